Background: an optimization exercise with open tools, aiming at small area, a short achievable clock period and few clock cycles per item. Do not read the settings as production practice. At most, simulation tests tie the RTL to the original design; equivalence was not proved. Runs are listed by start time; runs that overlapped did not see each other's results, and the first one shown may already differ from the original design. Not every run is shown, and edits may drop behaviour that the tests do not exercise. No functional check of the RTL was part of runs 2 to 7, 10, 11, 18, 20, 22, 23, 27, 28, 31 and 32. No activity file was given, so power comes from the tool's default toggle rates.

<file path="design/flow/design.v">
module and_4bit (
	output [3:0] out,
	input [3:0] ain,
	input [3:0] bin
);
	and (out[0], ain[0], bin[0]);
	and (out[1], ain[1], bin[1]);
	and (out[2], ain[2], bin[2]);
	and (out[3], ain[3], bin[3]);
endmodule
module and_8bit (
	output [7:0] out,
	input [7:0] ain,
	input [7:0] bin
);
	and_4bit and1 (
		.out(out[3:0]),
		.ain(ain[3:0]),
		.bin(bin[3:0])
	);
	and_4bit and2 (
		.out(out[7:4]),
		.ain(ain[7:4]),
		.bin(bin[7:4])
	);
endmodule
module and_16bit (
	output [15:0] out,
	input [15:0] ain,
	input [15:0] bin
);
	and_8bit and1 (
		.out(out[7:0]),
		.ain(ain[7:0]),
		.bin(bin[7:0])
	);
	and_8bit and2 (
		.out(out[15:8]),
		.ain(ain[15:8]),
		.bin(bin[15:8])
	);
endmodule
module and_32bit (
	output [31:0] out,
	input [31:0] ain,
	input [31:0] bin
);
	and_16bit and1 (
		.out(out[15:0]),
		.ain(ain[15:0]),
		.bin(bin[15:0])
	);
	and_16bit and2 (
		.out(out[31:16]),
		.ain(ain[31:16]),
		.bin(bin[31:16])
	);
endmodule
module or_4bit (
	output [3:0] out,
	input [3:0] ain,
	input [3:0] bin
);
	or (out[0], ain[0], bin[0]);
	or (out[1], ain[1], bin[1]);
	or (out[2], ain[2], bin[2]);
	or (out[3], ain[3], bin[3]);
endmodule
module or_8bit (
	output [7:0] out,
	input [7:0] ain,
	input [7:0] bin
);
	or_4bit or1 (
		.out(out[3:0]),
		.ain(ain[3:0]),
		.bin(bin[3:0])
	);
	or_4bit or2 (
		.out(out[7:4]),
		.ain(ain[7:4]),
		.bin(bin[7:4])
	);
endmodule
module or_16bit (
	output [15:0] out,
	input [15:0] ain,
	input [15:0] bin
);
	or_8bit or1 (
		.out(out[7:0]),
		.ain(ain[7:0]),
		.bin(bin[7:0])
	);
	or_8bit or2 (
		.out(out[15:8]),
		.ain(ain[15:8]),
		.bin(bin[15:8])
	);
endmodule
module or_32bit (
	output [31:0] out,
	input [31:0] ain,
	input [31:0] bin
);
	or_16bit or1 (
		.out(out[15:0]),
		.ain(ain[15:0]),
		.bin(bin[15:0])
	);
	or_16bit or2 (
		.out(out[31:16]),
		.ain(ain[31:16]),
		.bin(bin[31:16])
	);
endmodule
module xor_4bit (
	output [3:0] out,
	input [3:0] ain,
	input [3:0] bin
);
	xor (out[0], ain[0], bin[0]);
	xor (out[1], ain[1], bin[1]);
	xor (out[2], ain[2], bin[2]);
	xor (out[3], ain[3], bin[3]);
endmodule
module xor_8bit (
	output [7:0] out,
	input [7:0] ain,
	input [7:0] bin
);
	xor_4bit xor1 (
		.out(out[3:0]),
		.ain(ain[3:0]),
		.bin(bin[3:0])
	);
	xor_4bit xor2 (
		.out(out[7:4]),
		.ain(ain[7:4]),
		.bin(bin[7:4])
	);
endmodule
module xor_16bit (
	output [15:0] out,
	input [15:0] ain,
	input [15:0] bin
);
	xor_8bit xor1 (
		.out(out[7:0]),
		.ain(ain[7:0]),
		.bin(bin[7:0])
	);
	xor_8bit xor2 (
		.out(out[15:8]),
		.ain(ain[15:8]),
		.bin(bin[15:8])
	);
endmodule
module xor_32bit (
	output [31:0] out,
	input [31:0] ain,
	input [31:0] bin
);
	xor_16bit xor1 (
		.out(out[15:0]),
		.ain(ain[15:0]),
		.bin(bin[15:0])
	);
	xor_16bit xor2 (
		.out(out[31:16]),
		.ain(ain[31:16]),
		.bin(bin[31:16])
	);
endmodule
module nor_4bit (
	output [3:0] out,
	input [3:0] ain,
	input [3:0] bin
);
	nor (out[0], ain[0], bin[0]);
	nor (out[1], ain[1], bin[1]);
	nor (out[2], ain[2], bin[2]);
	nor (out[3], ain[3], bin[3]);
endmodule
module nor_8bit (
	output [7:0] out,
	input [7:0] ain,
	input [7:0] bin
);
	nor_4bit nor1 (
		.out(out[3:0]),
		.ain(ain[3:0]),
		.bin(bin[3:0])
	);
	nor_4bit nor2 (
		.out(out[7:4]),
		.ain(ain[7:4]),
		.bin(bin[7:4])
	);
endmodule
module nor_16bit (
	output [15:0] out,
	input [15:0] ain,
	input [15:0] bin
);
	nor_8bit nor1 (
		.out(out[7:0]),
		.ain(ain[7:0]),
		.bin(bin[7:0])
	);
	nor_8bit nor2 (
		.out(out[15:8]),
		.ain(ain[15:8]),
		.bin(bin[15:8])
	);
endmodule
module nor_32bit (
	output [31:0] out,
	input [31:0] ain,
	input [31:0] bin
);
	nor_16bit nor1 (
		.out(out[15:0]),
		.ain(ain[15:0]),
		.bin(bin[15:0])
	);
	nor_16bit nor2 (
		.out(out[31:16]),
		.ain(ain[31:16]),
		.bin(bin[31:16])
	);
endmodule
module not_4bit (
	output [3:0] out,
	input [3:0] inp
);
	not (out[0], inp[0]);
	not (out[1], inp[1]);
	not (out[2], inp[2]);
	not (out[3], inp[3]);
endmodule
module not_8bit (
	output [7:0] out,
	input [7:0] inp
);
	not_4bit not1 (
		.out(out[3:0]),
		.inp(inp[3:0])
	);
	not_4bit not2 (
		.out(out[7:4]),
		.inp(inp[7:4])
	);
endmodule
module not_16bit (
	output [15:0] out,
	input [15:0] inp
);
	not_8bit not1 (
		.out(out[7:0]),
		.inp(inp[7:0])
	);
	not_8bit not2 (
		.out(out[15:8]),
		.inp(inp[15:8])
	);
endmodule
module not_32bit (
	output [31:0] out,
	input [31:0] inp
);
	not_16bit not1 (
		.out(out[15:0]),
		.inp(inp[15:0])
	);
	not_16bit not2 (
		.out(out[31:16]),
		.inp(inp[31:16])
	);
endmodule
module prop_gen_generator (
	output
		prop,
		gen,
	input
		ain,
		bin
);
	xor (prop, ain, bin);	 
	and (gen, ain, bin);		 
endmodule
module cla_2bit (
	output [1:0] sum,
	output cout,
	input [1:0] ain,
	input [1:0] bin,
	input cin
);
	wire [1:0] prop;
	wire [1:0] gen;
	wire carry;
	wire [2:0] tmp;
	prop_gen_generator genr1 (
		.prop(prop[0]),
		.gen(gen[0]),
		.ain(ain[0]),
		.bin(bin[0])
	);
	prop_gen_generator genr2 (
		.prop(prop[1]),
		.gen(gen[1]),
		.ain(ain[1]),
		.bin(bin[1])
	);
	and (tmp[0], prop[0], cin);				 
	or (carry, gen[0], tmp[0]);				 
	and (tmp[1], prop[1], prop[0], cin);	 
	and (tmp[2], prop[1], gen[0]);			 
	or (cout, gen[1], tmp[2], tmp[1]);		 
	xor (sum[0], prop[0], cin);				 
	xor (sum[1], prop[1], carry);				 
endmodule
module cla_4bit (
	output [3:0] sum,
	output cout,
	input [3:0] ain,
	input [3:0] bin,
	input cin
);
	wire [3:0] prop;
	wire [3:0] gen;
	wire carry;
	wire [4:0] tmp;
	cla_2bit cla1 (
		.sum(sum[1:0]),
		.cout(carry),
		.ain(ain[1:0]),
		.bin(bin[1:0]),
		.cin(cin)
	);
	cla_2bit cla2 (
		.sum(sum[3:2]),
		.cout(cout),
		.ain(ain[3:2]),
		.bin(bin[3:2]),
		.cin(carry)
	);
endmodule
module cla_8bit (
	output [7:0] sum,
	output cout,
	input [7:0] ain,
	input [7:0] bin,
	input cin
);
	wire [7:0] prop;
	wire [7:0] gen;
	wire carry;
	cla_4bit cla1 (
		.sum(sum[3:0]),
		.cout(carry),
		.ain(ain[3:0]),
		.bin(bin[3:0]),
		.cin(cin)
	);
	cla_4bit cla2 (
		.sum(sum[7:4]),
		.cout(cout),
		.ain(ain[7:4]),
		.bin(bin[7:4]),
		.cin(carry)
	);
endmodule
module cla_16bit (
	output [15:0] sum,
	output cout,
	input [15:0] ain,
	input [15:0] bin,
	input cin
);
	wire [15:0] prop;
	wire [15:0] gen;
	wire carry;
	cla_8bit cla1 (
		.sum(sum[7:0]),
		.cout(carry),
		.ain(ain[7:0]),
		.bin(bin[7:0]),
		.cin(cin)
	);
	cla_8bit cla2 (
		.sum(sum[15:8]),
		.cout(cout),
		.ain(ain[15:8]),
		.bin(bin[15:8]),
		.cin(carry)
	);
endmodule
module cla_32bit (
	output [31:0] sum,
	output cout,
	input [31:0] ain,
	input [31:0] bin,
	input cin
);
	wire [31:0] prop;
	wire [31:0] gen;
	wire carry;
	cla_16bit cla1 (
		.sum(sum[15:0]),
		.cout(carry),
		.ain(ain[15:0]),
		.bin(bin[15:0]),
		.cin(cin)
	);
	cla_16bit cla2 (
		.sum(sum[31:16]),
		.cout(cout),
		.ain(ain[31:16]),
		.bin(bin[31:16]),
		.cin(carry)
	);
endmodule
module subtractor_32bit (
	output [31:0] diff,
	input [31:0] ain,
	input [31:0] bin
);
	wire [31:0] temp, wcout;
	not_32bit not1 (
		.out(temp),
		.inp(bin)
	);
	cla_32bit cla1 (
		.sum(diff),
		.cout(wcout),
		.ain(ain),
		.bin(temp),
		.cin(1'b1)
	);
endmodule
module comparator_2bit (
	output
		greater,
		less,
		equal,
	input [1:0] ain,
	input [1:0] bin
);
	wire [2:0] w;
	wire [5:0] tmp_g;
	wire [5:0] tmp_l;
	wire [5:0] tmp_e;
	not (tmp_g[0], bin[0]);					 
	and (tmp_g[1], ain[0], tmp_g[0]);	 
	xnor (tmp_g[2], ain[1], bin[1]);		 
	not (tmp_g[3], bin[1]);					 
	and (tmp_g[4], ain[1], tmp_g[3]);	 
	and (tmp_g[5], tmp_g[1], tmp_g[2]);	 
	or (greater, tmp_g[4], tmp_g[5]);	 
	not (tmp_l[0], ain[0]);					 
	and (tmp_l[1], tmp_l[0], bin[0]);	 
	xnor (tmp_l[2], ain[1], bin[1]);		 
	not (tmp_l[3], ain[1]);					 
	and (tmp_l[4], tmp_l[3], bin[1]);	 
	and (tmp_l[5], tmp_l[1], tmp_l[2]);	 
	or (less, tmp_l[4], tmp_l[5]);		 
	xnor (tmp_e[0], ain[0], bin[0]);	 
	xnor (tmp_e[1], ain[1], bin[1]);	 
	and (equal, tmp_e[0], tmp_e[1]);	 
endmodule
module comparator_4bit (
	output
		greater,
		less,
		equal,
	input [3:0] ain,
	input [3:0] bin
);
	wire [1:0] G;
	wire [1:0] L;
	wire [1:0] E;
	wire [1:0] tmp;
	comparator_2bit comp1 (
		.greater(G[0]),
		.less(L[0]),
		.equal(E[0]),
		.ain(ain[1:0]),
		.bin(bin[1:0])
	);
	comparator_2bit comp2 (
		.greater(G[1]),
		.less(L[1]),
		.equal(E[1]),
		.ain(ain[3:2]),
		.bin(bin[3:2])
	);
	and (tmp[0], E[1], G[0]);		 
	or (greater, G[1], tmp[0]);	 
	and (tmp[1], E[1], L[0]);		 
	or (less, L[1], tmp[1]);		 
	and (equal, E[0], E[1]);		 
endmodule
module comparator_8bit (
	output
		greater,
		less,
		equal,
	input [7:0] ain,
	input [7:0] bin
);
	wire [1:0] G;
	wire [1:0] L;
	wire [1:0] E;
	wire [1:0] tmp;
	comparator_4bit comp1 (
		.greater(G[0]),
		.less(L[0]),
		.equal(E[0]),
		.ain(ain[3:0]),
		.bin(bin[3:0])
	);
	comparator_4bit comp2 (
		.greater(G[1]),
		.less(L[1]),
		.equal(E[1]),
		.ain(ain[7:4]),
		.bin(bin[7:4])
	);
	and (tmp[0], E[1], G[0]);		 
	or (greater, G[1], tmp[0]);	 
	and (tmp[1], E[1], L[0]);		 
	or (less, L[1], tmp[1]);		 
	and (equal, E[0], E[1]);		 
endmodule
module comparator_16bit (
	output
		greater,
		less,
		equal,
	input [15:0] ain,
	input [15:0] bin
);
	wire [1:0] G;
	wire [1:0] L;
	wire [1:0] E;
	wire [1:0] tmp;
	comparator_8bit comp1 (
		.greater(G[0]),
		.less(L[0]),
		.equal(E[0]),
		.ain(ain[7:0]),
		.bin(bin[7:0])
	);
	comparator_8bit comp2 (
		.greater(G[1]),
		.less(L[1]),
		.equal(E[1]),
		.ain(ain[15:8]),
		.bin(bin[15:8])
	);
	and (tmp[0], E[1], G[0]);		 
	or (greater, G[1], tmp[0]);	 
	and (tmp[1], E[1], L[0]);		 
	or (less, L[1], tmp[1]);		 
	and (equal, E[0], E[1]);		 
endmodule
module comparator_32bit (
	output
		greater,
		less,
		equal,
	input [31:0] ain,
	input [31:0] bin
);
	wire [1:0] G;
	wire [1:0] L;
	wire [1:0] E;
	wire [1:0] tmp;
	comparator_16bit comp1 (
		.greater(G[0]),
		.less(L[0]),
		.equal(E[0]),
		.ain(ain[15:0]),
		.bin(bin[15:0])
	);
	comparator_16bit comp2 (
		.greater(G[1]),
		.less(L[1]),
		.equal(E[1]),
		.ain(ain[31:16]),
		.bin(bin[31:16])
	);
	and (tmp[0], E[1], G[0]);		 
	or (greater, G[1], tmp[0]);	 
	and (tmp[1], E[1], L[0]);		 
	or (less, L[1], tmp[1]);		 
	and (equal, E[0], E[1]);		 
endmodule
module less_than_32bit (
	output out,
	input [31:0] ain,
	input [31:0] bin
);
	wire tmp [1:0];
	comparator_32bit comp1 (
		.greater(tmp[0]),
		.less(out),
		.equal(tmp[1]),
		.ain(ain),
		.bin(bin)
	);
endmodule
module and41_32bit (
	output [31:0] out,
	input [31:0] ain,
	input
		bin,
		cin,
		din
);
	and(w, bin, cin, din);
	and_32bit and1 (out, ain, {32{w}});
endmodule
module or81_32bit(
	output [31:0] out,
	input [31:0] ain,
	input [31:0] bin,
	input [31:0] cin,
	input [31:0] din,
	input [31:0] ein,
	input [31:0] fin,
	input [31:0] gin,
	input [31:0] hin
);
	wire [31:0] w [5:0];
	or_32bit or1 (
		.out(w[0]),
		.ain(ain),
		.bin(bin)
	);
	or_32bit or2 (
		.out(w[1]),
		.ain(w[0]),
		.bin(cin)
	);
	or_32bit or3 (
		.out(w[2]),
		.ain(w[1]),
		.bin(din)
	);
	or_32bit or4 (
		.out(w[3]),
		.ain(w[2]),
		.bin(ein)
	);
	or_32bit or5 (
		.out(w[4]),
		.ain(w[3]),
		.bin(fin)
	);
	or_32bit or6 (
		.out(w[5]),
		.ain(w[4]),
		.bin(gin)
	);
	or_32bit or7 (
		.out(out),
		.ain(w[5]),
		.bin(hin)
	);
endmodule
module mux81_32bit (
	output [31:0] out,
	input [31:0] ain,
	input [31:0] bin,
	input [31:0] cin,
	input [31:0] din,
	input [31:0] ein,
	input [31:0] fin,
	input [31:0] gin,
	input [31:0] hin,
	input [2:0] control
);
	wire [31:0] w [7:0];
	and41_32bit and1(
		.out(w[0]),
		.ain(ain),
		.bin(!control[0]),
		.cin(!control[1]),
		.din(!control[2])
	);
	and41_32bit and2(
		.out(w[1]),
		.ain(bin),
		.bin(control[0]),
		.cin(!control[1]),
		.din(!control[2])
	);
	and41_32bit and3(
		.out(w[2]),
		.ain(cin),
		.bin(!control[0]),
		.cin(control[1]),
		.din(!control[2])
	);
	and41_32bit and4(
		.out(w[3]),
		.ain(din),
		.bin(control[0]),
		.cin(control[1]),
		.din(!control[2])
	);
	and41_32bit and5(
		.out(w[4]),
		.ain(ein),
		.bin(!control[0]),
		.cin(!control[1]),
		.din(control[2])
	);
	and41_32bit and6(
		.out(w[5]),
		.ain(fin),
		.bin(control[0]),
		.cin(!control[1]),
		.din(control[2])
	);
	and41_32bit and7(
		.out(w[6]),
		.ain(gin),
		.bin(!control[0]),
		.cin(control[1]),
		.din(control[2])
	);
	and41_32bit and8(
		.out(w[7]),
		.ain(hin),
		.bin(control[0]),
		.cin(control[1]),
		.din(control[2])
	);
	or81_32bit or1(
		.out(out),
		.ain(w[0]),
		.bin(w[1]),
		.cin(w[2]),
		.din(w[3]),
		.ein(w[4]),
		.fin(w[5]),
		.gin(w[6]),
		.hin(w[7])
	);
endmodule
module mod_dp (
	output reg [31:0] res,
	output less_than,
	input [31:0] ain,
	input [31:0] bin,
	input
		isSub,
		isAssgn,
		isComp,
		assgn,
		isDone,
		CLK
);
	reg[31:0] wres;
	reg[31:0] wsub;
	assign less_than = (wres < bin) || (bin == 32'd0);
	always @(posedge CLK)
		begin
			if(isAssgn)
				wres <= ain;
			else if(isSub)
				wsub <= wres - bin;
			else if(assgn)
				wres <= wsub;
			if(isDone)
				res <= wres;
		end
endmodule
module mod_cu (
	output reg
		isSub,
		isAssgn,
		isComp,
		assgn,
		isDone,
	output done,
	input
		less_than,
		start,
		CLK,
		reset
);
	reg [2:0] curr_state, next_state;
	localparam 
		START = 3'b000,
		SUB 	= 3'b001,
		ASSGN = 3'b010,
		COMP	= 3'b011,
		END = 3'b100;
	assign done = (curr_state == END);
	always @(posedge CLK)
		begin
			if(reset)
				curr_state <= START;
			else
				curr_state <= next_state;
		end
	always @(*)
		begin
			case(curr_state)
				START:
					begin
						if(start)
							next_state = COMP;
						else
							next_state = START;
					end		
				SUB: 
					begin
						next_state = ASSGN;
					end
				ASSGN:
					begin
						next_state = COMP;
					end
				COMP:
					begin
						if(less_than)
							next_state = END;
						else
							next_state = SUB;
					end
				END:
					begin
						if(start)
							next_state = COMP;
						else
							next_state = END; 
					end
				default:
					begin
						next_state = START;
					end
			endcase
		end
	always @(*)
		begin
			isSub = 1'b0;
			isAssgn = 1'b0;
			isComp = 1'b0;
			assgn = 1'b0;
			isDone = 1'b0;
			case(curr_state)
				START:
					begin
						isAssgn = start;
					end
				SUB: 
					begin
						isSub = 1'b1;
					end		
				ASSGN:
					begin
						assgn = 1'b1;
					end
				COMP:
					begin
						isComp = 1'b1;
						isDone = less_than;
					end	
				END:
					begin
						isAssgn = start;
					end
				default:
					begin
					end
			endcase
		end
endmodule
module mod (
	output [31:0] res,
	output done,
	input [31:0] ain, 
	input [31:0] bin, 
	input
		start,
		CLK,
		reset
	);
	wire Wsub, weq, wcomp, wtemp, wdone, wlt;
	mod_cu cu (
		.isSub(Wsub), 
		.isAssgn(weq), 
		.isComp(wcomp), 
		.assgn(wtemp), 
		.isDone(wdone),
		.done(done),
		.less_than(wlt),
		.start(start),
		.CLK(CLK), 
		.reset(reset) 
	);
	mod_dp dp (
		.res(res),
		.less_than(wlt),
		.ain(ain),
		.bin(bin),
		.isSub(Wsub), 
		.isAssgn(weq), 
		.isComp(wcomp), 
		.assgn(wtemp), 
		.isDone(wdone),
		.CLK(CLK) 
	);
endmodule
module alu (
	output [31:0] result,
	output cout,
	output done,
	input [31:0] ain,
	input [31:0] bin,
	input [2:0] alu_op,
	input
		cin,
		start,
		CLK,
		reset
);
	wire [31:0] res [7:0];
	and_32bit and1 (
		.out(res[0]),
		.ain(ain),
		.bin(bin)
	);
	or_32bit or1 (
		.out(res[1]),
		.ain(ain),
		.bin(bin)
	);
	xor_32bit xor1 (
		.out(res[2]),
		.ain(ain),
		.bin(bin)
	);
	nor_32bit nor1 (
		.out(res[3]),
		.ain(ain),
		.bin(bin)
	);
	less_than_32bit lt1 (
		.out(res[4][0]),
		.ain(ain),
		.bin(bin)
	);
	assign res[4][31:1] = 31'b0;
	cla_32bit cla1 (
		.sum(res[5]),
		.cout(cout),
		.ain(ain),
		.bin(bin),
		.cin(cin)
	);
	subtractor_32bit sub1 (
		.diff(res[6]),
		.ain(ain),
		.bin(bin)
	);
	mod mod1 (
		.res(res[7]),
		.done(done),
		.ain(ain),
		.bin(bin),
		.start(start),
		.CLK(CLK),
		.reset(reset)
	);
	mux81_32bit mux1 (
		.out(result),
		.ain(res[0]),
		.bin(res[1]),
		.cin(res[2]),
		.din(res[3]),
		.ein(res[4]),
		.fin(res[5]),
		.gin(res[6]),
		.hin(res[7]),
		.control(alu_op)
	);
endmodule
</file>
<file path="design/flow/run.sh">
#!/bin/bash
# synth_recipe.tcl (not shown) runs the flow's synth.tcl, then flattens the netlist and writes it again
# the make line also repeats each setting of config.mk as NAME=value (left out here)
make -C /OpenROAD-flow-scripts/flow DESIGN_CONFIG=/design/flow/config.mk WORK_HOME=/design/flow/orfs CLKGATE_MAP_FILE= SYNTH_SCRIPT=/design/flow/synth_recipe.tcl finish
</file>
<file path="design/flow/config.mk">
export PLATFORM = sky130hd
export DESIGN_NAME = alu
export DESIGN_NICKNAME = alu
export VERILOG_FILES = /design/flow/design.v
export SDC_FILE = /design/flow/constraint.sdc
export NUM_CORES = 4
export LEC_CHECK = 0
export CAP_MARGIN = 20
export CORE_MARGIN = 2
export CORE_UTILIZATION = 40
export SLEW_MARGIN = 20
</file>
<file path="design/flow/constraint.sdc">
create_clock -name core_clock -period 11.0 [get_ports {CLK}]
set_input_delay 2.2000 -clock core_clock [delete_from_list [all_inputs] [get_ports {CLK}]]
set_output_delay 2.2000 -clock core_clock [all_outputs]
set_load 0.01 [all_outputs]
</file>
==> qor.yml, run 1 <==
outcome: "timing/DRC/antenna clean"
pre_cts_slack_ps: 1610
arrival_ps: 7300
skew_ps: 7.32
swShare: 0.387
syn-num-nets: 1449
die_h_um: 169
netlist_instances: 1188
grt_pass1_wl_um: 52000
start_util: 0.405
synth-seq-cells: 99
cts_tree: "built"
hold_class: "flop to flop"
antenna_found_initial: 0
layout_common_cells: "157 x ha_1, 110 x inv_1, 106 x a21oi_1, 101 x clkdlybuf4s50_1, 96 x edfxtp_1"
clock_path_buffers: 2
synth_top_area_frac: 0.265
ys_seq_area_frac: 0.270
grt_max_degree: 89
cts_buffers: 9
drcViolationCount: 0
ir_drop_uv: 69.6
timing.setup.tns_ps: 0
worst_slew_pin_slew_ps: 1040
synth_cell_type_count: 70
yosys.area_share.xor_xnor: 0.0402
p_int_mw: 1.14
comb_power_share: 0.475
fmax_mhz: 105
final_cell_area_sq_um: 12600
cts_root_buf: "clkbuf_16"
synthAdderAreaFrac: 0.241
syn_avg_cell_area_sq_um: 9.17
setup_slack_ps: 1500
cts.htree.levels: 3
seq_power_share: 0.325
cp_common_cell: "clkdlybuf4s50_1"
rsz0062_at_grt: "false"
critical_path_class: "input pin to output pin"
vias: 9185
layout_commonest_cell: "ha_1"
ant_nets: 0
yosys-top-cells-area: "edfxtp_1 26%, ha_1 18%, fa_1 6.1%"
drive_above_1_share: 0.0720
final_util: 0.468
drv_cap: 0
drt_first_pass_iters: 7
path_cells: "clkdlybuf4s50_1 -> inv_1 -> ha_1 -> nand4_1 -> nor4_1 -> o2111ai_1 -> nand3_1 -> nor3_1 -> o31ai_1 -> a31oi_1 -> fa_1 -> xor2_1 -> nor2_1 -> a21oi_1 -> o221ai_1 -> clkdlybuf4s50_1"
postSynth.asyncResetShare: 0
track_usage: 0.239
worst-path-buf-inv: 3
grt_pass1_vias: 8822
rr_worst_depth: 12
fin_cells: 1605
timing.final.crit_share: 0.863
final_nets: 1520
power.density_nw_per_um2: 148
io_pins: 105
power_mw: 1.86
synth_compound_area_frac: 0.211
rows: 60
p_leak_nw: 5.24
die_w_um: 169
postCtsSetupRepairBufs: 0
hold_slack_ps: 457
die_area_sq_um: 28600
post-route-min-period_ps: 9500
hold_path_depth: 0
pwr-share-clk: 0.201
clkTransAtPathRegs_ps: 80
cts.sinks: 99
syn_area_sq_um: 10900
gr-total-overflow: 0
final_hold_viol_count: 0
place_congestion: 0.943
yosys_warnings: 8
drtIter0Drc: 800
dpl.cell_count: 1589
hold_buffers: 0
synthToLayoutAreaGrowth_pct: 15.4
wl_per_cell_um: 21.1
max_stage_delay_ps: 750
routed_wl_um: 33800
clk_latency_ps: 370
yosysTopAreaCell: "edfxtp_1"
cp_slowest_cell: "clkdlybuf4s50_1"
synth_edf_count: 96
max-slew-margin-rel: 0.298
crit_required_ps: 8800
place_area_sq_um: 12200
core-area_sq_um: 26900
ys.flop_type: "edfxtp_1"
io_buffers: 104
synth-simple-area-share: 0.120
finalSetupViolCount: 0
cp-end-kind: "output pin"
viasPerCell: 5.72
finalMaxSlewViolations: 0
cts_resized: 0
critical-path-top-delay-family: "buffers and inverters"
dp_hpwl_um: 25600
synth_mux_area_frac: 0.0606
antenna_cells: 0
worstSetupPathDepth: 16
p_sw_mw: 0.721
path_max_fanout: 6
synth_top_family_by_area: "adder cells"
worstSetupStartpointType: "input pin"
-- path summary, 6_finish.rpt --
path / start / end / slack [ps]
hold / removal: mod1.dp.wres[22]$_DFFE_PP_ / mod1.dp.res[22]$_DFFE_PP_ / 460
setup reg to reg: mod1.dp.wres[0]$_DFFE_PP_ / mod1.dp.res[20]$_DFFE_PP_ / 6430
setup / recovery: bin[12] / result[31] / 1500
hold reg to reg: mod1.dp.wres[22]$_DFFE_PP_ / mod1.dp.res[22]$_DFFE_PP_ / 460
-- routing by layer --
metal,wire length [um],vias up,global-route usage,share of wire
met2,15100,313,0.372,0.45
met3,2170,43,0.0367,0.064
met5,0,-,0,0
li1,-,4414,-,-
met4,817,0,0.0684,0.024
met1,15800,4415,0.344,0.47
-- area by class of cell --
| cell class | instances | area, sq um |
|---|---|---|
| multi-input combinational | 927 | 7370 |
| inverter | 110 | 413 |
| fill | 2586 | 14300 |
| clock inverter | 7 | 108 |
| timing repair buffer | 112 | 1090 |
| sequential | 99 | 2940 |
| clock buffer | 9 | 225 |
| tap | 341 | 427 |
-- Yosys cell counts, types with 24 or more instances --
| cell | n |
|---|---|
| clkbuf_1 | 34 |
| nand2_1 | 72 |
| xnor2_1 | 32 |
| a21oi_1 | 107 |
| nor2_1 | 90 |
| mux2_2 | 46 |
| nor2b_1 | 24 |
| ha_1 | 157 |
| o21ai_0 | 71 |
| edfxtp_1 | 96 |
| fa_1 | 33 |
| inv_1 | 110 |
| a21o_1 | 26 |
-- power by group through the flow --
stage | clock network (mW) | registers, mW | logic (mW)
floorplan | 0 | 0.598 | 0.607
global placement | 0 | 0.611 | 0.868
detailed placement | 0 | 0.614 | 0.876
CTS | 0.382 | 0.606 | 0.882
global route | 0.392 | 0.616 | 0.978
finish | 0.374 | 0.605 | 0.884
-- cell families (layout without fill, tap and decap cells) --
logic type,count (synthesis),after routing
xor+xnor,50,50
fa+ha+maj,190,190
compound gates,351,351
simple gates,277,277
mux,59,59
flops,99,99
buf+inv,162,238
-- registers in the layout, indices dropped and copies added (netlist names) --
signal / cells
mod1.dp.res: 32
mod1.cu.curr_state: 3
mod1.dp.wres: 32
mod1.dp.wsub: 32
-- worst reg2reg max path: stages, from the launching register on --
cell      delay [ps]
edfxtp_1         350
inv_1             50
ha_1             210
fa_1             500
nor2b_4          160
o31ai_1          120
a311oi_2         530
o21ai_1          280
a21oi_2          360
o21ai_0          150
o311ai_1         900
nor2_4           350
buf_4            350
Testbench counts, summed over its fixed seeds: cycles 381,936, items 1,200.
==> inputs of run 2 (changes only) <==
==> design/flow/design.v (replaced) <==
module mod #(parameter K = 3) (
	output [31:0] res,
	output reg done,
	input [31:0] ain,
	input [31:0] bin,
	input lt,
	input start,
	input CLK,
	input reset
);
	localparam NG = (32 + K - 1) / K;
	localparam W  = NG * K;
	wire [W-1:0] a = {{(W-32){1'b0}}, ain};
	wire [W-1:0] b = {{(W-32){1'b0}}, bin};
	reg [31:0] p;
	reg [3:0] cnt;
	reg busy;
	assign res = p;
	reg [3:0] ia, ib;
	integer i;
	always @(*) begin
		ia = 4'd0;
		ib = 4'd0;
		for (i = 0; i < NG; i = i + 1) begin
			if (|a[i*K +: K]) ia = i;
			if (|b[i*K +: K]) ib = i;
		end
	end
	wire bz = ~|bin;
	wire [3:0] span = ia - ib;
	reg [31:0] pinit;
	always @(*) begin
		pinit = 32'd0;
		for (i = 0; i < NG; i = i + 1)
			if (span == i) pinit = a >> (K * (i + 1));
	end
	reg [K-1:0] grp;
	always @(*) begin
		grp = {K{1'b0}};
		for (i = 0; i < NG; i = i + 1)
			if (cnt == i) grp = a[i*K +: K];
	end
	reg [31:0] q;
	reg [33:0] t;
	integer j;
	always @(*) begin
		q = p;
		for (j = 0; j < K; j = j + 1) begin
			t = {1'b0, q, grp[K-1-j]} - {2'b0, bin};
			q = t[33] ? {q[30:0], grp[K-1-j]} : t[31:0];
		end
	end
	always @(posedge CLK) begin
		if (reset) begin
			busy <= 1'b0;
			done <= 1'b0;
		end else if (start) begin
			busy <= ~(bz | lt);
			done <= bz | lt;
		end else if (busy) begin
			busy <= |cnt;
			done <= ~|cnt;
		end
		if (start) begin
			p <= (bz | lt) ? ain : pinit;
			cnt <= span;
		end else if (busy) begin
			p <= q;
			cnt <= cnt - 4'd1;
		end
	end
endmodule
module alu (
	output reg [31:0] result,
	output cout,
	output done,
	input [31:0] ain,
	input [31:0] bin,
	input [2:0] alu_op,
	input
		cin,
		start,
		CLK,
		reset
);
	wire [32:0] sum  = {1'b0, ain} + {1'b0, bin} + {32'b0, cin};
	wire [32:0] diff = {1'b0, ain} - {1'b0, bin};
	wire lt = diff[32];
	wire [31:0] rem;
	assign cout = sum[32];
	mod mod1 (
		.res(rem),
		.done(done),
		.ain(ain),
		.bin(bin),
		.lt(lt),
		.start(start),
		.CLK(CLK),
		.reset(reset)
	);
	always @(*)
		case (alu_op)
			3'd0: result = ain & bin;
			3'd1: result = ain | bin;
			3'd2: result = ain ^ bin;
			3'd3: result = ~(ain | bin);
			3'd4: result = {31'b0, lt};
			3'd5: result = sum[31:0];
			3'd6: result = diff[31:0];
			default: result = rem;
		endcase
endmodule
==> run 2 against run 1 <==
Effect of this change: die area is 36% higher; register-to-register slack worse by 5100 ps; fmax is 10% lower; cell count is 72% higher; sequential share of layout area is 17 points lower; core utilization is 2.2 points higher; largest cell class unchanged.
==> qor.yml, run 2 <==
path_max_fanout: 5  # -1
hold_slack_ps: 574  # +116 ps
gr-total-overflow: 0  # unchanged
skew_ps: 6.48  # -0.833 ps
worstSetupStartpointType: "input pin"
start_util: 0.407  # +0.00160
synth_cell_type_count: 93  # +33%
netlist_instances: 2095  # +76%
antenna_found_initial: 0  # unchanged
crit_required_ps: 11030  # +2230 ps
met1Wirelength_um: 26600  # +68%
layout_commonest_cell: "nor2_1"
drv_cap: 0  # unchanged
finalMaxSlewViolations: 0  # unchanged
arrival_ps: 10630  # +3330 ps
io_buffers: 104  # unchanged
timing.setup.tns_ps: 0  # unchanged
max_stage_delay_ps: 490  # -260 ps
timing.final.crit_share: 0.963  # +0.100
rows: 70  # +17%
die_h_um: 197  # +17%
yosysMostFrequentCell: "nor2_1"
synth-seq-cells: 38  # -62%
synth_edf_count: 36  # -63%
critical_path_class: "input pin to flop"
reg.largest.list: "mod1.p (32), mod1.cnt (4)"
cts.htree.levels: 2  # -1
place_congestion: 1.01  # +6.8%
critical-path-top-delay-family: "compound AO/OA/AOI/OAI gates"
drtIter0Drc: 1817  # +130%
clock_path_buffers: 2  # unchanged
drive_above_1_share: 0.141  # +0.0692
worst-path-buf-inv: 4  # +1
dp_hpwl_um: 51500  # +100%
setup_slack_ps: 402  # -1100 ps
clk_latency_ps: 300  # -70 ps
io_pins: 105  # unchanged
postSynth.asyncResetShare: 0  # unchanged
ys.flop_type: "edfxtp_1"
dpl.cell_count: 2745  # +73%
synth_top_area_frac: 0.168  # -0.0967
fillers: 3730  # +44%
wl_met3_um: 5240  # +140%
yosys-top-cells-count: "206 x nor2_1, 200 x a21oi_1, 200 x ha_1"
grt_max_degree: 53  # -40%
max-slew-margin-rel: 0.244  # -0.0539
fmax_mhz: 94.4  # -10%
grt_pass1_vias: 16400  # +86%
die_area_sq_um: 38800  # +36%
cts_root_buf: "clkbuf_16"
core-area_sq_um: 36600  # +36%
routed_wl_um: 64400  # +91%
vias: 17500  # +90%
maxUsedRoutingLayer: "met4"
clkTransAtPathRegs_ps: 70  # about the same
yosysTopAreaCell: "ha_1"
syn_area_sq_um: 14900  # +37%
final_nets: 2565  # +69%
cp_slowest_cell: "clkdlybuf4s50_1"
ant_nets: 0  # unchanged
ys_seq_area_frac: 0.0753  # -0.195
cp-end-kind: "flop"
layout_common_cells: "203 x nor2_1, 199 x buf_4, 197 x ha_1, 193 x a21oi_1, 177 x nand2_1"
seqCellArea_sq_um: 1120  # -62%
hold_class: "flop to flop"
die_w_um: 197  # +17%
viasPerCell: 6.34  # +11%
wl_per_cell_um: 23.4  # +11%
final_hold_viol_count: 0  # unchanged
cts_buffers: 5  # -4
syn-num-nets: 2373  # +64%
syn_avg_cell_area_sq_um: 7.11  # -22%
route.met2.wl_um: 29000  # +93%
outcome: "timing/DRC/antenna clean"
worst_slew_pin_slew_ps: 1130  # +94.5 ps
hold_buffers: 0  # unchanged
cts_tree: "built"
largest-register: "mod1.p"
rrSetupSlack_ps: 1310  # -5120 ps
grt_pass1_wl_um: 96000  # +85%
yosys_warnings: 2  # -6
cts.sinks: 38  # -62%
track_usage: 0.320  # +0.0812
post-route-min-period_ps: 10600  # +1100 ps
synthToLayoutAreaGrowth_pct: 20.5
finalSetupViolCount: 0  # unchanged
pre_cts_slack_ps: -448  # -2050 ps
multi_input_area_sq_um: 13000  # +76%
drcViolationCount: 0  # unchanged
fin_cells: 2757  # +72%
yosys-top-cells-area: "ha_1 17%, edfxtp_1 7.3%, a21oi_1 6.7%"
drt_first_pass_iters: 6  # -1
largest_register_ffs: 32
-- run 2: cell types whose count changed in the layout (fill, tap and decap cells not counted), sizes merged, moves of 22 or more --
cell,previous run,this run
buf,11,206
nor2,90,206
nand2,72,177
a21oi,108,201
o21ai,76,149
mux2i,12,79
edfxtp,96,36
ha,157,200
nor3,18,57
a21o,26,62
a211oi,13,47
fa,33,7
o211ai,7,29
xnor2,32,54
-- run 2: kinds of logic after synthesis --
kind of cell	after synthesis	synth area share
AO/OA/AOI/OAI	775	0.350
AND/OR/NAND/NOR	611	0.187
buffers and inverters	250	0.0667
adder cells (fa/ha/maj)	207	0.177
multiplexers	121	0.0879
XOR/XNOR	93	0.0556
flip-flops	38	0.0753
-- run 2: layer usage --
metal / track usage / vias to the layer above
met5: 0 / -
met4: 0.155 / 0
met3: 0.0414 / 157
met2: 0.526 / 862
met1: 0.415 / 8308
li1: - / 8159
-- run 2: worst paths after layout --
kind / startpoint / depth (start not counted) / to
min reg2reg: mod1.busy$_SDFF_PP0_ / 2 / mod1.busy$_SDFF_PP0_
max reg2reg: mod1.cnt[1]$_DFFE_PP_ / 41 / mod1.p[28]$_DFFE_PP_
max: ain[26] / 41 / mod1.p[28]$_DFFE_PP_
min: mod1.busy$_SDFF_PP0_ / 2 / mod1.busy$_SDFF_PP0_
-- run 2: worst reg2reg max path: cells and delay by family, from the launching register on --
| family | cells | cell delay (ps) |
|---|---|---|
| AO/OA/AOI/OAI | 23 | 4530 |
| buffers and inverters | 4 | 650 |
| multiplexers | 3 | 900 |
| XOR/XNOR | 1 | 80 |
| adder cells (fa/ha/maj) | 4 | 1620 |
| flip-flops | 1 | 440 |
| AND/OR/NAND/NOR | 6 | 1180 |
-- run 2: layout make-up --
| type | instances | area share |
|---|---|---|
| Antenna cell | 1 | 0.000139 |
| Clock buffer | 7 | 0.00795 |
| Clock inverter | 1 | 0.00167 |
| Inverter | 128 | 0.0268 |
| Multi-Input combinational cell | 1807 | 0.724 |
| Sequential cell | 38 | 0.0625 |
| Tap cell | 468 | 0.0326 |
| Timing Repair Buffer | 307 | 0.144 |
-- run 2: timing repair --
item / in CTS / in global routing
setup buffers: 0 / 3
pin swaps: 0 / 13
endpoints found under the setup margin: 32 / 32
gates resized for setup: 4 / 39
-- run 2: per-stage QoR --
| stage | util | instance area (sq um) |
|---|---|---|
| 6_report | 0.490 | 17900 |
| 5_1_grt | 0.490 | 17900 |
| 4_1_cts | 0.484 | 17700 |
| 3_5_place_dp | 0.479 | 17500 |
| 3_3_place_gp | 0.479 | 17500 |
| 2_1_floorplan | - | 14900 |
Power of run 2 is not shown: the default activity estimate is doubtful for this run.
==> inputs of run 3 (changes only) <==
--- a/design/flow/design.v
+++ b/design/flow/design.v
@@ -34,11 +34,13 @@
 		for (i = 0; i < NG; i = i + 1)
 			if (span == i) pinit = a >> (K * (i + 1));
 	end
-	reg [K-1:0] grp;
+	wire [3:0] nidx = start ? span : cnt - 4'd1;
+	reg [K-1:0] grp_n, grp;
+	reg [31:0] b_r;
 	always @(*) begin
-		grp = {K{1'b0}};
+		grp_n = {K{1'b0}};
 		for (i = 0; i < NG; i = i + 1)
-			if (cnt == i) grp = a[i*K +: K];
+			if (nidx == i) grp_n = a[i*K +: K];
 	end
 	reg [31:0] q;
 	reg [33:0] t;
@@ -46,7 +48,7 @@
 	always @(*) begin
 		q = p;
 		for (j = 0; j < K; j = j + 1) begin
-			t = {1'b0, q, grp[K-1-j]} - {2'b0, bin};
+			t = {1'b0, q, grp[K-1-j]} - {2'b0, b_r};
 			q = t[33] ? {q[30:0], grp[K-1-j]} : t[31:0];
 		end
 	end
@@ -61,6 +63,8 @@
 			busy <= |cnt;
 			done <= ~|cnt;
 		end
+		b_r <= bin;
+		grp <= grp_n;
 		if (start) begin
 			p <= (bz | lt) ? ain : pinit;
 			cnt <= span;
==> run 3 against run 2 <==
Effect of this change: largest cell class unchanged; sequential share of layout area rose by 4.2 points; non-clock buffer count fell by 180; design area fell by 3.2%; synthesized cell count rose by 3.5%; critical path type is now flop to flop; die area rose by 5.4%; still clean; critical path depth fell by 11; synthesized area rose by 5.5%.
==> qor.yml, run 3 <==
timing.setup.tns_ps: 0  # unchanged
wl_per_cell_um: 23.1  # -1.2%
crit_required_ps: 11190  # +160 ps
cts_tree: "built"
cts.sinks: 73  # +92%
worstSetupStartpointType: "flop"
clkTransAtPathRegs_ps: 60  # about the same
grt_max_degree: 47  # -11%
max_stage_delay_ps: 730  # +240 ps
io_pins: 105  # unchanged
clk_latency_ps: 350  # +50 ps
clock_path_buffers: 2  # unchanged
die_w_um: 202  # +2.6%
syn_avg_cell_area_sq_um: 7.25  # +1.9%
drcViolationCount: 0  # unchanged
seqCellArea_sq_um: 1820  # +62%
gr-total-overflow: 0  # unchanged
finalMaxSlewViolations: 0  # unchanged
antenna_cells: 0  # -1
rsz0062_at_grt: "false"
synth_top_area_frac: 0.156  # -0.0119
drt_first_pass_iters: 6  # unchanged
yosys-top-cells-count: "196 x ha_1, 196 x o21ai_0, 182 x a21oi_1"
cp-end-kind: "flop"
cts.htree.levels: 3  # +1
max-slew-margin-rel: 0.315  # +0.0709
postSynth.asyncResetShare: 0  # unchanged
yosysTopAreaCell: "ha_1"
synth-seq-cells: 73  # +92%
die_area_sq_um: 40900  # +5.4%
cts_resized: 0  # -4
cts_root_buf: "clkbuf_16"
arrival_ps: 10400  # -230 ps
post-route-min-period_ps: 10210  # -386 ps
layout_commonest_cell: "o21ai_0"
layout_common_cells: "196 x o21ai_0, 195 x ha_1, 182 x a21oi_1, 179 x nor2_1, 176 x nand2_1"
track_usage: 0.299  # -0.0213
cts_buffers: 9  # +4
start_util: 0.406  # -0.00132
fmax_mhz: 97.9  # +3.8%
synth_edf_count: 36  # unchanged
cp_slowest_cell: "a2111o_2"
skew_ps: 8.45  # +1.97 ps
io_buffers: 104  # unchanged
grt_pass1_wl_um: 95900  # -0.12%
finalSetupViolCount: 0  # unchanged
core-area_sq_um: 38700  # +5.8%
vias: 17400  # -0.77%
yosys-top-cells-area: "ha_1 16%, edfxtp_1 6.9%, o21ai_0 6.2%"
critical-path-top-delay-family: "compound AO/OA/AOI/OAI gates"
die_h_um: 202  # +2.6%
hold_class: "flop to flop"
fillers: 4041  # +8.3%
rows: 72  # +2.9%
path_max_fanout: 31  # +26
reg.largest.list: "mod1.b_r (32), mod1.p (32), mod1.cnt (4)"
yosys_warnings: 2  # unchanged
ys_seq_area_frac: 0.116  # +0.0407
ys.flop_type: "dfxtp_1"
viasPerCell: 6.39  # +0.73%
final_hold_viol_count: 0  # unchanged
ant_nets: 0  # unchanged
final_nets: 2467  # -3.8%
outcome: "timing/DRC/antenna clean"
timing.final.crit_share: 0.928  # -0.0351
place_congestion: 0.979  # -2.7%
synthToLayoutAreaGrowth_pct: 10.6
drtIter0Drc: 1550  # -15%
postCtsSetupRepairBufs: 0  # unchanged
drive_above_1_share: 0.0528  # -0.0884
grt_pass1_vias: 16700  # +1.9%
worst-path-buf-inv: 1  # -3
syn_area_sq_um: 15700  # +5.5%
netlist_instances: 2168  # +3.5%
multi_input_area_sq_um: 12800  # -1.6%
drv_cap: 0  # unchanged
critical_path_class: "flop to flop"
synth_cell_type_count: 96  # +3.2%
routed_wl_um: 62700  # -2.7%
antenna_found_initial: 0  # unchanged
dp_hpwl_um: 49300  # -4.3%
hold_buffers: 0  # unchanged
worst_slew_pin_slew_ps: 1030  # -104 ps
syn-num-nets: 2442  # +2.9%
## run 3: cell types whose count changed after synthesis, sizes merged, moves of 7 or more
| cell | change |
|---|---|
| mux2i | -19 |
| o21ai | +52 |
| nor4 | +9 |
| a21oi | -19 |
| nor2 | -24 |
| nor3 | +10 |
| dfxtp | +35 |
| mux2 | -7 |
| or2 | -9 |
| o21a | +9 |
| a211o | -7 |
| inv | +42 |
| a21o | -8 |
| clkbuf | -10 |
## run 3: logic make-up after synthesis
group	count (synthesis)	share of synthesized area
mux	98	0.0698
simple gates	597	0.176
xor+xnor	92	0.0522
buf+inv	283	0.0706
fa+ha+maj	203	0.165
flops	73	0.116
compound gates	822	0.350
## run 3: cell type report
| cell class | count | area share |
|---|---|---|
| Tap cell | 518 | 0.0373 |
| Inverter | 170 | 0.0367 |
| Clock inverter | 6 | 0.00346 |
| Timing Repair Buffer | 127 | 0.0687 |
| Clock buffer | 10 | 0.0132 |
| Sequential cell | 73 | 0.105 |
| Multi-Input combinational cell | 1812 | 0.736 |
## run 3: final timing paths
kind | start | to | slack, ps | depth (start not counted)
max | mod1.p[1]$_DFFE_PP_ | mod1.p[20]$_DFFE_PP_ | 790 | 30
min reg2reg | mod1.done$_SDFFE_PP0P_ | mod1.done$_SDFFE_PP0P_ | 530 | 2
min | mod1.done$_SDFFE_PP0P_ | mod1.done$_SDFFE_PP0P_ | 530 | 2
max reg2reg | mod1.p[1]$_DFFE_PP_ | mod1.p[20]$_DFFE_PP_ | 790 | 30
## run 3: metal layers
metal  track usage  share of wire  wire [um]
met3        0.0311          0.079       4960
met1         0.408           0.44      27300
met4         0.136          0.051       3170
met5             0              0          0
met2         0.475           0.43      27200
## run 3: per-stage QoR
step	setup WS, ps	hold WS, ps	utilization	instances	instance area [sq um]
6_report	788	532	0.449	2716	17400
5_1_grt	192	597	0.449	2716	17400
4_1_cts	902	529	0.449	2716	17400
3_5_place_dp	943	516	0.441	2700	17100
3_3_place_gp	1240	491	0.441	2700	17100
2_1_floorplan	3190	510	-	2168	15700
## run 3: worst reg2reg max path: cells and delay by family (launching register included)
kind	cells	cell delay (ps)
compound gates	19	5310
fa+ha+maj	3	1130
buf+inv	1	460
flops	1	450
mux	2	860
simple gates	5	1820
Power of run 3 is not shown: the default activity estimate is doubtful for this run.
==> inputs of run 4 (changes only) <==
--- a/design/flow/config.mk
+++ b/design/flow/config.mk
@@ -5,7 +5,9 @@
 export SDC_FILE = /design/flow/constraint.sdc
 export NUM_CORES = 4
 export LEC_CHECK = 0
+export ABC_CLOCK_PERIOD_IN_PS = 6500
 export CAP_MARGIN = 20
 export CORE_MARGIN = 2
 export CORE_UTILIZATION = 40
+export SETUP_SLACK_MARGIN = 4
 export SLEW_MARGIN = 20
==> run 4 against run 3 <==
Effect of this change: sequential share of layout area shrank 1.8 points; routed wire length up 16%; first-iteration DRC count grew 46%; synthesized cell count unchanged; largest cell class unchanged; critical endpoint is now mod1.p[24]$_DFFE_PP_; clock skew rose by 3.5 ps; setup slack better by 2100 ps; clock-buffer cell count increased by 1; non-clock buffer count grew 189; die area did not move; still clean on timing, DRC and antenna; synthesized area stayed put; highest routed layer unchanged; design area increased by 22%; sequential cell count unchanged.
==> qor.yml, run 4 <==
layout_commonest_cell: "buf_4"
layout_common_cells: "179 x buf_4, 169 x nand2_1, 168 x nor2_1, 151 x a21oi_1, 147 x o21ai_0"
drv_cap: 0  # unchanged
syn_area_sq_um: 15700  # unchanged
reg.largest.list: "mod1.b_r (32), mod1.p (32), mod1.cnt (4)"
io_buffers: 104  # unchanged
rows: 72  # unchanged
place_congestion: 0.976  # -0.33%
outcome: "timing/DRC/antenna clean"
antenna_found_initial: 1  # +1
synthToLayoutAreaGrowth_pct: 34.5
synth_edf_count: 36  # unchanged
start_util: 0.406  # unchanged
dp_hpwl_um: 51400  # +4.1%
pre_cts_slack_ps: 1440  # +502 ps
syn_avg_cell_area_sq_um: 7.25  # unchanged
clkTransAtPathRegs_ps: 70  # about the same
drive_above_1_share: 0.286  # +0.233
arrival_ps: 8160  # -2240 ps
grt_pass1_wl_um: 107000  # +11%
cts_root_buf: "clkbuf_16"
netlist_instances: 2168  # unchanged
gr-max-usage-layer: "met2"
cts_tree: "built"
dpl.cell_count: 2700  # unchanged
path_max_fanout: 8  # -74%
core-area_sq_um: 38700  # unchanged
synth_cell_type_count: 96  # unchanged
syn-num-nets: 2442  # unchanged
yosys_warnings: 2  # unchanged
vias: 18800  # +8.6%
routed_wl_um: 72500  # +16%
timing.final.crit_share: 0.736  # -0.193
timing.setup.tns_ps: 0  # unchanged
setup_slack_ps: 2910  # +2120 ps
use_met2: 0.539  # +0.0641
rsz0062_at_grt: "true"
cp-end-kind: "flop"
wl_per_cell_um: 24.9  # +8.0%
skew_ps: 12.0  # +3.53 ps
fmax_mhz: 124  # +26%
final_hold_viol_count: 0  # unchanged
fin_cells: 2909  # +7.1%
cts_buffers: 9  # unchanged
worst_slew_pin_slew_ps: 1090  # +66.2 ps
clk_latency_ps: 360  # about the same
cts.htree.levels: 3  # unchanged
grt_max_degree: 47  # unchanged
finalMaxSlewViolations: 0  # unchanged
crit_required_ps: 11060  # -130 ps
finalSetupViolCount: 0  # unchanged
drt_first_pass_iters: 8  # +2
grt_use_met3: 0.0342  # +0.00306
die_h_um: 202  # unchanged
clock_path_buffers: 2  # unchanged
postSynth.asyncResetShare: 0  # unchanged
antenna_cells: 0  # unchanged
yosysTopAreaCell: "ha_1"
max-slew-margin-rel: 0.271  # -0.0441
synth-seq-cells: 73  # unchanged
drtIter0Drc: 2257  # +46%
worstSetupStartpointType: "flop"
viasPerCell: 6.48  # +1.4%
ys.flop_type: "dfxtp_1"
hold_class: "flop to flop"
post-route-min-period_ps: 8090  # -2120 ps
track_usage: 0.336  # +0.0374
max_stage_delay_ps: 500  # -230 ps
cp_slowest_cell: "edfxtp_1"
die_w_um: 202  # unchanged
hold_buffers: 0  # unchanged
yosys-top-cells-count: "196 x ha_1, 196 x o21ai_0, 182 x a21oi_1"
grt_pass1_vias: 17500  # +5.0%
final_nets: 2660  # +7.8%
grtUsageMet1: 0.466  # +0.0580
ys_seq_area_frac: 0.116  # unchanged
yosys-top-cells-area: "ha_1 16%, edfxtp_1 6.9%, o21ai_0 6.2%"
cp_common_cell: "buf_4"
critical_path_class: "flop to flop"
ant_nets: 0  # unchanged
cts.sinks: 73  # unchanged
drcViolationCount: 0  # unchanged
io_pins: 105  # unchanged
gr-total-overflow: 0  # unchanged
die_area_sq_um: 40900  # unchanged
synth_top_area_frac: 0.156  # unchanged
rrSetupSlack_ps: 2910  # +2120 ps
[run 4: logic make-up after synthesis]
| group | after synthesis | synth area share |
|---|---|---|
| AO/OA/AOI/OAI | 822 | 0.350 |
| AND/OR/NAND/NOR | 597 | 0.176 |
| buffers and inverters | 283 | 0.0706 |
| adder cells (fa/ha/maj) | 203 | 0.165 |
| multiplexers | 98 | 0.0698 |
| XOR/XNOR | 92 | 0.0522 |
| flip-flops | 73 | 0.116 |
[run 4: per-layer routing]
layer  up-vias  wire length (um)
met3       194              5860
met4         0              3140
met1      9083             31100
met5         -                 0
li1       8559                 -
met2      1009             32400
[run 4: layout make-up]
type | instances | area (sq um)
repair buffers | 316 | 2740
fillers | 3656 | 17600
clock inverters | 5 | 62.6
clock buffers | 11 | 254
well taps | 518 | 648
flip-flops and latches | 73 | 1830
multi-input cells | 1816 | 14900
inverters | 170 | 678
[run 4: final timing paths]
path                                        startpoint  cells after the start                endpoint
worst min register to register  mod1.done$_SDFFE_PP0P_                      2  mod1.done$_SDFFE_PP0P_
worst max-delay path              mod1.p[11]$_DFFE_PP_                     35    mod1.p[24]$_DFFE_PP_
worst max register to register    mod1.p[11]$_DFFE_PP_                     35    mod1.p[24]$_DFFE_PP_
worst min-delay path            mod1.done$_SDFFE_PP0P_                      2  mod1.done$_SDFFE_PP0P_
[run 4: timing repair]
action / CTS / global route
setup endpoints to repair: 67 / 62
hold endpoints to repair: 0 / 0
pin swaps: 132 / 106
resized for setup: 661 / 185
buffers inserted: 131 / 56
cloned: 5 / 1
[run 4: critical path, delay by kind of cell (launching register included)]
family          cells  cell delay (ps)
flops               1              500
mux                 1              300
compound gates     16             3910
buf+inv             7             1010
simple gates        8             1110
fa+ha+maj           3              910
[run 4: metrics by stage]
stage               utilization  hold slack, ps  instance area (sq um)
floorplan                     -             510                  16100
global placement          0.450             488                  17400
detailed placement        0.450             515                  17400
CTS                       0.519             521                  20100
global route              0.545             545                  21100
finish                    0.545             532                  21100
Power of run 4 is not shown: the default activity estimate is doubtful for this run.
==> inputs of run 5 (changes only) <==
--- a/design/flow/design.v
+++ b/design/flow/design.v
@@ -1,9 +1,10 @@
-module mod #(parameter K = 3) (
+module mod #(parameter K = 2) (
 	output [31:0] res,
 	output reg done,
 	input [31:0] ain,
 	input [31:0] bin,
 	input lt,
+	input [31:0] diff,
 	input start,
 	input CLK,
 	input reset
@@ -16,18 +17,20 @@
 	reg [3:0] cnt;
 	reg busy;
 	assign res = p;
-	reg [3:0] ia, ib;
+	reg [4:0] ia, ib;
 	integer i;
 	always @(*) begin
-		ia = 4'd0;
-		ib = 4'd0;
-		for (i = 0; i < NG; i = i + 1) begin
-			if (|a[i*K +: K]) ia = i;
-			if (|b[i*K +: K]) ib = i;
+		ia = 5'd0;
+		ib = 5'd0;
+		for (i = 0; i < 32; i = i + 1) begin
+			if (ain[i]) ia = i;
+			if (bin[i]) ib = i;
 		end
 	end
 	wire bz = ~|bin;
-	wire [3:0] span = ia - ib;
+	wire [4:0] s = ia - ib;
+	wire [3:0] span = s / K;
+	wire s0 = (s == 5'd0);
 	reg [31:0] pinit;
 	always @(*) begin
 		pinit = 32'd0;
@@ -57,8 +60,8 @@
 			busy <= 1'b0;
 			done <= 1'b0;
 		end else if (start) begin
-			busy <= ~(bz | lt);
-			done <= bz | lt;
+			busy <= ~(bz | lt | s0);
+			done <= bz | lt | s0;
 		end else if (busy) begin
 			busy <= |cnt;
 			done <= ~|cnt;
@@ -66,7 +69,7 @@
 		b_r <= bin;
 		grp <= grp_n;
 		if (start) begin
-			p <= (bz | lt) ? ain : pinit;
+			p <= (bz | lt) ? ain : s0 ? diff : pinit;
 			cnt <= span;
 		end else if (busy) begin
 			p <= q;
@@ -98,6 +101,7 @@
 		.ain(ain),
 		.bin(bin),
 		.lt(lt),
+		.diff(diff[31:0]),
 		.start(start),
 		.CLK(CLK),
 		.reset(reset)
==> run 5 against run 4 <==
Effect of this change: clock-buffer cell count decreased by 1; design area decreased by 3.3%; cell count increased by 0.65%; critical path type is now input pin to output pin; critical endpoint is now result[28]; largest cell class unchanged.
==> qor.yml, run 5 <==
cts_tree: "built"
worstSetupStartpointType: "input pin"
drcViolationCount: 0  # unchanged
synth_cell_type_count: 96  # unchanged
yosysTopAreaCell: "ha_1"
max-slew-margin-rel: 0.288  # +0.0174
fmax_mhz: 129  # +4.5%
synth-seq-cells: 72  # -1.4%
yosys_warnings: 2  # unchanged
skew_ps: 16.8  # +4.79 ps
drv_cap: 0  # unchanged
hold_slack_ps: 497  # -35.6 ps
viasPerCell: 6.64  # +2.6%
routed_wl_um: 79600  # +9.7%
ys_seq_area_frac: 0.114  # -0.00211
place_congestion: 1.02  # +4.1%
synth_mux_area_frac: 0.0705  # +0.000758
p_leak_nw: 8.37
layout_commonest_cell: "nand2_1"
ys.flop_type: "edfxtp_1"
track_usage: 0.373  # +0.0367
netlist_instances: 2241  # +3.4%
yosysMostFrequentCell: "a21oi_1"
yosys-top-cells-area: "ha_1 13%, edfxtp_1 6.8%, a21oi_1 6.5%"
grt_pass1_wl_um: 116000  # +8.9%
hold_class: "flop to flop"
grt_max_degree: 74  # +57%
drtIter0Drc: 2630  # +17%
grt_pass1_vias: 18000  # +2.9%
drt_first_pass_iters: 6  # -2
power.density_nw_per_um2: 241
synth-simple-area-share: 0.186  # +0.0101
ir_drop_uv: 126
layout_common_cells: "183 x nand2_1, 178 x nor2_1, 174 x a21oi_1, 173 x buf_4, 159 x o21ai_0"
syn-num-nets: 2483  # +1.7%
syn_area_sq_um: 15800  # +0.73%
core-area_sq_um: 38800  # +0.23%
synthToLayoutAreaGrowth_pct: 29.2
arrival_ps: 5540  # -2620 ps
io_pins: 105  # unchanged
synthAdderAreaFrac: 0.138  # -0.0270
synth_top_area_frac: 0.130  # -0.0256
synth_compound_area_frac: 0.355  # +0.00465
syn_avg_cell_area_sq_um: 7.06  # -2.5%
worst_slew_pin_slew_ps: 1070  # -26.1 ps
path_max_fanout: 12  # +4
reg.largest.list: "mod1.b_r (32), mod1.p (32), mod1.cnt (4)"
drive_above_1_share: 0.258  # -0.0282
finalSetupViolCount: 0  # unchanged
die_h_um: 203  # +0.36%
cts.sinks: 72  # -1.4%
rsz0062_at_grt: "true"
wl_per_cell_um: 27.2  # +9.0%
io_buffers: 104  # unchanged
post-route-min-period_ps: 7740  # -352 ps
cp-end-kind: "output pin"
postSynth.asyncResetShare: 0  # unchanged
final_nets: 2645  # -0.56%
die_w_um: 203  # +0.36%
rows: 72  # unchanged
clock_path_buffers: 2  # unchanged
synth_edf_count: 36  # unchanged
finalMaxSlewViolations: 0  # unchanged
fillers: 3736  # +2.2%
timing.final.crit_share: 0.704  # -0.0320
crit_required_ps: 8800  # -2260 ps
gr-total-overflow: 0  # unchanged
clk_latency_ps: 380  # +20 ps
dp_hpwl_um: 57800  # +13%
yosys.area_share.xor_xnor: 0.0572  # +0.00508
final_hold_viol_count: 0  # unchanged
outcome: "timing/DRC/antenna clean"
start_util: 0.408  # +0.00202
cts_root_buf: "clkbuf_16"
cts.htree.levels: 3  # unchanged
antenna_found_initial: 4  # +3
timing.setup.tns_ps: 0  # unchanged
cts_buffers: 9  # unchanged
synth_top_family_by_area: "compound AO/OA/AOI/OAI gates"
die_area_sq_um: 41200  # +0.72%
clkTransAtPathRegs_ps: 60  # about the same
hold_buffers: 0  # unchanged
yosys-top-cells-count: "207 x a21oi_1, 194 x nand2_1, 193 x o21ai_0"
critical_path_class: "input pin to output pin"
ant_nets: 0  # unchanged
vias: 19500  # +3.2%
## run 5: cell count changes in the layout (fill, tap and decap cells not counted), moves of 12 or more
cell,previous run,this run
a31oi_1,22,34
buf_6,43,26
o21ai_0,147,159
xnor2_1,55,68
mux2_2,24,36
inv_2,35,16
nor3_1,56,40
xor2_1,36,22
a21o_1,54,30
o21ai_1,37,19
ha_4,57,25
nand3_1,30,56
nand2_1,169,183
a21oi_1,151,174
## run 5: final timing paths
check	startpoint	to	slack (ps)	depth (start not counted)
worst max-delay path	ain[17]	result[28]	3260	15
worst max register to register	mod1.b_r[1]$_DFF_P_	mod1.p[26]$_DFFE_PP_	4270	23
worst min register to register	mod1.done$_SDFFE_PP0P_	mod1.done$_SDFFE_PP0P_	500	2
worst min-delay path	mod1.done$_SDFFE_PP0P_	mod1.done$_SDFFE_PP0P_	500	2
## run 5: critical path, stage by stage
cell and delay (ps):
buf_2 340, inv_1 260, ha_4 400, inv_1 110, a21oi_2 360, o221ai_2 200, a31oi_4 260, o41ai_4 90
buf_6 150, buf_12 130, o31ai_4 320, xnor2_1 180, nor3_2 70, o22ai_1 240, buf_2 190
## run 5: timing repair
item / CTS / global route
endpoints found under the setup margin: 70 / 67
gates resized for setup: 616 / 150
cloned: 2 / 3
pin swaps: 99 / 80
buffers inserted: 108 / 38
## run 5: where the power goes
group	internal (mW)	switching [mW]	leakage, nW	total [mW]
Combinational	1.68	2.39	7.56	4.08
Sequential	0.414	0.108	0.660	0.522
Clock	0.197	0.135	0.146	0.332
## run 5: metal layers
layer	GRT usage	vias to the layer above	wire length, um
li1	-	8612	-
met1	0.507	9290	32900
met2	0.547	1283	33100
met3	0.0966	266	9200
met4	0.178	2	4320
met5	0	-	13
## run 5: cells by family after synthesis
| logic type | Yosys count |
|---|---|
| xor+xnor | 100 |
| simple gates | 638 |
| buf+inv | 314 |
| fa+ha+maj | 171 |
| flops | 72 |
| mux | 102 |
| compound gates | 844 |
## run 5: final cells by class
| class | instances | area (sq um) | share of cell area |
|---|---|---|---|
| timing repair buffer | 295 | 2570 | 0.126 |
| antenna | 2 | 5.00 | 0.000245 |
| tap | 518 | 648 | 0.0317 |
| clock inverter | 6 | 83.8 | 0.00410 |
| inverter | 167 | 693 | 0.0339 |
| sequential | 72 | 1800 | 0.0881 |
| multi-input combinational | 1858 | 14400 | 0.705 |
| clock buffer | 10 | 229 | 0.0112 |
## run 5: through the flow
stage                util  power, mW  worst slack, ps  area [sq um]  cells
finish              0.526       4.93             3260         20400   2928
global route        0.526       5.27             3250         20400   2927
CTS                 0.504       4.66             3360         19600   2885
detailed placement  0.446       4.13             1790         17300   2759
global placement    0.446       4.10             1750         17300   2759
floorplan               -       3.14             3820         15900   2241
==> inputs of run 6 (changes only) <==
--- a/design/flow/design.v
+++ b/design/flow/design.v
@@ -1,4 +1,4 @@
-module mod #(parameter K = 2) (
+module mod #(parameter K = 3) (
 	output [31:0] res,
 	output reg done,
 	input [31:0] ain,
==> run 6 against run 5 <==
Effect of this change: design area up 13%; register-to-register slack got worse by 2000 ps; cell count up 3.7%; critical path depth rose by 20; clock-buffer cell count rose by 1; synthesized cell count is essentially flat; routed wire length decreased by 2.4%; fmax is 11% lower; still clean on timing, DRC and antenna; die area is 4.0% higher.
==> qor.yml, run 6 <==
outcome: "timing/DRC/antenna clean"
routed_wl_um: 77600  # -2.4%
finalSetupViolCount: 0  # unchanged
pre_cts_slack_ps: 938  # -853 ps
synth-seq-cells: 73  # +1.4%
hold_buffers: 0  # unchanged
max_stage_delay_ps: 430  # +30 ps
start_util: 0.404  # -0.00334
grtUsageMet1: 0.469  # -0.0380
cp-end-kind: "flop"
grt_pass1_vias: 18700  # +3.7%
yosysTopAreaCell: "ha_1"
syn-num-nets: 2519  # +1.4%
yosys-top-cells-count: "217 x a21oi_1, 199 x ha_1, 185 x nor2_1"
path_max_fanout: 7  # -5
drv_cap: 0  # unchanged
grt_use_met3: 0.0538  # -0.0428
gr-max-usage-layer: "met2"
gr-total-overflow: 0  # unchanged
postSynth.asyncResetShare: 0  # unchanged
yosysMostFrequentCell: "a21oi_1"
rows: 74  # +2.8%
clk_latency_ps: 350  # -30 ps
critical_path_class: "flop to flop"
yosys-top-cells-area: "ha_1 15%, a21oi_1 6.6%, edfxtp_1 6.6%"
drtIter0Drc: 2105  # -20%
cts_buffers: 9  # unchanged
reg.largest.list: "mod1.b_r (32), mod1.p (32), mod1.cnt (4)"
netlist_instances: 2242  # +0.045%
timing.final.crit_share: 0.793  # +0.0886
core-area_sq_um: 40700  # +4.9%
clkTransAtPathRegs_ps: 60  # about the same
layout_common_cells: "203 x buf_4, 168 x nor2_1, 165 x a21oi_1, 158 x nand2_1, 136 x ha_1"
cp_slowest_cell: "a2111oi_4"
crit_required_ps: 11190  # +2390 ps
vias: 20000  # +2.7%
use_met2: 0.538  # -0.00887
cts_root_buf: "clkbuf_16"
antenna_cells: 0  # -2
wl_per_cell_um: 25.6  # -5.9%
worst_slew_pin_slew_ps: 1170  # +104 ps
clock_path_buffers: 2  # unchanged
drive_above_1_share: 0.341  # +0.0836
die_h_um: 207  # +2.0%
syn_avg_cell_area_sq_um: 7.35  # +4.0%
place_congestion: 1.00  # -1.6%
final_hold_viol_count: 0  # unchanged
cts_tree: "built"
viasPerCell: 6.58  # -0.98%
max-slew-margin-rel: 0.214  # -0.0741
synth_edf_count: 36  # unchanged
drcViolationCount: 0  # unchanged
synth_top_area_frac: 0.151  # +0.0207
yosys_warnings: 2  # unchanged
ys_seq_area_frac: 0.111  # -0.00323
drt_first_pass_iters: 8  # +2
die_w_um: 207  # +2.0%
io_pins: 105  # unchanged
die_area_sq_um: 42800  # +4.0%
final_nets: 2776  # +5.0%
finalMaxSlewViolations: 0  # unchanged
setup_slack_ps: 2280  # -975 ps
hold_class: "flop to flop"
ys.flop_type: "dfxtp_1"
antenna_found_initial: 0  # -4
ant_nets: 0  # unchanged
arrival_ps: 8910  # +3370 ps
rsz0062_at_grt: "true"
grt_pass1_wl_um: 113000  # -2.5%
dp_hpwl_um: 54200  # -6.2%
grt_max_degree: 61  # -18%
synth_cell_type_count: 104  # +8.3%
skew_ps: 8.33  # -8.45 ps
layout_commonest_cell: "buf_4"
fmax_mhz: 115  # -11%
worstSetupStartpointType: "flop"
io_buffers: 104  # unchanged
timing.setup.tns_ps: 0  # unchanged
cts.htree.levels: 3  # unchanged
track_usage: 0.347  # -0.0260
cts.sinks: 73  # +1.4%
syn_area_sq_um: 16500  # +4.1%
synthToLayoutAreaGrowth_pct: 40.2
post-route-min-period_ps: 8720  # +975 ps
==> run 6: cell count changes in the layout (fill, tap and decap cells not counted), moves of 16 or more <==
cell      previous run  this run
a222oi_1             0        22
buf_4              173       203
o21ai_0            159        93
mux2i_1             59        31
ha_4                25        50
nand2_1            183       158
a21oi_2             30        46
a21o_1              30        55
a31oi_1             34        12
xor2_1              22        39
buf_6               26        58
==> run 6: final timing paths <==
| path | start | to | slack (ps) | cells past startpoint |
|---|---|---|---|---|
| min reg2reg | mod1.busy$_SDFF_PP0_ | mod1.busy$_SDFF_PP0_ | 560 | 2 |
| min | mod1.busy$_SDFF_PP0_ | mod1.busy$_SDFF_PP0_ | 560 | 2 |
| max | mod1.b_r[6]$_DFF_P_ | mod1.p[30]$_DFFE_PP_ | 2280 | 35 |
| max reg2reg | mod1.b_r[6]$_DFF_P_ | mod1.p[30]$_DFFE_PP_ | 2280 | 35 |
==> run 6: area by class of cell <==
type | count | area [sq um]
well taps | 532 | 666
multi-input cells | 1885 | 16300
clock inverters | 5 | 103
clock buffers | 11 | 243
repair buffers | 365 | 3290
flip-flops and latches | 73 | 1830
fillers | 3609 | 17700
inverters | 165 | 678
==> run 6: cell families (layout without fill, tap and decap cells) <==
kind of cell               after synthesis  after routing  share of synthesized area
AOI/OAI and AO/OA                      816            817                      0.340
xor gates and xnor gates               133            133                     0.0738
adders and majority gates              206            206                      0.160
buffers and inverters                  291            546                     0.0714
DFF                                     73             73                      0.111
muxes                                   96             96                     0.0642
and+or+nand+nor                        627            633                      0.180
==> run 6: worst max-delay path, delay by kind of cell (launching register included) <==
kind                       cells  cell delay (ps)
DFF                            1              300
AOI/OAI and AO/OA             20             4660
and+or+nand+nor                6             1280
muxes                          2              660
buffers and inverters          3              570
xor gates and xnor gates       1              140
adders and majority gates      3              890
==> run 6: routing by layer <==
layer,routed length (um),share of wire,up-vias
met3,7750,0.10,279
met4,4560,0.059,0
met2,33700,0.43,1235
met1,31600,0.41,9555
met5,0,0,-
li1,-,-,8903
==> run 6: timing repair <==
item,4_1_cts,5_1_grt
endpoints found under the setup margin,72,68
buffers inserted,157,73
pin swaps,148,160
resized for setup,676,209
gates cloned,11,0
==> run 6: metrics by stage <==
step	util	cells	hold WS, ps	area, sq um
2_1_floorplan	-	2242	480	17300
3_3_place_gp	0.454	2779	504	18500
3_5_place_dp	0.454	2779	530	18500
4_1_cts	0.534	2963	549	21800
5_1_grt	0.567	3036	614	23100
6_report	0.567	3036	557	23100
Power of run 6 is not shown: default switching activity piles up to over one toggle a cycle in this logic, so the estimate is an artifact.
==> inputs of run 7 (changes only) <==
==> design/flow/design.v (replaced) <==
module add32 (input [31:0] a, input [31:0] b, input ci, output [31:0] s, output co);
	wire [31:0] bx = b;
	wire [31:0] p0 = a ^ bx;
	wire [31:0] g0 = a & bx;
	wire g_0_1 = g0[0] | (p0[0] & ci);
	wire g_0_3 = g0[2] | (p0[2] & g0[1]);
	wire p_0_3 = p0[2] & p0[1];
	wire g_0_5 = g0[4] | (p0[4] & g0[3]);
	wire p_0_5 = p0[4] & p0[3];
	wire g_0_7 = g0[6] | (p0[6] & g0[5]);
	wire p_0_7 = p0[6] & p0[5];
	wire g_0_9 = g0[8] | (p0[8] & g0[7]);
	wire p_0_9 = p0[8] & p0[7];
	wire g_0_11 = g0[10] | (p0[10] & g0[9]);
	wire p_0_11 = p0[10] & p0[9];
	wire g_0_13 = g0[12] | (p0[12] & g0[11]);
	wire p_0_13 = p0[12] & p0[11];
	wire g_0_15 = g0[14] | (p0[14] & g0[13]);
	wire p_0_15 = p0[14] & p0[13];
	wire g_0_17 = g0[16] | (p0[16] & g0[15]);
	wire p_0_17 = p0[16] & p0[15];
	wire g_0_19 = g0[18] | (p0[18] & g0[17]);
	wire p_0_19 = p0[18] & p0[17];
	wire g_0_21 = g0[20] | (p0[20] & g0[19]);
	wire p_0_21 = p0[20] & p0[19];
	wire g_0_23 = g0[22] | (p0[22] & g0[21]);
	wire p_0_23 = p0[22] & p0[21];
	wire g_0_25 = g0[24] | (p0[24] & g0[23]);
	wire p_0_25 = p0[24] & p0[23];
	wire g_0_27 = g0[26] | (p0[26] & g0[25]);
	wire p_0_27 = p0[26] & p0[25];
	wire g_0_29 = g0[28] | (p0[28] & g0[27]);
	wire p_0_29 = p0[28] & p0[27];
	wire g_0_31 = g0[30] | (p0[30] & g0[29]);
	wire p_0_31 = p0[30] & p0[29];
	wire g_1_3 = g_0_3 | (p_0_3 & g_0_1);
	wire g_1_7 = g_0_7 | (p_0_7 & g_0_5);
	wire p_1_7 = p_0_7 & p_0_5;
	wire g_1_11 = g_0_11 | (p_0_11 & g_0_9);
	wire p_1_11 = p_0_11 & p_0_9;
	wire g_1_15 = g_0_15 | (p_0_15 & g_0_13);
	wire p_1_15 = p_0_15 & p_0_13;
	wire g_1_19 = g_0_19 | (p_0_19 & g_0_17);
	wire p_1_19 = p_0_19 & p_0_17;
	wire g_1_23 = g_0_23 | (p_0_23 & g_0_21);
	wire p_1_23 = p_0_23 & p_0_21;
	wire g_1_27 = g_0_27 | (p_0_27 & g_0_25);
	wire p_1_27 = p_0_27 & p_0_25;
	wire g_1_31 = g_0_31 | (p_0_31 & g_0_29);
	wire p_1_31 = p_0_31 & p_0_29;
	wire g_2_7 = g_1_7 | (p_1_7 & g_1_3);
	wire g_2_15 = g_1_15 | (p_1_15 & g_1_11);
	wire p_2_15 = p_1_15 & p_1_11;
	wire g_2_23 = g_1_23 | (p_1_23 & g_1_19);
	wire p_2_23 = p_1_23 & p_1_19;
	wire g_2_31 = g_1_31 | (p_1_31 & g_1_27);
	wire p_2_31 = p_1_31 & p_1_27;
	wire g_3_15 = g_2_15 | (p_2_15 & g_2_7);
	wire g_3_31 = g_2_31 | (p_2_31 & g_2_23);
	wire p_3_31 = p_2_31 & p_2_23;
	wire g_4_31 = g_3_31 | (p_3_31 & g_3_15);
	wire g_5_23 = g_2_23 | (p_2_23 & g_3_15);
	wire g_6_11 = g_1_11 | (p_1_11 & g_2_7);
	wire g_6_19 = g_1_19 | (p_1_19 & g_3_15);
	wire g_6_27 = g_1_27 | (p_1_27 & g_5_23);
	wire g_7_5 = g_0_5 | (p_0_5 & g_1_3);
	wire g_7_9 = g_0_9 | (p_0_9 & g_2_7);
	wire g_7_13 = g_0_13 | (p_0_13 & g_6_11);
	wire g_7_17 = g_0_17 | (p_0_17 & g_3_15);
	wire g_7_21 = g_0_21 | (p_0_21 & g_6_19);
	wire g_7_25 = g_0_25 | (p_0_25 & g_5_23);
	wire g_7_29 = g_0_29 | (p_0_29 & g_6_27);
	wire g_8_2 = g0[1] | (p0[1] & g_0_1);
	wire g_8_4 = g0[3] | (p0[3] & g_1_3);
	wire g_8_6 = g0[5] | (p0[5] & g_7_5);
	wire g_8_8 = g0[7] | (p0[7] & g_2_7);
	wire g_8_10 = g0[9] | (p0[9] & g_7_9);
	wire g_8_12 = g0[11] | (p0[11] & g_6_11);
	wire g_8_14 = g0[13] | (p0[13] & g_7_13);
	wire g_8_16 = g0[15] | (p0[15] & g_3_15);
	wire g_8_18 = g0[17] | (p0[17] & g_7_17);
	wire g_8_20 = g0[19] | (p0[19] & g_6_19);
	wire g_8_22 = g0[21] | (p0[21] & g_7_21);
	wire g_8_24 = g0[23] | (p0[23] & g_5_23);
	wire g_8_26 = g0[25] | (p0[25] & g_7_25);
	wire g_8_28 = g0[27] | (p0[27] & g_6_27);
	wire g_8_30 = g0[29] | (p0[29] & g_7_29);
	wire g_8_32 = g0[31] | (p0[31] & g_4_31);
	assign s[0] = p0[0] ^ ci;
	assign s[1] = p0[1] ^ g_0_1;
	assign s[2] = p0[2] ^ g_8_2;
	assign s[3] = p0[3] ^ g_1_3;
	assign s[4] = p0[4] ^ g_8_4;
	assign s[5] = p0[5] ^ g_7_5;
	assign s[6] = p0[6] ^ g_8_6;
	assign s[7] = p0[7] ^ g_2_7;
	assign s[8] = p0[8] ^ g_8_8;
	assign s[9] = p0[9] ^ g_7_9;
	assign s[10] = p0[10] ^ g_8_10;
	assign s[11] = p0[11] ^ g_6_11;
	assign s[12] = p0[12] ^ g_8_12;
	assign s[13] = p0[13] ^ g_7_13;
	assign s[14] = p0[14] ^ g_8_14;
	assign s[15] = p0[15] ^ g_3_15;
	assign s[16] = p0[16] ^ g_8_16;
	assign s[17] = p0[17] ^ g_7_17;
	assign s[18] = p0[18] ^ g_8_18;
	assign s[19] = p0[19] ^ g_6_19;
	assign s[20] = p0[20] ^ g_8_20;
	assign s[21] = p0[21] ^ g_7_21;
	assign s[22] = p0[22] ^ g_8_22;
	assign s[23] = p0[23] ^ g_5_23;
	assign s[24] = p0[24] ^ g_8_24;
	assign s[25] = p0[25] ^ g_7_25;
	assign s[26] = p0[26] ^ g_8_26;
	assign s[27] = p0[27] ^ g_6_27;
	assign s[28] = p0[28] ^ g_8_28;
	assign s[29] = p0[29] ^ g_7_29;
	assign s[30] = p0[30] ^ g_8_30;
	assign s[31] = p0[31] ^ g_4_31;
	assign co = g_8_32;
endmodule
module sub32 (input [31:0] a, input [31:0] b, input ci, output [31:0] s, output co);
	wire [31:0] bx = ~b;
	wire [31:0] p0 = a ^ bx;
	wire [31:0] g0 = a & bx;
	wire g_0_1 = g0[0] | (p0[0] & ci);
	wire g_0_3 = g0[2] | (p0[2] & g0[1]);
	wire p_0_3 = p0[2] & p0[1];
	wire g_0_5 = g0[4] | (p0[4] & g0[3]);
	wire p_0_5 = p0[4] & p0[3];
	wire g_0_7 = g0[6] | (p0[6] & g0[5]);
	wire p_0_7 = p0[6] & p0[5];
	wire g_0_9 = g0[8] | (p0[8] & g0[7]);
	wire p_0_9 = p0[8] & p0[7];
	wire g_0_11 = g0[10] | (p0[10] & g0[9]);
	wire p_0_11 = p0[10] & p0[9];
	wire g_0_13 = g0[12] | (p0[12] & g0[11]);
	wire p_0_13 = p0[12] & p0[11];
	wire g_0_15 = g0[14] | (p0[14] & g0[13]);
	wire p_0_15 = p0[14] & p0[13];
	wire g_0_17 = g0[16] | (p0[16] & g0[15]);
	wire p_0_17 = p0[16] & p0[15];
	wire g_0_19 = g0[18] | (p0[18] & g0[17]);
	wire p_0_19 = p0[18] & p0[17];
	wire g_0_21 = g0[20] | (p0[20] & g0[19]);
	wire p_0_21 = p0[20] & p0[19];
	wire g_0_23 = g0[22] | (p0[22] & g0[21]);
	wire p_0_23 = p0[22] & p0[21];
	wire g_0_25 = g0[24] | (p0[24] & g0[23]);
	wire p_0_25 = p0[24] & p0[23];
	wire g_0_27 = g0[26] | (p0[26] & g0[25]);
	wire p_0_27 = p0[26] & p0[25];
	wire g_0_29 = g0[28] | (p0[28] & g0[27]);
	wire p_0_29 = p0[28] & p0[27];
	wire g_0_31 = g0[30] | (p0[30] & g0[29]);
	wire p_0_31 = p0[30] & p0[29];
	wire g_1_3 = g_0_3 | (p_0_3 & g_0_1);
	wire g_1_7 = g_0_7 | (p_0_7 & g_0_5);
	wire p_1_7 = p_0_7 & p_0_5;
	wire g_1_11 = g_0_11 | (p_0_11 & g_0_9);
	wire p_1_11 = p_0_11 & p_0_9;
	wire g_1_15 = g_0_15 | (p_0_15 & g_0_13);
	wire p_1_15 = p_0_15 & p_0_13;
	wire g_1_19 = g_0_19 | (p_0_19 & g_0_17);
	wire p_1_19 = p_0_19 & p_0_17;
	wire g_1_23 = g_0_23 | (p_0_23 & g_0_21);
	wire p_1_23 = p_0_23 & p_0_21;
	wire g_1_27 = g_0_27 | (p_0_27 & g_0_25);
	wire p_1_27 = p_0_27 & p_0_25;
	wire g_1_31 = g_0_31 | (p_0_31 & g_0_29);
	wire p_1_31 = p_0_31 & p_0_29;
	wire g_2_7 = g_1_7 | (p_1_7 & g_1_3);
	wire g_2_15 = g_1_15 | (p_1_15 & g_1_11);
	wire p_2_15 = p_1_15 & p_1_11;
	wire g_2_23 = g_1_23 | (p_1_23 & g_1_19);
	wire p_2_23 = p_1_23 & p_1_19;
	wire g_2_31 = g_1_31 | (p_1_31 & g_1_27);
	wire p_2_31 = p_1_31 & p_1_27;
	wire g_3_15 = g_2_15 | (p_2_15 & g_2_7);
	wire g_3_31 = g_2_31 | (p_2_31 & g_2_23);
	wire p_3_31 = p_2_31 & p_2_23;
	wire g_4_31 = g_3_31 | (p_3_31 & g_3_15);
	wire g_5_23 = g_2_23 | (p_2_23 & g_3_15);
	wire g_6_11 = g_1_11 | (p_1_11 & g_2_7);
	wire g_6_19 = g_1_19 | (p_1_19 & g_3_15);
	wire g_6_27 = g_1_27 | (p_1_27 & g_5_23);
	wire g_7_5 = g_0_5 | (p_0_5 & g_1_3);
	wire g_7_9 = g_0_9 | (p_0_9 & g_2_7);
	wire g_7_13 = g_0_13 | (p_0_13 & g_6_11);
	wire g_7_17 = g_0_17 | (p_0_17 & g_3_15);
	wire g_7_21 = g_0_21 | (p_0_21 & g_6_19);
	wire g_7_25 = g_0_25 | (p_0_25 & g_5_23);
	wire g_7_29 = g_0_29 | (p_0_29 & g_6_27);
	wire g_8_2 = g0[1] | (p0[1] & g_0_1);
	wire g_8_4 = g0[3] | (p0[3] & g_1_3);
	wire g_8_6 = g0[5] | (p0[5] & g_7_5);
	wire g_8_8 = g0[7] | (p0[7] & g_2_7);
	wire g_8_10 = g0[9] | (p0[9] & g_7_9);
	wire g_8_12 = g0[11] | (p0[11] & g_6_11);
	wire g_8_14 = g0[13] | (p0[13] & g_7_13);
	wire g_8_16 = g0[15] | (p0[15] & g_3_15);
	wire g_8_18 = g0[17] | (p0[17] & g_7_17);
	wire g_8_20 = g0[19] | (p0[19] & g_6_19);
	wire g_8_22 = g0[21] | (p0[21] & g_7_21);
	wire g_8_24 = g0[23] | (p0[23] & g_5_23);
	wire g_8_26 = g0[25] | (p0[25] & g_7_25);
	wire g_8_28 = g0[27] | (p0[27] & g_6_27);
	wire g_8_30 = g0[29] | (p0[29] & g_7_29);
	wire g_8_32 = g0[31] | (p0[31] & g_4_31);
	assign s[0] = p0[0] ^ ci;
	assign s[1] = p0[1] ^ g_0_1;
	assign s[2] = p0[2] ^ g_8_2;
	assign s[3] = p0[3] ^ g_1_3;
	assign s[4] = p0[4] ^ g_8_4;
	assign s[5] = p0[5] ^ g_7_5;
	assign s[6] = p0[6] ^ g_8_6;
	assign s[7] = p0[7] ^ g_2_7;
	assign s[8] = p0[8] ^ g_8_8;
	assign s[9] = p0[9] ^ g_7_9;
	assign s[10] = p0[10] ^ g_8_10;
	assign s[11] = p0[11] ^ g_6_11;
	assign s[12] = p0[12] ^ g_8_12;
	assign s[13] = p0[13] ^ g_7_13;
	assign s[14] = p0[14] ^ g_8_14;
	assign s[15] = p0[15] ^ g_3_15;
	assign s[16] = p0[16] ^ g_8_16;
	assign s[17] = p0[17] ^ g_7_17;
	assign s[18] = p0[18] ^ g_8_18;
	assign s[19] = p0[19] ^ g_6_19;
	assign s[20] = p0[20] ^ g_8_20;
	assign s[21] = p0[21] ^ g_7_21;
	assign s[22] = p0[22] ^ g_8_22;
	assign s[23] = p0[23] ^ g_5_23;
	assign s[24] = p0[24] ^ g_8_24;
	assign s[25] = p0[25] ^ g_7_25;
	assign s[26] = p0[26] ^ g_8_26;
	assign s[27] = p0[27] ^ g_6_27;
	assign s[28] = p0[28] ^ g_8_28;
	assign s[29] = p0[29] ^ g_7_29;
	assign s[30] = p0[30] ^ g_8_30;
	assign s[31] = p0[31] ^ g_4_31;
	assign co = g_8_32;
endmodule
module div_step (
	input [31:0] r,
	input x,
	input [31:0] b,
	output [31:0] ro
);
	wire [31:0] t = {r[30:0], x};
	wire [31:0] d;
	wire nb;
	stepsub32 sub (.a(t), .b(b), .ci(1'b1), .s(d), .co(nb));
	assign ro = (r[31] | nb) ? d : t;
endmodule
module stepsub32 (input [31:0] a, input [31:0] b, input ci, output [31:0] s, output co);
	wire [31:0] bx = ~b;
	wire [31:0] p0 = a ^ bx;
	wire [31:0] g0 = a & bx;
	wire g_0_1 = g0[0] | (p0[0] & ci);
	wire g_0_2 = g0[1] | (p0[1] & g0[0]);
	wire p_0_2 = p0[1] & p0[0];
	wire g_0_3 = g0[2] | (p0[2] & g0[1]);
	wire p_0_3 = p0[2] & p0[1];
	wire g_0_4 = g0[3] | (p0[3] & g0[2]);
	wire p_0_4 = p0[3] & p0[2];
	wire g_0_5 = g0[4] | (p0[4] & g0[3]);
	wire p_0_5 = p0[4] & p0[3];
	wire g_0_6 = g0[5] | (p0[5] & g0[4]);
	wire p_0_6 = p0[5] & p0[4];
	wire g_0_7 = g0[6] | (p0[6] & g0[5]);
	wire p_0_7 = p0[6] & p0[5];
	wire g_0_8 = g0[7] | (p0[7] & g0[6]);
	wire p_0_8 = p0[7] & p0[6];
	wire g_0_9 = g0[8] | (p0[8] & g0[7]);
	wire p_0_9 = p0[8] & p0[7];
	wire g_0_10 = g0[9] | (p0[9] & g0[8]);
	wire p_0_10 = p0[9] & p0[8];
	wire g_0_11 = g0[10] | (p0[10] & g0[9]);
	wire p_0_11 = p0[10] & p0[9];
	wire g_0_12 = g0[11] | (p0[11] & g0[10]);
	wire p_0_12 = p0[11] & p0[10];
	wire g_0_13 = g0[12] | (p0[12] & g0[11]);
	wire p_0_13 = p0[12] & p0[11];
	wire g_0_14 = g0[13] | (p0[13] & g0[12]);
	wire p_0_14 = p0[13] & p0[12];
	wire g_0_15 = g0[14] | (p0[14] & g0[13]);
	wire p_0_15 = p0[14] & p0[13];
	wire g_0_16 = g0[15] | (p0[15] & g0[14]);
	wire p_0_16 = p0[15] & p0[14];
	wire g_0_17 = g0[16] | (p0[16] & g0[15]);
	wire p_0_17 = p0[16] & p0[15];
	wire g_0_18 = g0[17] | (p0[17] & g0[16]);
	wire p_0_18 = p0[17] & p0[16];
	wire g_0_19 = g0[18] | (p0[18] & g0[17]);
	wire p_0_19 = p0[18] & p0[17];
	wire g_0_20 = g0[19] | (p0[19] & g0[18]);
	wire p_0_20 = p0[19] & p0[18];
	wire g_0_21 = g0[20] | (p0[20] & g0[19]);
	wire p_0_21 = p0[20] & p0[19];
	wire g_0_22 = g0[21] | (p0[21] & g0[20]);
	wire p_0_22 = p0[21] & p0[20];
	wire g_0_23 = g0[22] | (p0[22] & g0[21]);
	wire p_0_23 = p0[22] & p0[21];
	wire g_0_24 = g0[23] | (p0[23] & g0[22]);
	wire p_0_24 = p0[23] & p0[22];
	wire g_0_25 = g0[24] | (p0[24] & g0[23]);
	wire p_0_25 = p0[24] & p0[23];
	wire g_0_26 = g0[25] | (p0[25] & g0[24]);
	wire p_0_26 = p0[25] & p0[24];
	wire g_0_27 = g0[26] | (p0[26] & g0[25]);
	wire p_0_27 = p0[26] & p0[25];
	wire g_0_28 = g0[27] | (p0[27] & g0[26]);
	wire p_0_28 = p0[27] & p0[26];
	wire g_0_29 = g0[28] | (p0[28] & g0[27]);
	wire p_0_29 = p0[28] & p0[27];
	wire g_0_30 = g0[29] | (p0[29] & g0[28]);
	wire p_0_30 = p0[29] & p0[28];
	wire g_0_31 = g0[30] | (p0[30] & g0[29]);
	wire p_0_31 = p0[30] & p0[29];
	wire g_0_32 = g0[31] | (p0[31] & g0[30]);
	wire p_0_32 = p0[31] & p0[30];
	wire g_1_2 = g_0_2 | (p_0_2 & ci);
	wire g_1_3 = g_0_3 | (p_0_3 & g_0_1);
	wire g_1_4 = g_0_4 | (p_0_4 & g_0_2);
	wire p_1_4 = p_0_4 & p_0_2;
	wire g_1_5 = g_0_5 | (p_0_5 & g_0_3);
	wire p_1_5 = p_0_5 & p_0_3;
	wire g_1_6 = g_0_6 | (p_0_6 & g_0_4);
	wire p_1_6 = p_0_6 & p_0_4;
	wire g_1_7 = g_0_7 | (p_0_7 & g_0_5);
	wire p_1_7 = p_0_7 & p_0_5;
	wire g_1_8 = g_0_8 | (p_0_8 & g_0_6);
	wire p_1_8 = p_0_8 & p_0_6;
	wire g_1_9 = g_0_9 | (p_0_9 & g_0_7);
	wire p_1_9 = p_0_9 & p_0_7;
	wire g_1_10 = g_0_10 | (p_0_10 & g_0_8);
	wire p_1_10 = p_0_10 & p_0_8;
	wire g_1_11 = g_0_11 | (p_0_11 & g_0_9);
	wire p_1_11 = p_0_11 & p_0_9;
	wire g_1_12 = g_0_12 | (p_0_12 & g_0_10);
	wire p_1_12 = p_0_12 & p_0_10;
	wire g_1_13 = g_0_13 | (p_0_13 & g_0_11);
	wire p_1_13 = p_0_13 & p_0_11;
	wire g_1_14 = g_0_14 | (p_0_14 & g_0_12);
	wire p_1_14 = p_0_14 & p_0_12;
	wire g_1_15 = g_0_15 | (p_0_15 & g_0_13);
	wire p_1_15 = p_0_15 & p_0_13;
	wire g_1_16 = g_0_16 | (p_0_16 & g_0_14);
	wire p_1_16 = p_0_16 & p_0_14;
	wire g_1_17 = g_0_17 | (p_0_17 & g_0_15);
	wire p_1_17 = p_0_17 & p_0_15;
	wire g_1_18 = g_0_18 | (p_0_18 & g_0_16);
	wire p_1_18 = p_0_18 & p_0_16;
	wire g_1_19 = g_0_19 | (p_0_19 & g_0_17);
	wire p_1_19 = p_0_19 & p_0_17;
	wire g_1_20 = g_0_20 | (p_0_20 & g_0_18);
	wire p_1_20 = p_0_20 & p_0_18;
	wire g_1_21 = g_0_21 | (p_0_21 & g_0_19);
	wire p_1_21 = p_0_21 & p_0_19;
	wire g_1_22 = g_0_22 | (p_0_22 & g_0_20);
	wire p_1_22 = p_0_22 & p_0_20;
	wire g_1_23 = g_0_23 | (p_0_23 & g_0_21);
	wire p_1_23 = p_0_23 & p_0_21;
	wire g_1_24 = g_0_24 | (p_0_24 & g_0_22);
	wire p_1_24 = p_0_24 & p_0_22;
	wire g_1_25 = g_0_25 | (p_0_25 & g_0_23);
	wire p_1_25 = p_0_25 & p_0_23;
	wire g_1_26 = g_0_26 | (p_0_26 & g_0_24);
	wire p_1_26 = p_0_26 & p_0_24;
	wire g_1_27 = g_0_27 | (p_0_27 & g_0_25);
	wire p_1_27 = p_0_27 & p_0_25;
	wire g_1_28 = g_0_28 | (p_0_28 & g_0_26);
	wire p_1_28 = p_0_28 & p_0_26;
	wire g_1_29 = g_0_29 | (p_0_29 & g_0_27);
	wire p_1_29 = p_0_29 & p_0_27;
	wire g_1_30 = g_0_30 | (p_0_30 & g_0_28);
	wire p_1_30 = p_0_30 & p_0_28;
	wire g_1_31 = g_0_31 | (p_0_31 & g_0_29);
	wire p_1_31 = p_0_31 & p_0_29;
	wire g_1_32 = g_0_32 | (p_0_32 & g_0_30);
	wire p_1_32 = p_0_32 & p_0_30;
	wire g_2_4 = g_1_4 | (p_1_4 & ci);
	wire g_2_5 = g_1_5 | (p_1_5 & g_0_1);
	wire g_2_6 = g_1_6 | (p_1_6 & g_1_2);
	wire g_2_7 = g_1_7 | (p_1_7 & g_1_3);
	wire g_2_8 = g_1_8 | (p_1_8 & g_1_4);
	wire p_2_8 = p_1_8 & p_1_4;
	wire g_2_9 = g_1_9 | (p_1_9 & g_1_5);
	wire p_2_9 = p_1_9 & p_1_5;
	wire g_2_10 = g_1_10 | (p_1_10 & g_1_6);
	wire p_2_10 = p_1_10 & p_1_6;
	wire g_2_11 = g_1_11 | (p_1_11 & g_1_7);
	wire p_2_11 = p_1_11 & p_1_7;
	wire g_2_12 = g_1_12 | (p_1_12 & g_1_8);
	wire p_2_12 = p_1_12 & p_1_8;
	wire g_2_13 = g_1_13 | (p_1_13 & g_1_9);
	wire p_2_13 = p_1_13 & p_1_9;
	wire g_2_14 = g_1_14 | (p_1_14 & g_1_10);
	wire p_2_14 = p_1_14 & p_1_10;
	wire g_2_15 = g_1_15 | (p_1_15 & g_1_11);
	wire p_2_15 = p_1_15 & p_1_11;
	wire g_2_16 = g_1_16 | (p_1_16 & g_1_12);
	wire p_2_16 = p_1_16 & p_1_12;
	wire g_2_17 = g_1_17 | (p_1_17 & g_1_13);
	wire p_2_17 = p_1_17 & p_1_13;
	wire g_2_18 = g_1_18 | (p_1_18 & g_1_14);
	wire p_2_18 = p_1_18 & p_1_14;
	wire g_2_19 = g_1_19 | (p_1_19 & g_1_15);
	wire p_2_19 = p_1_19 & p_1_15;
	wire g_2_20 = g_1_20 | (p_1_20 & g_1_16);
	wire p_2_20 = p_1_20 & p_1_16;
	wire g_2_21 = g_1_21 | (p_1_21 & g_1_17);
	wire p_2_21 = p_1_21 & p_1_17;
	wire g_2_22 = g_1_22 | (p_1_22 & g_1_18);
	wire p_2_22 = p_1_22 & p_1_18;
	wire g_2_23 = g_1_23 | (p_1_23 & g_1_19);
	wire p_2_23 = p_1_23 & p_1_19;
	wire g_2_24 = g_1_24 | (p_1_24 & g_1_20);
	wire p_2_24 = p_1_24 & p_1_20;
	wire g_2_25 = g_1_25 | (p_1_25 & g_1_21);
	wire p_2_25 = p_1_25 & p_1_21;
	wire g_2_26 = g_1_26 | (p_1_26 & g_1_22);
	wire p_2_26 = p_1_26 & p_1_22;
	wire g_2_27 = g_1_27 | (p_1_27 & g_1_23);
	wire p_2_27 = p_1_27 & p_1_23;
	wire g_2_28 = g_1_28 | (p_1_28 & g_1_24);
	wire p_2_28 = p_1_28 & p_1_24;
	wire g_2_29 = g_1_29 | (p_1_29 & g_1_25);
	wire p_2_29 = p_1_29 & p_1_25;
	wire g_2_30 = g_1_30 | (p_1_30 & g_1_26);
	wire p_2_30 = p_1_30 & p_1_26;
	wire g_2_31 = g_1_31 | (p_1_31 & g_1_27);
	wire p_2_31 = p_1_31 & p_1_27;
	wire g_2_32 = g_1_32 | (p_1_32 & g_1_28);
	wire p_2_32 = p_1_32 & p_1_28;
	wire g_3_8 = g_2_8 | (p_2_8 & ci);
	wire g_3_9 = g_2_9 | (p_2_9 & g_0_1);
	wire g_3_10 = g_2_10 | (p_2_10 & g_1_2);
	wire g_3_11 = g_2_11 | (p_2_11 & g_1_3);
	wire g_3_12 = g_2_12 | (p_2_12 & g_2_4);
	wire g_3_13 = g_2_13 | (p_2_13 & g_2_5);
	wire g_3_14 = g_2_14 | (p_2_14 & g_2_6);
	wire g_3_15 = g_2_15 | (p_2_15 & g_2_7);
	wire g_3_16 = g_2_16 | (p_2_16 & g_2_8);
	wire p_3_16 = p_2_16 & p_2_8;
	wire g_3_17 = g_2_17 | (p_2_17 & g_2_9);
	wire p_3_17 = p_2_17 & p_2_9;
	wire g_3_18 = g_2_18 | (p_2_18 & g_2_10);
	wire p_3_18 = p_2_18 & p_2_10;
	wire g_3_19 = g_2_19 | (p_2_19 & g_2_11);
	wire p_3_19 = p_2_19 & p_2_11;
	wire g_3_20 = g_2_20 | (p_2_20 & g_2_12);
	wire p_3_20 = p_2_20 & p_2_12;
	wire g_3_21 = g_2_21 | (p_2_21 & g_2_13);
	wire p_3_21 = p_2_21 & p_2_13;
	wire g_3_22 = g_2_22 | (p_2_22 & g_2_14);
	wire p_3_22 = p_2_22 & p_2_14;
	wire g_3_23 = g_2_23 | (p_2_23 & g_2_15);
	wire p_3_23 = p_2_23 & p_2_15;
	wire g_3_24 = g_2_24 | (p_2_24 & g_2_16);
	wire p_3_24 = p_2_24 & p_2_16;
	wire g_3_25 = g_2_25 | (p_2_25 & g_2_17);
	wire p_3_25 = p_2_25 & p_2_17;
	wire g_3_26 = g_2_26 | (p_2_26 & g_2_18);
	wire p_3_26 = p_2_26 & p_2_18;
	wire g_3_27 = g_2_27 | (p_2_27 & g_2_19);
	wire p_3_27 = p_2_27 & p_2_19;
	wire g_3_28 = g_2_28 | (p_2_28 & g_2_20);
	wire p_3_28 = p_2_28 & p_2_20;
	wire g_3_29 = g_2_29 | (p_2_29 & g_2_21);
	wire p_3_29 = p_2_29 & p_2_21;
	wire g_3_30 = g_2_30 | (p_2_30 & g_2_22);
	wire p_3_30 = p_2_30 & p_2_22;
	wire g_3_31 = g_2_31 | (p_2_31 & g_2_23);
	wire p_3_31 = p_2_31 & p_2_23;
	wire g_3_32 = g_2_32 | (p_2_32 & g_2_24);
	wire p_3_32 = p_2_32 & p_2_24;
	wire g_4_16 = g_3_16 | (p_3_16 & ci);
	wire g_4_17 = g_3_17 | (p_3_17 & g_0_1);
	wire g_4_18 = g_3_18 | (p_3_18 & g_1_2);
	wire g_4_19 = g_3_19 | (p_3_19 & g_1_3);
	wire g_4_20 = g_3_20 | (p_3_20 & g_2_4);
	wire g_4_21 = g_3_21 | (p_3_21 & g_2_5);
	wire g_4_22 = g_3_22 | (p_3_22 & g_2_6);
	wire g_4_23 = g_3_23 | (p_3_23 & g_2_7);
	wire g_4_24 = g_3_24 | (p_3_24 & g_3_8);
	wire g_4_25 = g_3_25 | (p_3_25 & g_3_9);
	wire g_4_26 = g_3_26 | (p_3_26 & g_3_10);
	wire g_4_27 = g_3_27 | (p_3_27 & g_3_11);
	wire g_4_28 = g_3_28 | (p_3_28 & g_3_12);
	wire g_4_29 = g_3_29 | (p_3_29 & g_3_13);
	wire g_4_30 = g_3_30 | (p_3_30 & g_3_14);
	wire g_4_31 = g_3_31 | (p_3_31 & g_3_15);
	wire g_4_32 = g_3_32 | (p_3_32 & g_3_16);
	wire p_4_32 = p_3_32 & p_3_16;
	wire g_5_32 = g_4_32 | (p_4_32 & ci);
	assign s[0] = p0[0] ^ ci;
	assign s[1] = p0[1] ^ g_0_1;
	assign s[2] = p0[2] ^ g_1_2;
	assign s[3] = p0[3] ^ g_1_3;
	assign s[4] = p0[4] ^ g_2_4;
	assign s[5] = p0[5] ^ g_2_5;
	assign s[6] = p0[6] ^ g_2_6;
	assign s[7] = p0[7] ^ g_2_7;
	assign s[8] = p0[8] ^ g_3_8;
	assign s[9] = p0[9] ^ g_3_9;
	assign s[10] = p0[10] ^ g_3_10;
	assign s[11] = p0[11] ^ g_3_11;
	assign s[12] = p0[12] ^ g_3_12;
	assign s[13] = p0[13] ^ g_3_13;
	assign s[14] = p0[14] ^ g_3_14;
	assign s[15] = p0[15] ^ g_3_15;
	assign s[16] = p0[16] ^ g_4_16;
	assign s[17] = p0[17] ^ g_4_17;
	assign s[18] = p0[18] ^ g_4_18;
	assign s[19] = p0[19] ^ g_4_19;
	assign s[20] = p0[20] ^ g_4_20;
	assign s[21] = p0[21] ^ g_4_21;
	assign s[22] = p0[22] ^ g_4_22;
	assign s[23] = p0[23] ^ g_4_23;
	assign s[24] = p0[24] ^ g_4_24;
	assign s[25] = p0[25] ^ g_4_25;
	assign s[26] = p0[26] ^ g_4_26;
	assign s[27] = p0[27] ^ g_4_27;
	assign s[28] = p0[28] ^ g_4_28;
	assign s[29] = p0[29] ^ g_4_29;
	assign s[30] = p0[30] ^ g_4_30;
	assign s[31] = p0[31] ^ g_4_31;
	assign co = g_5_32;
endmodule
module mod #(parameter K = 3) (
	output [31:0] res,
	output reg done,
	input [31:0] ain,
	input [31:0] bin,
	input lt,
	input [31:0] diff,
	input start,
	input CLK,
	input reset
);
	localparam NG = (32 + K - 1) / K;	 
	localparam W  = NG * K;
	wire [W-1:0] a = {{(W-32){1'b0}}, ain};
	reg [31:0] p;		 
	reg [3:0] cnt;		 
	reg busy;
	reg [K-1:0] grp;	 
	reg [31:0] b_r;
	assign res = p;
	reg [4:0] ia, ib;
	integer i;
	always @(*) begin
		ia = 5'd0;
		ib = 5'd0;
		for (i = 0; i < 32; i = i + 1) begin
			if (ain[i]) ia = i;
			if (bin[i]) ib = i;
		end
	end
	wire bz = ~|bin;
	wire [4:0] s = ia - ib;
	wire [3:0] span = s / K;
	wire s0 = (s == 5'd0);
	wire fin = bz | lt | s0;
	reg [W-1:0] sh;
	always @(*) begin
		sh = a >> K;
		for (i = 0; i < 4; i = i + 1)
			if (span[i]) sh = sh >> (K << i);
	end
	wire [3:0] nidx = start ? span : cnt - 4'd1;
	reg [K-1:0] grp_n;
	always @(*) begin
		grp_n = {K{1'b0}};
		for (i = 0; i < NG; i = i + 1)
			if (nidx == i) grp_n = a[i*K +: K];
	end
	wire [32*K+31:0] q;
	assign q[31:0] = p;
	genvar j;
	generate
		for (j = 0; j < K; j = j + 1) begin : step
			div_step st (
				.r(q[32*j +: 32]),
				.x(grp[K-1-j]),
				.b(b_r),
				.ro(q[32*(j+1) +: 32])
			);
		end
	endgenerate
	always @(posedge CLK) begin
		if (reset) begin
			busy <= 1'b0;
			done <= 1'b0;
		end else if (start) begin
			busy <= ~fin;
			done <= fin;
		end else if (busy) begin
			busy <= |cnt;
			done <= ~|cnt;
		end
		b_r <= bin;
		grp <= grp_n;
		if (start) begin
			p <= (bz | lt) ? ain : s0 ? diff : sh[31:0];
			cnt <= span;
		end else if (busy) begin
			p <= q[32*K +: 32];
			cnt <= cnt - 4'd1;
		end
	end
endmodule
module alu (
	output reg [31:0] result,
	output cout,
	output done,
	input [31:0] ain,
	input [31:0] bin,
	input [2:0] alu_op,
	input
		cin,
		start,
		CLK,
		reset
);
	wire [31:0] sum, diff, rem;
	wire nb;
	wire lt = ~nb;
	add32 add1 (.a(ain), .b(bin), .ci(cin), .s(sum), .co(cout));
	sub32 sub1 (.a(ain), .b(bin), .ci(1'b1), .s(diff), .co(nb));
	mod mod1 (
		.res(rem),
		.done(done),
		.ain(ain),
		.bin(bin),
		.lt(lt),
		.diff(diff),
		.start(start),
		.CLK(CLK),
		.reset(reset)
	);
	always @(*)
		case (alu_op)
			3'd0: result = ain & bin;
			3'd1: result = ain | bin;
			3'd2: result = ain ^ bin;
			3'd3: result = ~(ain | bin);
			3'd4: result = {31'b0, lt};
			3'd5: result = sum;
			3'd6: result = diff;
			default: result = rem;
		endcase
endmodule
==> design/flow/config.mk (replaced) <==
export PLATFORM = sky130hd
export DESIGN_NAME = alu
export DESIGN_NICKNAME = alu
export VERILOG_FILES = /design/flow/design.v
export SDC_FILE = /design/flow/constraint.sdc
export NUM_CORES = 4
export LEC_CHECK = 0
export ABC_CLOCK_PERIOD_IN_PS = 8000
export CAP_MARGIN = 20
export CORE_MARGIN = 2
export CORE_UTILIZATION = 40
export SETUP_SLACK_MARGIN = 2.5
export SLEW_MARGIN = 20
==> run 7 against run 6 <==
Effect of this change: still clean; design area shrank 11%; global-route usage shrank 1.2 points; synthesized cell count shrank 7.3%; core utilization shrank 3.7 points; first-iteration DRC count shrank 4.4%; via count shrank 9.3%; clock-buffer cell count shrank 1; critical path type unchanged; critical endpoint is now mod1.p[6]$_DFFE_PP_; highest routed layer unchanged.
==> qor.yml, run 7 <==
die_w_um: 202  # -2.5%
grt_pass1_wl_um: 105000  # -7.6%
syn_avg_cell_area_sq_um: 7.53  # +2.5%
synth_top_family_by_area: "compound AO/OA/AOI/OAI gates"
postSynth.asyncResetShare: 0  # unchanged
fmax_mhz: 115  # -0.13%
place_congestion: 1.02  # +2.2%
timing.setup.tns_ps: 0  # unchanged
syn_area_sq_um: 15600  # -5.0%
drt_first_pass_iters: 5  # -3
drive_above_1_share: 0.233  # -0.109
drtIter0Drc: 2012  # -4.4%
yosysTopAreaCell: "ha_1"
netlist_instances: 2078  # -7.3%
hold_slack_ps: 513  # -44.1 ps
layout_commonest_cell: "a21oi_1"
clock_path_buffers: 2  # unchanged
skew_ps: 13.7  # +5.36 ps
ant_nets: 0  # unchanged
clk_latency_ps: 360  # about the same
cts_tree: "built"
final_hold_viol_count: 0  # unchanged
ys.flop_type: "dfxtp_1"
yosys-top-cells-area: "ha_1 16%, a21oi_1 7.3%, edfxtp_1 6.9%"
cts.sinks: 73  # unchanged
hold_path_depth: 2  # unchanged
ys_seq_area_frac: 0.116  # +0.00583
core-area_sq_um: 38600  # -5.1%
cp-end-kind: "flop"
post-route-min-period_ps: 8730  # +11.2 ps
path_max_fanout: 7  # unchanged
timing.final.crit_share: 0.794  # +0.00102
syn-num-nets: 2384  # -5.4%
fillers: 3629  # +0.55%
synth_edf_count: 36  # unchanged
drcViolationCount: 0  # unchanged
cts.htree.levels: 3  # unchanged
drv_cap: 0  # unchanged
setup_slack_ps: 2270  # -11.2 ps
reg.largest.list: "mod1.b_r (32), mod1.p (32), mod1.cnt (4)"
pre_cts_slack_ps: 675  # -263 ps
synth_top_area_frac: 0.161  # +0.00957
synth-simple-area-share: 0.151  # -0.0298
yosys_warnings: 2  # unchanged
rr_worst_depth: 35  # unchanged
track_usage: 0.335  # -0.0120
antenna_cells: 0  # unchanged
dp_hpwl_um: 52100  # -4.0%
die_h_um: 202  # -2.5%
cts_root_buf: "clkbuf_16"
crit_required_ps: 11100  # -90 ps
finalSetupViolCount: 0  # unchanged
routed_wl_um: 71700  # -7.7%
rsz0062_at_grt: "true"
die_area_sq_um: 40700  # -4.9%
synth_cell_type_count: 82  # -21%
synthAdderAreaFrac: 0.204  # +0.0446
cts_buffers: 9  # unchanged
synth-seq-cells: 73  # unchanged
clkTransAtPathRegs_ps: 70  # about the same
synth_mux_area_frac: 0.0682  # +0.00402
grt_pass1_vias: 17200  # -8.3%
critical_path_class: "flop to flop"
max_stage_delay_ps: 550  # +120 ps
worst_slew_pin_slew_ps: 1200  # +31.7 ps
hold_class: "flop to flop"
wl_per_cell_um: 25.6  # about the same
grt_max_degree: 67  # +9.8%
synthToLayoutAreaGrowth_pct: 30.8
gr-total-overflow: 0  # unchanged
vias: 18100  # -9.3%
yosys.area_share.xor_xnor: 0.0607  # -0.0131
cp_slowest_cell: "edfxtp_1"
antenna_found_initial: 1  # +1
outcome: "timing/DRC/antenna clean"
max-slew-margin-rel: 0.198  # -0.0164
start_util: 0.405  # +0.000548
arrival_ps: 8830  # -80 ps
finalMaxSlewViolations: 0  # unchanged
worstSetupStartpointType: "flop"
rows: 72  # -2.7%
viasPerCell: 6.46  # -1.7%
io_pins: 105  # unchanged
yosysMostFrequentCell: "a21oi_1"
io_buffers: 104  # unchanged
synth_compound_area_frac: 0.334  # -0.00536
yosys-top-cells-count: "227 x a21oi_1, 201 x ha_1, 186 x o21ai_0"
layout_common_cells: "201 x a21oi_1, 159 x nor2_1, 154 x o21ai_0, 151 x ha_1, 144 x buf_4"
final_nets: 2584  # -6.9%
==> run 7: cell families after synthesis <==
family | Yosys count
buffers and inverters | 262
XOR/XNOR | 104
AND/OR/NAND/NOR | 503
multiplexers | 93
AO/OA/AOI/OAI | 808
flip-flops | 73
adder cells (fa/ha/maj) | 235
==> run 7: path summary, 6_finish.rpt <==
path,start,to,slack (ps)
max,mod1.p[6]$_DFFE_PP_,mod1.p[6]$_DFFE_PP_,2270
min,mod1.busy$_SDFF_PP0_,mod1.busy$_SDFF_PP0_,510
max reg2reg,mod1.p[6]$_DFFE_PP_,mod1.p[6]$_DFFE_PP_,2270
min reg2reg,mod1.busy$_SDFF_PP0_,mod1.busy$_SDFF_PP0_,510
==> run 7: stage by stage <==
step | cell area, sq um | instances | util
after floorplan | 15700 | 2078 | -
after global placement | 17300 | 2644 | 0.447
after detailed placement | 17300 | 2644 | 0.447
after CTS | 19100 | 2736 | 0.494
after global routing | 20500 | 2801 | 0.530
final | 20500 | 2801 | 0.530
==> run 7: what timing repair did <==
action / 4_1_cts / 5_1_grt
endpoints found under the setup margin: 59 / 49
gates cloned: 5 / 2
buffers inserted: 71 / 63
resized for setup: 266 / 246
hold buffers: 0 / 0
hold endpoints to repair: 0 / 0
pin swaps: 72 / 71
==> run 7: critical path: cells and delay by family, from the launching register on <==
family,cells,cell delay (ps)
AND/OR/NAND/NOR,7,1690
multiplexers,3,1010
adder cells (fa/ha/maj),3,790
flip-flops,1,550
buffers and inverters,6,860
AO/OA/AOI/OAI,16,3500
==> run 7: cell type report <==
cell class                 count  area (sq um)  share of cell area
clock buffer                  10           229              0.0112
clock inverter                 6          90.1             0.00440
inverter                     166           647              0.0316
multi-input combinational   1744         14400               0.703
sequential                    73          1820              0.0891
tap                          518           648              0.0317
timing repair buffer         284          2640               0.129
==> run 7: layer usage <==
layer  track usage  vias to the layer above  part of all wire
met5             0                        -                 0
met4         0.168                        0             0.055
met3        0.0674                      252              0.10
met2         0.524                     1079              0.44
met1         0.439                     8658              0.40
li1              -                     8119                 -
Power of run 7 is left out for the same reason.
==> inputs of run 8 (changes only) <==
--- a/design/flow/design.v
+++ b/design/flow/design.v
@@ -259,278 +259,124 @@
 	wire [31:0] p0 = a ^ bx;
 	wire [31:0] g0 = a & bx;
 	wire g_0_1 = g0[0] | (p0[0] & ci);
-	wire g_0_2 = g0[1] | (p0[1] & g0[0]);
-	wire p_0_2 = p0[1] & p0[0];
 	wire g_0_3 = g0[2] | (p0[2] & g0[1]);
 	wire p_0_3 = p0[2] & p0[1];
-	wire g_0_4 = g0[3] | (p0[3] & g0[2]);
-	wire p_0_4 = p0[3] & p0[2];
 	wire g_0_5 = g0[4] | (p0[4] & g0[3]);
 	wire p_0_5 = p0[4] & p0[3];
-	wire g_0_6 = g0[5] | (p0[5] & g0[4]);
-	wire p_0_6 = p0[5] & p0[4];
 	wire g_0_7 = g0[6] | (p0[6] & g0[5]);
 	wire p_0_7 = p0[6] & p0[5];
-	wire g_0_8 = g0[7] | (p0[7] & g0[6]);
-	wire p_0_8 = p0[7] & p0[6];
 	wire g_0_9 = g0[8] | (p0[8] & g0[7]);
 	wire p_0_9 = p0[8] & p0[7];
-	wire g_0_10 = g0[9] | (p0[9] & g0[8]);
-	wire p_0_10 = p0[9] & p0[8];
 	wire g_0_11 = g0[10] | (p0[10] & g0[9]);
 	wire p_0_11 = p0[10] & p0[9];
-	wire g_0_12 = g0[11] | (p0[11] & g0[10]);
-	wire p_0_12 = p0[11] & p0[10];
 	wire g_0_13 = g0[12] | (p0[12] & g0[11]);
 	wire p_0_13 = p0[12] & p0[11];
-	wire g_0_14 = g0[13] | (p0[13] & g0[12]);
-	wire p_0_14 = p0[13] & p0[12];
 	wire g_0_15 = g0[14] | (p0[14] & g0[13]);
 	wire p_0_15 = p0[14] & p0[13];
-	wire g_0_16 = g0[15] | (p0[15] & g0[14]);
-	wire p_0_16 = p0[15] & p0[14];
 	wire g_0_17 = g0[16] | (p0[16] & g0[15]);
 	wire p_0_17 = p0[16] & p0[15];
-	wire g_0_18 = g0[17] | (p0[17] & g0[16]);
-	wire p_0_18 = p0[17] & p0[16];
 	wire g_0_19 = g0[18] | (p0[18] & g0[17]);
 	wire p_0_19 = p0[18] & p0[17];
-	wire g_0_20 = g0[19] | (p0[19] & g0[18]);
-	wire p_0_20 = p0[19] & p0[18];
 	wire g_0_21 = g0[20] | (p0[20] & g0[19]);
 	wire p_0_21 = p0[20] & p0[19];
-	wire g_0_22 = g0[21] | (p0[21] & g0[20]);
-	wire p_0_22 = p0[21] & p0[20];
 	wire g_0_23 = g0[22] | (p0[22] & g0[21]);
 	wire p_0_23 = p0[22] & p0[21];
-	wire g_0_24 = g0[23] | (p0[23] & g0[22]);
-	wire p_0_24 = p0[23] & p0[22];
 	wire g_0_25 = g0[24] | (p0[24] & g0[23]);
 	wire p_0_25 = p0[24] & p0[23];
-	wire g_0_26 = g0[25] | (p0[25] & g0[24]);
-	wire p_0_26 = p0[25] & p0[24];
 	wire g_0_27 = g0[26] | (p0[26] & g0[25]);
 	wire p_0_27 = p0[26] & p0[25];
-	wire g_0_28 = g0[27] | (p0[27] & g0[26]);
-	wire p_0_28 = p0[27] & p0[26];
 	wire g_0_29 = g0[28] | (p0[28] & g0[27]);
 	wire p_0_29 = p0[28] & p0[27];
-	wire g_0_30 = g0[29] | (p0[29] & g0[28]);
-	wire p_0_30 = p0[29] & p0[28];
 	wire g_0_31 = g0[30] | (p0[30] & g0[29]);
 	wire p_0_31 = p0[30] & p0[29];
-	wire g_0_32 = g0[31] | (p0[31] & g0[30]);
-	wire p_0_32 = p0[31] & p0[30];
-	wire g_1_2 = g_0_2 | (p_0_2 & ci);
 	wire g_1_3 = g_0_3 | (p_0_3 & g_0_1);
-	wire g_1_4 = g_0_4 | (p_0_4 & g_0_2);
-	wire p_1_4 = p_0_4 & p_0_2;
-	wire g_1_5 = g_0_5 | (p_0_5 & g_0_3);
-	wire p_1_5 = p_0_5 & p_0_3;
-	wire g_1_6 = g_0_6 | (p_0_6 & g_0_4);
-	wire p_1_6 = p_0_6 & p_0_4;
 	wire g_1_7 = g_0_7 | (p_0_7 & g_0_5);
 	wire p_1_7 = p_0_7 & p_0_5;
-	wire g_1_8 = g_0_8 | (p_0_8 & g_0_6);
-	wire p_1_8 = p_0_8 & p_0_6;
-	wire g_1_9 = g_0_9 | (p_0_9 & g_0_7);
-	wire p_1_9 = p_0_9 & p_0_7;
-	wire g_1_10 = g_0_10 | (p_0_10 & g_0_8);
-	wire p_1_10 = p_0_10 & p_0_8;
 	wire g_1_11 = g_0_11 | (p_0_11 & g_0_9);
 	wire p_1_11 = p_0_11 & p_0_9;
-	wire g_1_12 = g_0_12 | (p_0_12 & g_0_10);
-	wire p_1_12 = p_0_12 & p_0_10;
-	wire g_1_13 = g_0_13 | (p_0_13 & g_0_11);
-	wire p_1_13 = p_0_13 & p_0_11;
-	wire g_1_14 = g_0_14 | (p_0_14 & g_0_12);
-	wire p_1_14 = p_0_14 & p_0_12;
 	wire g_1_15 = g_0_15 | (p_0_15 & g_0_13);
 	wire p_1_15 = p_0_15 & p_0_13;
-	wire g_1_16 = g_0_16 | (p_0_16 & g_0_14);
-	wire p_1_16 = p_0_16 & p_0_14;
-	wire g_1_17 = g_0_17 | (p_0_17 & g_0_15);
-	wire p_1_17 = p_0_17 & p_0_15;
-	wire g_1_18 = g_0_18 | (p_0_18 & g_0_16);
-	wire p_1_18 = p_0_18 & p_0_16;
 	wire g_1_19 = g_0_19 | (p_0_19 & g_0_17);
 	wire p_1_19 = p_0_19 & p_0_17;
-	wire g_1_20 = g_0_20 | (p_0_20 & g_0_18);
-	wire p_1_20 = p_0_20 & p_0_18;
-	wire g_1_21 = g_0_21 | (p_0_21 & g_0_19);
-	wire p_1_21 = p_0_21 & p_0_19;
-	wire g_1_22 = g_0_22 | (p_0_22 & g_0_20);
-	wire p_1_22 = p_0_22 & p_0_20;
 	wire g_1_23 = g_0_23 | (p_0_23 & g_0_21);
 	wire p_1_23 = p_0_23 & p_0_21;
-	wire g_1_24 = g_0_24 | (p_0_24 & g_0_22);
-	wire p_1_24 = p_0_24 & p_0_22;
-	wire g_1_25 = g_0_25 | (p_0_25 & g_0_23);
-	wire p_1_25 = p_0_25 & p_0_23;
-	wire g_1_26 = g_0_26 | (p_0_26 & g_0_24);
-	wire p_1_26 = p_0_26 & p_0_24;
 	wire g_1_27 = g_0_27 | (p_0_27 & g_0_25);
 	wire p_1_27 = p_0_27 & p_0_25;
-	wire g_1_28 = g_0_28 | (p_0_28 & g_0_26);
-	wire p_1_28 = p_0_28 & p_0_26;
-	wire g_1_29 = g_0_29 | (p_0_29 & g_0_27);
-	wire p_1_29 = p_0_29 & p_0_27;
-	wire g_1_30 = g_0_30 | (p_0_30 & g_0_28);
-	wire p_1_30 = p_0_30 & p_0_28;
 	wire g_1_31 = g_0_31 | (p_0_31 & g_0_29);
 	wire p_1_31 = p_0_31 & p_0_29;
-	wire g_1_32 = g_0_32 | (p_0_32 & g_0_30);
-	wire p_1_32 = p_0_32 & p_0_30;
-	wire g_2_4 = g_1_4 | (p_1_4 & ci);
-	wire g_2_5 = g_1_5 | (p_1_5 & g_0_1);
-	wire g_2_6 = g_1_6 | (p_1_6 & g_1_2);
 	wire g_2_7 = g_1_7 | (p_1_7 & g_1_3);
-	wire g_2_8 = g_1_8 | (p_1_8 & g_1_4);
-	wire p_2_8 = p_1_8 & p_1_4;
-	wire g_2_9 = g_1_9 | (p_1_9 & g_1_5);
-	wire p_2_9 = p_1_9 & p_1_5;
-	wire g_2_10 = g_1_10 | (p_1_10 & g_1_6);
-	wire p_2_10 = p_1_10 & p_1_6;
-	wire g_2_11 = g_1_11 | (p_1_11 & g_1_7);
-	wire p_2_11 = p_1_11 & p_1_7;
-	wire g_2_12 = g_1_12 | (p_1_12 & g_1_8);
-	wire p_2_12 = p_1_12 & p_1_8;
-	wire g_2_13 = g_1_13 | (p_1_13 & g_1_9);
-	wire p_2_13 = p_1_13 & p_1_9;
-	wire g_2_14 = g_1_14 | (p_1_14 & g_1_10);
-	wire p_2_14 = p_1_14 & p_1_10;
 	wire g_2_15 = g_1_15 | (p_1_15 & g_1_11);
 	wire p_2_15 = p_1_15 & p_1_11;
-	wire g_2_16 = g_1_16 | (p_1_16 & g_1_12);
-	wire p_2_16 = p_1_16 & p_1_12;
-	wire g_2_17 = g_1_17 | (p_1_17 & g_1_13);
-	wire p_2_17 = p_1_17 & p_1_13;
-	wire g_2_18 = g_1_18 | (p_1_18 & g_1_14);
-	wire p_2_18 = p_1_18 & p_1_14;
-	wire g_2_19 = g_1_19 | (p_1_19 & g_1_15);
-	wire p_2_19 = p_1_19 & p_1_15;
-	wire g_2_20 = g_1_20 | (p_1_20 & g_1_16);
-	wire p_2_20 = p_1_20 & p_1_16;
-	wire g_2_21 = g_1_21 | (p_1_21 & g_1_17);
-	wire p_2_21 = p_1_21 & p_1_17;
-	wire g_2_22 = g_1_22 | (p_1_22 & g_1_18);
-	wire p_2_22 = p_1_22 & p_1_18;
 	wire g_2_23 = g_1_23 | (p_1_23 & g_1_19);
 	wire p_2_23 = p_1_23 & p_1_19;
-	wire g_2_24 = g_1_24 | (p_1_24 & g_1_20);
-	wire p_2_24 = p_1_24 & p_1_20;
-	wire g_2_25 = g_1_25 | (p_1_25 & g_1_21);
-	wire p_2_25 = p_1_25 & p_1_21;
-	wire g_2_26 = g_1_26 | (p_1_26 & g_1_22);
-	wire p_2_26 = p_1_26 & p_1_22;
-	wire g_2_27 = g_1_27 | (p_1_27 & g_1_23);
-	wire p_2_27 = p_1_27 & p_1_23;
-	wire g_2_28 = g_1_28 | (p_1_28 & g_1_24);
-	wire p_2_28 = p_1_28 & p_1_24;
-	wire g_2_29 = g_1_29 | (p_1_29 & g_1_25);
-	wire p_2_29 = p_1_29 & p_1_25;
-	wire g_2_30 = g_1_30 | (p_1_30 & g_1_26);
-	wire p_2_30 = p_1_30 & p_1_26;
 	wire g_2_31 = g_1_31 | (p_1_31 & g_1_27);
 	wire p_2_31 = p_1_31 & p_1_27;
-	wire g_2_32 = g_1_32 | (p_1_32 & g_1_28);
-	wire p_2_32 = p_1_32 & p_1_28;
-	wire g_3_8 = g_2_8 | (p_2_8 & ci);
-	wire g_3_9 = g_2_9 | (p_2_9 & g_0_1);
-	wire g_3_10 = g_2_10 | (p_2_10 & g_1_2);
-	wire g_3_11 = g_2_11 | (p_2_11 & g_1_3);
-	wire g_3_12 = g_2_12 | (p_2_12 & g_2_4);
-	wire g_3_13 = g_2_13 | (p_2_13 & g_2_5);
-	wire g_3_14 = g_2_14 | (p_2_14 & g_2_6);
 	wire g_3_15 = g_2_15 | (p_2_15 & g_2_7);
-	wire g_3_16 = g_2_16 | (p_2_16 & g_2_8);
-	wire p_3_16 = p_2_16 & p_2_8;
-	wire g_3_17 = g_2_17 | (p_2_17 & g_2_9);
-	wire p_3_17 = p_2_17 & p_2_9;
-	wire g_3_18 = g_2_18 | (p_2_18 & g_2_10);
-	wire p_3_18 = p_2_18 & p_2_10;
-	wire g_3_19 = g_2_19 | (p_2_19 & g_2_11);
-	wire p_3_19 = p_2_19 & p_2_11;
-	wire g_3_20 = g_2_20 | (p_2_20 & g_2_12);
-	wire p_3_20 = p_2_20 & p_2_12;
-	wire g_3_21 = g_2_21 | (p_2_21 & g_2_13);
-	wire p_3_21 = p_2_21 & p_2_13;
-	wire g_3_22 = g_2_22 | (p_2_22 & g_2_14);
-	wire p_3_22 = p_2_22 & p_2_14;
-	wire g_3_23 = g_2_23 | (p_2_23 & g_2_15);
-	wire p_3_23 = p_2_23 & p_2_15;
-	wire g_3_24 = g_2_24 | (p_2_24 & g_2_16);
-	wire p_3_24 = p_2_24 & p_2_16;
-	wire g_3_25 = g_2_25 | (p_2_25 & g_2_17);
-	wire p_3_25 = p_2_25 & p_2_17;
-	wire g_3_26 = g_2_26 | (p_2_26 & g_2_18);
-	wire p_3_26 = p_2_26 & p_2_18;
-	wire g_3_27 = g_2_27 | (p_2_27 & g_2_19);
-	wire p_3_27 = p_2_27 & p_2_19;
-	wire g_3_28 = g_2_28 | (p_2_28 & g_2_20);
-	wire p_3_28 = p_2_28 & p_2_20;
-	wire g_3_29 = g_2_29 | (p_2_29 & g_2_21);
-	wire p_3_29 = p_2_29 & p_2_21;
-	wire g_3_30 = g_2_30 | (p_2_30 & g_2_22);
-	wire p_3_30 = p_2_30 & p_2_22;
 	wire g_3_31 = g_2_31 | (p_2_31 & g_2_23);
 	wire p_3_31 = p_2_31 & p_2_23;
-	wire g_3_32 = g_2_32 | (p_2_32 & g_2_24);
-	wire p_3_32 = p_2_32 & p_2_24;
-	wire g_4_16 = g_3_16 | (p_3_16 & ci);
-	wire g_4_17 = g_3_17 | (p_3_17 & g_0_1);
-	wire g_4_18 = g_3_18 | (p_3_18 & g_1_2);
-	wire g_4_19 = g_3_19 | (p_3_19 & g_1_3);
-	wire g_4_20 = g_3_20 | (p_3_20 & g_2_4);
-	wire g_4_21 = g_3_21 | (p_3_21 & g_2_5);
-	wire g_4_22 = g_3_22 | (p_3_22 & g_2_6);
-	wire g_4_23 = g_3_23 | (p_3_23 & g_2_7);
-	wire g_4_24 = g_3_24 | (p_3_24 & g_3_8);
-	wire g_4_25 = g_3_25 | (p_3_25 & g_3_9);
-	wire g_4_26 = g_3_26 | (p_3_26 & g_3_10);
-	wire g_4_27 = g_3_27 | (p_3_27 & g_3_11);
-	wire g_4_28 = g_3_28 | (p_3_28 & g_3_12);
-	wire g_4_29 = g_3_29 | (p_3_29 & g_3_13);
-	wire g_4_30 = g_3_30 | (p_3_30 & g_3_14);
 	wire g_4_31 = g_3_31 | (p_3_31 & g_3_15);
-	wire g_4_32 = g_3_32 | (p_3_32 & g_3_16);
-	wire p_4_32 = p_3_32 & p_3_16;
-	wire g_5_32 = g_4_32 | (p_4_32 & ci);
+	wire g_5_23 = g_2_23 | (p_2_23 & g_3_15);
+	wire g_6_11 = g_1_11 | (p_1_11 & g_2_7);
+	wire g_6_19 = g_1_19 | (p_1_19 & g_3_15);
+	wire g_6_27 = g_1_27 | (p_1_27 & g_5_23);
+	wire g_7_5 = g_0_5 | (p_0_5 & g_1_3);
+	wire g_7_9 = g_0_9 | (p_0_9 & g_2_7);
+	wire g_7_13 = g_0_13 | (p_0_13 & g_6_11);
+	wire g_7_17 = g_0_17 | (p_0_17 & g_3_15);
+	wire g_7_21 = g_0_21 | (p_0_21 & g_6_19);
+	wire g_7_25 = g_0_25 | (p_0_25 & g_5_23);
+	wire g_7_29 = g_0_29 | (p_0_29 & g_6_27);
+	wire g_8_2 = g0[1] | (p0[1] & g_0_1);
+	wire g_8_4 = g0[3] | (p0[3] & g_1_3);
+	wire g_8_6 = g0[5] | (p0[5] & g_7_5);
+	wire g_8_8 = g0[7] | (p0[7] & g_2_7);
+	wire g_8_10 = g0[9] | (p0[9] & g_7_9);
+	wire g_8_12 = g0[11] | (p0[11] & g_6_11);
+	wire g_8_14 = g0[13] | (p0[13] & g_7_13);
+	wire g_8_16 = g0[15] | (p0[15] & g_3_15);
+	wire g_8_18 = g0[17] | (p0[17] & g_7_17);
+	wire g_8_20 = g0[19] | (p0[19] & g_6_19);
+	wire g_8_22 = g0[21] | (p0[21] & g_7_21);
+	wire g_8_24 = g0[23] | (p0[23] & g_5_23);
+	wire g_8_26 = g0[25] | (p0[25] & g_7_25);
+	wire g_8_28 = g0[27] | (p0[27] & g_6_27);
+	wire g_8_30 = g0[29] | (p0[29] & g_7_29);
+	wire g_8_32 = g0[31] | (p0[31] & g_4_31);
 	assign s[0] = p0[0] ^ ci;
 	assign s[1] = p0[1] ^ g_0_1;
-	assign s[2] = p0[2] ^ g_1_2;
+	assign s[2] = p0[2] ^ g_8_2;
 	assign s[3] = p0[3] ^ g_1_3;
-	assign s[4] = p0[4] ^ g_2_4;
-	assign s[5] = p0[5] ^ g_2_5;
-	assign s[6] = p0[6] ^ g_2_6;
+	assign s[4] = p0[4] ^ g_8_4;
+	assign s[5] = p0[5] ^ g_7_5;
+	assign s[6] = p0[6] ^ g_8_6;
 	assign s[7] = p0[7] ^ g_2_7;
-	assign s[8] = p0[8] ^ g_3_8;
-	assign s[9] = p0[9] ^ g_3_9;
-	assign s[10] = p0[10] ^ g_3_10;
-	assign s[11] = p0[11] ^ g_3_11;
-	assign s[12] = p0[12] ^ g_3_12;
-	assign s[13] = p0[13] ^ g_3_13;
-	assign s[14] = p0[14] ^ g_3_14;
+	assign s[8] = p0[8] ^ g_8_8;
+	assign s[9] = p0[9] ^ g_7_9;
+	assign s[10] = p0[10] ^ g_8_10;
+	assign s[11] = p0[11] ^ g_6_11;
+	assign s[12] = p0[12] ^ g_8_12;
+	assign s[13] = p0[13] ^ g_7_13;
+	assign s[14] = p0[14] ^ g_8_14;
 	assign s[15] = p0[15] ^ g_3_15;
-	assign s[16] = p0[16] ^ g_4_16;
-	assign s[17] = p0[17] ^ g_4_17;
-	assign s[18] = p0[18] ^ g_4_18;
-	assign s[19] = p0[19] ^ g_4_19;
-	assign s[20] = p0[20] ^ g_4_20;
-	assign s[21] = p0[21] ^ g_4_21;
-	assign s[22] = p0[22] ^ g_4_22;
-	assign s[23] = p0[23] ^ g_4_23;
-	assign s[24] = p0[24] ^ g_4_24;
-	assign s[25] = p0[25] ^ g_4_25;
-	assign s[26] = p0[26] ^ g_4_26;
-	assign s[27] = p0[27] ^ g_4_27;
-	assign s[28] = p0[28] ^ g_4_28;
-	assign s[29] = p0[29] ^ g_4_29;
-	assign s[30] = p0[30] ^ g_4_30;
+	assign s[16] = p0[16] ^ g_8_16;
+	assign s[17] = p0[17] ^ g_7_17;
+	assign s[18] = p0[18] ^ g_8_18;
+	assign s[19] = p0[19] ^ g_6_19;
+	assign s[20] = p0[20] ^ g_8_20;
+	assign s[21] = p0[21] ^ g_7_21;
+	assign s[22] = p0[22] ^ g_8_22;
+	assign s[23] = p0[23] ^ g_5_23;
+	assign s[24] = p0[24] ^ g_8_24;
+	assign s[25] = p0[25] ^ g_7_25;
+	assign s[26] = p0[26] ^ g_8_26;
+	assign s[27] = p0[27] ^ g_6_27;
+	assign s[28] = p0[28] ^ g_8_28;
+	assign s[29] = p0[29] ^ g_7_29;
+	assign s[30] = p0[30] ^ g_8_30;
 	assign s[31] = p0[31] ^ g_4_31;
-	assign co = g_5_32;
+	assign co = g_8_32;
 endmodule
-module mod #(parameter K = 3) (
+module mod #(parameter K = 2) (
 	output [31:0] res,
 	output reg done,
 	input [31:0] ain,
==> design/flow/config.mk (replaced) <==
export PLATFORM = sky130hd
export DESIGN_NAME = alu
export DESIGN_NICKNAME = alu
export VERILOG_FILES = /design/flow/design.v
export SDC_FILE = /design/flow/constraint.sdc
export NUM_CORES = 4
export LEC_CHECK = 0
export ABC_CLOCK_PERIOD_IN_PS = 7500
export CAP_MARGIN = 20
export CORE_MARGIN = 2
export CORE_UTILIZATION = 40
export SETUP_SLACK_MARGIN = 3.3
export SLEW_MARGIN = 20
==> run 8 against run 7 <==
Effect of this change: fmax rose by 10%; highest routed layer unchanged; cell count down 17%; critical path type is now input pin to output pin; global-route usage fell by 2.2 points; design area shrank 19%; critical path depth down 21; sequential share of layout area rose by 2.0 points; clock-buffer cell count is 2 higher; first-iteration DRC count fell by 18%; register-to-register slack improved by 1500 ps; clock skew up 1.7 ps; synthesized area is 14% lower; core utilization decreased by 3.5 points; still clean.
==> qor.yml, run 8 <==
grt_pass1_wl_um: 84900  # -19%
die_area_sq_um: 35200  # -14%
hold_buffers: 0  # unchanged
io_buffers: 104  # unchanged
cts_tree: "built"
rows: 67  # -6.9%
reg.largest.list: "mod1.b_r (32), mod1.p (32), mod1.cnt (4)"
synth_cell_type_count: 94  # +15%
ir_drop_uv: 115
routed_wl_um: 56000  # -22%
synth-seq-cells: 72  # -1.4%
ys.flop_type: "edfxtp_1"
fmax_mhz: 126  # +10%
die_w_um: 188  # -7.1%
layout_commonest_cell: "nor2_1"
finalSetupViolCount: 0  # unchanged
cp_slowest_cell: "a222oi_1"
wl_per_cell_um: 24.2  # -5.3%
worstSetupStartpointType: "input pin"
netlist_instances: 1739  # -16%
critical_path_class: "input pin to output pin"
dp_hpwl_um: 42800  # -18%
drtIter0Drc: 1647  # -18%
swShare: 0.512
rrSetupSlack_ps: 3800  # +1530 ps
r2r-end: "mod1.p[31]$_DFFE_PP_"
timing.final.crit_share: 0.720  # -0.0730
syn-num-nets: 2038  # -15%
max_stage_delay_ps: 700  # +150 ps
cts.htree.levels: 3  # unchanged
clkTransAtPathRegs_ps: 60  # about the same
ys_seq_area_frac: 0.134  # +0.0173
pwr-share-clk: 0.081
rsz0062_at_grt: "true"
power.density_nw_per_um2: 233
timing.setup.tns_ps: 0  # unchanged
cts_buffers: 9  # unchanged
drv_cap: 0  # unchanged
rr_worst_depth: 28  # -20%
seq_power_share: 0.137
finalMaxSlewViolations: 0  # unchanged
max-slew-margin-rel: 0.248  # +0.0499
cts_root_buf: "clkbuf_16"
path_cells: "buf_6 -> fa_2 -> a211oi_4 -> o21a_1 -> o211ai_2 -> or3_4 -> nand4_1 -> o211ai_1 -> fa_2 -> o21ai_1 -> o21ai_1 -> a222oi_1 -> nor2_1 -> buf_2"
clock_path_buffers: 2  # unchanged
synth_edf_count: 36  # unchanged
final_nets: 2158  # -16%
path_max_fanout: 4  # -3
track_usage: 0.313  # -0.0217
fillers: 3339  # -8.0%
drcViolationCount: 0  # unchanged
grt_max_degree: 67  # unchanged
worst_slew_pin_slew_ps: 1120  # -81.0 ps
skew_ps: 15.4  # +1.74 ps
syn_area_sq_um: 13500  # -14%
antenna_found_initial: 0  # -1
timing.rr.start: "mod1.b_r[16]$_DFF_P_"
yosys_warnings: 2  # unchanged
worst-path-buf-inv: 2  # -4
crit_required_ps: 8800  # -2300 ps
drt_first_pass_iters: 6  # +1
min_to: "mod1.done$_SDFFE_PP0P_"
drive_above_1_share: 0.203  # -0.0293
yosysTopAreaCell: "ha_1"
yosys-top-cells-count: "196 x nor2_1, 162 x ha_1, 148 x inv_1, 148 x nand2_1, 148 x o21ai_0"
grt_pass1_vias: 13900  # -19%
postSynth.asyncResetShare: 0  # unchanged
place_congestion: 0.956  # -6.4%
clk_latency_ps: 350  # about the same
layout_common_cells: "192 x nor2_1, 148 x nand2_1, 137 x ha_1, 133 x a21oi_1, 132 x o21ai_0"
syn_avg_cell_area_sq_um: 7.75  # +2.9%
viasPerCell: 6.21  # -3.9%
hold_path_depth: 2  # unchanged
gr-total-overflow: 0  # unchanged
synthToLayoutAreaGrowth_pct: 22.4
comb_power_share: 0.782
post-route-min-period_ps: 7930  # -803 ps
io_pins: 105  # unchanged
p_int_mw: 1.87
power_mw: 3.83
start_util: 0.404  # -0.00108
yosys-top-cells-area: "ha_1 15%, fa_1 9.8%, edfxtp_1 8.0%"
arrival_ps: 5730  # -3100 ps
ant_nets: 0  # unchanged
p_leak_nw: 7.08
yosysMostFrequentCell: "nor2_1"
min_from: "mod1.done$_SDFFE_PP0P_"
vias: 14400  # -21%
die_h_um: 188  # -7.1%
antenna_cells: 0  # unchanged
hold_class: "flop to flop"
final_hold_viol_count: 0  # unchanged
core-area_sq_um: 33400  # -14%
outcome: "timing/DRC/antenna clean"
cts.sinks: 72  # -1.4%
critical-path-top-delay-family: "compound AO/OA/AOI/OAI gates"
cp-end-kind: "output pin"
synth_top_area_frac: 0.150  # -0.0103
p_sw_mw: 1.96
==> run 8: cell types whose count changed after synthesis, sizes merged, moves of 23 or more <==
cell    before  now
a21oi      229  147
fa          34   66
ha         201  162
nor2       162  197
o21ai      187  150
o211ai      35   12
==> run 8: worst register-to-register path: cells and delay by family (launching register included) <==
family                   cells  cell delay, ps
AO/OA/AOI/OAI               12            2510
adder cells (fa/ha/maj)      4            1550
buffers and inverters        2             290
flip-flops                   1             400
multiplexers                 2             650
AND/OR/NAND/NOR              8            1510
==> run 8: power by group through the flow <==
stage	combinational, mW	sequential, mW	clock, mW
after floorplan	2.00	0.462	0
after global placement	2.63	0.519	0
after detailed placement	2.69	0.524	0
after CTS	2.86	0.522	0.312
after global routing	3.35	0.534	0.322
final	3.00	0.527	0.310
==> run 8: how the worst max path moves through the flow <==
stage,startpoint,endpoint,cells after the start
6_report,cin,result[23],14
5_1_grt,cin,result[23],14
4_1_cts,ain[18],result[0],18
3_5_place_dp,ain[1],result[0],18
3_3_place_gp,ain[1],result[0],18
2_1_floorplan,ain[20],result[0],16
==> run 8: layout make-up <==
class | instances | area [sq um] | share of cell area
Tap cell | 448 | 561 | 0.0340
Timing Repair Buffer | 200 | 1720 | 0.104
Multi-Input combinational cell | 1424 | 11500 | 0.697
Clock inverter | 4 | 31.3 | 0.00190
Sequential cell | 72 | 1800 | 0.109
Clock buffer | 12 | 278 | 0.0168
Inverter | 152 | 616 | 0.0373
==> run 8: routing by layer <==
| metal | share of wire | global-route usage | vias to the layer above |
|---|---|---|---|
| li1 | - | - | 6493 |
| met1 | 0.43 | 0.449 | 6949 |
| met2 | 0.43 | 0.473 | 791 |
| met3 | 0.10 | 0.0526 | 130 |
| met4 | 0.039 | 0.112 | 0 |
| met5 | 0 | 0 | - |
==> run 8: cell families after synthesis <==
family / after synthesis / synth area share
AOI/OAI and AO/OA: 558 / 0.267
xor gates and xnor gates: 65 / 0.0434
adders and majority gates: 228 / 0.249
buffers and inverters: 246 / 0.0747
DFF: 72 / 0.134
muxes: 85 / 0.0676
and+or+nand+nor: 485 / 0.165
==> run 8: repair_timing <==
action	4_1_cts	5_1_grt
cloned	2	1
resized for setup	447	130
pin swaps	62	62
setup buffers	43	29
setup endpoints to repair	62	57
==> run 8: per-stage QoR <==
| stage | instance area (sq um) | setup WS (ps) | std cells | hold WS, ps | util |
|---|---|---|---|---|---|
| CTS | 16000 | 3070 | 2282 | 519 | 0.479 |
| floorplan | 13500 | 3380 | 1739 | 534 | - |
| finish | 16500 | 3070 | 2312 | 514 | 0.494 |
| global placement | 14800 | 1370 | 2221 | 493 | 0.445 |
| global route | 16500 | 2960 | 2312 | 537 | 0.494 |
| detailed placement | 14800 | 1270 | 2221 | 503 | 0.445 |
Testbench counts for the RTL of run 8, summed over its fixed seeds: cycles 3,717, items 1,200.
==> inputs of run 9 (changes only) <==
==> design/flow/config.mk (replaced) <==
export PLATFORM = sky130hd
export DESIGN_NAME = alu
export DESIGN_NICKNAME = alu
export VERILOG_FILES = /design/flow/design.v
export SDC_FILE = /design/flow/constraint.sdc
export NUM_CORES = 4
export LEC_CHECK = 0
export CAP_MARGIN = 20
export CORE_MARGIN = 2
export CORE_UTILIZATION = 60
export SETUP_SLACK_MARGIN = 3.3
export SLEW_MARGIN = 20
==> run 9 against run 8 <==
Effect of this change: still clean; routed wire length is 2.2% lower; total power is 3.4% higher; register-to-register slack worse by 100 ps; critical endpoint is now result[0].
==> qor.yml, run 9 <==
io_buffers: 104  # unchanged
cts_buffers: 9  # unchanged
cts.htree.levels: 3  # unchanged
cts_root_buf: "clkbuf_16"
worst_slew_pin_slew_ps: 1090  # -27.8 ps
final_nets: 2164  # +0.28%
yosysTopAreaCell: "ha_1"
worstSetupStartpointType: "input pin"
clk_latency_ps: 360  # about the same
synthToLayoutAreaGrowth_pct: 21.8
max-slew-margin-rel: 0.270  # +0.0226
ys.flop_type: "edfxtp_1"
arrival_ps: 5790  # +60 ps
critical_path_class: "input pin to output pin"
clkTransAtPathRegs_ps: 50  # about the same
yosys-top-cells-count: "196 x nor2_1, 162 x ha_1, 148 x inv_1, 148 x nand2_1, 148 x o21ai_0"
timing.setup.tns_ps: 0  # unchanged
yosysMostFrequentCell: "nor2_1"
grt_max_degree: 72  # +7.5%
drtIter0Drc: 2236  # +36%
post-route-min-period_ps: 7990  # +61.6 ps
synth_edf_count: 36  # unchanged
place_congestion: 1.03  # +8.1%
ys_seq_area_frac: 0.134  # unchanged
antenna_found_initial: 3  # +3
path_max_fanout: 5  # +1
synth-seq-cells: 72  # unchanged
rsz0062_at_grt: "true"
start_util: 0.613  # +0.210
layout_commonest_cell: "nor2_1"
netlist_instances: 1739  # unchanged
viasPerCell: 6.89  # +11%
clock_path_buffers: 2  # unchanged
postSynth.asyncResetShare: 0  # unchanged
ir_drop_uv: 175  # +52%
gr-total-overflow: 0  # unchanged
met1Wirelength_um: 21100  # -12%
final_cell_area_sq_um: 16400  # -0.47%
wl_per_cell_um: 25.5  # +5.1%
drive_above_1_share: 0.209  # +0.00534
die_h_um: 154  # -18%
rows: 54  # -19%
cts.sinks: 72  # unchanged
timing.final.crit_share: 0.726  # +0.00560
routed_wl_um: 54800  # -2.2%
route.met2.wl_um: 22200  # -7.5%
track_usage: 0.451  # +0.137
grt_pass1_wl_um: 81900  # -3.5%
final_hold_viol_count: 0  # unchanged
ant_nets: 0  # unchanged
cp-end-kind: "output pin"
dpl.cell_count: 2052  # -7.6%
skew_ps: 18.4  # +3.00 ps
fin_cells: 2150  # -7.0%
dp_hpwl_um: 40700  # -4.9%
core-area_sq_um: 22000  # -34%
outcome: "timing/DRC/antenna clean"
wl_met3_um: 8420  # +47%
io_pins: 105  # unchanged
syn_area_sq_um: 13500  # unchanged
synth_cell_type_count: 94  # unchanged
finalMaxSlewViolations: 0  # unchanged
cts_tree: "built"
drv_cap: 0  # unchanged
drt_first_pass_iters: 6  # unchanged
finalSetupViolCount: 0  # unchanged
die_area_sq_um: 23700  # -33%
drcViolationCount: 0  # unchanged
die_w_um: 154  # -18%
setup_slack_ps: 3010  # -61.6 ps
power_mw: 3.97  # +3.4%
yosys-top-cells-area: "ha_1 15%, fa_1 9.8%, edfxtp_1 8.0%"
power.density_nw_per_um2: 242  # +3.9%
rrSetupSlack_ps: 3700  # -100 ps
pre_cts_slack_ps: 1430  # +160 ps
syn-num-nets: 2038  # unchanged
hold_buffers: 0  # unchanged
place_area_sq_um: 14600  # -1.5%
vias: 14800  # +3.1%
synth_top_area_frac: 0.150  # unchanged
reg.largest.list: "mod1.b_r (32), mod1.p (32), mod1.cnt (4)"
grt_pass1_vias: 14100  # +1.7%
maxUsedRoutingLayer: "met5"
layout_common_cells: "191 x nor2_1, 147 x nand2_1, 137 x a21oi_1, 134 x ha_1, 126 x o21ai_0"
yosys_warnings: 2  # unchanged
fmax_mhz: 125  # -0.77%
p_leak_nw: 7.10  # +0.32%
syn_avg_cell_area_sq_um: 7.75  # unchanged
crit_required_ps: 8800  # about the same
hold_class: "flop to flop"
-- run 9: cell counts after synthesis --
No cell type changed its count.
-- run 9: per-stage QoR --
stage / util / hold WS (ps)
2_1_floorplan: - / 534
3_3_place_gp: 0.666 / 485
3_5_place_dp: 0.666 / 493
4_1_cts: 0.719 / 510
5_1_grt: 0.747 / 543
6_report: 0.747 / 502
-- run 9: worst paths after layout --
kind                               start                     end  depth (start not counted)
setup / recovery                 bin[14]               result[0]                         19
hold / removal    mod1.done$_SDFFE_PP0P_  mod1.done$_SDFFE_PP0P_                          2
setup reg to reg     mod1.p[8]$_DFFE_PP_    mod1.p[22]$_DFFE_PP_                         28
hold reg to reg   mod1.done$_SDFFE_PP0P_  mod1.done$_SDFFE_PP0P_                          2
-- run 9: kinds of logic (layout without fill, tap and decap cells) --
family                     after synthesis  count (layout)  share of synthesized area
AOI/OAI and AO/OA                      558             558                      0.267
and+or+nand+nor                        485             487                      0.165
buffers and inverters                  246             374                     0.0747
adders and majority gates              228             228                      0.249
muxes                                   85              85                     0.0676
DFF                                     72              72                      0.134
xor gates and xnor gates                65              65                     0.0434
other                                    0               1                          0
-- run 9: power by group --
group	internal, mW	leakage (nW)	switching (mW)
registers	0.410	0.663	0.107
logic	1.34	6.27	1.75
clock network	0.233	0.169	0.126
total	1.98	7.10	1.99
-- run 9: layout make-up --
type / count / area (sq um)
timing repair buffer: 207 / 1760
clock buffer: 12 / 256
sequential: 72 / 1800
tap: 280 / 350
multi-input combinational: 1423 / 11500
inverter: 152 / 627
fill: 1653 / 5550
antenna: 1 / 2.50
clock inverter: 3 / 90.1
-- run 9: metal layers --
layer | global-route usage | vias to the layer above
li1 | - | 6501
met5 | 0 | -
met3 | 0.169 | 241
met2 | 0.639 | 1115
met4 | 0.196 | 2
met1 | 0.612 | 6951
-- run 9: repair_timing --
| action | in CTS | in global routing |
|---|---|---|
| gates cloned | 1 | 1 |
| pin swaps | 62 | 58 |
| gates resized for setup | 449 | 145 |
| setup endpoints to repair | 62 | 54 |
| setup buffers | 45 | 35 |
-- run 9: worst max-delay path, stage by stage --
cell,delay [ps]
buf_12,110
inv_4,50
ha_1,210
nor2_2,200
a221oi_4,100
or4b_4,500
a31o_1,210
a211oi_2,260
o41ai_2,100
buf_4,160
a221oi_4,250
o31ai_2,100
fa_2,390
nor2_1,110
o22ai_1,80
o22ai_1,240
o21ai_1,130
a21oi_2,200
buf_2,160
==> inputs of run 10 (changes only) <==
==> design/flow/design.v: back to that of run 7 <==
--- a/design/flow/config.mk
+++ b/design/flow/config.mk
@@ -5,8 +5,9 @@
 export SDC_FILE = /design/flow/constraint.sdc
 export NUM_CORES = 4
 export LEC_CHECK = 0
+export ABC_AREA = 1
 export CAP_MARGIN = 20
 export CORE_MARGIN = 2
 export CORE_UTILIZATION = 60
-export SETUP_SLACK_MARGIN = 3.3
+export SETUP_SLACK_MARGIN = 2.5
 export SLEW_MARGIN = 20
==> run 10 against run 9 <==
Effect of this change: global-route usage down 1.1 points; via count up 22%; die area up 13%; cell count up 30%; sequential cell count up 1; fmax down 4.6%; synthesized cell count up 36%; core utilization down 5.5 points; first-iteration DRC count up 4.0%; critical path type unchanged.
==> qor.yml, run 10 <==
outcome: "timing/DRC/antenna clean"
layout_commonest_cell: "nand2_1"
die_area_sq_um: 26700  # +13%
hold_slack_ps: 501  # -0.994 ps
netlist_instances: 2363  # +36%
timing.setup.tns_ps: 0  # unchanged
synth_cell_type_count: 65  # -31%
die_w_um: 163  # +6.2%
layout_common_cells: "526 x nand2_1, 287 x inv_1, 237 x a21oi_1, 194 x ha_1, 155 x nor2_1"
critical_path_class: "input pin to output pin"
syn_avg_cell_area_sq_um: 6.45  # -17%
reg.largest.list: "mod1.b_r (32), mod1.p (32), mod1.cnt (4)"
antenna_found_initial: 0  # -3
ant_nets: 0  # unchanged
drtIter0Drc: 2325  # +4.0%
path_max_fanout: 3  # -2
drcViolationCount: 0  # unchanged
drt_first_pass_iters: 6  # unchanged
synth_top_area_frac: 0.165  # +0.0144
gr-total-overflow: 0  # unchanged
grt_max_degree: 51  # -29%
pre_cts_slack_ps: 1460  # +29.7 ps
ys.flop_type: "dfxtp_1"
postSynth.asyncResetShare: 0  # unchanged
cts.sinks: 73  # +1.4%
synth-seq-cells: 73  # +1.4%
cts.htree.levels: 3  # unchanged
io_buffers: 104  # unchanged
fillers: 2219  # +34%
finalMaxSlewViolations: 0  # unchanged
worst_slew_pin_slew_ps: 1160  # +61.0 ps
fin_cells: 2787  # +30%
final_nets: 2757  # +27%
grt_pass1_wl_um: 90400  # +10%
yosys_warnings: 2  # unchanged
cp_common_cell: "nand2_1"
cts_root_buf: "clkbuf_16"
cts_tree: "built"
path_cells: "clkdlybuf4s50_1 -> fa_2 -> a21oi_1 -> o21bai_2 -> nand4_1 -> nand2_2 -> nand2_1 -> nand2_2 -> nand3_1 -> nand2_2 -> nand2_1 -> nand2_1 -> nand3_1 -> o21ai_2 -> nand3_2 -> o21ai_4 -> nand3_4 -> o21ai_4 -> nand2_1 -> nand2_1 -> fa_1 -> a221oi_1 -> o211ai_1 -> dlygate4sd2_1"
wl_met3_um: 8140  # -3.4%
yosys-top-cells-count: "533 x nand2_1, 297 x inv_1, 241 x a21oi_1"
grt_pass1_vias: 16700  # +18%
max-slew-margin-rel: 0.229  # -0.0415
arrival_ps: 6170  # +380 ps
yosysMostFrequentCell: "nand2_1"
yosysTopAreaCell: "ha_1"
timing.final.crit_share: 0.761  # +0.0351
synthToLayoutAreaGrowth_pct: 13.6
cts_buffers: 9  # unchanged
synth_edf_count: 36  # unchanged
skew_ps: 20.0  # +1.59 ps
core-area_sq_um: 25000  # +14%
drive_above_1_share: 0.0900  # -0.119
start_util: 0.609  # -0.00425
route.met2.wl_um: 26300  # +19%
syn-num-nets: 2669  # +31%
syn_area_sq_um: 15300  # +13%
clock_path_buffers: 2  # unchanged
rows: 58  # +7.4%
routed_wl_um: 60900  # +11%
track_usage: 0.440  # -0.0107
place_congestion: 1.06  # +2.3%
rsz0062_at_grt: "true"
maxUsedRoutingLayer: "met4"
seqCellArea_sq_um: 1820  # +1.1%
crit_required_ps: 8800  # about the same
finalSetupViolCount: 0  # unchanged
max_stage_delay_ps: 480  # -20 ps
multi_input_area_sq_um: 12200  # +6.2%
io_pins: 105  # unchanged
final_hold_viol_count: 0  # unchanged
viasPerCell: 6.47  # -6.1%
dpl.cell_count: 2741  # +34%
met1Wirelength_um: 23400  # +11%
setup_slack_ps: 2630  # -386 ps
yosys-top-cells-area: "ha_1 16%, nand2_1 13%, a21oi_1 7.9%"
clk_latency_ps: 370  # about the same
post-route-min-period_ps: 8370  # +386 ps
cp-end-kind: "output pin"
hold_class: "flop to flop"
ys_seq_area_frac: 0.119  # -0.0143
fmax_mhz: 119  # -4.6%
wl_per_cell_um: 21.8  # -14%
die_h_um: 163  # +6.2%
drv_cap: 0  # unchanged
vias: 18000  # +22%
cp_slowest_cell: "clkdlybuf4s50_1"
worstSetupStartpointType: "input pin"
clkTransAtPathRegs_ps: 80  # +30 ps
dp_hpwl_um: 47100  # +16%
[run 10: changes by cell type in the layout (fill, tap and decap cells not counted), moves of 24 or more]
cell / delta
xor2_1: +46
o21ai_1: +42
buf_4: -68
inv_1: +174
nand3_1: +63
mux2i_1: -49
clkdlybuf4s50_1: +42
nand2_1: +379
a21oi_1: +100
nor2_1: -36
buf_2: -24
ha_1: +60
[run 10: per-layer routing]
| layer | GRT usage | vias up |
|---|---|---|
| li1 | - | 8223 |
| met1 | 0.571 | 8333 |
| met2 | 0.695 | 1272 |
| met3 | 0.111 | 205 |
| met4 | 0.182 | 0 |
| met5 | 0 | - |
[run 10: cell families (layout without fill, tap and decap cells)]
logic type	after synthesis	in the layout	share of synthesized area
simple gates	897	898	0.250
compound gates	639	639	0.244
buf+inv	388	480	0.100
fa+ha+maj	235	235	0.210
xor+xnor	116	116	0.0666
flops	73	73	0.119
mux	15	15	0.00984
other cells	0	1	0
[run 10: layout make-up]
type | instances | area share
timing repair inverter | 2 | 0.000938
tap | 330 | 0.0238
timing repair buffer | 144 | 0.0753
multi-input combinational | 1903 | 0.706
antenna | 1 | 0.000144
sequential | 73 | 0.105
clock inverter | 7 | 0.00448
inverter | 318 | 0.0708
clock buffer | 9 | 0.0130
[run 10: timing repair]
item,CTS,global route
setup buffers,6,20
resized for setup,79,117
endpoints found under the setup margin,54,48
hold buffers,0,0
cloned,0,3
pin swaps,6,18
[run 10: worst paths after layout]
path	cells past startpoint	slack, ps	end	startpoint
worst max register to register	43	3030	mod1.p[7]$_DFFE_PP_	mod1.b_r[5]$_DFF_P_
worst min-delay path	2	500	mod1.done$_SDFFE_PP0P_	mod1.done$_SDFFE_PP0P_
worst min register to register	2	500	mod1.done$_SDFFE_PP0P_	mod1.done$_SDFFE_PP0P_
worst max-delay path	24	2630	result[31]	cin
[run 10: worst max-delay path, delay by kind of cell]
kind | cells | cell delay, ps
buffers and inverters | 2 | 790
AOI/OAI and AO/OA | 7 | 1250
adders and majority gates | 2 | 620
and+or+nand+nor | 13 | 1290
[run 10: stage by stage]
step,utilization,area [sq um]
finish,0.692,17300
global route,0.692,17300
CTS,0.676,16900
detailed placement,0.659,16500
global placement,0.659,16500
floorplan,-,15300
Power of run 10 is left out: the tool's default activity adds up to more than one toggle a clock period on the data nets, which glitch-free logic cannot reach.
==> inputs of run 11 (changes only) <==
==> design/flow/design.v (replaced) <==
module add32 (input [31:0] a, input [31:0] b, input ci, output [31:0] s, output co);
	wire [31:0] bx = b;
	wire [31:0] p0 = a ^ bx;
	wire [31:0] g0 = a & bx;
	wire g_0_1 = g0[0] | (p0[0] & ci);
	wire g_0_3 = g0[2] | (p0[2] & g0[1]);
	wire p_0_3 = p0[2] & p0[1];
	wire g_0_5 = g0[4] | (p0[4] & g0[3]);
	wire p_0_5 = p0[4] & p0[3];
	wire g_0_7 = g0[6] | (p0[6] & g0[5]);
	wire p_0_7 = p0[6] & p0[5];
	wire g_0_9 = g0[8] | (p0[8] & g0[7]);
	wire p_0_9 = p0[8] & p0[7];
	wire g_0_11 = g0[10] | (p0[10] & g0[9]);
	wire p_0_11 = p0[10] & p0[9];
	wire g_0_13 = g0[12] | (p0[12] & g0[11]);
	wire p_0_13 = p0[12] & p0[11];
	wire g_0_15 = g0[14] | (p0[14] & g0[13]);
	wire p_0_15 = p0[14] & p0[13];
	wire g_0_17 = g0[16] | (p0[16] & g0[15]);
	wire p_0_17 = p0[16] & p0[15];
	wire g_0_19 = g0[18] | (p0[18] & g0[17]);
	wire p_0_19 = p0[18] & p0[17];
	wire g_0_21 = g0[20] | (p0[20] & g0[19]);
	wire p_0_21 = p0[20] & p0[19];
	wire g_0_23 = g0[22] | (p0[22] & g0[21]);
	wire p_0_23 = p0[22] & p0[21];
	wire g_0_25 = g0[24] | (p0[24] & g0[23]);
	wire p_0_25 = p0[24] & p0[23];
	wire g_0_27 = g0[26] | (p0[26] & g0[25]);
	wire p_0_27 = p0[26] & p0[25];
	wire g_0_29 = g0[28] | (p0[28] & g0[27]);
	wire p_0_29 = p0[28] & p0[27];
	wire g_0_31 = g0[30] | (p0[30] & g0[29]);
	wire p_0_31 = p0[30] & p0[29];
	wire g_1_2 = g0[1] | (p0[1] & g_0_1);
	wire g_1_3 = g_0_3 | (p_0_3 & g_0_1);
	wire g_1_6 = g0[5] | (p0[5] & g_0_5);
	wire p_1_6 = p0[5] & p_0_5;
	wire g_1_7 = g_0_7 | (p_0_7 & g_0_5);
	wire p_1_7 = p_0_7 & p_0_5;
	wire g_1_10 = g0[9] | (p0[9] & g_0_9);
	wire p_1_10 = p0[9] & p_0_9;
	wire g_1_11 = g_0_11 | (p_0_11 & g_0_9);
	wire p_1_11 = p_0_11 & p_0_9;
	wire g_1_14 = g0[13] | (p0[13] & g_0_13);
	wire p_1_14 = p0[13] & p_0_13;
	wire g_1_15 = g_0_15 | (p_0_15 & g_0_13);
	wire p_1_15 = p_0_15 & p_0_13;
	wire g_1_18 = g0[17] | (p0[17] & g_0_17);
	wire p_1_18 = p0[17] & p_0_17;
	wire g_1_19 = g_0_19 | (p_0_19 & g_0_17);
	wire p_1_19 = p_0_19 & p_0_17;
	wire g_1_22 = g0[21] | (p0[21] & g_0_21);
	wire p_1_22 = p0[21] & p_0_21;
	wire g_1_23 = g_0_23 | (p_0_23 & g_0_21);
	wire p_1_23 = p_0_23 & p_0_21;
	wire g_1_26 = g0[25] | (p0[25] & g_0_25);
	wire p_1_26 = p0[25] & p_0_25;
	wire g_1_27 = g_0_27 | (p_0_27 & g_0_25);
	wire p_1_27 = p_0_27 & p_0_25;
	wire g_1_30 = g0[29] | (p0[29] & g_0_29);
	wire p_1_30 = p0[29] & p_0_29;
	wire g_1_31 = g_0_31 | (p_0_31 & g_0_29);
	wire p_1_31 = p_0_31 & p_0_29;
	wire g_2_4 = g0[3] | (p0[3] & g_1_3);
	wire g_2_5 = g_0_5 | (p_0_5 & g_1_3);
	wire g_2_6 = g_1_6 | (p_1_6 & g_1_3);
	wire g_2_7 = g_1_7 | (p_1_7 & g_1_3);
	wire g_2_12 = g0[11] | (p0[11] & g_1_11);
	wire p_2_12 = p0[11] & p_1_11;
	wire g_2_13 = g_0_13 | (p_0_13 & g_1_11);
	wire p_2_13 = p_0_13 & p_1_11;
	wire g_2_14 = g_1_14 | (p_1_14 & g_1_11);
	wire p_2_14 = p_1_14 & p_1_11;
	wire g_2_15 = g_1_15 | (p_1_15 & g_1_11);
	wire p_2_15 = p_1_15 & p_1_11;
	wire g_2_20 = g0[19] | (p0[19] & g_1_19);
	wire p_2_20 = p0[19] & p_1_19;
	wire g_2_21 = g_0_21 | (p_0_21 & g_1_19);
	wire p_2_21 = p_0_21 & p_1_19;
	wire g_2_22 = g_1_22 | (p_1_22 & g_1_19);
	wire p_2_22 = p_1_22 & p_1_19;
	wire g_2_23 = g_1_23 | (p_1_23 & g_1_19);
	wire p_2_23 = p_1_23 & p_1_19;
	wire g_2_28 = g0[27] | (p0[27] & g_1_27);
	wire p_2_28 = p0[27] & p_1_27;
	wire g_2_29 = g_0_29 | (p_0_29 & g_1_27);
	wire p_2_29 = p_0_29 & p_1_27;
	wire g_2_30 = g_1_30 | (p_1_30 & g_1_27);
	wire p_2_30 = p_1_30 & p_1_27;
	wire g_2_31 = g_1_31 | (p_1_31 & g_1_27);
	wire p_2_31 = p_1_31 & p_1_27;
	wire g_3_8 = g0[7] | (p0[7] & g_2_7);
	wire g_3_9 = g_0_9 | (p_0_9 & g_2_7);
	wire g_3_10 = g_1_10 | (p_1_10 & g_2_7);
	wire g_3_11 = g_1_11 | (p_1_11 & g_2_7);
	wire g_3_12 = g_2_12 | (p_2_12 & g_2_7);
	wire g_3_13 = g_2_13 | (p_2_13 & g_2_7);
	wire g_3_14 = g_2_14 | (p_2_14 & g_2_7);
	wire g_3_15 = g_2_15 | (p_2_15 & g_2_7);
	wire g_3_24 = g0[23] | (p0[23] & g_2_23);
	wire p_3_24 = p0[23] & p_2_23;
	wire g_3_25 = g_0_25 | (p_0_25 & g_2_23);
	wire p_3_25 = p_0_25 & p_2_23;
	wire g_3_26 = g_1_26 | (p_1_26 & g_2_23);
	wire p_3_26 = p_1_26 & p_2_23;
	wire g_3_27 = g_1_27 | (p_1_27 & g_2_23);
	wire p_3_27 = p_1_27 & p_2_23;
	wire g_3_28 = g_2_28 | (p_2_28 & g_2_23);
	wire p_3_28 = p_2_28 & p_2_23;
	wire g_3_29 = g_2_29 | (p_2_29 & g_2_23);
	wire p_3_29 = p_2_29 & p_2_23;
	wire g_3_30 = g_2_30 | (p_2_30 & g_2_23);
	wire p_3_30 = p_2_30 & p_2_23;
	wire g_3_31 = g_2_31 | (p_2_31 & g_2_23);
	wire p_3_31 = p_2_31 & p_2_23;
	wire g_4_16 = g0[15] | (p0[15] & g_3_15);
	wire g_4_17 = g_0_17 | (p_0_17 & g_3_15);
	wire g_4_18 = g_1_18 | (p_1_18 & g_3_15);
	wire g_4_19 = g_1_19 | (p_1_19 & g_3_15);
	wire g_4_20 = g_2_20 | (p_2_20 & g_3_15);
	wire g_4_21 = g_2_21 | (p_2_21 & g_3_15);
	wire g_4_22 = g_2_22 | (p_2_22 & g_3_15);
	wire g_4_23 = g_2_23 | (p_2_23 & g_3_15);
	wire g_4_24 = g_3_24 | (p_3_24 & g_3_15);
	wire g_4_25 = g_3_25 | (p_3_25 & g_3_15);
	wire g_4_26 = g_3_26 | (p_3_26 & g_3_15);
	wire g_4_27 = g_3_27 | (p_3_27 & g_3_15);
	wire g_4_28 = g_3_28 | (p_3_28 & g_3_15);
	wire g_4_29 = g_3_29 | (p_3_29 & g_3_15);
	wire g_4_30 = g_3_30 | (p_3_30 & g_3_15);
	wire g_4_31 = g_3_31 | (p_3_31 & g_3_15);
	wire g_5_32 = g0[31] | (p0[31] & g_4_31);
	assign s[0] = p0[0] ^ ci;
	assign s[1] = p0[1] ^ g_0_1;
	assign s[2] = p0[2] ^ g_1_2;
	assign s[3] = p0[3] ^ g_1_3;
	assign s[4] = p0[4] ^ g_2_4;
	assign s[5] = p0[5] ^ g_2_5;
	assign s[6] = p0[6] ^ g_2_6;
	assign s[7] = p0[7] ^ g_2_7;
	assign s[8] = p0[8] ^ g_3_8;
	assign s[9] = p0[9] ^ g_3_9;
	assign s[10] = p0[10] ^ g_3_10;
	assign s[11] = p0[11] ^ g_3_11;
	assign s[12] = p0[12] ^ g_3_12;
	assign s[13] = p0[13] ^ g_3_13;
	assign s[14] = p0[14] ^ g_3_14;
	assign s[15] = p0[15] ^ g_3_15;
	assign s[16] = p0[16] ^ g_4_16;
	assign s[17] = p0[17] ^ g_4_17;
	assign s[18] = p0[18] ^ g_4_18;
	assign s[19] = p0[19] ^ g_4_19;
	assign s[20] = p0[20] ^ g_4_20;
	assign s[21] = p0[21] ^ g_4_21;
	assign s[22] = p0[22] ^ g_4_22;
	assign s[23] = p0[23] ^ g_4_23;
	assign s[24] = p0[24] ^ g_4_24;
	assign s[25] = p0[25] ^ g_4_25;
	assign s[26] = p0[26] ^ g_4_26;
	assign s[27] = p0[27] ^ g_4_27;
	assign s[28] = p0[28] ^ g_4_28;
	assign s[29] = p0[29] ^ g_4_29;
	assign s[30] = p0[30] ^ g_4_30;
	assign s[31] = p0[31] ^ g_4_31;
	assign co = g_5_32;
endmodule
module sub32 (input [31:0] a, input [31:0] b, input ci, output [31:0] s, output co);
	wire [31:0] bx = ~b;
	wire [31:0] p0 = a ^ bx;
	wire [31:0] g0 = a & bx;
	wire g_0_1 = g0[0] | (p0[0] & ci);
	wire g_0_3 = g0[2] | (p0[2] & g0[1]);
	wire p_0_3 = p0[2] & p0[1];
	wire g_0_5 = g0[4] | (p0[4] & g0[3]);
	wire p_0_5 = p0[4] & p0[3];
	wire g_0_7 = g0[6] | (p0[6] & g0[5]);
	wire p_0_7 = p0[6] & p0[5];
	wire g_0_9 = g0[8] | (p0[8] & g0[7]);
	wire p_0_9 = p0[8] & p0[7];
	wire g_0_11 = g0[10] | (p0[10] & g0[9]);
	wire p_0_11 = p0[10] & p0[9];
	wire g_0_13 = g0[12] | (p0[12] & g0[11]);
	wire p_0_13 = p0[12] & p0[11];
	wire g_0_15 = g0[14] | (p0[14] & g0[13]);
	wire p_0_15 = p0[14] & p0[13];
	wire g_0_17 = g0[16] | (p0[16] & g0[15]);
	wire p_0_17 = p0[16] & p0[15];
	wire g_0_19 = g0[18] | (p0[18] & g0[17]);
	wire p_0_19 = p0[18] & p0[17];
	wire g_0_21 = g0[20] | (p0[20] & g0[19]);
	wire p_0_21 = p0[20] & p0[19];
	wire g_0_23 = g0[22] | (p0[22] & g0[21]);
	wire p_0_23 = p0[22] & p0[21];
	wire g_0_25 = g0[24] | (p0[24] & g0[23]);
	wire p_0_25 = p0[24] & p0[23];
	wire g_0_27 = g0[26] | (p0[26] & g0[25]);
	wire p_0_27 = p0[26] & p0[25];
	wire g_0_29 = g0[28] | (p0[28] & g0[27]);
	wire p_0_29 = p0[28] & p0[27];
	wire g_0_31 = g0[30] | (p0[30] & g0[29]);
	wire p_0_31 = p0[30] & p0[29];
	wire g_1_2 = g0[1] | (p0[1] & g_0_1);
	wire g_1_3 = g_0_3 | (p_0_3 & g_0_1);
	wire g_1_6 = g0[5] | (p0[5] & g_0_5);
	wire p_1_6 = p0[5] & p_0_5;
	wire g_1_7 = g_0_7 | (p_0_7 & g_0_5);
	wire p_1_7 = p_0_7 & p_0_5;
	wire g_1_10 = g0[9] | (p0[9] & g_0_9);
	wire p_1_10 = p0[9] & p_0_9;
	wire g_1_11 = g_0_11 | (p_0_11 & g_0_9);
	wire p_1_11 = p_0_11 & p_0_9;
	wire g_1_14 = g0[13] | (p0[13] & g_0_13);
	wire p_1_14 = p0[13] & p_0_13;
	wire g_1_15 = g_0_15 | (p_0_15 & g_0_13);
	wire p_1_15 = p_0_15 & p_0_13;
	wire g_1_18 = g0[17] | (p0[17] & g_0_17);
	wire p_1_18 = p0[17] & p_0_17;
	wire g_1_19 = g_0_19 | (p_0_19 & g_0_17);
	wire p_1_19 = p_0_19 & p_0_17;
	wire g_1_22 = g0[21] | (p0[21] & g_0_21);
	wire p_1_22 = p0[21] & p_0_21;
	wire g_1_23 = g_0_23 | (p_0_23 & g_0_21);
	wire p_1_23 = p_0_23 & p_0_21;
	wire g_1_26 = g0[25] | (p0[25] & g_0_25);
	wire p_1_26 = p0[25] & p_0_25;
	wire g_1_27 = g_0_27 | (p_0_27 & g_0_25);
	wire p_1_27 = p_0_27 & p_0_25;
	wire g_1_30 = g0[29] | (p0[29] & g_0_29);
	wire p_1_30 = p0[29] & p_0_29;
	wire g_1_31 = g_0_31 | (p_0_31 & g_0_29);
	wire p_1_31 = p_0_31 & p_0_29;
	wire g_2_4 = g0[3] | (p0[3] & g_1_3);
	wire g_2_5 = g_0_5 | (p_0_5 & g_1_3);
	wire g_2_6 = g_1_6 | (p_1_6 & g_1_3);
	wire g_2_7 = g_1_7 | (p_1_7 & g_1_3);
	wire g_2_12 = g0[11] | (p0[11] & g_1_11);
	wire p_2_12 = p0[11] & p_1_11;
	wire g_2_13 = g_0_13 | (p_0_13 & g_1_11);
	wire p_2_13 = p_0_13 & p_1_11;
	wire g_2_14 = g_1_14 | (p_1_14 & g_1_11);
	wire p_2_14 = p_1_14 & p_1_11;
	wire g_2_15 = g_1_15 | (p_1_15 & g_1_11);
	wire p_2_15 = p_1_15 & p_1_11;
	wire g_2_20 = g0[19] | (p0[19] & g_1_19);
	wire p_2_20 = p0[19] & p_1_19;
	wire g_2_21 = g_0_21 | (p_0_21 & g_1_19);
	wire p_2_21 = p_0_21 & p_1_19;
	wire g_2_22 = g_1_22 | (p_1_22 & g_1_19);
	wire p_2_22 = p_1_22 & p_1_19;
	wire g_2_23 = g_1_23 | (p_1_23 & g_1_19);
	wire p_2_23 = p_1_23 & p_1_19;
	wire g_2_28 = g0[27] | (p0[27] & g_1_27);
	wire p_2_28 = p0[27] & p_1_27;
	wire g_2_29 = g_0_29 | (p_0_29 & g_1_27);
	wire p_2_29 = p_0_29 & p_1_27;
	wire g_2_30 = g_1_30 | (p_1_30 & g_1_27);
	wire p_2_30 = p_1_30 & p_1_27;
	wire g_2_31 = g_1_31 | (p_1_31 & g_1_27);
	wire p_2_31 = p_1_31 & p_1_27;
	wire g_3_8 = g0[7] | (p0[7] & g_2_7);
	wire g_3_9 = g_0_9 | (p_0_9 & g_2_7);
	wire g_3_10 = g_1_10 | (p_1_10 & g_2_7);
	wire g_3_11 = g_1_11 | (p_1_11 & g_2_7);
	wire g_3_12 = g_2_12 | (p_2_12 & g_2_7);
	wire g_3_13 = g_2_13 | (p_2_13 & g_2_7);
	wire g_3_14 = g_2_14 | (p_2_14 & g_2_7);
	wire g_3_15 = g_2_15 | (p_2_15 & g_2_7);
	wire g_3_24 = g0[23] | (p0[23] & g_2_23);
	wire p_3_24 = p0[23] & p_2_23;
	wire g_3_25 = g_0_25 | (p_0_25 & g_2_23);
	wire p_3_25 = p_0_25 & p_2_23;
	wire g_3_26 = g_1_26 | (p_1_26 & g_2_23);
	wire p_3_26 = p_1_26 & p_2_23;
	wire g_3_27 = g_1_27 | (p_1_27 & g_2_23);
	wire p_3_27 = p_1_27 & p_2_23;
	wire g_3_28 = g_2_28 | (p_2_28 & g_2_23);
	wire p_3_28 = p_2_28 & p_2_23;
	wire g_3_29 = g_2_29 | (p_2_29 & g_2_23);
	wire p_3_29 = p_2_29 & p_2_23;
	wire g_3_30 = g_2_30 | (p_2_30 & g_2_23);
	wire p_3_30 = p_2_30 & p_2_23;
	wire g_3_31 = g_2_31 | (p_2_31 & g_2_23);
	wire p_3_31 = p_2_31 & p_2_23;
	wire g_4_16 = g0[15] | (p0[15] & g_3_15);
	wire g_4_17 = g_0_17 | (p_0_17 & g_3_15);
	wire g_4_18 = g_1_18 | (p_1_18 & g_3_15);
	wire g_4_19 = g_1_19 | (p_1_19 & g_3_15);
	wire g_4_20 = g_2_20 | (p_2_20 & g_3_15);
	wire g_4_21 = g_2_21 | (p_2_21 & g_3_15);
	wire g_4_22 = g_2_22 | (p_2_22 & g_3_15);
	wire g_4_23 = g_2_23 | (p_2_23 & g_3_15);
	wire g_4_24 = g_3_24 | (p_3_24 & g_3_15);
	wire g_4_25 = g_3_25 | (p_3_25 & g_3_15);
	wire g_4_26 = g_3_26 | (p_3_26 & g_3_15);
	wire g_4_27 = g_3_27 | (p_3_27 & g_3_15);
	wire g_4_28 = g_3_28 | (p_3_28 & g_3_15);
	wire g_4_29 = g_3_29 | (p_3_29 & g_3_15);
	wire g_4_30 = g_3_30 | (p_3_30 & g_3_15);
	wire g_4_31 = g_3_31 | (p_3_31 & g_3_15);
	wire g_5_32 = g0[31] | (p0[31] & g_4_31);
	assign s[0] = p0[0] ^ ci;
	assign s[1] = p0[1] ^ g_0_1;
	assign s[2] = p0[2] ^ g_1_2;
	assign s[3] = p0[3] ^ g_1_3;
	assign s[4] = p0[4] ^ g_2_4;
	assign s[5] = p0[5] ^ g_2_5;
	assign s[6] = p0[6] ^ g_2_6;
	assign s[7] = p0[7] ^ g_2_7;
	assign s[8] = p0[8] ^ g_3_8;
	assign s[9] = p0[9] ^ g_3_9;
	assign s[10] = p0[10] ^ g_3_10;
	assign s[11] = p0[11] ^ g_3_11;
	assign s[12] = p0[12] ^ g_3_12;
	assign s[13] = p0[13] ^ g_3_13;
	assign s[14] = p0[14] ^ g_3_14;
	assign s[15] = p0[15] ^ g_3_15;
	assign s[16] = p0[16] ^ g_4_16;
	assign s[17] = p0[17] ^ g_4_17;
	assign s[18] = p0[18] ^ g_4_18;
	assign s[19] = p0[19] ^ g_4_19;
	assign s[20] = p0[20] ^ g_4_20;
	assign s[21] = p0[21] ^ g_4_21;
	assign s[22] = p0[22] ^ g_4_22;
	assign s[23] = p0[23] ^ g_4_23;
	assign s[24] = p0[24] ^ g_4_24;
	assign s[25] = p0[25] ^ g_4_25;
	assign s[26] = p0[26] ^ g_4_26;
	assign s[27] = p0[27] ^ g_4_27;
	assign s[28] = p0[28] ^ g_4_28;
	assign s[29] = p0[29] ^ g_4_29;
	assign s[30] = p0[30] ^ g_4_30;
	assign s[31] = p0[31] ^ g_4_31;
	assign co = g_5_32;
endmodule
module div_step (
	input [31:0] r,
	input x,
	input [31:0] b,
	output [31:0] ro
);
	wire [31:0] t = {r[30:0], x};
	wire [31:0] d;
	wire nb;
	stepsub32 sub (.a(t), .b(b), .ci(1'b1), .s(d), .co(nb));
	assign ro = (r[31] | nb) ? d : t;
endmodule
module stepsub32 (input [31:0] a, input [31:0] b, input ci, output [31:0] s, output co);
	wire [31:0] bx = ~b;
	wire [31:0] p0 = a ^ bx;
	wire [31:0] g0 = a & bx;
	wire g_0_1 = g0[0] | (p0[0] & ci);
	wire g_0_3 = g0[2] | (p0[2] & g0[1]);
	wire p_0_3 = p0[2] & p0[1];
	wire g_0_5 = g0[4] | (p0[4] & g0[3]);
	wire p_0_5 = p0[4] & p0[3];
	wire g_0_7 = g0[6] | (p0[6] & g0[5]);
	wire p_0_7 = p0[6] & p0[5];
	wire g_0_9 = g0[8] | (p0[8] & g0[7]);
	wire p_0_9 = p0[8] & p0[7];
	wire g_0_11 = g0[10] | (p0[10] & g0[9]);
	wire p_0_11 = p0[10] & p0[9];
	wire g_0_13 = g0[12] | (p0[12] & g0[11]);
	wire p_0_13 = p0[12] & p0[11];
	wire g_0_15 = g0[14] | (p0[14] & g0[13]);
	wire p_0_15 = p0[14] & p0[13];
	wire g_0_17 = g0[16] | (p0[16] & g0[15]);
	wire p_0_17 = p0[16] & p0[15];
	wire g_0_19 = g0[18] | (p0[18] & g0[17]);
	wire p_0_19 = p0[18] & p0[17];
	wire g_0_21 = g0[20] | (p0[20] & g0[19]);
	wire p_0_21 = p0[20] & p0[19];
	wire g_0_23 = g0[22] | (p0[22] & g0[21]);
	wire p_0_23 = p0[22] & p0[21];
	wire g_0_25 = g0[24] | (p0[24] & g0[23]);
	wire p_0_25 = p0[24] & p0[23];
	wire g_0_27 = g0[26] | (p0[26] & g0[25]);
	wire p_0_27 = p0[26] & p0[25];
	wire g_0_29 = g0[28] | (p0[28] & g0[27]);
	wire p_0_29 = p0[28] & p0[27];
	wire g_0_31 = g0[30] | (p0[30] & g0[29]);
	wire p_0_31 = p0[30] & p0[29];
	wire g_1_2 = g0[1] | (p0[1] & g_0_1);
	wire g_1_3 = g_0_3 | (p_0_3 & g_0_1);
	wire g_1_6 = g0[5] | (p0[5] & g_0_5);
	wire p_1_6 = p0[5] & p_0_5;
	wire g_1_7 = g_0_7 | (p_0_7 & g_0_5);
	wire p_1_7 = p_0_7 & p_0_5;
	wire g_1_10 = g0[9] | (p0[9] & g_0_9);
	wire p_1_10 = p0[9] & p_0_9;
	wire g_1_11 = g_0_11 | (p_0_11 & g_0_9);
	wire p_1_11 = p_0_11 & p_0_9;
	wire g_1_14 = g0[13] | (p0[13] & g_0_13);
	wire p_1_14 = p0[13] & p_0_13;
	wire g_1_15 = g_0_15 | (p_0_15 & g_0_13);
	wire p_1_15 = p_0_15 & p_0_13;
	wire g_1_18 = g0[17] | (p0[17] & g_0_17);
	wire p_1_18 = p0[17] & p_0_17;
	wire g_1_19 = g_0_19 | (p_0_19 & g_0_17);
	wire p_1_19 = p_0_19 & p_0_17;
	wire g_1_22 = g0[21] | (p0[21] & g_0_21);
	wire p_1_22 = p0[21] & p_0_21;
	wire g_1_23 = g_0_23 | (p_0_23 & g_0_21);
	wire p_1_23 = p_0_23 & p_0_21;
	wire g_1_26 = g0[25] | (p0[25] & g_0_25);
	wire p_1_26 = p0[25] & p_0_25;
	wire g_1_27 = g_0_27 | (p_0_27 & g_0_25);
	wire p_1_27 = p_0_27 & p_0_25;
	wire g_1_30 = g0[29] | (p0[29] & g_0_29);
	wire p_1_30 = p0[29] & p_0_29;
	wire g_1_31 = g_0_31 | (p_0_31 & g_0_29);
	wire p_1_31 = p_0_31 & p_0_29;
	wire g_2_4 = g0[3] | (p0[3] & g_1_3);
	wire g_2_5 = g_0_5 | (p_0_5 & g_1_3);
	wire g_2_6 = g_1_6 | (p_1_6 & g_1_3);
	wire g_2_7 = g_1_7 | (p_1_7 & g_1_3);
	wire g_2_12 = g0[11] | (p0[11] & g_1_11);
	wire p_2_12 = p0[11] & p_1_11;
	wire g_2_13 = g_0_13 | (p_0_13 & g_1_11);
	wire p_2_13 = p_0_13 & p_1_11;
	wire g_2_14 = g_1_14 | (p_1_14 & g_1_11);
	wire p_2_14 = p_1_14 & p_1_11;
	wire g_2_15 = g_1_15 | (p_1_15 & g_1_11);
	wire p_2_15 = p_1_15 & p_1_11;
	wire g_2_20 = g0[19] | (p0[19] & g_1_19);
	wire p_2_20 = p0[19] & p_1_19;
	wire g_2_21 = g_0_21 | (p_0_21 & g_1_19);
	wire p_2_21 = p_0_21 & p_1_19;
	wire g_2_22 = g_1_22 | (p_1_22 & g_1_19);
	wire p_2_22 = p_1_22 & p_1_19;
	wire g_2_23 = g_1_23 | (p_1_23 & g_1_19);
	wire p_2_23 = p_1_23 & p_1_19;
	wire g_2_28 = g0[27] | (p0[27] & g_1_27);
	wire p_2_28 = p0[27] & p_1_27;
	wire g_2_29 = g_0_29 | (p_0_29 & g_1_27);
	wire p_2_29 = p_0_29 & p_1_27;
	wire g_2_30 = g_1_30 | (p_1_30 & g_1_27);
	wire p_2_30 = p_1_30 & p_1_27;
	wire g_2_31 = g_1_31 | (p_1_31 & g_1_27);
	wire p_2_31 = p_1_31 & p_1_27;
	wire g_3_8 = g0[7] | (p0[7] & g_2_7);
	wire g_3_9 = g_0_9 | (p_0_9 & g_2_7);
	wire g_3_10 = g_1_10 | (p_1_10 & g_2_7);
	wire g_3_11 = g_1_11 | (p_1_11 & g_2_7);
	wire g_3_12 = g_2_12 | (p_2_12 & g_2_7);
	wire g_3_13 = g_2_13 | (p_2_13 & g_2_7);
	wire g_3_14 = g_2_14 | (p_2_14 & g_2_7);
	wire g_3_15 = g_2_15 | (p_2_15 & g_2_7);
	wire g_3_24 = g0[23] | (p0[23] & g_2_23);
	wire p_3_24 = p0[23] & p_2_23;
	wire g_3_25 = g_0_25 | (p_0_25 & g_2_23);
	wire p_3_25 = p_0_25 & p_2_23;
	wire g_3_26 = g_1_26 | (p_1_26 & g_2_23);
	wire p_3_26 = p_1_26 & p_2_23;
	wire g_3_27 = g_1_27 | (p_1_27 & g_2_23);
	wire p_3_27 = p_1_27 & p_2_23;
	wire g_3_28 = g_2_28 | (p_2_28 & g_2_23);
	wire p_3_28 = p_2_28 & p_2_23;
	wire g_3_29 = g_2_29 | (p_2_29 & g_2_23);
	wire p_3_29 = p_2_29 & p_2_23;
	wire g_3_30 = g_2_30 | (p_2_30 & g_2_23);
	wire p_3_30 = p_2_30 & p_2_23;
	wire g_3_31 = g_2_31 | (p_2_31 & g_2_23);
	wire p_3_31 = p_2_31 & p_2_23;
	wire g_4_16 = g0[15] | (p0[15] & g_3_15);
	wire g_4_17 = g_0_17 | (p_0_17 & g_3_15);
	wire g_4_18 = g_1_18 | (p_1_18 & g_3_15);
	wire g_4_19 = g_1_19 | (p_1_19 & g_3_15);
	wire g_4_20 = g_2_20 | (p_2_20 & g_3_15);
	wire g_4_21 = g_2_21 | (p_2_21 & g_3_15);
	wire g_4_22 = g_2_22 | (p_2_22 & g_3_15);
	wire g_4_23 = g_2_23 | (p_2_23 & g_3_15);
	wire g_4_24 = g_3_24 | (p_3_24 & g_3_15);
	wire g_4_25 = g_3_25 | (p_3_25 & g_3_15);
	wire g_4_26 = g_3_26 | (p_3_26 & g_3_15);
	wire g_4_27 = g_3_27 | (p_3_27 & g_3_15);
	wire g_4_28 = g_3_28 | (p_3_28 & g_3_15);
	wire g_4_29 = g_3_29 | (p_3_29 & g_3_15);
	wire g_4_30 = g_3_30 | (p_3_30 & g_3_15);
	wire g_4_31 = g_3_31 | (p_3_31 & g_3_15);
	wire g_5_32 = g0[31] | (p0[31] & g_4_31);
	assign s[0] = p0[0] ^ ci;
	assign s[1] = p0[1] ^ g_0_1;
	assign s[2] = p0[2] ^ g_1_2;
	assign s[3] = p0[3] ^ g_1_3;
	assign s[4] = p0[4] ^ g_2_4;
	assign s[5] = p0[5] ^ g_2_5;
	assign s[6] = p0[6] ^ g_2_6;
	assign s[7] = p0[7] ^ g_2_7;
	assign s[8] = p0[8] ^ g_3_8;
	assign s[9] = p0[9] ^ g_3_9;
	assign s[10] = p0[10] ^ g_3_10;
	assign s[11] = p0[11] ^ g_3_11;
	assign s[12] = p0[12] ^ g_3_12;
	assign s[13] = p0[13] ^ g_3_13;
	assign s[14] = p0[14] ^ g_3_14;
	assign s[15] = p0[15] ^ g_3_15;
	assign s[16] = p0[16] ^ g_4_16;
	assign s[17] = p0[17] ^ g_4_17;
	assign s[18] = p0[18] ^ g_4_18;
	assign s[19] = p0[19] ^ g_4_19;
	assign s[20] = p0[20] ^ g_4_20;
	assign s[21] = p0[21] ^ g_4_21;
	assign s[22] = p0[22] ^ g_4_22;
	assign s[23] = p0[23] ^ g_4_23;
	assign s[24] = p0[24] ^ g_4_24;
	assign s[25] = p0[25] ^ g_4_25;
	assign s[26] = p0[26] ^ g_4_26;
	assign s[27] = p0[27] ^ g_4_27;
	assign s[28] = p0[28] ^ g_4_28;
	assign s[29] = p0[29] ^ g_4_29;
	assign s[30] = p0[30] ^ g_4_30;
	assign s[31] = p0[31] ^ g_4_31;
	assign co = g_5_32;
endmodule
module mod #(parameter K = 2) (
	output [31:0] res,
	output reg done,
	input [31:0] ain,
	input [31:0] bin,
	input lt,
	input [31:0] diff,
	input start,
	input CLK,
	input reset
);
	localparam NG = (32 + K - 1) / K;	 
	localparam W  = NG * K;
	wire [W-1:0] a = {{(W-32){1'b0}}, ain};
	reg [31:0] p;		 
	reg [3:0] cnt;		 
	reg busy;
	reg [K-1:0] grp;	 
	reg [31:0] b_r;
	assign res = p;
	reg [4:0] ia, ib;
	integer i;
	always @(*) begin
		ia = 5'd0;
		ib = 5'd0;
		for (i = 0; i < 32; i = i + 1) begin
			if (ain[i]) ia = i;
			if (bin[i]) ib = i;
		end
	end
	wire bz = ~|bin;
	wire [4:0] s = ia - ib;
	wire [3:0] span = s / K;
	wire s0 = (s == 5'd0);
	wire fin = bz | lt | s0;
	reg [W-1:0] sh;
	always @(*) begin
		sh = a >> K;
		for (i = 0; i < 4; i = i + 1)
			if (span[i]) sh = sh >> (K << i);
	end
	wire [3:0] nidx = start ? span : cnt - 4'd1;
	reg [K-1:0] grp_n;
	always @(*) begin
		grp_n = {K{1'b0}};
		for (i = 0; i < NG; i = i + 1)
			if (nidx == i) grp_n = a[i*K +: K];
	end
	wire [32*K+31:0] q;
	assign q[31:0] = p;
	genvar j;
	generate
		for (j = 0; j < K; j = j + 1) begin : step
			div_step st (
				.r(q[32*j +: 32]),
				.x(grp[K-1-j]),
				.b(b_r),
				.ro(q[32*(j+1) +: 32])
			);
		end
	endgenerate
	always @(posedge CLK) begin
		if (reset) begin
			busy <= 1'b0;
			done <= 1'b0;
		end else if (start) begin
			busy <= ~fin;
			done <= fin;
		end else if (busy) begin
			busy <= |cnt;
			done <= ~|cnt;
		end
		b_r <= bin;
		grp <= grp_n;
		if (start) begin
			p <= (bz | lt) ? ain : s0 ? diff : sh[31:0];
			cnt <= span;
		end else if (busy) begin
			p <= q[32*K +: 32];
			cnt <= cnt - 4'd1;
		end
	end
endmodule
module alu (
	output reg [31:0] result,
	output cout,
	output done,
	input [31:0] ain,
	input [31:0] bin,
	input [2:0] alu_op,
	input
		cin,
		start,
		CLK,
		reset
);
	wire [31:0] sum, diff, rem;
	wire nb;
	wire lt = ~nb;
	add32 add1 (.a(ain), .b(bin), .ci(cin), .s(sum), .co(cout));
	sub32 sub1 (.a(ain), .b(bin), .ci(1'b1), .s(diff), .co(nb));
	mod mod1 (
		.res(rem),
		.done(done),
		.ain(ain),
		.bin(bin),
		.lt(lt),
		.diff(diff),
		.start(start),
		.CLK(CLK),
		.reset(reset)
	);
	always @(*)
		case (alu_op)
			3'd0: result = ain & bin;
			3'd1: result = ain | bin;
			3'd2: result = ain ^ bin;
			3'd3: result = ~(ain | bin);
			3'd4: result = {31'b0, lt};
			3'd5: result = sum;
			3'd6: result = diff;
			default: result = rem;
		endcase
endmodule
--- a/design/flow/config.mk
+++ b/design/flow/config.mk
@@ -9,5 +9,5 @@
 export CAP_MARGIN = 20
 export CORE_MARGIN = 2
 export CORE_UTILIZATION = 60
-export SETUP_SLACK_MARGIN = 2.5
+export SETUP_SLACK_MARGIN = 3.3
 export SLEW_MARGIN = 20
==> run 11 against run 10 <==
Effect of this change: still clean on timing, DRC and antenna; non-clock buffer count is 18 higher; sequential cell count shrank 1; critical path depth decreased by 13; via count down 14%; routed wire length is 12% lower; sequential share of layout area grew 1.3 points; cell count shrank 14%; worst hold slack better by 22 ps; clock skew fell by 3.2 ps; synthesized area fell by 17%; die area down 17%; critical endpoint is now result[28].
==> qor.yml, run 11 <==
fillers: 1795  # -19%
grt_max_degree: 40  # -22%
gr-total-overflow: 0  # unchanged
yosys.area_share.xor_xnor: 0.0352  # -0.0314
path_cells: "clkdlybuf4s50_1 -> inv_1 -> nor2_4 -> clkinv_1 -> buf_4 -> o21ai_0 -> a211oi_1 -> o211ai_1 -> o21ai_1 -> inv_1 -> clkdlybuf4s50_1"
outcome: "timing/DRC/antenna clean"
track_usage: 0.465  # +0.0251
yosysMostFrequentCell: "nand2_1"
skew_ps: 16.8  # -3.19 ps
synthToLayoutAreaGrowth_pct: 20.0
synthAdderAreaFrac: 0.195  # -0.0148
cts.sinks: 72  # -1.4%
finalSetupViolCount: 0  # unchanged
worst-path-buf-inv: 6  # +4
syn_area_sq_um: 12700  # -17%
synth_compound_area_frac: 0.229  # -0.0152
yosys_warnings: 2  # unchanged
syn-num-nets: 2257  # -15%
syn_avg_cell_area_sq_um: 6.33  # -1.9%
drv_cap: 0  # unchanged
layout_common_cells: "433 x nand2_1, 269 x inv_1, 145 x nor2_1, 144 x nand3_1, 141 x a21oi_1"
ys_seq_area_frac: 0.142  # +0.0227
drive_above_1_share: 0.129  # +0.0390
dp_hpwl_um: 38500  # -18%
drcViolationCount: 0  # unchanged
hold_class: "flop to flop"
finalMaxSlewViolations: 0  # unchanged
core-area_sq_um: 20900  # -17%
hold_slack_ps: 523  # +21.8 ps
cp-end-kind: "output pin"
critical_path_class: "input pin to output pin"
antenna_found_initial: 0  # unchanged
crit_required_ps: 8800  # about the same
synth-seq-cells: 72  # -1.4%
rsz0062_at_grt: "true"
yosys-top-cells-count: "443 x nand2_1, 299 x inv_1, 162 x ha_1"
start_util: 0.607  # -0.00255
max_stage_delay_ps: 860  # +380 ps
final_hold_viol_count: 0  # unchanged
clk_latency_ps: 370  # about the same
synth_top_family_by_area: "simple AND/OR/NAND/NOR gates"
synth_mux_area_frac: 0.00237  # -0.00747
antenna_cells: 0  # -1
synth_cell_type_count: 69  # +6.2%
worst_slew_pin_slew_ps: 1040  # -112 ps
final_nets: 2366  # -14%
ant_nets: 0  # unchanged
grt_pass1_wl_um: 79300  # -12%
setup_slack_ps: 3170  # +547 ps
p_leak_nw: 7.31
vias: 15500  # -14%
drtIter0Drc: 2063  # -11%
power.density_nw_per_um2: 239
synth_edf_count: 36  # unchanged
wl_per_cell_um: 22.3  # +2.3%
io_pins: 105  # unchanged
arrival_ps: 5630  # -540 ps
routed_wl_um: 53400  # -12%
drt_first_pass_iters: 7  # +1
netlist_instances: 2002  # -15%
clock_path_buffers: 2  # unchanged
place_area_sq_um: 13900  # -16%
postSynth.asyncResetShare: 0  # unchanged
die_area_sq_um: 22300  # -17%
grt_pass1_vias: 14700  # -12%
io_buffers: 104  # unchanged
multi_input_area_sq_um: 10000  # -18%
clkTransAtPathRegs_ps: 70  # about the same
timing.setup.tns_ps: 0  # unchanged
max-slew-margin-rel: 0.304  # +0.0757
place_congestion: 1.08  # +1.7%
layout_commonest_cell: "nand2_1"
fmax_mhz: 128  # +7.0%
hold_buffers: 0  # unchanged
ys.flop_type: "edfxtp_1"
path_max_fanout: 14  # +11
viasPerCell: 6.50  # +0.38%
final_cell_area_sq_um: 15200  # -12%
seqCellArea_sq_um: 1800  # -1.1%
reg.largest.list: "mod1.b_r (32), mod1.p (32), mod1.cnt (4)"
cp_slowest_cell: "clkdlybuf4s50_1"
yosys-top-cells-area: "ha_1 16%, nand2_1 13%, inv_1 8.9%"
ir_drop_uv: 186
yosysTopAreaCell: "ha_1"
cts.htree.levels: 3  # unchanged
critical-path-top-delay-family: "buffers and inverters"
die_w_um: 149  # -8.6%
timing.final.crit_share: 0.711  # -0.0497
cts_root_buf: "clkbuf_16"
cts_buffers: 9  # unchanged
synth-simple-area-share: 0.281  # +0.0315
synth_top_area_frac: 0.160  # -0.00494
die_h_um: 149  # -8.6%
post-route-min-period_ps: 7830  # -547 ps
pre_cts_slack_ps: 1970  # +512 ps
worstSetupStartpointType: "input pin"
cts_tree: "built"
rows: 53  # -8.6%
-- run 11: changes by cell type after synthesis, sizes merged, moves of 28 or more --
cell / before / now
xnor2: 53 / 16
nand2: 546 / 459
ha: 201 / 162
xor2: 63 / 35
o21ai: 218 / 157
a21oi: 244 / 151
nand3: 100 / 148
-- run 11: layout make-up --
class / count / area share
repair buffers: 162 / 0.0962
well taps: 275 / 0.0226
repair inverters: 5 / 0.00247
multi-input cells: 1554 / 0.659
inverters: 307 / 0.0783
flip-flops and latches: 72 / 0.118
clock inverters: 4 / 0.00477
clock buffers: 12 / 0.0183
-- run 11: worst reg2reg max path, delay by kind of cell (launching register included) --
| kind | cells | cell delay, ps |
|---|---|---|
| and+or+nand+nor | 23 | 2260 |
| adders and majority gates | 4 | 1290 |
| buffers and inverters | 10 | 1080 |
| AOI/OAI and AO/OA | 12 | 2180 |
| DFF | 1 | 450 |
-- run 11: where the power goes --
part	switching (mW)	internal, mW
combinational	1.76	1.04
sequential	0.0700	0.406
clock	0.130	0.225
total	1.96	1.67
-- run 11: what timing repair did --
item,CTS,global route
setup endpoints to repair,62,57
setup buffers,15,24
endpoints found under the hold margin,0,0
resized for setup,224,123
cloned,3,2
pin swaps,22,43
-- run 11: routing by layer --
layer | vias to the layer above | GRT usage | part of all wire | routed length, um
met5 | - | 0 | 0 | 0
met4 | 0 | 0.256 | 0.067 | 3590
met3 | 302 | 0.134 | 0.15 | 7840
met2 | 1161 | 0.690 | 0.41 | 21700
met1 | 7094 | 0.606 | 0.38 | 20200
li1 | 6973 | - | - | -
-- run 11: cell families (layout without fill, tap and decap cells) --
family | after synthesis | in the layout
AOI/OAI and AO/OA | 476 | 476
xor gates and xnor gates | 51 | 51
adders and majority gates | 184 | 184
buffers and inverters | 376 | 490
DFF | 72 | 72
muxes | 3 | 3
and+or+nand+nor | 840 | 840
-- run 11: final timing paths --
check / endpoint / depth (start not counted) / startpoint / slack, ps
worst max-delay path: result[28] / 11 / alu_op[2] / 3170
worst min-delay path: mod1.done$_SDFFE_PP0P_ / 2 / mod1.done$_SDFFE_PP0P_ / 520
worst max register to register: mod1.p[27]$_DFFE_PP_ / 49 / mod1.p[0]$_DFFE_PP_ / 3450
worst min register to register: mod1.done$_SDFFE_PP0P_ / 2 / mod1.done$_SDFFE_PP0P_ / 520
-- run 11: per-stage QoR --
stage                      util  std cells  power (mW)
after floorplan               -       2002        2.23
after global placement    0.666       2331        2.81
after detailed placement  0.666       2331        2.89
after CTS                 0.707       2365        3.38
after global routing      0.728       2391        3.89
final                     0.728       2391        3.63
==> inputs of run 12 (changes only) <==
==> design/flow/design.v: back to that of run 8 <==
==> run 12 against run 11 <==
Effect of this change: global-route usage down 2.0 points; clock-buffer cell count is 2 lower; synthesized cell count fell by 12%; critical path depth rose by 10; total power rose by 8.0%; sequential power increased by 4.8%; register-to-register slack improved by 130 ps; first-iteration DRC count fell by 4.7%; cell count shrank 9.2%; clock power fell by 4%; critical endpoint is now result[0]; largest power group unchanged.
==> qor.yml, run 12 <==
fmax_mhz: 128  # +0.18%
ant_nets: 0  # unchanged
routed_wl_um: 50900  # -4.7%
cts_tree: "built"
finalSetupViolCount: 0  # unchanged
drt_first_pass_iters: 6  # -1
vias: 14100  # -9.0%
cts_buffers: 9  # unchanged
track_usage: 0.445  # -0.0199
ys.flop_type: "edfxtp_1"
max-slew-margin-rel: 0.216  # -0.0881
synth_top_area_frac: 0.163  # +0.00329
core-area_sq_um: 20300  # -2.8%
gr-total-overflow: 0  # unchanged
antenna_cells: 0  # unchanged
crit_required_ps: 8800  # about the same
synth-seq-cells: 72  # unchanged
yosys-top-cells-area: "ha_1 16%, nand2_1 11%, fa_1 11%"
cts_root_buf: "clkbuf_16"
drcViolationCount: 0  # unchanged
rr_worst_depth: 52  # +6.1%
power.density_nw_per_um2: 259  # +8.5%
seq_power_share: 0.127  # -0.004
rows: 52  # -1.9%
fillers: 1642  # -8.5%
timing.setup.tns_ps: 0  # unchanged
skew_ps: 24.2  # +7.36 ps
finalMaxSlewViolations: 0  # unchanged
synth_edf_count: 36  # unchanged
die_h_um: 148  # -0.99%
yosysMostFrequentCell: "nand2_1"
antenna_found_initial: 0  # unchanged
p_sw_mw: 2.10  # +6.9%
synth_cell_type_count: 62  # -10%
io_buffers: 104  # unchanged
grt_pass1_wl_um: 74800  # -5.7%
yosys_warnings: 2  # unchanged
clkTransAtPathRegs_ps: 70  # about the same
r2r-end: "mod1.p[28]$_DFFE_PP_"
syn_area_sq_um: 12400  # -2.0%
cts.htree.levels: 3  # unchanged
dpl.cell_count: 2084  # -11%
layout_commonest_cell: "nand2_1"
grt_pass1_vias: 13000  # -11%
viasPerCell: 6.51  # +0.22%
io_pins: 105  # unchanged
p_int_mw: 1.82  # +9.2%
ys_seq_area_frac: 0.145  # +0.00292
path_max_fanout: 6  # -8
rrSetupSlack_ps: 3580  # +130 ps
min_to: "mod1.done$_SDFFE_PP0P_"
yosys-top-cells-count: "378 x nand2_1, 218 x inv_1, 162 x ha_1"
cts.sinks: 72  # unchanged
worst_slew_pin_slew_ps: 1170  # +129 ps
place_congestion: 1.08  # +0.27%
p_leak_nw: 7.12  # -2.6%
final_nets: 2195  # -7.2%
hold_class: "flop to flop"
ir_drop_uv: 179  # -3.9%
timing.final.crit_share: 0.710  # -0.00128
worstSetupStartpointType: "input pin"
wl_per_cell_um: 23.4  # +4.9%
final_hold_viol_count: 0  # unchanged
outcome: "timing/DRC/antenna clean"
drv_cap: 0  # unchanged
min_from: "mod1.done$_SDFFE_PP0P_"
drtIter0Drc: 1967  # -4.7%
pwr-share-clk: 0.087  # -0.011
yosysTopAreaCell: "ha_1"
rsz0062_at_grt: "true"
layout_common_cells: "366 x nand2_1, 184 x inv_1, 145 x ha_1, 136 x nor2_1, 112 x o21ai_0"
syn_avg_cell_area_sq_um: 7.03  # +11%
clock_path_buffers: 2  # unchanged
hold_path_depth: 2  # unchanged
arrival_ps: 5610  # -20 ps
swShare: 0.535  # -0.00526
grt_max_degree: 60  # +50%
hold_slack_ps: 501  # -22.1 ps
netlist_instances: 1766  # -12%
reg.largest.list: "mod1.b_r (32), mod1.p (32), mod1.cnt (4)"
timing.rr.start: "mod1.grp[1]$_DFF_P_"
critical_path_class: "input pin to output pin"
start_util: 0.612  # +0.00504
post-route-min-period_ps: 7810  # -14.1 ps
syn-num-nets: 2065  # -8.5%
fin_cells: 2171  # -9.2%
drive_above_1_share: 0.182  # +0.0530
clk_latency_ps: 370  # about the same
die_w_um: 148  # -0.99%
die_area_sq_um: 21900  # -2.0%
postSynth.asyncResetShare: 0  # unchanged
synthToLayoutAreaGrowth_pct: 21.9
cp-end-kind: "output pin"
dp_hpwl_um: 37000  # -4.1%
comb_power_share: 0.785  # +0.014
==> run 12: layout make-up <==
type / count / area, sq um / share of cell area
multi-input combinational: 1395 / 10100 / 0.666
sequential: 72 / 1810 / 0.119
timing repair buffer: 185 / 1650 / 0.109
inverter: 230 / 928 / 0.0613
tap: 270 / 338 / 0.0223
clock buffer: 10 / 229 / 0.0151
clock inverter: 6 / 85.1 / 0.00562
timing repair inverter: 3 / 17.5 / 0.00116
==> run 12: power by group through the flow <==
stage | Combinational (mW) | Sequential (mW) | Clock [mW]
finish | 3.08 | 0.499 | 0.342
global route | 3.34 | 0.502 | 0.344
CTS | 2.71 | 0.488 | 0.337
detailed placement | 2.50 | 0.493 | 0
global placement | 2.42 | 0.489 | 0
floorplan | 1.84 | 0.457 | 0
==> run 12: cell families after synthesis <==
group           Yosys count  share of synthesized area
fa+ha+maj               228                      0.270
compound gates          452                      0.229
buf+inv                 299                     0.0917
flops                    72                      0.145
simple gates            660                      0.226
xor+xnor                 55                     0.0388
==> run 12: worst max-delay path by stage <==
stage,slack (ps),to,startpoint,depth (start not counted)
final,3190,result[0],ain[1],21
after global routing,3120,result[31],bin[22],19
after CTS,3160,result[0],bin[2],21
after detailed placement,1770,result[30],ain[1],23
after global placement,1820,result[30],ain[1],23
after floorplan,3650,result[30],ain[4],25
==> run 12: critical path: stages <==
cell and delay [ps]:
buf_12 100, inv_6 40, ha_4 250, o31ai_4 320
nand4_1 150, nand2_2 160, a21oi_4 80, o21ai_2 180
a21oi_2 80, o21bai_2 160, nand3_2 120, nor2_2 120
nand2_1 70, nand2_2 120, nand3_4 110, o211ai_1 270
fa_2 410, nor3_2 70, a311oi_1 220, a41oi_1 170
buf_2 180
==> run 12: layer usage <==
| layer | track usage | wire length, um |
|---|---|---|
| met5 | 0.0182 | 53 |
| met4 | 0.139 | 1810 |
| met3 | 0.156 | 8220 |
| met2 | 0.637 | 21000 |
| met1 | 0.628 | 19800 |
==> run 12: metrics by stage <==
step                      instance area, sq um  total power, mW   util  setup WS [ps]
final                                    15100             3.92  0.746           3190
after global routing                     15100             4.18  0.746           3120
after CTS                                14500             3.53  0.716           3160
after detailed placement                 13600             3.00  0.672           1770
after global placement                   13600             2.91  0.672           1820
after floorplan                          12400             2.30      -           3650
==> run 12: what timing repair did <==
item	4_1_cts	5_1_grt
gates cloned	2	4
endpoints found under the hold margin	0	0
buffers inserted	35	30
pin swaps	53	56
endpoints found under the setup margin	63	58
gates resized for setup	296	148
hold buffers	0	0
Testbench counts for the RTL of run 12, summed over its fixed seeds: cycles 3,717, items 1,200.
==> inputs of run 13 (changes only) <==
--- a/design/flow/config.mk
+++ b/design/flow/config.mk
@@ -11,3 +11,4 @@
 export CORE_UTILIZATION = 60
 export SETUP_SLACK_MARGIN = 3.3
 export SLEW_MARGIN = 20
+export TNS_END_PERCENT = 10
==> run 13 against run 12 <==
Effect of this change: clock skew rose by 1.2 ps; first-iteration DRC count is 3.8% lower; synthesized cell count unchanged; register-to-register slack got worse by 30 ps; still clean on timing, DRC and antenna; largest cell class unchanged; clock-buffer cell count unchanged; die area unchanged; critical path type unchanged.
==> qor.yml, run 13 <==
outcome: "timing/DRC/antenna clean"
synth_compound_area_frac: 0.229  # unchanged
routed_wl_um: 49900  # -1.9%
timing.final.crit_share: 0.720  # +0.0101
crit_required_ps: 8800  # about the same
fmax_mhz: 126  # -1.4%
core-area_sq_um: 20300  # unchanged
timing.setup.tns_ps: 0  # unchanged
arrival_ps: 5720  # +110 ps
skew_ps: 25.4  # +1.19 ps
synth_top_area_frac: 0.163  # unchanged
io_buffers: 104  # unchanged
grt_max_degree: 60  # unchanged
path_cells: "buf_2 -> inv_2 -> ha_4 -> inv_2 -> a21o_1 -> a221oi_2 -> nand2_2 -> a21oi_4 -> o21ai_2 -> a21oi_2 -> o21bai_2 -> buf_4 -> buf_4 -> fa_1 -> inv_1 -> nor2_1 -> a221oi_2 -> nand3_1 -> clkdlybuf4s50_1"
finalSetupViolCount: 0  # unchanged
worst-path-buf-inv: 7  # +4
vias: 13900  # -1.6%
antenna_found_initial: 1  # +1
pre_cts_slack_ps: 1770  # unchanged
synth_cell_type_count: 62  # unchanged
cts_root_buf: "clkbuf_16"
clk_latency_ps: 370  # about the same
reg.largest.list: "mod1.b_r (32), mod1.p (32), mod1.cnt (4)"
hold_class: "flop to flop"
syn-num-nets: 2065  # unchanged
clock_path_buffers: 2  # unchanged
drtIter0Drc: 1892  # -3.8%
ys.flop_type: "edfxtp_1"
rsz0062_at_grt: "true"
max-slew-margin-rel: 0.255  # +0.0383
ir_drop_uv: 167  # -7.0%
die_h_um: 148  # unchanged
yosys-top-cells-area: "ha_1 16%, nand2_1 11%, fa_1 11%"
io_pins: 105  # unchanged
worstSetupStartpointType: "input pin"
place_area_sq_um: 13600  # unchanged
setup_slack_ps: 3080  # -111 ps
netlist_instances: 1766  # unchanged
layout_common_cells: "368 x nand2_1, 194 x inv_1, 146 x ha_1, 138 x nor2_1"
path_max_fanout: 6  # unchanged
power.density_nw_per_um2: 260  # +0.43%
yosys.area_share.xor_xnor: 0.0388  # unchanged
wl_per_cell_um: 23.2  # -1.1%
die_w_um: 148  # unchanged
yosysMostFrequentCell: "nand2_1"
ys_seq_area_frac: 0.145  # unchanged
clkTransAtPathRegs_ps: 70  # about the same
gr-total-overflow: 0  # unchanged
dpl.cell_count: 2084  # unchanged
track_usage: 0.444  # -0.000722
worst_slew_pin_slew_ps: 1120  # -57.3 ps
synthToLayoutAreaGrowth_pct: 19.9
yosys_warnings: 2  # unchanged
hold_buffers: 0  # unchanged
critical-path-top-delay-family: "compound AO/OA/AOI/OAI gates"
max_stage_delay_ps: 520  # +110 ps
syn_area_sq_um: 12400  # unchanged
viasPerCell: 6.46  # -0.74%
critical_path_class: "input pin to output pin"
drive_above_1_share: 0.153  # -0.0290
grt_pass1_vias: 13000  # -0.18%
synth_mux_area_frac: 0  # unchanged
drt_first_pass_iters: 7  # +1
fin_cells: 2152  # -0.88%
cts_buffers: 9  # unchanged
rows: 52  # unchanged
synth_top_family_by_area: "adder cells"
final_nets: 2176  # -0.87%
finalMaxSlewViolations: 0  # unchanged
cp_slowest_cell: "clkdlybuf4s50_1"
cts.htree.levels: 3  # unchanged
synth-seq-cells: 72  # unchanged
synth-simple-area-share: 0.226  # unchanged
post-route-min-period_ps: 7920  # +111 ps
drv_cap: 0  # unchanged
cts.sinks: 72  # unchanged
yosys-top-cells-count: "378 x nand2_1, 218 x inv_1, 162 x ha_1"
die_area_sq_um: 21900  # unchanged
final_hold_viol_count: 0  # unchanged
p_leak_nw: 6.99  # -1.9%
drcViolationCount: 0  # unchanged
dp_hpwl_um: 37000  # unchanged
synth_edf_count: 36  # unchanged
layout_commonest_cell: "nand2_1"
grt_pass1_wl_um: 74800  # about the same
syn_avg_cell_area_sq_um: 7.03  # unchanged
synthAdderAreaFrac: 0.270  # unchanged
cts_tree: "built"
postSynth.asyncResetShare: 0  # unchanged
antenna_cells: 0  # unchanged
start_util: 0.612  # unchanged
place_congestion: 1.08  # unchanged
cp-end-kind: "output pin"
ant_nets: 0  # unchanged
yosysTopAreaCell: "ha_1"
final_cell_area_sq_um: 14900  # -1.7%
==> run 13: logic make-up after synthesis <==
family	Yosys count
AOI/OAI and AO/OA	452
DFF	72
adders and majority gates	228
and+or+nand+nor	660
xor gates and xnor gates	55
buffers and inverters	299
==> run 13: path summary, 6_finish.rpt <==
| path | start | end | slack, ps | cells past startpoint |
|---|---|---|---|---|
| min | mod1.done$_SDFFE_PP0P_ | mod1.done$_SDFFE_PP0P_ | 500 | 2 |
| max reg2reg | mod1.p[0]$_DFFE_PP_ | mod1.p[8]$_DFFE_PP_ | 3550 | 47 |
| min reg2reg | mod1.done$_SDFFE_PP0P_ | mod1.done$_SDFFE_PP0P_ | 500 | 2 |
| max | bin[4] | result[15] | 3080 | 19 |
==> run 13: stage by stage <==
| stage | total power, mW | hold slack (ps) | util |
|---|---|---|---|
| after floorplan | 2.30 | 515 | - |
| after global placement | 2.91 | 484 | 0.672 |
| after detailed placement | 3.00 | 497 | 0.672 |
| after CTS | 3.52 | 505 | 0.714 |
| after global routing | 4.14 | 542 | 0.733 |
| final | 3.87 | 501 | 0.733 |
==> run 13: routing by layer <==
metal  track usage  vias up  wire length [um]
met5        0.0182        -                 0
met4         0.137        0              1700
li1              -     6247                 -
met3         0.160      139              7740
met2         0.635     1011             20500
met1         0.625     6508             19900
==> run 13: layout make-up <==
type | count | area [sq um]
flip-flops and latches | 72 | 1810
well taps | 270 | 338
repair inverters | 2 | 12.5
multi-input cells | 1395 | 9980
fillers | 1680 | 5410
inverters | 230 | 895
repair buffers | 167 | 1550
clock inverters | 6 | 85.1
clock buffers | 10 | 229
==> run 13: timing repair <==
item | 4_1_cts | 5_1_grt
resized for setup | 268 | 69
gates cloned | 2 | 3
pin swaps | 47 | 32
setup buffers | 33 | 14
endpoints found under the setup margin | 63 | 58
==> run 13: power by group <==
| part | internal [mW] | switching, mW | total [mW] |
|---|---|---|---|
| logic | 1.20 | 1.83 | 3.03 |
| clock network | 0.199 | 0.142 | 0.341 |
| registers | 0.411 | 0.0865 | 0.498 |
| total | 1.81 | 2.06 | 3.87 |
==> run 13: worst min-delay path: stages, from the launching register on <==
cell	delay [ps]
dfxtp_1	310
nor2_1	90
nor3b_1	50
==> inputs of run 14 (changes only) <==
--- a/design/flow/config.mk
+++ b/design/flow/config.mk
@@ -9,6 +9,6 @@
 export CAP_MARGIN = 20
 export CORE_MARGIN = 2
 export CORE_UTILIZATION = 60
+export CTS_BUF_LIST = sky130_fd_sc_hd__clkbuf_4 sky130_fd_sc_hd__clkbuf_8
 export SETUP_SLACK_MARGIN = 3.3
 export SLEW_MARGIN = 20
-export TNS_END_PERCENT = 10
==> run 14 against run 13 <==
Effect of this change: clock power is 23% lower; synthesized cell count unchanged; total power down 4.2%; sequential share of layout area hardly changed; register-to-register slack improved by 70 ps; non-clock buffer count rose by 4; via count is 0.42% higher; critical path depth increased by 1; worst hold slack better by 4.6 ps.
==> qor.yml, run 14 <==
outcome: "timing/DRC/antenna clean"
seqCellArea_sq_um: 1810  # unchanged
synthToLayoutAreaGrowth_pct: 20.1
fmax_mhz: 129  # +1.9%
post-route-min-period_ps: 7770  # -149 ps
yosys.area_share.xor_xnor: 0.0388  # unchanged
clock_path_buffers: 2  # unchanged
finalMaxSlewViolations: 0  # unchanged
hold_slack_ps: 506  # +4.63 ps
worst-path-buf-inv: 3  # -4
finalSetupViolCount: 0  # unchanged
cts.htree.levels: 3  # unchanged
wl_per_cell_um: 23.0  # -0.92%
hold_class: "flop to flop"
ys.flop_type: "edfxtp_1"
grt_pass1_vias: 12900  # -0.74%
clk_latency_ps: 400  # +30 ps
yosys-top-cells-area: "ha_1 16%, nand2_1 11%, fa_1 11%"
synth_top_family_by_area: "adder cells"
yosys-top-cells-count: "378 x nand2_1, 218 x inv_1, 162 x ha_1"
skew_ps: 37.8  # +12.4 ps
rsz0062_at_grt: "true"
worst_slew_pin_slew_ps: 1150  # +35.9 ps
syn_avg_cell_area_sq_um: 7.03  # unchanged
die_area_sq_um: 21900  # unchanged
track_usage: 0.439  # -0.00489
viasPerCell: 6.48  # +0.23%
syn_area_sq_um: 12400  # unchanged
synthAdderAreaFrac: 0.270  # unchanged
max-slew-margin-rel: 0.231  # -0.0240
die_w_um: 148  # unchanged
yosysTopAreaCell: "ha_1"
drt_first_pass_iters: 7  # unchanged
clkTransAtPathRegs_ps: 100  # +30 ps
worstSetupStartpointType: "input pin"
power.density_nw_per_um2: 249  # -4.3%
timing.setup.tns_ps: 0  # unchanged
ir_drop_uv: 190  # +14%
gr-total-overflow: 0  # unchanged
drtIter0Drc: 1977  # +4.5%
cts_tree: "built"
place_area_sq_um: 13600  # unchanged
max_stage_delay_ps: 510  # about the same
final_cell_area_sq_um: 14900  # +0.13%
antenna_found_initial: 0  # -1
yosysMostFrequentCell: "nand2_1"
timing.final.crit_share: 0.707  # -0.0135
start_util: 0.612  # unchanged
rows: 52  # unchanged
synth-simple-area-share: 0.226  # unchanged
synth_compound_area_frac: 0.229  # unchanged
drive_above_1_share: 0.172  # +0.0189
critical_path_class: "input pin to output pin"
grt_max_degree: 60  # unchanged
multi_input_area_sq_um: 10100  # +0.93%
synth_top_area_frac: 0.163  # unchanged
core-area_sq_um: 20300  # unchanged
die_h_um: 148  # unchanged
dp_hpwl_um: 37000  # unchanged
synth_cell_type_count: 62  # unchanged
crit_required_ps: 8800  # about the same
timing.rr.start: "mod1.p[0]$_DFFE_PP_"
path_max_fanout: 3  # -3
p_leak_nw: 7.04  # +0.81%
rr_worst_depth: 50  # +6.4%
vias: 14000  # +0.42%
drv_cap: 0  # unchanged
layout_common_cells: "368 x nand2_1, 182 x inv_1, 143 x ha_1, 137 x nor2_1, 111 x o21ai_0"
drcViolationCount: 0  # unchanged
grt_pass1_wl_um: 74000  # -1.1%
layout_commonest_cell: "nand2_1"
cts_buffers: 9  # unchanged
place_congestion: 1.08  # unchanged
critical-path-top-delay-family: "compound AO/OA/AOI/OAI gates"
reg.largest.list: "mod1.b_r (32), mod1.p (32), mod1.cnt (4)"
cts_root_buf: "clkbuf_8"
ant_nets: 0  # unchanged
min_from: "mod1.done$_SDFFE_PP0P_"
synth_edf_count: 36  # unchanged
cp-end-kind: "output pin"
io_buffers: 104  # unchanged
final_hold_viol_count: 0  # unchanged
hold_path_depth: 2  # unchanged
io_pins: 105  # unchanged
postSynth.asyncResetShare: 0  # unchanged
critPathLaunch: "ain[2]"
arrival_ps: 5570  # -150 ps
ys_seq_area_frac: 0.145  # unchanged
cp_slowest_cell: "fa_2"
worstSetupPathDepth: 20  # +1
path_cells: "buf_12 -> inv_8 -> ha_4 -> o31ai_4 -> nand4_1 -> nand2_2 -> a21oi_4 -> o21ai_2 -> a21oi_2 -> o21bai_2 -> nand3_2 -> nor2_2 -> nand2_1 -> nand2_2 -> nand3_4 -> o211ai_1 -> fa_2 -> a221oi_2 -> o211ai_1 -> buf_2"
synth_mux_area_frac: 0  # unchanged
yosys_warnings: 2  # unchanged
cts.sinks: 72  # unchanged
syn-num-nets: 2065  # unchanged
final_nets: 2179  # +0.14%
power_mw: 3.71  # -4.2%
routed_wl_um: 49500  # -0.74%
fillers: 1660  # -1.2%
final_util: 0.734  # +0.000925
netlist_instances: 1766  # unchanged
synth-seq-cells: 72  # unchanged
-- run 14: power by group --
part,internal [mW],switching (mW),total (mW)
sequential,0.411,0.0863,0.497
clock,0.130,0.133,0.263
combinational,1.15,1.80,2.95
-- run 14: cell families after synthesis --
| kind of cell | count (synthesis) |
|---|---|
| AOI/OAI and AO/OA | 452 |
| xor gates and xnor gates | 55 |
| adders and majority gates | 228 |
| buffers and inverters | 299 |
| DFF | 72 |
| and+or+nand+nor | 660 |
-- run 14: worst reg2reg max path: cells and delay by family, from the launching register on --
family	cells	cell delay (ps)
buffers and inverters	5	650
adder cells (fa/ha/maj)	4	1470
AO/OA/AOI/OAI	14	1900
flip-flops	1	460
AND/OR/NAND/NOR	27	2560
-- run 14: metal layers --
metal | GRT usage | up-vias | wire (um)
met5 | 0 | - | 0
met3 | 0.136 | 143 | 7920
met4 | 0.130 | 0 | 1590
li1 | - | 6244 | -
met1 | 0.635 | 6497 | 19800
met2 | 0.629 | 1079 | 20200
-- run 14: what timing repair did --
action / in CTS / in global routing
setup buffers: 29 / 23
endpoints found under the setup margin: 63 / 56
hold buffers: 0 / 0
pin swaps: 52 / 56
gates cloned: 1 / 2
gates resized for setup: 295 / 152
endpoints found under the hold margin: 0 / 0
-- run 14: area by class of cell --
class | count | share of cell area
antenna | 1 | 0.000168
tap | 270 | 0.0227
clock buffer | 10 | 0.00881
timing repair inverter | 1 | 0.000420
multi-input combinational | 1395 | 0.676
sequential | 72 | 0.121
inverter | 230 | 0.0619
clock inverter | 6 | 0.00571
timing repair buffer | 171 | 0.104
-- run 14: through the flow --
step           setup slack (ps)  cells
3_3_place_gp               1820   2084
4_1_cts                    3160   2130
6_report                   3230   2156
5_1_grt                    3140   2155
2_1_floorplan              3650   1766
3_5_place_dp               1770   2084
-- run 14: path summary, 6_finish.rpt --
path                             to  slack, ps
max                      result[31]       3230
min          mod1.done$_SDFFE_PP0P_        510
max reg2reg    mod1.p[28]$_DFFE_PP_       3620
min reg2reg  mod1.done$_SDFFE_PP0P_        510
==> inputs of run 15 (changes only) <==
==> design/flow/flow/run.sh (new file) <==
#!/bin/bash
export BUFFER_PORTS_ARGS="-buffer_cell sky130_fd_sc_hd__buf_1"
bash standard.sh > standard.log 2>&1
==> design/flow/standard.sh (new file) <==
#!/bin/bash
# synth_recipe.tcl (not shown) runs the flow's synth.tcl, then flattens the netlist and writes it again
# the make line also repeats each setting of config.mk as NAME=value (left out here)
make -C /OpenROAD-flow-scripts/flow DESIGN_CONFIG=/design/flow/config.mk WORK_HOME=/design/flow/orfs CLKGATE_MAP_FILE= SYNTH_SCRIPT=/design/flow/synth_recipe.tcl "${@:-finish}"
--- a/design/flow/config.mk
+++ b/design/flow/config.mk
@@ -9,6 +9,5 @@
 export CAP_MARGIN = 20
 export CORE_MARGIN = 2
 export CORE_UTILIZATION = 60
-export CTS_BUF_LIST = sky130_fd_sc_hd__clkbuf_4 sky130_fd_sc_hd__clkbuf_8
 export SETUP_SLACK_MARGIN = 3.3
 export SLEW_MARGIN = 20
removed: design/flow/run.sh
==> run 15 against run 14 <==
Effect of this change: synthesized cell count is the same; die area is the same; fmax shrank 0.83%; via count is essentially flat; synthesized area is the same; cell count grew 0.97%; clock-buffer cell count shrank 1; total power grew 1.1%; routed wire length shrank 1.4%; global-route usage shrank 0.38 points; sequential share of layout area grew 0.13 points; combinational power is essentially flat; critical path type unchanged; largest cell class unchanged.
==> qor.yml, run 15 <==
io_pins: 105  # unchanged
grt_pass1_vias: 12900  # -0.0077%
crit_end: "result[31]"
rows: 52  # unchanged
crit_required_ps: 8800  # about the same
ant_nets: 0  # unchanged
drv_cap: 0  # unchanged
synth_cell_type_count: 62  # unchanged
hold_class: "flop to flop"
r2r-end: "mod1.p[4]$_DFFE_PP_"
hold_buffers: 0  # unchanged
synth_compound_area_frac: 0.229  # unchanged
skew_ps: 14.0  # -23.8 ps
syn_area_sq_um: 12400  # unchanged
grtUsageMet1: 0.644  # +0.00904
grt_pass1_wl_um: 73300  # -0.85%
gr-total-overflow: 0  # unchanged
synthToLayoutAreaGrowth_pct: 18.5
yosysMostFrequentCell: "nand2_1"
power_mw: 3.75  # +1.1%
worst_slew_pin_slew_ps: 1070  # -83.2 ps
grt_max_degree: 60  # unchanged
antenna_found_initial: 1  # +1
worstSetupStartpointType: "input pin"
core-area_sq_um: 20300  # unchanged
yosysTopAreaCell: "ha_1"
synth_top_family_by_area: "adder cells"
yosys_warnings: 2  # unchanged
synth_edf_count: 36  # unchanged
timing.final.crit_share: 0.713  # +0.00589
power.density_nw_per_um2: 255  # +2.4%
drcViolationCount: 0  # unchanged
die_h_um: 148  # unchanged
start_util: 0.612  # unchanged
finalMaxSlewViolations: 0  # unchanged
timing.rr.start: "mod1.p[0]$_DFFE_PP_"
synthAdderAreaFrac: 0.270  # unchanged
rr_worst_depth: 50  # unchanged
wl_per_cell_um: 22.4  # -2.3%
grt_use_met3: 0.104  # -0.0321
yosys-top-cells-count: "378 x nand2_1, 218 x inv_1, 162 x ha_1"
ys_seq_area_frac: 0.145  # unchanged
setup_slack_ps: 3160  # -64.8 ps
post-route-min-period_ps: 7840  # +64.8 ps
synth_top_area_frac: 0.163  # unchanged
vias: 14000  # -0.043%
rrSetupSlack_ps: 3770  # +150 ps
layout_commonest_cell: "nand2_1"
yosys.area_share.xor_xnor: 0.0388  # unchanged
p_leak_nw: 6.85  # -2.7%
cts_root_buf: "clkbuf_16"
cts_buffers: 9  # unchanged
dp_hpwl_um: 36400  # -1.5%
cts.htree.levels: 3  # unchanged
die_w_um: 148  # unchanged
die_area_sq_um: 21900  # unchanged
reg.largest.list: "mod1.b_r (32), mod1.p (32), mod1.cnt (4)"
io_buffers: 104  # unchanged
final_hold_viol_count: 0  # unchanged
netlist_instances: 1766  # unchanged
cts_tree: "built"
path_max_fanout: 9  # +6
max-slew-margin-rel: 0.287  # +0.0565
critPathLaunch: "ain[21]"
clk_latency_ps: 360  # -40 ps
postSynth.asyncResetShare: 0  # unchanged
critical_path_class: "input pin to output pin"
synth-seq-cells: 72  # unchanged
syn-num-nets: 2065  # unchanged
clkTransAtPathRegs_ps: 80  # -20 ps
ir_drop_uv: 165  # -14%
min_from: "mod1.done$_SDFFE_PP0P_"
drtIter0Drc: 1985  # +0.40%
finalSetupViolCount: 0  # unchanged
use_met2: 0.633  # +0.00442
syn_avg_cell_area_sq_um: 7.03  # unchanged
pre_cts_slack_ps: 1920  # +151 ps
synth-simple-area-share: 0.226  # unchanged
drt_first_pass_iters: 6  # -1
yosys-top-cells-area: "ha_1 16%, nand2_1 11%, fa_1 11%"
drive_above_1_share: 0.166  # -0.00600
routed_wl_um: 48800  # -1.4%
gr-max-usage-layer: "met1"
ys.flop_type: "edfxtp_1"
timing.setup.tns_ps: 0  # unchanged
track_usage: 0.436  # -0.00378
outcome: "timing/DRC/antenna clean"
cp-end-kind: "output pin"
layout_common_cells: "368 x nand2_1, 195 x inv_1, 146 x ha_1, 138 x nor2_1, 113 x a21oi_1"
cts.sinks: 72  # unchanged
place_congestion: 1.04  # -3.6%
rsz0062_at_grt: "true"
arrival_ps: 5640  # +70 ps
fmax_mhz: 128  # -0.83%
viasPerCell: 6.41  # -1.0%
final_nets: 2199  # +0.92%
clock_path_buffers: 2  # unchanged
synth_mux_area_frac: 0  # unchanged
-- run 15: cell counts after synthesis --
Identical to the previous run, type by type.
-- run 15: final cells by class --
type / count / area, sq um
Sequential cell: 72 / 1800
Fill cell: 1708 / 5580
Timing Repair inverter: 2 / 10.0
Antenna cell: 2 / 5.00
Multi-Input combinational cell: 1395 / 9980
Inverter: 230 / 946
Tap cell: 270 / 338
Timing Repair Buffer: 190 / 1320
Clock buffer: 9 / 225
Clock inverter: 7 / 98.8
-- run 15: worst min-delay path by stage --
stage	endpoint	slack (ps)	cells past startpoint
final	mod1.done$_SDFFE_PP0P_	500	2
after global routing	mod1.done$_SDFFE_PP0P_	550	2
after CTS	mod1.done$_SDFFE_PP0P_	500	2
after detailed placement	mod1.done$_SDFFE_PP0P_	490	2
after global placement	mod1.done$_SDFFE_PP0P_	490	2
after floorplan	mod1.done$_SDFFE_PP0P_	510	2
-- run 15: repair_timing --
action	in CTS	in global routing
pin swaps	51	53
endpoints found under the setup margin	55	49
resized for setup	179	65
cloned	3	2
setup buffers	38	29
-- run 15: power by group --
group | switching (mW) | total (mW) | internal, mW
Clock | 0.143 | 0.345 | 0.202
Sequential | 0.0787 | 0.489 | 0.410
Combinational | 1.78 | 2.92 | 1.13
-- run 15: worst max-delay path, cell delays in order --
cell and delay, ps:
buf_1 510, inv_1 300, ha_1 400, nor4_1 420
a21oi_1 160, nand2_2 160, nand3_4 100, o211ai_1 300
fa_2 520, a221oi_2 260, o211ai_1 120, buf_2 170
-- run 15: metal layers --
metal / routed length (um) / part of all wire / vias to the layer above
met2: 20100 / 0.41 / 1028
met5: 0 / 0 / -
met1: 19500 / 0.40 / 6480
met3: 7400 / 0.15 / 163
met4: 1830 / 0.037 / 0
li1: - / - / 6286
-- run 15: cells by family (layout without fill, tap and decap cells) --
group | Yosys count | count (layout)
other | 0 | 2
AOI/OAI and AO/OA | 452 | 452
xor gates and xnor gates | 55 | 55
DFF | 72 | 72
buffers and inverters | 299 | 438
and+or+nand+nor | 660 | 660
adders and majority gates | 228 | 228
-- run 15: stage by stage --
stage          utilization  std cells  hold WS (ps)  cell area [sq um]
4_1_cts              0.700       2144           500              14200
3_3_place_gp         0.641       2087           485              13000
6_report             0.725       2177           495              14700
5_1_grt              0.725       2176           553              14700
2_1_floorplan            -       1766           515              12400
3_5_place_dp         0.641       2087           491              13000
==> inputs of run 16 (changes only) <==
--- a/design/flow/config.mk
+++ b/design/flow/config.mk
@@ -9,5 +9,7 @@
 export CAP_MARGIN = 20
 export CORE_MARGIN = 2
 export CORE_UTILIZATION = 60
+export CTS_BUF_LIST = sky130_fd_sc_hd__clkbuf_4 sky130_fd_sc_hd__clkbuf_8
 export SETUP_SLACK_MARGIN = 3.3
 export SLEW_MARGIN = 20
+export TNS_END_PERCENT = 10
==> run 16 against run 15 <==
Effect of this change: still clean on timing, DRC and antenna; synthesized area stayed put; register-to-register slack got worse by 80 ps; die area did not move; sequential share of layout area up 0.13 points; clock skew rose by 11 ps; setup slack better by 2.8 ps; worst hold slack improved by 5.3 ps; sequential cell count unchanged; critical path depth up 9; clock power fell by 23%; design area is 1.0% lower.
==> qor.yml, run 16 <==
r2r-end: "mod1.p[22]$_DFFE_PP_"
critPathLaunch: "ain[4]"
critical_path_class: "input pin to output pin"
met1Wirelength_um: 19500  # +0.11%
p_leak_nw: 6.79  # -0.84%
timing.setup.tns_ps: 0  # unchanged
max-slew-margin-rel: 0.316  # +0.0293
route.met2.wl_um: 20300  # +0.84%
yosysTopAreaCell: "ha_1"
viasPerCell: 6.43  # +0.33%
grt_max_degree: 60  # unchanged
post-route-min-period_ps: 7840  # -2.81 ps
arrival_ps: 5640  # about the same
yosys-top-cells-area: "ha_1 16%, nand2_1 11%, fa_1 11%"
timing.rr.start: "mod1.p[0]$_DFFE_PP_"
synth_top_area_frac: 0.163  # unchanged
clkTransAtPathRegs_ps: 110  # +30 ps
yosys-top-cells-count: "378 x nand2_1, 218 x inv_1, 162 x ha_1"
seqCellArea_sq_um: 1800  # about the same
worst_slew_pin_slew_ps: 1020  # -43.9 ps
maxUsedRoutingLayer: "met5"
wl_met3_um: 7350  # -0.76%
ir_drop_uv: 151  # -8.5%
routed_wl_um: 49000  # +0.28%
die_h_um: 148  # unchanged
ys.flop_type: "edfxtp_1"
synthToLayoutAreaGrowth_pct: 17.3
die_w_um: 148  # unchanged
clock_path_buffers: 2  # unchanged
cts_buffers: 9  # unchanged
finalSetupViolCount: 0  # unchanged
hold_class: "flop to flop"
yosys_warnings: 2  # unchanged
syn_area_sq_um: 12400  # unchanged
yosysMostFrequentCell: "nand2_1"
drcViolationCount: 0  # unchanged
cts_tree: "built"
ys_seq_area_frac: 0.145  # unchanged
rows: 52  # unchanged
track_usage: 0.432  # -0.00328
reg.largest.list: "mod1.b_r (32), mod1.p (32), mod1.cnt (4)"
final_cell_area_sq_um: 14600  # -1.0%
rrSetupSlack_ps: 3690  # -80 ps
rr_worst_depth: 51  # +2.0%
drv_cap: 0  # unchanged
place_area_sq_um: 13000  # unchanged
synth_edf_count: 36  # unchanged
core-area_sq_um: 20300  # unchanged
die_area_sq_um: 21900  # unchanged
start_util: 0.612  # unchanged
synth-seq-cells: 72  # unchanged
cts.sinks: 72  # unchanged
wl_per_cell_um: 22.5  # +0.38%
rsz0062_at_grt: "true"
cts_root_buf: "clkbuf_8"
io_buffers: 104  # unchanged
final_nets: 2199  # unchanged
synth_cell_type_count: 62  # unchanged
drtIter0Drc: 1855  # -6.5%
place_congestion: 1.04  # unchanged
hold_buffers: 0  # unchanged
path_max_fanout: 4  # -5
final_util: 0.718  # -0.00727
postSynth.asyncResetShare: 0  # unchanged
drt_first_pass_iters: 6  # unchanged
drive_above_1_share: 0.156  # -0.00945
dp_hpwl_um: 36400  # unchanged
fillers: 1733  # +1.5%
multi_input_area_sq_um: 9920  # -0.58%
cts.htree.levels: 3  # unchanged
grt_pass1_vias: 12700  # -1.6%
antenna_cells: 0  # -2
final_hold_viol_count: 0  # unchanged
syn-num-nets: 2065  # unchanged
dpl.cell_count: 2087  # unchanged
layout_commonest_cell: "nand2_1"
io_pins: 105  # unchanged
finalMaxSlewViolations: 0  # unchanged
fin_cells: 2175  # -0.092%
crit_end: "result[19]"
power.density_nw_per_um2: 268  # +5.3%
netlist_instances: 1766  # unchanged
crit_required_ps: 8800  # about the same
cp-end-kind: "output pin"
outcome: "timing/DRC/antenna clean"
layout_common_cells: "370 x nand2_1, 198 x inv_1, 148 x ha_1, 138 x nor2_1, 114 x a21oi_1"
worstSetupStartpointType: "input pin"
grt_pass1_wl_um: 72800  # -0.77%
timing.final.crit_share: 0.712  # about the same
antenna_found_initial: 2  # +1
skew_ps: 25.5  # +11.5 ps
clk_latency_ps: 390  # +30 ps
fmax_mhz: 128  # about the same
syn_avg_cell_area_sq_um: 7.03  # unchanged
vias: 14000  # +0.24%
gr-total-overflow: 0  # unchanged
hold_slack_ps: 501  # +5.29 ps
ant_nets: 0  # unchanged
==> run 16: cell type report <==
class | count | area share
Timing Repair Buffer | 188 | 0.0889
Inverter | 230 | 0.0659
Clock buffer | 9 | 0.00850
Clock inverter | 7 | 0.00678
Timing Repair inverter | 4 | 0.00215
Sequential cell | 72 | 0.124
Tap cell | 270 | 0.0232
Multi-Input combinational cell | 1395 | 0.681
==> run 16: worst min path at each step <==
stage | to | depth (start not counted) | slack (ps) | from
finish | mod1.done$_SDFFE_PP0P_ | 2 | 500 | mod1.done$_SDFFE_PP0P_
global route | mod1.done$_SDFFE_PP0P_ | 2 | 560 | mod1.done$_SDFFE_PP0P_
CTS | mod1.done$_SDFFE_PP0P_ | 2 | 500 | mod1.done$_SDFFE_PP0P_
detailed placement | mod1.done$_SDFFE_PP0P_ | 2 | 490 | mod1.done$_SDFFE_PP0P_
global placement | mod1.done$_SDFFE_PP0P_ | 2 | 490 | mod1.done$_SDFFE_PP0P_
floorplan | mod1.done$_SDFFE_PP0P_ | 2 | 510 | mod1.done$_SDFFE_PP0P_
==> run 16: cell families after synthesis <==
kind of cell             share of synthesized area
AND/OR/NAND/NOR                              0.226
AO/OA/AOI/OAI                                0.229
buffers and inverters                       0.0917
adder cells (fa/ha/maj)                      0.270
flip-flops                                   0.145
XOR/XNOR                                    0.0388
==> run 16: worst max-delay path, stage by stage <==
cell	delay, ps
buf_12	90
inv_8	30
ha_4	290
inv_4	40
a21o_1	210
a221oi_2	290
nand2_2	140
a21oi_4	220
o21ai_2	90
a21oi_2	170
o21bai_2	90
nand3_2	100
nor2_2	50
or2_1	250
buf_4	140
fa_1	420
inv_1	100
nor2_1	60
a221oi_1	270
nand3_1	190
buf_1	170
==> run 16: metrics by stage <==
| step | worst slack, ps | power, mW |
|---|---|---|
| floorplan | 3650 | 2.30 |
| global placement | 2250 | 2.90 |
| detailed placement | 1920 | 2.95 |
| CTS | 3200 | 3.34 |
| global route | 3030 | 4.20 |
| finish | 3160 | 3.91 |
==> run 16: metal layers <==
metal	track usage	up-vias
met1	0.646	6498
li1	-	6278
met2	0.622	1042
met4	0.113	2
met3	0.106	170
met5	0	-
==> run 16: repair_timing <==
| item | CTS | global route |
|---|---|---|
| endpoints found under the hold margin | 0 | 0 |
| buffers inserted | 27 | 37 |
| gates resized for setup | 152 | 69 |
| pin swaps | 33 | 36 |
| gates cloned | 2 | 6 |
| endpoints found under the setup margin | 55 | 50 |
==> run 16: where the power goes <==
group	internal (mW)	leakage [nW]	total (mW)	switching [mW]
registers	0.410	0.666	0.490	0.0805
clock network	0.130	0.115	0.266	0.135
logic	1.27	6.01	3.15	1.88
total	1.81	6.79	3.91	2.09
==> inputs of run 17 (changes only) <==
--- a/design/flow/config.mk
+++ b/design/flow/config.mk
@@ -9,7 +9,7 @@
 export CAP_MARGIN = 20
 export CORE_MARGIN = 2
 export CORE_UTILIZATION = 60
-export CTS_BUF_LIST = sky130_fd_sc_hd__clkbuf_4 sky130_fd_sc_hd__clkbuf_8
+export CTS_BUF_LIST = sky130_fd_sc_hd__clkbuf_8
 export SETUP_SLACK_MARGIN = 3.3
 export SLEW_MARGIN = 20
 export TNS_END_PERCENT = 10
==> run 17 against run 16 <==
Effect of this change: sequential cell count is the same; register-to-register slack is essentially flat; total power is the same; fmax is the same; clock-buffer cell count is the same; synthesized area is the same; largest cell class unchanged; largest power group unchanged.
==> qor.yml, run 17 <==
finalSetupViolCount: 0  # unchanged
ys_seq_area_frac: 0.145  # unchanged
skew_ps: 25.5  # unchanged
worstSetupStartpointType: "input pin"
cts.htree.levels: 3  # unchanged
crit_required_ps: 8800  # about the same
yosysMostFrequentCell: "nand2_1"
synth_edf_count: 36  # unchanged
synthToLayoutAreaGrowth_pct: 17.3  # unchanged
drive_above_1_share: 0.156  # unchanged
hold_class: "flop to flop"
power_mw: 3.91  # unchanged
max-slew-margin-rel: 0.316  # unchanged
hold_buffers: 0  # unchanged
clock_path_buffers: 2  # unchanged
grt_pass1_wl_um: 72800  # unchanged
p_leak_nw: 6.79  # unchanged
worst-path-buf-inv: 6  # unchanged
cp_slowest_cell: "fa_1"
arrival_ps: 5640  # about the same
syn_avg_cell_area_sq_um: 7.03  # unchanged
yosysTopAreaCell: "ha_1"
viasPerCell: 6.43  # unchanged
ir_drop_uv: 151  # unchanged
fmax_mhz: 128  # unchanged
critical-path-top-delay-family: "compound AO/OA/AOI/OAI gates"
drcViolationCount: 0  # unchanged
cts_root_buf: "clkbuf_8"
ys.flop_type: "edfxtp_1"
postSynth.asyncResetShare: 0  # unchanged
power.density_nw_per_um2: 268  # unchanged
ant_nets: 0  # unchanged
min_to: "mod1.done$_SDFFE_PP0P_"
final_hold_viol_count: 0  # unchanged
min_from: "mod1.done$_SDFFE_PP0P_"
pre_cts_slack_ps: 1920  # unchanged
timing.rr.start: "mod1.p[0]$_DFFE_PP_"
cp-end-kind: "output pin"
drtIter0Drc: 1855  # unchanged
io_buffers: 104  # unchanged
final_cell_area_sq_um: 14600  # unchanged
place_congestion: 1.04  # unchanged
clkTransAtPathRegs_ps: 110  # about the same
io_pins: 105  # unchanged
vias: 14000  # unchanged
clk_latency_ps: 390  # about the same
finalMaxSlewViolations: 0  # unchanged
path_max_fanout: 4  # unchanged
rr_worst_depth: 51  # unchanged
critical_path_class: "input pin to output pin"
yosys-top-cells-area: "ha_1 16%, nand2_1 11%, fa_1 11%"
post-route-min-period_ps: 7840  # unchanged
timing.setup.tns_ps: 0  # unchanged
hold_path_depth: 2  # unchanged
path_cells: "buf_12 -> inv_8 -> ha_4 -> inv_4 -> a21o_1 -> a221oi_2 -> nand2_2 -> a21oi_4 -> o21ai_2 -> a21oi_2 -> o21bai_2 -> nand3_2 -> nor2_2 -> or2_1 -> buf_4 -> fa_1 -> inv_1 -> nor2_1 -> a221oi_1 -> nand3_1 -> buf_1"
drt_first_pass_iters: 6  # unchanged
layout_common_cells: "370 x nand2_1, 198 x inv_1, 148 x ha_1, 138 x nor2_1, 114 x a21oi_1"
syn_area_sq_um: 12400  # unchanged
rsz0062_at_grt: "true"
netlist_instances: 1766  # unchanged
grt_pass1_vias: 12700  # unchanged
synth_cell_type_count: 62  # unchanged
worst_slew_pin_slew_ps: 1020  # unchanged
track_usage: 0.432  # unchanged
syn-num-nets: 2065  # unchanged
dp_hpwl_um: 36400  # unchanged
cts.sinks: 72  # unchanged
final_nets: 2199  # unchanged
die_area_sq_um: 21900  # unchanged
layout_commonest_cell: "nand2_1"
core-area_sq_um: 20300  # unchanged
reg.largest.list: "mod1.b_r (32), mod1.p (32), mod1.cnt (4)"
max_stage_delay_ps: 420  # about the same
antenna_cells: 0  # unchanged
setup_slack_ps: 3160  # unchanged
timing.final.crit_share: 0.712  # unchanged
die_w_um: 148  # unchanged
yosys-top-cells-count: "378 x nand2_1, 218 x inv_1, 162 x ha_1"
grt_max_degree: 60  # unchanged
hold_slack_ps: 501  # unchanged
critPathLaunch: "ain[4]"
antenna_found_initial: 2  # unchanged
gr-total-overflow: 0  # unchanged
place_area_sq_um: 13000  # unchanged
worstSetupPathDepth: 21  # unchanged
cts_tree: "built"
die_h_um: 148  # unchanged
synth_top_area_frac: 0.163  # unchanged
cts_buffers: 9  # unchanged
r2r-end: "mod1.p[22]$_DFFE_PP_"
drv_cap: 0  # unchanged
wl_per_cell_um: 22.5  # unchanged
outcome: "timing/DRC/antenna clean"
rrSetupSlack_ps: 3690  # about the same
rows: 52  # unchanged
synth-seq-cells: 72  # unchanged
routed_wl_um: 49000  # unchanged
start_util: 0.612  # unchanged
yosys_warnings: 2  # unchanged
[run 17: logic make-up (layout without fill, tap and decap cells)]
logic type / count (synthesis) / count (layout) / share of synthesized area
XOR/XNOR: 55 / 55 / 0.0388
adder cells (fa/ha/maj): 228 / 228 / 0.270
flip-flops: 72 / 72 / 0.145
AO/OA/AOI/OAI: 452 / 452 / 0.229
buffers and inverters: 299 / 438 / 0.0917
AND/OR/NAND/NOR: 660 / 660 / 0.226
[run 17: tightest hold or removal path, delay by kind of cell (launching register included)]
family	cells	cell delay, ps
flip-flops	1	320
AND/OR/NAND/NOR	2	140
[run 17: repair_timing]
item	in CTS	in global routing
buffers inserted	27	37
pin swaps	33	36
endpoints found under the setup margin	55	50
endpoints found under the hold margin	0	0
resized for setup	152	69
gates cloned	2	6
[run 17: cell type report]
| type | count | area (sq um) |
|---|---|---|
| Sequential cell | 72 | 1800 |
| Inverter | 230 | 960 |
| Tap cell | 270 | 338 |
| Clock buffer | 9 | 124 |
| Fill cell | 1733 | 5730 |
| Multi-Input combinational cell | 1395 | 9920 |
| Clock inverter | 7 | 98.8 |
| Timing Repair Buffer | 188 | 1290 |
| Timing Repair inverter | 4 | 31.3 |
[run 17: report_power, final]
| part | total (mW) | internal, mW | switching (mW) |
|---|---|---|---|
| Sequential | 0.490 | 0.410 | 0.0805 |
| Clock | 0.266 | 0.130 | 0.135 |
| Combinational | 3.15 | 1.27 | 1.88 |
| Total | 3.91 | 1.81 | 2.09 |
[run 17: how the worst max path moves through the flow]
stage                           endpoint  slack (ps)
detailed placement   mod1.p[8]$_DFFE_PP_        1920
global placement    mod1.p[12]$_DFFE_PP_        2250
global route                  result[31]        3030
finish                        result[19]        3160
floorplan                     result[30]        3650
CTS                           result[22]        3200
[run 17: layer usage]
metal	track usage	part of all wire
met2	0.622	0.41
met4	0.113	0.037
met1	0.646	0.40
met5	0	0.00037
met3	0.106	0.15
[run 17: per-stage QoR]
step,instances,utilization
6_report,2175,0.718
5_1_grt,2175,0.718
4_1_cts,2132,0.687
3_5_place_dp,2087,0.641
3_3_place_gp,2087,0.641
2_1_floorplan,1766,-
==> inputs of run 18 (changes only) <==
==> design/flow/design.v: back to that of run 7 <==
==> run 18 against run 17 <==
Effect of this change: sequential cell count up 1; global-route usage up 0.96 points; critical path depth up 7; clock-buffer cell count unchanged; sequential share of layout area down 1.9 points; synthesized cell count up 34%; register-to-register slack worse by 110 ps.
==> qor.yml, run 18 <==
timing.setup.tns_ps: 0  # unchanged
dp_hpwl_um: 46000  # +26%
hold_class: "flop to flop"
cts.htree.levels: 3  # unchanged
layout_commonest_cell: "nand2_1"
cp-end-kind: "output pin"
rsz0062_at_grt: "true"
place_congestion: 1.03  # -0.53%
ys_seq_area_frac: 0.119  # -0.0257
outcome: "timing/DRC/antenna clean"
arrival_ps: 5600  # -40 ps
fin_cells: 2811  # +29%
vias: 17900  # +28%
crit_required_ps: 8800  # about the same
worst_slew_pin_slew_ps: 1190  # +168 ps
gr-total-overflow: 0  # unchanged
drt_first_pass_iters: 6  # unchanged
fmax_mhz: 128  # +0.43%
final_hold_viol_count: 0  # unchanged
synth-seq-cells: 73  # +1.4%
yosys_warnings: 2  # unchanged
die_h_um: 163  # +11%
reg.largest.list: "mod1.b_r (32), mod1.p (32), mod1.cnt (4)"
antenna_found_initial: 2  # unchanged
fillers: 2253  # +30%
critPathLaunch: "ain[4]"
die_w_um: 163  # +11%
final_nets: 2779  # +26%
viasPerCell: 6.38  # -0.74%
timing.rr.start: "mod1.p[0]$_DFFE_PP_"
finalSetupViolCount: 0  # unchanged
cts_root_buf: "clkbuf_8"
drv_cap: 0  # unchanged
layout_common_cells: "517 x nand2_1, 273 x inv_1, 228 x a21oi_1, 186 x ha_1, 151 x nor2_1"
start_util: 0.609  # -0.00249
grt_pass1_wl_um: 91500  # +26%
clkTransAtPathRegs_ps: 110  # about the same
postSynth.asyncResetShare: 0  # unchanged
yosys-top-cells-area: "ha_1 16%, nand2_1 13%, a21oi_1 7.9%"
track_usage: 0.442  # +0.00957
wl_per_cell_um: 21.5  # -4.7%
drive_above_1_share: 0.130  # -0.0265
worstSetupStartpointType: "input pin"
dpl.cell_count: 2741  # +31%
yosysMostFrequentCell: "nand2_1"
syn_area_sq_um: 15300  # +23%
ant_nets: 0  # unchanged
syn_avg_cell_area_sq_um: 6.45  # -8.2%
io_buffers: 104  # unchanged
synth_top_area_frac: 0.165  # +0.00165
post-route-min-period_ps: 7800  # -33.8 ps
routed_wl_um: 60300  # +23%
cts_buffers: 9  # unchanged
max-slew-margin-rel: 0.204  # -0.112
hold_slack_ps: 501  # -0.0340 ps
finalMaxSlewViolations: 0  # unchanged
multi_input_area_sq_um: 12600  # +27%
syn-num-nets: 2669  # +29%
synth_edf_count: 36  # unchanged
clk_latency_ps: 390  # about the same
place_area_sq_um: 15800  # +22%
yosys-top-cells-count: "533 x nand2_1, 297 x inv_1, 241 x a21oi_1"
final_cell_area_sq_um: 17300  # +19%
timing.final.crit_share: 0.709  # -0.00307
yosysTopAreaCell: "ha_1"
ys.flop_type: "dfxtp_1"
min_from: "mod1.done$_SDFFE_PP0P_"
synth_cell_type_count: 65  # +4.8%
critical_path_class: "input pin to output pin"
grt_pass1_vias: 16900  # +33%
cts_tree: "built"
path_max_fanout: 8  # +4
io_pins: 105  # unchanged
core-area_sq_um: 25000  # +23%
grt_max_degree: 51  # -15%
skew_ps: 30.5  # +4.93 ps
seqCellArea_sq_um: 1820  # +0.97%
rows: 58  # +12%
drcViolationCount: 0  # unchanged
hold_buffers: 0  # unchanged
clock_path_buffers: 2  # unchanged
netlist_instances: 2363  # +34%
drtIter0Drc: 2013  # +8.5%
synthToLayoutAreaGrowth_pct: 13.7
cts.sinks: 73  # +1.4%
die_area_sq_um: 26700  # +22%
## run 18: cell count changes in the layout (fill, tap and decap cells not counted), sizes merged, moves of 34 or more
cell / delta
nand2: +156
a21oi: +119
inv: +86
o21ai: +83
xor2: +43
ha: +39
nand3: +34
## run 18: repair_timing
action,in CTS,in global routing
setup endpoints to repair,56,47
setup buffers,26,20
pin swaps,33,23
gates cloned,2,3
resized for setup,164,95
## run 18: final timing paths
| kind | slack, ps | to | cells past startpoint |
|---|---|---|---|
| setup / recovery | 3200 | result[24] | 28 |
| hold / removal | 500 | mod1.done$_SDFFE_PP0P_ | 2 |
| setup reg to reg | 3580 | mod1.p[27]$_DFFE_PP_ | 39 |
| hold reg to reg | 500 | mod1.done$_SDFFE_PP0P_ | 2 |
## run 18: worst max-delay path, cell delays in order
cell and delay (ps):
buf_6 130, inv_2 90, ha_4 300, inv_1 80, nand2_1 60, nand2_1 80
a221oi_2 250, nand2_2 110, nand3_2 80, nand2_2 80, nand3_2 80, nand2_2 60
nand2_2 60, nand2_2 60, nand4_1 70, nand2_1 80, nand3_1 90, nand2_1 80
nand2_1 90, nand2_2 70, buf_4 140, buf_4 130, fa_1 380, xor2_1 200
o22ai_1 90, a21oi_1 150, o211ai_1 120, buf_1 170
## run 18: per-stage QoR
stage	utilization	setup slack [ps]
floorplan	-	3370
global placement	0.633	2240
detailed placement	0.633	2060
CTS	0.670	3300
global route	0.692	3010
finish	0.693	3200
## run 18: cells by family (layout without fill, tap and decap cells)
logic type      after synthesis  after routing  synth area share
mux                          15             15           0.00984
simple gates                897            901             0.250
buf+inv                     388            499             0.100
flops                        73             73             0.119
other cells                   0              3                 0
xor+xnor                    116            116            0.0666
fa+ha+maj                   235            235             0.210
compound gates              639            639             0.244
## run 18: layer usage
layer / GRT usage / wire length (um) / share of wire / up-vias
li1: - / - / - / 8250
met1: 0.587 / 23600 / 0.39 / 8219
met2: 0.680 / 25800 / 0.43 / 1232
met3: 0.101 / 7560 / 0.13 / 244
met4: 0.204 / 3390 / 0.056 / 2
met5: 0 / 13 / 0.00022 / -
## run 18: layout make-up
cell class | instances | area share
multi-input combinational | 1906 | 0.727
sequential | 73 | 0.105
tap | 330 | 0.0238
timing repair buffer | 164 | 0.0594
clock buffer | 9 | 0.00714
clock inverter | 7 | 0.00447
antenna | 3 | 0.000433
timing repair inverter | 1 | 0.000289
inverter | 318 | 0.0724
Power of run 18 is left out: the tool's default activity adds up to more than one toggle a clock period on the data nets, which glitch-free logic cannot reach.
==> inputs of run 19 (changes only) <==
==> design/flow/design.v: back to that of run 8 <==
--- a/design/flow/config.mk
+++ b/design/flow/config.mk
@@ -10,6 +10,6 @@
 export CORE_MARGIN = 2
 export CORE_UTILIZATION = 60
 export CTS_BUF_LIST = sky130_fd_sc_hd__clkbuf_8
-export SETUP_SLACK_MARGIN = 3.3
+export SETUP_SLACK_MARGIN = 2.2
 export SLEW_MARGIN = 20
 export TNS_END_PERCENT = 10
==> run 19 against run 18 <==
Effect of this change: design area fell by 23%; via count is 26% lower; core utilization fell by 3.9 points; non-clock buffer count is 43 lower; clock skew down 8.7 ps; register-to-register slack lost 570 ps; global-route usage down 2.2 points; critical path depth decreased by 5; worst hold slack got worse by 1.0 ps; synthesized area fell by 19%; setup slack got worse by 920 ps; critical path type unchanged.
==> qor.yml, run 19 <==
die_h_um: 148  # -9.5%
rsz0062_at_grt: "true"
viasPerCell: 6.34  # -0.66%
synthToLayoutAreaGrowth_pct: 6.87
pre_cts_slack_ps: 1920  # -143 ps
yosysTopAreaCell: "ha_1"
finalSetupViolCount: 0  # unchanged
ir_drop_uv: 192
synth_top_family_by_area: "adder cells"
final_nets: 2129  # -23%
seqCellArea_sq_um: 1800  # -1.1%
synth-simple-area-share: 0.226  # -0.0240
cts.htree.levels: 3  # unchanged
die_w_um: 148  # -9.5%
critical_path_class: "input pin to output pin"
final_hold_viol_count: 0  # unchanged
p_sw_mw: 1.84
timing.rr.start: "mod1.p[0]$_DFFE_PP_"
cts_root_buf: "clkbuf_8"
cts_buffers: 9  # unchanged
pwr-share-clk: 0.079
path_max_fanout: 7  # -1
wl_per_cell_um: 21.9  # +1.9%
p_leak_nw: 6.25
cts.sinks: 72  # -1.4%
routed_wl_um: 46000  # -24%
antenna_found_initial: 0  # -2
hold_path_depth: 2  # unchanged
max-slew-margin-rel: 0.296  # +0.0919
crit_required_ps: 8800  # about the same
synthAdderAreaFrac: 0.270  # +0.0601
syn_avg_cell_area_sq_um: 7.03  # +8.9%
track_usage: 0.420  # -0.0217
p_int_mw: 1.48
yosys-top-cells-area: "ha_1 16%, nand2_1 11%, fa_1 11%"
vias: 13400  # -26%
syn-num-nets: 2065  # -23%
power.density_nw_per_um2: 250
fillers: 1919  # -15%
clkTransAtPathRegs_ps: 100  # about the same
drv_cap: 0  # unchanged
cp-end-kind: "output pin"
setup_slack_ps: 2280  # -919 ps
skew_ps: 21.8  # -8.66 ps
finalMaxSlewViolations: 0  # unchanged
yosys-top-cells-count: "378 x nand2_1, 218 x inv_1, 162 x ha_1"
rr_worst_depth: 48  # +23%
layout_commonest_cell: "nand2_1"
netlist_instances: 1766  # -25%
outcome: "timing/DRC/antenna clean"
multi_input_area_sq_um: 9500  # -25%
drive_above_1_share: 0.0649  # -0.0651
drcViolationCount: 0  # unchanged
drtIter0Drc: 1848  # -8.2%
yosys_warnings: 2  # unchanged
postSynth.asyncResetShare: 0  # unchanged
die_area_sq_um: 21900  # -18%
clock_path_buffers: 2  # unchanged
synth_top_area_frac: 0.163  # -0.00165
synth_compound_area_frac: 0.229  # -0.0154
grt_max_degree: 60  # +18%
worstSetupStartpointType: "input pin"
timing.setup.tns_ps: 0  # unchanged
grt_pass1_wl_um: 70700  # -23%
min_from: "mod1.done$_SDFFE_PP0P_"
grt_pass1_vias: 12400  # -27%
synth_cell_type_count: 62  # -4.6%
reg.largest.list: "mod1.b_r (32), mod1.p (32), mod1.cnt (4)"
core-area_sq_um: 20300  # -19%
place_congestion: 1.04  # +0.53%
critPathLaunch: "ain[2]"
ant_nets: 0  # unchanged
syn_area_sq_um: 12400  # -19%
layout_common_cells: "378 x nand2_1, 217 x inv_1, 162 x ha_1, 140 x nor2_1, 120 x o21ai_0"
post-route-min-period_ps: 8720  # +919 ps
synth_edf_count: 36  # unchanged
ys_seq_area_frac: 0.145  # +0.0257
rows: 52  # -10%
ys.flop_type: "edfxtp_1"
fmax_mhz: 115  # -11%
antenna_cells: 0  # -3
synth_mux_area_frac: 0  # -0.00984
cts_tree: "built"
yosysMostFrequentCell: "nand2_1"
comb_power_share: 0.774
clk_latency_ps: 390  # about the same
io_pins: 105  # unchanged
yosys.area_share.xor_xnor: 0.0388  # -0.0278
seq_power_share: 0.147
worst_slew_pin_slew_ps: 1050  # -138 ps
dp_hpwl_um: 36400  # -21%
start_util: 0.612  # +0.00249
drt_first_pass_iters: 6  # unchanged
timing.final.crit_share: 0.793  # +0.0835
gr-total-overflow: 0  # unchanged
synth-seq-cells: 72  # -1.4%
arrival_ps: 6520  # +920 ps
hold_class: "flop to flop"
swShare: 0.553
io_buffers: 104  # unchanged
[run 19: changes by cell type in the layout (fill, tap and decap cells not counted), sizes merged, moves of 32 or more]
cell,delta
nand2,-156
ha,-39
nand3,-34
buf,-44
a21oi,-119
fa,+32
xor2,-43
inv,-85
o21ai,-83
[run 19: worst paths after layout]
| path | end | slack (ps) |
|---|---|---|
| setup reg to reg | mod1.p[28]$_DFFE_PP_ | 3010 |
| hold / removal | mod1.done$_SDFFE_PP0P_ | 500 |
| setup / recovery | result[30] | 2280 |
| hold reg to reg | mod1.done$_SDFFE_PP0P_ | 500 |
[run 19: cell families (layout without fill, tap and decap cells)]
family	count (synthesis)	in the layout
fa+ha+maj	228	228
simple gates	660	660
compound gates	452	452
flops	72	72
buf+inv	299	368
xor+xnor	55	55
[run 19: area by class of cell]
type / instances / share of cell area
Timing Repair Buffer: 121 / 0.0400
Timing Repair inverter: 1 / 0.000377
Inverter: 230 / 0.0656
Multi-Input combinational cell: 1395 / 0.716
Clock inverter: 7 / 0.00745
Tap cell: 270 / 0.0255
Clock buffer: 9 / 0.00933
Sequential cell: 72 / 0.136
[run 19: per-stage QoR]
step / hold WS (ps) / utilization / power (mW) / instances / cell area, sq um
after global placement: 485 / 0.641 / 2.90 / 2087 / 13000
after detailed placement: 491 / 0.641 / 2.95 / 2087 / 13000
after global routing: 557 / 0.654 / 3.64 / 2105 / 13300
after CTS: 505 / 0.652 / 3.24 / 2103 / 13200
final: 500 / 0.654 / 3.32 / 2105 / 13300
after floorplan: 515 / - / 2.30 / 1766 / 12400
[run 19: routing by layer]
| layer | global-route usage | vias up | share of wire |
|---|---|---|---|
| li1 | - | 6137 | - |
| met1 | 0.648 | 6202 | 0.42 |
| met2 | 0.601 | 915 | 0.41 |
| met3 | 0.0818 | 97 | 0.14 |
| met4 | 0.0995 | 0 | 0.026 |
| met5 | 0 | - | 0 |
[run 19: repair_timing]
action	CTS	global route
hold buffers	0	0
gates cloned	0	1
gates resized for setup	1	11
setup endpoints to repair	24	33
buffers inserted	0	1
[run 19: worst max-delay path, stage by stage]
cell and delay, ps:
buf_1 410, inv_1 170, ha_1 390, o31ai_2 400
nand4_1 180, nand2_2 160, a21oi_2 110, o21ai_2 210
a21oi_2 100, o21bai_2 180, nand3_2 120, nor2_2 130
nand2_1 80, nand2_2 120, nand3_2 120, nand2_1 120
a21oi_1 90, fa_1 380, xnor2_1 170, inv_1 90
a221oi_1 280, o211ai_1 130, buf_1 160
[run 19: power groups by stage]
stage | Clock, mW | Combinational [mW] | Sequential (mW)
floorplan | 0 | 1.84 | 0.457
global placement | 0 | 2.41 | 0.486
detailed placement | 0 | 2.46 | 0.488
CTS | 0.264 | 2.49 | 0.482
global route | 0.273 | 2.88 | 0.492
finish | 0.264 | 2.57 | 0.487
Testbench counts for the RTL of run 19, summed over its fixed seeds: cycles 3,717, items 1,200.
==> inputs of run 20 (changes only) <==
==> design/flow/design.v: back to that of run 7 <==
--- a/design/flow/config.mk
+++ b/design/flow/config.mk
@@ -10,6 +10,6 @@
 export CORE_MARGIN = 2
 export CORE_UTILIZATION = 60
 export CTS_BUF_LIST = sky130_fd_sc_hd__clkbuf_8
-export SETUP_SLACK_MARGIN = 2.2
+export SETUP_SLACK_MARGIN = 2.6
 export SLEW_MARGIN = 20
 export TNS_END_PERCENT = 10
==> run 20 against run 19 <==
Effect of this change: worst hold slack better by 1.6 ps; register-to-register slack improved by 50 ps; global-route usage increased by 1.1 points; synthesized cell count is 34% higher; largest cell class unchanged; setup slack better by 530 ps; non-clock buffer count grew 11.
==> qor.yml, run 20 <==
outcome: "timing/DRC/antenna clean"
core-area_sq_um: 25000  # +23%
critPathLaunch: "ain[0]"
start_util: 0.609  # -0.00249
post-route-min-period_ps: 8200  # -525 ps
timing.setup.tns_ps: 0  # unchanged
path_max_fanout: 5  # -2
clkTransAtPathRegs_ps: 110  # about the same
hold_class: "flop to flop"
timing.rr.start: "mod1.p[0]$_DFFE_PP_"
yosysMostFrequentCell: "nand2_1"
yosysTopAreaCell: "ha_1"
ys_seq_area_frac: 0.119  # -0.0257
place_congestion: 1.03  # -0.53%
finalMaxSlewViolations: 0  # unchanged
grt_pass1_vias: 16400  # +33%
drive_above_1_share: 0.0802  # +0.0154
grt_pass1_wl_um: 89200  # +26%
rr_worst_depth: 40  # -17%
drv_cap: 0  # unchanged
cts_root_buf: "clkbuf_8"
ys.flop_type: "dfxtp_1"
rsz0062_at_grt: "true"
cts_tree: "built"
max-slew-margin-rel: 0.262  # -0.0340
netlist_instances: 2363  # +34%
wl_met3_um: 7430  # +13%
maxUsedRoutingLayer: "met4"
crit_required_ps: 8800  # about the same
track_usage: 0.431  # +0.0105
drt_first_pass_iters: 6  # unchanged
ant_nets: 0  # unchanged
pre_cts_slack_ps: 2060  # +143 ps
die_area_sq_um: 26700  # +22%
final_hold_viol_count: 0  # unchanged
skew_ps: 29.8  # +7.97 ps
layout_commonest_cell: "nand2_1"
synth_cell_type_count: 65  # +4.8%
met1Wirelength_um: 23300  # +19%
worst_slew_pin_slew_ps: 1110  # +50.9 ps
layout_common_cells: "529 x nand2_1, 293 x inv_1, 240 x a21oi_1, 195 x ha_1, 154 x nor2_1"
cp-end-kind: "output pin"
hold_buffers: 0  # unchanged
critical_path_class: "input pin to output pin"
rrSetupSlack_ps: 3060  # +50 ps
routed_wl_um: 58800  # +28%
io_buffers: 104  # unchanged
yosys-top-cells-area: "ha_1 16%, nand2_1 13%, a21oi_1 7.9%"
setup_slack_ps: 2800  # +525 ps
wl_per_cell_um: 21.2  # -3.0%
r2r-end: "mod1.p[8]$_DFFE_PP_"
synth_top_area_frac: 0.165  # +0.00165
vias: 17600  # +32%
cts_buffers: 9  # unchanged
timing.final.crit_share: 0.745  # -0.0478
synthToLayoutAreaGrowth_pct: 7.98
io_pins: 105  # unchanged
arrival_ps: 6000  # -520 ps
cts.htree.levels: 3  # unchanged
drcViolationCount: 0  # unchanged
route.met2.wl_um: 25100  # +34%
reg.largest.list: "mod1.b_r (32), mod1.p (32), mod1.cnt (4)"
gr-total-overflow: 0  # unchanged
die_w_um: 163  # +11%
fmax_mhz: 122  # +6.4%
drtIter0Drc: 1960  # +6.1%
syn-num-nets: 2669  # +29%
antenna_found_initial: 1  # +1
hold_slack_ps: 501  # +1.58 ps
rows: 58  # +12%
syn_area_sq_um: 15300  # +23%
yosys-top-cells-count: "533 x nand2_1, 297 x inv_1, 241 x a21oi_1"
grt_max_degree: 51  # -15%
clk_latency_ps: 390  # about the same
viasPerCell: 6.35  # about the same
worstSetupStartpointType: "input pin"
yosys_warnings: 2  # unchanged
final_nets: 2744  # +29%
clock_path_buffers: 2  # unchanged
synth-seq-cells: 73  # +1.4%
cts.sinks: 73  # +1.4%
die_h_um: 163  # +11%
syn_avg_cell_area_sq_um: 6.45  # -8.2%
postSynth.asyncResetShare: 0  # unchanged
crit_end: "result[30]"
synth_edf_count: 36  # unchanged
finalSetupViolCount: 0  # unchanged
dp_hpwl_um: 46000  # +26%
==> run 20: logic make-up (layout without fill, tap and decap cells) <==
kind of cell	after synthesis	count (layout)	synth area share
simple gates	897	898	0.250
compound gates	639	639	0.244
buf+inv	388	467	0.100
fa+ha+maj	235	235	0.210
xor+xnor	116	116	0.0666
flops	73	73	0.119
mux	15	15	0.00984
other cells	0	2	0
==> run 20: timing repair <==
item | in CTS | in global routing
gates cloned | 0 | 2
setup endpoints to repair | 40 | 44
setup buffers | 0 | 14
pin swaps | 0 | 13
gates resized for setup | 20 | 74
hold endpoints to repair | 0 | 0
==> run 20: routing by layer <==
metal | GRT usage | up-vias
li1 | - | 8176
met4 | 0.189 | 0
met3 | 0.0945 | 212
met1 | 0.580 | 8067
met5 | 0 | -
met2 | 0.661 | 1163
==> run 20: layout make-up <==
class	count	area, sq um
Multi-Input combinational cell	1903	12200
Clock buffer	9	124
Inverter	318	1210
Tap cell	330	413
Fill cell	2400	8570
Sequential cell	73	1820
Timing Repair inverter	1	5.00
Antenna cell	2	5.00
Timing Repair Buffer	132	642
Clock inverter	7	77.6
==> run 20: worst max-delay path, cell delays in order <==
cell and delay (ps):
clkbuf_2 200, inv_1 100, ha_1 290, o31ai_4 270, nand4_1 160, nand2_2 130
nand3_1 90, nand2_2 110, nand3_1 80, nand2_1 100, nand2_1 60, nand2_1 120
nand4_1 90, nand2_1 110, nand3_1 80, nand2_1 100, nand2_1 70, nand2_2 90
nand3_2 80, o21ai_2 200, a21oi_1 110, fa_1 390, xnor2_1 230, o22ai_1 100
a21oi_1 160, nand3_1 110, buf_1 150
==> run 20: worst min path at each step <==
stage,start,end,slack (ps),cells past startpoint
floorplan,mod1.done$_SDFFE_PP0P_,mod1.done$_SDFFE_PP0P_,510,2
global placement,mod1.done$_SDFFE_PP0P_,mod1.done$_SDFFE_PP0P_,480,2
detailed placement,mod1.done$_SDFFE_PP0P_,mod1.done$_SDFFE_PP0P_,490,2
CTS,mod1.done$_SDFFE_PP0P_,mod1.done$_SDFFE_PP0P_,500,2
global route,mod1.done$_SDFFE_PP0P_,mod1.done$_SDFFE_PP0P_,540,2
finish,mod1.done$_SDFFE_PP0P_,mod1.done$_SDFFE_PP0P_,500,2
==> run 20: stage by stage <==
| step | area (sq um) | std cells | util |
|---|---|---|---|
| 2_1_floorplan | 15300 | 2363 | - |
| 3_3_place_gp | 15800 | 2741 | 0.633 |
| 3_5_place_dp | 15800 | 2741 | 0.633 |
| 4_1_cts | 16100 | 2757 | 0.643 |
| 5_1_grt | 16500 | 2774 | 0.658 |
| 6_report | 16500 | 2775 | 0.658 |
Power of run 20 is not shown: default switching activity piles up to over one toggle a cycle in this logic, so the estimate is an artifact.
==> inputs of run 21 (changes only) <==
==> design/flow/design.v: back to that of run 8 <==
--- a/design/flow/config.mk
+++ b/design/flow/config.mk
@@ -10,6 +10,6 @@
 export CORE_MARGIN = 2
 export CORE_UTILIZATION = 60
 export CTS_BUF_LIST = sky130_fd_sc_hd__clkbuf_8
-export SETUP_SLACK_MARGIN = 2.6
+export SETUP_SLACK_MARGIN = 2.8
 export SLEW_MARGIN = 20
 export TNS_END_PERCENT = 10
==> run 21 against run 20 <==
Effect of this change: sequential share of layout area grew 2.2 points; first-iteration DRC count shrank 3.3%; cell count shrank 24%; worst hold slack lost 1.4 ps; die area shrank 18%; synthesized cell count shrank 25%; critical endpoint is now result[31].
==> qor.yml, run 21 <==
final_hold_viol_count: 0  # unchanged
synth_edf_count: 36  # unchanged
route.met2.wl_um: 19200  # -24%
grt_pass1_vias: 12400  # -25%
io_pins: 105  # unchanged
start_util: 0.612  # +0.00249
drt_first_pass_iters: 8  # +2
synthToLayoutAreaGrowth_pct: 9.66
timing.final.crit_share: 0.737  # -0.00783
cts.sinks: 72  # -1.4%
drv_cap: 0  # unchanged
synth_top_area_frac: 0.163  # -0.00165
die_w_um: 148  # -9.5%
ant_nets: 0  # unchanged
max-slew-margin-rel: 0.230  # -0.0317
final_nets: 2138  # -22%
p_leak_nw: 6.36
critical_path_class: "input pin to output pin"
postSynth.asyncResetShare: 0  # unchanged
hold_class: "flop to flop"
cp_slowest_cell: "fa_2"
fmax_mhz: 123  # +1.1%
cp-end-kind: "output pin"
worst-path-buf-inv: 3  # unchanged
clkTransAtPathRegs_ps: 110  # about the same
crit_required_ps: 8800  # about the same
fillers: 1886  # -21%
syn-num-nets: 2065  # -23%
path_cells: "buf_4 -> inv_2 -> ha_4 -> o31ai_4 -> nand4_1 -> nand2_2 -> a21oi_4 -> o21ai_2 -> a21oi_2 -> o21bai_2 -> nand3_2 -> nor2_2 -> nand2_1 -> nand2_2 -> nand3_2 -> o211ai_1 -> fa_2 -> a221oi_2 -> o211ai_1 -> buf_2"
critical-path-top-delay-family: "compound AO/OA/AOI/OAI gates"
netlist_instances: 1766  # -25%
grt_pass1_wl_um: 70900  # -21%
yosys_warnings: 2  # unchanged
cts_buffers: 9  # unchanged
drtIter0Drc: 1895  # -3.3%
post-route-min-period_ps: 8110  # -86.2 ps
power.density_nw_per_um2: 250
yosysMostFrequentCell: "nand2_1"
yosys-top-cells-area: "ha_1 16%, nand2_1 11%, fa_1 11%"
hold_buffers: 0  # unchanged
grt_max_degree: 60  # +18%
clock_path_buffers: 2  # unchanged
syn_avg_cell_area_sq_um: 7.03  # +8.9%
power_mw: 3.41
drive_above_1_share: 0.102  # +0.0217
cts_tree: "built"
layout_commonest_cell: "nand2_1"
skew_ps: 24.9  # -4.87 ps
dp_hpwl_um: 36400  # -21%
antenna_found_initial: 0  # -1
layout_common_cells: "377 x nand2_1, 203 x inv_1, 153 x ha_1, 138 x nor2_1, 118 x o21ai_0"
place_congestion: 1.04  # +0.53%
vias: 13600  # -23%
reg.largest.list: "mod1.b_r (32), mod1.p (32), mod1.cnt (4)"
antenna_cells: 0  # -2
viasPerCell: 6.42  # +1.1%
yosys-top-cells-count: "378 x nand2_1, 218 x inv_1, 162 x ha_1"
wl_per_cell_um: 22.2  # +4.5%
gr-total-overflow: 0  # unchanged
rows: 52  # -10%
seqCellArea_sq_um: 1800  # -1.1%
io_buffers: 104  # unchanged
ir_drop_uv: 181
maxUsedRoutingLayer: "met4"
arrival_ps: 5910  # -90 ps
clk_latency_ps: 390  # about the same
path_max_fanout: 7  # +2
met1Wirelength_um: 19400  # -17%
die_area_sq_um: 21900  # -18%
die_h_um: 148  # -9.5%
wl_met3_um: 6800  # -8.5%
cts_root_buf: "clkbuf_8"
outcome: "timing/DRC/antenna clean"
ys.flop_type: "edfxtp_1"
ys_seq_area_frac: 0.145  # +0.0257
cts.htree.levels: 3  # unchanged
core-area_sq_um: 20300  # -19%
drcViolationCount: 0  # unchanged
routed_wl_um: 46800  # -20%
finalMaxSlewViolations: 0  # unchanged
yosysTopAreaCell: "ha_1"
timing.setup.tns_ps: 0  # unchanged
finalSetupViolCount: 0  # unchanged
worst_slew_pin_slew_ps: 1150  # +47.5 ps
max_stage_delay_ps: 520  # +130 ps
track_usage: 0.421  # -0.0101
worstSetupStartpointType: "input pin"
rsz0062_at_grt: "true"
multi_input_area_sq_um: 9700  # -20%
synth-seq-cells: 72  # -1.4%
syn_area_sq_um: 12400  # -19%
synth_cell_type_count: 62  # -4.6%
run 21: cell types whose count changed in the layout (fill, tap and decap cells not counted), moves of 16 or more:
| cell | previous run | this run |
|---|---|---|
| xor2_1 | 63 | 20 |
| o21ai_1 | 52 | 9 |
| nor2_1 | 154 | 138 |
| a21oi_1 | 240 | 117 |
| inv_1 | 293 | 203 |
| ha_1 | 195 | 153 |
| xnor2_1 | 53 | 35 |
| nand3_1 | 89 | 58 |
| o21ai_0 | 148 | 118 |
| fa_1 | 33 | 65 |
| nand2_1 | 529 | 377 |
run 21: final timing paths:
kind         slack [ps]                   start                      to  depth (start not counted)
max                2890                  ain[2]              result[31]                         20
min reg2reg         500  mod1.done$_SDFFE_PP0P_  mod1.done$_SDFFE_PP0P_                          2
min                 500  mod1.done$_SDFFE_PP0P_  mod1.done$_SDFFE_PP0P_                          2
max reg2reg        3540     mod1.p[0]$_DFFE_PP_     mod1.p[4]$_DFFE_PP_                         49
run 21: cell families after synthesis:
family,after synthesis,synth area share
xor gates and xnor gates,55,0.0388
AOI/OAI and AO/OA,452,0.229
buffers and inverters,299,0.0917
and+or+nand+nor,660,0.226
DFF,72,0.145
adders and majority gates,228,0.270
run 21: power breakdown:
group / leakage [nW] / switching, mW / internal [mW]
logic: 5.58 / 1.68 / 0.983
registers: 0.666 / 0.0768 / 0.409
clock network: 0.115 / 0.134 / 0.130
total: 6.36 / 1.89 / 1.52
run 21: final cells by class:
class	instances	share of cell area
flip-flops and latches	72	0.132
multi-input cells	1395	0.712
clock buffers	9	0.00910
repair buffers	130	0.0486
well taps	270	0.0248
clock inverters	7	0.00726
repair inverters	1	0.000368
inverters	230	0.0652
run 21: tightest hold or removal path, delay by kind of cell, from the launching register on:
| kind | cells | cell delay [ps] |
|---|---|---|
| DFF | 1 | 320 |
| and+or+nand+nor | 2 | 140 |
run 21: per-layer routing:
metal	vias to the layer above	track usage
met2	947	0.604
met1	6357	0.648
li1	6150	-
met5	-	0
met4	0	0.0962
met3	110	0.0824
run 21: timing repair:
item,4_1_cts,5_1_grt
setup buffers,1,8
pin swaps,0,12
resized for setup,22,84
gates cloned,1,1
setup endpoints to repair,45,47
endpoints found under the hold margin,0,0
run 21: per-stage QoR:
step           hold WS [ps]  cell area (sq um)  cells  utilization  worst slack [ps]
2_1_floorplan           515              12400   1766            -              3650
3_3_place_gp            485              13000   2087        0.641              2250
3_5_place_dp            491              13000   2087        0.641              1920
4_1_cts                 505              13300   2105        0.655              2760
5_1_grt                 557              13600   2114        0.671              2750
6_report                500              13600   2114        0.671              2890
Testbench counts for the RTL of run 21, summed over its fixed seeds: cycles 3,717, items 1,200.
==> inputs of run 22 (changes only) <==
==> design/flow/design.v (replaced) <==
module add32 (input [31:0] p0, input [31:0] g0, input ci, output [31:0] s, output co);
	wire g_0_1 = g0[0] | (p0[0] & ci);
	wire g_0_3 = g0[2] | (p0[2] & g0[1]);
	wire p_0_3 = p0[2] & p0[1];
	wire g_0_5 = g0[4] | (p0[4] & g0[3]);
	wire p_0_5 = p0[4] & p0[3];
	wire g_0_7 = g0[6] | (p0[6] & g0[5]);
	wire p_0_7 = p0[6] & p0[5];
	wire g_0_9 = g0[8] | (p0[8] & g0[7]);
	wire p_0_9 = p0[8] & p0[7];
	wire g_0_11 = g0[10] | (p0[10] & g0[9]);
	wire p_0_11 = p0[10] & p0[9];
	wire g_0_13 = g0[12] | (p0[12] & g0[11]);
	wire p_0_13 = p0[12] & p0[11];
	wire g_0_15 = g0[14] | (p0[14] & g0[13]);
	wire p_0_15 = p0[14] & p0[13];
	wire g_0_17 = g0[16] | (p0[16] & g0[15]);
	wire p_0_17 = p0[16] & p0[15];
	wire g_0_19 = g0[18] | (p0[18] & g0[17]);
	wire p_0_19 = p0[18] & p0[17];
	wire g_0_21 = g0[20] | (p0[20] & g0[19]);
	wire p_0_21 = p0[20] & p0[19];
	wire g_0_23 = g0[22] | (p0[22] & g0[21]);
	wire p_0_23 = p0[22] & p0[21];
	wire g_0_25 = g0[24] | (p0[24] & g0[23]);
	wire p_0_25 = p0[24] & p0[23];
	wire g_0_27 = g0[26] | (p0[26] & g0[25]);
	wire p_0_27 = p0[26] & p0[25];
	wire g_0_29 = g0[28] | (p0[28] & g0[27]);
	wire p_0_29 = p0[28] & p0[27];
	wire g_0_31 = g0[30] | (p0[30] & g0[29]);
	wire p_0_31 = p0[30] & p0[29];
	wire g_1_3 = g_0_3 | (p_0_3 & g_0_1);
	wire g_1_7 = g_0_7 | (p_0_7 & g_0_5);
	wire p_1_7 = p_0_7 & p_0_5;
	wire g_1_11 = g_0_11 | (p_0_11 & g_0_9);
	wire p_1_11 = p_0_11 & p_0_9;
	wire g_1_15 = g_0_15 | (p_0_15 & g_0_13);
	wire p_1_15 = p_0_15 & p_0_13;
	wire g_1_19 = g_0_19 | (p_0_19 & g_0_17);
	wire p_1_19 = p_0_19 & p_0_17;
	wire g_1_23 = g_0_23 | (p_0_23 & g_0_21);
	wire p_1_23 = p_0_23 & p_0_21;
	wire g_1_27 = g_0_27 | (p_0_27 & g_0_25);
	wire p_1_27 = p_0_27 & p_0_25;
	wire g_1_31 = g_0_31 | (p_0_31 & g_0_29);
	wire p_1_31 = p_0_31 & p_0_29;
	wire g_2_7 = g_1_7 | (p_1_7 & g_1_3);
	wire g_2_15 = g_1_15 | (p_1_15 & g_1_11);
	wire p_2_15 = p_1_15 & p_1_11;
	wire g_2_23 = g_1_23 | (p_1_23 & g_1_19);
	wire p_2_23 = p_1_23 & p_1_19;
	wire g_2_31 = g_1_31 | (p_1_31 & g_1_27);
	wire p_2_31 = p_1_31 & p_1_27;
	wire g_3_15 = g_2_15 | (p_2_15 & g_2_7);
	wire g_3_31 = g_2_31 | (p_2_31 & g_2_23);
	wire p_3_31 = p_2_31 & p_2_23;
	wire g_4_31 = g_3_31 | (p_3_31 & g_3_15);
	wire g_5_23 = g_2_23 | (p_2_23 & g_3_15);
	wire g_6_11 = g_1_11 | (p_1_11 & g_2_7);
	wire g_6_19 = g_1_19 | (p_1_19 & g_3_15);
	wire g_6_27 = g_1_27 | (p_1_27 & g_5_23);
	wire g_7_5 = g_0_5 | (p_0_5 & g_1_3);
	wire g_7_9 = g_0_9 | (p_0_9 & g_2_7);
	wire g_7_13 = g_0_13 | (p_0_13 & g_6_11);
	wire g_7_17 = g_0_17 | (p_0_17 & g_3_15);
	wire g_7_21 = g_0_21 | (p_0_21 & g_6_19);
	wire g_7_25 = g_0_25 | (p_0_25 & g_5_23);
	wire g_7_29 = g_0_29 | (p_0_29 & g_6_27);
	wire g_8_2 = g0[1] | (p0[1] & g_0_1);
	wire g_8_4 = g0[3] | (p0[3] & g_1_3);
	wire g_8_6 = g0[5] | (p0[5] & g_7_5);
	wire g_8_8 = g0[7] | (p0[7] & g_2_7);
	wire g_8_10 = g0[9] | (p0[9] & g_7_9);
	wire g_8_12 = g0[11] | (p0[11] & g_6_11);
	wire g_8_14 = g0[13] | (p0[13] & g_7_13);
	wire g_8_16 = g0[15] | (p0[15] & g_3_15);
	wire g_8_18 = g0[17] | (p0[17] & g_7_17);
	wire g_8_20 = g0[19] | (p0[19] & g_6_19);
	wire g_8_22 = g0[21] | (p0[21] & g_7_21);
	wire g_8_24 = g0[23] | (p0[23] & g_5_23);
	wire g_8_26 = g0[25] | (p0[25] & g_7_25);
	wire g_8_28 = g0[27] | (p0[27] & g_6_27);
	wire g_8_30 = g0[29] | (p0[29] & g_7_29);
	wire g_8_32 = g0[31] | (p0[31] & g_4_31);
	assign s[0] = p0[0] ^ ci;
	assign s[1] = p0[1] ^ g_0_1;
	assign s[2] = p0[2] ^ g_8_2;
	assign s[3] = p0[3] ^ g_1_3;
	assign s[4] = p0[4] ^ g_8_4;
	assign s[5] = p0[5] ^ g_7_5;
	assign s[6] = p0[6] ^ g_8_6;
	assign s[7] = p0[7] ^ g_2_7;
	assign s[8] = p0[8] ^ g_8_8;
	assign s[9] = p0[9] ^ g_7_9;
	assign s[10] = p0[10] ^ g_8_10;
	assign s[11] = p0[11] ^ g_6_11;
	assign s[12] = p0[12] ^ g_8_12;
	assign s[13] = p0[13] ^ g_7_13;
	assign s[14] = p0[14] ^ g_8_14;
	assign s[15] = p0[15] ^ g_3_15;
	assign s[16] = p0[16] ^ g_8_16;
	assign s[17] = p0[17] ^ g_7_17;
	assign s[18] = p0[18] ^ g_8_18;
	assign s[19] = p0[19] ^ g_6_19;
	assign s[20] = p0[20] ^ g_8_20;
	assign s[21] = p0[21] ^ g_7_21;
	assign s[22] = p0[22] ^ g_8_22;
	assign s[23] = p0[23] ^ g_5_23;
	assign s[24] = p0[24] ^ g_8_24;
	assign s[25] = p0[25] ^ g_7_25;
	assign s[26] = p0[26] ^ g_8_26;
	assign s[27] = p0[27] ^ g_6_27;
	assign s[28] = p0[28] ^ g_8_28;
	assign s[29] = p0[29] ^ g_7_29;
	assign s[30] = p0[30] ^ g_8_30;
	assign s[31] = p0[31] ^ g_4_31;
	assign co = g_8_32;
endmodule
module div_step (
	input [31:0] r,
	input x,
	input [31:0] b,
	output [31:0] ro
);
	wire [31:0] t = {r[30:0], x};
	wire [31:0] d;
	wire nb;
	stepsub32 sub (.a(t), .b(b), .ci(1'b1), .s(d), .co(nb));
	assign ro = (r[31] | nb) ? d : t;
endmodule
module stepsub32 (input [31:0] a, input [31:0] b, input ci, output [31:0] s, output co);
	wire [31:0] bx = ~b;
	wire [31:0] p0 = a ^ bx;
	wire [31:0] g0 = a & bx;
	wire g_0_1 = g0[0] | (p0[0] & ci);
	wire g_0_2 = g0[1] | (p0[1] & g0[0]);
	wire p_0_2 = p0[1] & p0[0];
	wire g_0_3 = g0[2] | (p0[2] & g0[1]);
	wire p_0_3 = p0[2] & p0[1];
	wire g_0_4 = g0[3] | (p0[3] & g0[2]);
	wire p_0_4 = p0[3] & p0[2];
	wire g_0_5 = g0[4] | (p0[4] & g0[3]);
	wire p_0_5 = p0[4] & p0[3];
	wire g_0_6 = g0[5] | (p0[5] & g0[4]);
	wire p_0_6 = p0[5] & p0[4];
	wire g_0_7 = g0[6] | (p0[6] & g0[5]);
	wire p_0_7 = p0[6] & p0[5];
	wire g_0_8 = g0[7] | (p0[7] & g0[6]);
	wire p_0_8 = p0[7] & p0[6];
	wire g_0_9 = g0[8] | (p0[8] & g0[7]);
	wire p_0_9 = p0[8] & p0[7];
	wire g_0_10 = g0[9] | (p0[9] & g0[8]);
	wire p_0_10 = p0[9] & p0[8];
	wire g_0_11 = g0[10] | (p0[10] & g0[9]);
	wire p_0_11 = p0[10] & p0[9];
	wire g_0_12 = g0[11] | (p0[11] & g0[10]);
	wire p_0_12 = p0[11] & p0[10];
	wire g_0_13 = g0[12] | (p0[12] & g0[11]);
	wire p_0_13 = p0[12] & p0[11];
	wire g_0_14 = g0[13] | (p0[13] & g0[12]);
	wire p_0_14 = p0[13] & p0[12];
	wire g_0_15 = g0[14] | (p0[14] & g0[13]);
	wire p_0_15 = p0[14] & p0[13];
	wire g_0_16 = g0[15] | (p0[15] & g0[14]);
	wire p_0_16 = p0[15] & p0[14];
	wire g_0_17 = g0[16] | (p0[16] & g0[15]);
	wire p_0_17 = p0[16] & p0[15];
	wire g_0_18 = g0[17] | (p0[17] & g0[16]);
	wire p_0_18 = p0[17] & p0[16];
	wire g_0_19 = g0[18] | (p0[18] & g0[17]);
	wire p_0_19 = p0[18] & p0[17];
	wire g_0_20 = g0[19] | (p0[19] & g0[18]);
	wire p_0_20 = p0[19] & p0[18];
	wire g_0_21 = g0[20] | (p0[20] & g0[19]);
	wire p_0_21 = p0[20] & p0[19];
	wire g_0_22 = g0[21] | (p0[21] & g0[20]);
	wire p_0_22 = p0[21] & p0[20];
	wire g_0_23 = g0[22] | (p0[22] & g0[21]);
	wire p_0_23 = p0[22] & p0[21];
	wire g_0_24 = g0[23] | (p0[23] & g0[22]);
	wire p_0_24 = p0[23] & p0[22];
	wire g_0_25 = g0[24] | (p0[24] & g0[23]);
	wire p_0_25 = p0[24] & p0[23];
	wire g_0_26 = g0[25] | (p0[25] & g0[24]);
	wire p_0_26 = p0[25] & p0[24];
	wire g_0_27 = g0[26] | (p0[26] & g0[25]);
	wire p_0_27 = p0[26] & p0[25];
	wire g_0_28 = g0[27] | (p0[27] & g0[26]);
	wire p_0_28 = p0[27] & p0[26];
	wire g_0_29 = g0[28] | (p0[28] & g0[27]);
	wire p_0_29 = p0[28] & p0[27];
	wire g_0_30 = g0[29] | (p0[29] & g0[28]);
	wire p_0_30 = p0[29] & p0[28];
	wire g_0_31 = g0[30] | (p0[30] & g0[29]);
	wire p_0_31 = p0[30] & p0[29];
	wire g_0_32 = g0[31] | (p0[31] & g0[30]);
	wire p_0_32 = p0[31] & p0[30];
	wire g_1_2 = g_0_2 | (p_0_2 & ci);
	wire g_1_3 = g_0_3 | (p_0_3 & g_0_1);
	wire g_1_4 = g_0_4 | (p_0_4 & g_0_2);
	wire p_1_4 = p_0_4 & p_0_2;
	wire g_1_5 = g_0_5 | (p_0_5 & g_0_3);
	wire p_1_5 = p_0_5 & p_0_3;
	wire g_1_6 = g_0_6 | (p_0_6 & g_0_4);
	wire p_1_6 = p_0_6 & p_0_4;
	wire g_1_7 = g_0_7 | (p_0_7 & g_0_5);
	wire p_1_7 = p_0_7 & p_0_5;
	wire g_1_8 = g_0_8 | (p_0_8 & g_0_6);
	wire p_1_8 = p_0_8 & p_0_6;
	wire g_1_9 = g_0_9 | (p_0_9 & g_0_7);
	wire p_1_9 = p_0_9 & p_0_7;
	wire g_1_10 = g_0_10 | (p_0_10 & g_0_8);
	wire p_1_10 = p_0_10 & p_0_8;
	wire g_1_11 = g_0_11 | (p_0_11 & g_0_9);
	wire p_1_11 = p_0_11 & p_0_9;
	wire g_1_12 = g_0_12 | (p_0_12 & g_0_10);
	wire p_1_12 = p_0_12 & p_0_10;
	wire g_1_13 = g_0_13 | (p_0_13 & g_0_11);
	wire p_1_13 = p_0_13 & p_0_11;
	wire g_1_14 = g_0_14 | (p_0_14 & g_0_12);
	wire p_1_14 = p_0_14 & p_0_12;
	wire g_1_15 = g_0_15 | (p_0_15 & g_0_13);
	wire p_1_15 = p_0_15 & p_0_13;
	wire g_1_16 = g_0_16 | (p_0_16 & g_0_14);
	wire p_1_16 = p_0_16 & p_0_14;
	wire g_1_17 = g_0_17 | (p_0_17 & g_0_15);
	wire p_1_17 = p_0_17 & p_0_15;
	wire g_1_18 = g_0_18 | (p_0_18 & g_0_16);
	wire p_1_18 = p_0_18 & p_0_16;
	wire g_1_19 = g_0_19 | (p_0_19 & g_0_17);
	wire p_1_19 = p_0_19 & p_0_17;
	wire g_1_20 = g_0_20 | (p_0_20 & g_0_18);
	wire p_1_20 = p_0_20 & p_0_18;
	wire g_1_21 = g_0_21 | (p_0_21 & g_0_19);
	wire p_1_21 = p_0_21 & p_0_19;
	wire g_1_22 = g_0_22 | (p_0_22 & g_0_20);
	wire p_1_22 = p_0_22 & p_0_20;
	wire g_1_23 = g_0_23 | (p_0_23 & g_0_21);
	wire p_1_23 = p_0_23 & p_0_21;
	wire g_1_24 = g_0_24 | (p_0_24 & g_0_22);
	wire p_1_24 = p_0_24 & p_0_22;
	wire g_1_25 = g_0_25 | (p_0_25 & g_0_23);
	wire p_1_25 = p_0_25 & p_0_23;
	wire g_1_26 = g_0_26 | (p_0_26 & g_0_24);
	wire p_1_26 = p_0_26 & p_0_24;
	wire g_1_27 = g_0_27 | (p_0_27 & g_0_25);
	wire p_1_27 = p_0_27 & p_0_25;
	wire g_1_28 = g_0_28 | (p_0_28 & g_0_26);
	wire p_1_28 = p_0_28 & p_0_26;
	wire g_1_29 = g_0_29 | (p_0_29 & g_0_27);
	wire p_1_29 = p_0_29 & p_0_27;
	wire g_1_30 = g_0_30 | (p_0_30 & g_0_28);
	wire p_1_30 = p_0_30 & p_0_28;
	wire g_1_31 = g_0_31 | (p_0_31 & g_0_29);
	wire p_1_31 = p_0_31 & p_0_29;
	wire g_1_32 = g_0_32 | (p_0_32 & g_0_30);
	wire p_1_32 = p_0_32 & p_0_30;
	wire g_2_4 = g_1_4 | (p_1_4 & ci);
	wire g_2_5 = g_1_5 | (p_1_5 & g_0_1);
	wire g_2_6 = g_1_6 | (p_1_6 & g_1_2);
	wire g_2_7 = g_1_7 | (p_1_7 & g_1_3);
	wire g_2_8 = g_1_8 | (p_1_8 & g_1_4);
	wire p_2_8 = p_1_8 & p_1_4;
	wire g_2_9 = g_1_9 | (p_1_9 & g_1_5);
	wire p_2_9 = p_1_9 & p_1_5;
	wire g_2_10 = g_1_10 | (p_1_10 & g_1_6);
	wire p_2_10 = p_1_10 & p_1_6;
	wire g_2_11 = g_1_11 | (p_1_11 & g_1_7);
	wire p_2_11 = p_1_11 & p_1_7;
	wire g_2_12 = g_1_12 | (p_1_12 & g_1_8);
	wire p_2_12 = p_1_12 & p_1_8;
	wire g_2_13 = g_1_13 | (p_1_13 & g_1_9);
	wire p_2_13 = p_1_13 & p_1_9;
	wire g_2_14 = g_1_14 | (p_1_14 & g_1_10);
	wire p_2_14 = p_1_14 & p_1_10;
	wire g_2_15 = g_1_15 | (p_1_15 & g_1_11);
	wire p_2_15 = p_1_15 & p_1_11;
	wire g_2_16 = g_1_16 | (p_1_16 & g_1_12);
	wire p_2_16 = p_1_16 & p_1_12;
	wire g_2_17 = g_1_17 | (p_1_17 & g_1_13);
	wire p_2_17 = p_1_17 & p_1_13;
	wire g_2_18 = g_1_18 | (p_1_18 & g_1_14);
	wire p_2_18 = p_1_18 & p_1_14;
	wire g_2_19 = g_1_19 | (p_1_19 & g_1_15);
	wire p_2_19 = p_1_19 & p_1_15;
	wire g_2_20 = g_1_20 | (p_1_20 & g_1_16);
	wire p_2_20 = p_1_20 & p_1_16;
	wire g_2_21 = g_1_21 | (p_1_21 & g_1_17);
	wire p_2_21 = p_1_21 & p_1_17;
	wire g_2_22 = g_1_22 | (p_1_22 & g_1_18);
	wire p_2_22 = p_1_22 & p_1_18;
	wire g_2_23 = g_1_23 | (p_1_23 & g_1_19);
	wire p_2_23 = p_1_23 & p_1_19;
	wire g_2_24 = g_1_24 | (p_1_24 & g_1_20);
	wire p_2_24 = p_1_24 & p_1_20;
	wire g_2_25 = g_1_25 | (p_1_25 & g_1_21);
	wire p_2_25 = p_1_25 & p_1_21;
	wire g_2_26 = g_1_26 | (p_1_26 & g_1_22);
	wire p_2_26 = p_1_26 & p_1_22;
	wire g_2_27 = g_1_27 | (p_1_27 & g_1_23);
	wire p_2_27 = p_1_27 & p_1_23;
	wire g_2_28 = g_1_28 | (p_1_28 & g_1_24);
	wire p_2_28 = p_1_28 & p_1_24;
	wire g_2_29 = g_1_29 | (p_1_29 & g_1_25);
	wire p_2_29 = p_1_29 & p_1_25;
	wire g_2_30 = g_1_30 | (p_1_30 & g_1_26);
	wire p_2_30 = p_1_30 & p_1_26;
	wire g_2_31 = g_1_31 | (p_1_31 & g_1_27);
	wire p_2_31 = p_1_31 & p_1_27;
	wire g_2_32 = g_1_32 | (p_1_32 & g_1_28);
	wire p_2_32 = p_1_32 & p_1_28;
	wire g_3_8 = g_2_8 | (p_2_8 & ci);
	wire g_3_9 = g_2_9 | (p_2_9 & g_0_1);
	wire g_3_10 = g_2_10 | (p_2_10 & g_1_2);
	wire g_3_11 = g_2_11 | (p_2_11 & g_1_3);
	wire g_3_12 = g_2_12 | (p_2_12 & g_2_4);
	wire g_3_13 = g_2_13 | (p_2_13 & g_2_5);
	wire g_3_14 = g_2_14 | (p_2_14 & g_2_6);
	wire g_3_15 = g_2_15 | (p_2_15 & g_2_7);
	wire g_3_16 = g_2_16 | (p_2_16 & g_2_8);
	wire p_3_16 = p_2_16 & p_2_8;
	wire g_3_17 = g_2_17 | (p_2_17 & g_2_9);
	wire p_3_17 = p_2_17 & p_2_9;
	wire g_3_18 = g_2_18 | (p_2_18 & g_2_10);
	wire p_3_18 = p_2_18 & p_2_10;
	wire g_3_19 = g_2_19 | (p_2_19 & g_2_11);
	wire p_3_19 = p_2_19 & p_2_11;
	wire g_3_20 = g_2_20 | (p_2_20 & g_2_12);
	wire p_3_20 = p_2_20 & p_2_12;
	wire g_3_21 = g_2_21 | (p_2_21 & g_2_13);
	wire p_3_21 = p_2_21 & p_2_13;
	wire g_3_22 = g_2_22 | (p_2_22 & g_2_14);
	wire p_3_22 = p_2_22 & p_2_14;
	wire g_3_23 = g_2_23 | (p_2_23 & g_2_15);
	wire p_3_23 = p_2_23 & p_2_15;
	wire g_3_24 = g_2_24 | (p_2_24 & g_2_16);
	wire p_3_24 = p_2_24 & p_2_16;
	wire g_3_25 = g_2_25 | (p_2_25 & g_2_17);
	wire p_3_25 = p_2_25 & p_2_17;
	wire g_3_26 = g_2_26 | (p_2_26 & g_2_18);
	wire p_3_26 = p_2_26 & p_2_18;
	wire g_3_27 = g_2_27 | (p_2_27 & g_2_19);
	wire p_3_27 = p_2_27 & p_2_19;
	wire g_3_28 = g_2_28 | (p_2_28 & g_2_20);
	wire p_3_28 = p_2_28 & p_2_20;
	wire g_3_29 = g_2_29 | (p_2_29 & g_2_21);
	wire p_3_29 = p_2_29 & p_2_21;
	wire g_3_30 = g_2_30 | (p_2_30 & g_2_22);
	wire p_3_30 = p_2_30 & p_2_22;
	wire g_3_31 = g_2_31 | (p_2_31 & g_2_23);
	wire p_3_31 = p_2_31 & p_2_23;
	wire g_3_32 = g_2_32 | (p_2_32 & g_2_24);
	wire p_3_32 = p_2_32 & p_2_24;
	wire g_4_16 = g_3_16 | (p_3_16 & ci);
	wire g_4_17 = g_3_17 | (p_3_17 & g_0_1);
	wire g_4_18 = g_3_18 | (p_3_18 & g_1_2);
	wire g_4_19 = g_3_19 | (p_3_19 & g_1_3);
	wire g_4_20 = g_3_20 | (p_3_20 & g_2_4);
	wire g_4_21 = g_3_21 | (p_3_21 & g_2_5);
	wire g_4_22 = g_3_22 | (p_3_22 & g_2_6);
	wire g_4_23 = g_3_23 | (p_3_23 & g_2_7);
	wire g_4_24 = g_3_24 | (p_3_24 & g_3_8);
	wire g_4_25 = g_3_25 | (p_3_25 & g_3_9);
	wire g_4_26 = g_3_26 | (p_3_26 & g_3_10);
	wire g_4_27 = g_3_27 | (p_3_27 & g_3_11);
	wire g_4_28 = g_3_28 | (p_3_28 & g_3_12);
	wire g_4_29 = g_3_29 | (p_3_29 & g_3_13);
	wire g_4_30 = g_3_30 | (p_3_30 & g_3_14);
	wire g_4_31 = g_3_31 | (p_3_31 & g_3_15);
	wire g_4_32 = g_3_32 | (p_3_32 & g_3_16);
	wire p_4_32 = p_3_32 & p_3_16;
	wire g_5_32 = g_4_32 | (p_4_32 & ci);
	assign s[0] = p0[0] ^ ci;
	assign s[1] = p0[1] ^ g_0_1;
	assign s[2] = p0[2] ^ g_1_2;
	assign s[3] = p0[3] ^ g_1_3;
	assign s[4] = p0[4] ^ g_2_4;
	assign s[5] = p0[5] ^ g_2_5;
	assign s[6] = p0[6] ^ g_2_6;
	assign s[7] = p0[7] ^ g_2_7;
	assign s[8] = p0[8] ^ g_3_8;
	assign s[9] = p0[9] ^ g_3_9;
	assign s[10] = p0[10] ^ g_3_10;
	assign s[11] = p0[11] ^ g_3_11;
	assign s[12] = p0[12] ^ g_3_12;
	assign s[13] = p0[13] ^ g_3_13;
	assign s[14] = p0[14] ^ g_3_14;
	assign s[15] = p0[15] ^ g_3_15;
	assign s[16] = p0[16] ^ g_4_16;
	assign s[17] = p0[17] ^ g_4_17;
	assign s[18] = p0[18] ^ g_4_18;
	assign s[19] = p0[19] ^ g_4_19;
	assign s[20] = p0[20] ^ g_4_20;
	assign s[21] = p0[21] ^ g_4_21;
	assign s[22] = p0[22] ^ g_4_22;
	assign s[23] = p0[23] ^ g_4_23;
	assign s[24] = p0[24] ^ g_4_24;
	assign s[25] = p0[25] ^ g_4_25;
	assign s[26] = p0[26] ^ g_4_26;
	assign s[27] = p0[27] ^ g_4_27;
	assign s[28] = p0[28] ^ g_4_28;
	assign s[29] = p0[29] ^ g_4_29;
	assign s[30] = p0[30] ^ g_4_30;
	assign s[31] = p0[31] ^ g_4_31;
	assign co = g_5_32;
endmodule
module mod #(parameter K = 3) (
	output [31:0] res,
	output reg done,
	input [31:0] ain,
	input [31:0] bin,
	input lt,
	input [31:0] diff,
	input start,
	input CLK,
	input reset
);
	localparam NG = (32 + K - 1) / K;	 
	localparam W  = NG * K;
	wire [W-1:0] a = {{(W-32){1'b0}}, ain};
	reg [31:0] p;		 
	reg [3:0] cnt;		 
	reg busy;
	reg [K-1:0] grp;	 
	reg [31:0] b_r;
	assign res = p;
	reg [4:0] ia, ib;
	integer i;
	always @(*) begin
		ia = 5'd0;
		ib = 5'd0;
		for (i = 0; i < 32; i = i + 1) begin
			if (ain[i]) ia = i;
			if (bin[i]) ib = i;
		end
	end
	wire bz = ~|bin;
	wire [4:0] s = ia - ib;
	wire [3:0] span = s / K;
	wire s0 = (s == 5'd0);
	wire fin = bz | lt | s0;
	reg [W-1:0] sh;
	always @(*) begin
		sh = a;
		for (i = 0; i < 4; i = i + 1)
			if (span[i]) sh = sh >> (K << i);
	end
	wire [3:0] nidx = cnt - 4'd1;
	reg [K-1:0] grp_n;
	always @(*) begin
		grp_n = sh[K-1:0];
		if (!start) begin
			grp_n = {K{1'b0}};
			for (i = 0; i < NG; i = i + 1)
				if (nidx == i) grp_n = a[i*K +: K];
		end
	end
	wire [32*K+31:0] q;
	assign q[31:0] = p;
	genvar j;
	generate
		for (j = 0; j < K; j = j + 1) begin : step
			div_step st (
				.r(q[32*j +: 32]),
				.x(grp[K-1-j]),
				.b(b_r),
				.ro(q[32*(j+1) +: 32])
			);
		end
	endgenerate
	always @(posedge CLK) begin
		if (reset) begin
			busy <= 1'b0;
			done <= 1'b0;
		end else if (start) begin
			busy <= ~fin;
			done <= fin;
		end else if (busy) begin
			busy <= |cnt;
			done <= ~|cnt;
		end
		b_r <= bin;
		grp <= grp_n;
		if (start) begin
			p <= (bz | lt) ? ain : s0 ? diff : sh[W-1:K];
			cnt <= span;
		end else if (busy) begin
			p <= q[32*K +: 32];
			cnt <= cnt - 4'd1;
		end
	end
endmodule
module alu (
	output reg [31:0] result,
	output cout,
	output done,
	input [31:0] ain,
	input [31:0] bin,
	input [2:0] alu_op,
	input
		cin,
		start,
		CLK,
		reset
);
	wire [31:0] sum, diff, rem;
	wire nb;
	wire lt = ~nb;
	wire [31:0] p = ain ^ bin;
	wire [31:0] g = ain & bin;
	add32 add1 (.p0(p), .g0(g), .ci(cin), .s(sum), .co(cout));
	add32 sub1 (.p0(~p), .g0(ain & p), .ci(1'b1), .s(diff), .co(nb));
	mod mod1 (
		.res(rem),
		.done(done),
		.ain(ain),
		.bin(bin),
		.lt(lt),
		.diff(diff),
		.start(start),
		.CLK(CLK),
		.reset(reset)
	);
	always @(*)
		case (alu_op)
			3'd0: result = g;
			3'd1: result = g | p;
			3'd2: result = p;
			3'd3: result = ~(g | p);
			3'd4: result = {31'b0, lt};
			3'd5: result = sum;
			3'd6: result = diff;
			default: result = rem;
		endcase
endmodule
==> run 22 against run 21 <==
Effect of this change: critical path depth increased by 5; setup slack worse by 81 ps; sequential cell count is 1 higher; global-route usage grew 1.8 points; register-to-register slack got worse by 420 ps; first-iteration DRC count rose by 31%; design area grew 24%; cell count up 39%; synthesized cell count up 43%; critical endpoint is now result[30]; via count rose by 42%; highest routed layer unchanged; largest cell class unchanged.
==> qor.yml, run 22 <==
outcome: "timing/DRC/antenna clean"
worstSetupStartpointType: "input pin"
die_w_um: 166  # +12%
reg.largest.list: "mod1.b_r (32), mod1.p (32), mod1.cnt (4)"
final_nets: 2882  # +35%
netlist_instances: 2527  # +43%
yosys-top-cells-count: "618 x nand2_1, 299 x inv_1, 217 x a21oi_1"
clkTransAtPathRegs_ps: 110  # about the same
yosys-top-cells-area: "ha_1 15%, nand2_1 15%, inv_1 7.1%"
place_congestion: 1.09  # +5.2%
max-slew-margin-rel: 0.318  # +0.0878
yosysMostFrequentCell: "nand2_1"
post-route-min-period_ps: 8190  # +81.4 ps
drtIter0Drc: 2478  # +31%
layout_common_cells: "615 x nand2_1, 297 x inv_1, 212 x a21oi_1, 187 x ha_1, 175 x nor2_1"
critical_path_class: "input pin to output pin"
postSynth.asyncResetShare: 0  # unchanged
drive_above_1_share: 0.0763  # -0.0257
drv_cap: 0  # unchanged
gr-total-overflow: 0  # unchanged
drcViolationCount: 0  # unchanged
finalSetupViolCount: 0  # unchanged
hold_class: "flop to flop"
vias: 19200  # +42%
synthToLayoutAreaGrowth_pct: 7.38
ant_nets: 0  # unchanged
timing.final.crit_share: 0.745  # +0.00740
arrival_ps: 5990  # +80 ps
final_hold_viol_count: 0  # unchanged
seqCellArea_sq_um: 1820  # +1.2%
syn-num-nets: 2805  # +36%
timing.setup.tns_ps: 0  # unchanged
skew_ps: 27.3  # +2.40 ps
drt_first_pass_iters: 8  # unchanged
io_pins: 105  # unchanged
io_buffers: 104  # unchanged
cts.sinks: 73  # +1.4%
ys_seq_area_frac: 0.116  # -0.0292
synth_cell_type_count: 70  # +13%
synth_top_area_frac: 0.150  # -0.0128
core-area_sq_um: 25900  # +28%
wl_per_cell_um: 22.0  # -0.91%
layout_commonest_cell: "nand2_1"
rows: 59  # +13%
dp_hpwl_um: 49600  # +36%
clock_path_buffers: 2  # unchanged
grt_max_degree: 55  # -8.3%
cts.htree.levels: 3  # unchanged
grt_pass1_vias: 17300  # +40%
synth_edf_count: 36  # unchanged
rrSetupSlack_ps: 3120  # -420 ps
clk_latency_ps: 390  # about the same
multi_input_area_sq_um: 12600  # +29%
track_usage: 0.438  # +0.0178
ys.flop_type: "dfxtp_1"
syn_area_sq_um: 15700  # +27%
rsz0062_at_grt: "true"
path_max_fanout: 7  # unchanged
yosysTopAreaCell: "ha_1"
die_area_sq_um: 27500  # +26%
cp-end-kind: "output pin"
start_util: 0.607  # -0.00490
routed_wl_um: 64600  # +38%
yosys_warnings: 2  # unchanged
viasPerCell: 6.52  # +1.6%
worst_slew_pin_slew_ps: 1020  # -137 ps
antenna_found_initial: 0  # unchanged
cts_tree: "built"
fillers: 2544  # +35%
fmax_mhz: 122  # -0.99%
hold_buffers: 0  # unchanged
crit_required_ps: 8800  # about the same
synth-seq-cells: 73  # +1.4%
finalMaxSlewViolations: 0  # unchanged
cts_root_buf: "clkbuf_8"
grt_pass1_wl_um: 96000  # +35%
die_h_um: 166  # +12%
cts_buffers: 9  # unchanged
syn_avg_cell_area_sq_um: 6.22  # -12%
run 22: final timing paths:
check / from / end / depth (start not counted)
min: mod1.done$_SDFFE_PP0P_ / mod1.done$_SDFFE_PP0P_ / 2
max: ain[1] / result[30] / 25
min reg2reg: mod1.done$_SDFFE_PP0P_ / mod1.done$_SDFFE_PP0P_ / 2
max reg2reg: mod1.p[22]$_DFFE_PP_ / mod1.p[23]$_DFFE_PP_ / 33
run 22: routing by layer:
| layer | wire length [um] | share of wire | GRT usage | up-vias |
|---|---|---|---|---|
| met4 | 4070 | 0.063 | 0.229 | 0 |
| met3 | 7950 | 0.12 | 0.0734 | 274 |
| met2 | 27500 | 0.43 | 0.675 | 1364 |
| li1 | - | - | - | 8744 |
| met5 | 0 | 0 | 0 | - |
| met1 | 25100 | 0.39 | 0.590 | 8822 |
run 22: layout make-up:
cell class / count / area share
sequential: 73 / 0.108
antenna: 1 / 0.000148
clock inverter: 7 / 0.00593
inverter: 322 / 0.0720
timing repair inverter: 1 / 0.000296
clock buffer: 9 / 0.00734
timing repair buffer: 133 / 0.0379
tap: 335 / 0.0248
multi-input combinational: 2064 / 0.743
run 22: worst max-delay path, stage by stage:
cell      delay (ps)
buf_4            160
inv_1             90
ha_1             350
a21oi_2          170
o21bai_2          90
nand3_1           80
nand2_1          100
a21oi_2          190
o21bai_2         110
nand2_1           90
nand2_2           80
nand3_2          100
o21ai_2           80
a21oi_2          220
o211ai_1         160
nand2_1          130
nand3_2          110
nand3_1          100
nand2_1           70
fa_1             380
xnor2_1          190
o221ai_1         140
a221oi_1         270
a31oi_1          130
buf_2            190
run 22: kinds of logic after synthesis:
group,Yosys count,share of synthesized area
xor gates and xnor gates,121,0.0674
adders and majority gates,207,0.173
buffers and inverters,398,0.104
AOI/OAI and AO/OA,647,0.246
DFF,73,0.116
and+or+nand+nor,1080,0.293
muxes,1,0.000637
run 22: repair_timing:
| action | 4_1_cts | 5_1_grt |
|---|---|---|
| setup endpoints to repair | 21 | 45 |
| gates resized for setup | 19 | 45 |
| pin swaps | 3 | 11 |
| setup buffers | 3 | 17 |
| cloned | 1 | 8 |
run 22: metrics by stage:
step | utilization | instances | instance area (sq um) | hold WS (ps) | setup WS, ps
global placement | 0.624 | 2899 | 16200 | 488 | 2280
finish | 0.652 | 2945 | 16900 | 512 | 2810
floorplan | - | 2527 | 15700 | 515 | 3510
global route | 0.651 | 2944 | 16900 | 565 | 2680
detailed placement | 0.624 | 2899 | 16200 | 498 | 2170
CTS | 0.637 | 2919 | 16500 | 514 | 2750
Power of run 22 is left out: the tool's default activity adds up to more than one toggle a clock period on the data nets, which glitch-free logic cannot reach.
==> inputs of run 23 (changes only) <==
==> design/flow/design.v (replaced) <==
module add32 (input [31:0] p0, input [31:0] g0, input ci, output [31:0] s, output co);
	wire g_0_1 = g0[0] | (p0[0] & ci);
	wire g_0_3 = g0[2] | (p0[2] & g0[1]);
	wire p_0_3 = p0[2] & p0[1];
	wire g_0_5 = g0[4] | (p0[4] & g0[3]);
	wire p_0_5 = p0[4] & p0[3];
	wire g_0_7 = g0[6] | (p0[6] & g0[5]);
	wire p_0_7 = p0[6] & p0[5];
	wire g_0_9 = g0[8] | (p0[8] & g0[7]);
	wire p_0_9 = p0[8] & p0[7];
	wire g_0_11 = g0[10] | (p0[10] & g0[9]);
	wire p_0_11 = p0[10] & p0[9];
	wire g_0_13 = g0[12] | (p0[12] & g0[11]);
	wire p_0_13 = p0[12] & p0[11];
	wire g_0_15 = g0[14] | (p0[14] & g0[13]);
	wire p_0_15 = p0[14] & p0[13];
	wire g_0_17 = g0[16] | (p0[16] & g0[15]);
	wire p_0_17 = p0[16] & p0[15];
	wire g_0_19 = g0[18] | (p0[18] & g0[17]);
	wire p_0_19 = p0[18] & p0[17];
	wire g_0_21 = g0[20] | (p0[20] & g0[19]);
	wire p_0_21 = p0[20] & p0[19];
	wire g_0_23 = g0[22] | (p0[22] & g0[21]);
	wire p_0_23 = p0[22] & p0[21];
	wire g_0_25 = g0[24] | (p0[24] & g0[23]);
	wire p_0_25 = p0[24] & p0[23];
	wire g_0_27 = g0[26] | (p0[26] & g0[25]);
	wire p_0_27 = p0[26] & p0[25];
	wire g_0_29 = g0[28] | (p0[28] & g0[27]);
	wire p_0_29 = p0[28] & p0[27];
	wire g_0_31 = g0[30] | (p0[30] & g0[29]);
	wire p_0_31 = p0[30] & p0[29];
	wire g_1_3 = g_0_3 | (p_0_3 & g_0_1);
	wire g_1_7 = g_0_7 | (p_0_7 & g_0_5);
	wire p_1_7 = p_0_7 & p_0_5;
	wire g_1_11 = g_0_11 | (p_0_11 & g_0_9);
	wire p_1_11 = p_0_11 & p_0_9;
	wire g_1_15 = g_0_15 | (p_0_15 & g_0_13);
	wire p_1_15 = p_0_15 & p_0_13;
	wire g_1_19 = g_0_19 | (p_0_19 & g_0_17);
	wire p_1_19 = p_0_19 & p_0_17;
	wire g_1_23 = g_0_23 | (p_0_23 & g_0_21);
	wire p_1_23 = p_0_23 & p_0_21;
	wire g_1_27 = g_0_27 | (p_0_27 & g_0_25);
	wire p_1_27 = p_0_27 & p_0_25;
	wire g_1_31 = g_0_31 | (p_0_31 & g_0_29);
	wire p_1_31 = p_0_31 & p_0_29;
	wire g_2_7 = g_1_7 | (p_1_7 & g_1_3);
	wire g_2_15 = g_1_15 | (p_1_15 & g_1_11);
	wire p_2_15 = p_1_15 & p_1_11;
	wire g_2_23 = g_1_23 | (p_1_23 & g_1_19);
	wire p_2_23 = p_1_23 & p_1_19;
	wire g_2_31 = g_1_31 | (p_1_31 & g_1_27);
	wire p_2_31 = p_1_31 & p_1_27;
	wire g_3_15 = g_2_15 | (p_2_15 & g_2_7);
	wire g_3_31 = g_2_31 | (p_2_31 & g_2_23);
	wire p_3_31 = p_2_31 & p_2_23;
	wire g_4_31 = g_3_31 | (p_3_31 & g_3_15);
	wire g_5_23 = g_2_23 | (p_2_23 & g_3_15);
	wire g_6_11 = g_1_11 | (p_1_11 & g_2_7);
	wire g_6_19 = g_1_19 | (p_1_19 & g_3_15);
	wire g_6_27 = g_1_27 | (p_1_27 & g_5_23);
	wire g_7_5 = g_0_5 | (p_0_5 & g_1_3);
	wire g_7_9 = g_0_9 | (p_0_9 & g_2_7);
	wire g_7_13 = g_0_13 | (p_0_13 & g_6_11);
	wire g_7_17 = g_0_17 | (p_0_17 & g_3_15);
	wire g_7_21 = g_0_21 | (p_0_21 & g_6_19);
	wire g_7_25 = g_0_25 | (p_0_25 & g_5_23);
	wire g_7_29 = g_0_29 | (p_0_29 & g_6_27);
	wire g_8_2 = g0[1] | (p0[1] & g_0_1);
	wire g_8_4 = g0[3] | (p0[3] & g_1_3);
	wire g_8_6 = g0[5] | (p0[5] & g_7_5);
	wire g_8_8 = g0[7] | (p0[7] & g_2_7);
	wire g_8_10 = g0[9] | (p0[9] & g_7_9);
	wire g_8_12 = g0[11] | (p0[11] & g_6_11);
	wire g_8_14 = g0[13] | (p0[13] & g_7_13);
	wire g_8_16 = g0[15] | (p0[15] & g_3_15);
	wire g_8_18 = g0[17] | (p0[17] & g_7_17);
	wire g_8_20 = g0[19] | (p0[19] & g_6_19);
	wire g_8_22 = g0[21] | (p0[21] & g_7_21);
	wire g_8_24 = g0[23] | (p0[23] & g_5_23);
	wire g_8_26 = g0[25] | (p0[25] & g_7_25);
	wire g_8_28 = g0[27] | (p0[27] & g_6_27);
	wire g_8_30 = g0[29] | (p0[29] & g_7_29);
	wire g_8_32 = g0[31] | (p0[31] & g_4_31);
	assign s[0] = p0[0] ^ ci;
	assign s[1] = p0[1] ^ g_0_1;
	assign s[2] = p0[2] ^ g_8_2;
	assign s[3] = p0[3] ^ g_1_3;
	assign s[4] = p0[4] ^ g_8_4;
	assign s[5] = p0[5] ^ g_7_5;
	assign s[6] = p0[6] ^ g_8_6;
	assign s[7] = p0[7] ^ g_2_7;
	assign s[8] = p0[8] ^ g_8_8;
	assign s[9] = p0[9] ^ g_7_9;
	assign s[10] = p0[10] ^ g_8_10;
	assign s[11] = p0[11] ^ g_6_11;
	assign s[12] = p0[12] ^ g_8_12;
	assign s[13] = p0[13] ^ g_7_13;
	assign s[14] = p0[14] ^ g_8_14;
	assign s[15] = p0[15] ^ g_3_15;
	assign s[16] = p0[16] ^ g_8_16;
	assign s[17] = p0[17] ^ g_7_17;
	assign s[18] = p0[18] ^ g_8_18;
	assign s[19] = p0[19] ^ g_6_19;
	assign s[20] = p0[20] ^ g_8_20;
	assign s[21] = p0[21] ^ g_7_21;
	assign s[22] = p0[22] ^ g_8_22;
	assign s[23] = p0[23] ^ g_5_23;
	assign s[24] = p0[24] ^ g_8_24;
	assign s[25] = p0[25] ^ g_7_25;
	assign s[26] = p0[26] ^ g_8_26;
	assign s[27] = p0[27] ^ g_6_27;
	assign s[28] = p0[28] ^ g_8_28;
	assign s[29] = p0[29] ^ g_7_29;
	assign s[30] = p0[30] ^ g_8_30;
	assign s[31] = p0[31] ^ g_4_31;
	assign co = g_8_32;
endmodule
module div_step (
	input [31:0] r,
	input x,
	input [31:0] b,
	output [31:0] ro
);
	wire [31:0] t = {r[30:0], x};
	wire [31:0] d;
	wire nb;
	stepsub32 sub (.a(t), .b(b), .ci(1'b1), .s(d), .co(nb));
	assign ro = (r[31] | nb) ? d : t;
endmodule
module stepsub32 (input [31:0] a, input [31:0] b, input ci, output [31:0] s, output co);
	wire [31:0] bx = ~b;
	wire [31:0] p0 = a ^ bx;
	wire [31:0] g0 = a & bx;
	wire g_0_1 = g0[0] | (p0[0] & ci);
	wire g_0_3 = g0[2] | (p0[2] & g0[1]);
	wire p_0_3 = p0[2] & p0[1];
	wire g_0_5 = g0[4] | (p0[4] & g0[3]);
	wire p_0_5 = p0[4] & p0[3];
	wire g_0_7 = g0[6] | (p0[6] & g0[5]);
	wire p_0_7 = p0[6] & p0[5];
	wire g_0_9 = g0[8] | (p0[8] & g0[7]);
	wire p_0_9 = p0[8] & p0[7];
	wire g_0_11 = g0[10] | (p0[10] & g0[9]);
	wire p_0_11 = p0[10] & p0[9];
	wire g_0_13 = g0[12] | (p0[12] & g0[11]);
	wire p_0_13 = p0[12] & p0[11];
	wire g_0_15 = g0[14] | (p0[14] & g0[13]);
	wire p_0_15 = p0[14] & p0[13];
	wire g_0_17 = g0[16] | (p0[16] & g0[15]);
	wire p_0_17 = p0[16] & p0[15];
	wire g_0_19 = g0[18] | (p0[18] & g0[17]);
	wire p_0_19 = p0[18] & p0[17];
	wire g_0_21 = g0[20] | (p0[20] & g0[19]);
	wire p_0_21 = p0[20] & p0[19];
	wire g_0_23 = g0[22] | (p0[22] & g0[21]);
	wire p_0_23 = p0[22] & p0[21];
	wire g_0_25 = g0[24] | (p0[24] & g0[23]);
	wire p_0_25 = p0[24] & p0[23];
	wire g_0_27 = g0[26] | (p0[26] & g0[25]);
	wire p_0_27 = p0[26] & p0[25];
	wire g_0_29 = g0[28] | (p0[28] & g0[27]);
	wire p_0_29 = p0[28] & p0[27];
	wire g_0_31 = g0[30] | (p0[30] & g0[29]);
	wire p_0_31 = p0[30] & p0[29];
	wire g_1_3 = g_0_3 | (p_0_3 & g_0_1);
	wire g_1_7 = g_0_7 | (p_0_7 & g_0_5);
	wire p_1_7 = p_0_7 & p_0_5;
	wire g_1_11 = g_0_11 | (p_0_11 & g_0_9);
	wire p_1_11 = p_0_11 & p_0_9;
	wire g_1_15 = g_0_15 | (p_0_15 & g_0_13);
	wire p_1_15 = p_0_15 & p_0_13;
	wire g_1_19 = g_0_19 | (p_0_19 & g_0_17);
	wire p_1_19 = p_0_19 & p_0_17;
	wire g_1_23 = g_0_23 | (p_0_23 & g_0_21);
	wire p_1_23 = p_0_23 & p_0_21;
	wire g_1_27 = g_0_27 | (p_0_27 & g_0_25);
	wire p_1_27 = p_0_27 & p_0_25;
	wire g_1_31 = g_0_31 | (p_0_31 & g_0_29);
	wire p_1_31 = p_0_31 & p_0_29;
	wire g_2_7 = g_1_7 | (p_1_7 & g_1_3);
	wire g_2_15 = g_1_15 | (p_1_15 & g_1_11);
	wire p_2_15 = p_1_15 & p_1_11;
	wire g_2_23 = g_1_23 | (p_1_23 & g_1_19);
	wire p_2_23 = p_1_23 & p_1_19;
	wire g_2_31 = g_1_31 | (p_1_31 & g_1_27);
	wire p_2_31 = p_1_31 & p_1_27;
	wire g_3_15 = g_2_15 | (p_2_15 & g_2_7);
	wire g_3_31 = g_2_31 | (p_2_31 & g_2_23);
	wire p_3_31 = p_2_31 & p_2_23;
	wire g_4_31 = g_3_31 | (p_3_31 & g_3_15);
	wire g_5_23 = g_2_23 | (p_2_23 & g_3_15);
	wire g_6_11 = g_1_11 | (p_1_11 & g_2_7);
	wire g_6_19 = g_1_19 | (p_1_19 & g_3_15);
	wire g_6_27 = g_1_27 | (p_1_27 & g_5_23);
	wire g_7_5 = g_0_5 | (p_0_5 & g_1_3);
	wire g_7_9 = g_0_9 | (p_0_9 & g_2_7);
	wire g_7_13 = g_0_13 | (p_0_13 & g_6_11);
	wire g_7_17 = g_0_17 | (p_0_17 & g_3_15);
	wire g_7_21 = g_0_21 | (p_0_21 & g_6_19);
	wire g_7_25 = g_0_25 | (p_0_25 & g_5_23);
	wire g_7_29 = g_0_29 | (p_0_29 & g_6_27);
	wire g_8_2 = g0[1] | (p0[1] & g_0_1);
	wire g_8_4 = g0[3] | (p0[3] & g_1_3);
	wire g_8_6 = g0[5] | (p0[5] & g_7_5);
	wire g_8_8 = g0[7] | (p0[7] & g_2_7);
	wire g_8_10 = g0[9] | (p0[9] & g_7_9);
	wire g_8_12 = g0[11] | (p0[11] & g_6_11);
	wire g_8_14 = g0[13] | (p0[13] & g_7_13);
	wire g_8_16 = g0[15] | (p0[15] & g_3_15);
	wire g_8_18 = g0[17] | (p0[17] & g_7_17);
	wire g_8_20 = g0[19] | (p0[19] & g_6_19);
	wire g_8_22 = g0[21] | (p0[21] & g_7_21);
	wire g_8_24 = g0[23] | (p0[23] & g_5_23);
	wire g_8_26 = g0[25] | (p0[25] & g_7_25);
	wire g_8_28 = g0[27] | (p0[27] & g_6_27);
	wire g_8_30 = g0[29] | (p0[29] & g_7_29);
	wire g_8_32 = g0[31] | (p0[31] & g_4_31);
	assign s[0] = p0[0] ^ ci;
	assign s[1] = p0[1] ^ g_0_1;
	assign s[2] = p0[2] ^ g_8_2;
	assign s[3] = p0[3] ^ g_1_3;
	assign s[4] = p0[4] ^ g_8_4;
	assign s[5] = p0[5] ^ g_7_5;
	assign s[6] = p0[6] ^ g_8_6;
	assign s[7] = p0[7] ^ g_2_7;
	assign s[8] = p0[8] ^ g_8_8;
	assign s[9] = p0[9] ^ g_7_9;
	assign s[10] = p0[10] ^ g_8_10;
	assign s[11] = p0[11] ^ g_6_11;
	assign s[12] = p0[12] ^ g_8_12;
	assign s[13] = p0[13] ^ g_7_13;
	assign s[14] = p0[14] ^ g_8_14;
	assign s[15] = p0[15] ^ g_3_15;
	assign s[16] = p0[16] ^ g_8_16;
	assign s[17] = p0[17] ^ g_7_17;
	assign s[18] = p0[18] ^ g_8_18;
	assign s[19] = p0[19] ^ g_6_19;
	assign s[20] = p0[20] ^ g_8_20;
	assign s[21] = p0[21] ^ g_7_21;
	assign s[22] = p0[22] ^ g_8_22;
	assign s[23] = p0[23] ^ g_5_23;
	assign s[24] = p0[24] ^ g_8_24;
	assign s[25] = p0[25] ^ g_7_25;
	assign s[26] = p0[26] ^ g_8_26;
	assign s[27] = p0[27] ^ g_6_27;
	assign s[28] = p0[28] ^ g_8_28;
	assign s[29] = p0[29] ^ g_7_29;
	assign s[30] = p0[30] ^ g_8_30;
	assign s[31] = p0[31] ^ g_4_31;
	assign co = g_8_32;
endmodule
module mod #(parameter K = 2) (
	output [31:0] res,
	output reg done,
	input [31:0] ain,
	input [31:0] bin,
	input lt,
	input [31:0] diff,
	input start,
	input CLK,
	input reset
);
	localparam NG = (32 + K - 1) / K;	 
	localparam W  = NG * K;
	wire [W-1:0] a = {{(W-32){1'b0}}, ain};
	reg [31:0] p;		 
	reg [3:0] cnt;		 
	reg busy;
	reg [K-1:0] grp;	 
	reg [31:0] b_r;
	assign res = p;
	reg [4:0] ia, ib;
	integer i;
	always @(*) begin
		ia = 5'd0;
		ib = 5'd0;
		for (i = 0; i < 32; i = i + 1) begin
			if (ain[i]) ia = i;
			if (bin[i]) ib = i;
		end
	end
	wire bz = ~|bin;
	wire [4:0] s = ia - ib;
	wire [3:0] span = s / K;
	wire s0 = (s == 5'd0);
	wire fin = bz | lt | s0;
	reg [W-1:0] sh;
	always @(*) begin
		sh = a;
		for (i = 0; i < 4; i = i + 1)
			if (span[i]) sh = sh >> (K << i);
	end
	wire [3:0] nidx = cnt - 4'd1;
	reg [K-1:0] grp_n;
	always @(*) begin
		grp_n = sh[K-1:0];
		if (!start) begin
			grp_n = {K{1'b0}};
			for (i = 0; i < NG; i = i + 1)
				if (nidx == i) grp_n = a[i*K +: K];
		end
	end
	wire [32*K+31:0] q;
	assign q[31:0] = p;
	genvar j;
	generate
		for (j = 0; j < K; j = j + 1) begin : step
			div_step st (
				.r(q[32*j +: 32]),
				.x(grp[K-1-j]),
				.b(b_r),
				.ro(q[32*(j+1) +: 32])
			);
		end
	endgenerate
	always @(posedge CLK) begin
		if (reset) begin
			busy <= 1'b0;
			done <= 1'b0;
		end else if (start) begin
			busy <= ~fin;
			done <= fin;
		end else if (busy) begin
			busy <= |cnt;
			done <= ~|cnt;
		end
		b_r <= bin;
		grp <= grp_n;
		if (start) begin
			p <= (bz | lt) ? ain : s0 ? diff : sh[W-1:K];
			cnt <= span;
		end else if (busy) begin
			p <= q[32*K +: 32];
			cnt <= cnt - 4'd1;
		end
	end
endmodule
module alu (
	output reg [31:0] result,
	output cout,
	output done,
	input [31:0] ain,
	input [31:0] bin,
	input [2:0] alu_op,
	input
		cin,
		start,
		CLK,
		reset
);
	wire [31:0] sum, diff, rem;
	wire nb;
	wire lt = ~nb;
	wire [31:0] p = ain ^ bin;
	wire [31:0] g = ain & bin;
	add32 add1 (.p0(p), .g0(g), .ci(cin), .s(sum), .co(cout));
	add32 sub1 (.p0(~p), .g0(ain & p), .ci(1'b1), .s(diff), .co(nb));
	mod mod1 (
		.res(rem),
		.done(done),
		.ain(ain),
		.bin(bin),
		.lt(lt),
		.diff(diff),
		.start(start),
		.CLK(CLK),
		.reset(reset)
	);
	always @(*)
		case (alu_op)
			3'd0: result = g;
			3'd1: result = g | p;
			3'd2: result = p;
			3'd3: result = ~(g | p);
			3'd4: result = {31'b0, lt};
			3'd5: result = sum;
			3'd6: result = diff;
			default: result = rem;
		endcase
endmodule
==> run 23 against run 22 <==
Effect of this change: fmax rose by 1.9%; core utilization increased by 2.2 points; register-to-register slack gained 270 ps; still clean on timing, DRC and antenna.
==> qor.yml, run 23 <==
die_w_um: 149  # -10%
fin_cells: 2279  # -23%
critical-path-top-delay-family: "compound AO/OA/AOI/OAI gates"
rows: 52  # -12%
start_util: 0.617  # +0.0102
netlist_instances: 1927  # -24%
vias: 14400  # -25%
viasPerCell: 6.31  # -3.3%
pwr-share-clk: 0.071
synth_cell_type_count: 58  # -17%
p_int_mw: 1.48
critical_path_class: "input pin to output pin"
io_buffers: 104  # unchanged
layout_commonest_cell: "nand2_1"
yosys-top-cells-area: "ha_1 15%, nand2_1 15%, o21ai_0 8.7%"
fmax_mhz: 124  # +1.9%
dpl.cell_count: 2242  # -23%
ir_drop_uv: 218
clk_latency_ps: 390  # about the same
clkTransAtPathRegs_ps: 100  # about the same
syn-num-nets: 2198  # -22%
worst-path-buf-inv: 4  # +1
layout_common_cells: "481 x nand2_1, 243 x inv_1, 213 x o21ai_0, 144 x ha_1, 119 x a21oi_1"
finalSetupViolCount: 0  # unchanged
dp_hpwl_um: 37000  # -25%
swShare: 0.556
cts.sinks: 72  # -1.4%
max_stage_delay_ps: 390  # about the same
drcViolationCount: 0  # unchanged
io_pins: 105  # unchanged
finalMaxSlewViolations: 0  # unchanged
synth_edf_count: 36  # unchanged
die_area_sq_um: 22100  # -20%
place_congestion: 1.06  # -2.9%
synth-seq-cells: 72  # -1.4%
cp_slowest_cell: "fa_1"
cts.htree.levels: 3  # unchanged
rsz0062_at_grt: "true"
grt_pass1_vias: 13100  # -25%
final_nets: 2275  # -21%
power.density_nw_per_um2: 244
worst_slew_pin_slew_ps: 1050  # +32.5 ps
ys_seq_area_frac: 0.143  # +0.0275
drive_above_1_share: 0.0692  # -0.00709
final_hold_viol_count: 0  # unchanged
cts_root_buf: "clkbuf_8"
syn_avg_cell_area_sq_um: 6.52  # +4.8%
arrival_ps: 5840  # -150 ps
cp_common_cell: "nand2_1"
cts_tree: "built"
antenna_cells: 0  # -1
ys.flop_type: "edfxtp_1"
core-area_sq_um: 20400  # -21%
grt_pass1_wl_um: 73100  # -24%
p_leak_nw: 6.46
yosys-top-cells-count: "486 x nand2_1, 253 x inv_1, 219 x o21ai_0"
synth_top_area_frac: 0.149  # -0.00103
final_util: 0.673  # +0.0219
seq_power_share: 0.147
drt_first_pass_iters: 7  # -1
crit_required_ps: 8800  # about the same
postSynth.asyncResetShare: 0  # unchanged
track_usage: 0.431  # -0.00719
routed_wl_um: 49100  # -24%
antenna_found_initial: 1  # +1
path_max_fanout: 6  # -1
hold_class: "flop to flop"
ant_nets: 0  # unchanged
reg.largest.list: "mod1.b_r (32), mod1.p (32), mod1.cnt (4)"
cts_buffers: 9  # unchanged
gr-total-overflow: 0  # unchanged
wl_per_cell_um: 21.5  # -1.9%
grt_max_degree: 62  # +13%
yosysMostFrequentCell: "nand2_1"
comb_power_share: 0.782
pre_cts_slack_ps: 1510  # -658 ps
outcome: "timing/DRC/antenna clean"
yosysTopAreaCell: "ha_1"
setup_slack_ps: 2960  # +149 ps
hold_buffers: 0  # unchanged
timing.setup.tns_ps: 0  # unchanged
cp-end-kind: "output pin"
synthToLayoutAreaGrowth_pct: 9.15
p_sw_mw: 1.86
post-route-min-period_ps: 8040  # -149 ps
die_h_um: 149  # -10%
yosys_warnings: 2  # unchanged
skew_ps: 35.6  # +8.34 ps
syn_area_sq_um: 12600  # -20%
drtIter0Drc: 1683  # -32%
clock_path_buffers: 2  # unchanged
worstSetupStartpointType: "input pin"
drv_cap: 0  # unchanged
max-slew-margin-rel: 0.299  # -0.0192
timing.final.crit_share: 0.731  # -0.0136
==> run 23: changes by cell type after synthesis, moves of 16 or more <==
cell / change
a21oi_1: -97
clkbuf_1: +20
fa_1: +32
ha_1: -39
inv_1: -46
inv_2: -16
nand2_1: -132
nand2_2: -21
nand3_1: -86
nor2_1: -60
o211ai_1: -37
o21ai_0: +72
o21ai_1: -37
xor2_1: -48
==> run 23: power by group through the flow <==
stage	registers (mW)	logic [mW]	clock network [mW]
global placement	0.486	2.29	0
floorplan	0.459	1.78	0
CTS	0.484	2.45	0.234
finish	0.490	2.62	0.238
global route	0.495	2.90	0.246
detailed placement	0.490	2.35	0
==> run 23: cells by family after synthesis <==
kind of cell               Yosys count  synth area share
and+or+nand+nor                    749             0.244
xor gates and xnor gates            61            0.0425
adders and majority gates          200             0.229
AOI/OAI and AO/OA                  507             0.234
DFF                                 72             0.143
muxes                                6           0.00478
buffers and inverters              332             0.102
==> run 23: stage by stage <==
step / power (mW) / cell area [sq um] / hold WS, ps
2_1_floorplan: 2.24 / 12600 / 477
3_3_place_gp: 2.77 / 13100 / 451
3_5_place_dp: 2.84 / 13100 / 461
4_1_cts: 3.17 / 13400 / 475
5_1_grt: 3.64 / 13700 / 504
6_report: 3.34 / 13700 / 477
==> run 23: path summary, 6_finish.rpt <==
check / end / depth (start not counted) / slack [ps] / start
setup reg to reg: mod1.p[28]$_DFFE_PP_ / 42 / 3390 / mod1.p[3]$_DFFE_PP_
setup / recovery: result[30] / 27 / 2960 / ain[4]
hold reg to reg: mod1.done$_SDFFE_PP0P_ / 2 / 480 / mod1.done$_SDFFE_PP0P_
hold / removal: mod1.done$_SDFFE_PP0P_ / 2 / 480 / mod1.done$_SDFFE_PP0P_
==> run 23: repair_timing <==
| item | 4_1_cts | 5_1_grt |
|---|---|---|
| buffers inserted | 4 | 11 |
| gates resized for setup | 9 | 86 |
| pin swaps | 2 | 11 |
| cloned | 2 | 3 |
| endpoints found under the setup margin | 38 | 49 |
| endpoints found under the hold margin | 0 | 0 |
==> run 23: worst reg2reg max path: cells and delay by family, from the launching register on <==
kind / cells / cell delay, ps
buffers and inverters: 3 / 420
flip-flops: 1 / 440
adder cells (fa/ha/maj): 4 / 1560
AND/OR/NAND/NOR: 19 / 2100
AO/OA/AOI/OAI: 16 / 2850
==> run 23: area by class of cell <==
type,count,area [sq um]
clock buffers,10,138
clock inverters,6,68.8
fillers,1921,6650
inverters,259,992
multi-input cells,1524,9680
flip-flops and latches,72,1800
well taps,270,338
repair buffers,134,672
repair inverters,4,22.5
==> run 23: metal layers <==
| layer | global-route usage | part of all wire | vias up |
|---|---|---|---|
| li1 | - | - | 6625 |
| met1 | 0.595 | 0.39 | 6587 |
| met2 | 0.625 | 0.40 | 1004 |
| met3 | 0.163 | 0.17 | 156 |
| met4 | 0.133 | 0.037 | 2 |
| met5 | 0 | 0.00020 | - |
==> inputs of run 24 (changes only) <==
--- a/design/flow/design.v
+++ b/design/flow/design.v
@@ -288,19 +288,16 @@
 	wire fin = bz | lt | s0;
 	reg [W-1:0] sh;
 	always @(*) begin
-		sh = a;
+		sh = a >> K;
 		for (i = 0; i < 4; i = i + 1)
 			if (span[i]) sh = sh >> (K << i);
 	end
-	wire [3:0] nidx = cnt - 4'd1;
+	wire [3:0] nidx = start ? span : cnt - 4'd1;
 	reg [K-1:0] grp_n;
 	always @(*) begin
-		grp_n = sh[K-1:0];
-		if (!start) begin
-			grp_n = {K{1'b0}};
-			for (i = 0; i < NG; i = i + 1)
-				if (nidx == i) grp_n = a[i*K +: K];
-		end
+		grp_n = {K{1'b0}};
+		for (i = 0; i < NG; i = i + 1)
+			if (nidx == i) grp_n = a[i*K +: K];
 	end
 	wire [32*K+31:0] q;
 	assign q[31:0] = p;
@@ -329,7 +326,7 @@
 		b_r <= bin;
 		grp <= grp_n;
 		if (start) begin
-			p <= (bz | lt) ? ain : s0 ? diff : sh[W-1:K];
+			p <= (bz | lt) ? ain : s0 ? diff : sh[31:0];
 			cnt <= span;
 		end else if (busy) begin
 			p <= q[32*K +: 32];
==> run 24 against run 23 <==
Effect of this change: still clean; register-to-register slack got worse by 40 ps; synthesized cell count decreased by 4.0%; die area decreased by 1.7%; sequential power about the same; non-clock buffer count increased by 6; worst hold slack improved by 120 ps; clock power decreased by 6%; global-route usage increased by 0.10 points; critical endpoint unchanged; largest cell class unchanged; highest routed layer unchanged.
==> qor.yml, run 24 <==
hold_class: "flop to flop"
synth_top_area_frac: 0.149  # -0.000316
core-area_sq_um: 20200  # -0.64%
cts.sinks: 72  # unchanged
arrival_ps: 5810  # -30 ps
ys_seq_area_frac: 0.146  # +0.00262
rows: 52  # unchanged
finalSetupViolCount: 0  # unchanged
outcome: "timing/DRC/antenna clean"
place_area_sq_um: 12900  # -1.5%
ys.flop_type: "edfxtp_1"
max-slew-margin-rel: 0.265  # -0.0339
start_util: 0.610  # -0.00716
grt_max_degree: 60  # -3.2%
cp-end-kind: "output pin"
drcViolationCount: 0  # unchanged
hold_buffers: 0  # unchanged
vias: 14200  # -1.1%
timing.final.crit_share: 0.729  # -0.00243
yosys_warnings: 2  # unchanged
yosys-top-cells-area: "ha_1 15%, nand2_1 13%, edfxtp_1 8.8%"
drtIter0Drc: 2011  # +19%
p_int_mw: 1.54  # +4.1%
syn-num-nets: 2118  # -3.6%
post-route-min-period_ps: 8010  # -26.8 ps
clkTransAtPathRegs_ps: 90  # about the same
syn_area_sq_um: 12300  # -1.8%
drv_cap: 0  # unchanged
path_cells: "buf_1 -> inv_1 -> ha_1 -> inv_1 -> nor4_2 -> nand2_1 -> o21ai_4 -> nand3_2 -> o21ai_4 -> nand3_1 -> nand2_1 -> fa_2 -> xnor2_1 -> o221ai_1 -> a2111oi_2 -> a22oi_1 -> clkbuf_2"
synth_cell_type_count: 57  # -1.7%
ir_drop_uv: 140  # -36%
skew_ps: 20.3  # -15.3 ps
worst_slew_pin_slew_ps: 1100  # +52.2 ps
hold_path_depth: 3  # +1
rrSetupSlack_ps: 3350  # -40 ps
worstSetupPathDepth: 17  # -37%
fmax_mhz: 125  # +0.33%
reg.largest.list: "mod1.b_r (32), mod1.p (32), mod1.cnt (4)"
cts.htree.levels: 3  # unchanged
rr_worst_depth: 48  # +14%
layout_common_cells: "418 x nand2_1, 229 x inv_1, 150 x o21ai_0, 141 x ha_1, 125 x nor2_1"
cts_buffers: 9  # unchanged
ant_nets: 0  # unchanged
track_usage: 0.432  # +0.000997
hold_slack_ps: 597  # +119 ps
rsz0062_at_grt: "true"
timing.setup.tns_ps: 0  # unchanged
die_h_um: 147  # -0.88%
antenna_cells: 0  # unchanged
pwr-share-clk: 0.066  # -0.005
power.density_nw_per_um2: 250  # +2.7%
p_sw_mw: 1.85  # -0.48%
io_buffers: 104  # unchanged
finalMaxSlewViolations: 0  # unchanged
comb_power_share: 0.790  # +0.008
max_stage_delay_ps: 520  # +130 ps
grt_pass1_wl_um: 72600  # -0.66%
cts_root_buf: "clkbuf_8"
clock_path_buffers: 2  # unchanged
syn_avg_cell_area_sq_um: 6.67  # +2.3%
critical-path-top-delay-family: "compound AO/OA/AOI/OAI gates"
swShare: 0.545  # -0.0111
critical_path_class: "input pin to output pin"
routed_wl_um: 48000  # -2.3%
drive_above_1_share: 0.0785  # +0.00932
yosys-top-cells-count: "425 x nand2_1, 237 x inv_1, 153 x o21ai_0"
yosysTopAreaCell: "ha_1"
seq_power_share: 0.145  # -0.002
gr-total-overflow: 0  # unchanged
die_w_um: 147  # -0.88%
cp_slowest_cell: "ha_1"
layout_commonest_cell: "nand2_1"
p_leak_nw: 6.33  # -2.1%
grt_pass1_vias: 13000  # -0.79%
final_cell_area_sq_um: 13600  # -1.1%
clk_latency_ps: 380  # about the same
viasPerCell: 6.45  # +2.2%
synthToLayoutAreaGrowth_pct: 9.94
crit_required_ps: 8800  # about the same
wl_per_cell_um: 21.7  # +0.94%
worstSetupStartpointType: "input pin"
cts_tree: "built"
netlist_instances: 1850  # -4.0%
path_max_fanout: 8  # +2
antenna_found_initial: 1  # unchanged
die_area_sq_um: 21700  # -1.7%
io_pins: 105  # unchanged
dp_hpwl_um: 36300  # -1.9%
worst-path-buf-inv: 4  # unchanged
drt_first_pass_iters: 8  # +1
final_hold_viol_count: 0  # unchanged
place_congestion: 1.06  # -0.54%
synth_edf_count: 36  # unchanged
final_nets: 2199  # -3.3%
synth-seq-cells: 72  # unchanged
postSynth.asyncResetShare: 0  # unchanged
yosysMostFrequentCell: "nand2_1"
## run 24: cell count changes in the layout (fill, tap and decap cells not counted), sizes merged, moves of 8 or more
cell    previous run  this run
o21ai            241       184
nand2            490       432
nand3             91       109
inv              254       238
nor2             118       129
nand4             13        21
o211ai            25        36
## run 24: kinds of logic after synthesis
logic type / synth area share
and+or+nand+nor: 0.250
AOI/OAI and AO/OA: 0.230
buffers and inverters: 0.0987
adders and majority gates: 0.230
DFF: 0.146
xor gates and xnor gates: 0.0419
muxes: 0.00406
## run 24: final timing paths
check,startpoint,end
worst min register to register,mod1.done$_SDFFE_PP0P_,mod1.done$_SDFFE_PP0P_
worst max register to register,mod1.b_r[1]$_DFF_P_,mod1.p[16]$_DFFE_PP_
worst min-delay path,mod1.done$_SDFFE_PP0P_,mod1.done$_SDFFE_PP0P_
worst max-delay path,ain[18],result[30]
## run 24: power by group through the flow
| stage | logic (mW) | registers [mW] | clock network, mW |
|---|---|---|---|
| after floorplan | 1.76 | 0.458 | 0 |
| after global placement | 2.25 | 0.488 | 0 |
| after detailed placement | 2.32 | 0.492 | 0 |
| after CTS | 2.43 | 0.486 | 0.222 |
| after global routing | 2.99 | 0.499 | 0.233 |
| final | 2.68 | 0.492 | 0.223 |
## run 24: cell type report
class | count | area, sq um
Inverter | 243 | 932
Sequential cell | 72 | 1800
Fill cell | 1900 | 6670
Timing Repair inverter | 2 | 12.5
Tap cell | 270 | 338
Multi-Input combinational cell | 1463 | 9550
Timing Repair Buffer | 140 | 738
Clock buffer | 9 | 124
Clock inverter | 7 | 66.3
## run 24: worst reg2reg max path, delay by kind of cell (launching register included)
family                   cells  cell delay [ps]
adder cells (fa/ha/maj)      4             1560
AO/OA/AOI/OAI                9             1550
flip-flops                   1              410
AND/OR/NAND/NOR             29             2930
buffers and inverters        6              900
## run 24: per-stage QoR
step                worst slack [ps]   util  power, mW  instances
floorplan                       3530      -       2.22       1850
global placement                2260  0.638       2.74       2169
detailed placement              2170  0.638       2.81       2169
CTS                             2790  0.653       3.13       2190
global route                    2710  0.670       3.72       2206
finish                          2990  0.670       3.40       2206
## run 24: what timing repair did
item	4_1_cts	5_1_grt
pin swaps	1	12
cloned	1	3
hold endpoints to repair	0	0
buffers inserted	4	13
resized for setup	20	62
endpoints found under the setup margin	34	41
## run 24: layer usage
| layer | GRT usage | wire, um |
|---|---|---|
| met5 | 0 | 11 |
| met4 | 0.118 | 1440 |
| met3 | 0.120 | 7250 |
| met2 | 0.634 | 19700 |
| met1 | 0.625 | 19500 |
Testbench counts for the RTL of run 24, summed over its fixed seeds: cycles 3,717, items 1,200.
==> inputs of run 25 (changes only) <==
--- a/design/flow/config.mk
+++ b/design/flow/config.mk
@@ -8,7 +8,7 @@
 export ABC_AREA = 1
 export CAP_MARGIN = 20
 export CORE_MARGIN = 2
-export CORE_UTILIZATION = 60
+export CORE_UTILIZATION = 70
 export CTS_BUF_LIST = sky130_fd_sc_hd__clkbuf_8
 export SETUP_SLACK_MARGIN = 2.8
 export SLEW_MARGIN = 20
==> run 25 against run 24 <==
Effect of this change: routed wire length rose by 2.2%; cell count fell by 2.0%; clock-buffer cell count did not move; register-to-register slack got worse by 340 ps; first-iteration DRC count rose by 21%; fmax fell by 3.0%; critical path depth did not move; synthesized area did not move; global-route usage rose by 6.9 points; largest cell class unchanged.
==> qor.yml, run 25 <==
outcome: "timing/DRC/antenna clean"
grt_pass1_wl_um: 71500  # -1.5%
drcViolationCount: 0  # unchanged
postSynth.asyncResetShare: 0  # unchanged
drtIter0Drc: 2424  # +21%
clock_path_buffers: 2  # unchanged
syn_avg_cell_area_sq_um: 6.67  # unchanged
cts_buffers: 9  # unchanged
netlist_instances: 1850  # unchanged
yosys.area_share.xor_xnor: 0.0419  # unchanged
post-route-min-period_ps: 8260  # +245 ps
hold_class: "flop to flop"
final_util: 0.784  # +0.114
grt_max_degree: 60  # unchanged
synth_edf_count: 36  # unchanged
synthAdderAreaFrac: 0.230  # unchanged
synth_top_area_frac: 0.149  # unchanged
core-area_sq_um: 17200  # -15%
io_pins: 105  # unchanged
timing.setup.tns_ps: 0  # unchanged
grt_pass1_vias: 13100  # +1.2%
layout_commonest_cell: "nand2_1"
synth_mux_area_frac: 0.00406  # unchanged
track_usage: 0.501  # +0.0692
routed_wl_um: 49000  # +2.2%
cp-end-kind: "output pin"
p_leak_nw: 6.34  # +0.28%
final_nets: 2198  # -0.045%
synth-seq-cells: 72  # unchanged
synth-simple-area-share: 0.250  # unchanged
synth_top_family_by_area: "simple AND/OR/NAND/NOR gates"
dp_hpwl_um: 35900  # -1.2%
max-slew-margin-rel: 0.206  # -0.0591
yosys-top-cells-area: "ha_1 15%, nand2_1 13%, edfxtp_1 8.8%"
die_area_sq_um: 18700  # -14%
vias: 14600  # +3.0%
crit_required_ps: 8800  # about the same
final_hold_viol_count: 0  # unchanged
gr-total-overflow: 0  # unchanged
start_util: 0.716  # +0.106
synth_compound_area_frac: 0.230  # unchanged
finalSetupViolCount: 0  # unchanged
yosysMostFrequentCell: "nand2_1"
yosys_warnings: 2  # unchanged
syn_area_sq_um: 12300  # unchanged
layout_common_cells: "419 x nand2_1, 230 x inv_1, 147 x o21ai_0, 143 x ha_1, 124 x nor2_1"
yosys-top-cells-count: "425 x nand2_1, 237 x inv_1, 153 x o21ai_0"
worstSetupStartpointType: "input pin"
place_congestion: 1.07  # +0.95%
cts_tree: "built"
timing.final.crit_share: 0.751  # +0.0222
ir_drop_uv: 285  # +100%
worst_slew_pin_slew_ps: 1190  # +88.6 ps
io_buffers: 104  # unchanged
ys_seq_area_frac: 0.146  # unchanged
path_max_fanout: 9  # +1
finalMaxSlewViolations: 0  # unchanged
clkTransAtPathRegs_ps: 100  # about the same
cts_root_buf: "clkbuf_8"
rsz0062_at_grt: "true"
fmax_mhz: 121  # -3.0%
antenna_found_initial: 2  # +1
drv_cap: 0  # unchanged
synthToLayoutAreaGrowth_pct: 9.57
skew_ps: 28.1  # +7.72 ps
reg.largest.list: "mod1.b_r (32), mod1.p (32), mod1.cnt (4)"
rows: 48  # -7.7%
cts.htree.levels: 3  # unchanged
die_h_um: 137  # -7.2%
yosysTopAreaCell: "ha_1"
ant_nets: 0  # unchanged
drt_first_pass_iters: 7  # -1
drive_above_1_share: 0.0729  # -0.00564
cts.sinks: 72  # unchanged
viasPerCell: 6.78  # +5.1%
clk_latency_ps: 410  # +30 ps
power.density_nw_per_um2: 267  # +6.6%
synth_cell_type_count: 57  # unchanged
arrival_ps: 6060  # +250 ps
power_mw: 3.61  # +6.2%
critical_path_class: "input pin to output pin"
syn-num-nets: 2118  # unchanged
die_w_um: 137  # -7.2%
ys.flop_type: "edfxtp_1"
wl_per_cell_um: 22.7  # +4.3%
==> run 25: cell counts after synthesis <==
Identical to the previous run, type by type.
==> run 25: worst paths after layout <==
check,to,depth (start not counted),start,slack (ps)
worst min-delay path,mod1.done$_SDFFE_PP0P_,3,mod1.done$_SDFFE_PP0P_,660
worst max register to register,mod1.p[15]$_DFFE_PP_,44,mod1.b_r[2]$_DFF_P_,3010
worst min register to register,mod1.done$_SDFFE_PP0P_,3,mod1.done$_SDFFE_PP0P_,660
worst max-delay path,result[30],17,ain[17],2740
==> run 25: per-layer routing <==
| metal | global-route usage | share of wire | up-vias |
|---|---|---|---|
| met5 | 0 | 0 | - |
| met4 | 0.208 | 0.056 | 0 |
| met3 | 0.199 | 0.18 | 312 |
| met2 | 0.718 | 0.40 | 1321 |
| met1 | 0.670 | 0.36 | 6566 |
| li1 | - | - | 6449 |
==> run 25: where the power goes <==
| part | internal, mW | switching, mW | total, mW |
|---|---|---|---|
| Combinational | 1.03 | 1.79 | 2.82 |
| Sequential | 0.410 | 0.0807 | 0.491 |
| Clock | 0.154 | 0.143 | 0.297 |
==> run 25: worst max-delay path, cell delays in order <==
cell and delay (ps):
buf_1 330, clkinv_1 470, ha_1 550, inv_1 120, nor4_1 370, nand2_1 170, o21ai_4 230, nand3_2 140
o21ai_4 200, nand3_1 90, nand2_1 90, fa_1 180, xnor2_1 110, o221ai_1 140, a2111oi_2 350, a22oi_1 160
buf_1 160
==> run 25: cell families (layout without fill, tap and decap cells) <==
group                    after synthesis  after routing
adder cells (fa/ha/maj)              197            197
buffers and inverters                315            400
flip-flops                            72             72
other                                  0              1
XOR/XNOR                              59             59
AO/OA/AOI/OAI                        470            470
multiplexers                           5              5
AND/OR/NAND/NOR                      732            732
==> run 25: cell type report <==
class	instances	area [sq um]
sequential	72	1800
multi-input combinational	1463	9510
antenna	1	2.50
clock inverter	7	126
timing repair inverter	1	7.51
inverter	243	930
timing repair buffer	140	732
fill	1305	3720
clock buffer	9	124
tap	225	282
==> run 25: timing repair <==
action,CTS,global route
hold buffers,0,0
gates cloned,1,2
endpoints found under the setup margin,32,45
setup buffers,4,12
pin swaps,0,12
gates resized for setup,15,59
==> run 25: per-stage QoR <==
step	worst slack, ps	cell area [sq um]	cells	hold WS (ps)
floorplan	3530	12300	1850	550
global placement	2520	12900	2125	558
detailed placement	2350	12900	2125	632
CTS	2770	13200	2146	659
global route	2540	13500	2160	717
finish	2740	13500	2161	658
==> inputs of run 26 (changes only) <==
--- a/design/flow/design.v
+++ b/design/flow/design.v
@@ -30,92 +30,138 @@
 	wire p_0_29 = p0[28] & p0[27];
 	wire g_0_31 = g0[30] | (p0[30] & g0[29]);
 	wire p_0_31 = p0[30] & p0[29];
+	wire g_1_2 = g0[1] | (p0[1] & g_0_1);
 	wire g_1_3 = g_0_3 | (p_0_3 & g_0_1);
+	wire g_1_6 = g0[5] | (p0[5] & g_0_5);
+	wire p_1_6 = p0[5] & p_0_5;
 	wire g_1_7 = g_0_7 | (p_0_7 & g_0_5);
 	wire p_1_7 = p_0_7 & p_0_5;
+	wire g_1_10 = g0[9] | (p0[9] & g_0_9);
+	wire p_1_10 = p0[9] & p_0_9;
 	wire g_1_11 = g_0_11 | (p_0_11 & g_0_9);
 	wire p_1_11 = p_0_11 & p_0_9;
+	wire g_1_14 = g0[13] | (p0[13] & g_0_13);
+	wire p_1_14 = p0[13] & p_0_13;
 	wire g_1_15 = g_0_15 | (p_0_15 & g_0_13);
 	wire p_1_15 = p_0_15 & p_0_13;
+	wire g_1_18 = g0[17] | (p0[17] & g_0_17);
+	wire p_1_18 = p0[17] & p_0_17;
 	wire g_1_19 = g_0_19 | (p_0_19 & g_0_17);
 	wire p_1_19 = p_0_19 & p_0_17;
+	wire g_1_22 = g0[21] | (p0[21] & g_0_21);
+	wire p_1_22 = p0[21] & p_0_21;
 	wire g_1_23 = g_0_23 | (p_0_23 & g_0_21);
 	wire p_1_23 = p_0_23 & p_0_21;
+	wire g_1_26 = g0[25] | (p0[25] & g_0_25);
+	wire p_1_26 = p0[25] & p_0_25;
 	wire g_1_27 = g_0_27 | (p_0_27 & g_0_25);
 	wire p_1_27 = p_0_27 & p_0_25;
+	wire g_1_30 = g0[29] | (p0[29] & g_0_29);
+	wire p_1_30 = p0[29] & p_0_29;
 	wire g_1_31 = g_0_31 | (p_0_31 & g_0_29);
 	wire p_1_31 = p_0_31 & p_0_29;
+	wire g_2_4 = g0[3] | (p0[3] & g_1_3);
+	wire g_2_5 = g_0_5 | (p_0_5 & g_1_3);
+	wire g_2_6 = g_1_6 | (p_1_6 & g_1_3);
 	wire g_2_7 = g_1_7 | (p_1_7 & g_1_3);
+	wire g_2_12 = g0[11] | (p0[11] & g_1_11);
+	wire p_2_12 = p0[11] & p_1_11;
+	wire g_2_13 = g_0_13 | (p_0_13 & g_1_11);
+	wire p_2_13 = p_0_13 & p_1_11;
+	wire g_2_14 = g_1_14 | (p_1_14 & g_1_11);
+	wire p_2_14 = p_1_14 & p_1_11;
 	wire g_2_15 = g_1_15 | (p_1_15 & g_1_11);
 	wire p_2_15 = p_1_15 & p_1_11;
+	wire g_2_20 = g0[19] | (p0[19] & g_1_19);
+	wire p_2_20 = p0[19] & p_1_19;
+	wire g_2_21 = g_0_21 | (p_0_21 & g_1_19);
+	wire p_2_21 = p_0_21 & p_1_19;
+	wire g_2_22 = g_1_22 | (p_1_22 & g_1_19);
+	wire p_2_22 = p_1_22 & p_1_19;
 	wire g_2_23 = g_1_23 | (p_1_23 & g_1_19);
 	wire p_2_23 = p_1_23 & p_1_19;
+	wire g_2_28 = g0[27] | (p0[27] & g_1_27);
+	wire p_2_28 = p0[27] & p_1_27;
+	wire g_2_29 = g_0_29 | (p_0_29 & g_1_27);
+	wire p_2_29 = p_0_29 & p_1_27;
+	wire g_2_30 = g_1_30 | (p_1_30 & g_1_27);
+	wire p_2_30 = p_1_30 & p_1_27;
 	wire g_2_31 = g_1_31 | (p_1_31 & g_1_27);
 	wire p_2_31 = p_1_31 & p_1_27;
+	wire g_3_8 = g0[7] | (p0[7] & g_2_7);
+	wire g_3_9 = g_0_9 | (p_0_9 & g_2_7);
+	wire g_3_10 = g_1_10 | (p_1_10 & g_2_7);
+	wire g_3_11 = g_1_11 | (p_1_11 & g_2_7);
+	wire g_3_12 = g_2_12 | (p_2_12 & g_2_7);
+	wire g_3_13 = g_2_13 | (p_2_13 & g_2_7);
+	wire g_3_14 = g_2_14 | (p_2_14 & g_2_7);
 	wire g_3_15 = g_2_15 | (p_2_15 & g_2_7);
+	wire g_3_24 = g0[23] | (p0[23] & g_2_23);
+	wire p_3_24 = p0[23] & p_2_23;
+	wire g_3_25 = g_0_25 | (p_0_25 & g_2_23);
+	wire p_3_25 = p_0_25 & p_2_23;
+	wire g_3_26 = g_1_26 | (p_1_26 & g_2_23);
+	wire p_3_26 = p_1_26 & p_2_23;
+	wire g_3_27 = g_1_27 | (p_1_27 & g_2_23);
+	wire p_3_27 = p_1_27 & p_2_23;
+	wire g_3_28 = g_2_28 | (p_2_28 & g_2_23);
+	wire p_3_28 = p_2_28 & p_2_23;
+	wire g_3_29 = g_2_29 | (p_2_29 & g_2_23);
+	wire p_3_29 = p_2_29 & p_2_23;
+	wire g_3_30 = g_2_30 | (p_2_30 & g_2_23);
+	wire p_3_30 = p_2_30 & p_2_23;
 	wire g_3_31 = g_2_31 | (p_2_31 & g_2_23);
 	wire p_3_31 = p_2_31 & p_2_23;
+	wire g_4_16 = g0[15] | (p0[15] & g_3_15);
+	wire g_4_17 = g_0_17 | (p_0_17 & g_3_15);
+	wire g_4_18 = g_1_18 | (p_1_18 & g_3_15);
+	wire g_4_19 = g_1_19 | (p_1_19 & g_3_15);
+	wire g_4_20 = g_2_20 | (p_2_20 & g_3_15);
+	wire g_4_21 = g_2_21 | (p_2_21 & g_3_15);
+	wire g_4_22 = g_2_22 | (p_2_22 & g_3_15);
+	wire g_4_23 = g_2_23 | (p_2_23 & g_3_15);
+	wire g_4_24 = g_3_24 | (p_3_24 & g_3_15);
+	wire g_4_25 = g_3_25 | (p_3_25 & g_3_15);
+	wire g_4_26 = g_3_26 | (p_3_26 & g_3_15);
+	wire g_4_27 = g_3_27 | (p_3_27 & g_3_15);
+	wire g_4_28 = g_3_28 | (p_3_28 & g_3_15);
+	wire g_4_29 = g_3_29 | (p_3_29 & g_3_15);
+	wire g_4_30 = g_3_30 | (p_3_30 & g_3_15);
 	wire g_4_31 = g_3_31 | (p_3_31 & g_3_15);
-	wire g_5_23 = g_2_23 | (p_2_23 & g_3_15);
-	wire g_6_11 = g_1_11 | (p_1_11 & g_2_7);
-	wire g_6_19 = g_1_19 | (p_1_19 & g_3_15);
-	wire g_6_27 = g_1_27 | (p_1_27 & g_5_23);
-	wire g_7_5 = g_0_5 | (p_0_5 & g_1_3);
-	wire g_7_9 = g_0_9 | (p_0_9 & g_2_7);
-	wire g_7_13 = g_0_13 | (p_0_13 & g_6_11);
-	wire g_7_17 = g_0_17 | (p_0_17 & g_3_15);
-	wire g_7_21 = g_0_21 | (p_0_21 & g_6_19);
-	wire g_7_25 = g_0_25 | (p_0_25 & g_5_23);
-	wire g_7_29 = g_0_29 | (p_0_29 & g_6_27);
-	wire g_8_2 = g0[1] | (p0[1] & g_0_1);
-	wire g_8_4 = g0[3] | (p0[3] & g_1_3);
-	wire g_8_6 = g0[5] | (p0[5] & g_7_5);
-	wire g_8_8 = g0[7] | (p0[7] & g_2_7);
-	wire g_8_10 = g0[9] | (p0[9] & g_7_9);
-	wire g_8_12 = g0[11] | (p0[11] & g_6_11);
-	wire g_8_14 = g0[13] | (p0[13] & g_7_13);
-	wire g_8_16 = g0[15] | (p0[15] & g_3_15);
-	wire g_8_18 = g0[17] | (p0[17] & g_7_17);
-	wire g_8_20 = g0[19] | (p0[19] & g_6_19);
-	wire g_8_22 = g0[21] | (p0[21] & g_7_21);
-	wire g_8_24 = g0[23] | (p0[23] & g_5_23);
-	wire g_8_26 = g0[25] | (p0[25] & g_7_25);
-	wire g_8_28 = g0[27] | (p0[27] & g_6_27);
-	wire g_8_30 = g0[29] | (p0[29] & g_7_29);
-	wire g_8_32 = g0[31] | (p0[31] & g_4_31);
+	wire g_5_32 = g0[31] | (p0[31] & g_4_31);
 	assign s[0] = p0[0] ^ ci;
 	assign s[1] = p0[1] ^ g_0_1;
-	assign s[2] = p0[2] ^ g_8_2;
+	assign s[2] = p0[2] ^ g_1_2;
 	assign s[3] = p0[3] ^ g_1_3;
-	assign s[4] = p0[4] ^ g_8_4;
-	assign s[5] = p0[5] ^ g_7_5;
-	assign s[6] = p0[6] ^ g_8_6;
+	assign s[4] = p0[4] ^ g_2_4;
+	assign s[5] = p0[5] ^ g_2_5;
+	assign s[6] = p0[6] ^ g_2_6;
 	assign s[7] = p0[7] ^ g_2_7;
-	assign s[8] = p0[8] ^ g_8_8;
-	assign s[9] = p0[9] ^ g_7_9;
-	assign s[10] = p0[10] ^ g_8_10;
-	assign s[11] = p0[11] ^ g_6_11;
-	assign s[12] = p0[12] ^ g_8_12;
-	assign s[13] = p0[13] ^ g_7_13;
-	assign s[14] = p0[14] ^ g_8_14;
+	assign s[8] = p0[8] ^ g_3_8;
+	assign s[9] = p0[9] ^ g_3_9;
+	assign s[10] = p0[10] ^ g_3_10;
+	assign s[11] = p0[11] ^ g_3_11;
+	assign s[12] = p0[12] ^ g_3_12;
+	assign s[13] = p0[13] ^ g_3_13;
+	assign s[14] = p0[14] ^ g_3_14;
 	assign s[15] = p0[15] ^ g_3_15;
-	assign s[16] = p0[16] ^ g_8_16;
-	assign s[17] = p0[17] ^ g_7_17;
-	assign s[18] = p0[18] ^ g_8_18;
-	assign s[19] = p0[19] ^ g_6_19;
-	assign s[20] = p0[20] ^ g_8_20;
-	assign s[21] = p0[21] ^ g_7_21;
-	assign s[22] = p0[22] ^ g_8_22;
-	assign s[23] = p0[23] ^ g_5_23;
-	assign s[24] = p0[24] ^ g_8_24;
-	assign s[25] = p0[25] ^ g_7_25;
-	assign s[26] = p0[26] ^ g_8_26;
-	assign s[27] = p0[27] ^ g_6_27;
-	assign s[28] = p0[28] ^ g_8_28;
-	assign s[29] = p0[29] ^ g_7_29;
-	assign s[30] = p0[30] ^ g_8_30;
+	assign s[16] = p0[16] ^ g_4_16;
+	assign s[17] = p0[17] ^ g_4_17;
+	assign s[18] = p0[18] ^ g_4_18;
+	assign s[19] = p0[19] ^ g_4_19;
+	assign s[20] = p0[20] ^ g_4_20;
+	assign s[21] = p0[21] ^ g_4_21;
+	assign s[22] = p0[22] ^ g_4_22;
+	assign s[23] = p0[23] ^ g_4_23;
+	assign s[24] = p0[24] ^ g_4_24;
+	assign s[25] = p0[25] ^ g_4_25;
+	assign s[26] = p0[26] ^ g_4_26;
+	assign s[27] = p0[27] ^ g_4_27;
+	assign s[28] = p0[28] ^ g_4_28;
+	assign s[29] = p0[29] ^ g_4_29;
+	assign s[30] = p0[30] ^ g_4_30;
 	assign s[31] = p0[31] ^ g_4_31;
-	assign co = g_8_32;
+	assign co = g_5_32;
 endmodule
 module div_step (
 	input [31:0] r,
--- a/design/flow/config.mk
+++ b/design/flow/config.mk
@@ -8,8 +8,8 @@
 export ABC_AREA = 1
 export CAP_MARGIN = 20
 export CORE_MARGIN = 2
-export CORE_UTILIZATION = 70
+export CORE_UTILIZATION = 60
 export CTS_BUF_LIST = sky130_fd_sc_hd__clkbuf_8
-export SETUP_SLACK_MARGIN = 2.8
+export SETUP_SLACK_MARGIN = 3.0
 export SLEW_MARGIN = 20
 export TNS_END_PERCENT = 10
==> run 26 against run 25 <==
Effect of this change: routed wire length up 5.0%; synthesized cell count up 7.0%; clock power down 22%; critical path depth up 3; sequential share of layout area down 0.077 points; global-route usage down 4.8 points; non-clock buffer count down 14; critical path type unchanged; highest routed layer unchanged.
==> qor.yml, run 26 <==
viasPerCell: 6.38  # -5.9%
io_pins: 105  # unchanged
core-area_sq_um: 20900  # +21%
max-slew-margin-rel: 0.258  # +0.0520
vias: 14800  # +1.3%
rr_worst_depth: 40  # -9.1%
cts_buffers: 9  # unchanged
worst_slew_pin_slew_ps: 1110  # -76.7 ps
final_util: 0.651  # -0.134
p_leak_nw: 6.52  # +2.7%
syn-num-nets: 2237  # +5.6%
ant_nets: 0  # unchanged
seq_power_share: 0.150  # +0.014
drive_above_1_share: 0.0517  # -0.0212
comb_power_share: 0.781  # about the same
yosysTopAreaCell: "nand2_1"
syn_area_sq_um: 12700  # +2.6%
yosysMostFrequentCell: "nand2_1"
grt_pass1_vias: 13600  # +3.1%
yosys_warnings: 2  # unchanged
hold_buffers: 0  # unchanged
finalSetupViolCount: 0  # unchanged
die_h_um: 149  # +9.1%
finalMaxSlewViolations: 0  # unchanged
routed_wl_um: 51500  # +5.0%
arrival_ps: 5720  # -340 ps
timing.final.crit_share: 0.720  # -0.0306
rrSetupSlack_ps: 3580  # +570 ps
yosys-top-cells-count: "501 x nand2_1, 263 x inv_1, 178 x o21ai_0"
cts_tree: "built"
synth_top_area_frac: 0.149  # -0.000554
syn_avg_cell_area_sq_um: 6.40  # -4.1%
p_sw_mw: 1.89  # -5.7%
synth_edf_count: 36  # unchanged
r2r-end: "mod1.p[8]$_DFFE_PP_"
p_int_mw: 1.45  # -9.5%
cp_slowest_cell: "fa_1"
layout_commonest_cell: "nand2_1"
ys_seq_area_frac: 0.142  # -0.00374
start_util: 0.606  # -0.110
die_area_sq_um: 22300  # +19%
clk_latency_ps: 400  # about the same
timing.rr.start: "mod1.p[3]$_DFFE_PP_"
cts.htree.levels: 3  # unchanged
die_w_um: 149  # +9.1%
synthToLayoutAreaGrowth_pct: 7.31
synth-seq-cells: 72  # unchanged
cts.sinks: 72  # unchanged
ys.flop_type: "edfxtp_1"
critical_path_class: "input pin to output pin"
post-route-min-period_ps: 7920  # -337 ps
dp_hpwl_um: 39200  # +9.2%
drcViolationCount: 0  # unchanged
yosys-top-cells-area: "nand2_1 15%, ha_1 15%, edfxtp_1 8.5%"
min_to: "mod1.done$_SDFFE_PP0P_"
drt_first_pass_iters: 6  # -1
worstSetupStartpointType: "input pin"
fmax_mhz: 126  # +4.2%
rows: 53  # +10%
power_mw: 3.34  # -7.4%
swShare: 0.567  # +0.0102
cts_root_buf: "clkbuf_8"
grt_max_degree: 61  # +1.7%
path_max_fanout: 5  # -4
place_congestion: 1.02  # -4.6%
hold_class: "flop to flop"
postSynth.asyncResetShare: 0  # unchanged
final_hold_viol_count: 0  # unchanged
min_from: "mod1.done$_SDFFE_PP0P_"
skew_ps: 26.9  # -1.15 ps
reg.largest.list: "mod1.b_r (32), mod1.p (32), mod1.cnt (4)"
cp-end-kind: "output pin"
track_usage: 0.453  # -0.0483
grt_pass1_wl_um: 76600  # +7.2%
power.density_nw_per_um2: 246  # -7.9%
timing.setup.tns_ps: 0  # unchanged
clkTransAtPathRegs_ps: 110  # about the same
rsz0062_at_grt: "true"
drv_cap: 0  # unchanged
clock_path_buffers: 2  # unchanged
synth_cell_type_count: 56  # -1.8%
gr-total-overflow: 0  # unchanged
netlist_instances: 1980  # +7.0%
path_cells: "clkbuf_2 -> inv_1 -> ha_1 -> nand2_1 -> nand2_1 -> a31oi_2 -> o21ai_1 -> nand2_1 -> a21oi_2 -> nor2_2 -> o31ai_4 -> buf_12 -> nand3_1 -> nand2_1 -> nand2_1 -> nand2_1 -> fa_1 -> a221oi_1 -> a32oi_1 -> buf_1"
io_buffers: 104  # unchanged
layout_common_cells: "498 x nand2_1, 261 x inv_1, 173 x o21ai_0, 147 x ha_1, 138 x nand3_1"
pwr-share-clk: 0.069  # -0.013
wl_per_cell_um: 22.1  # -2.4%
cp_common_cell: "nand2_1"
outcome: "timing/DRC/antenna clean"
antenna_found_initial: 1  # -1
drtIter0Drc: 1886  # -22%
ir_drop_uv: 242  # -15%
max_stage_delay_ps: 430  # -120 ps
crit_required_ps: 8800  # about the same
hold_path_depth: 2  # -1
hold_slack_ps: 557  # -102 ps
final_nets: 2302  # +4.7%
## run 26: area by class of cell
type | count | area, sq um
multi-input cells | 1559 | 9610
well taps | 275 | 344
inverters | 276 | 1050
flip-flops and latches | 72 | 1800
repair inverters | 1 | 5.00
repair buffers | 126 | 589
fillers | 1973 | 7300
diodes | 1 | 2.50
clock buffers | 9 | 124
clock inverters | 7 | 60.1
## run 26: power by group through the flow
stage	Clock, mW	Sequential (mW)	Combinational [mW]
global route	0.233	0.505	2.91
global placement	0	0.497	2.34
floorplan	0	0.461	1.81
CTS	0.225	0.495	2.45
detailed placement	0	0.501	2.41
finish	0.231	0.501	2.61
## run 26: how the worst max path moves through the flow
stage,from,to,slack [ps],cells after the start
floorplan,mod1.p[1]$_DFFE_PP_,mod1.p[24]$_DFFE_PP_,3810,43
global placement,mod1.p[1]$_DFFE_PP_,mod1.p[24]$_DFFE_PP_,2010,41
detailed placement,mod1.p[1]$_DFFE_PP_,mod1.p[20]$_DFFE_PP_,1670,41
CTS,ain[17],result[31],2890,15
global route,ain[2],result[13],2860,25
finish,ain[2],result[31],3080,20
## run 26: metrics by stage
stage | setup slack, ps | instances | instance area (sq um)
final | 3080 | 2326 | 13600
after global routing | 2860 | 2325 | 13600
after CTS | 2890 | 2323 | 13500
after detailed placement | 1670 | 2304 | 13200
after global placement | 2010 | 2304 | 13200
after floorplan | 3810 | 1980 | 12700
## run 26: what timing repair did
| item | in CTS | in global routing |
|---|---|---|
| endpoints found under the hold margin | 0 | 0 |
| resized for setup | 8 | 33 |
| setup endpoints to repair | 36 | 54 |
| setup buffers | 3 | 0 |
| cloned | 0 | 2 |
| pin swaps | 1 | 2 |
## run 26: layer usage
metal  GRT usage  up-vias  wire [um]
li1            -     6830          -
met3       0.136      171       7560
met4       0.144        0       2030
met1       0.638     6852      20900
met5           0        -          0
met2       0.663      991      21000
## run 26: critical path: cells and delay by family
kind | cells | cell delay [ps]
buffers and inverters | 4 | 630
adder cells (fa/ha/maj) | 2 | 840
AO/OA/AOI/OAI | 6 | 1130
AND/OR/NAND/NOR | 8 | 900
## run 26: cell families (layout without fill, tap and decap cells)
kind of cell               count (synthesis)  in the layout  share of synthesized area
and+or+nand+nor                          841            842                      0.279
AOI/OAI and AO/OA                        468            468                      0.220
buffers and inverters                    350            419                      0.108
adders and majority gates                186            186                      0.207
DFF                                       72             72                      0.142
xor gates and xnor gates                  54             54                     0.0373
muxes                                      9              9                    0.00711
other                                      0              1                          0
Testbench counts for the RTL of run 26, summed over its fixed seeds: cycles 3,717, items 1,200.
==> inputs of run 27 (changes only) <==
--- a/design/flow/design.v
+++ b/design/flow/design.v
@@ -180,124 +180,278 @@
 	wire [31:0] p0 = a ^ bx;
 	wire [31:0] g0 = a & bx;
 	wire g_0_1 = g0[0] | (p0[0] & ci);
+	wire g_0_2 = g0[1] | (p0[1] & g0[0]);
+	wire p_0_2 = p0[1] & p0[0];
 	wire g_0_3 = g0[2] | (p0[2] & g0[1]);
 	wire p_0_3 = p0[2] & p0[1];
+	wire g_0_4 = g0[3] | (p0[3] & g0[2]);
+	wire p_0_4 = p0[3] & p0[2];
 	wire g_0_5 = g0[4] | (p0[4] & g0[3]);
 	wire p_0_5 = p0[4] & p0[3];
+	wire g_0_6 = g0[5] | (p0[5] & g0[4]);
+	wire p_0_6 = p0[5] & p0[4];
 	wire g_0_7 = g0[6] | (p0[6] & g0[5]);
 	wire p_0_7 = p0[6] & p0[5];
+	wire g_0_8 = g0[7] | (p0[7] & g0[6]);
+	wire p_0_8 = p0[7] & p0[6];
 	wire g_0_9 = g0[8] | (p0[8] & g0[7]);
 	wire p_0_9 = p0[8] & p0[7];
+	wire g_0_10 = g0[9] | (p0[9] & g0[8]);
+	wire p_0_10 = p0[9] & p0[8];
 	wire g_0_11 = g0[10] | (p0[10] & g0[9]);
 	wire p_0_11 = p0[10] & p0[9];
+	wire g_0_12 = g0[11] | (p0[11] & g0[10]);
+	wire p_0_12 = p0[11] & p0[10];
 	wire g_0_13 = g0[12] | (p0[12] & g0[11]);
 	wire p_0_13 = p0[12] & p0[11];
+	wire g_0_14 = g0[13] | (p0[13] & g0[12]);
+	wire p_0_14 = p0[13] & p0[12];
 	wire g_0_15 = g0[14] | (p0[14] & g0[13]);
 	wire p_0_15 = p0[14] & p0[13];
+	wire g_0_16 = g0[15] | (p0[15] & g0[14]);
+	wire p_0_16 = p0[15] & p0[14];
 	wire g_0_17 = g0[16] | (p0[16] & g0[15]);
 	wire p_0_17 = p0[16] & p0[15];
+	wire g_0_18 = g0[17] | (p0[17] & g0[16]);
+	wire p_0_18 = p0[17] & p0[16];
 	wire g_0_19 = g0[18] | (p0[18] & g0[17]);
 	wire p_0_19 = p0[18] & p0[17];
+	wire g_0_20 = g0[19] | (p0[19] & g0[18]);
+	wire p_0_20 = p0[19] & p0[18];
 	wire g_0_21 = g0[20] | (p0[20] & g0[19]);
 	wire p_0_21 = p0[20] & p0[19];
+	wire g_0_22 = g0[21] | (p0[21] & g0[20]);
+	wire p_0_22 = p0[21] & p0[20];
 	wire g_0_23 = g0[22] | (p0[22] & g0[21]);
 	wire p_0_23 = p0[22] & p0[21];
+	wire g_0_24 = g0[23] | (p0[23] & g0[22]);
+	wire p_0_24 = p0[23] & p0[22];
 	wire g_0_25 = g0[24] | (p0[24] & g0[23]);
 	wire p_0_25 = p0[24] & p0[23];
+	wire g_0_26 = g0[25] | (p0[25] & g0[24]);
+	wire p_0_26 = p0[25] & p0[24];
 	wire g_0_27 = g0[26] | (p0[26] & g0[25]);
 	wire p_0_27 = p0[26] & p0[25];
+	wire g_0_28 = g0[27] | (p0[27] & g0[26]);
+	wire p_0_28 = p0[27] & p0[26];
 	wire g_0_29 = g0[28] | (p0[28] & g0[27]);
 	wire p_0_29 = p0[28] & p0[27];
+	wire g_0_30 = g0[29] | (p0[29] & g0[28]);
+	wire p_0_30 = p0[29] & p0[28];
 	wire g_0_31 = g0[30] | (p0[30] & g0[29]);
 	wire p_0_31 = p0[30] & p0[29];
+	wire g_0_32 = g0[31] | (p0[31] & g0[30]);
+	wire p_0_32 = p0[31] & p0[30];
+	wire g_1_2 = g_0_2 | (p_0_2 & ci);
 	wire g_1_3 = g_0_3 | (p_0_3 & g_0_1);
+	wire g_1_4 = g_0_4 | (p_0_4 & g_0_2);
+	wire p_1_4 = p_0_4 & p_0_2;
+	wire g_1_5 = g_0_5 | (p_0_5 & g_0_3);
+	wire p_1_5 = p_0_5 & p_0_3;
+	wire g_1_6 = g_0_6 | (p_0_6 & g_0_4);
+	wire p_1_6 = p_0_6 & p_0_4;
 	wire g_1_7 = g_0_7 | (p_0_7 & g_0_5);
 	wire p_1_7 = p_0_7 & p_0_5;
+	wire g_1_8 = g_0_8 | (p_0_8 & g_0_6);
+	wire p_1_8 = p_0_8 & p_0_6;
+	wire g_1_9 = g_0_9 | (p_0_9 & g_0_7);
+	wire p_1_9 = p_0_9 & p_0_7;
+	wire g_1_10 = g_0_10 | (p_0_10 & g_0_8);
+	wire p_1_10 = p_0_10 & p_0_8;
 	wire g_1_11 = g_0_11 | (p_0_11 & g_0_9);
 	wire p_1_11 = p_0_11 & p_0_9;
+	wire g_1_12 = g_0_12 | (p_0_12 & g_0_10);
+	wire p_1_12 = p_0_12 & p_0_10;
+	wire g_1_13 = g_0_13 | (p_0_13 & g_0_11);
+	wire p_1_13 = p_0_13 & p_0_11;
+	wire g_1_14 = g_0_14 | (p_0_14 & g_0_12);
+	wire p_1_14 = p_0_14 & p_0_12;
 	wire g_1_15 = g_0_15 | (p_0_15 & g_0_13);
 	wire p_1_15 = p_0_15 & p_0_13;
+	wire g_1_16 = g_0_16 | (p_0_16 & g_0_14);
+	wire p_1_16 = p_0_16 & p_0_14;
+	wire g_1_17 = g_0_17 | (p_0_17 & g_0_15);
+	wire p_1_17 = p_0_17 & p_0_15;
+	wire g_1_18 = g_0_18 | (p_0_18 & g_0_16);
+	wire p_1_18 = p_0_18 & p_0_16;
 	wire g_1_19 = g_0_19 | (p_0_19 & g_0_17);
 	wire p_1_19 = p_0_19 & p_0_17;
+	wire g_1_20 = g_0_20 | (p_0_20 & g_0_18);
+	wire p_1_20 = p_0_20 & p_0_18;
+	wire g_1_21 = g_0_21 | (p_0_21 & g_0_19);
+	wire p_1_21 = p_0_21 & p_0_19;
+	wire g_1_22 = g_0_22 | (p_0_22 & g_0_20);
+	wire p_1_22 = p_0_22 & p_0_20;
 	wire g_1_23 = g_0_23 | (p_0_23 & g_0_21);
 	wire p_1_23 = p_0_23 & p_0_21;
+	wire g_1_24 = g_0_24 | (p_0_24 & g_0_22);
+	wire p_1_24 = p_0_24 & p_0_22;
+	wire g_1_25 = g_0_25 | (p_0_25 & g_0_23);
+	wire p_1_25 = p_0_25 & p_0_23;
+	wire g_1_26 = g_0_26 | (p_0_26 & g_0_24);
+	wire p_1_26 = p_0_26 & p_0_24;
 	wire g_1_27 = g_0_27 | (p_0_27 & g_0_25);
 	wire p_1_27 = p_0_27 & p_0_25;
+	wire g_1_28 = g_0_28 | (p_0_28 & g_0_26);
+	wire p_1_28 = p_0_28 & p_0_26;
+	wire g_1_29 = g_0_29 | (p_0_29 & g_0_27);
+	wire p_1_29 = p_0_29 & p_0_27;
+	wire g_1_30 = g_0_30 | (p_0_30 & g_0_28);
+	wire p_1_30 = p_0_30 & p_0_28;
 	wire g_1_31 = g_0_31 | (p_0_31 & g_0_29);
 	wire p_1_31 = p_0_31 & p_0_29;
+	wire g_1_32 = g_0_32 | (p_0_32 & g_0_30);
+	wire p_1_32 = p_0_32 & p_0_30;
+	wire g_2_4 = g_1_4 | (p_1_4 & ci);
+	wire g_2_5 = g_1_5 | (p_1_5 & g_0_1);
+	wire g_2_6 = g_1_6 | (p_1_6 & g_1_2);
 	wire g_2_7 = g_1_7 | (p_1_7 & g_1_3);
+	wire g_2_8 = g_1_8 | (p_1_8 & g_1_4);
+	wire p_2_8 = p_1_8 & p_1_4;
+	wire g_2_9 = g_1_9 | (p_1_9 & g_1_5);
+	wire p_2_9 = p_1_9 & p_1_5;
+	wire g_2_10 = g_1_10 | (p_1_10 & g_1_6);
+	wire p_2_10 = p_1_10 & p_1_6;
+	wire g_2_11 = g_1_11 | (p_1_11 & g_1_7);
+	wire p_2_11 = p_1_11 & p_1_7;
+	wire g_2_12 = g_1_12 | (p_1_12 & g_1_8);
+	wire p_2_12 = p_1_12 & p_1_8;
+	wire g_2_13 = g_1_13 | (p_1_13 & g_1_9);
+	wire p_2_13 = p_1_13 & p_1_9;
+	wire g_2_14 = g_1_14 | (p_1_14 & g_1_10);
+	wire p_2_14 = p_1_14 & p_1_10;
 	wire g_2_15 = g_1_15 | (p_1_15 & g_1_11);
 	wire p_2_15 = p_1_15 & p_1_11;
+	wire g_2_16 = g_1_16 | (p_1_16 & g_1_12);
+	wire p_2_16 = p_1_16 & p_1_12;
+	wire g_2_17 = g_1_17 | (p_1_17 & g_1_13);
+	wire p_2_17 = p_1_17 & p_1_13;
+	wire g_2_18 = g_1_18 | (p_1_18 & g_1_14);
+	wire p_2_18 = p_1_18 & p_1_14;
+	wire g_2_19 = g_1_19 | (p_1_19 & g_1_15);
+	wire p_2_19 = p_1_19 & p_1_15;
+	wire g_2_20 = g_1_20 | (p_1_20 & g_1_16);
+	wire p_2_20 = p_1_20 & p_1_16;
+	wire g_2_21 = g_1_21 | (p_1_21 & g_1_17);
+	wire p_2_21 = p_1_21 & p_1_17;
+	wire g_2_22 = g_1_22 | (p_1_22 & g_1_18);
+	wire p_2_22 = p_1_22 & p_1_18;
 	wire g_2_23 = g_1_23 | (p_1_23 & g_1_19);
 	wire p_2_23 = p_1_23 & p_1_19;
+	wire g_2_24 = g_1_24 | (p_1_24 & g_1_20);
+	wire p_2_24 = p_1_24 & p_1_20;
+	wire g_2_25 = g_1_25 | (p_1_25 & g_1_21);
+	wire p_2_25 = p_1_25 & p_1_21;
+	wire g_2_26 = g_1_26 | (p_1_26 & g_1_22);
+	wire p_2_26 = p_1_26 & p_1_22;
+	wire g_2_27 = g_1_27 | (p_1_27 & g_1_23);
+	wire p_2_27 = p_1_27 & p_1_23;
+	wire g_2_28 = g_1_28 | (p_1_28 & g_1_24);
+	wire p_2_28 = p_1_28 & p_1_24;
+	wire g_2_29 = g_1_29 | (p_1_29 & g_1_25);
+	wire p_2_29 = p_1_29 & p_1_25;
+	wire g_2_30 = g_1_30 | (p_1_30 & g_1_26);
+	wire p_2_30 = p_1_30 & p_1_26;
 	wire g_2_31 = g_1_31 | (p_1_31 & g_1_27);
 	wire p_2_31 = p_1_31 & p_1_27;
+	wire g_2_32 = g_1_32 | (p_1_32 & g_1_28);
+	wire p_2_32 = p_1_32 & p_1_28;
+	wire g_3_8 = g_2_8 | (p_2_8 & ci);
+	wire g_3_9 = g_2_9 | (p_2_9 & g_0_1);
+	wire g_3_10 = g_2_10 | (p_2_10 & g_1_2);
+	wire g_3_11 = g_2_11 | (p_2_11 & g_1_3);
+	wire g_3_12 = g_2_12 | (p_2_12 & g_2_4);
+	wire g_3_13 = g_2_13 | (p_2_13 & g_2_5);
+	wire g_3_14 = g_2_14 | (p_2_14 & g_2_6);
 	wire g_3_15 = g_2_15 | (p_2_15 & g_2_7);
+	wire g_3_16 = g_2_16 | (p_2_16 & g_2_8);
+	wire p_3_16 = p_2_16 & p_2_8;
+	wire g_3_17 = g_2_17 | (p_2_17 & g_2_9);
+	wire p_3_17 = p_2_17 & p_2_9;
+	wire g_3_18 = g_2_18 | (p_2_18 & g_2_10);
+	wire p_3_18 = p_2_18 & p_2_10;
+	wire g_3_19 = g_2_19 | (p_2_19 & g_2_11);
+	wire p_3_19 = p_2_19 & p_2_11;
+	wire g_3_20 = g_2_20 | (p_2_20 & g_2_12);
+	wire p_3_20 = p_2_20 & p_2_12;
+	wire g_3_21 = g_2_21 | (p_2_21 & g_2_13);
+	wire p_3_21 = p_2_21 & p_2_13;
+	wire g_3_22 = g_2_22 | (p_2_22 & g_2_14);
+	wire p_3_22 = p_2_22 & p_2_14;
+	wire g_3_23 = g_2_23 | (p_2_23 & g_2_15);
+	wire p_3_23 = p_2_23 & p_2_15;
+	wire g_3_24 = g_2_24 | (p_2_24 & g_2_16);
+	wire p_3_24 = p_2_24 & p_2_16;
+	wire g_3_25 = g_2_25 | (p_2_25 & g_2_17);
+	wire p_3_25 = p_2_25 & p_2_17;
+	wire g_3_26 = g_2_26 | (p_2_26 & g_2_18);
+	wire p_3_26 = p_2_26 & p_2_18;
+	wire g_3_27 = g_2_27 | (p_2_27 & g_2_19);
+	wire p_3_27 = p_2_27 & p_2_19;
+	wire g_3_28 = g_2_28 | (p_2_28 & g_2_20);
+	wire p_3_28 = p_2_28 & p_2_20;
+	wire g_3_29 = g_2_29 | (p_2_29 & g_2_21);
+	wire p_3_29 = p_2_29 & p_2_21;
+	wire g_3_30 = g_2_30 | (p_2_30 & g_2_22);
+	wire p_3_30 = p_2_30 & p_2_22;
 	wire g_3_31 = g_2_31 | (p_2_31 & g_2_23);
 	wire p_3_31 = p_2_31 & p_2_23;
+	wire g_3_32 = g_2_32 | (p_2_32 & g_2_24);
+	wire p_3_32 = p_2_32 & p_2_24;
+	wire g_4_16 = g_3_16 | (p_3_16 & ci);
+	wire g_4_17 = g_3_17 | (p_3_17 & g_0_1);
+	wire g_4_18 = g_3_18 | (p_3_18 & g_1_2);
+	wire g_4_19 = g_3_19 | (p_3_19 & g_1_3);
+	wire g_4_20 = g_3_20 | (p_3_20 & g_2_4);
+	wire g_4_21 = g_3_21 | (p_3_21 & g_2_5);
+	wire g_4_22 = g_3_22 | (p_3_22 & g_2_6);
+	wire g_4_23 = g_3_23 | (p_3_23 & g_2_7);
+	wire g_4_24 = g_3_24 | (p_3_24 & g_3_8);
+	wire g_4_25 = g_3_25 | (p_3_25 & g_3_9);
+	wire g_4_26 = g_3_26 | (p_3_26 & g_3_10);
+	wire g_4_27 = g_3_27 | (p_3_27 & g_3_11);
+	wire g_4_28 = g_3_28 | (p_3_28 & g_3_12);
+	wire g_4_29 = g_3_29 | (p_3_29 & g_3_13);
+	wire g_4_30 = g_3_30 | (p_3_30 & g_3_14);
 	wire g_4_31 = g_3_31 | (p_3_31 & g_3_15);
-	wire g_5_23 = g_2_23 | (p_2_23 & g_3_15);
-	wire g_6_11 = g_1_11 | (p_1_11 & g_2_7);
-	wire g_6_19 = g_1_19 | (p_1_19 & g_3_15);
-	wire g_6_27 = g_1_27 | (p_1_27 & g_5_23);
-	wire g_7_5 = g_0_5 | (p_0_5 & g_1_3);
-	wire g_7_9 = g_0_9 | (p_0_9 & g_2_7);
-	wire g_7_13 = g_0_13 | (p_0_13 & g_6_11);
-	wire g_7_17 = g_0_17 | (p_0_17 & g_3_15);
-	wire g_7_21 = g_0_21 | (p_0_21 & g_6_19);
-	wire g_7_25 = g_0_25 | (p_0_25 & g_5_23);
-	wire g_7_29 = g_0_29 | (p_0_29 & g_6_27);
-	wire g_8_2 = g0[1] | (p0[1] & g_0_1);
-	wire g_8_4 = g0[3] | (p0[3] & g_1_3);
-	wire g_8_6 = g0[5] | (p0[5] & g_7_5);
-	wire g_8_8 = g0[7] | (p0[7] & g_2_7);
-	wire g_8_10 = g0[9] | (p0[9] & g_7_9);
-	wire g_8_12 = g0[11] | (p0[11] & g_6_11);
-	wire g_8_14 = g0[13] | (p0[13] & g_7_13);
-	wire g_8_16 = g0[15] | (p0[15] & g_3_15);
-	wire g_8_18 = g0[17] | (p0[17] & g_7_17);
-	wire g_8_20 = g0[19] | (p0[19] & g_6_19);
-	wire g_8_22 = g0[21] | (p0[21] & g_7_21);
-	wire g_8_24 = g0[23] | (p0[23] & g_5_23);
-	wire g_8_26 = g0[25] | (p0[25] & g_7_25);
-	wire g_8_28 = g0[27] | (p0[27] & g_6_27);
-	wire g_8_30 = g0[29] | (p0[29] & g_7_29);
-	wire g_8_32 = g0[31] | (p0[31] & g_4_31);
+	wire g_4_32 = g_3_32 | (p_3_32 & g_3_16);
+	wire p_4_32 = p_3_32 & p_3_16;
+	wire g_5_32 = g_4_32 | (p_4_32 & ci);
 	assign s[0] = p0[0] ^ ci;
 	assign s[1] = p0[1] ^ g_0_1;
-	assign s[2] = p0[2] ^ g_8_2;
+	assign s[2] = p0[2] ^ g_1_2;
 	assign s[3] = p0[3] ^ g_1_3;
-	assign s[4] = p0[4] ^ g_8_4;
-	assign s[5] = p0[5] ^ g_7_5;
-	assign s[6] = p0[6] ^ g_8_6;
+	assign s[4] = p0[4] ^ g_2_4;
+	assign s[5] = p0[5] ^ g_2_5;
+	assign s[6] = p0[6] ^ g_2_6;
 	assign s[7] = p0[7] ^ g_2_7;
-	assign s[8] = p0[8] ^ g_8_8;
-	assign s[9] = p0[9] ^ g_7_9;
-	assign s[10] = p0[10] ^ g_8_10;
-	assign s[11] = p0[11] ^ g_6_11;
-	assign s[12] = p0[12] ^ g_8_12;
-	assign s[13] = p0[13] ^ g_7_13;
-	assign s[14] = p0[14] ^ g_8_14;
+	assign s[8] = p0[8] ^ g_3_8;
+	assign s[9] = p0[9] ^ g_3_9;
+	assign s[10] = p0[10] ^ g_3_10;
+	assign s[11] = p0[11] ^ g_3_11;
+	assign s[12] = p0[12] ^ g_3_12;
+	assign s[13] = p0[13] ^ g_3_13;
+	assign s[14] = p0[14] ^ g_3_14;
 	assign s[15] = p0[15] ^ g_3_15;
-	assign s[16] = p0[16] ^ g_8_16;
-	assign s[17] = p0[17] ^ g_7_17;
-	assign s[18] = p0[18] ^ g_8_18;
-	assign s[19] = p0[19] ^ g_6_19;
-	assign s[20] = p0[20] ^ g_8_20;
-	assign s[21] = p0[21] ^ g_7_21;
-	assign s[22] = p0[22] ^ g_8_22;
-	assign s[23] = p0[23] ^ g_5_23;
-	assign s[24] = p0[24] ^ g_8_24;
-	assign s[25] = p0[25] ^ g_7_25;
-	assign s[26] = p0[26] ^ g_8_26;
-	assign s[27] = p0[27] ^ g_6_27;
-	assign s[28] = p0[28] ^ g_8_28;
-	assign s[29] = p0[29] ^ g_7_29;
-	assign s[30] = p0[30] ^ g_8_30;
+	assign s[16] = p0[16] ^ g_4_16;
+	assign s[17] = p0[17] ^ g_4_17;
+	assign s[18] = p0[18] ^ g_4_18;
+	assign s[19] = p0[19] ^ g_4_19;
+	assign s[20] = p0[20] ^ g_4_20;
+	assign s[21] = p0[21] ^ g_4_21;
+	assign s[22] = p0[22] ^ g_4_22;
+	assign s[23] = p0[23] ^ g_4_23;
+	assign s[24] = p0[24] ^ g_4_24;
+	assign s[25] = p0[25] ^ g_4_25;
+	assign s[26] = p0[26] ^ g_4_26;
+	assign s[27] = p0[27] ^ g_4_27;
+	assign s[28] = p0[28] ^ g_4_28;
+	assign s[29] = p0[29] ^ g_4_29;
+	assign s[30] = p0[30] ^ g_4_30;
 	assign s[31] = p0[31] ^ g_4_31;
-	assign co = g_8_32;
+	assign co = g_5_32;
 endmodule
-module mod #(parameter K = 2) (
+module mod #(parameter K = 3) (
 	output [31:0] res,
 	output reg done,
 	input [31:0] ain,
==> run 27 against run 26 <==
Effect of this change: still clean; register-to-register slack got worse by 450 ps; global-route usage rose by 0.39 points; routed wire length rose by 27%; synthesized cell count rose by 30%; critical endpoint unchanged.
==> qor.yml, run 27 <==
outcome: "timing/DRC/antenna clean"
synthToLayoutAreaGrowth_pct: 10.9
cts.htree.levels: 3  # unchanged
cts.sinks: 73  # +1.4%
fmax_mhz: 126  # +0.17%
critPathLaunch: "ain[1]"
die_area_sq_um: 27300  # +22%
place_congestion: 1.09  # +6.8%
yosysMostFrequentCell: "nand2_1"
ys.flop_type: "dfxtp_1"
grt_use_met3: 0.103  # -0.0332
timing.final.crit_share: 0.719  # -0.00119
rr_worst_depth: 43  # +7.5%
dp_hpwl_um: 48700  # +24%
hold_class: "flop to flop"
track_usage: 0.457  # +0.00393
die_h_um: 165  # +11%
syn_avg_cell_area_sq_um: 6.06  # -5.3%
antenna_found_initial: 2  # +1
synth_edf_count: 36  # unchanged
yosys-top-cells-count: "680 x nand2_1, 339 x inv_1, 215 x a21oi_1"
grt_pass1_wl_um: 95700  # +25%
drv_cap: 0  # unchanged
syn-num-nets: 2837  # +27%
max-slew-margin-rel: 0.233  # -0.0246
grtUsageMet1: 0.585  # -0.0526
cp-end-kind: "output pin"
finalSetupViolCount: 0  # unchanged
postSynth.asyncResetShare: 0  # unchanged
clkTransAtPathRegs_ps: 120  # about the same
rrSetupSlack_ps: 3130  # -450 ps
multi_input_area_sq_um: 12600  # +32%
layout_common_cells: "674 x nand2_1, 336 x inv_1, 200 x a21oi_1, 170 x nand3_1, 169 x ha_1"
ant_nets: 0  # unchanged
io_buffers: 104  # unchanged
gr-total-overflow: 0  # unchanged
pre_cts_slack_ps: 1920  # +254 ps
drive_above_1_share: 0.0935  # +0.0418
fillers: 2350  # +19%
drtIter0Drc: 2816  # +49%
wl_per_cell_um: 21.8  # -1.6%
start_util: 0.615  # +0.00922
timing.setup.tns_ps: 0  # unchanged
skew_ps: 35.5  # +8.59 ps
drt_first_pass_iters: 12  # +6
vias: 19600  # +32%
grt_pass1_vias: 17800  # +31%
netlist_instances: 2573  # +30%
worstSetupStartpointType: "input pin"
post-route-min-period_ps: 7910  # -13.1 ps
layout_commonest_cell: "nand2_1"
rows: 58  # +9.4%
final_nets: 2933  # +27%
timing.rr.start: "mod1.p[5]$_DFFE_PP_"
viasPerCell: 6.53  # +2.3%
finalMaxSlewViolations: 0  # unchanged
synth-seq-cells: 73  # +1.4%
yosysTopAreaCell: "nand2_1"
clock_path_buffers: 2  # unchanged
path_max_fanout: 7  # +2
setup_slack_ps: 3090  # +13.1 ps
core-area_sq_um: 25300  # +21%
yosys-top-cells-area: "nand2_1 16%, ha_1 15%, inv_1 8.2%"
routed_wl_um: 65500  # +27%
syn_area_sq_um: 15600  # +23%
cts_tree: "built"
ys_seq_area_frac: 0.117  # -0.0254
crit_required_ps: 8800  # about the same
die_w_um: 165  # +11%
worst_slew_pin_slew_ps: 1150  # +35.7 ps
seqCellArea_sq_um: 1820  # +1.2%
drcViolationCount: 0  # unchanged
rsz0062_at_grt: "true"
gr-max-usage-layer: "met2"
cts_buffers: 9  # unchanged
clk_latency_ps: 380  # -20 ps
crit_end: "result[31]"
yosys_warnings: 2  # unchanged
synth_top_area_frac: 0.164  # +0.0152
synth_cell_type_count: 71  # +27%
critical_path_class: "input pin to output pin"
cts_root_buf: "clkbuf_8"
arrival_ps: 5710  # about the same
io_pins: 105  # unchanged
use_met2: 0.701  # +0.0377
final_hold_viol_count: 0  # unchanged
grt_max_degree: 54  # -11%
r2r-end: "mod1.p[13]$_DFFE_PP_"
reg.largest.list: "mod1.b_r (32), mod1.p (32), mod1.cnt (4)"
[run 27: final cells by class]
class	instances	share of cell area
diodes	2	0.000290
clock buffers	10	0.00796
clock inverters	6	0.00420
inverters	360	0.0800
multi-input cells	2076	0.732
flip-flops and latches	73	0.105
well taps	330	0.0239
repair buffers	148	0.0460
repair inverters	1	0.000434
[run 27: cells by family after synthesis]
| group | Yosys count | share of synthesized area |
|---|---|---|
| compound gates | 619 | 0.235 |
| xor+xnor | 101 | 0.0568 |
| fa+ha+maj | 193 | 0.158 |
| buf+inv | 434 | 0.114 |
| flops | 73 | 0.117 |
| mux | 4 | 0.00265 |
| simple gates | 1149 | 0.317 |
[run 27: stage by stage]
step	instances	area, sq um	hold WS, ps	utilization
floorplan	2573	15600	477	-
global placement	2944	16100	453	0.634
detailed placement	2944	16100	472	0.634
CTS	2968	16500	489	0.651
global route	3005	17300	528	0.682
finish	3006	17300	484	0.682
[run 27: critical path: stages]
cell and delay [ps]:
clkbuf_4 190, inv_1 90, ha_1 360, nand2_1 70, nand2_1 80, a21oi_2 80
o21ai_1 220, nand2_1 110, a21oi_1 190, nor2_1 110, inv_1 130, a31o_2 260
nand3_2 150, nand2_4 140, nand2_1 90, nand2_1 100, nand2_1 70, nand2_1 80
fa_1 410, nand2_1 70, o21ai_0 100, a21oi_1 150, nand3_1 100, buf_1 150
[run 27: repair_timing]
action	CTS	global route
cloned	5	7
setup buffers	3	29
resized for setup	40	112
setup endpoints to repair	45	50
pin swaps	3	20
hold buffers	0	0
[run 27: worst min-delay path by stage]
stage / startpoint / to / slack, ps / cells past startpoint
after global placement: mod1.done$_SDFFE_PP0P_ / mod1.done$_SDFFE_PP0P_ / 450 / 2
final: mod1.done$_SDFFE_PP0P_ / mod1.done$_SDFFE_PP0P_ / 480 / 2
after floorplan: mod1.busy$_SDFF_PP0_ / mod1.done$_SDFFE_PP0P_ / 480 / 3
after detailed placement: mod1.done$_SDFFE_PP0P_ / mod1.done$_SDFFE_PP0P_ / 470 / 2
after global routing: mod1.done$_SDFFE_PP0P_ / mod1.done$_SDFFE_PP0P_ / 530 / 2
after CTS: mod1.done$_SDFFE_PP0P_ / mod1.done$_SDFFE_PP0P_ / 490 / 2
[run 27: per-layer routing]
| metal | wire length (um) | part of all wire | vias to the layer above |
|---|---|---|---|
| met5 | 12 | 0.00018 | - |
| met4 | 4670 | 0.071 | 2 |
| met3 | 9290 | 0.14 | 364 |
| met2 | 27600 | 0.42 | 1588 |
| met1 | 23900 | 0.36 | 8802 |
| li1 | - | - | 8872 |
Power of run 27 is not shown: default switching activity piles up to over one toggle a cycle in this logic, so the estimate is an artifact.
==> inputs of run 28 (changes only) <==
--- a/design/flow/design.v
+++ b/design/flow/design.v
@@ -451,7 +451,7 @@
 	assign s[31] = p0[31] ^ g_4_31;
 	assign co = g_5_32;
 endmodule
-module mod #(parameter K = 3) (
+module mod #(parameter K = 2) (
 	output [31:0] res,
 	output reg done,
 	input [31:0] ain,
--- a/design/flow/config.mk
+++ b/design/flow/config.mk
@@ -10,6 +10,6 @@
 export CORE_MARGIN = 2
 export CORE_UTILIZATION = 60
 export CTS_BUF_LIST = sky130_fd_sc_hd__clkbuf_8
-export SETUP_SLACK_MARGIN = 3.0
+export SETUP_SLACK_MARGIN = 3.3
 export SLEW_MARGIN = 20
 export TNS_END_PERCENT = 10
==> run 28 against run 27 <==
Effect of this change: still clean; register-to-register slack improved by 1200 ps; clock-buffer cell count unchanged; sequential share of layout area up 1.8 points; critical path type unchanged; fmax up 2.4%; routed wire length shrank 16%; setup slack improved by 180 ps.
==> qor.yml, run 28 <==
power.density_nw_per_um2: 279
worst_slew_pin_slew_ps: 1200  # +48.4 ps
p_leak_nw: 7.19
reg.largest.list: "mod1.b_r (32), mod1.p (32), mod1.cnt (4)"
timing.final.crit_share: 0.702  # -0.0168
syn_area_sq_um: 13600  # -13%
arrival_ps: 5520  # -190 ps
cp-end-kind: "output pin"
clkTransAtPathRegs_ps: 100  # -20 ps
synth_top_area_frac: 0.160  # -0.00411
yosysTopAreaCell: "nand2_1"
viasPerCell: 6.42  # -1.8%
final_hold_viol_count: 0  # unchanged
cts_root_buf: "clkbuf_8"
grt_max_degree: 60  # +11%
power_mw: 4.06
postSynth.asyncResetShare: 0  # unchanged
crit_required_ps: 8800  # about the same
syn-num-nets: 2513  # -11%
yosysMostFrequentCell: "nand2_1"
final_cell_area_sq_um: 14600  # -16%
rr_worst_depth: 30  # -30%
yosys-top-cells-count: "579 x nand2_1, 331 x inv_1, 198 x o21ai_0"
ant_nets: 0  # unchanged
max-slew-margin-rel: 0.195  # -0.0388
wl_per_cell_um: 20.9  # -4.0%
post-route-min-period_ps: 7720  # -184 ps
antenna_cells: 0  # -2
ys_seq_area_frac: 0.132  # +0.0155
synthToLayoutAreaGrowth_pct: 7.03
drtIter0Drc: 2423  # -14%
antenna_found_initial: 1  # -1
path_max_fanout: 9  # +2
synth_edf_count: 36  # unchanged
io_pins: 105  # unchanged
core-area_sq_um: 22400  # -11%
critPathLaunch: "ain[8]"
fmax_mhz: 129  # +2.4%
grt_pass1_vias: 15300  # -14%
r2r-end: "mod1.p[31]$_DFFE_PP_"
min_to: "mod1.done$_SDFFE_PP0P_"
yosys_warnings: 2  # unchanged
netlist_instances: 2284  # -11%
clk_latency_ps: 390  # about the same
yosys-top-cells-area: "nand2_1 16%, ha_1 14%, inv_1 9.1%"
timing.setup.tns_ps: 0  # unchanged
drcViolationCount: 0  # unchanged
timing.rr.start: "mod1.p[6]$_DFFE_PP_"
layout_common_cells: "576 x nand2_1, 326 x inv_1, 196 x o21ai_0, 176 x a21oi_1, 168 x nand3_1"
place_area_sq_um: 14200  # -12%
setup_slack_ps: 3280  # +184 ps
dp_hpwl_um: 43500  # -11%
drive_above_1_share: 0.0569  # -0.0366
hold_path_depth: 2  # unchanged
synth_cell_type_count: 62  # -13%
hold_class: "flop to flop"
ir_drop_uv: 306
skew_ps: 31.5  # -4.02 ps
vias: 16900  # -14%
worstSetupStartpointType: "input pin"
layout_commonest_cell: "nand2_1"
cts_tree: "built"
io_buffers: 104  # unchanged
rrSetupSlack_ps: 4360  # +1230 ps
synth-seq-cells: 72  # -1.4%
die_area_sq_um: 23900  # -12%
hold_slack_ps: 510  # +25.9 ps
die_h_um: 155  # -6.4%
gr-total-overflow: 0  # unchanged
min_from: "mod1.done$_SDFFE_PP0P_"
drv_cap: 0  # unchanged
syn_avg_cell_area_sq_um: 5.96  # -1.6%
final_nets: 2578  # -12%
place_congestion: 1.08  # -0.61%
finalSetupViolCount: 0  # unchanged
ys.flop_type: "edfxtp_1"
cts_buffers: 9  # unchanged
die_w_um: 155  # -6.4%
rsz0062_at_grt: "true"
drt_first_pass_iters: 6  # -6
pre_cts_slack_ps: 2380  # +460 ps
finalMaxSlewViolations: 0  # unchanged
cts.htree.levels: 3  # unchanged
critical_path_class: "input pin to output pin"
start_util: 0.607  # -0.00859
clock_path_buffers: 2  # unchanged
hold_buffers: 0  # unchanged
rows: 55  # -5.2%
outcome: "timing/DRC/antenna clean"
grt_pass1_wl_um: 83800  # -12%
cts.sinks: 72  # -1.4%
routed_wl_um: 55200  # -16%
track_usage: 0.448  # -0.00933
run 28: cell count changes after synthesis, moves of 7 or more:
| cell | previous run | this run |
|---|---|---|
| nand2_1 | 680 | 579 |
| a21oi_1 | 215 | 179 |
| ha_1 | 186 | 151 |
| xor2_1 | 76 | 45 |
| o21ai_0 | 176 | 198 |
| o21ai_1 | 38 | 19 |
| inv_2 | 19 | 4 |
| clkbuf_1 | 38 | 52 |
| o211ai_1 | 40 | 28 |
| nand4_1 | 41 | 30 |
| a221oi_1 | 5 | 13 |
| inv_1 | 339 | 331 |
| buf_6 | 9 | 2 |
| o22ai_1 | 37 | 30 |
run 28: worst max-delay path by stage:
stage | end | slack, ps | depth (start not counted)
3_3_place_gp | mod1.p[11]$_DFFE_PP_ | 2560 | 46
4_1_cts | result[29] | 3240 | 25
5_1_grt | result[26] | 3140 | 24
6_report | result[31] | 3280 | 16
3_5_place_dp | mod1.p[9]$_DFFE_PP_ | 2380 | 46
2_1_floorplan | result[31] | 4100 | 18
run 28: worst max-delay path, stage by stage:
cell and delay, ps:
buf_2 200, inv_1 150, ha_1 460, a21oi_2 230, o31ai_2 110, a221oi_2 350, o31ai_4 110, buf_4 180
nand2_1 90, nand2_1 140, nand3_1 130, o311ai_2 130, fa_1 560, a21oi_1 60, a41oi_1 250, buf_1 180
run 28: layout make-up:
type / count / area [sq um]
multi-input combinational: 1798 / 10400
timing repair inverter: 1 / 5.00
sequential: 72 / 1800
tap: 285 / 357
clock buffer: 10 / 138
timing repair buffer: 129 / 606
clock inverter: 6 / 28.8
fill: 2205 / 7860
inverter: 338 / 1280
run 28: cell families (layout without fill, tap and decap cells):
family          Yosys count  after routing  share of synthesized area
simple gates           1005           1005                      0.313
flops                    72             72                      0.132
xor+xnor                 70             70                     0.0450
buf+inv                 414            484                      0.117
fa+ha+maj               158            158                      0.149
mux                       4              4                    0.00294
compound gates          561            561                      0.241
run 28: power by group:
group	leakage (nW)	internal, mW	switching [mW]
registers	0.665	0.416	0.105
clock network	0.101	0.0859	0.121
logic	6.43	1.15	2.19
run 28: metal layers:
metal | global-route usage | routed length [um] | vias to the layer above
met4 | 0.217 | 3070 | 0
li1 | - | - | 7792
met2 | 0.657 | 22500 | 1226
met5 | 0 | 0 | -
met3 | 0.107 | 7560 | 213
met1 | 0.616 | 22100 | 7699
run 28: per-stage QoR:
step,cells,util
finish,2639,0.650
global route,2639,0.650
CTS,2634,0.643
detailed placement,2613,0.631
global placement,2613,0.631
floorplan,2284,-
run 28: what timing repair did:
item | CTS | global route
gates cloned | 1 | 0
setup buffers | 4 | 5
gates resized for setup | 17 | 42
pin swaps | 3 | 9
setup endpoints to repair | 50 | 58
==> inputs of run 29 (changes only) <==
==> design/flow/design.v: back to that of run 26 <==
==> run 29 against run 28 <==
Effect of this change: sequential power fell by 4%; synthesized area fell by 7.0%; routed wire length fell by 4.9%; via count fell by 11%; design area fell by 4.5%; first-iteration DRC count fell by 23%; critical endpoint is now result[28]; die area fell by 6.8%; sequential share of layout area rose by 0.58 points; largest power group unchanged; clock power rose by about 10%; setup slack improved by 45 ps; sequential cell count did not move; global-route usage rose by 0.86 points.
==> qor.yml, run 29 <==
seq_power_share: 0.145  # +0.017
min_to: "mod1.done$_SDFFE_PP0P_"
p_leak_nw: 6.66  # -7.4%
syn_area_sq_um: 12700  # -7.0%
synth_top_area_frac: 0.149  # -0.0111
seqCellArea_sq_um: 1800  # unchanged
synthToLayoutAreaGrowth_pct: 9.89
drt_first_pass_iters: 6  # unchanged
synth_compound_area_frac: 0.220  # -0.0211
syn_avg_cell_area_sq_um: 6.40  # +7.3%
synth-seq-cells: 72  # unchanged
p_int_mw: 1.51  # -8.5%
finalSetupViolCount: 0  # unchanged
arrival_ps: 5480  # -40 ps
synthAdderAreaFrac: 0.207  # +0.0578
ant_nets: 0  # unchanged
rsz0062_at_grt: "true"
layout_commonest_cell: "nand2_1"
worstSetupStartpointType: "input pin"
dpl.cell_count: 2304  # -12%
power.density_nw_per_um2: 248  # -11%
clk_latency_ps: 390  # about the same
hold_buffers: 0  # unchanged
hold_slack_ps: 552  # +42.1 ps
viasPerCell: 6.43  # +0.28%
cts.sinks: 72  # unchanged
pwr-share-clk: 0.066  # +0.015
drcViolationCount: 0  # unchanged
cp_slowest_cell: "nand2_1"
finalMaxSlewViolations: 0  # unchanged
crit_required_ps: 8800  # about the same
reg.largest.list: "mod1.b_r (32), mod1.p (32), mod1.cnt (4)"
clkTransAtPathRegs_ps: 110  # about the same
p_sw_mw: 1.95  # -19%
gr-total-overflow: 0  # unchanged
synth_mux_area_frac: 0.00711  # +0.00417
syn-num-nets: 2237  # -11%
multi_input_area_sq_um: 9730  # -6.1%
path_max_fanout: 12  # +3
io_pins: 105  # unchanged
min_from: "mod1.done$_SDFFE_PP0P_"
post-route-min-period_ps: 7680  # -45.4 ps
grt_pass1_wl_um: 77100  # -8.0%
critical-path-top-delay-family: "buffers and inverters"
yosys.area_share.xor_xnor: 0.0373  # -0.00768
yosys-top-cells-area: "nand2_1 15%, ha_1 15%, edfxtp_1 8.5%"
ys.flop_type: "edfxtp_1"
final_nets: 2322  # -9.9%
postSynth.asyncResetShare: 0  # unchanged
cts.htree.levels: 3  # unchanged
timing.final.crit_share: 0.698  # -0.00413
skew_ps: 25.6  # -5.88 ps
rrSetupSlack_ps: 3740  # -620 ps
final_hold_viol_count: 0  # unchanged
cp_common_cell: "buf_1"
max_stage_delay_ps: 820  # +260 ps
clock_path_buffers: 2  # unchanged
io_buffers: 104  # unchanged
outcome: "timing/DRC/antenna clean"
yosysMostFrequentCell: "nand2_1"
timing.setup.tns_ps: 0  # unchanged
hold_class: "flop to flop"
core-area_sq_um: 20900  # -6.9%
swShare: 0.564  # -0.0312
place_congestion: 1.02  # -5.8%
drive_above_1_share: 0.0841  # +0.0271
timing.rr.start: "mod1.p[3]$_DFFE_PP_"
rows: 53  # -3.6%
antenna_found_initial: 1  # unchanged
die_w_um: 149  # -3.5%
layout_common_cells: "496 x nand2_1, 254 x inv_1, 159 x o21ai_0, 140 x ha_1, 138 x nand3_1"
hold_path_depth: 2  # unchanged
synth_top_family_by_area: "simple AND/OR/NAND/NOR gates"
critical_path_class: "input pin to output pin"
rr_worst_depth: 41  # +37%
netlist_instances: 1980  # -13%
cts_root_buf: "clkbuf_8"
synth-simple-area-share: 0.279  # -0.0337
power_mw: 3.45  # -15%
vias: 15100  # -11%
synth_edf_count: 36  # unchanged
track_usage: 0.456  # +0.00857
fillers: 1936  # -12%
ys_seq_area_frac: 0.142  # +0.00994
worst_slew_pin_slew_ps: 1130  # -63.6 ps
ir_drop_uv: 197  # -36%
worst-path-buf-inv: 6  # +2
cts_tree: "built"
r2r-end: "mod1.p[28]$_DFFE_PP_"
drtIter0Drc: 1858  # -23%
drv_cap: 0  # unchanged
start_util: 0.606  # -0.000631
path_cells: "buf_1 -> buf_4 -> clkinv_1 -> nand2_1 -> clkinvlp_4 -> a211oi_1 -> o211ai_1 -> o21ai_0 -> inv_1 -> buf_1"
routed_wl_um: 52500  # -4.9%
die_h_um: 149  # -3.5%
wl_per_cell_um: 22.4  # +7.0%
yosys-top-cells-count: "501 x nand2_1, 263 x inv_1, 178 x o21ai_0"
fin_cells: 2346  # -11%
cts_buffers: 9  # unchanged
yosys_warnings: 2  # unchanged
fmax_mhz: 130  # +0.59%
grt_pass1_vias: 13600  # -11%
yosysTopAreaCell: "nand2_1"
comb_power_share: 0.789  # -0.032
cp-end-kind: "output pin"
dp_hpwl_um: 39200  # -10%
grt_max_degree: 61  # +1.7%
synth_cell_type_count: 56  # -9.7%
max-slew-margin-rel: 0.244  # +0.0497
die_area_sq_um: 22300  # -6.8%
## run 29: cell types whose count changed after synthesis, sizes merged, moves of 13 or more
cell   change
nand3     -30
nand4     +14
o21ai     -16
buf       -13
inv       -67
fa        +32
xor2      -16
a21oi     -55
nor2      -43
nand2     -81
## run 29: stage by stage
step	cell area [sq um]	util	setup slack [ps]
final	13900	0.666	3320
after global routing	13900	0.666	3190
after CTS	13500	0.648	3290
after detailed placement	13200	0.633	1670
after global placement	13200	0.633	2010
after floorplan	12700	-	3810
## run 29: final cells by class
cell class                 count  area share
antenna                        1    0.000180
clock buffer                   9     0.00890
clock inverter                 7     0.00432
inverter                     276      0.0776
multi-input combinational   1560       0.699
sequential                    72       0.129
tap                          275      0.0247
timing repair buffer         144      0.0546
timing repair inverter         2    0.000899
## run 29: timing repair
item                       in CTS  in global routing
resized for setup              23                 91
gates cloned                    1                  4
setup endpoints to repair      52                 63
setup buffers                   5                 15
pin swaps                       3                 10
## run 29: kinds of logic after synthesis
family                     after synthesis
and+or+nand+nor                        841
AOI/OAI and AO/OA                      468
buffers and inverters                  350
adders and majority gates              186
DFF                                     72
xor gates and xnor gates                54
muxes                                    9
## run 29: how the worst max path moves through the flow
stage	cells after the start	endpoint	slack, ps	start
6_report	10	result[28]	3320	alu_op[2]
5_1_grt	41	mod1.p[2]$_DFFE_PP_	3190	mod1.p[3]$_DFFE_PP_
4_1_cts	15	result[31]	3290	ain[22]
3_5_place_dp	41	mod1.p[20]$_DFFE_PP_	1670	mod1.p[1]$_DFFE_PP_
3_3_place_gp	41	mod1.p[24]$_DFFE_PP_	2010	mod1.p[1]$_DFFE_PP_
2_1_floorplan	43	mod1.p[24]$_DFFE_PP_	3810	mod1.p[1]$_DFFE_PP_
## run 29: per-layer routing
| metal | vias to the layer above | track usage | wire length (um) |
|---|---|---|---|
| met3 | 190 | 0.132 | 8060 |
| li1 | 6866 | - | - |
| met5 | - | 0 | 0 |
| met1 | 6915 | 0.643 | 20700 |
| met2 | 1122 | 0.667 | 21400 |
| met4 | 0 | 0.152 | 2320 |
## run 29: power by group through the flow
stage	combinational, mW	sequential, mW	clock (mW)
detailed placement	2.41	0.501	0
global route	3.02	0.505	0.234
floorplan	1.81	0.461	0
CTS	2.48	0.495	0.225
global placement	2.34	0.497	0
finish	2.72	0.502	0.228
## run 29: worst min-delay path, stage by stage, from the launching register on
cell,delay (ps)
dfxtp_1,340
o21bai_1,140
nor3_1,50
Testbench counts for the RTL of run 29, summed over its fixed seeds: cycles 3,717, items 1,200.
==> inputs of run 30 (changes only) <==
--- a/design/flow/config.mk
+++ b/design/flow/config.mk
@@ -10,6 +10,6 @@
 export CORE_MARGIN = 2
 export CORE_UTILIZATION = 60
 export CTS_BUF_LIST = sky130_fd_sc_hd__clkbuf_8
-export SETUP_SLACK_MARGIN = 3.3
+export SETUP_SLACK_MARGIN = 3.6
 export SLEW_MARGIN = 20
 export TNS_END_PERCENT = 10
==> run 30 against run 29 <==
Effect of this change: first-iteration DRC count up 5.0%; routed wire length up 2.4%; clock-buffer cell count unchanged; clock power about the same; sequential share of layout area down 0.52 points; still clean on timing, DRC and antenna; global-route usage up 0.73 points; worst hold slack better by 9.1 ps; core utilization up 2.8 points; critical endpoint is now result[16]; total power up 2.9%; largest cell class unchanged; largest power group unchanged; sequential power up 0.8%; clock skew about the same; critical path type unchanged.
==> qor.yml, run 30 <==
cp-end-kind: "output pin"
synth-seq-cells: 72  # unchanged
setup_slack_ps: 3520  # +201 ps
cts_tree: "built"
rsz0062_at_grt: "true"
ant_nets: 0  # unchanged
grt_max_degree: 61  # unchanged
hold_buffers: 0  # unchanged
fillers: 1852  # -4.3%
fmax_mhz: 134  # +2.7%
synth_top_area_frac: 0.149  # unchanged
outcome: "timing/DRC/antenna clean"
ir_drop_uv: 190  # -3.8%
arrival_ps: 5280  # -200 ps
final_nets: 2341  # +0.82%
drv_cap: 0  # unchanged
comb_power_share: 0.793  # +0.004
swShare: 0.563  # about the same
worst_slew_pin_slew_ps: 1140  # +6.96 ps
postSynth.asyncResetShare: 0  # unchanged
finalMaxSlewViolations: 0  # unchanged
ys_seq_area_frac: 0.142  # unchanged
io_buffers: 104  # unchanged
final_hold_viol_count: 0  # unchanged
clk_latency_ps: 400  # about the same
rrSetupSlack_ps: 3950  # +210 ps
crit_required_ps: 8800  # about the same
yosysTopAreaCell: "nand2_1"
io_pins: 105  # unchanged
timing.final.crit_share: 0.680  # -0.0183
r2r-end: "mod1.p[14]$_DFFE_PP_"
rr_worst_depth: 40  # -2.4%
core-area_sq_um: 20900  # unchanged
yosys-top-cells-count: "501 x nand2_1, 263 x inv_1, 178 x o21ai_0"
finalSetupViolCount: 0  # unchanged
syn_avg_cell_area_sq_um: 6.40  # unchanged
path_cells: "buf_2 -> inv_2 -> ha_4 -> nand2_1 -> nand2_2 -> a31oi_4 -> o21ai_2 -> nand2_2 -> a21oi_4 -> nor2_4 -> o31ai_4 -> buf_12 -> buf_4 -> inv_1 -> fa_1 -> xor2_1 -> o21ai_1 -> a21oi_2 -> nand3_1 -> buf_2"
p_int_mw: 1.55  # +2.9%
place_congestion: 1.02  # unchanged
grt_pass1_wl_um: 78200  # +1.4%
cts.sinks: 72  # unchanged
hold_class: "flop to flop"
p_sw_mw: 2.00  # +2.8%
synth_cell_type_count: 56  # unchanged
die_h_um: 149  # unchanged
crit_end: "result[16]"
critical_path_class: "input pin to output pin"
timing.rr.start: "mod1.p[3]$_DFFE_PP_"
routed_wl_um: 53700  # +2.4%
syn_area_sq_um: 12700  # unchanged
multi_input_area_sq_um: 10100  # +3.6%
reg.largest.list: "mod1.b_r (32), mod1.p (32), mod1.cnt (4)"
die_w_um: 149  # unchanged
worstSetupStartpointType: "input pin"
die_area_sq_um: 22300  # unchanged
netlist_instances: 1980  # unchanged
clock_path_buffers: 2  # unchanged
pwr-share-clk: 0.065  # about the same
vias: 15400  # +2.1%
critPathLaunch: "bin[2]"
drtIter0Drc: 1951  # +5.0%
rows: 53  # unchanged
viasPerCell: 6.51  # +1.2%
antenna_found_initial: 1  # unchanged
gr-total-overflow: 0  # unchanged
skew_ps: 25.8  # +0.156 ps
layout_common_cells: "486 x nand2_1, 238 x inv_1, 152 x o21ai_0, 135 x nand3_1, 126 x ha_1"
max_stage_delay_ps: 380  # -440 ps
power.density_nw_per_um2: 245  # -1.2%
synthToLayoutAreaGrowth_pct: 14.4
cts_root_buf: "clkbuf_8"
yosys_warnings: 2  # unchanged
start_util: 0.606  # unchanged
yosys-top-cells-area: "nand2_1 15%, ha_1 15%, edfxtp_1 8.5%"
max-slew-margin-rel: 0.240  # -0.00464
p_leak_nw: 6.84  # +2.7%
clkTransAtPathRegs_ps: 110  # about the same
wl_per_cell_um: 22.7  # +1.5%
dp_hpwl_um: 39200  # unchanged
cp_slowest_cell: "fa_1"
track_usage: 0.464  # +0.00733
seqCellArea_sq_um: 1800  # unchanged
grt_pass1_vias: 13800  # +1.4%
drt_first_pass_iters: 6  # unchanged
layout_commonest_cell: "nand2_1"
yosysMostFrequentCell: "nand2_1"
drive_above_1_share: 0.131  # +0.0466
post-route-min-period_ps: 7480  # -201 ps
syn-num-nets: 2237  # unchanged
cts.htree.levels: 3  # unchanged
seq_power_share: 0.142  # -0.003
path_max_fanout: 5  # -7
synth_edf_count: 36  # unchanged
ys.flop_type: "edfxtp_1"
drcViolationCount: 0  # unchanged
timing.setup.tns_ps: 0  # unchanged
pre_cts_slack_ps: 1670  # unchanged
cts_buffers: 9  # unchanged
## run 30: worst min path at each step
stage / endpoint / startpoint / cells past startpoint / slack [ps]
after floorplan: mod1.p[0]$_DFFE_PP_ / mod1.grp[0]$_DFF_P_ / 2 / 530
after global placement: mod1.done$_SDFFE_PP0P_ / mod1.done$_SDFFE_PP0P_ / 2 / 540
after detailed placement: mod1.done$_SDFFE_PP0P_ / mod1.done$_SDFFE_PP0P_ / 2 / 540
after CTS: mod1.done$_SDFFE_PP0P_ / mod1.done$_SDFFE_PP0P_ / 2 / 560
after global routing: mod1.done$_SDFFE_PP0P_ / mod1.done$_SDFFE_PP0P_ / 2 / 590
final: mod1.done$_SDFFE_PP0P_ / mod1.done$_SDFFE_PP0P_ / 2 / 560
## run 30: layout make-up
type	count	share of cell area
multi-input cells	1560	0.696
flip-flops and latches	72	0.124
inverters	276	0.0758
repair buffers	163	0.0666
well taps	275	0.0237
clock buffers	9	0.00855
clock inverters	7	0.00414
repair inverters	2	0.000863
diodes	2	0.000345
## run 30: worst max-delay path, delay by kind of cell
family                     cells  cell delay [ps]
and+or+nand+nor                5              500
AOI/OAI and AO/OA              6              940
buffers and inverters          6              770
adders and majority gates      2              690
xor gates and xnor gates       1              180
## run 30: layer usage
metal  routed length [um]  GRT usage  up-vias
li1                     -          -     6915
met1                20700      0.650     7104
met2                22200      0.679     1204
met3                 8460      0.131      183
met4                 2410      0.166        0
met5                    0          0        -
## run 30: through the flow
| stage | utilization | power, mW | hold WS [ps] | std cells | instance area, sq um |
|---|---|---|---|---|---|
| after CTS | 0.656 | 3.27 | 556 | 2333 | 13700 |
| final | 0.694 | 3.55 | 561 | 2366 | 14500 |
| after detailed placement | 0.633 | 2.91 | 541 | 2304 | 13200 |
| after floorplan | - | 2.27 | 535 | 1980 | 12700 |
| after global placement | 0.633 | 2.83 | 542 | 2304 | 13200 |
| after global routing | 0.694 | 3.85 | 594 | 2364 | 14500 |
## run 30: logic make-up (layout without fill, tap and decap cells)
group / count (synthesis) / after routing / synth area share
AND/OR/NAND/NOR: 841 / 843 / 0.279
AO/OA/AOI/OAI: 468 / 468 / 0.220
buffers and inverters: 350 / 457 / 0.108
adder cells (fa/ha/maj): 186 / 186 / 0.207
flip-flops: 72 / 72 / 0.142
XOR/XNOR: 54 / 54 / 0.0373
multiplexers: 9 / 9 / 0.00711
other: 0 / 2 / 0
## run 30: power by group through the flow
stage,logic [mW],registers (mW),clock network (mW)
after detailed placement,2.41,0.501,0
after CTS,2.55,0.495,0.225
after global routing,3.11,0.508,0.233
after global placement,2.34,0.497,0
final,2.82,0.506,0.231
after floorplan,1.81,0.461,0
## run 30: timing repair
item,CTS,global route
buffers inserted,9,30
pin swaps,6,23
endpoints found under the hold margin,0,0
cloned,4,1
resized for setup,72,162
endpoints found under the setup margin,63,59
==> inputs of run 31 (changes only) <==
--- a/design/flow/design.v
+++ b/design/flow/design.v
@@ -1,134 +1,242 @@
 module add32 (input [31:0] p0, input [31:0] g0, input ci, output [31:0] s, output co);
 	wire g_0_1 = g0[0] | (p0[0] & ci);
+	wire g_0_2 = g0[1] | (p0[1] & g0[0]);
+	wire p_0_2 = p0[1] & p0[0];
 	wire g_0_3 = g0[2] | (p0[2] & g0[1]);
 	wire p_0_3 = p0[2] & p0[1];
+	wire g_0_4 = g0[3] | (p0[3] & g0[2]);
+	wire p_0_4 = p0[3] & p0[2];
 	wire g_0_5 = g0[4] | (p0[4] & g0[3]);
 	wire p_0_5 = p0[4] & p0[3];
+	wire g_0_6 = g0[5] | (p0[5] & g0[4]);
+	wire p_0_6 = p0[5] & p0[4];
 	wire g_0_7 = g0[6] | (p0[6] & g0[5]);
 	wire p_0_7 = p0[6] & p0[5];
+	wire g_0_8 = g0[7] | (p0[7] & g0[6]);
+	wire p_0_8 = p0[7] & p0[6];
 	wire g_0_9 = g0[8] | (p0[8] & g0[7]);
 	wire p_0_9 = p0[8] & p0[7];
+	wire g_0_10 = g0[9] | (p0[9] & g0[8]);
+	wire p_0_10 = p0[9] & p0[8];
 	wire g_0_11 = g0[10] | (p0[10] & g0[9]);
 	wire p_0_11 = p0[10] & p0[9];
+	wire g_0_12 = g0[11] | (p0[11] & g0[10]);
+	wire p_0_12 = p0[11] & p0[10];
 	wire g_0_13 = g0[12] | (p0[12] & g0[11]);
 	wire p_0_13 = p0[12] & p0[11];
+	wire g_0_14 = g0[13] | (p0[13] & g0[12]);
+	wire p_0_14 = p0[13] & p0[12];
 	wire g_0_15 = g0[14] | (p0[14] & g0[13]);
 	wire p_0_15 = p0[14] & p0[13];
+	wire g_0_16 = g0[15] | (p0[15] & g0[14]);
+	wire p_0_16 = p0[15] & p0[14];
 	wire g_0_17 = g0[16] | (p0[16] & g0[15]);
 	wire p_0_17 = p0[16] & p0[15];
+	wire g_0_18 = g0[17] | (p0[17] & g0[16]);
+	wire p_0_18 = p0[17] & p0[16];
 	wire g_0_19 = g0[18] | (p0[18] & g0[17]);
 	wire p_0_19 = p0[18] & p0[17];
+	wire g_0_20 = g0[19] | (p0[19] & g0[18]);
+	wire p_0_20 = p0[19] & p0[18];
 	wire g_0_21 = g0[20] | (p0[20] & g0[19]);
 	wire p_0_21 = p0[20] & p0[19];
+	wire g_0_22 = g0[21] | (p0[21] & g0[20]);
+	wire p_0_22 = p0[21] & p0[20];
 	wire g_0_23 = g0[22] | (p0[22] & g0[21]);
 	wire p_0_23 = p0[22] & p0[21];
+	wire g_0_24 = g0[23] | (p0[23] & g0[22]);
+	wire p_0_24 = p0[23] & p0[22];
 	wire g_0_25 = g0[24] | (p0[24] & g0[23]);
 	wire p_0_25 = p0[24] & p0[23];
+	wire g_0_26 = g0[25] | (p0[25] & g0[24]);
+	wire p_0_26 = p0[25] & p0[24];
 	wire g_0_27 = g0[26] | (p0[26] & g0[25]);
 	wire p_0_27 = p0[26] & p0[25];
+	wire g_0_28 = g0[27] | (p0[27] & g0[26]);
+	wire p_0_28 = p0[27] & p0[26];
 	wire g_0_29 = g0[28] | (p0[28] & g0[27]);
 	wire p_0_29 = p0[28] & p0[27];
+	wire g_0_30 = g0[29] | (p0[29] & g0[28]);
+	wire p_0_30 = p0[29] & p0[28];
 	wire g_0_31 = g0[30] | (p0[30] & g0[29]);
 	wire p_0_31 = p0[30] & p0[29];
-	wire g_1_2 = g0[1] | (p0[1] & g_0_1);
+	wire g_0_32 = g0[31] | (p0[31] & g0[30]);
+	wire p_0_32 = p0[31] & p0[30];
+	wire g_1_2 = g_0_2 | (p_0_2 & ci);
 	wire g_1_3 = g_0_3 | (p_0_3 & g_0_1);
-	wire g_1_6 = g0[5] | (p0[5] & g_0_5);
-	wire p_1_6 = p0[5] & p_0_5;
+	wire g_1_4 = g_0_4 | (p_0_4 & g_0_2);
+	wire p_1_4 = p_0_4 & p_0_2;
+	wire g_1_5 = g_0_5 | (p_0_5 & g_0_3);
+	wire p_1_5 = p_0_5 & p_0_3;
+	wire g_1_6 = g_0_6 | (p_0_6 & g_0_4);
+	wire p_1_6 = p_0_6 & p_0_4;
 	wire g_1_7 = g_0_7 | (p_0_7 & g_0_5);
 	wire p_1_7 = p_0_7 & p_0_5;
-	wire g_1_10 = g0[9] | (p0[9] & g_0_9);
-	wire p_1_10 = p0[9] & p_0_9;
+	wire g_1_8 = g_0_8 | (p_0_8 & g_0_6);
+	wire p_1_8 = p_0_8 & p_0_6;
+	wire g_1_9 = g_0_9 | (p_0_9 & g_0_7);
+	wire p_1_9 = p_0_9 & p_0_7;
+	wire g_1_10 = g_0_10 | (p_0_10 & g_0_8);
+	wire p_1_10 = p_0_10 & p_0_8;
 	wire g_1_11 = g_0_11 | (p_0_11 & g_0_9);
 	wire p_1_11 = p_0_11 & p_0_9;
-	wire g_1_14 = g0[13] | (p0[13] & g_0_13);
-	wire p_1_14 = p0[13] & p_0_13;
+	wire g_1_12 = g_0_12 | (p_0_12 & g_0_10);
+	wire p_1_12 = p_0_12 & p_0_10;
+	wire g_1_13 = g_0_13 | (p_0_13 & g_0_11);
+	wire p_1_13 = p_0_13 & p_0_11;
+	wire g_1_14 = g_0_14 | (p_0_14 & g_0_12);
+	wire p_1_14 = p_0_14 & p_0_12;
 	wire g_1_15 = g_0_15 | (p_0_15 & g_0_13);
 	wire p_1_15 = p_0_15 & p_0_13;
-	wire g_1_18 = g0[17] | (p0[17] & g_0_17);
-	wire p_1_18 = p0[17] & p_0_17;
+	wire g_1_16 = g_0_16 | (p_0_16 & g_0_14);
+	wire p_1_16 = p_0_16 & p_0_14;
+	wire g_1_17 = g_0_17 | (p_0_17 & g_0_15);
+	wire p_1_17 = p_0_17 & p_0_15;
+	wire g_1_18 = g_0_18 | (p_0_18 & g_0_16);
+	wire p_1_18 = p_0_18 & p_0_16;
 	wire g_1_19 = g_0_19 | (p_0_19 & g_0_17);
 	wire p_1_19 = p_0_19 & p_0_17;
-	wire g_1_22 = g0[21] | (p0[21] & g_0_21);
-	wire p_1_22 = p0[21] & p_0_21;
+	wire g_1_20 = g_0_20 | (p_0_20 & g_0_18);
+	wire p_1_20 = p_0_20 & p_0_18;
+	wire g_1_21 = g_0_21 | (p_0_21 & g_0_19);
+	wire p_1_21 = p_0_21 & p_0_19;
+	wire g_1_22 = g_0_22 | (p_0_22 & g_0_20);
+	wire p_1_22 = p_0_22 & p_0_20;
 	wire g_1_23 = g_0_23 | (p_0_23 & g_0_21);
 	wire p_1_23 = p_0_23 & p_0_21;
-	wire g_1_26 = g0[25] | (p0[25] & g_0_25);
-	wire p_1_26 = p0[25] & p_0_25;
+	wire g_1_24 = g_0_24 | (p_0_24 & g_0_22);
+	wire p_1_24 = p_0_24 & p_0_22;
+	wire g_1_25 = g_0_25 | (p_0_25 & g_0_23);
+	wire p_1_25 = p_0_25 & p_0_23;
+	wire g_1_26 = g_0_26 | (p_0_26 & g_0_24);
+	wire p_1_26 = p_0_26 & p_0_24;
 	wire g_1_27 = g_0_27 | (p_0_27 & g_0_25);
 	wire p_1_27 = p_0_27 & p_0_25;
-	wire g_1_30 = g0[29] | (p0[29] & g_0_29);
-	wire p_1_30 = p0[29] & p_0_29;
+	wire g_1_28 = g_0_28 | (p_0_28 & g_0_26);
+	wire p_1_28 = p_0_28 & p_0_26;
+	wire g_1_29 = g_0_29 | (p_0_29 & g_0_27);
+	wire p_1_29 = p_0_29 & p_0_27;
+	wire g_1_30 = g_0_30 | (p_0_30 & g_0_28);
+	wire p_1_30 = p_0_30 & p_0_28;
 	wire g_1_31 = g_0_31 | (p_0_31 & g_0_29);
 	wire p_1_31 = p_0_31 & p_0_29;
-	wire g_2_4 = g0[3] | (p0[3] & g_1_3);
-	wire g_2_5 = g_0_5 | (p_0_5 & g_1_3);
-	wire g_2_6 = g_1_6 | (p_1_6 & g_1_3);
+	wire g_1_32 = g_0_32 | (p_0_32 & g_0_30);
+	wire p_1_32 = p_0_32 & p_0_30;
+	wire g_2_4 = g_1_4 | (p_1_4 & ci);
+	wire g_2_5 = g_1_5 | (p_1_5 & g_0_1);
+	wire g_2_6 = g_1_6 | (p_1_6 & g_1_2);
 	wire g_2_7 = g_1_7 | (p_1_7 & g_1_3);
-	wire g_2_12 = g0[11] | (p0[11] & g_1_11);
-	wire p_2_12 = p0[11] & p_1_11;
-	wire g_2_13 = g_0_13 | (p_0_13 & g_1_11);
-	wire p_2_13 = p_0_13 & p_1_11;
-	wire g_2_14 = g_1_14 | (p_1_14 & g_1_11);
-	wire p_2_14 = p_1_14 & p_1_11;
+	wire g_2_8 = g_1_8 | (p_1_8 & g_1_4);
+	wire p_2_8 = p_1_8 & p_1_4;
+	wire g_2_9 = g_1_9 | (p_1_9 & g_1_5);
+	wire p_2_9 = p_1_9 & p_1_5;
+	wire g_2_10 = g_1_10 | (p_1_10 & g_1_6);
+	wire p_2_10 = p_1_10 & p_1_6;
+	wire g_2_11 = g_1_11 | (p_1_11 & g_1_7);
+	wire p_2_11 = p_1_11 & p_1_7;
+	wire g_2_12 = g_1_12 | (p_1_12 & g_1_8);
+	wire p_2_12 = p_1_12 & p_1_8;
+	wire g_2_13 = g_1_13 | (p_1_13 & g_1_9);
+	wire p_2_13 = p_1_13 & p_1_9;
+	wire g_2_14 = g_1_14 | (p_1_14 & g_1_10);
+	wire p_2_14 = p_1_14 & p_1_10;
 	wire g_2_15 = g_1_15 | (p_1_15 & g_1_11);
 	wire p_2_15 = p_1_15 & p_1_11;
-	wire g_2_20 = g0[19] | (p0[19] & g_1_19);
-	wire p_2_20 = p0[19] & p_1_19;
-	wire g_2_21 = g_0_21 | (p_0_21 & g_1_19);
-	wire p_2_21 = p_0_21 & p_1_19;
-	wire g_2_22 = g_1_22 | (p_1_22 & g_1_19);
-	wire p_2_22 = p_1_22 & p_1_19;
+	wire g_2_16 = g_1_16 | (p_1_16 & g_1_12);
+	wire p_2_16 = p_1_16 & p_1_12;
+	wire g_2_17 = g_1_17 | (p_1_17 & g_1_13);
+	wire p_2_17 = p_1_17 & p_1_13;
+	wire g_2_18 = g_1_18 | (p_1_18 & g_1_14);
+	wire p_2_18 = p_1_18 & p_1_14;
+	wire g_2_19 = g_1_19 | (p_1_19 & g_1_15);
+	wire p_2_19 = p_1_19 & p_1_15;
+	wire g_2_20 = g_1_20 | (p_1_20 & g_1_16);
+	wire p_2_20 = p_1_20 & p_1_16;
+	wire g_2_21 = g_1_21 | (p_1_21 & g_1_17);
+	wire p_2_21 = p_1_21 & p_1_17;
+	wire g_2_22 = g_1_22 | (p_1_22 & g_1_18);
+	wire p_2_22 = p_1_22 & p_1_18;
 	wire g_2_23 = g_1_23 | (p_1_23 & g_1_19);
 	wire p_2_23 = p_1_23 & p_1_19;
-	wire g_2_28 = g0[27] | (p0[27] & g_1_27);
-	wire p_2_28 = p0[27] & p_1_27;
-	wire g_2_29 = g_0_29 | (p_0_29 & g_1_27);
-	wire p_2_29 = p_0_29 & p_1_27;
-	wire g_2_30 = g_1_30 | (p_1_30 & g_1_27);
-	wire p_2_30 = p_1_30 & p_1_27;
+	wire g_2_24 = g_1_24 | (p_1_24 & g_1_20);
+	wire p_2_24 = p_1_24 & p_1_20;
+	wire g_2_25 = g_1_25 | (p_1_25 & g_1_21);
+	wire p_2_25 = p_1_25 & p_1_21;
+	wire g_2_26 = g_1_26 | (p_1_26 & g_1_22);
+	wire p_2_26 = p_1_26 & p_1_22;
+	wire g_2_27 = g_1_27 | (p_1_27 & g_1_23);
+	wire p_2_27 = p_1_27 & p_1_23;
+	wire g_2_28 = g_1_28 | (p_1_28 & g_1_24);
+	wire p_2_28 = p_1_28 & p_1_24;
+	wire g_2_29 = g_1_29 | (p_1_29 & g_1_25);
+	wire p_2_29 = p_1_29 & p_1_25;
+	wire g_2_30 = g_1_30 | (p_1_30 & g_1_26);
+	wire p_2_30 = p_1_30 & p_1_26;
 	wire g_2_31 = g_1_31 | (p_1_31 & g_1_27);
 	wire p_2_31 = p_1_31 & p_1_27;
-	wire g_3_8 = g0[7] | (p0[7] & g_2_7);
-	wire g_3_9 = g_0_9 | (p_0_9 & g_2_7);
-	wire g_3_10 = g_1_10 | (p_1_10 & g_2_7);
-	wire g_3_11 = g_1_11 | (p_1_11 & g_2_7);
-	wire g_3_12 = g_2_12 | (p_2_12 & g_2_7);
-	wire g_3_13 = g_2_13 | (p_2_13 & g_2_7);
-	wire g_3_14 = g_2_14 | (p_2_14 & g_2_7);
+	wire g_2_32 = g_1_32 | (p_1_32 & g_1_28);
+	wire p_2_32 = p_1_32 & p_1_28;
+	wire g_3_8 = g_2_8 | (p_2_8 & ci);
+	wire g_3_9 = g_2_9 | (p_2_9 & g_0_1);
+	wire g_3_10 = g_2_10 | (p_2_10 & g_1_2);
+	wire g_3_11 = g_2_11 | (p_2_11 & g_1_3);
+	wire g_3_12 = g_2_12 | (p_2_12 & g_2_4);
+	wire g_3_13 = g_2_13 | (p_2_13 & g_2_5);
+	wire g_3_14 = g_2_14 | (p_2_14 & g_2_6);
 	wire g_3_15 = g_2_15 | (p_2_15 & g_2_7);
-	wire g_3_24 = g0[23] | (p0[23] & g_2_23);
-	wire p_3_24 = p0[23] & p_2_23;
-	wire g_3_25 = g_0_25 | (p_0_25 & g_2_23);
-	wire p_3_25 = p_0_25 & p_2_23;
-	wire g_3_26 = g_1_26 | (p_1_26 & g_2_23);
-	wire p_3_26 = p_1_26 & p_2_23;
-	wire g_3_27 = g_1_27 | (p_1_27 & g_2_23);
-	wire p_3_27 = p_1_27 & p_2_23;
-	wire g_3_28 = g_2_28 | (p_2_28 & g_2_23);
-	wire p_3_28 = p_2_28 & p_2_23;
-	wire g_3_29 = g_2_29 | (p_2_29 & g_2_23);
-	wire p_3_29 = p_2_29 & p_2_23;
-	wire g_3_30 = g_2_30 | (p_2_30 & g_2_23);
-	wire p_3_30 = p_2_30 & p_2_23;
+	wire g_3_16 = g_2_16 | (p_2_16 & g_2_8);
+	wire p_3_16 = p_2_16 & p_2_8;
+	wire g_3_17 = g_2_17 | (p_2_17 & g_2_9);
+	wire p_3_17 = p_2_17 & p_2_9;
+	wire g_3_18 = g_2_18 | (p_2_18 & g_2_10);
+	wire p_3_18 = p_2_18 & p_2_10;
+	wire g_3_19 = g_2_19 | (p_2_19 & g_2_11);
+	wire p_3_19 = p_2_19 & p_2_11;
+	wire g_3_20 = g_2_20 | (p_2_20 & g_2_12);
+	wire p_3_20 = p_2_20 & p_2_12;
+	wire g_3_21 = g_2_21 | (p_2_21 & g_2_13);
+	wire p_3_21 = p_2_21 & p_2_13;
+	wire g_3_22 = g_2_22 | (p_2_22 & g_2_14);
+	wire p_3_22 = p_2_22 & p_2_14;
+	wire g_3_23 = g_2_23 | (p_2_23 & g_2_15);
+	wire p_3_23 = p_2_23 & p_2_15;
+	wire g_3_24 = g_2_24 | (p_2_24 & g_2_16);
+	wire p_3_24 = p_2_24 & p_2_16;
+	wire g_3_25 = g_2_25 | (p_2_25 & g_2_17);
+	wire p_3_25 = p_2_25 & p_2_17;
+	wire g_3_26 = g_2_26 | (p_2_26 & g_2_18);
+	wire p_3_26 = p_2_26 & p_2_18;
+	wire g_3_27 = g_2_27 | (p_2_27 & g_2_19);
+	wire p_3_27 = p_2_27 & p_2_19;
+	wire g_3_28 = g_2_28 | (p_2_28 & g_2_20);
+	wire p_3_28 = p_2_28 & p_2_20;
+	wire g_3_29 = g_2_29 | (p_2_29 & g_2_21);
+	wire p_3_29 = p_2_29 & p_2_21;
+	wire g_3_30 = g_2_30 | (p_2_30 & g_2_22);
+	wire p_3_30 = p_2_30 & p_2_22;
 	wire g_3_31 = g_2_31 | (p_2_31 & g_2_23);
 	wire p_3_31 = p_2_31 & p_2_23;
-	wire g_4_16 = g0[15] | (p0[15] & g_3_15);
-	wire g_4_17 = g_0_17 | (p_0_17 & g_3_15);
-	wire g_4_18 = g_1_18 | (p_1_18 & g_3_15);
-	wire g_4_19 = g_1_19 | (p_1_19 & g_3_15);
-	wire g_4_20 = g_2_20 | (p_2_20 & g_3_15);
-	wire g_4_21 = g_2_21 | (p_2_21 & g_3_15);
-	wire g_4_22 = g_2_22 | (p_2_22 & g_3_15);
-	wire g_4_23 = g_2_23 | (p_2_23 & g_3_15);
-	wire g_4_24 = g_3_24 | (p_3_24 & g_3_15);
-	wire g_4_25 = g_3_25 | (p_3_25 & g_3_15);
-	wire g_4_26 = g_3_26 | (p_3_26 & g_3_15);
-	wire g_4_27 = g_3_27 | (p_3_27 & g_3_15);
-	wire g_4_28 = g_3_28 | (p_3_28 & g_3_15);
-	wire g_4_29 = g_3_29 | (p_3_29 & g_3_15);
-	wire g_4_30 = g_3_30 | (p_3_30 & g_3_15);
+	wire g_3_32 = g_2_32 | (p_2_32 & g_2_24);
+	wire p_3_32 = p_2_32 & p_2_24;
+	wire g_4_16 = g_3_16 | (p_3_16 & ci);
+	wire g_4_17 = g_3_17 | (p_3_17 & g_0_1);
+	wire g_4_18 = g_3_18 | (p_3_18 & g_1_2);
+	wire g_4_19 = g_3_19 | (p_3_19 & g_1_3);
+	wire g_4_20 = g_3_20 | (p_3_20 & g_2_4);
+	wire g_4_21 = g_3_21 | (p_3_21 & g_2_5);
+	wire g_4_22 = g_3_22 | (p_3_22 & g_2_6);
+	wire g_4_23 = g_3_23 | (p_3_23 & g_2_7);
+	wire g_4_24 = g_3_24 | (p_3_24 & g_3_8);
+	wire g_4_25 = g_3_25 | (p_3_25 & g_3_9);
+	wire g_4_26 = g_3_26 | (p_3_26 & g_3_10);
+	wire g_4_27 = g_3_27 | (p_3_27 & g_3_11);
+	wire g_4_28 = g_3_28 | (p_3_28 & g_3_12);
+	wire g_4_29 = g_3_29 | (p_3_29 & g_3_13);
+	wire g_4_30 = g_3_30 | (p_3_30 & g_3_14);
 	wire g_4_31 = g_3_31 | (p_3_31 & g_3_15);
-	wire g_5_32 = g0[31] | (p0[31] & g_4_31);
+	wire g_4_32 = g_3_32 | (p_3_32 & g_3_16);
+	wire p_4_32 = p_3_32 & p_3_16;
+	wire g_5_32 = g_4_32 | (p_4_32 & ci);
 	assign s[0] = p0[0] ^ ci;
 	assign s[1] = p0[1] ^ g_0_1;
 	assign s[2] = p0[2] ^ g_1_2;
--- a/design/flow/config.mk
+++ b/design/flow/config.mk
@@ -10,6 +10,6 @@
 export CORE_MARGIN = 2
 export CORE_UTILIZATION = 60
 export CTS_BUF_LIST = sky130_fd_sc_hd__clkbuf_8
-export SETUP_SLACK_MARGIN = 3.6
+export SETUP_SLACK_MARGIN = 3.3
 export SLEW_MARGIN = 20
 export TNS_END_PERCENT = 10
==> run 31 against run 30 <==
Effect of this change: critical path depth is 1 higher; core utilization decreased by 3.9 points; design area up 1.4%; global-route usage down 2.1 points; largest cell class unchanged.
==> qor.yml, run 31 <==
outcome: "timing/DRC/antenna clean"
clk_latency_ps: 400  # about the same
postSynth.asyncResetShare: 0  # unchanged
hold_class: "flop to flop"
place_area_sq_um: 14100  # +6.2%
skew_ps: 31.3  # +5.53 ps
grt_pass1_wl_um: 81200  # +3.9%
track_usage: 0.443  # -0.0208
arrival_ps: 5450  # +170 ps
worst_slew_pin_slew_ps: 1210  # +68.3 ps
min_from: "mod1.done$_SDFFE_PP0P_"
synth-seq-cells: 72  # unchanged
yosys_warnings: 2  # unchanged
syn_avg_cell_area_sq_um: 6.37  # -0.42%
post-route-min-period_ps: 7650  # +175 ps
power_mw: 3.51  # -1.1%
vias: 15700  # +1.9%
drcViolationCount: 0  # unchanged
hold_buffers: 0  # unchanged
start_util: 0.606  # about the same
max-slew-margin-rel: 0.193  # -0.0464
path_max_fanout: 7  # +2
setup_slack_ps: 3350  # -175 ps
reg.largest.list: "mod1.b_r (32), mod1.p (32), mod1.cnt (4)"
cts.htree.levels: 3  # unchanged
timing.rr.start: "mod1.p[1]$_DFFE_PP_"
fin_cells: 2485  # +5.0%
synth_cell_type_count: 71  # +27%
cts.sinks: 72  # unchanged
clkTransAtPathRegs_ps: 90  # -20 ps
path_cells: "buf_2 -> inv_1 -> ha_2 -> nand2_1 -> nor2_1 -> inv_1 -> nor4_2 -> nand3_1 -> nand3_1 -> nand2_1 -> o211ai_1 -> nand3_1 -> o211ai_2 -> nand2_1 -> nand2_1 -> a21oi_1 -> o21ai_1 -> nand4_1 -> o21ai_1 -> inv_1 -> buf_1"
power.density_nw_per_um2: 239  # -2.4%
crit_required_ps: 8800  # about the same
cts_buffers: 9  # unchanged
worstSetupStartpointType: "input pin"
rsz0062_at_grt: "true"
viasPerCell: 6.32  # -3.0%
p_leak_nw: 6.96  # +1.7%
grt_pass1_vias: 14200  # +2.9%
fmax_mhz: 131  # -2.3%
io_pins: 105  # unchanged
yosys-top-cells-area: "ha_1 15%, nand2_1 14%, edfxtp_1 7.9%"
io_buffers: 104  # unchanged
met1Wirelength_um: 22200  # +7.5%
syn_area_sq_um: 13600  # +7.4%
ant_nets: 0  # unchanged
r2r-end: "mod1.p[9]$_DFFE_PP_"
ys.flop_type: "edfxtp_1"
synthToLayoutAreaGrowth_pct: 8.04
route.met2.wl_um: 22400  # +1.1%
pre_cts_slack_ps: 2470  # +799 ps
antenna_found_initial: 2  # +1
yosysTopAreaCell: "ha_1"
rrSetupSlack_ps: 3740  # -210 ps
die_h_um: 155  # +3.5%
routed_wl_um: 54800  # +2.0%
rows: 55  # +3.8%
final_cell_area_sq_um: 14700  # +1.4%
cp_slowest_cell: "ha_2"
maxUsedRoutingLayer: "met4"
syn-num-nets: 2403  # +7.4%
layout_common_cells: "504 x nand2_1, 239 x inv_1, 186 x o21ai_0, 168 x nor2_1, 150 x a21oi_1"
critical_path_class: "input pin to output pin"
die_w_um: 155  # +3.5%
timing.setup.tns_ps: 0  # unchanged
drtIter0Drc: 2364  # +21%
synth_edf_count: 36  # unchanged
layout_commonest_cell: "nand2_1"
die_area_sq_um: 23900  # +7.2%
final_util: 0.655  # -0.0389
core-area_sq_um: 22400  # +7.4%
cts_root_buf: "clkbuf_8"
clock_path_buffers: 2  # unchanged
timing.final.crit_share: 0.696  # +0.0159
final_hold_viol_count: 0  # unchanged
finalMaxSlewViolations: 0  # unchanged
dp_hpwl_um: 42600  # +8.8%
yosysMostFrequentCell: "nand2_1"
hold_path_depth: 2  # unchanged
drive_above_1_share: 0.0968  # -0.0339
drt_first_pass_iters: 6  # unchanged
drv_cap: 0  # unchanged
ir_drop_uv: 208  # +9.7%
yosys-top-cells-count: "506 x nand2_1, 241 x inv_1, 191 x o21ai_0"
hold_slack_ps: 520  # -40.8 ps
synth_top_area_frac: 0.150  # +0.00148
cp-end-kind: "output pin"
rr_worst_depth: 45  # +13%
place_congestion: 1.08  # +5.8%
cts_tree: "built"
wl_met3_um: 8420  # -0.38%
cp_common_cell: "nand2_1"
max_stage_delay_ps: 440  # +60 ps
ys_seq_area_frac: 0.132  # -0.00978
fillers: 2209  # +19%
dpl.cell_count: 2451  # +6.4%
min_to: "mod1.done$_SDFFE_PP0P_"
netlist_instances: 2135  # +7.8%
final_nets: 2463  # +5.2%
grt_max_degree: 60  # -1.6%
gr-total-overflow: 0  # unchanged
wl_per_cell_um: 22.1  # -2.9%
antenna_cells: 0  # -2
finalSetupViolCount: 0  # unchanged
[run 31: cell count changes in the layout (fill, tap and decap cells not counted), moves of 18 or more]
cell	change
nor2_1	+62
nand3_1	-38
a21oi_1	+37
o21ai_0	+34
buf_4	-29
ha_1	+21
buf_1	+19
inv_2	+19
nand2_1	+18
[run 31: final cells by class]
class,count,area [sq um],area share
multi-input cells,1691,10500,0.716
flip-flops and latches,72,1800,0.123
inverters,286,1110,0.0756
repair buffers,133,673,0.0458
well taps,285,357,0.0243
clock buffers,9,124,0.00843
clock inverters,7,88.8,0.00605
repair inverters,2,16.3,0.00111
[run 31: repair_timing]
| action | 4_1_cts | 5_1_grt |
|---|---|---|
| endpoints found under the setup margin | 37 | 50 |
| buffers inserted | 3 | 11 |
| gates resized for setup | 20 | 67 |
| cloned | 2 | 2 |
| pin swaps | 0 | 7 |
[run 31: power breakdown]
part / internal, mW / leakage, nW / switching, mW / total (mW)
combinational: 1.05 / 6.19 / 1.72 / 2.77
clock: 0.126 / 0.106 / 0.125 / 0.251
sequential: 0.411 / 0.666 / 0.0855 / 0.497
total: 1.58 / 6.96 / 1.93 / 3.51
[run 31: cell families (layout without fill, tap and decap cells)]
kind of cell               Yosys count  after routing  synth area share
AOI/OAI and AO/OA                  542            542             0.238
xor gates and xnor gates            64             64            0.0412
adders and majority gates          197            197             0.200
buffers and inverters              372            437             0.108
DFF                                 72             72             0.132
muxes                                3              3           0.00221
and+or+nand+nor                    885            885             0.278
[run 31: metal layers]
layer | vias to the layer above | track usage
met1 | 7199 | 0.637
met2 | 1050 | 0.642
li1 | 7309 | -
met4 | 0 | 0.131
met3 | 135 | 0.126
met5 | - | 0
[run 31: worst max path at each step]
stage                        start                   end  slack (ps)
2_1_floorplan  mod1.p[1]$_DFFE_PP_  mod1.p[28]$_DFFE_PP_        3810
3_3_place_gp   mod1.p[1]$_DFFE_PP_  mod1.p[16]$_DFFE_PP_        2330
3_5_place_dp   mod1.p[1]$_DFFE_PP_  mod1.p[15]$_DFFE_PP_        2470
4_1_cts                     ain[3]            result[30]        3280
5_1_grt                    bin[12]            result[31]        3220
6_report                   ain[12]            result[31]        3350
[run 31: worst max-delay path, delay by kind of cell]
kind | cells | cell delay (ps)
and+or+nand+nor | 10 | 1500
AOI/OAI and AO/OA | 5 | 650
adders and majority gates | 1 | 440
buffers and inverters | 5 | 660
==> inputs of run 32 (changes only) <==
==> design/flow/design.v (replaced) <==
module add32 (input [31:0] p0, input [31:0] g0, input ci, output [31:0] s, output co);
	wire g_0_1 = g0[0] | (p0[0] & ci);
	wire g_0_3 = g0[2] | (p0[2] & g0[1]);
	wire p_0_3 = p0[2] & p0[1];
	wire g_0_5 = g0[4] | (p0[4] & g0[3]);
	wire p_0_5 = p0[4] & p0[3];
	wire g_0_7 = g0[6] | (p0[6] & g0[5]);
	wire p_0_7 = p0[6] & p0[5];
	wire g_0_9 = g0[8] | (p0[8] & g0[7]);
	wire p_0_9 = p0[8] & p0[7];
	wire g_0_11 = g0[10] | (p0[10] & g0[9]);
	wire p_0_11 = p0[10] & p0[9];
	wire g_0_13 = g0[12] | (p0[12] & g0[11]);
	wire p_0_13 = p0[12] & p0[11];
	wire g_0_15 = g0[14] | (p0[14] & g0[13]);
	wire p_0_15 = p0[14] & p0[13];
	wire g_0_17 = g0[16] | (p0[16] & g0[15]);
	wire p_0_17 = p0[16] & p0[15];
	wire g_0_19 = g0[18] | (p0[18] & g0[17]);
	wire p_0_19 = p0[18] & p0[17];
	wire g_0_21 = g0[20] | (p0[20] & g0[19]);
	wire p_0_21 = p0[20] & p0[19];
	wire g_0_23 = g0[22] | (p0[22] & g0[21]);
	wire p_0_23 = p0[22] & p0[21];
	wire g_0_25 = g0[24] | (p0[24] & g0[23]);
	wire p_0_25 = p0[24] & p0[23];
	wire g_0_27 = g0[26] | (p0[26] & g0[25]);
	wire p_0_27 = p0[26] & p0[25];
	wire g_0_29 = g0[28] | (p0[28] & g0[27]);
	wire p_0_29 = p0[28] & p0[27];
	wire g_0_31 = g0[30] | (p0[30] & g0[29]);
	wire p_0_31 = p0[30] & p0[29];
	wire g_1_2 = g0[1] | (p0[1] & g_0_1);
	wire g_1_3 = g_0_3 | (p_0_3 & g_0_1);
	wire g_1_6 = g0[5] | (p0[5] & g_0_5);
	wire p_1_6 = p0[5] & p_0_5;
	wire g_1_7 = g_0_7 | (p_0_7 & g_0_5);
	wire p_1_7 = p_0_7 & p_0_5;
	wire g_1_10 = g0[9] | (p0[9] & g_0_9);
	wire p_1_10 = p0[9] & p_0_9;
	wire g_1_11 = g_0_11 | (p_0_11 & g_0_9);
	wire p_1_11 = p_0_11 & p_0_9;
	wire g_1_14 = g0[13] | (p0[13] & g_0_13);
	wire p_1_14 = p0[13] & p_0_13;
	wire g_1_15 = g_0_15 | (p_0_15 & g_0_13);
	wire p_1_15 = p_0_15 & p_0_13;
	wire g_1_18 = g0[17] | (p0[17] & g_0_17);
	wire p_1_18 = p0[17] & p_0_17;
	wire g_1_19 = g_0_19 | (p_0_19 & g_0_17);
	wire p_1_19 = p_0_19 & p_0_17;
	wire g_1_22 = g0[21] | (p0[21] & g_0_21);
	wire p_1_22 = p0[21] & p_0_21;
	wire g_1_23 = g_0_23 | (p_0_23 & g_0_21);
	wire p_1_23 = p_0_23 & p_0_21;
	wire g_1_26 = g0[25] | (p0[25] & g_0_25);
	wire p_1_26 = p0[25] & p_0_25;
	wire g_1_27 = g_0_27 | (p_0_27 & g_0_25);
	wire p_1_27 = p_0_27 & p_0_25;
	wire g_1_30 = g0[29] | (p0[29] & g_0_29);
	wire p_1_30 = p0[29] & p_0_29;
	wire g_1_31 = g_0_31 | (p_0_31 & g_0_29);
	wire p_1_31 = p_0_31 & p_0_29;
	wire g_2_4 = g0[3] | (p0[3] & g_1_3);
	wire g_2_5 = g_0_5 | (p_0_5 & g_1_3);
	wire g_2_6 = g_1_6 | (p_1_6 & g_1_3);
	wire g_2_7 = g_1_7 | (p_1_7 & g_1_3);
	wire g_2_12 = g0[11] | (p0[11] & g_1_11);
	wire p_2_12 = p0[11] & p_1_11;
	wire g_2_13 = g_0_13 | (p_0_13 & g_1_11);
	wire p_2_13 = p_0_13 & p_1_11;
	wire g_2_14 = g_1_14 | (p_1_14 & g_1_11);
	wire p_2_14 = p_1_14 & p_1_11;
	wire g_2_15 = g_1_15 | (p_1_15 & g_1_11);
	wire p_2_15 = p_1_15 & p_1_11;
	wire g_2_20 = g0[19] | (p0[19] & g_1_19);
	wire p_2_20 = p0[19] & p_1_19;
	wire g_2_21 = g_0_21 | (p_0_21 & g_1_19);
	wire p_2_21 = p_0_21 & p_1_19;
	wire g_2_22 = g_1_22 | (p_1_22 & g_1_19);
	wire p_2_22 = p_1_22 & p_1_19;
	wire g_2_23 = g_1_23 | (p_1_23 & g_1_19);
	wire p_2_23 = p_1_23 & p_1_19;
	wire g_2_28 = g0[27] | (p0[27] & g_1_27);
	wire p_2_28 = p0[27] & p_1_27;
	wire g_2_29 = g_0_29 | (p_0_29 & g_1_27);
	wire p_2_29 = p_0_29 & p_1_27;
	wire g_2_30 = g_1_30 | (p_1_30 & g_1_27);
	wire p_2_30 = p_1_30 & p_1_27;
	wire g_2_31 = g_1_31 | (p_1_31 & g_1_27);
	wire p_2_31 = p_1_31 & p_1_27;
	wire g_3_8 = g0[7] | (p0[7] & g_2_7);
	wire g_3_9 = g_0_9 | (p_0_9 & g_2_7);
	wire g_3_10 = g_1_10 | (p_1_10 & g_2_7);
	wire g_3_11 = g_1_11 | (p_1_11 & g_2_7);
	wire g_3_12 = g_2_12 | (p_2_12 & g_2_7);
	wire g_3_13 = g_2_13 | (p_2_13 & g_2_7);
	wire g_3_14 = g_2_14 | (p_2_14 & g_2_7);
	wire g_3_15 = g_2_15 | (p_2_15 & g_2_7);
	wire g_3_24 = g0[23] | (p0[23] & g_2_23);
	wire p_3_24 = p0[23] & p_2_23;
	wire g_3_25 = g_0_25 | (p_0_25 & g_2_23);
	wire p_3_25 = p_0_25 & p_2_23;
	wire g_3_26 = g_1_26 | (p_1_26 & g_2_23);
	wire p_3_26 = p_1_26 & p_2_23;
	wire g_3_27 = g_1_27 | (p_1_27 & g_2_23);
	wire p_3_27 = p_1_27 & p_2_23;
	wire g_3_28 = g_2_28 | (p_2_28 & g_2_23);
	wire p_3_28 = p_2_28 & p_2_23;
	wire g_3_29 = g_2_29 | (p_2_29 & g_2_23);
	wire p_3_29 = p_2_29 & p_2_23;
	wire g_3_30 = g_2_30 | (p_2_30 & g_2_23);
	wire p_3_30 = p_2_30 & p_2_23;
	wire g_3_31 = g_2_31 | (p_2_31 & g_2_23);
	wire p_3_31 = p_2_31 & p_2_23;
	wire g_4_16 = g0[15] | (p0[15] & g_3_15);
	wire g_4_17 = g_0_17 | (p_0_17 & g_3_15);
	wire g_4_18 = g_1_18 | (p_1_18 & g_3_15);
	wire g_4_19 = g_1_19 | (p_1_19 & g_3_15);
	wire g_4_20 = g_2_20 | (p_2_20 & g_3_15);
	wire g_4_21 = g_2_21 | (p_2_21 & g_3_15);
	wire g_4_22 = g_2_22 | (p_2_22 & g_3_15);
	wire g_4_23 = g_2_23 | (p_2_23 & g_3_15);
	wire g_4_24 = g_3_24 | (p_3_24 & g_3_15);
	wire g_4_25 = g_3_25 | (p_3_25 & g_3_15);
	wire g_4_26 = g_3_26 | (p_3_26 & g_3_15);
	wire g_4_27 = g_3_27 | (p_3_27 & g_3_15);
	wire g_4_28 = g_3_28 | (p_3_28 & g_3_15);
	wire g_4_29 = g_3_29 | (p_3_29 & g_3_15);
	wire g_4_30 = g_3_30 | (p_3_30 & g_3_15);
	wire g_4_31 = g_3_31 | (p_3_31 & g_3_15);
	wire g_5_32 = g0[31] | (p0[31] & g_4_31);
	assign s[0] = p0[0] ^ ci;
	assign s[1] = p0[1] ^ g_0_1;
	assign s[2] = p0[2] ^ g_1_2;
	assign s[3] = p0[3] ^ g_1_3;
	assign s[4] = p0[4] ^ g_2_4;
	assign s[5] = p0[5] ^ g_2_5;
	assign s[6] = p0[6] ^ g_2_6;
	assign s[7] = p0[7] ^ g_2_7;
	assign s[8] = p0[8] ^ g_3_8;
	assign s[9] = p0[9] ^ g_3_9;
	assign s[10] = p0[10] ^ g_3_10;
	assign s[11] = p0[11] ^ g_3_11;
	assign s[12] = p0[12] ^ g_3_12;
	assign s[13] = p0[13] ^ g_3_13;
	assign s[14] = p0[14] ^ g_3_14;
	assign s[15] = p0[15] ^ g_3_15;
	assign s[16] = p0[16] ^ g_4_16;
	assign s[17] = p0[17] ^ g_4_17;
	assign s[18] = p0[18] ^ g_4_18;
	assign s[19] = p0[19] ^ g_4_19;
	assign s[20] = p0[20] ^ g_4_20;
	assign s[21] = p0[21] ^ g_4_21;
	assign s[22] = p0[22] ^ g_4_22;
	assign s[23] = p0[23] ^ g_4_23;
	assign s[24] = p0[24] ^ g_4_24;
	assign s[25] = p0[25] ^ g_4_25;
	assign s[26] = p0[26] ^ g_4_26;
	assign s[27] = p0[27] ^ g_4_27;
	assign s[28] = p0[28] ^ g_4_28;
	assign s[29] = p0[29] ^ g_4_29;
	assign s[30] = p0[30] ^ g_4_30;
	assign s[31] = p0[31] ^ g_4_31;
	assign co = g_5_32;
endmodule
module div_step (
	input [31:0] r,
	input x,
	input [31:0] b,
	output [31:0] ro
);
	wire [31:0] t = {r[30:0], x};
	wire [31:0] d;
	wire nb;
	stepsub32 sub (.a(t), .b(b), .ci(1'b1), .s(d), .co(nb));
	assign ro = (r[31] | nb) ? d : t;
endmodule
module stepsub32 (input [31:0] a, input [31:0] b, input ci, output [31:0] s, output co);
	wire [31:0] bx = ~b;
	wire [31:0] p0 = a ^ bx;
	wire [31:0] g0 = a & bx;
	wire g_0_1 = g0[0] | (p0[0] & ci);
	wire g_0_3 = g0[2] | (p0[2] & g0[1]);
	wire p_0_3 = p0[2] & p0[1];
	wire g_0_5 = g0[4] | (p0[4] & g0[3]);
	wire p_0_5 = p0[4] & p0[3];
	wire g_0_7 = g0[6] | (p0[6] & g0[5]);
	wire p_0_7 = p0[6] & p0[5];
	wire g_0_9 = g0[8] | (p0[8] & g0[7]);
	wire p_0_9 = p0[8] & p0[7];
	wire g_0_11 = g0[10] | (p0[10] & g0[9]);
	wire p_0_11 = p0[10] & p0[9];
	wire g_0_13 = g0[12] | (p0[12] & g0[11]);
	wire p_0_13 = p0[12] & p0[11];
	wire g_0_15 = g0[14] | (p0[14] & g0[13]);
	wire p_0_15 = p0[14] & p0[13];
	wire g_0_17 = g0[16] | (p0[16] & g0[15]);
	wire p_0_17 = p0[16] & p0[15];
	wire g_0_19 = g0[18] | (p0[18] & g0[17]);
	wire p_0_19 = p0[18] & p0[17];
	wire g_0_21 = g0[20] | (p0[20] & g0[19]);
	wire p_0_21 = p0[20] & p0[19];
	wire g_0_23 = g0[22] | (p0[22] & g0[21]);
	wire p_0_23 = p0[22] & p0[21];
	wire g_0_25 = g0[24] | (p0[24] & g0[23]);
	wire p_0_25 = p0[24] & p0[23];
	wire g_0_27 = g0[26] | (p0[26] & g0[25]);
	wire p_0_27 = p0[26] & p0[25];
	wire g_0_29 = g0[28] | (p0[28] & g0[27]);
	wire p_0_29 = p0[28] & p0[27];
	wire g_0_31 = g0[30] | (p0[30] & g0[29]);
	wire p_0_31 = p0[30] & p0[29];
	wire g_1_2 = g0[1] | (p0[1] & g_0_1);
	wire g_1_3 = g_0_3 | (p_0_3 & g_0_1);
	wire g_1_6 = g0[5] | (p0[5] & g_0_5);
	wire p_1_6 = p0[5] & p_0_5;
	wire g_1_7 = g_0_7 | (p_0_7 & g_0_5);
	wire p_1_7 = p_0_7 & p_0_5;
	wire g_1_10 = g0[9] | (p0[9] & g_0_9);
	wire p_1_10 = p0[9] & p_0_9;
	wire g_1_11 = g_0_11 | (p_0_11 & g_0_9);
	wire p_1_11 = p_0_11 & p_0_9;
	wire g_1_14 = g0[13] | (p0[13] & g_0_13);
	wire p_1_14 = p0[13] & p_0_13;
	wire g_1_15 = g_0_15 | (p_0_15 & g_0_13);
	wire p_1_15 = p_0_15 & p_0_13;
	wire g_1_18 = g0[17] | (p0[17] & g_0_17);
	wire p_1_18 = p0[17] & p_0_17;
	wire g_1_19 = g_0_19 | (p_0_19 & g_0_17);
	wire p_1_19 = p_0_19 & p_0_17;
	wire g_1_22 = g0[21] | (p0[21] & g_0_21);
	wire p_1_22 = p0[21] & p_0_21;
	wire g_1_23 = g_0_23 | (p_0_23 & g_0_21);
	wire p_1_23 = p_0_23 & p_0_21;
	wire g_1_26 = g0[25] | (p0[25] & g_0_25);
	wire p_1_26 = p0[25] & p_0_25;
	wire g_1_27 = g_0_27 | (p_0_27 & g_0_25);
	wire p_1_27 = p_0_27 & p_0_25;
	wire g_1_30 = g0[29] | (p0[29] & g_0_29);
	wire p_1_30 = p0[29] & p_0_29;
	wire g_1_31 = g_0_31 | (p_0_31 & g_0_29);
	wire p_1_31 = p_0_31 & p_0_29;
	wire g_2_4 = g0[3] | (p0[3] & g_1_3);
	wire g_2_5 = g_0_5 | (p_0_5 & g_1_3);
	wire g_2_6 = g_1_6 | (p_1_6 & g_1_3);
	wire g_2_7 = g_1_7 | (p_1_7 & g_1_3);
	wire g_2_12 = g0[11] | (p0[11] & g_1_11);
	wire p_2_12 = p0[11] & p_1_11;
	wire g_2_13 = g_0_13 | (p_0_13 & g_1_11);
	wire p_2_13 = p_0_13 & p_1_11;
	wire g_2_14 = g_1_14 | (p_1_14 & g_1_11);
	wire p_2_14 = p_1_14 & p_1_11;
	wire g_2_15 = g_1_15 | (p_1_15 & g_1_11);
	wire p_2_15 = p_1_15 & p_1_11;
	wire g_2_20 = g0[19] | (p0[19] & g_1_19);
	wire p_2_20 = p0[19] & p_1_19;
	wire g_2_21 = g_0_21 | (p_0_21 & g_1_19);
	wire p_2_21 = p_0_21 & p_1_19;
	wire g_2_22 = g_1_22 | (p_1_22 & g_1_19);
	wire p_2_22 = p_1_22 & p_1_19;
	wire g_2_23 = g_1_23 | (p_1_23 & g_1_19);
	wire p_2_23 = p_1_23 & p_1_19;
	wire g_2_28 = g0[27] | (p0[27] & g_1_27);
	wire p_2_28 = p0[27] & p_1_27;
	wire g_2_29 = g_0_29 | (p_0_29 & g_1_27);
	wire p_2_29 = p_0_29 & p_1_27;
	wire g_2_30 = g_1_30 | (p_1_30 & g_1_27);
	wire p_2_30 = p_1_30 & p_1_27;
	wire g_2_31 = g_1_31 | (p_1_31 & g_1_27);
	wire p_2_31 = p_1_31 & p_1_27;
	wire g_3_8 = g0[7] | (p0[7] & g_2_7);
	wire g_3_9 = g_0_9 | (p_0_9 & g_2_7);
	wire g_3_10 = g_1_10 | (p_1_10 & g_2_7);
	wire g_3_11 = g_1_11 | (p_1_11 & g_2_7);
	wire g_3_12 = g_2_12 | (p_2_12 & g_2_7);
	wire g_3_13 = g_2_13 | (p_2_13 & g_2_7);
	wire g_3_14 = g_2_14 | (p_2_14 & g_2_7);
	wire g_3_15 = g_2_15 | (p_2_15 & g_2_7);
	wire g_3_24 = g0[23] | (p0[23] & g_2_23);
	wire p_3_24 = p0[23] & p_2_23;
	wire g_3_25 = g_0_25 | (p_0_25 & g_2_23);
	wire p_3_25 = p_0_25 & p_2_23;
	wire g_3_26 = g_1_26 | (p_1_26 & g_2_23);
	wire p_3_26 = p_1_26 & p_2_23;
	wire g_3_27 = g_1_27 | (p_1_27 & g_2_23);
	wire p_3_27 = p_1_27 & p_2_23;
	wire g_3_28 = g_2_28 | (p_2_28 & g_2_23);
	wire p_3_28 = p_2_28 & p_2_23;
	wire g_3_29 = g_2_29 | (p_2_29 & g_2_23);
	wire p_3_29 = p_2_29 & p_2_23;
	wire g_3_30 = g_2_30 | (p_2_30 & g_2_23);
	wire p_3_30 = p_2_30 & p_2_23;
	wire g_3_31 = g_2_31 | (p_2_31 & g_2_23);
	wire p_3_31 = p_2_31 & p_2_23;
	wire g_4_16 = g0[15] | (p0[15] & g_3_15);
	wire g_4_17 = g_0_17 | (p_0_17 & g_3_15);
	wire g_4_18 = g_1_18 | (p_1_18 & g_3_15);
	wire g_4_19 = g_1_19 | (p_1_19 & g_3_15);
	wire g_4_20 = g_2_20 | (p_2_20 & g_3_15);
	wire g_4_21 = g_2_21 | (p_2_21 & g_3_15);
	wire g_4_22 = g_2_22 | (p_2_22 & g_3_15);
	wire g_4_23 = g_2_23 | (p_2_23 & g_3_15);
	wire g_4_24 = g_3_24 | (p_3_24 & g_3_15);
	wire g_4_25 = g_3_25 | (p_3_25 & g_3_15);
	wire g_4_26 = g_3_26 | (p_3_26 & g_3_15);
	wire g_4_27 = g_3_27 | (p_3_27 & g_3_15);
	wire g_4_28 = g_3_28 | (p_3_28 & g_3_15);
	wire g_4_29 = g_3_29 | (p_3_29 & g_3_15);
	wire g_4_30 = g_3_30 | (p_3_30 & g_3_15);
	wire g_4_31 = g_3_31 | (p_3_31 & g_3_15);
	wire g_5_32 = g0[31] | (p0[31] & g_4_31);
	assign s[0] = p0[0] ^ ci;
	assign s[1] = p0[1] ^ g_0_1;
	assign s[2] = p0[2] ^ g_1_2;
	assign s[3] = p0[3] ^ g_1_3;
	assign s[4] = p0[4] ^ g_2_4;
	assign s[5] = p0[5] ^ g_2_5;
	assign s[6] = p0[6] ^ g_2_6;
	assign s[7] = p0[7] ^ g_2_7;
	assign s[8] = p0[8] ^ g_3_8;
	assign s[9] = p0[9] ^ g_3_9;
	assign s[10] = p0[10] ^ g_3_10;
	assign s[11] = p0[11] ^ g_3_11;
	assign s[12] = p0[12] ^ g_3_12;
	assign s[13] = p0[13] ^ g_3_13;
	assign s[14] = p0[14] ^ g_3_14;
	assign s[15] = p0[15] ^ g_3_15;
	assign s[16] = p0[16] ^ g_4_16;
	assign s[17] = p0[17] ^ g_4_17;
	assign s[18] = p0[18] ^ g_4_18;
	assign s[19] = p0[19] ^ g_4_19;
	assign s[20] = p0[20] ^ g_4_20;
	assign s[21] = p0[21] ^ g_4_21;
	assign s[22] = p0[22] ^ g_4_22;
	assign s[23] = p0[23] ^ g_4_23;
	assign s[24] = p0[24] ^ g_4_24;
	assign s[25] = p0[25] ^ g_4_25;
	assign s[26] = p0[26] ^ g_4_26;
	assign s[27] = p0[27] ^ g_4_27;
	assign s[28] = p0[28] ^ g_4_28;
	assign s[29] = p0[29] ^ g_4_29;
	assign s[30] = p0[30] ^ g_4_30;
	assign s[31] = p0[31] ^ g_4_31;
	assign co = g_5_32;
endmodule
module mod #(parameter K = 2) (
	output [31:0] res,
	output reg done,
	input [31:0] ain,
	input [31:0] bin,
	input lt,
	input [31:0] diff,
	input start,
	input CLK,
	input reset
);
	localparam NG = (32 + K - 1) / K;	 
	localparam W  = NG * K;
	wire [W-1:0] a = {{(W-32){1'b0}}, ain};
	reg [31:0] p;		 
	reg [3:0] cnt;		 
	reg busy;
	reg [K-1:0] grp;	 
	reg [31:0] b_r;
	assign res = p;
	reg [4:0] ia, ib;
	integer i;
	always @(*) begin
		ia = 5'd0;
		ib = 5'd0;
		for (i = 0; i < 32; i = i + 1) begin
			if (ain[i]) ia = i;
			if (bin[i]) ib = i;
		end
	end
	wire bz = ~|bin;
	wire [4:0] s = ia - ib;
	wire [3:0] span = s / K;
	wire s0 = (s == 5'd0);
	wire fin = bz | lt | s0;
	reg [W-1:0] sh;
	always @(*) begin
		sh = a >> K;
		for (i = 0; i < 4; i = i + 1)
			if (span[i]) sh = sh >> (K << i);
	end
	wire [3:0] nidx = start ? span : cnt - 4'd1;
	reg [K-1:0] grp_n;
	always @(*) begin
		grp_n = {K{1'b0}};
		for (i = 0; i < NG; i = i + 1)
			if (nidx == i) grp_n = a[i*K +: K];
	end
	wire [32*K+31:0] q;
	assign q[31:0] = p;
	genvar j;
	generate
		for (j = 0; j < K; j = j + 1) begin : step
			div_step st (
				.r(q[32*j +: 32]),
				.x(grp[K-1-j]),
				.b(b_r),
				.ro(q[32*(j+1) +: 32])
			);
		end
	endgenerate
	always @(posedge CLK) begin
		if (reset) begin
			busy <= 1'b0;
			done <= 1'b0;
		end else if (start) begin
			busy <= ~fin;
			done <= fin;
		end else if (busy) begin
			busy <= |cnt;
			done <= ~|cnt;
		end
		b_r <= bin;
		grp <= grp_n;
		if (start) begin
			p <= (bz | lt) ? ain : s0 ? diff : sh[31:0];
			cnt <= span;
		end else if (busy) begin
			p <= q[32*K +: 32];
			cnt <= cnt - 4'd1;
		end
	end
endmodule
module alu (
	output reg [31:0] result,
	output cout,
	output done,
	input [31:0] ain,
	input [31:0] bin,
	input [2:0] alu_op,
	input
		cin,
		start,
		CLK,
		reset
);
	wire [31:0] sum, diff, rem;
	wire nb;
	wire lt = ~nb;
	wire [31:0] p = ain ^ bin;
	wire [31:0] g = ain & bin;
	add32 add1 (.p0(p), .g0(g), .ci(cin), .s(sum), .co(cout));
	add32 sub1 (.p0(~p), .g0(ain & p), .ci(1'b1), .s(diff), .co(nb));
	mod mod1 (
		.res(rem),
		.done(done),
		.ain(ain),
		.bin(bin),
		.lt(lt),
		.diff(diff),
		.start(start),
		.CLK(CLK),
		.reset(reset)
	);
	always @(*)
		case (alu_op)
			3'd0: result = g;
			3'd1: result = g | p;
			3'd2: result = p;
			3'd3: result = ~(g | p);
			3'd4: result = {31'b0, lt};
			3'd5: result = sum;
			3'd6: result = diff;
			default: result = rem;
		endcase
endmodule
==> run 32 against run 31 <==
Effect of this change: cell count barely moved; die area down 5.5%; routed wire length fell by 3.8%; critical endpoint unchanged; largest cell class unchanged.
==> qor.yml, run 32 <==
outcome: "timing/DRC/antenna clean"
timing.setup.tns_ps: 0  # unchanged
grt_pass1_wl_um: 77500  # -4.6%
hold_buffers: 0  # unchanged
rsz0062_at_grt: "true"
cp_common_cell: "nand2_1"
critical_path_class: "input pin to output pin"
drv_cap: 0  # unchanged
final_util: 0.671  # +0.0162
ir_drop_uv: 153  # -27%
dp_hpwl_um: 40200  # -5.8%
hold_class: "flop to flop"
io_buffers: 104  # unchanged
final_hold_viol_count: 0  # unchanged
drtIter0Drc: 1838  # -22%
cts.sinks: 72  # unchanged
met1Wirelength_um: 21000  # -5.7%
synthAdderAreaFrac: 0.170  # -0.0302
post-route-min-period_ps: 7650  # -0.960 ps
yosysTopAreaCell: "nand2_1"
clk_latency_ps: 400  # about the same
rr_worst_depth: 37  # -18%
synth_top_area_frac: 0.158  # +0.00794
final_nets: 2443  # -0.81%
antenna_found_initial: 2  # unchanged
synth_mux_area_frac: 0.00390  # +0.00169
p_leak_nw: 6.91  # -0.71%
worst_slew_pin_slew_ps: 1150  # -56.6 ps
die_h_um: 150  # -2.8%
yosys_warnings: 2  # unchanged
worstSetupStartpointType: "input pin"
fmax_mhz: 131  # about the same
die_area_sq_um: 22600  # -5.5%
power.density_nw_per_um2: 235  # -1.7%
arrival_ps: 5450  # about the same
synth_top_family_by_area: "simple AND/OR/NAND/NOR gates"
synthToLayoutAreaGrowth_pct: 9.91
reg.largest.list: "mod1.b_r (32), mod1.p (32), mod1.cnt (4)"
min_from: "mod1.done$_SDFFE_PP0P_"
rows: 53  # -3.6%
yosys.area_share.xor_xnor: 0.0239  # -0.0173
synth_edf_count: 36  # unchanged
max_stage_delay_ps: 450  # about the same
ys.flop_type: "edfxtp_1"
setup_slack_ps: 3350  # +0.960 ps
crit_end: "result[31]"
cts_root_buf: "clkbuf_8"
clock_path_buffers: 2  # unchanged
track_usage: 0.450  # +0.00744
ys_seq_area_frac: 0.140  # +0.00788
drcViolationCount: 0  # unchanged
antenna_cells: 0  # unchanged
critical-path-top-delay-family: "compound AO/OA/AOI/OAI gates"
worst-path-buf-inv: 4  # -1
yosys-top-cells-area: "nand2_1 16%, ha_1 14%, edfxtp_1 8.4%"
drt_first_pass_iters: 6  # unchanged
synth-simple-area-share: 0.324  # +0.0462
start_util: 0.611  # +0.00442
syn-num-nets: 2360  # -1.8%
cts_tree: "built"
synth_cell_type_count: 57  # -20%
cp-end-kind: "output pin"
wl_per_cell_um: 21.2  # -3.9%
viasPerCell: 6.34  # +0.42%
cts_buffers: 9  # unchanged
netlist_instances: 2125  # -0.47%
die_w_um: 150  # -2.8%
path_max_fanout: 7  # unchanged
synth-seq-cells: 72  # unchanged
clkTransAtPathRegs_ps: 90  # about the same
ant_nets: 0  # unchanged
timing.final.crit_share: 0.696  # about the same
gr-total-overflow: 0  # unchanged
core-area_sq_um: 21000  # -6.3%
syn_avg_cell_area_sq_um: 6.04  # -5.2%
maxUsedRoutingLayer: "met5"
syn_area_sq_um: 12800  # -5.6%
skew_ps: 36.3  # +4.97 ps
place_congestion: 1.09  # +1.7%
pre_cts_slack_ps: 2360  # -109 ps
yosys-top-cells-count: "540 x nand2_1, 288 x inv_1, 207 x nand3_1"
grt_pass1_vias: 14100  # -0.59%
vias: 15800  # +0.50%
synth_compound_area_frac: 0.223  # -0.0149
path_cells: "buf_1 -> inv_1 -> ha_1 -> nand2_1 -> o221ai_1 -> inv_1 -> o21ai_4 -> a2111oi_4 -> nand2_1 -> nand2_1 -> nand2_1 -> fa_1 -> nand2_1 -> nand3_1 -> nor2_4 -> o21ai_2 -> clkbuf_2"
yosysMostFrequentCell: "nand2_1"
r2r-end: "mod1.p[24]$_DFFE_PP_"
postSynth.asyncResetShare: 0  # unchanged
route.met2.wl_um: 21700  # -3.3%
max-slew-margin-rel: 0.232  # +0.0386
cp_slowest_cell: "ha_1"
finalSetupViolCount: 0  # unchanged
layout_commonest_cell: "nand2_1"
worstSetupPathDepth: 17  # -19%
rrSetupSlack_ps: 3760  # +20 ps
finalMaxSlewViolations: 0  # unchanged
routed_wl_um: 52700  # -3.8%
timing.rr.start: "mod1.p[15]$_DFFE_PP_"
critPathLaunch: "bin[17]"
drive_above_1_share: 0.0778  # -0.0191
wl_met3_um: 7860  # -6.7%
io_pins: 105  # unchanged
grt_max_degree: 60  # unchanged
crit_required_ps: 8800  # about the same
layout_common_cells: "534 x nand2_1, 277 x inv_1, 206 x nand3_1, 174 x o21ai_0, 161 x nor2_1"
cts.htree.levels: 3  # unchanged
run 32: cell count changes in the layout (fill, tap and decap cells not counted), sizes merged, moves of 14 or more:
cell | previous run | this run
nand3 | 100 | 210
a21oi | 158 | 130
o21ai | 228 | 205
nand4 | 42 | 21
xor2 | 43 | 24
nand2 | 525 | 543
fa | 34 | 17
ha | 163 | 147
buf | 110 | 124
run 32: what timing repair did:
item                                    in CTS  in global routing
pin swaps                                    3                  5
gates resized for setup                     28                 84
setup buffers                                7                 17
endpoints found under the hold margin        0                  0
endpoints found under the setup margin      52                 55
cloned                                       1                  3
run 32: layout make-up:
cell class                      count  area, sq um
Timing Repair Buffer              146          816
Sequential cell                    72         1800
Clock inverter                      6         61.3
Tap cell                          275          344
Multi-Input combinational cell   1675         9800
Fill cell                        2012         6910
Inverter                          301         1150
Timing Repair inverter              3         15.0
Clock buffer                        9          124
run 32: worst min path at each step:
stage                                   endpoint  slack (ps)  depth (start not counted)
after detailed placement  mod1.done$_SDFFE_PP0P_         520                          2
after global placement    mod1.done$_SDFFE_PP0P_         510                          2
after global routing      mod1.done$_SDFFE_PP0P_         560                          2
final                     mod1.done$_SDFFE_PP0P_         530                          2
after floorplan              mod1.p[0]$_DFFE_PP_         530                          2
after CTS                 mod1.done$_SDFFE_PP0P_         540                          2
run 32: kinds of logic after synthesis:
family,Yosys count
compound gates,482
xor+xnor,35
fa+ha+maj,164
buf+inv,378
flops,72
mux,5
simple gates,989
run 32: routing by layer:
layer | vias to the layer above | GRT usage
li1 | 7338 | -
met1 | 7129 | 0.616
met2 | 1122 | 0.661
met3 | 181 | 0.146
met4 | 2 | 0.165
met5 | - | 0
run 32: worst min-delay path: cells and delay by family, from the launching register on:
| kind | cells | cell delay (ps) |
|---|---|---|
| DFF | 1 | 320 |
| AOI/OAI and AO/OA | 1 | 130 |
| and+or+nand+nor | 1 | 50 |
run 32: report_power, final:
| part | switching, mW | total, mW | leakage [nW] | internal, mW |
|---|---|---|---|---|
| logic | 1.67 | 2.61 | 6.15 | 0.942 |
| clock network | 0.124 | 0.226 | 0.0948 | 0.103 |
| registers | 0.0736 | 0.480 | 0.665 | 0.406 |
| total | 1.87 | 3.32 | 6.91 | 1.45 |
run 32: through the flow:
step                power (mW)  cells  instance area, sq um  hold WS, ps
global placement          2.73   2443                 13400          513
detailed placement        2.82   2443                 13400          523
finish                    3.32   2487                 14100          530
global route              3.59   2487                 14100          556
floorplan                 2.23   2125                 12800          535
CTS                       3.08   2466                 13700          536

## port drivers added, routing unchanged
How much do the figures lean on ideal ports? The routed layouts below were timed once more, with nothing changed but the port constraints. Step 1: set_driving_cell puts a clkbuf_16 on CLK and a buf_2 on each other input, an assumption about the parent block. Step 2 adds t to the input delays and takes it off the output delays; t is the mean of the earliest and latest rising clock arrival at the registers after step 1. Input paths then give back, and output paths get back, about the clock's delay inside the block. a / b / c = no drivers / after step 1 / after step 2; a / b = the first two.
run | t (ns) | slack for setup (ns) | cell pins on the clock port's net
run 1 | 0.413 | 1.504 / 1.460 / 1.460 | 1
run 2 | 0.338 | 0.402 / 0.420 / 0.082 | 1
run 3 | 0.389 | 0.788 / 0.788 / 0.788 | 1
run 4 | 0.392 | 2.906 / 2.906 / 2.906 | 1
run 5 | 0.420 | 3.258 / 3.236 / 3.236 | 1
run 6 | 0.396 | 2.282 / 2.282 / 2.282 | 1
run 7 | 0.405 | 2.271 / 2.271 / 2.242 | 1
run 8 | 0.393 | 3.075 / 3.043 / 3.043 | 1
run 9 | 0.388 | 3.013 / 2.935 / 2.935 | 1
run 10 | 0.404 | 2.627 / 2.602 / 2.602 | 1
run 11 | 0.406 | 3.174 / 3.153 / 3.153 | 1
run 12 | 0.407 | 3.188 / 3.128 / 3.128 | 1
run 13 | 0.405 | 3.078 / 3.042 / 3.042 | 1
run 14 | 0.434 | 3.226 / 3.157 / 3.157 | 1
run 15 | 0.402 | 3.162 / 3.127 / 3.127 | 1
run 16 | 0.425 | 3.164 / 3.096 / 3.096 | 1
run 17 | 0.425 | 3.164 / 3.096 / 3.096 | 1
run 18 | 0.423 | 3.198 / 3.137 / 3.137 | 1
run 19 | 0.426 | 2.279 / 2.256 / 2.256 | 1
run 20 | 0.417 | 2.805 / 2.782 / 2.686 | 1
run 21 | 0.428 | 2.891 / 2.866 / 2.866 | 1
run 22 | 0.418 | 2.810 / 2.774 / 2.774 | 1
run 23 | 0.420 | 2.959 / 2.931 / 2.806 | 1
run 24 | 0.414 | 2.986 / 2.964 / 2.898 | 1
run 25 | 0.439 | 2.741 / 2.719 / 2.645 | 1
run 26 | 0.442 | 3.078 / 3.053 / 2.941 | 1
run 27 | 0.416 | 3.091 / 3.064 / 3.010 | 1
run 28 | 0.420 | 3.275 / 3.251 / 3.251 | 1
run 29 | 0.433 | 3.321 / 3.292 / 3.292 | 1
run 30 | 0.440 | 3.522 / 3.495 / 3.495 | 1
run 31 | 0.428 | 3.346 / 3.324 / 3.197 | 1
run 32 | 0.426 | 3.347 / 3.326 / 3.196 | 1
After both steps setup and hold are still met in every run listed. The setup slack of run 2, which loses most, moves by +0.018 ns with the drivers and by -0.320 ns with both steps.
